This design comes from an exercise in tuning for small area, a short achievable clock period and few clock cycles on the open sky130 flow, not from production work.
Where RTL was checked, it was by simulation tests only, not by an equivalence proof against the original.
Runs are listed by start time; runs that overlapped did not see each other's results, and the first one shown may already differ from the original design.
Not every run is shown, and edits may drop behaviour that the tests do not exercise.
No functional check of the RTL was part of runs 2 to 7, 10 to 12, 14, 15, 18, 21, 22, 26 to 30, 32, 33 and 36.

<file path="flow/config.mk">
export PLATFORM = sky130hd
export DESIGN_NAME = rsa_encrypt
export DESIGN_NICKNAME = rsa_encrypt
export VERILOG_FILES = /design/flow/design.v
export SDC_FILE = /design/flow/constraint.sdc
export NUM_CORES = 4
export LEC_CHECK = 0
export CAP_MARGIN = 20
export CORE_MARGIN = 2
export CORE_UTILIZATION = 40
export PLACE_DENSITY = 0.6
export SLEW_MARGIN = 20
</file>
<file path="flow/constraint.sdc">
create_clock -name core_clock -period 5.0 [get_ports {clk}]
set_input_delay 1.0000 -clock core_clock [delete_from_list [all_inputs] [get_ports {clk}]]
set_output_delay 1.0000 -clock core_clock [all_outputs]
set_load 0.01 [all_outputs]
</file>
<file path="flow/design.v">
module rsa_encrypt(input clk, reset_n, compute,
                   input [31:0] M, e, n,
                   output logic [31:0] C,
                   output logic encrypt_done);
  logic        busy, mul;
  logic [4:0]  i;       
  logic [3:0]  j;       
  logic [15:0] acc, X;
  function automatic [4:0] msb32(input [31:0] v);
    msb32 = 5'd0;
    for (int k = 1; k < 32; k++) if (v[k]) msb32 = k[4:0];
  endfunction
  function automatic [3:0] msb16(input [15:0] v);
    msb16 = 4'd0;
    for (int k = 1; k < 16; k++) if (v[k]) msb16 = k[3:0];
  endfunction
  wire [15:0] nn = n[15:0];
  wire [3:0]  jtop = msb16(nn);
  wire [4:0]  itop = msb32(e);
  wire [15:0] a = mul ? M[15:0] : X;
  wire        b = X[j];
  wire [17:0] t  = {1'b0, acc, 1'b0} + (b ? {2'b0, a} : 18'd0);
  wire [18:0] t1 = {1'b0, t} - {3'b0, nn};
  wire [18:0] t2 = {1'b0, t} - {2'b0, nn, 1'b0};
  wire [15:0] acc_n = !t2[18] ? t2[15:0] : (!t1[18] ? t1[15:0] : t[15:0]);
  always_ff @(posedge clk, negedge reset_n) begin
    if (!reset_n) begin
      busy <= 1'b0;
      encrypt_done <= 1'b0;
    end else if (busy) begin
      if (j == 4'd0 && !(!mul && e[i]) && i == 5'd0) begin
        busy <= 1'b0;
        encrypt_done <= 1'b1;
      end
    end else if (encrypt_done) begin
      if (!compute) encrypt_done <= 1'b0;
    end else if (compute) begin
      if (itop == 5'd0) encrypt_done <= 1'b1;
      else busy <= 1'b1;
    end
  end
  always_ff @(posedge clk) begin
    if (busy) begin
      if (j != 4'd0) begin
        acc <= acc_n;
        j <= j - 4'd1;
      end else begin
        X <= acc_n;
        acc <= 16'd0;
        j <= jtop;
        if (!mul && e[i]) mul <= 1'b1;
        else begin
          mul <= 1'b0;
          i <= i - 5'd1;
        end
      end
    end else if (!encrypt_done) begin
      X <= M[15:0];
      acc <= 16'd0;
      j <= jtop;
      mul <= 1'b0;
      i <= itop - 5'd1;
    end
  end
  assign C = {16'd0, X};
endmodule
</file>
<file path="flow/run.sh">
#!/bin/bash
# synth_recipe.tcl (not shown) runs the flow's synth.tcl, then flattens the netlist and writes it again
# the make line also repeats each setting of config.mk as NAME=value (left out here)
make -C /OpenROAD-flow-scripts/flow DESIGN_CONFIG=/design/flow/config.mk WORK_HOME=/design/flow/orfs CLKGATE_MAP_FILE= SYNTH_SCRIPT=/design/flow/synth_recipe.tcl finish
</file>
==> summary.md, run 1 <==
| Metric | Value |
|---|---|
| Nets | `about 1.0k` |
| Mapped Avg Cell Area | `between 8 and 9 um2` |
| Placed cell count | `about 1.0k` |
| Core area | `around 0.014 mm2` |
| Via count | `approximately 5.9k` |
| CP Class | `flop to flop` |
| Arr. time, crit path | `approximately 5.7 ns` |
| Async SR Flop Fraction | `0.0455` |
| Setup Slack @ Placement | `-0.699 ns` |
| Finished Layout Cells | `1,071` |
| CP Capture Type | `flop` |
| CTS max path bufs | `2` |
| Worst Max-Slew Pin Slew | `between 0.9 and 1 ns` |
| Vias in the first global route | `roughly 5.9k` |
| Total Routed Length | `approximately 19,000 um` |
| GRT Total Usage | `0.248` |
| Hpwl dp | `approximately 14,000 um` |
| Top cell type's share of synthesized area | `0.224` |
| Fin crit period | `around 5.6 ns` |
| Root buffer cell | `clkbuf_16` |
| Pin count of the biggest net entering global routing | `24` |
| TritonCTS Buffers | `5` |
| Finish-stage setup viols | `32` |
| Worst-Skew Late Latency | `approximately 0.29 ns` |
| Max Clk Rate | `178 MHz` |
| Detailed Route Iter0 Violations | `about 360` |
| IO Count | `approximately 130` |
| Worst-path clk slew | `0.07 ns` |
| Synth warnings | `1` |
| Row count | `43` |
| RSZ-0062 raised after global routing | `true` |
| Residual DRC | `0` |
| Sequential element share of the synthesized area | `0.232` |
| Fraction of layout cells with a size suffix above 1 | `0.334` |
| Area Overhead vs Synth | `54.3%` |
| Yosys reg bits | `44` |
| Area of the mapped netlist | `around 0.0056 mm2` |
| Max-cap violations | `0` |
| Largest fanout on the critical path | `5` |
| ANT cells | `0` |
| Per-cell routed wire length | `17.4 um` |
| Initial antenna violation count | `0` |
| Mapped Cells | `around 650` |
| Finished Core Util | `0.630` |
| Maximum level of the CTS H-tree | `2` |
| Largest cells by area after synthesis | `edfxtp_1 22%, ha_1 11%, mux2i_1 6.0%` |
| Final GP Congestion | `between 0.9 and 1` |
| # fillers | `1,159` |
| Setup TNS | `-16.20 ns` |
| Clk sinks | `44` |
| First-pass GRT wire length | `~30,000 um` |
| Die width | `about 120 um` |
| GR Overflow Total | `0` |
| Slew Limit Fails | `0` |
| Number of synthesized flops with an enable pin | `42` |
| CTS tree | `done` |
| Routed Antenna Nets | `0` |
| Initial Util | `0.408` |
| Period utilization | `1.12` |
| Port bufs | `83` |
| Top FF cell, synth | `edfxtp_1` |
| Synth area leader | `edfxtp_1` |
| Die Y | `123 um` |
| Worst setup margin | `-0.603 ns` |
| Status | `complete, but fails checks` |
| Final hold violations | `0` |
| Final Skew | `between 0.01 and 0.015 ns` |
| DR vias/cell | `~5.5` |
| Blocking Checks | `negative setup slack` |
| Min-Delay Path Class | `flop to flop` |
| Required @ worst endpoint | `about 5.1 ns` |
| Drt first pass iters | `7` |
| Post-synthesis cell type count | `a little under 70` |
| Relative slew slack | `0.355` |
| Hold Buf Count CTS | `0` |
| Die footprint | `approximately 0.015 mm2` |
| Kind of start point of the critical path | `flop` |
## critical path, cell delays in order, from the launching register on
cell and delay [ns]:
edfxtp_1 0.45, buf_4 0.17, buf_6 0.11, mux2i_1 0.25
a31oi_2 0.16, nor2_1 0.11, nor2_1 0.06, a221oi_2 0.17
buf_4 0.21, nor2_4 0.05, ha_4 0.17, fa_2 0.41
buf_6 0.13, a21o_1 0.20, a41oi_2 0.17, a31o_2 0.23
xnor2_2 0.14, buf_4 0.16, ha_4 0.19, or2_4 0.26
a31oi_4 0.22, a21oi_4 0.07, a2111oi_4 0.43, o21ai_4 0.18
buf_6 0.18, mux2i_4 0.18, mux2_4 0.27
## cell type report
| cell class | count | area, um2 | area share |
|---|---|---|---|
| multi-input cells | 546 | 4670 | 0.537 |
| clock buffers | 5 | 125 | 0.0144 |
| clock inverters | 3 | 23.8 | 0.00273 |
| flip-flops and latches | 44 | 1310 | 0.151 |
| well taps | 180 | 225 | 0.0259 |
| inverters | 39 | 146 | 0.0168 |
| repair buffers | 254 | 2200 | 0.253 |
## metrics by stage
step / hold slack (ns) / instance area, um2
final: 0.628 / 8710
after global routing: 0.659 / 8710
after CTS: 0.624 / 8530
after detailed placement: 0.607 / 7840
after global placement: 0.595 / 7840
after floorplan: 0.620 / 5830
## routing by layer
layer,track usage,share of wire,vias to the layer above,wire [um]
li1,-,-,2884,-
met1,0.330,0.43,2789,8040
met2,0.436,0.51,168,9490
met3,0.0237,0.043,23,811
met4,0.0474,0.017,0,318
met5,0,0,-,0
## synth_stat cells (all sizes together) (3+ instances only)
library cell / instances
nor3b: 4
inv: 39
ha: 49
o211ai: 5
a21o: 12
nor2b: 11
edfxtp: 42
fa: 3
or2: 4
o21a: 13
a31oi: 9
a21boi: 3
mux2i: 35
a21oi: 48
xnor2: 25
nor4b: 4
o31a: 3
nor3: 18
o41ai: 4
and3: 4
o21bai: 4
nand4: 4
a211oi: 15
nand2: 25
nor2: 86
nand3: 9
nand2b: 5
or3: 3
clkbuf: 7
nor4: 7
or4: 3
xor2: 12
mux2: 16
buf: 26
o21ai: 36
mux4: 12
and2: 13
## cells by family after synthesis
logic type,count (synthesis),synth area share
adder cells (fa/ha/maj),52,0.119
AO/OA/AOI/OAI,175,0.210
AND/OR/NAND/NOR,202,0.174
XOR/XNOR,37,0.0574
buffers and inverters,72,0.0623
multiplexers,63,0.144
flip-flops,44,0.232
other,1,0.000665
## final timing paths
path	cells past startpoint	start	end	slack, ns
setup / recovery	26	j[0]	X[14]	-0.60
hold / removal	1	encrypt_done	encrypt_done	0.63
setup reg to reg	26	j[0]	X[14]	-0.60
hold reg to reg	1	encrypt_done	encrypt_done	0.63
max in group asynchronous	1	reset_n	encrypt_done	4.02
min in group asynchronous	1	reset_n	busy	0.86
## repair_timing
item,in CTS,in global routing
setup endpoints to repair,32,32
gates cloned,3,0
pin swaps,47,26
buffers inserted,14,5
gates resized for setup,86,37
## registers in the layout, indices dropped and copies added, names as in the netlist
signal,count
mul,1
j,4
encrypt_done,1
i,5
X,16
busy,1
acc,16
## cells in the final DEF, fill, tap and decap left out, drive strengths merged, types with 3 or more instances in the layout
cell type,count
o21bai,4
xor2,12
xnor2,25
o31a,3
mux2i,35
a31oi,9
a21oi,48
inv,39
nor3,18
nand2b,5
nor4,7
edfxtp,42
or2,4
o41ai,4
o211ai,5
buf,171
or3,3
fa,3
nor2,86
clkdlybuf4s50,83
nand3,9
nor4b,4
or4,3
nand2,25
mux4,12
nand4,4
conb,16
mux2,16
o21ai,37
and3,4
clkbuf,5
a211oi,15
a21boi,3
nor2b,11
o21a,13
a21o,12
and2,13
ha,49
nor3b,4
Testbench counts, summed over its fixed seeds: cycles 6,521.
Power of run 1 is not shown: default switching activity piles up to over one toggle a cycle in this logic, so the estimate is an artifact.
==> run 2, diff against run 1 <==
--- a/flow/design.v
+++ b/flow/design.v
@@ -18,10 +18,18 @@
   wire [3:0]  jtop = msb16(nn);
   wire [4:0]  itop = msb32(e);
-  wire [15:0] a = mul ? M[15:0] : X;
-  wire        b = X[j];
-  wire [17:0] t  = {1'b0, acc, 1'b0} + (b ? {2'b0, a} : 18'd0);
-  wire [18:0] t1 = {1'b0, t} - {3'b0, nn};
-  wire [18:0] t2 = {1'b0, t} - {2'b0, nn, 1'b0};
-  wire [15:0] acc_n = !t2[18] ? t2[15:0] : (!t1[18] ? t1[15:0] : t[15:0]);
+  wire [15:0] a  = mul ? M[15:0] : X;
+  wire        b  = X[j];
+  wire [18:0] x  = {2'b0, acc, 1'b0};
+  wire [18:0] y  = b ? {3'b0, a} : 19'd0;
+  wire [18:0] z1 = ~{3'b0, nn};
+  wire [18:0] z2 = ~{2'b0, nn, 1'b0};
+  wire [18:0] s1 = x ^ y ^ z1;
+  wire [18:0] c1 = {(x[17:0] & y[17:0]) | (x[17:0] & z1[17:0]) | (y[17:0] & z1[17:0]), 1'b1};
+  wire [18:0] s2 = x ^ y ^ z2;
+  wire [18:0] c2 = {(x[17:0] & y[17:0]) | (x[17:0] & z2[17:0]) | (y[17:0] & z2[17:0]), 1'b1};
+  wire [18:0] t0 = x + y;
+  wire [18:0] t1 = s1 + c1;    
+  wire [18:0] t2 = s2 + c2;    
+  wire [15:0] acc_n = !t2[18] ? t2[15:0] : (!t1[18] ? t1[15:0] : t0[15:0]);
   always_ff @(posedge clk, negedge reset_n) begin
     if (!reset_n) begin
==> run 2 against run 1 <==
Net effect: now clean on timing, DRC and antenna; sequential share of layout area up 1.6 points; register-to-register slack better by 0.91 ns; synthesized cell count up 7.0%; global-route usage down 1.1 points; final area down 9.8%; hold slack worse by 0.044 ns; cell count down 5.0%; via count down 1.2%.
==> summary.md, run 2 <==
| Metric | Value |
|---|---|
| Status | `finished clean` |
| Die footprint | `0.0165 mm2 (+9.8%)` |
| Per-cell routed wire length | `18.6 um (+6.6%)` |
| Area Overhead vs Synth | `26.5%` |
| Setup slack, reg-to-reg | `0.31 ns (+0.91 ns)` |
| Final hold violations | `0 (unchanged)` |
| Largest cells by area after synthesis | `edfxtp_1 20%, fa_1 11%, ha_1 10%` |
| Synth top cells by count | `87 x nor2_1, 53 x a21oi_1, 50 x ha_1` |
| Worst Max-Slew Pin Slew | `0.906 ns (-0.0616 ns)` |
| Port bufs | `83 (unchanged)` |
| Fin crit period | `4.75 ns (-0.856 ns)` |
| Max Clk Rate | `211 MHz (+18%)` |
| Required @ worst endpoint | `5.12 ns (+0.07 ns)` |
| Relative slew slack | `0.396 (+0.0404)` |
| Initial Util | `0.409 (+0.000625)` |
| Most common cell after layout, fill and taps aside | `nor2_1` |
| Vias in the first global route | `5,821 (-0.67%)` |
| Routed Antenna Nets | `0 (unchanged)` |
| Root buffer cell | `clkbuf_16` |
| Nets | `1,011 (-2.9%)` |
| Row count | `45 (+4.7%)` |
| First-pass GRT wire length | `30,600 um (+4.6%)` |
| Finished Core Util | `0.517 (-0.113)` |
| Slew Limit Fails | `0 (unchanged)` |
| CTS max path bufs | `2 (unchanged)` |
| GR Overflow Total | `0 (unchanged)` |
| CP Class | `input pin to flop` |
| Top cell type's share of synthesized area | `0.203 (-0.0205)` |
| Mapped Cells | `691 (+7.0%)` |
| Arr. time, crit path | `4.86 ns (-0.79 ns)` |
| CP Capture Type | `flop` |
| Finish-stage setup viols | `0 (-100%)` |
| Core area | `0.0152 mm2 (+9.9%)` |
| Placed cell count | `1,007 (-3.6%)` |
| Maximum level of the CTS H-tree | `2 (unchanged)` |
| Initial antenna violation count | `0 (unchanged)` |
| CTS tree | `done` |
| Worst-Skew Late Latency | `0.30 ns (about the same)` |
| Yosys reg bits | `44 (unchanged)` |
| # fillers | `1,431 (+23%)` |
| Post-synthesis cell type count | `72 (+4.3%)` |
| Clk sinks | `44 (unchanged)` |
| Drt first pass iters | `5 (-2)` |
| Worst R2R Start | `X[1]` |
| Final GP Congestion | `0.925 (+0.31%)` |
| Min-Delay Path Class | `flop to flop` |
| Detailed Route Iter0 Violations | `285 (-20%)` |
| Max-cap violations | `0 (unchanged)` |
| IO Count | `132 (unchanged)` |
| Die Y | `129 um (+4.8%)` |
| Worst-path clk slew | `0.06 ns (about the same)` |
| Fraction of layout cells with a size suffix above 1 | `0.151 (-0.184)` |
| RSZ-0062 raised after global routing | `true` |
| Die width | `129 um (+4.8%)` |
| Period utilization | `0.949 (-0.171)` |
| Setup crit start | `M[0]` |
| Top-count cell post-synth | `nor2_1` |
| Crit path capture | `X[11]` |
| Hpwl dp | `15,900 um (+10%)` |
| Biggest regs | `X: 16 flops, acc: 16 flops, i: 5 flops` |
| Async SR Flop Fraction | `0.0455 (unchanged)` |
| Synth warnings | `1 (unchanged)` |
| Via count | `5,792 (-1.2%)` |
| Area of the mapped netlist | `0.00621 mm2 (+10%)` |
| Top FF cell, synth | `edfxtp_1` |
| DR vias/cell | `5.70 (+4.0%)` |
| Finished Layout Cells | `1,017 (-5.0%)` |
| Reg2Reg Capture Point | `X[11]` |
| TritonCTS Buffers | `5 (unchanged)` |
| Largest fanout on the critical path | `5 (unchanged)` |
| Final Skew | `0.00707 ns (-0.00487 ns)` |
| Kind of start point of the critical path | `input pin` |
| Most frequent cells in the layout | `85 x nor2_1, 83 x clkdlybuf4s50_1, 69 x buf_4` |
| ANT cells | `0 (unchanged)` |
| Sequential element share of the synthesized area | `0.211 (-0.0213)` |
| Residual DRC | `0 (unchanged)` |
| Synth area leader | `edfxtp_1` |
| Worst R2R Path Depth | `18 (-31%)` |
| GRT Total Usage | `0.236 (-0.0111)` |
| Pin count of the biggest net entering global routing | `35 (+46%)` |
| Total Routed Length | `18,900 um (+1.3%)` |
| Number of synthesized flops with an enable pin | `42 (unchanged)` |
| Mapped Avg Cell Area | `8.99 um2 (+2.9%)` |
run 2: cell count changes after synthesis, moves of 8 or more:
cell,delta
a21oi_1,+11
and2_1,-11
clkbuf_1,+8
fa_1,+30
mux2i_1,-9
nand2_1,+11
xnor2_1,-8
run 2: per-layer routing:
metal | routed length, um | part of all wire | GRT usage | vias to the layer above
met5 | 0 | 0 | 0 | -
met4 | 346 | 0.018 | 0.0575 | 0
met3 | 1240 | 0.066 | 0.0453 | 25
met2 | 8620 | 0.46 | 0.381 | 191
met1 | 8690 | 0.46 | 0.330 | 2774
li1 | - | - | - | 2802
run 2: repair_timing:
item,CTS,global route
endpoints found under the hold margin,0,0
setup endpoints to repair,1,30
pin swaps,0,2
cloned,0,0
gates resized for setup,1,14
buffers inserted,0,2
hold buffers,0,0
run 2: logic make-up (layout without fill, tap and decap cells):
family,count (synthesis),count (layout),synth area share
simple gates,212,212,0.159
compound gates,193,193,0.212
fa+ha+maj,83,83,0.207
buf+inv,77,200,0.0582
mux,45,45,0.102
flops,44,44,0.211
xor+xnor,36,36,0.0508
other cells,1,16,0.000604
run 2: final cells by class:
cell class | instances | area (um2) | area share
sequential | 44 | 1310 | 0.167
inverter | 40 | 150 | 0.0191
multi-input combinational | 585 | 4650 | 0.592
tap | 188 | 235 | 0.0299
timing repair buffer | 153 | 1370 | 0.174
clock buffer | 5 | 125 | 0.0159
clock inverter | 2 | 12.5 | 0.00159
run 2: how the worst min path moves through the flow:
stage / from / to / slack [ns] / cells after the start
after floorplan: encrypt_done / encrypt_done / 0.58 / 2
after global placement: encrypt_done / encrypt_done / 0.57 / 2
after detailed placement: encrypt_done / encrypt_done / 0.56 / 2
after CTS: encrypt_done / encrypt_done / 0.58 / 2
after global routing: encrypt_done / encrypt_done / 0.61 / 2
final: encrypt_done / encrypt_done / 0.58 / 2
run 2: worst max-delay path, cell delays in order:
cell and delay [ns]:
clkdlybuf4s50_1 0.44, mux2_2 0.29, and4b_1 0.22, a211oi_4 0.35, inv_2 0.07, ha_1 0.30, inv_1 0.06, fa_1 0.40
nor2b_2 0.16, o31a_1 0.18, o2111ai_2 0.19, a21oi_2 0.21, or2_0 0.16, buf_4 0.16, o22ai_1 0.08, a211o_1 0.33
a31oi_2 0.25
run 2: through the flow:
step / hold slack [ns] / setup slack (ns) / area [um2] / TNS [ns]
floorplan: 0.583 / 0.0293 / 6270 / 0
global placement: 0.571 / -0.168 / 7640 / -1.33
detailed placement: 0.565 / -0.242 / 7640 / -2.70
CTS: 0.583 / 0.0483 / 7780 / 0
global route: 0.609 / -0.00769 / 7860 / -0.0119
finish: 0.584 / 0.253 / 7860 / 0
Power of run 2 is left out for the same reason.
==> run 3, diff against run 2 <==
--- a/flow/design.v
+++ b/flow/design.v
@@ -3,8 +3,8 @@
                    output logic [31:0] C,
                    output logic encrypt_done);
-  logic        busy, mul;
+  logic        busy, first, mul, yb, eb;
   logic [4:0]  i;       
   logic [3:0]  j;       
-  logic [15:0] acc, X;
+  logic [15:0] acc, X, nr;
   function automatic [4:0] msb32(input [31:0] v);
     msb32 = 5'd0;
@@ -15,13 +15,12 @@
     for (int k = 1; k < 16; k++) if (v[k]) msb16 = k[3:0];
   endfunction
-  wire [15:0] nn = n[15:0];
-  wire [3:0]  jtop = msb16(nn);
+  always_ff @(posedge clk) nr <= n[15:0];
+  wire [3:0]  jtop = msb16(nr);
   wire [4:0]  itop = msb32(e);
-  wire [15:0] a  = mul ? M[15:0] : X;
-  wire        b  = X[j];
+  wire [15:0] Y    = mul ? M[15:0] : X;
   wire [18:0] x  = {2'b0, acc, 1'b0};
-  wire [18:0] y  = b ? {3'b0, a} : 19'd0;
-  wire [18:0] z1 = ~{3'b0, nn};
-  wire [18:0] z2 = ~{2'b0, nn, 1'b0};
+  wire [18:0] y  = yb ? {3'b0, X} : 19'd0;
+  wire [18:0] z1 = ~{3'b0, nr};
+  wire [18:0] z2 = ~{2'b0, nr, 1'b0};
   wire [18:0] s1 = x ^ y ^ z1;
   wire [18:0] c1 = {(x[17:0] & y[17:0]) | (x[17:0] & z1[17:0]) | (y[17:0] & z1[17:0]), 1'b1};
@@ -32,4 +31,5 @@
   wire [18:0] t2 = s2 + c2;    
   wire [15:0] acc_n = !t2[18] ? t2[15:0] : (!t1[18] ? t1[15:0] : t0[15:0]);
+  wire last = !first && j == 4'd0;
   always_ff @(posedge clk, negedge reset_n) begin
     if (!reset_n) begin
@@ -37,5 +37,5 @@
       encrypt_done <= 1'b0;
     end else if (busy) begin
-      if (j == 4'd0 && !(!mul && e[i]) && i == 5'd0) begin
+      if (last && !(!mul && eb) && i == 5'd0) begin
         busy <= 1'b0;
         encrypt_done <= 1'b1;
@@ -49,13 +49,19 @@
   end
   always_ff @(posedge clk) begin
+    eb <= e[i];
     if (busy) begin
-      if (j != 4'd0) begin
+      if (first) begin
+        acc <= Y[jtop] ? X : 16'd0;
+        yb <= Y[jtop - 4'd1];
+        j <= jtop - 4'd1;
+        first <= 1'b0;
+      end else if (!last) begin
         acc <= acc_n;
+        yb <= Y[j - 4'd1];
         j <= j - 4'd1;
       end else begin
         X <= acc_n;
-        acc <= 16'd0;
-        j <= jtop;
-        if (!mul && e[i]) mul <= 1'b1;
+        first <= 1'b1;
+        if (!mul && eb) mul <= 1'b1;
         else begin
           mul <= 1'b0;
@@ -65,6 +71,5 @@
     end else if (!encrypt_done) begin
       X <= M[15:0];
-      acc <= 16'd0;
-      j <= jtop;
+      first <= 1'b1;
       mul <= 1'b0;
       i <= itop - 5'd1;
==> run 3 against run 2 <==
Net effect: routed wire length up 0.71%; first-iteration DRC count increased by 15%; synthesized area increased by 17%; final area rose by 8.7%; via count up 4.6%; clock-buffer cell count rose by 4; cell count is 10% higher; maximum frequency up 1.8%; hold slack lost 0.022 ns; utilization fell by 3.8 points; synthesized cell count increased by 17%; die area is 16% higher.
==> summary.md, run 3 <==
| Metric | Value |
|---|---|
| Status | `finished clean` |
| Die width | `139 um (+7.8%)` |
| Via count | `6,059 (+4.6%)` |
| Biggest regs | `X: 16 flops, acc: 16 flops, nr: 16 flops` |
| Post-CTS Setup Repair Bufs | `0 (unchanged)` |
| Mapped Avg Cell Area | `8.97 um2 (-0.25%)` |
| Worst R2R Start | `yb` |
| Hold Path Stages | `1 (-1)` |
| ANT cells | `0 (unchanged)` |
| CTS tree | `done` |
| Slowest CP cell | `edfxtp_1` |
| Nets | `1,070 (+5.8%)` |
| Largest cells by area after synthesis | `edfxtp_1 18%, fa_1 9.1%, ha_1 8.6%` |
| Post-Synth Adder-Cell Area | `0.178 (-0.0295)` |
| Hold EP | `first` |
| Core area | `0.0178 mm2 (+17%)` |
| DR vias/cell | `5.40 (-5.2%)` |
| Drt first pass iters | `5 (unchanged)` |
| Max Clk Rate | `215 MHz (+1.8%)` |
| CP Capture Type | `flop` |
| Critical path's top delay family | `compound AO/OA/AOI/OAI gates` |
| Required @ worst endpoint | `5.07 ns (-0.05 ns)` |
| Sequential element share of the synthesized area | `0.236 (+0.0252)` |
| Die Y | `139 um (+7.8%)` |
| Placed cell count | `1,106 (+9.8%)` |
| Crit path largest cell delay | `0.75 ns (+0.31 ns)` |
| Per-cell routed wire length | `17.0 um (-8.7%)` |
| Top FF cell, synth | `edfxtp_1` |
| Finished Layout Cells | `1,122 (+10%)` |
| Synth area leader | `edfxtp_1` |
| Pin count of the biggest net entering global routing | `36 (+2.9%)` |
| GR Overflow Total | `0 (unchanged)` |
| Fin crit period | `4.66 ns (-0.0856 ns)` |
| GRT Total Usage | `0.203 (-0.0338)` |
| Vias in the first global route | `5,910 (+1.5%)` |
| Top-count cell post-synth | `inv_1` |
| Mux cell area share after synthesis | `0.117 (+0.0148)` |
| Final GP Congestion | `0.869 (-6.0%)` |
| Area Overhead vs Synth | `17.8%` |
| Root buffer cell | `clkbuf_16` |
| CTS max path bufs | `2 (unchanged)` |
| Largest fanout on the critical path | `17 (+12)` |
| Max-cap violations | `0 (unchanged)` |
| Initial Util | `0.406 (-0.00251)` |
| Top cell type's share of synthesized area | `0.182 (-0.0207)` |
| Die footprint | `0.0192 mm2 (+16%)` |
| Area of the mapped netlist | `0.00725 mm2 (+17%)` |
| Crit-path cells | `nand2_1 -> fa_1 -> inv_1 -> ha_1 -> nor3_1 -> nor3_1 -> a221oi_1 -> a21oi_1 -> a31oi_1 -> mux2i_1 -> o211ai_1 -> mux2i_1 -> buf_4 -> o22ai_2` |
| Yosys reg bits | `63 (+43%)` |
| Reg2Reg Capture Point | `acc[15]` |
| Quantity of gates resized following cts | `0 (-1)` |
| Worst-path clk slew | `0.06 ns (about the same)` |
| First-pass GRT wire length | `30,700 um (+0.57%)` |
| Mapped Cells | `808 (+17%)` |
| Most frequent cells in the layout | `115 x inv_1, 83 x clkdlybuf4s50_1, 62 x nand2_1` |
| Synth top cells by count | `115 x inv_1, 62 x nand2_1, 58 x nor2_1` |
| Clk sinks | `63 (+43%)` |
| Total Routed Length | `19,000 um (+0.71%)` |
| CP bufs+invs | `2 (-2)` |
| IO Count | `132 (unchanged)` |
| Period utilization | `0.932 (-0.0171)` |
| Worst R2R Path Depth | `14 (-4)` |
| Row count | `49 (+8.9%)` |
| Kind of start point of the critical path | `flop` |
| Number of synthesized flops with an enable pin | `44 (+4.8%)` |
| CP Class | `flop to flop` |
| Largest family of logic cells by synthesized area | `compound AO/OA/AOI/OAI gates` |
| Post-synthesis cell type count | `73 (+1.4%)` |
| Synth warnings | `1 (unchanged)` |
| Initial antenna violation count | `0 (unchanged)` |
| Routed Antenna Nets | `0 (unchanged)` |
| Fraction of layout cells with a size suffix above 1 | `0.0896 (-0.0612)` |
| Hpwl dp | `15,600 um (-2.1%)` |
| Setup TNS | `0 ns (unchanged)` |
| Hold wc startpoint | `busy` |
| Finish-stage setup viols | `0 (unchanged)` |
| Slew Limit Fails | `0 (unchanged)` |
| Relative slew slack | `0.361 (-0.0346)` |
| Async SR Flop Fraction | `0.0317 (-0.0137)` |
| XOR/XNOR Fraction of Synth Area | `0.0447 (-0.00603)` |
| Min-Delay Path Class | `flop to flop` |
| RSZ-0062 raised after global routing | `false` |
| Final hold violations | `0 (unchanged)` |
| Arr. time, crit path | `4.73 ns (-0.13 ns)` |
| Detailed Route Iter0 Violations | `329 (+15%)` |
| Setup slack, reg-to-reg | `0.34 ns (+0.03 ns)` |
| Final Skew | `0.0107 ns (+0.00368 ns)` |
| Most common cell after layout, fill and taps aside | `inv_1` |
| Hold Buf Count CTS | `0 (unchanged)` |
| Residual DRC | `0 (unchanged)` |
| TritonCTS Buffers | `9 (+4)` |
| Maximum level of the CTS H-tree | `3 (+1)` |
| Worst-Skew Late Latency | `0.35 ns (+0.05 ns)` |
| Port bufs | `83 (unchanged)` |
| Synth Area in Compound Gates | `0.198 (-0.0143)` |
| Worst Max-Slew Pin Slew | `0.958 ns (+0.0518 ns)` |
| Simple-gate portion of the synthesized area | `0.133 (-0.0254)` |
[run 3: layout make-up]
cell class                 count  area [um2]
clock buffer                   9         225
clock inverter                 7        55.1
fill                        1746        9300
inverter                     115         432
multi-input combinational    607        4920
sequential                    63        1710
tap                          229         287
timing repair buffer          92         911
[run 3: how the worst max path moves through the flow]
| stage | start | slack, ns | cells after the start | to |
|---|---|---|---|---|
| after floorplan | yb | 1.16 | 17 | acc[2] |
| after global placement | yb | 0.45 | 14 | acc[15] |
| after detailed placement | yb | 0.39 | 14 | acc[15] |
| after CTS | yb | 0.37 | 14 | acc[15] |
| after global routing | yb | 0.06 | 14 | acc[15] |
| final | yb | 0.34 | 14 | acc[15] |
[run 3: cell families after synthesis]
family                   after synthesis
multiplexers                          58
AND/OR/NAND/NOR                      206
AO/OA/AOI/OAI                        207
XOR/XNOR                              37
buffers and inverters                153
adder cells (fa/ha/maj)               83
flip-flops                            63
other                                  1
[run 3: layer usage]
metal | global-route usage | wire length (um) | up-vias
met3 | 0.0300 | 862 | 14
met1 | 0.286 | 9150 | 2899
met4 | 0.0456 | 197 | 0
met2 | 0.331 | 8820 | 127
li1 | - | - | 3019
met5 | 0 | 0 | -
[run 3: per-stage QoR]
step	utilization	area, um2	setup WS [ns]	hold slack, ns
final	0.479	8540	0.338	0.563
after global routing	0.479	8540	0.0618	0.594
after CTS	0.479	8540	0.368	0.561
after detailed placement	0.463	8260	0.386	0.555
after global placement	0.463	8260	0.448	0.535
after floorplan	-	7300	1.16	0.521
[run 3: worst register-to-register path, cell delays in order, from the launching register on]
cell and delay, ns:
edfxtp_1 0.75, nand2_1 0.28, fa_1 0.54, inv_1 0.04, ha_1 0.33, nor3_1 0.41, nor3_1 0.12, a221oi_1 0.51
a21oi_1 0.28, a31oi_1 0.26, mux2i_1 0.21, o211ai_1 0.12, mux2i_1 0.30, buf_4 0.18, o22ai_2 0.06
Power of run 3 is not shown: the default activity estimate is doubtful for this run.
==> run 4, diff against run 3 <==
--- a/flow/config.mk
+++ b/flow/config.mk
@@ -6,7 +6,9 @@
 export NUM_CORES = 4
 export LEC_CHECK = 0
+export ABC_CLOCK_PERIOD_IN_PS = 3000
 export CAP_MARGIN = 20
 export CORE_MARGIN = 2
 export CORE_UTILIZATION = 40
 export PLACE_DENSITY = 0.6
+export SETUP_SLACK_MARGIN = 1.5
 export SLEW_MARGIN = 20
==> run 4 against run 3 <==
Net effect: still clean; final area is 15% higher; first-iteration DRC count is 13% higher; sequential share of layout area is 2.6 points lower; via count is 6.2% higher; hold slack worse by 0.013 ns; global-route usage is 1.3 points higher; utilization is 7.3 points higher; largest cell class unchanged; setup slack better by 0.90 ns; synthesized cell count stayed put.
==> summary.md, run 4 <==
| Metric | Value |
|---|---|
| Mapped Cells | `808 (unchanged)` |
| Vias in the first global route | `6,367 (+7.7%)` |
| Max-cap violations | `0 (unchanged)` |
| CTS max path bufs | `2 (unchanged)` |
| Worst Max-Slew Pin Slew | `0.955 ns (-0.00277 ns)` |
| DR vias/cell | `5.50 (+1.8%)` |
| Area Overhead vs Synth | `35.7%` |
| Per-cell routed wire length | `18.0 um (+6.0%)` |
| Most frequent cells in the layout | `110 x inv_1, 83 x clkdlybuf4s50_1, 57 x nor2_1` |
| Kind of start point of the critical path | `flop` |
| Async SR Flop Fraction | `0.0317 (unchanged)` |
| Number of synthesized flops with an enable pin | `44 (unchanged)` |
| Die Y | `139 um (unchanged)` |
| Drt first pass iters | `4 (-1)` |
| Nets | `1,118 (+4.5%)` |
| Die footprint | `0.0192 mm2 (unchanged)` |
| Max Clk Rate | `266 MHz (+24%)` |
| Post-synthesis cell type count | `73 (unchanged)` |
| Via count | `6,432 (+6.2%)` |
| Sequential element share of the synthesized area | `0.236 (unchanged)` |
| Finish-stage setup viols | `0 (unchanged)` |
| Hold Buf Count CTS | `0 (unchanged)` |
| Synth warnings | `1 (unchanged)` |
| Detailed Route Iter0 Violations | `372 (+13%)` |
| Row count | `49 (unchanged)` |
| Yosys reg bits | `63 (unchanged)` |
| Initial antenna violation count | `0 (unchanged)` |
| CTS tree | `done` |
| Setup Slack @ Placement | `0.529 ns (+0.143 ns)` |
| Arr. time, crit path | `3.84 ns (-0.89 ns)` |
| Top FF cell, synth | `edfxtp_1` |
| Biggest regs | `X: 16 flops, acc: 16 flops, nr: 16 flops` |
| Initial Util | `0.406 (unchanged)` |
| Routed wl met3 | `966 um (+12%)` |
| RSZ-0062 raised after global routing | `true` |
| Die width | `139 um (unchanged)` |
| First-pass GRT wire length | `33,200 um (+7.9%)` |
| Uppermost layer routed | `met4` |
| IO Count | `132 (unchanged)` |
| Residual DRC | `0 (unchanged)` |
| Worst-path clk slew | `0.06 ns (about the same)` |
| GR Overflow Total | `0 (unchanged)` |
| Required @ worst endpoint | `5.08 ns (about the same)` |
| Top cell type's share of synthesized area | `0.182 (unchanged)` |
| Largest fanout on the critical path | `6 (-11)` |
| CP Capture Type | `flop` |
| Routed Antenna Nets | `0 (unchanged)` |
| Slew Limit Fails | `0 (unchanged)` |
| Pin count of the biggest net entering global routing | `36 (unchanged)` |
| Register area | `0.00171 mm2 (unchanged)` |
| Status | `finished clean` |
| Setup TNS | `0 ns (unchanged)` |
| Met2 WL | `10,300 um (+16%)` |
| Mapped Avg Cell Area | `8.97 um2 (unchanged)` |
| Synth area leader | `edfxtp_1` |
| Synth top cells by count | `115 x inv_1, 62 x nand2_1, 58 x nor2_1` |
| Wl on met1 | `9410 um (+2.8%)` |
| Fraction of layout cells with a size suffix above 1 | `0.244 (+0.155)` |
| Finished Layout Cells | `1,170 (+4.3%)` |
| Largest cells by area after synthesis | `edfxtp_1 18%, fa_1 9.1%, ha_1 8.6%` |
| Most common cell after layout, fill and taps aside | `inv_1` |
| Final Skew | `0.00896 ns (-0.00178 ns)` |
| GRT Total Usage | `0.216 (+0.0134)` |
| Clk sinks | `63 (unchanged)` |
| Placed cell count | `1,109 (+0.27%)` |
| CP Class | `flop to flop` |
| TritonCTS Buffers | `9 (unchanged)` |
| Fin crit period | `3.76 ns (-0.900 ns)` |
| Port bufs | `83 (unchanged)` |
| Final hold violations | `0 (unchanged)` |
| Min-Delay Path Class | `flop to flop` |
| # fillers | `1,557 (-11%)` |
| Hpwl dp | `15,700 um (+0.72%)` |
| Area of the mapped netlist | `0.00725 mm2 (unchanged)` |
| Finished Core Util | `0.551 (+0.0725)` |
| Core area | `0.0178 mm2 (unchanged)` |
| Worst-Skew Late Latency | `0.35 ns (about the same)` |
| Relative slew slack | `0.363 (+0.00185)` |
| Multi-input logic area | `0.00570 mm2 (+16%)` |
| Top-count cell post-synth | `inv_1` |
| Final GP Congestion | `0.916 (+5.3%)` |
| ANT cells | `0 (unchanged)` |
| Maximum level of the CTS H-tree | `3 (unchanged)` |
| Period utilization | `0.752 (-0.180)` |
| Total Routed Length | `21,000 um (+10%)` |
| Root buffer cell | `clkbuf_16` |
| Worst setup margin | `1.24 ns (+0.900 ns)` |
## run 4: cell counts after synthesis
No cell type changed its count.
## run 4: critical path, cell delays in order (launching register included)
cell and delay [ns]:
edfxtp_1 0.44, buf_6 0.16, nand2_8 0.06, fa_1 0.51
inv_2 0.05, ha_4 0.21, nor2b_4 0.12, o31a_1 0.37
o21ai_4 0.21, a31oi_4 0.13, o211ai_1 0.26, buf_4 0.21
nand2_8 0.08, buf_6 0.13, mux2i_1 0.13, mux2i_2 0.27
o22ai_2 0.12
## run 4: final timing paths
path | end | slack (ns) | start | depth (start not counted)
max reg2reg | acc[7] | 1.24 | yb | 16
max in group asynchronous | busy | 4.07 | reset_n | 1
min reg2reg | first | 0.55 | busy | 1
min in group asynchronous | encrypt_done | 0.81 | reset_n | 1
min | first | 0.55 | busy | 1
max | acc[7] | 1.24 | yb | 16
## run 4: area by class of cell
class                      instances  share of cell area
multi-input combinational        609               0.579
sequential                        63               0.174
timing repair buffer             138               0.137
inverter                         115              0.0443
tap                              229              0.0291
clock buffer                      11              0.0247
clock inverter                     5              0.0108
## run 4: metrics by stage
stage | hold WS (ns) | cell area, um2
after global routing | 0.585 | 9830
after global placement | 0.536 | 8290
after floorplan | 0.521 | 7360
after detailed placement | 0.537 | 8290
after CTS | 0.547 | 9370
final | 0.549 | 9830
## run 4: routing by layer
layer | track usage | vias up
li1 | - | 3128
met1 | 0.291 | 3088
met2 | 0.360 | 184
met3 | 0.0376 | 32
met4 | 0.0607 | 0
met5 | 0 | -
## run 4: cells by family (layout without fill, tap and decap cells)
kind of cell,Yosys count,count (layout),share of synthesized area
AOI/OAI and AO/OA,207,208,0.198
and+or+nand+nor,206,207,0.133
buffers and inverters,153,269,0.0936
adders and majority gates,83,83,0.178
DFF,63,63,0.236
muxes,58,58,0.117
xor gates and xnor gates,37,37,0.0447
other,1,16,0.000518
## run 4: what timing repair did
item / 4_1_cts / 5_1_grt
pin swaps: 34 / 28
endpoints found under the setup margin: 33 / 33
gates cloned: 2 / 1
resized for setup: 108 / 53
buffers inserted: 24 / 18
Power of run 4 is not shown: default switching activity piles up to over one toggle a cycle in this logic, so the estimate is an artifact.
==> run 5, diff against run 4 <==
--- a/flow/config.mk
+++ b/flow/config.mk
@@ -6,9 +6,9 @@
 export NUM_CORES = 4
 export LEC_CHECK = 0
-export ABC_CLOCK_PERIOD_IN_PS = 3000
+export ABC_CLOCK_PERIOD_IN_PS = 2000
 export CAP_MARGIN = 20
 export CORE_MARGIN = 2
 export CORE_UTILIZATION = 40
 export PLACE_DENSITY = 0.6
-export SETUP_SLACK_MARGIN = 1.5
+export SETUP_SLACK_MARGIN = 2.5
 export SLEW_MARGIN = 20
==> run 5 against run 4 <==
Net effect: routed wire length increased by 8.1%; first-iteration DRC count decreased by 9.9%; setup slack improved by 0.029 ns; clock skew about the same; die area unchanged; synthesized area unchanged; maximum frequency increased by 0.78%; highest routed layer unchanged.
==> summary.md, run 5 <==
| Metric | Value |
|---|---|
| First-pass GRT wire length | `35,100 um (+5.9%)` |
| Die width | `139 um (unchanged)` |
| Most common cell after layout, fill and taps aside | `inv_1` |
| CTS max path bufs | `2 (unchanged)` |
| Core area | `0.0178 mm2 (unchanged)` |
| Routed Antenna Nets | `0 (unchanged)` |
| # fillers | `1,531 (-1.7%)` |
| Setup crit start | `yb` |
| Initial antenna violation count | `0 (unchanged)` |
| Port bufs | `83 (unchanged)` |
| XOR/XNOR Fraction of Synth Area | `0.0447 (unchanged)` |
| Pin count of the biggest net entering global routing | `35 (-2.8%)` |
| Detailed Route Iter0 Violations | `335 (-9.9%)` |
| Finish-stage setup viols | `0 (unchanged)` |
| Die footprint | `0.0192 mm2 (unchanged)` |
| CTS tree | `done` |
| Largest cells by area after synthesis | `edfxtp_1 18%, fa_1 9.1%, ha_1 8.6%` |
| Most frequent cells in the layout | `106 x inv_1, 56 x buf_4, 49 x nor2_1` |
| Residual DRC | `0 (unchanged)` |
| Biggest regs | `X: 16 flops, acc: 16 flops, nr: 16 flops` |
| Slew Limit Fails | `0 (unchanged)` |
| Clk sinks | `63 (unchanged)` |
| Row count | `49 (unchanged)` |
| Area Overhead vs Synth | `43.9%` |
| GR Overflow Total | `0 (unchanged)` |
| Async SR Flop Fraction | `0.0317 (unchanged)` |
| Worst-Skew Late Latency | `0.35 ns (about the same)` |
| RSZ-0062 raised after global routing | `true` |
| Initial Util | `0.406 (unchanged)` |
| Final Skew | `0.00872 ns (-0.000244 ns)` |
| DR vias/cell | `5.66 (+2.9%)` |
| IO Count | `132 (unchanged)` |
| GRT Total Usage | `0.230 (+0.0143)` |
| Drt first pass iters | `5 (+1)` |
| Mapped Cells | `808 (unchanged)` |
| Vias in the first global route | `6,683 (+5.0%)` |
| Hold Buf Count CTS | `0 (unchanged)` |
| Synth warnings | `1 (unchanged)` |
| Worst Max-Slew Pin Slew | `0.692 ns (-0.263 ns)` |
| Post-synthesis cell type count | `73 (unchanged)` |
| Period utilization | `0.746 (-0.00584)` |
| Kind of start point of the critical path | `flop` |
| Root buffer cell | `clkbuf_16` |
| Die Y | `139 um (unchanged)` |
| ANT cells | `0 (unchanged)` |
| Synth top cells by count | `115 x inv_1, 62 x nand2_1, 58 x nor2_1` |
| Hold wc startpoint | `i[4]` |
| Final hold violations | `0 (unchanged)` |
| Max-cap violations | `0 (unchanged)` |
| Top cell type's share of synthesized area | `0.182 (unchanged)` |
| Post-Synth Adder-Cell Area | `0.178 (unchanged)` |
| Hpwl dp | `16,000 um (+1.7%)` |
| Per-cell routed wire length | `19.2 um (+6.6%)` |
| CP Capture Type | `flop` |
| Sequential element share of the synthesized area | `0.236 (unchanged)` |
| Total Routed Length | `22,700 um (+8.1%)` |
| Yosys reg bits | `63 (unchanged)` |
| Fraction of layout cells with a size suffix above 1 | `0.333 (+0.0886)` |
| Worst-path clk slew | `0.06 ns (about the same)` |
| Arr. time, crit path | `3.83 ns (about the same)` |
| Simple-gate portion of the synthesized area | `0.133 (unchanged)` |
| Largest family of logic cells by synthesized area | `compound AO/OA/AOI/OAI gates` |
| Synth Area in Compound Gates | `0.198 (unchanged)` |
| Top-count cell post-synth | `inv_1` |
| Relative slew slack | `0.539 (+0.176)` |
| Maximum level of the CTS H-tree | `3 (unchanged)` |
| Worst R2R Start | `yb` |
| CP Class | `flop to flop` |
| Via count | `6,714 (+4.4%)` |
| Mapped Avg Cell Area | `8.97 um2 (unchanged)` |
| Number of synthesized flops with an enable pin | `44 (unchanged)` |
| Largest fanout on the critical path | `8 (+2)` |
| Status | `finished clean` |
| Area of the mapped netlist | `0.00725 mm2 (unchanged)` |
| Fin crit period | `3.73 ns (-0.0292 ns)` |
| Required @ worst endpoint | `5.10 ns (+0.02 ns)` |
| Mux cell area share after synthesis | `0.117 (unchanged)` |
| Max Clk Rate | `268 MHz (+0.78%)` |
| Synth area leader | `edfxtp_1` |
| Nets | `1,135 (+1.5%)` |
| Top FF cell, synth | `edfxtp_1` |
| Setup TNS | `0 ns (unchanged)` |
| Min-Delay Path Class | `flop to flop` |
| TritonCTS Buffers | `9 (unchanged)` |
| Final GP Congestion | `0.840 (-8.3%)` |
[run 5: cell types whose count changed in the layout (fill, tap and decap cells not counted), moves of 10 or more]
cell,before,now
dlymetal6s2s_1,0,12
dlygate4sd2_1,0,10
buf_4,39,56
a21oi_1,43,29
clkdlybuf4s50_1,83,48
a21oi_2,9,20
[run 5: logic make-up (layout without fill, tap and decap cells)]
kind of cell / Yosys count / after routing
compound gates: 207 / 207
simple gates: 206 / 207
buf+inv: 153 / 287
fa+ha+maj: 83 / 83
flops: 63 / 63
mux: 58 / 58
xor+xnor: 37 / 37
other cells: 1 / 16
[run 5: layout make-up]
type	count	area (um2)	area share
clock buffer	9	225	0.0216
multi-input combinational	608	6090	0.584
inverter	115	438	0.0420
sequential	63	1720	0.165
clock inverter	7	128	0.0122
timing repair buffer	155	1530	0.147
timing repair inverter	1	5.00	0.000480
tap	229	287	0.0275
[run 5: per-stage QoR]
step                hold WS (ns)  cells  cell area [um2]   util  setup WS, ns
floorplan                  0.521    823             7560      -          1.65
global placement           0.570   1103             8420  0.472         0.815
detailed placement         0.561   1103             8420  0.472         0.738
CTS                        0.597   1165             9830  0.551          1.33
global route               0.638   1187            10400  0.584          1.13
finish                     0.595   1187            10400  0.584          1.27
[run 5: final timing paths]
check	endpoint	slack, ns	depth (start not counted)
min in group asynchronous	busy	0.80	1
max in group asynchronous	encrypt_done	4.08	1
worst min-delay path	eb	0.59	1
worst min register to register	eb	0.59	1
worst max register to register	X[11]	1.27	18
worst max-delay path	X[11]	1.27	18
[run 5: repair_timing]
action                                  4_1_cts  5_1_grt
endpoints found under the setup margin       48       47
setup buffers                                41       22
cloned                                        5        0
pin swaps                                    47       42
gates resized for setup                     168      114
[run 5: metal layers]
layer / up-vias / track usage / routed length [um]
li1: 3158 / - / -
met1: 3286 / 0.300 / 9820
met2: 240 / 0.402 / 11300
met3: 30 / 0.0335 / 1200
met4: 0 / 0.0618 / 387
met5: - / 0 / 0
[run 5: worst max-delay path, stage by stage (launching register included)]
cell      delay (ns)
edfxtp_1        0.37
buf_12          0.16
nand2_8         0.07
fa_1            0.50
inv_1           0.06
ha_4            0.26
o211ai_1        0.08
buf_4           0.16
a21oi_4         0.19
nor3_4          0.07
o31ai_4         0.26
o31ai_2         0.11
a22o_2          0.28
buf_12          0.14
buf_12          0.13
buf_16          0.13
nor2_1          0.13
a21oi_2         0.08
mux2_2          0.27
Power of run 5 is left out for the same reason.
==> run 6, diff against run 5 <==
==> flow/design.v (replaced) <==
module rsa_encrypt(input clk, reset_n, compute,
                   input [31:0] M, e, n,
                   output logic [31:0] C,
                   output logic encrypt_done);
  logic        busy, first, keep, mul, yb, ec;
  logic [4:0]  i;       
  logic [3:0]  j;       
  logic [15:0] acc, X, nr;
  function automatic [4:0] msb32(input [31:0] v);
    msb32 = 5'd0;
    for (int k = 1; k < 32; k++) if (v[k]) msb32 = k[4:0];
  endfunction
  function automatic [3:0] msb16(input [15:0] v);
    msb16 = 4'd0;
    for (int k = 1; k < 16; k++) if (v[k]) msb16 = k[3:0];
  endfunction
  function automatic below16(input [15:0] v);
    below16 = 1'b0;
    for (int k = 0; k < 15; k++) if (v[k+1]) below16 = v[k];
  endfunction
  always_ff @(posedge clk) nr <= n[15:0];
  wire [15:0] Y = mul ? M[15:0] : X;
  wire [18:0] x  = first ? 19'd0 : {2'b0, acc, 1'b0};
  wire [18:0] y  = (first | yb) ? {3'b0, X} : 19'd0;
  wire [18:0] z1 = ~{3'b0, nr};
  wire [18:0] z2 = ~{2'b0, nr, 1'b0};
  wire [18:0] s1 = x ^ y ^ z1;
  wire [18:0] c1 = {(x[17:0] & y[17:0]) | (x[17:0] & z1[17:0]) | (y[17:0] & z1[17:0]), 1'b1};
  wire [18:0] s2 = x ^ y ^ z2;
  wire [18:0] c2 = {(x[17:0] & y[17:0]) | (x[17:0] & z2[17:0]) | (y[17:0] & z2[17:0]), 1'b1};
  wire [18:0] t0 = x + y;
  wire [18:0] t1 = s1 + c1;    
  wire [18:0] t2 = s2 + c2;    
  wire [15:0] acc_n = !t2[18] ? t2[15:0] : (!t1[18] ? t1[15:0] : t0[15:0]);
  wire y01  = Y[15:1] == 15'd0;           
  wire fin  = !first && j == 4'd0;
  wire more = !mul && ec;                 
  wire adv  = fin && !more;               
  wire triv = (e[31:1] == 31'd0) || (M[15:1] == 15'd0);    
  always_ff @(posedge clk, negedge reset_n) begin
    if (!reset_n) begin
      busy <= 1'b0;
      encrypt_done <= 1'b0;
    end else if (busy) begin
      if (adv && i == 5'd0) begin
        busy <= 1'b0;
        encrypt_done <= 1'b1;
      end
    end else if (encrypt_done) begin
      if (!compute) encrypt_done <= 1'b0;
    end else if (compute) begin
      if (triv) encrypt_done <= 1'b1;
      else busy <= 1'b1;
    end
  end
  always_ff @(posedge clk) begin
    acc <= acc_n;
    ec <= e[i];
    if (busy) begin
      if (first) begin
        first <= 1'b0;
        keep <= y01;
        j <= y01 ? 4'd0 : msb16({1'b0, Y[15:1]});
        yb <= below16(Y);
      end else begin
        j <= j - 4'd1;
        yb <= Y[j - 4'd1];
      end
      if (fin) begin
        if (!keep) X <= acc_n;
        first <= 1'b1;
        mul <= more;
        if (adv) i <= i - 5'd1;
      end
    end else if (!encrypt_done) begin
      X <= M[15:0];
      first <= 1'b1;
      mul <= 1'b0;
      i <= msb32({1'b0, e[31:1]});
    end
  end
  assign C = {16'd0, X};
endmodule
--- a/flow/config.mk
+++ b/flow/config.mk
@@ -6,9 +6,9 @@
 export NUM_CORES = 4
 export LEC_CHECK = 0
-export ABC_CLOCK_PERIOD_IN_PS = 2000
+export ABC_CLOCK_PERIOD_IN_PS = 3000
 export CAP_MARGIN = 20
 export CORE_MARGIN = 2
 export CORE_UTILIZATION = 40
 export PLACE_DENSITY = 0.6
-export SETUP_SLACK_MARGIN = 2.5
+export SETUP_SLACK_MARGIN = 1.5
 export SLEW_MARGIN = 20
==> run 6 against run 5 <==
Net effect: sequential share of layout area rose by 0.42 points; utilization fell by 4.0 points; via count fell by 13%; final area fell by 11%; clock-buffer cell count rose by 1.
==> summary.md, run 6 <==
| Metric | Value |
|---|---|
| Status | `finished clean` |
| Mux cell area share after synthesis | `0.140 (+0.0233)` |
| Die width | `135 um (-2.3%)` |
| Area Overhead vs Synth | `35.0%` |
| Biggest regs | `X: 16 flops, acc: 16 flops, nr: 16 flops` |
| Crit path largest cell delay | `0.51 ns (about the same)` |
| Synth top cells by count | `114 x inv_1, 56 x nand2_1, 52 x ha_1` |
| GR Overflow Total | `0 (unchanged)` |
| CP bufs+invs | `3 (-3)` |
| Row count | `48 (-2.0%)` |
| # fillers | `1,531 (unchanged)` |
| Min-Delay Path Class | `flop to flop` |
| Relative slew slack | `0.319 (-0.220)` |
| Arr. time, crit path | `4.09 ns (+0.26 ns)` |
| Largest family of logic cells by synthesized area | `adder cells` |
| Slew Limit Fails | `0 (unchanged)` |
| Top cell type's share of synthesized area | `0.126 (-0.0563)` |
| Root buffer cell | `clkbuf_16` |
| Final GP Congestion | `0.847 (+0.81%)` |
| Clk sinks | `64 (+1.6%)` |
| Core area | `0.0171 mm2 (-4.1%)` |
| Period utilization | `0.801 (+0.0543)` |
| Post-Synth Adder-Cell Area | `0.190 (+0.0123)` |
| Vias in the first global route | `5,845 (-13%)` |
| Simple-gate portion of the synthesized area | `0.135 (+0.00142)` |
| Setup TNS | `0 ns (unchanged)` |
| Finish-stage setup viols | `0 (unchanged)` |
| Die Y | `135 um (-2.3%)` |
| Worst setup margin | `0.996 ns (-0.271 ns)` |
| First-pass GRT wire length | `30,200 um (-14%)` |
| Largest fanout on the critical path | `8 (unchanged)` |
| Final hold violations | `0 (unchanged)` |
| Sequential element share of the synthesized area | `0.229 (-0.00733)` |
| GRT Total Usage | `0.211 (-0.0197)` |
| Largest cells by area after synthesis | `edfxtp_1 13%, dfxtp_1 9.6%, fa_1 9.6%` |
| Via count | `5,856 (-13%)` |
| Most common cell after layout, fill and taps aside | `inv_1` |
| Max Clk Rate | `250 MHz (-6.8%)` |
| Hold Buf Count CTS | `0 (unchanged)` |
| Post-synthesis cell type count | `68 (-6.8%)` |
| ANT cells | `0 (unchanged)` |
| Total Routed Length | `18,500 um (-19%)` |
| Worst-Skew Late Latency | `0.34 ns (about the same)` |
| Yosys reg bits | `64 (+1.6%)` |
| Slowest CP cell | `fa_1` |
| Async SR Flop Fraction | `0.0313 (-0.000496)` |
| Max-cap violations | `0 (unchanged)` |
| Port bufs | `83 (unchanged)` |
| CTS max path bufs | `2 (unchanged)` |
| Worst Max-Slew Pin Slew | `1.02 ns (+0.329 ns)` |
| Pin count of the biggest net entering global routing | `26 (-26%)` |
| XOR/XNOR Fraction of Synth Area | `0.0570 (+0.0123)` |
| Number of synthesized flops with an enable pin | `29 (-34%)` |
| Area of the mapped netlist | `0.00691 mm2 (-4.6%)` |
| Die footprint | `0.0183 mm2 (-4.5%)` |
| Mapped Cells | `772 (-4.5%)` |
| Top-count cell post-synth | `inv_1` |
| Critical path's top delay family | `compound AO/OA/AOI/OAI gates` |
| TritonCTS Buffers | `9 (unchanged)` |
| Synth Area in Compound Gates | `0.156 (-0.0416)` |
| Per-cell routed wire length | `16.5 um (-14%)` |
| DR vias/cell | `5.21 (-7.8%)` |
| Routed Antenna Nets | `0 (unchanged)` |
| Mapped Avg Cell Area | `8.95 um2 (-0.20%)` |
| Maximum level of the CTS H-tree | `3 (unchanged)` |
| Worst-path clk slew | `0.05 ns (about the same)` |
| IO Count | `132 (unchanged)` |
| RSZ-0062 raised after global routing | `true` |
| Synth warnings | `1 (unchanged)` |
| Synth area leader | `edfxtp_1` |
| CTS tree | `done` |
| Kind of start point of the critical path | `flop` |
| Final Skew | `0.0102 ns (+0.00148 ns)` |
| Crit-path cells | `buf_6 -> nand2b_4 -> fa_1 -> inv_2 -> ha_2 -> o211ai_1 -> a21oi_2 -> or3_4 -> a31o_4 -> a31o_4 -> a21oi_4 -> buf_12 -> mux2_4 -> mux2_4` |
| Initial antenna violation count | `0 (unchanged)` |
| Initial Util | `0.404 (-0.00247)` |
| Top FF cell, synth | `dfxtp_1` |
| Most frequent cells in the layout | `108 x inv_1, 83 x clkdlybuf4s50_1, 49 x nor2_1` |
| Hpwl dp | `14,000 um (-12%)` |
| Fin crit period | `4.00 ns (+0.271 ns)` |
| CP Class | `flop to flop` |
| Detailed Route Iter0 Violations | `321 (-4.2%)` |
| Fraction of layout cells with a size suffix above 1 | `0.215 (-0.118)` |
| Required @ worst endpoint | `5.09 ns (about the same)` |
| CP Capture Type | `flop` |
| Setup slack, reg-to-reg | `1.0 ns (-0.27 ns)` |
| Setup Slack @ Placement | `0.573 ns (-0.165 ns)` |
| Drt first pass iters | `4 (-1)` |
| Residual DRC | `0 (unchanged)` |
| Nets | `1,077 (-5.1%)` |
[run 6: cell types whose count changed in the layout (fill, tap and decap cells not counted), sizes merged, moves of 11 or more]
cell	change
buf	-29
dfxtp	+16
edfxtp	-15
mux2i	+11
nand2b	+12
o22ai	-15
mux2	+11
dlymetal6s2s	-12
o21ai	-16
clkdlybuf4s50	+35
[run 6: final cells by class]
| type | count | area, um2 | share of cell area |
|---|---|---|---|
| Clock buffer | 10 | 229 | 0.0246 |
| Sequential cell | 64 | 1580 | 0.170 |
| Multi-Input combinational cell | 574 | 5430 | 0.583 |
| Clock inverter | 6 | 82.6 | 0.00886 |
| Inverter | 115 | 434 | 0.0466 |
| Tap cell | 225 | 282 | 0.0302 |
| Timing Repair Buffer | 129 | 1280 | 0.138 |
[run 6: cell families (layout without fill, tap and decap cells)]
group	after synthesis	after routing
AND/OR/NAND/NOR	195	196
other	1	16
AO/OA/AOI/OAI	158	158
buffers and inverters	150	260
XOR/XNOR	45	45
flip-flops	64	64
multiplexers	74	74
adder cells (fa/ha/maj)	85	85
[run 6: timing repair]
item	4_1_cts	5_1_grt
gates resized for setup	83	40
buffers inserted	32	7
endpoints found under the setup margin	32	32
pin swaps	21	5
cloned	1	0
[run 6: worst min-delay path, cell delays in order, from the launching register on]
cell and delay (ns):
dfrtp_1 0.40, nor2_1 0.06, nor2_1 0.09
[run 6: per-layer routing]
layer,vias to the layer above,share of wire,global-route usage
met2,107,0.49,0.353
met5,-,0,0
met4,0,0.013,0.0475
li1,2885,-,-
met1,2850,0.47,0.287
met3,14,0.033,0.0344
[run 6: final timing paths]
check / startpoint / to / cells past startpoint
max in group asynchronous: reset_n / busy / 1
max reg2reg: first / X[2] / 14
min reg2reg: encrypt_done / encrypt_done / 2
min in group asynchronous: reset_n / encrypt_done / 1
max: first / X[2] / 14
min: encrypt_done / encrypt_done / 2
[run 6: metrics by stage]
step            util  hold WS, ns  instances  area, um2
5_1_grt        0.545        0.622       1123       9320
2_1_floorplan      -        0.532        787       7150
6_report       0.545        0.585       1123       9320
4_1_cts        0.529        0.587       1116       9060
3_3_place_gp   0.470        0.600       1067       8050
3_5_place_dp   0.470        0.571       1067       8050
Power of run 6 is left out for the same reason.
==> run 7, diff against run 6 <==
--- a/flow/config.mk
+++ b/flow/config.mk
@@ -6,9 +6,9 @@
 export NUM_CORES = 4
 export LEC_CHECK = 0
-export ABC_CLOCK_PERIOD_IN_PS = 3000
+export ABC_CLOCK_PERIOD_IN_PS = 2500
 export CAP_MARGIN = 20
 export CORE_MARGIN = 2
 export CORE_UTILIZATION = 40
 export PLACE_DENSITY = 0.6
-export SETUP_SLACK_MARGIN = 1.5
+export SETUP_SLACK_MARGIN = 2.2
 export SLEW_MARGIN = 20
==> run 7 against run 6 <==
Net effect: via count decreased by 0.60%; clock-buffer cell count increased by 2; maximum frequency increased by 0.23%; sequential share of layout area about the same; first-iteration DRC count decreased by 10%; utilization about the same; setup slack improved by 0.0093 ns; die area unchanged; cell count about the same; register-to-register slack about the same; clock skew decreased by 0.0058 ns; routed wire length decreased by 0.65%.
==> summary.md, run 7 <==
| Metric | Value |
|---|---|
| Status | `finished clean` |
| CP Capture Type | `flop` |
| Maximum level of the CTS H-tree | `3 (unchanged)` |
| Row count | `48 (unchanged)` |
| Number of synthesized flops with an enable pin | `29 (unchanged)` |
| Detailed Route Iter0 Violations | `289 (-10%)` |
| Worst-Skew Late Latency | `0.35 ns (about the same)` |
| Finish-stage setup viols | `0 (unchanged)` |
| Slew Limit Fails | `0 (unchanged)` |
| Met2 usage | `0.345 (-0.00705)` |
| Setup Slack @ Placement | `0.546 ns (-0.0269 ns)` |
| TritonCTS Buffers | `9 (unchanged)` |
| CP Class | `flop to flop` |
| IO Count | `132 (unchanged)` |
| Synth top cells by count | `114 x inv_1, 56 x nand2_1, 52 x ha_1` |
| Root buffer cell | `clkbuf_16` |
| Slowest CP cell | `fa_1` |
| Global-route met3 utilization | `0.0325 (-0.00187)` |
| Min-Delay Path Class | `flop to flop` |
| Core area | `0.0171 mm2 (unchanged)` |
| Fin crit period | `3.99 ns (-0.00929 ns)` |
| Most frequent cells in the layout | `109 x inv_1, 76 x clkdlybuf4s50_1, 50 x nor2_1` |
| Area Overhead vs Synth | `35.0% (about the same)` |
| Worst setup margin | `1.01 ns (+0.00929 ns)` |
| Hold Buf Count CTS | `0 (unchanged)` |
| Synth warnings | `1 (unchanged)` |
| GR Overflow Total | `0 (unchanged)` |
| M1 GR Usage | `0.280 (-0.00712)` |
| Die Y | `135 um (unchanged)` |
| Final Skew | `0.00439 ns (-0.00581 ns)` |
| Top FF cell, synth | `dfxtp_1` |
| Crit path largest cell delay | `0.53 ns (+0.02 ns)` |
| Final hold violations | `0 (unchanged)` |
| Critical path's top delay family | `simple AND/OR/NAND/NOR gates` |
| Total Routed Length | `18,400 um (-0.65%)` |
| Vias in the first global route | `5,707 (-2.4%)` |
| Top cell type's share of synthesized area | `0.126 (unchanged)` |
| Initial Util | `0.404 (unchanged)` |
| CTS max path bufs | `2 (unchanged)` |
| Setup TNS | `0 ns (unchanged)` |
| Top-count cell post-synth | `inv_1` |
| Required @ worst endpoint | `5.10 ns (about the same)` |
| Worst-path clk slew | `0.06 ns (about the same)` |
| Fraction of layout cells with a size suffix above 1 | `0.219 (+0.00421)` |
| Critical Path Most Common Cell | `mux2_4` |
| First-pass GRT wire length | `29,300 um (-3.0%)` |
| Design area | `0.00933 mm2 (about the same)` |
| Clk sinks | `64 (unchanged)` |
| Residual DRC | `0 (unchanged)` |
| RSZ-0062 raised after global routing | `true` |
| Initial antenna violation count | `0 (unchanged)` |
| Finished Core Util | `0.545 (about the same)` |
| CTS tree | `done` |
| Kind of start point of the critical path | `flop` |
| Area of the mapped netlist | `0.00691 mm2 (unchanged)` |
| Most common cell after layout, fill and taps aside | `inv_1` |
| Per-cell routed wire length | `16.3 um (-0.74%)` |
| Via count | `5,821 (-0.60%)` |
| GRT Total Usage | `0.206 (-0.00458)` |
| Biggest regs | `X: 16 flops, acc: 16 flops, nr: 16 flops` |
| Crit-path cells | `or2_4 -> buf_6 -> nand2_4 -> fa_1 -> inv_1 -> ha_4 -> or3_1 -> or3_4 -> a31o_1 -> a31o_4 -> a21oi_4 -> buf_12 -> mux2_4 -> mux2_4` |
| Routed Antenna Nets | `0 (unchanged)` |
| Die footprint | `0.0183 mm2 (unchanged)` |
| Arr. time, crit path | `4.09 ns (about the same)` |
| Mapped Avg Cell Area | `8.95 um2 (unchanged)` |
| Placed Instance Area | `0.00805 mm2 (about the same)` |
| Final GP Congestion | `0.855 (+0.90%)` |
| GRT Max-Usage Layer | `met2` |
| ANT cells | `0 (unchanged)` |
| Period utilization | `0.799 (-0.00186)` |
| # fillers | `1,520 (-0.72%)` |
| Largest fanout on the critical path | `8 (unchanged)` |
| DR vias/cell | `5.18 (-0.69%)` |
| Largest cells by area after synthesis | `edfxtp_1 13%, dfxtp_1 9.6%, fa_1 9.6%` |
| Die width | `135 um (unchanged)` |
| Nets | `1,078 (+0.093%)` |
| Pin count of the biggest net entering global routing | `25 (-3.8%)` |
| Max-cap violations | `0 (unchanged)` |
| Async SR Flop Fraction | `0.0313 (unchanged)` |
| Worst Max-Slew Pin Slew | `0.740 ns (-0.281 ns)` |
| Hpwl dp | `14,000 um (-0.14%)` |
| Drt first pass iters | `4 (unchanged)` |
| CP bufs+invs | `3 (unchanged)` |
| Post-synthesis cell type count | `68 (unchanged)` |
| Yosys reg bits | `64 (unchanged)` |
| Max Clk Rate | `250 MHz (+0.23%)` |
| Port bufs | `83 (unchanged)` |
| Mapped Cells | `772 (unchanged)` |
| Sequential element share of the synthesized area | `0.229 (unchanged)` |
| Synth area leader | `edfxtp_1` |
| Relative slew slack | `0.502 (+0.183)` |
run 7: repair_timing:
| item | in CTS | in global routing |
|---|---|---|
| resized for setup | 79 | 51 |
| endpoints found under the setup margin | 34 | 37 |
| cloned | 1 | 0 |
| hold endpoints to repair | 0 | 0 |
| pin swaps | 9 | 14 |
| setup buffers | 26 | 13 |
run 7: worst paths after layout:
path	cells past startpoint	to	from	slack, ns
worst min-delay path	2	encrypt_done	encrypt_done	0.60
worst max register to register	14	X[2]	first	1.01
min in group asynchronous	1	encrypt_done	reset_n	0.81
max in group asynchronous	1	busy	reset_n	4.06
worst min register to register	2	encrypt_done	encrypt_done	0.60
worst max-delay path	14	X[2]	first	1.01
run 7: cells by family (layout without fill, tap and decap cells):
| kind of cell | Yosys count | after routing | synth area share |
|---|---|---|---|
| buffers and inverters | 150 | 262 | 0.0933 |
| AND/OR/NAND/NOR | 195 | 195 | 0.135 |
| AO/OA/AOI/OAI | 158 | 158 | 0.156 |
| adder cells (fa/ha/maj) | 85 | 85 | 0.190 |
| flip-flops | 64 | 64 | 0.229 |
| multiplexers | 74 | 74 | 0.140 |
| XOR/XNOR | 45 | 45 | 0.0570 |
| other | 1 | 16 | 0.000543 |
run 7: final cells by class:
cell class                      instances  area (um2)  share of cell area
Inverter                              115         432              0.0463
Tap cell                              225         282              0.0302
Clock inverter                          4        22.5             0.00241
Multi-Input combinational cell        573        5460               0.586
Sequential cell                        64        1580               0.170
Timing Repair Buffer                  131        1310               0.140
Clock buffer                           12         236              0.0254
run 7: worst min-delay path, delay by kind of cell (launching register included):
family | cells | cell delay [ns]
simple gates | 2 | 0.16
flops | 1 | 0.41
run 7: stage by stage:
step / hold WS [ns] / instances
after floorplan: 0.532 / 787
after global placement: 0.600 / 1068
after detailed placement: 0.581 / 1068
after CTS: 0.597 / 1111
after global routing: 0.653 / 1124
final: 0.598 / 1124
run 7: per-layer routing:
metal | vias to the layer above | wire length, um
met3 | 19 | 545
li1 | 2899 | -
met2 | 97 | 8880
met4 | 0 | 267
met1 | 2806 | 8660
met5 | - | 0
Power of run 7 is left out for the same reason.
==> run 8, diff against run 7 <==
==> flow/design.v (replaced) <==
module rsa_encrypt(input clk, reset_n, compute,
                   input [31:0] M, e, n,
                   output logic [31:0] C,
                   output logic encrypt_done);
  logic        busy, first, init, keep, trv, mul, yb, ec;
  logic        sa, sx, zx;    
  logic [4:0]  i;             
  logic [3:0]  j;             
  logic [15:0] acc, X, nr;
  function automatic [4:0] msb32(input [31:0] v);
    msb32 = 5'd0;
    for (int k = 1; k < 32; k++) if (v[k]) msb32 = k[4:0];
  endfunction
  function automatic [3:0] msb16(input [15:0] v);
    msb16 = 4'd0;
    for (int k = 1; k < 16; k++) if (v[k]) msb16 = k[3:0];
  endfunction
  function automatic below16(input [15:0] v);
    below16 = 1'b0;
    for (int k = 0; k < 15; k++) if (v[k+1]) below16 = v[k];
  endfunction
  wire idle = !busy && !encrypt_done;
  always_ff @(posedge clk) if (idle) nr <= n[15:0];
  wire [18:0] xa = zx ? 19'd0 : {2'b0, acc, 1'b0};
  wire [18:0] xb = {3'b0, ({16{sa}} & acc) | ({16{sx}} & X)};
  wire [18:0] z1 = ~{3'b0, nr};
  wire [18:0] z2 = ~{2'b0, nr, 1'b0};
  wire [18:0] s1 = xa ^ xb ^ z1;
  wire [18:0] c1 = {(xa[17:0] & xb[17:0]) | (xa[17:0] & z1[17:0]) | (xb[17:0] & z1[17:0]), 1'b1};
  wire [18:0] s2 = xa ^ xb ^ z2;
  wire [18:0] c2 = {(xa[17:0] & xb[17:0]) | (xa[17:0] & z2[17:0]) | (xb[17:0] & z2[17:0]), 1'b1};
  wire [18:0] t0 = xa + xb;
  wire [18:0] t1 = s1 + c1;    
  wire [18:0] t2 = s2 + c2;    
  wire [15:0] acc_n = !t2[18] ? t2[15:0] : (!t1[18] ? t1[15:0] : t0[15:0]);
  wire [15:0] Yf  = mul ? M[15:0] : (init ? X : acc);    
  wire [15:0] Y   = mul ? M[15:0] : X;                   
  wire y01  = Yf[15:1] == 15'd0;          
  wire fin  = !first && j == 4'd0;
  wire more = !mul && ec;                 
  wire adv  = fin && !more;               
  wire triv = (e[31:1] == 31'd0) || (M[15:1] == 15'd0);    
  logic busy_n, done_n, first_n, init_n, keep_n, mul_n, yb_n;
  logic [3:0] j_n;
  logic [4:0] i_n;
  always_comb begin
    busy_n = busy; done_n = encrypt_done;
    first_n = first; init_n = init; keep_n = keep; mul_n = mul;
    yb_n = yb; j_n = j; i_n = i;
    if (busy) begin
      if ((first && init && trv) || (adv && i == 5'd0)) begin
        busy_n = 1'b0;
        done_n = 1'b1;
      end
      if (first) begin
        first_n = 1'b0;
        init_n = 1'b0;
        keep_n = y01;
        j_n = y01 ? 4'd0 : msb16({1'b0, Yf[15:1]});
        yb_n = below16(Yf);
      end else begin
        j_n = j - 4'd1;
        yb_n = Y[j - 4'd1];
        keep_n = 1'b0;
      end
      if (fin) begin
        first_n = 1'b1;
        mul_n = more;
        if (adv) i_n = i - 5'd1;
      end
    end else begin
      if (encrypt_done) begin
        if (!compute) done_n = 1'b0;
      end else if (compute) busy_n = 1'b1;
      first_n = 1'b1;
      init_n = 1'b1;
      keep_n = 1'b0;
      mul_n = 1'b0;
      i_n = msb32({1'b0, e[31:1]});
    end
  end
  always_ff @(posedge clk, negedge reset_n) begin
    if (!reset_n) begin
      busy <= 1'b0;
      encrypt_done <= 1'b0;
    end else begin
      busy <= busy_n;
      encrypt_done <= done_n;
    end
  end
  always_ff @(posedge clk) begin
    acc <= acc_n;
    ec <= e[i];
    first <= first_n; init <= init_n; keep <= keep_n; mul <= mul_n;
    yb <= yb_n; j <= j_n; i <= i_n;
    sa <= (first_n && !init_n) || keep_n || !busy_n;
    sx <= busy_n && ((first_n && init_n) || (!first_n && !keep_n && yb_n));
    zx <= first_n || keep_n || !busy_n;
    if (busy && first && !init) X <= acc;
    if (!busy) begin
      X <= M[15:0];
      trv <= triv;
    end
  end
  assign C = {16'd0, acc};
endmodule
--- a/flow/config.mk
+++ b/flow/config.mk
@@ -6,9 +6,7 @@
 export NUM_CORES = 4
 export LEC_CHECK = 0
-export ABC_CLOCK_PERIOD_IN_PS = 2500
 export CAP_MARGIN = 20
 export CORE_MARGIN = 2
 export CORE_UTILIZATION = 40
 export PLACE_DENSITY = 0.6
-export SETUP_SLACK_MARGIN = 2.2
 export SLEW_MARGIN = 20
==> run 8 against run 7 <==
Net effect: still clean on timing, DRC and antenna; setup slack worse by 0.21 ns; via count grew 6.0%; register-to-register slack worse by 0.21 ns; global-route usage is 1.3 points lower; final area fell by 6.3%.
==> summary.md, run 8 <==
| Metric | Value |
|---|---|
| Routed Antenna Nets | `0 (unchanged)` |
| Post-CTS Setup Repair Bufs | `0 (-100%)` |
| Per-cell routed wire length | `16.8 um (+2.8%)` |
| Async SR Flop Fraction | `0.0299 (-0.00140)` |
| Finish-stage setup viols | `0 (unchanged)` |
| Arr. time, crit path | `4.43 ns (+0.34 ns)` |
| Uppermost layer routed | `met4` |
| Min-Delay Path Class | `flop to flop` |
| Top FF cell, synth | `edfxtp_1` |
| GR Overflow Total | `0 (unchanged)` |
| Die footprint | `0.0198 mm2 (+8.2%)` |
| Period utilization | `0.840 (+0.0411)` |
| Biggest regs | `X: 16 flops, acc: 16 flops, nr: 16 flops` |
| Area Overhead vs Synth | `16.6%` |
| Required @ worst endpoint | `5.23 ns (+0.13 ns)` |
| Die width | `141 um (+4.0%)` |
| Slew Limit Fails | `0 (unchanged)` |
| Port bufs | `83 (unchanged)` |
| Fin crit period | `4.20 ns (+0.206 ns)` |
| Quantity of gates resized following cts | `0 (-100%)` |
| Final GP Congestion | `0.866 (+1.3%)` |
| Synth top cells by count | `71 x inv_1, 56 x a21oi_1, 52 x ha_1` |
| Max Clk Rate | `238 MHz (-4.9%)` |
| Max-cap violations | `0 (unchanged)` |
| Residual DRC | `0 (unchanged)` |
| Detailed Route Iter0 Violations | `331 (+15%)` |
| Number of synthesized flops with an enable pin | `42 (+45%)` |
| CP Capture Type | `flop` |
| Hpwl dp | `15,000 um (+7.7%)` |
| Vias in the first global route | `5,939 (+4.1%)` |
| IO Count | `132 (unchanged)` |
| Largest cells by area after synthesis | `edfxtp_1 17%, fa_1 8.8%, ha_1 8.7%` |
| Nets | `1,055 (-2.1%)` |
| Relative slew slack | `0.303 (-0.199)` |
| Wl on met1 | `8830 um (+2.0%)` |
| Largest fanout on the critical path | `16 (+8)` |
| Final Skew | `0.00709 ns (+0.00270 ns)` |
| CP Class | `flop to flop` |
| Fraction of layout cells with a size suffix above 1 | `0.0947 (-0.124)` |
| CTS tree | `done` |
| ANT cells | `0 (unchanged)` |
| Synth warnings | `1 (unchanged)` |
| Maximum level of the CTS H-tree | `3 (unchanged)` |
| Clk sinks | `67 (+4.7%)` |
| CTS max path bufs | `2 (unchanged)` |
| Synth area leader | `edfxtp_1` |
| Kind of start point of the critical path | `flop` |
| Die Y | `141 um (+4.0%)` |
| Status | `finished clean` |
| Row count | `50 (+4.2%)` |
| Yosys reg bits | `67 (+4.7%)` |
| Drt first pass iters | `5 (+1)` |
| First-pass GRT wire length | `30,400 um (+3.7%)` |
| Initial Util | `0.405 (+0.00107)` |
| Initial antenna violation count | `0 (unchanged)` |
| Setup TNS | `0 ns (unchanged)` |
| Worst-path clk slew | `0.06 ns (about the same)` |
| Hold Buf Count CTS | `0 (unchanged)` |
| Most common cell after layout, fill and taps aside | `clkdlybuf4s50_1` |
| Via count | `6,172 (+6.0%)` |
| Sequential element share of the synthesized area | `0.236 (+0.00749)` |
| Final hold violations | `0 (unchanged)` |
| Core area | `0.0185 mm2 (+8.2%)` |
| DR vias/cell | `5.56 (+7.4%)` |
| Top-count cell post-synth | `inv_1` |
| Area of the mapped netlist | `0.00749 mm2 (+8.5%)` |
| Mapped Avg Cell Area | `9.39 um2 (+4.9%)` |
| Pin count of the biggest net entering global routing | `24 (-4.0%)` |
| Root buffer cell | `clkbuf_16` |
| GRT Total Usage | `0.193 (-0.0130)` |
| Routed wl met3 | `720 um (+32%)` |
| RSZ-0062 raised after global routing | `false` |
| Total Routed Length | `18,600 um (+1.5%)` |
| Met2 WL | `8790 um (-1.0%)` |
| Worst Max-Slew Pin Slew | `1.04 ns (+0.304 ns)` |
| Post-synthesis cell type count | `78 (+15%)` |
| TritonCTS Buffers | `9 (unchanged)` |
| Mapped Cells | `798 (+3.4%)` |
| Top cell type's share of synthesized area | `0.168 (+0.0422)` |
| Most frequent cells in the layout | `83 x clkdlybuf4s50_1, 71 x inv_1, 56 x a21oi_1` |
| Worst-Skew Late Latency | `0.35 ns (about the same)` |
-- run 8: cell count changes in the layout (fill, tap and decap cells not counted), sizes merged, moves of 10 or more --
cell / previous run / this run
dfxtp: 33 / 23
o21ai: 28 / 44
buf: 48 / 6
xor2: 25 / 13
inv: 115 / 72
a22o: 0 / 15
nand2b: 21 / 8
o21a: 4 / 19
nor2b: 9 / 23
edfxtp: 29 / 42
-- run 8: stage by stage --
stage | util | instance area [um2] | worst slack, ns | instances | hold slack (ns)
2_1_floorplan | - | 7550 | 1.47 | 813 | 0.510
3_3_place_gp | 0.456 | 8450 | 0.836 | 1094 | 0.551
3_5_place_dp | 0.456 | 8450 | 0.812 | 1094 | 0.561
4_1_cts | 0.472 | 8740 | 0.806 | 1110 | 0.574
5_1_grt | 0.472 | 8740 | 0.530 | 1110 | 0.630
6_report | 0.472 | 8740 | 0.800 | 1110 | 0.571
-- run 8: final timing paths --
path,start,endpoint,slack [ns],cells past startpoint
setup / recovery,sa,acc[15],0.80,13
hold / removal,encrypt_done,encrypt_done,0.57,2
setup reg to reg,sa,acc[15],0.80,13
hold reg to reg,encrypt_done,encrypt_done,0.57,2
max in group asynchronous,reset_n,busy,4.06,1
min in group asynchronous,reset_n,encrypt_done,0.82,1
-- run 8: layout make-up --
| class | instances | area, um2 |
|---|---|---|
| fill | 1791 | 9780 |
| multi-input combinational | 632 | 5240 |
| sequential | 67 | 1770 |
| timing repair buffer | 89 | 876 |
| tap | 234 | 293 |
| inverter | 72 | 270 |
| clock buffer | 11 | 233 |
| clock inverter | 5 | 55.1 |
-- run 8: worst max-delay path, cell delays in order, from the launching register on --
cell and delay [ns]:
dfxtp_1 0.71, a22o_1 0.27, inv_1 0.11, fa_1 0.50
inv_1 0.04, ha_1 0.31, nor2b_1 0.15, o21a_1 0.19
o21ai_2 0.19, a211o_1 0.19, a31o_2 0.21, o21a_1 0.69
o41ai_2 0.16, or3_1 0.38
-- run 8: cells by family (layout without fill, tap and decap cells) --
group,Yosys count,in the layout,synth area share
AO/OA/AOI/OAI,224,224,0.207
AND/OR/NAND/NOR,198,198,0.130
buffers and inverters,114,177,0.0723
adder cells (fa/ha/maj),85,85,0.175
multiplexers,74,74,0.139
flip-flops,67,67,0.236
XOR/XNOR,35,35,0.0409
other,1,16,0.000500
-- run 8: metal layers --
metal,vias up,GRT usage
met5,-,0
met3,22,0.0292
met4,0,0.0616
met2,125,0.316
li1,3068,-
met1,2957,0.264
Testbench counts for the RTL of run 8, summed over its fixed seeds: cycles 5,383.
Power of run 8 is not shown: the default activity estimate is doubtful for this run.
==> run 9, diff against run 8 <==
--- a/flow/config.mk
+++ b/flow/config.mk
@@ -6,7 +6,9 @@
 export NUM_CORES = 4
 export LEC_CHECK = 0
+export ABC_CLOCK_PERIOD_IN_PS = 3000
 export CAP_MARGIN = 20
 export CORE_MARGIN = 2
 export CORE_UTILIZATION = 40
 export PLACE_DENSITY = 0.6
+export SETUP_SLACK_MARGIN = 1.5
 export SLEW_MARGIN = 20
==> run 9 against run 8 <==
Net effect: sequential cell count unchanged; non-clock buffer count up 18; synthesized cell count unchanged; hold slack worse by 0.0097 ns; die area unchanged; final area up 3.9%; synthesized area unchanged; cell count up 1.7%; setup slack better by 0.78 ns; routed wire length up 3.8%; largest cell class unchanged; highest routed layer unchanged.
==> summary.md, run 9 <==
| Metric | Value |
|---|---|
| Relative slew slack | `0.289 (-0.0135)` |
| CTS max path bufs | `2 (unchanged)` |
| Nets | `1,074 (+1.8%)` |
| Top-count cell post-synth | `inv_1` |
| Most frequent cells in the layout | `83 x clkdlybuf4s50_1, 69 x inv_1, 53 x a21oi_1` |
| Required @ worst endpoint | `5.21 ns (-0.02 ns)` |
| Largest family of logic cells by synthesized area | `compound AO/OA/AOI/OAI gates` |
| Crit path largest cell delay | `0.49 ns (-0.22 ns)` |
| Routed Antenna Nets | `0 (unchanged)` |
| GRT Total Usage | `0.197 (+0.00383)` |
| Synth area leader | `edfxtp_1` |
| Met2 usage | `0.336 (+0.0203)` |
| GRT Max-Usage Layer | `met2` |
| Synth warnings | `1 (unchanged)` |
| Synth top cells by count | `71 x inv_1, 56 x a21oi_1, 52 x ha_1` |
| Crit-path cells | `a22o_4 -> buf_4 -> fa_1 -> ha_1 -> o21ai_2 -> a21o_1 -> a21oi_2 -> o31a_1 -> buf_4 -> buf_4 -> a31o_2 -> a21oi_2 -> xor2_1 -> o22ai_1` |
| Area of the mapped netlist | `0.00749 mm2 (unchanged)` |
| XOR/XNOR Fraction of Synth Area | `0.0409 (unchanged)` |
| Worst Max-Slew Pin Slew | `1.06 ns (+0.0202 ns)` |
| Core area | `0.0185 mm2 (unchanged)` |
| Sequential element share of the synthesized area | `0.236 (unchanged)` |
| # fillers | `1,785 (-0.34%)` |
| Slowest CP cell | `fa_1` |
| Clk sinks | `67 (unchanged)` |
| Per-cell routed wire length | `17.1 um (+2.1%)` |
| Top cell type's share of synthesized area | `0.168 (unchanged)` |
| Pin count of the biggest net entering global routing | `39 (+63%)` |
| Detailed Route Iter0 Violations | `445 (+34%)` |
| Max Clk Rate | `292 MHz (+23%)` |
| Residual DRC | `0 (unchanged)` |
| GR Overflow Total | `0 (unchanged)` |
| Via count | `6,321 (+2.4%)` |
| Final hold violations | `0 (unchanged)` |
| First-pass GRT wire length | `31,200 um (+2.7%)` |
| CP Capture Type | `flop` |
| Port bufs | `83 (unchanged)` |
| Status | `finished clean` |
| Number of synthesized flops with an enable pin | `42 (unchanged)` |
| Area Overhead vs Synth | `21.2%` |
| Arr. time, crit path | `3.63 ns (-0.80 ns)` |
| Maximum level of the CTS H-tree | `3 (unchanged)` |
| Simple-gate portion of the synthesized area | `0.130 (unchanged)` |
| Mapped Cells | `798 (unchanged)` |
| Global-route met3 utilization | `0.0285 (-0.000679)` |
| Largest cells by area after synthesis | `edfxtp_1 17%, fa_1 8.8%, ha_1 8.7%` |
| Mapped Avg Cell Area | `9.39 um2 (unchanged)` |
| ANT cells | `0 (unchanged)` |
| Setup TNS | `0 ns (unchanged)` |
| CTS tree | `done` |
| Worst-Skew Late Latency | `0.34 ns (about the same)` |
| Row count | `50 (unchanged)` |
| Period utilization | `0.685 (-0.155)` |
| Async SR Flop Fraction | `0.0299 (unchanged)` |
| Root buffer cell | `clkbuf_16` |
| Drt first pass iters | `5 (unchanged)` |
| Finish-stage setup viols | `0 (unchanged)` |
| Max-cap violations | `0 (unchanged)` |
| Biggest regs | `X: 16 flops, acc: 16 flops, nr: 16 flops` |
| Die width | `141 um (unchanged)` |
| CP Class | `flop to flop` |
| RSZ-0062 raised after global routing | `true` |
| Final Skew | `0.00729 ns (+0.000198 ns)` |
| Most common cell after layout, fill and taps aside | `clkdlybuf4s50_1` |
| Hpwl dp | `15,200 um (+1.3%)` |
| Fraction of layout cells with a size suffix above 1 | `0.161 (+0.0661)` |
| M1 GR Usage | `0.258 (-0.00574)` |
| Die footprint | `0.0198 mm2 (unchanged)` |
| Worst-path clk slew | `0.06 ns (about the same)` |
| Fin crit period | `3.42 ns (-0.777 ns)` |
| Critical Path Most Common Cell | `buf_4` |
| Die Y | `141 um (unchanged)` |
| TritonCTS Buffers | `9 (unchanged)` |
| Vias in the first global route | `6,195 (+4.3%)` |
| Post-synthesis cell type count | `78 (unchanged)` |
| IO Count | `132 (unchanged)` |
| Top FF cell, synth | `edfxtp_1` |
| Setup slack, reg-to-reg | `1.58 ns (+0.78 ns)` |
| Initial antenna violation count | `0 (unchanged)` |
| Mux cell area share after synthesis | `0.139 (unchanged)` |
| Largest fanout on the critical path | `3 (-13)` |
| Slew Limit Fails | `0 (unchanged)` |
| Initial Util | `0.405 (unchanged)` |
| Synth Area in Compound Gates | `0.207 (unchanged)` |
| DR vias/cell | `5.60 (+0.69%)` |
| Final GP Congestion | `0.905 (+4.5%)` |
| Kind of start point of the critical path | `flop` |
| Min-Delay Path Class | `flop to flop` |
| Total Routed Length | `19,400 um (+3.8%)` |
| Yosys reg bits | `67 (unchanged)` |
| Post-Synth Adder-Cell Area | `0.175 (unchanged)` |
## run 9: cells by family (layout without fill, tap and decap cells)
logic type | Yosys count | after routing
flops | 67 | 67
xor+xnor | 35 | 35
compound gates | 224 | 225
mux | 74 | 74
fa+ha+maj | 85 | 85
simple gates | 198 | 198
buf+inv | 114 | 195
other cells | 1 | 16
## run 9: worst paths after layout
kind	start	to	depth (start not counted)
setup / recovery	X[1]	acc[14]	14
hold / removal	encrypt_done	encrypt_done	2
setup reg to reg	X[1]	acc[14]	14
hold reg to reg	encrypt_done	encrypt_done	2
max in group asynchronous	reset_n	busy	1
min in group asynchronous	reset_n	encrypt_done	1
## run 9: layout make-up
| cell class | count | area (um2) | area share |
|---|---|---|---|
| timing repair buffer | 107 | 1010 | 0.111 |
| multi-input combinational | 633 | 5430 | 0.597 |
| clock inverter | 6 | 66.3 | 0.00730 |
| inverter | 72 | 270 | 0.0298 |
| sequential | 67 | 1790 | 0.197 |
| tap | 234 | 293 | 0.0322 |
| clock buffer | 10 | 229 | 0.0252 |
## run 9: critical path, delay by kind of cell, from the launching register on
| kind | cells | cell delay, ns |
|---|---|---|
| DFF | 1 | 0.41 |
| xor gates and xnor gates | 1 | 0.16 |
| buffers and inverters | 3 | 0.43 |
| AOI/OAI and AO/OA | 8 | 1.57 |
| adders and majority gates | 2 | 0.73 |
## run 9: timing repair
item	CTS	global route
pin swaps	2	9
hold buffers	0	0
cloned	1	0
endpoints found under the setup margin	15	16
gates resized for setup	16	36
setup buffers	5	12
## run 9: metal layers
| layer | up-vias | share of wire |
|---|---|---|
| met3 | 31 | 0.045 |
| li1 | 3108 | - |
| met5 | - | 0 |
| met2 | 153 | 0.48 |
| met4 | 0 | 0.023 |
| met1 | 3029 | 0.45 |
## run 9: through the flow
step / hold WS, ns / cells / instance area, um2 / util / worst slack [ns]
global route: 0.594 / 1129 / 9080 / 0.491 / 1.43
CTS: 0.567 / 1117 / 8860 / 0.479 / 1.50
finish: 0.562 / 1129 / 9080 / 0.491 / 1.58
floorplan: 0.510 / 813 / 7550 / - / 1.52
global placement: 0.546 / 1095 / 8460 / 0.457 / 1.06
detailed placement: 0.552 / 1095 / 8460 / 0.457 / 1.03
Power of run 9 is not shown: the default activity estimate is doubtful for this run.
==> run 10, diff against run 9 <==
==> flow/design.v (replaced) <==
module rsa_encrypt(input clk, reset_n, compute,
                   input [31:0] M, e, n,
                   output logic [31:0] C,
                   output logic encrypt_done);
  logic        busy, first, keep, trv, mul, yb, ec;
  logic [4:0]  i;             
  logic [3:0]  j;             
  logic [15:0] A, B, X, nr;
  function automatic [4:0] msb32(input [31:0] v);
    msb32 = 5'd0;
    for (int k = 1; k < 32; k++) if (v[k]) msb32 = k[4:0];
  endfunction
  function automatic [3:0] msb16(input [15:0] v);
    msb16 = 4'd0;
    for (int k = 1; k < 16; k++) if (v[k]) msb16 = k[3:0];
  endfunction
  function automatic below16(input [15:0] v);
    below16 = 1'b0;
    for (int k = 0; k < 15; k++) if (v[k+1]) below16 = v[k];
  endfunction
  function automatic [18:0] add19(input [18:0] a, input [18:0] b);
    logic [18:0] g, p, gg, pp, g2, p2;
    g = a & b;
    p = a ^ b;
    gg = g; pp = p;
    for (int d = 1; d < 19; d = d * 2) begin
      g2 = gg; p2 = pp;
      for (int k = d; k < 19; k++) begin
        g2[k] = gg[k] | (pp[k] & gg[k-d]);
        p2[k] = pp[k] & pp[k-d];
      end
      gg = g2; pp = p2;
    end
    add19 = p ^ {gg[17:0], 1'b0};
  endfunction
  wire idle = !busy && !encrypt_done;
  always_ff @(posedge clk) if (idle) nr <= n[15:0];
  wire [18:0] xa = {2'b0, A, 1'b0};
  wire [18:0] xb = {3'b0, B};
  wire [18:0] z1 = ~{3'b0, nr};
  wire [18:0] z2 = ~{2'b0, nr, 1'b0};
  wire [18:0] s1 = xa ^ xb ^ z1;
  wire [18:0] c1 = {(xa[17:0] & xb[17:0]) | (xa[17:0] & z1[17:0]) | (xb[17:0] & z1[17:0]), 1'b1};
  wire [18:0] s2 = xa ^ xb ^ z2;
  wire [18:0] c2 = {(xa[17:0] & xb[17:0]) | (xa[17:0] & z2[17:0]) | (xb[17:0] & z2[17:0]), 1'b1};
  wire [18:0] t0 = add19(xa, xb);
  wire [18:0] t1 = add19(s1, c1);    
  wire [18:0] t2 = add19(s2, c2);    
  wire [15:0] acc_n = !t2[18] ? t2[15:0] : (!t1[18] ? t1[15:0] : t0[15:0]);
  wire [15:0] Yf  = mul ? M[15:0] : B;       
  wire [15:0] Y   = mul ? M[15:0] : X;       
  wire y01  = Yf[15:1] == 15'd0;          
  wire fin  = !first && j == 4'd0;
  wire more = !mul && ec;                 
  wire adv  = fin && !more;               
  wire triv = (e[31:1] == 31'd0) || (M[15:1] == 15'd0);    
  logic busy_n, done_n, first_n, keep_n, mul_n, yb_n;
  logic [3:0] j_n;
  logic [4:0] i_n;
  logic [15:0] X_n;
  always_comb begin
    busy_n = busy; done_n = encrypt_done;
    first_n = first; keep_n = keep; mul_n = mul;
    yb_n = yb; j_n = j; i_n = i; X_n = X;
    if (busy) begin
      if ((first && trv) || (adv && i == 5'd0)) begin
        busy_n = 1'b0;
        done_n = 1'b1;
      end
      if (first) begin
        X_n = B;
        first_n = 1'b0;
        keep_n = y01;
        j_n = y01 ? 4'd0 : msb16({1'b0, Yf[15:1]});
        yb_n = below16(Yf) && !y01;
      end else begin
        j_n = j - 4'd1;
        yb_n = Y[j - 4'd1];
        keep_n = 1'b0;
      end
      if (fin) begin
        first_n = 1'b1;
        mul_n = more;
        if (adv) i_n = i - 5'd1;
      end
    end else begin
      if (encrypt_done) begin
        if (!compute) done_n = 1'b0;
      end else if (compute) busy_n = 1'b1;
      X_n = M[15:0];
      first_n = 1'b1;
      keep_n = 1'b0;
      mul_n = 1'b0;
      i_n = msb32({1'b0, e[31:1]});
    end
  end
  wire a_acc = busy_n && !first_n && !keep_n;           
  wire b_acc = (busy_n && first_n && busy) || keep_n || !busy_n;
  wire b_X   = (busy_n && !busy) || (a_acc && yb_n);    
  always_ff @(posedge clk, negedge reset_n) begin
    if (!reset_n) begin
      busy <= 1'b0;
      encrypt_done <= 1'b0;
    end else begin
      busy <= busy_n;
      encrypt_done <= done_n;
    end
  end
  always_ff @(posedge clk) begin
    ec <= e[i];
    first <= first_n; keep <= keep_n; mul <= mul_n;
    yb <= yb_n; j <= j_n; i <= i_n;
    X <= X_n;
    A <= a_acc ? acc_n : 16'd0;
    B <= ({16{b_acc}} & acc_n) | ({16{b_X}} & X_n);
    if (!busy) trv <= triv;
  end
  assign C = {16'd0, B};
endmodule
--- a/flow/config.mk
+++ b/flow/config.mk
@@ -6,9 +6,8 @@
 export NUM_CORES = 4
 export LEC_CHECK = 0
-export ABC_CLOCK_PERIOD_IN_PS = 3000
 export CAP_MARGIN = 20
 export CORE_MARGIN = 2
 export CORE_UTILIZATION = 40
 export PLACE_DENSITY = 0.6
-export SETUP_SLACK_MARGIN = 1.5
+export SETUP_SLACK_MARGIN = 2.0
 export SLEW_MARGIN = 20
==> run 10 against run 9 <==
Net effect: register-to-register slack improved by 0.26 ns; utilization increased by 4.0 points; cell count increased by 11%; via count increased by 5.5%; first-iteration DRC count decreased by 35%; critical path depth decreased by 2; synthesized cell count increased by 9.1%; clock-buffer cell count increased by 2; synthesized area increased by 3.3%; sequential share of layout area decreased by 0.69 points; clock skew increased by 0.0011 ns; hold slack got worse by 0.0023 ns; highest routed layer unchanged.
==> summary.md, run 10 <==
| Metric | Value |
|---|---|
| Drt first pass iters | `5 (unchanged)` |
| Die footprint | `0.0205 mm2 (+3.2%)` |
| Min-Delay Path Class | `flop to flop` |
| TritonCTS Buffers | `9 (unchanged)` |
| Yosys reg bits | `79 (+18%)` |
| Largest cells by area after synthesis | `dfxtp_1 13%, edfxtp_1 10%, fa_1 8.5%` |
| Setup TNS | `0 ns (unchanged)` |
| ANT cells | `0 (unchanged)` |
| Register area | `0.00190 mm2 (+6.1%)` |
| Core area | `0.0188 mm2 (+1.7%)` |
| Period utilization | `0.632 (-0.0526)` |
| Max-cap violations | `0 (unchanged)` |
| XOR/XNOR Fraction of Synth Area | `0.0498 (+0.00886)` |
| Area Overhead vs Synth | `28.9%` |
| Mapped Cells | `871 (+9.1%)` |
| Maximum level of the CTS H-tree | `3 (unchanged)` |
| Synth Area in Compound Gates | `0.187 (-0.0197)` |
| Hold Buf Count CTS | `0 (unchanged)` |
| CTS max path bufs | `2 (unchanged)` |
| Fin crit period | `3.16 ns (-0.263 ns)` |
| First-pass GRT wire length | `33,500 um (+7.5%)` |
| DR vias/cell | `5.33 (-4.9%)` |
| Sequential element share of the synthesized area | `0.239 (+0.00274)` |
| Required @ worst endpoint | `5.30 ns (+0.09 ns)` |
| Root buffer cell | `clkbuf_16` |
| Hpwl dp | `15,800 um (+3.9%)` |
| Number of synthesized flops with an enable pin | `26 (-38%)` |
| CTS tree | `done` |
| Most frequent cells in the layout | `101 x inv_1, 72 x nor2_1, 71 x clkdlybuf4s50_1` |
| Final hold violations | `0 (unchanged)` |
| Detailed Route Iter0 Violations | `288 (-35%)` |
| Worst-Skew Late Latency | `0.36 ns (+0.02 ns)` |
| Largest fanout on the critical path | `9 (+6)` |
| Per-cell routed wire length | `17.0 um (-0.89%)` |
| Row count | `50 (unchanged)` |
| Max Clk Rate | `316 MHz (+8.3%)` |
| Post-Synth Adder-Cell Area | `0.169 (-0.00563)` |
| GRT Total Usage | `0.211 (+0.0147)` |
| Multi-input logic area | `0.00575 mm2 (+5.9%)` |
| Simple-gate portion of the synthesized area | `0.147 (+0.0168)` |
| Die width | `143 um (+1.6%)` |
| Initial antenna violation count | `0 (unchanged)` |
| Most common cell after layout, fill and taps aside | `inv_1` |
| Fraction of layout cells with a size suffix above 1 | `0.208 (+0.0468)` |
| Arr. time, crit path | `3.46 ns (-0.17 ns)` |
| Total Routed Length | `21,300 um (+9.9%)` |
| Nets | `1,171 (+9.0%)` |
| Area of the mapped netlist | `0.00774 mm2 (+3.3%)` |
| Via count | `6,667 (+5.5%)` |
| # fillers | `1,747 (-2.1%)` |
| Port bufs | `83 (unchanged)` |
| Worst Max-Slew Pin Slew | `0.642 ns (-0.422 ns)` |
| Finished Core Util | `0.530 (+0.0397)` |
| Top cell type's share of synthesized area | `0.132 (-0.0364)` |
| Worst-path clk slew | `0.06 ns (about the same)` |
| Clk sinks | `79 (+18%)` |
| Synth top cells by count | `114 x inv_1, 75 x nor2_1, 70 x a21oi_1` |
| Initial Util | `0.411 (+0.00650)` |
| Top FF cell, synth | `dfxtp_1` |
| Mux cell area share after synthesis | `0.110 (-0.0287)` |
| Synth area leader | `dfxtp_1` |
| Synth warnings | `1 (unchanged)` |
| Async SR Flop Fraction | `0.0253 (-0.00453)` |
| Die Y | `143 um (+1.6%)` |
| Pin count of the biggest net entering global routing | `48 (+23%)` |
| Largest family of logic cells by synthesized area | `compound AO/OA/AOI/OAI gates` |
| Slew Limit Fails | `0 (unchanged)` |
| GR Overflow Total | `0 (unchanged)` |
| Setup slack, reg-to-reg | `1.84 ns (+0.26 ns)` |
| Residual DRC | `0 (unchanged)` |
| IO Count | `132 (unchanged)` |
| Kind of start point of the critical path | `flop` |
| CP Class | `flop to flop` |
| Mapped Avg Cell Area | `8.89 um2 (-5.3%)` |
| Post-synthesis cell type count | `83 (+6.4%)` |
| Final Skew | `0.00835 ns (+0.00106 ns)` |
| Relative slew slack | `0.569 (+0.279)` |
| Final GP Congestion | `0.869 (-4.0%)` |
| RSZ-0062 raised after global routing | `true` |
| Routed Antenna Nets | `0 (unchanged)` |
| Top-count cell post-synth | `inv_1` |
| CP Capture Type | `flop` |
| Finish-stage setup viols | `0 (unchanged)` |
| Vias in the first global route | `6,365 (+2.7%)` |
| Status | `finished clean` |
## run 10: area by class of cell
type	count	share of cell area
Clock buffer	12	0.0278
Clock inverter	4	0.00326
Inverter	115	0.0436
Multi-Input combinational cell	650	0.576
Sequential cell	79	0.190
Tap cell	260	0.0326
Timing Repair Buffer	132	0.127
## run 10: kinds of logic (layout without fill, tap and decap cells)
| kind of cell | after synthesis | count (layout) |
|---|---|---|
| compound gates | 220 | 220 |
| buf+inv | 158 | 263 |
| other cells | 1 | 16 |
| simple gates | 223 | 224 |
| mux | 61 | 61 |
| xor+xnor | 44 | 44 |
| flops | 79 | 79 |
| fa+ha+maj | 85 | 85 |
## run 10: worst max-delay path, stage by stage (launching register included)
cell	delay, ns
dfxtp_1	0.57
ha_1	0.37
fa_2	0.45
a211oi_4	0.26
o21a_2	0.24
nor3_4	0.07
nor3_4	0.22
nor2_4	0.06
buf_6	0.12
buf_6	0.12
o31a_1	0.33
nor3_2	0.16
a211o_1	0.11
## run 10: metal layers
| layer | GRT usage | wire length (um) | up-vias |
|---|---|---|---|
| met4 | 0.0641 | 395 | 0 |
| met2 | 0.360 | 10500 | 121 |
| met3 | 0.0362 | 760 | 24 |
| met1 | 0.275 | 9650 | 3215 |
| li1 | - | - | 3307 |
| met5 | 0 | 0 | - |
## run 10: worst paths after layout
check | start | to | cells past startpoint
hold reg to reg | encrypt_done | encrypt_done | 2
max in group asynchronous | reset_n | encrypt_done | 1
setup / recovery | B[0] | B[15] | 12
setup reg to reg | B[0] | B[15] | 12
min in group asynchronous | reset_n | busy | 1
hold / removal | encrypt_done | encrypt_done | 2
## run 10: through the flow
stage | hold WS (ns) | setup WS (ns) | cells | instance area, um2
floorplan | 0.529 | 1.98 | 886 | 7880
global placement | 0.551 | 0.953 | 1194 | 8770
detailed placement | 0.547 | 0.897 | 1194 | 8770
CTS | 0.561 | 1.82 | 1234 | 9680
global route | 0.591 | 1.75 | 1252 | 9980
finish | 0.559 | 1.84 | 1252 | 9980
## run 10: repair_timing
action | in CTS | in global routing
cloned | 1 | 0
gates resized for setup | 99 | 45
pin swaps | 30 | 29
endpoints found under the setup margin | 32 | 32
setup buffers | 23 | 18
Power of run 10 is not shown: default switching activity piles up to over one toggle a cycle in this logic, so the estimate is an artifact.
==> run 11, diff against run 10 <==
--- a/flow/config.mk
+++ b/flow/config.mk
@@ -10,4 +10,4 @@
 export CORE_UTILIZATION = 40
 export PLACE_DENSITY = 0.6
-export SETUP_SLACK_MARGIN = 2.0
+export SETUP_SLACK_MARGIN = 2.5
 export SLEW_MARGIN = 20
==> run 11 against run 10 <==
Net effect: still clean on timing, DRC and antenna; final area up 1.7%; setup slack better by 0.021 ns; cell count down 0.40%; die area unchanged; sequential cell count unchanged; clock skew up 0.0044 ns; sequential share of layout area down 0.20 points; maximum frequency up 0.66%; critical path type unchanged.
==> summary.md, run 11 <==
| Metric | Value |
|---|---|
| Worst-Skew Late Latency | `0.35 ns (about the same)` |
| ANT cells | `0 (unchanged)` |
| CTS max path bufs | `2 (unchanged)` |
| Per-cell routed wire length | `17.5 um (+2.8%)` |
| TritonCTS Buffers | `9 (unchanged)` |
| Finish-stage setup viols | `0 (unchanged)` |
| Hold wc startpoint | `X[8]` |
| IO Count | `132 (unchanged)` |
| Status | `finished clean` |
| Slew Limit Fails | `0 (unchanged)` |
| Nets | `1,166 (-0.43%)` |
| Critical Path Most Common Cell | `buf_4` |
| Residual DRC | `0 (unchanged)` |
| Setup TNS | `0 ns (unchanged)` |
| Fin crit period | `3.14 ns (-0.0208 ns)` |
| Die Y | `143 um (unchanged)` |
| Synth top cells by count | `114 x inv_1, 75 x nor2_1, 70 x a21oi_1` |
| Top-count cell post-synth | `inv_1` |
| Setup slack, reg-to-reg | `1.86 ns (+0.02 ns)` |
| Final hold violations | `0 (unchanged)` |
| Hpwl dp | `16,100 um (+2.1%)` |
| Initial Util | `0.411 (unchanged)` |
| Vias in the first global route | `6,459 (+1.5%)` |
| Detailed Route Iter0 Violations | `379 (+32%)` |
| Hold Buf Count CTS | `0 (unchanged)` |
| Worst R2R Path Depth | `14 (+2)` |
| Min-Delay Path Class | `flop to flop` |
| Max-cap violations | `0 (unchanged)` |
| Top FF cell, synth | `dfxtp_1` |
| Kind of start point of the critical path | `flop` |
| Largest fanout on the critical path | `6 (-3)` |
| Number of synthesized flops with an enable pin | `26 (unchanged)` |
| Fraction of layout cells with a size suffix above 1 | `0.243 (+0.0355)` |
| Worst R2R Start | `nr[1]` |
| Setup crit start | `nr[1]` |
| Routed Antenna Nets | `0 (unchanged)` |
| Register area | `0.00191 mm2 (+0.59%)` |
| Die width | `143 um (unchanged)` |
| Clk sinks | `79 (unchanged)` |
| Die footprint | `0.0205 mm2 (unchanged)` |
| Drt first pass iters | `6 (+1)` |
| RSZ-0062 raised after global routing | `true` |
| Final GP Congestion | `0.828 (-4.7%)` |
| Slowest CP cell | `fa_1` |
| Initial antenna violation count | `0 (unchanged)` |
| Synth area leader | `dfxtp_1` |
| Via count | `6,714 (+0.70%)` |
| Row count | `50 (unchanged)` |
| Sequential element share of the synthesized area | `0.239 (unchanged)` |
| Synth warnings | `1 (unchanged)` |
| Area Overhead vs Synth | `31.1%` |
| Hold Path Stages | `2 (unchanged)` |
| Setup Slack @ Placement | `0.929 ns (+0.0314 ns)` |
| Pin count of the biggest net entering global routing | `49 (+2.1%)` |
| Multi-input logic area | `0.00595 mm2 (+3.5%)` |
| Max Clk Rate | `319 MHz (+0.66%)` |
| First-pass GRT wire length | `34,000 um (+1.5%)` |
| GR Overflow Total | `0 (unchanged)` |
| Placed Instance Area | `0.00901 mm2 (+2.7%)` |
| Port bufs | `83 (unchanged)` |
| CP Class | `flop to flop` |
| Final Skew | `0.0127 ns (+0.00437 ns)` |
| Reg2Reg Capture Point | `B[15]` |
| CTS tree | `done` |
| Post-synthesis cell type count | `83 (unchanged)` |
| Worst setup margin | `1.86 ns (+0.0208 ns)` |
| Mapped Cells | `871 (unchanged)` |
| GRT Total Usage | `0.215 (+0.00371)` |
| Most common cell after layout, fill and taps aside | `inv_1` |
| Maximum level of the CTS H-tree | `3 (unchanged)` |
| Required @ worst endpoint | `5.24 ns (-0.06 ns)` |
| # fillers | `1,738 (-0.52%)` |
| Crit path largest cell delay | `0.49 ns (-0.08 ns)` |
| CP Capture Type | `flop` |
| Design area | `0.0102 mm2 (+1.7%)` |
| Worst-path clk slew | `0.07 ns (about the same)` |
| Async SR Flop Fraction | `0.0253 (unchanged)` |
| Mapped Avg Cell Area | `8.89 um2 (unchanged)` |
| Root buffer cell | `clkbuf_16` |
| Arr. time, crit path | `3.38 ns (-0.08 ns)` |
| DR vias/cell | `5.38 (+1.1%)` |
| Area of the mapped netlist | `0.00774 mm2 (unchanged)` |
| Top cell type's share of synthesized area | `0.132 (unchanged)` |
| Yosys reg bits | `79 (unchanged)` |
| Worst Max-Slew Pin Slew | `0.615 ns (-0.0276 ns)` |
| Total Routed Length | `21,800 um (+2.4%)` |
| Period utilization | `0.628 (-0.00417)` |
| Core area | `0.0188 mm2 (unchanged)` |
| Largest cells by area after synthesis | `dfxtp_1 13%, edfxtp_1 10%, fa_1 8.5%` |
| Relative slew slack | `0.587 (+0.0185)` |
| Most frequent cells in the layout | `97 x inv_1, 68 x nor2_1, 62 x a21oi_1` |
| Crit-path cells | `buf_4 -> fa_1 -> inv_2 -> ha_4 -> o211ai_1 -> buf_4 -> a21oi_4 -> o31ai_4 -> a2bb2oi_4 -> a221oi_4 -> buf_6 -> o31a_1 -> nor3_2 -> a211o_1` |
| Hold EP | `X[8]` |
==> run 11: layout make-up <==
class,instances,share of cell area
flip-flops and latches,79,0.188
repair buffers,127,0.120
clock inverters,5,0.00604
inverters,115,0.0433
well taps,260,0.0320
clock buffers,11,0.0250
multi-input cells,650,0.586
==> run 11: cell families after synthesis <==
group / count (synthesis) / share of synthesized area
AND/OR/NAND/NOR: 223 / 0.147
buffers and inverters: 158 / 0.0979
adder cells (fa/ha/maj): 85 / 0.169
XOR/XNOR: 44 / 0.0498
flip-flops: 79 / 0.239
AO/OA/AOI/OAI: 220 / 0.187
other: 1 / 0.000484
multiplexers: 61 / 0.110
==> run 11: repair_timing <==
item,4_1_cts,5_1_grt
resized for setup,118,47
setup buffers,18,15
pin swaps,35,23
endpoints found under the setup margin,43,39
gates cloned,3,1
endpoints found under the hold margin,0,0
==> run 11: critical path, delay by kind of cell (launching register included) <==
family          cells  cell delay [ns]
compound gates      7             1.30
fa+ha+maj           2             0.70
buf+inv             4             0.56
flops               1             0.42
simple gates        1             0.06
==> run 11: worst max path at each step <==
| stage | end | slack, ns |
|---|---|---|
| 3_3_place_gp | B[9] | 0.97 |
| 2_1_floorplan | B[8] | 2.16 |
| 4_1_cts | B[15] | 1.83 |
| 5_1_grt | B[15] | 1.74 |
| 3_5_place_dp | B[9] | 0.93 |
| 6_report | B[15] | 1.86 |
==> run 11: per-stage QoR <==
step | utilization | instances | hold slack [ns]
2_1_floorplan | - | 886 | 0.529
3_3_place_gp | 0.478 | 1194 | 0.555
3_5_place_dp | 0.478 | 1194 | 0.562
4_1_cts | 0.522 | 1231 | 0.572
5_1_grt | 0.539 | 1247 | 0.593
6_report | 0.539 | 1247 | 0.566
==> run 11: per-layer routing <==
layer | vias up | global-route usage | routed length, um
met3 | 20 | 0.0272 | 896
met4 | 0 | 0.0479 | 214
met5 | - | 0 | 0
met1 | 3239 | 0.285 | 9890
met2 | 149 | 0.375 | 10800
li1 | 3306 | - | -
Power of run 11 is left out for the same reason.
==> run 12, diff against run 11 <==
==> flow/design.v (replaced) <==
module rsa_encrypt(input clk, reset_n, compute,
                   input [31:0] M, e, n,
                   output logic [31:0] C,
                   output logic encrypt_done);
  logic        busy, first, init, keep, trv, mul, yb, ec;
  logic        sa, sx, zx;    
  logic [4:0]  i;             
  logic [3:0]  j;             
  logic [15:0] acc, X, nr;
  function automatic [4:0] msb32(input [31:0] v);
    msb32 = 5'd0;
    for (int k = 1; k < 32; k++) if (v[k]) msb32 = k[4:0];
  endfunction
  function automatic [3:0] msb16(input [15:0] v);
    msb16 = 4'd0;
    for (int k = 1; k < 16; k++) if (v[k]) msb16 = k[3:0];
  endfunction
  function automatic below16(input [15:0] v);
    below16 = 1'b0;
    for (int k = 0; k < 15; k++) if (v[k+1]) below16 = v[k];
  endfunction
  function automatic [18:0] add19(input [18:0] a, input [18:0] b, input ci);
    logic [18:0] g, p, gg, pp, g2, p2;
    g = a & b;
    p = a ^ b;
    gg = g; pp = p;
    gg[0] = g[0] | (p[0] & ci);
    for (int d = 1; d < 19; d = d * 2) begin
      g2 = gg; p2 = pp;
      for (int k = d; k < 19; k++) begin
        g2[k] = gg[k] | (pp[k] & gg[k-d]);
        p2[k] = pp[k] & pp[k-d];
      end
      gg = g2; pp = p2;
    end
    add19 = p ^ {gg[17:0], ci};
  endfunction
  wire idle = !busy && !encrypt_done;
  always_ff @(posedge clk) if (idle) nr <= n[15:0];
  wire [18:0] xa = zx ? 19'd0 : {2'b0, acc, 1'b0};
  wire [18:0] xb = {3'b0, ({16{sa}} & acc) | ({16{sx}} & X)};
  wire [18:0] z1 = ~{3'b0, nr};
  wire [18:0] z2 = ~{2'b0, nr, 1'b0};
  wire [18:0] s1 = xa ^ xb ^ z1;
  wire [18:0] c1 = {(xa[17:0] & xb[17:0]) | (xa[17:0] & z1[17:0]) | (xb[17:0] & z1[17:0]), 1'b1};
  wire [18:0] s2 = xa ^ xb ^ z2;
  wire [18:0] c2 = {(xa[17:0] & xb[17:0]) | (xa[17:0] & z2[17:0]) | (xb[17:0] & z2[17:0]), 1'b1};
  wire [18:0] t0 = add19(xa, xb, 1'b0);
  wire [18:0] t1 = add19(s1, c1, 1'b0);    
  wire [18:0] t2 = add19(s2, c2, 1'b0);    
  wire [15:0] acc_n = !t2[18] ? t2[15:0] : (!t1[18] ? t1[15:0] : t0[15:0]);
  wire [15:0] Yf  = mul ? M[15:0] : (init ? X : acc);    
  wire [15:0] Y   = mul ? M[15:0] : X;                   
  wire y01  = Yf[15:1] == 15'd0;          
  wire fin  = !first && j == 4'd0;
  wire more = !mul && ec;                 
  wire adv  = fin && !more;               
  wire triv = (e[31:1] == 31'd0) || (M[15:1] == 15'd0);    
  logic busy_n, done_n, first_n, init_n, keep_n, mul_n, yb_n;
  logic [3:0] j_n;
  logic [4:0] i_n;
  always_comb begin
    busy_n = busy; done_n = encrypt_done;
    first_n = first; init_n = init; keep_n = keep; mul_n = mul;
    yb_n = yb; j_n = j; i_n = i;
    if (busy) begin
      if ((first && init && trv) || (adv && i == 5'd0)) begin
        busy_n = 1'b0;
        done_n = 1'b1;
      end
      if (first) begin
        first_n = 1'b0;
        init_n = 1'b0;
        keep_n = y01;
        j_n = y01 ? 4'd0 : msb16({1'b0, Yf[15:1]});
        yb_n = below16(Yf);
      end else begin
        j_n = j - 4'd1;
        yb_n = Y[j - 4'd1];
        keep_n = 1'b0;
      end
      if (fin) begin
        first_n = 1'b1;
        mul_n = more;
        if (adv) i_n = i - 5'd1;
      end
    end else begin
      if (encrypt_done) begin
        if (!compute) done_n = 1'b0;
      end else if (compute) busy_n = 1'b1;
      first_n = 1'b1;
      init_n = 1'b1;
      keep_n = 1'b0;
      mul_n = 1'b0;
      i_n = msb32({1'b0, e[31:1]});
    end
  end
  always_ff @(posedge clk, negedge reset_n) begin
    if (!reset_n) begin
      busy <= 1'b0;
      encrypt_done <= 1'b0;
    end else begin
      busy <= busy_n;
      encrypt_done <= done_n;
    end
  end
  always_ff @(posedge clk) begin
    acc <= acc_n;
    ec <= e[i];
    first <= first_n; init <= init_n; keep <= keep_n; mul <= mul_n;
    yb <= yb_n; j <= j_n; i <= i_n;
    sa <= (first_n && !init_n) || keep_n || !busy_n;
    sx <= busy_n && ((first_n && init_n) || (!first_n && !keep_n && yb_n));
    zx <= first_n || keep_n || !busy_n;
    if (busy && first && !init) X <= acc;
    if (!busy) begin
      X <= M[15:0];
      trv <= triv;
    end
  end
  assign C = {16'd0, acc};
endmodule
--- a/flow/config.mk
+++ b/flow/config.mk
@@ -10,4 +10,4 @@
 export CORE_UTILIZATION = 40
 export PLACE_DENSITY = 0.6
-export SETUP_SLACK_MARGIN = 2.5
+export SETUP_SLACK_MARGIN = 2.0
 export SLEW_MARGIN = 20
==> run 12 against run 11 <==
Net effect: via count down 6.7%; non-clock buffer count is 3 lower; final area fell by 8.4%.
==> summary.md, run 12 <==
| Metric | Value |
|---|---|
| Setup TNS | `0 ns (unchanged)` |
| Top FF cell, synth | `edfxtp_1` |
| GR Overflow Total | `0 (unchanged)` |
| Worst-path clk slew | `0.06 ns (about the same)` |
| Nets | `1,048 (-10%)` |
| Yosys reg bits | `67 (-15%)` |
| CP Capture Type | `flop` |
| CTS max path bufs | `2 (unchanged)` |
| Post-synthesis cell type count | `76 (-8.4%)` |
| Number of synthesized flops with an enable pin | `42 (+62%)` |
| Setup slack, reg-to-reg | `1.44 ns (-0.42 ns)` |
| Mapped Cells | `755 (-13%)` |
| Top-count cell post-synth | `a21oi_1` |
| Max-cap violations | `0 (unchanged)` |
| Slew Limit Fails | `0 (unchanged)` |
| Area of the mapped netlist | `0.00724 mm2 (-6.4%)` |
| CP Class | `flop to flop` |
| Worst-Skew Late Latency | `0.35 ns (about the same)` |
| Largest cells by area after synthesis | `edfxtp_1 17%, fa_1 9.1%, ha_1 8.8%` |
| Hold EP | `ec` |
| Top cell type's share of synthesized area | `0.174 (+0.0422)` |
| DR vias/cell | `5.70 (+5.9%)` |
| Area Overhead vs Synth | `28.3%` |
| Finish-stage setup viols | `0 (unchanged)` |
| Per-cell routed wire length | `18.9 um (+7.9%)` |
| Final Skew | `0.0112 ns (-0.00154 ns)` |
| Arr. time, crit path | `3.79 ns (+0.41 ns)` |
| IO Count | `132 (unchanged)` |
| Multi-input logic area | `0.00545 mm2 (-8.5%)` |
| Placed cell count | `1,055 (-12%)` |
| Residual DRC | `0 (unchanged)` |
| Worst R2R Path Depth | `16 (+2)` |
| Root buffer cell | `clkbuf_16` |
| Maximum level of the CTS H-tree | `3 (unchanged)` |
| Register area | `0.00178 mm2 (-6.8%)` |
| Async SR Flop Fraction | `0.0299 (+0.00453)` |
| Mapped Avg Cell Area | `9.60 um2 (+7.9%)` |
| Synth area leader | `edfxtp_1` |
| Biggest regs | `X: 16 flops, acc: 16 flops, nr: 16 flops` |
| Die width | `139 um (-3.2%)` |
| Drt first pass iters | `5 (-1)` |
| Finished Layout Cells | `1,099 (-12%)` |
| RSZ-0062 raised after global routing | `true` |
| TritonCTS Buffers | `9 (unchanged)` |
| Reg2Reg Capture Point | `acc[13]` |
| Relative slew slack | `0.391 (-0.196)` |
| Die Y | `139 um (-3.2%)` |
| Period utilization | `0.712 (+0.0839)` |
| Most common cell after layout, fill and taps aside | `clkdlybuf4s50_1` |
| Hpwl dp | `15,200 um (-5.7%)` |
| # fillers | `1,559 (-10%)` |
| Max Clk Rate | `281 MHz (-12%)` |
| Required @ worst endpoint | `5.24 ns (about the same)` |
| Port bufs | `83 (unchanged)` |
| Sequential element share of the synthesized area | `0.245 (+0.00543)` |
| First-pass GRT wire length | `32,600 um (-4.2%)` |
| Pin count of the biggest net entering global routing | `41 (-16%)` |
| Hold wc startpoint | `i[4]` |
| ANT cells | `0 (unchanged)` |
| Initial antenna violation count | `0 (unchanged)` |
| Most frequent cells in the layout | `83 x clkdlybuf4s50_1, 54 x inv_1, 44 x a21oi_1` |
| Die footprint | `0.0192 mm2 (-6.3%)` |
| Hold Path Stages | `1 (-1)` |
| Vias in the first global route | `6,248 (-3.3%)` |
| Initial Util | `0.406 (-0.00517)` |
| Largest fanout on the critical path | `6 (unchanged)` |
| Worst Max-Slew Pin Slew | `0.913 ns (+0.298 ns)` |
| Synth top cells by count | `57 x a21oi_1, 55 x inv_1, 51 x ha_1` |
| Detailed Route Iter0 Violations | `457 (+21%)` |
| Via count | `6,267 (-6.7%)` |
| Min-Delay Path Class | `flop to flop` |
| Fraction of layout cells with a size suffix above 1 | `0.214 (-0.0294)` |
| CTS tree | `done` |
| Status | `finished clean` |
| Final GP Congestion | `0.906 (+9.4%)` |
| GRT Total Usage | `0.212 (-0.00289)` |
| Clk sinks | `67 (-15%)` |
| Total Routed Length | `20,700 um (-4.9%)` |
| Synth warnings | `1 (unchanged)` |
| Worst R2R Start | `sa` |
| Row count | `49 (-2.0%)` |
| Fin crit period | `3.56 ns (+0.420 ns)` |
| Kind of start point of the critical path | `flop` |
| Routed Antenna Nets | `0 (unchanged)` |
| Core area | `0.0178 mm2 (-5.3%)` |
| Final hold violations | `0 (unchanged)` |
## run 12: cell types whose count changed after synthesis, moves of 14 or more
cell,previous run,this run
nor2_1,75,50
inv_1,114,55
mux2_2,4,20
mux2i_1,39,21
edfxtp_1,26,42
dfxtp_1,51,23
a22o_1,1,15
## run 12: layout make-up
cell class	instances	share of cell area
clock buffer	9	0.0242
clock inverter	7	0.00740
inverter	55	0.0222
multi-input combinational	608	0.586
sequential	67	0.191
tap	229	0.0308
timing repair buffer	124	0.138
## run 12: cells by family (layout without fill, tap and decap cells)
logic type | count (synthesis) | after routing | share of synthesized area
AO/OA/AOI/OAI | 203 | 203 | 0.186
AND/OR/NAND/NOR | 199 | 199 | 0.142
buffers and inverters | 95 | 195 | 0.0655
adder cells (fa/ha/maj) | 84 | 84 | 0.179
multiplexers | 67 | 67 | 0.135
flip-flops | 67 | 67 | 0.245
XOR/XNOR | 39 | 39 | 0.0472
other | 1 | 16 | 0.000518
## run 12: what timing repair did
action,in CTS,in global routing
endpoints found under the setup margin,17,18
cloned,1,3
pin swaps,15,21
resized for setup,56,28
setup buffers,16,8
hold buffers,0,0
## run 12: worst max-delay path by stage
| stage | start | to | slack [ns] |
|---|---|---|---|
| after floorplan | sa | acc[15] | 1.74 |
| after global placement | zx | acc[4] | 0.98 |
| after detailed placement | zx | acc[4] | 0.93 |
| after CTS | sa | acc[0] | 1.49 |
| after global routing | sa | acc[11] | 1.33 |
| final | sa | acc[13] | 1.44 |
## run 12: per-stage QoR
| step | hold WS, ns | setup WS, ns | utilization | instance area (um2) |
|---|---|---|---|---|
| after floorplan | 0.536 | 1.74 | - | 7420 |
| after global placement | 0.566 | 0.981 | 0.468 | 8340 |
| after detailed placement | 0.570 | 0.926 | 0.468 | 8340 |
| after CTS | 0.589 | 1.49 | 0.507 | 9050 |
| after global routing | 0.636 | 1.33 | 0.521 | 9300 |
| final | 0.587 | 1.44 | 0.521 | 9300 |
## run 12: routing by layer
metal | vias to the layer above | wire [um] | global-route usage
li1 | 2978 | - | -
met5 | - | 0 | 0
met4 | 0 | 359 | 0.0585
met3 | 32 | 1060 | 0.0397
met1 | 3059 | 9440 | 0.289
met2 | 198 | 9860 | 0.348
## run 12: critical path, cell delays in order (launching register included)
cell	delay, ns
dfxtp_4	0.36
buf_8	0.14
a22o_1	0.26
inv_2	0.09
fa_1	0.47
fa_2	0.43
nor2b_4	0.15
o31ai_4	0.09
a211oi_4	0.36
o31ai_4	0.09
o21ai_2	0.22
a31o_4	0.29
buf_12	0.14
buf_16	0.13
nand2_1	0.06
o21ai_1	0.09
o21ai_1	0.07
Power of run 12 is left out for the same reason.
==> run 13, diff against run 12 <==
--- a/flow/design.v
+++ b/flow/design.v
@@ -20,20 +20,4 @@
     for (int k = 0; k < 15; k++) if (v[k+1]) below16 = v[k];
   endfunction
-  function automatic [18:0] add19(input [18:0] a, input [18:0] b, input ci);
-    logic [18:0] g, p, gg, pp, g2, p2;
-    g = a & b;
-    p = a ^ b;
-    gg = g; pp = p;
-    gg[0] = g[0] | (p[0] & ci);
-    for (int d = 1; d < 19; d = d * 2) begin
-      g2 = gg; p2 = pp;
-      for (int k = d; k < 19; k++) begin
-        g2[k] = gg[k] | (pp[k] & gg[k-d]);
-        p2[k] = pp[k] & pp[k-d];
-      end
-      gg = g2; pp = p2;
-    end
-    add19 = p ^ {gg[17:0], ci};
-  endfunction
   wire idle = !busy && !encrypt_done;
   always_ff @(posedge clk) if (idle) nr <= n[15:0];
@@ -46,7 +30,7 @@
   wire [18:0] s2 = xa ^ xb ^ z2;
   wire [18:0] c2 = {(xa[17:0] & xb[17:0]) | (xa[17:0] & z2[17:0]) | (xb[17:0] & z2[17:0]), 1'b1};
-  wire [18:0] t0 = add19(xa, xb, 1'b0);
-  wire [18:0] t1 = add19(s1, c1, 1'b0);    
-  wire [18:0] t2 = add19(s2, c2, 1'b0);    
+  wire [18:0] t0 = xa + xb;
+  wire [18:0] t1 = s1 + c1;    
+  wire [18:0] t2 = s2 + c2;    
   wire [15:0] acc_n = !t2[18] ? t2[15:0] : (!t1[18] ? t1[15:0] : t0[15:0]);
   wire [15:0] Yf  = mul ? M[15:0] : (init ? X : acc);    
==> flow/flow/run.sh (new file) <==
#!/bin/bash
# The standard layout, with the port buffers made from the smallest buffer
# cell instead of the delay cell buffer_ports picks by default.
set -euo pipefail
export BUFFER_PORTS_ARGS="-buffer_cell sky130_fd_sc_hd__buf_1"
bash standard.sh > standard_flow.log 2>&1
==> flow/standard.sh (new file) <==
#!/bin/bash
# synth_recipe.tcl (not shown) runs the flow's synth.tcl, then flattens the netlist and writes it again
# the make line also repeats each setting of config.mk as NAME=value (left out here)
make -C /OpenROAD-flow-scripts/flow DESIGN_CONFIG=/design/flow/config.mk WORK_HOME=/design/flow/orfs CLKGATE_MAP_FILE= SYNTH_SCRIPT=/design/flow/synth_recipe.tcl "${@:-finish}"
--- a/flow/config.mk
+++ b/flow/config.mk
@@ -6,8 +6,9 @@
 export NUM_CORES = 4
 export LEC_CHECK = 0
+export ABC_CLOCK_PERIOD_IN_PS = 3000
 export CAP_MARGIN = 20
 export CORE_MARGIN = 2
 export CORE_UTILIZATION = 40
 export PLACE_DENSITY = 0.6
-export SETUP_SLACK_MARGIN = 2.0
+export SETUP_SLACK_MARGIN = 1.5
 export SLEW_MARGIN = 20
removed: flow/run.sh
==> run 13 against run 12 <==
Net effect: still clean; via count grew 0.30%; hold slack lost 0.16 ns; synthesized area grew 3.5%.
==> summary.md, run 13 <==
| Metric | Value |
|---|---|
| Status | `finished clean` |
| Critical Path Most Common Cell | `o21a_1` |
| # fillers | `1,818 (+17%)` |
| RSZ-0062 raised after global routing | `true` |
| Per-cell routed wire length | `17.1 um (-9.2%)` |
| Kind of start point of the critical path | `flop` |
| Min-Delay Path Class | `input pin to async pin` |
| Routed Antenna Nets | `0 (unchanged)` |
| CP Capture Type | `flop` |
| Worst Max-Slew Pin Slew | `0.968 ns (+0.0551 ns)` |
| Largest family of logic cells by synthesized area | `compound AO/OA/AOI/OAI gates` |
| Detailed Route Iter0 Violations | `449 (-1.8%)` |
| Pin count of the biggest net entering global routing | `29 (-29%)` |
| Most frequent cells in the layout | `83 x buf_1, 69 x inv_1, 53 x a21oi_1` |
| Mapped Avg Cell Area | `9.39 um2 (-2.1%)` |
| CTS tree | `done` |
| Initial antenna violation count | `0 (unchanged)` |
| Worst-Skew Late Latency | `0.35 ns (about the same)` |
| Fin crit period | `3.45 ns (-0.113 ns)` |
| Final hold violations | `0 (unchanged)` |
| Fraction of layout cells with a size suffix above 1 | `0.158 (-0.0561)` |
| CTS max path bufs | `2 (unchanged)` |
| Setup Slack @ Placement | `0.865 ns (-0.0609 ns)` |
| Port bufs | `83 (unchanged)` |
| DR vias/cell | `5.57 (-2.3%)` |
| Synth area leader | `edfxtp_1` |
| IO Count | `132 (unchanged)` |
| First-pass GRT wire length | `30,900 um (-5.2%)` |
| Largest fanout on the critical path | `10 (+4)` |
| Max-cap violations | `0 (unchanged)` |
| XOR/XNOR Fraction of Synth Area | `0.0409 (-0.00625)` |
| Worst-path clk slew | `0.06 ns (about the same)` |
| Number of synthesized flops with an enable pin | `42 (unchanged)` |
| Nets | `1,073 (+2.4%)` |
| Via count | `6,286 (+0.30%)` |
| Register area | `0.00179 mm2 (+0.63%)` |
| Die Y | `141 um (+1.7%)` |
| Design area | `0.00858 mm2 (-7.7%)` |
| Synth Area in Compound Gates | `0.207 (+0.0205)` |
| Sequential element share of the synthesized area | `0.236 (-0.00817)` |
| Finished Core Util | `0.463 (-0.0578)` |
| Row count | `50 (+2.0%)` |
| Arr. time, crit path | `3.70 ns (-0.09 ns)` |
| Core area | `0.0185 mm2 (+3.8%)` |
| Clk sinks | `67 (unchanged)` |
| Maximum level of the CTS H-tree | `3 (unchanged)` |
| Biggest regs | `X: 16 flops, acc: 16 flops, nr: 16 flops` |
| Die width | `141 um (+1.7%)` |
| Top cell type's share of synthesized area | `0.168 (-0.00581)` |
| Required @ worst endpoint | `5.25 ns (about the same)` |
| Placed Instance Area | `0.00793 mm2 (-4.9%)` |
| GRT Total Usage | `0.196 (-0.0163)` |
| Root buffer cell | `clkbuf_16` |
| Hpwl dp | `15,300 um (+0.21%)` |
| Final GP Congestion | `0.917 (+1.3%)` |
| Mapped Cells | `798 (+5.7%)` |
| Area of the mapped netlist | `0.00749 mm2 (+3.5%)` |
| Final Skew | `0.00980 ns (-0.00138 ns)` |
| ANT cells | `0 (unchanged)` |
| Drt first pass iters | `4 (-1)` |
| Multi-input logic area | `0.00543 mm2 (-0.32%)` |
| Largest cells by area after synthesis | `edfxtp_1 17%, fa_1 8.8%, ha_1 8.7%` |
| Slowest CP cell | `fa_1` |
| Die footprint | `0.0198 mm2 (+3.4%)` |
| Crit-path cells | `buf_4 -> a22o_4 -> fa_1 -> ha_4 -> o21a_1 -> o21a_1 -> nor2_1 -> a211o_1 -> a31o_4 -> o21a_4 -> o31a_1 -> mux2i_1` |
| Synth top cells by count | `71 x inv_1, 56 x a21oi_1, 52 x ha_1` |
| CP bufs+invs | `1 (-3)` |
| Mux cell area share after synthesis | `0.139 (+0.00367)` |
| Critical path's top delay family | `compound AO/OA/AOI/OAI gates` |
| Top-count cell post-synth | `inv_1` |
| Simple-gate portion of the synthesized area | `0.130 (-0.0123)` |
| Area Overhead vs Synth | `14.4%` |
| Slew Limit Fails | `0 (unchanged)` |
| Top FF cell, synth | `edfxtp_1` |
| Crit path largest cell delay | `0.52 ns (+0.05 ns)` |
| Period utilization | `0.689 (-0.0227)` |
| Initial Util | `0.405 (-0.00133)` |
| Finish-stage setup viols | `0 (unchanged)` |
| Setup TNS | `0 ns (unchanged)` |
| Most common cell after layout, fill and taps aside | `buf_1` |
| Post-Synth Adder-Cell Area | `0.175 (-0.00432)` |
| TritonCTS Buffers | `9 (unchanged)` |
| Post-synthesis cell type count | `78 (+2.6%)` |
| GR Overflow Total | `0 (unchanged)` |
| Worst setup margin | `1.55 ns (+0.113 ns)` |
| Max Clk Rate | `290 MHz (+3.3%)` |
| Async SR Flop Fraction | `0.0299 (unchanged)` |
| Synth warnings | `1 (unchanged)` |
| Relative slew slack | `0.354 (-0.0368)` |
| Yosys reg bits | `67 (unchanged)` |
| CP Class | `flop to flop` |
| Residual DRC | `0 (unchanged)` |
| Vias in the first global route | `6,009 (-3.8%)` |
| Total Routed Length | `19,300 um (-6.8%)` |
run 13: cell types whose count changed after synthesis, sizes merged, moves of 8 or more:
cell,before,now
inv,55,72
nand2,40,49
o21a,10,19
mux2i,23,31
nand2b,16,8
xnor2,30,22
run 13: cell type report:
cell class	instances	area share
tap	234	0.0341
timing repair buffer	106	0.0565
inverter	72	0.0315
clock buffer	11	0.0296
sequential	67	0.209
clock inverter	5	0.00671
multi-input combinational	633	0.633
run 13: path summary, 6_finish.rpt:
| path | end | slack, ns | startpoint | cells past startpoint |
|---|---|---|---|---|
| hold reg to reg | encrypt_done | 0.55 | encrypt_done | 2 |
| min in group core_clock | encrypt_done | 0.55 | encrypt_done | 2 |
| setup / recovery | acc[12] | 1.55 | sa | 12 |
| setup reg to reg | acc[12] | 1.55 | sa | 12 |
| max in group asynchronous | busy | 4.43 | reset_n | 1 |
| hold / removal | encrypt_done | 0.43 | reset_n | 1 |
run 13: timing repair:
action,CTS,global route
hold buffers,0,0
setup buffers,6,11
cloned,1,0
setup endpoints to repair,16,17
pin swaps,6,11
gates resized for setup,25,25
run 13: through the flow:
| stage | std cells | hold slack, ns |
|---|---|---|
| floorplan | 813 | 0.510 |
| global placement | 1094 | 0.543 |
| detailed placement | 1094 | 0.549 |
| CTS | 1117 | 0.422 |
| global route | 1128 | 0.435 |
| finish | 1128 | 0.430 |
run 13: layer usage:
metal  vias to the layer above  track usage  part of all wire
met4                         0       0.0511             0.015
met5                         -            0                 0
met2                       151        0.329              0.48
met3                        22       0.0329             0.046
li1                       3102            -                 -
met1                      3011        0.264              0.45
run 13: kinds of logic (layout without fill, tap and decap cells):
logic type,count (synthesis),after routing
buffers and inverters,114,194
adders and majority gates,85,85
AOI/OAI and AO/OA,224,225
other,1,16
DFF,67,67
and+or+nand+nor,198,198
xor gates and xnor gates,35,35
muxes,74,74
run 13: worst reg2reg max path, cell delays in order (launching register included):
cell and delay (ns):
dfxtp_4 0.38, buf_4 0.18, a22o_4 0.29, fa_1 0.53
ha_4 0.31, o21a_1 0.14, o21a_1 0.11, nor2_1 0.05
a211o_1 0.32, a31o_4 0.28, o21a_4 0.27, o31a_1 0.30
mux2i_1 0.20
Testbench counts for the RTL of run 13, summed over its fixed seeds: cycles 5,383.
Power of run 13 is left out for the same reason.
==> run 14, diff against run 13 <==
--- a/flow/design.v
+++ b/flow/design.v
@@ -5,4 +5,5 @@
   logic        busy, first, init, keep, trv, mul, yb, ec;
   logic        sa, sx, zx;    
+  logic        nz;            
   logic [4:0]  i;             
   logic [3:0]  j;             
@@ -21,9 +22,10 @@
   endfunction
   wire idle = !busy && !encrypt_done;
-  always_ff @(posedge clk) if (idle) nr <= n[15:0];
+  always_ff @(posedge clk) nr <= n[15:0];
+  wire [15:0] nb = nz ? nr : 16'd0;
   wire [18:0] xa = zx ? 19'd0 : {2'b0, acc, 1'b0};
   wire [18:0] xb = {3'b0, ({16{sa}} & acc) | ({16{sx}} & X)};
-  wire [18:0] z1 = ~{3'b0, nr};
-  wire [18:0] z2 = ~{2'b0, nr, 1'b0};
+  wire [18:0] z1 = ~{3'b0, nb};
+  wire [18:0] z2 = ~{2'b0, nb, 1'b0};
   wire [18:0] s1 = xa ^ xb ^ z1;
   wire [18:0] c1 = {(xa[17:0] & xb[17:0]) | (xa[17:0] & z1[17:0]) | (xb[17:0] & z1[17:0]), 1'b1};
@@ -97,4 +99,5 @@
     sx <= busy_n && ((first_n && init_n) || (!first_n && !keep_n && yb_n));
     zx <= first_n || keep_n || !busy_n;
+    nz <= busy_n && !first_n && !keep_n;
     if (busy && first && !init) X <= acc;
     if (!busy) begin
--- a/flow/config.mk
+++ b/flow/config.mk
@@ -6,5 +6,4 @@
 export NUM_CORES = 4
 export LEC_CHECK = 0
-export ABC_CLOCK_PERIOD_IN_PS = 3000
 export CAP_MARGIN = 20
 export CORE_MARGIN = 2
==> run 14 against run 13 <==
Net effect: utilization increased by 1.8 points; maximum frequency decreased by 2.4%; routed wire length decreased by 1.9%; die area decreased by 6.2%; register-to-register slack got worse by 0.08 ns; setup slack got worse by 0.083 ns; global-route usage increased by 1.4 points; sequential cell count increased by 1.
==> summary.md, run 14 <==
| Metric | Value |
|---|---|
| Nets | `1,038 (-3.3%)` |
| Pin count of the biggest net entering global routing | `30 (+3.4%)` |
| Design area | `0.00829 mm2 (-3.3%)` |
| Largest cells by area after synthesis | `dfxtp_1 11%, edfxtp_1 11%, fa_1 9.4%` |
| Final hold violations | `0 (unchanged)` |
| Residual DRC | `0 (unchanged)` |
| Vias in the first global route | `5,782 (-3.8%)` |
| Worst-path clk slew | `0.06 ns (about the same)` |
| Most frequent cells in the layout | `83 x buf_1, 63 x nand2_1, 54 x nor2_1` |
| Yosys reg bits | `68 (+1.5%)` |
| Total Routed Length | `19,000 um (-1.9%)` |
| Crit path largest cell delay | `0.49 ns (-0.03 ns)` |
| Multi-input logic area | `0.00537 mm2 (-1.1%)` |
| Synth top cells by count | `64 x nand2_1, 54 x a21oi_1, 54 x nor2_1` |
| M1 GR Usage | `0.281 (+0.0168)` |
| GRT Total Usage | `0.210 (+0.0136)` |
| CTS max path bufs | `2 (unchanged)` |
| Biggest regs | `X: 16 flops, acc: 16 flops, nr: 16 flops` |
| TritonCTS Buffers | `9 (unchanged)` |
| Setup TNS | `0 ns (unchanged)` |
| Global-route met3 utilization | `0.0399 (+0.00695)` |
| Final Skew | `0.0109 ns (+0.00113 ns)` |
| CP bufs+invs | `2 (+1)` |
| CP Class | `flop to flop` |
| Port bufs | `83 (unchanged)` |
| Arr. time, crit path | `3.80 ns (+0.10 ns)` |
| Fraction of layout cells with a size suffix above 1 | `0.173 (+0.0157)` |
| Register area | `0.00165 mm2 (-8.0%)` |
| GRT Max-Usage Layer | `met2` |
| Largest fanout on the critical path | `12 (+2)` |
| Worst Max-Slew Pin Slew | `0.810 ns (-0.158 ns)` |
| Top cell type's share of synthesized area | `0.114 (-0.0542)` |
| Hpwl dp | `14,100 um (-7.8%)` |
| IO Count | `132 (unchanged)` |
| Required @ worst endpoint | `5.28 ns (+0.03 ns)` |
| Slowest CP cell | `fa_1` |
| Met2 usage | `0.346 (+0.0170)` |
| Core area | `0.0172 mm2 (-6.9%)` |
| Fin crit period | `3.53 ns (+0.0831 ns)` |
| CTS tree | `done` |
| Worst R2R Path Depth | `12 (unchanged)` |
| Number of synthesized flops with an enable pin | `26 (-38%)` |
| Sequential element share of the synthesized area | `0.232 (-0.00391)` |
| Synth area leader | `dfxtp_1` |
| Mapped Avg Cell Area | `9.32 um2 (-0.76%)` |
| Placed Instance Area | `0.00752 mm2 (-5.1%)` |
| Drt first pass iters | `5 (+1)` |
| Via count | `5,963 (-5.1%)` |
| CP Capture Type | `flop` |
| Placed cell count | `1,040 (-4.9%)` |
| Row count | `48 (-4.0%)` |
| # fillers | `1,658 (-8.8%)` |
| Die Y | `136 um (-3.1%)` |
| Detailed Route Iter0 Violations | `423 (-5.8%)` |
| Final GP Congestion | `0.859 (-6.4%)` |
| Die footprint | `0.0186 mm2 (-6.2%)` |
| DR vias/cell | `5.50 (-1.3%)` |
| Slew Limit Fails | `0 (unchanged)` |
| Top-count cell post-synth | `nand2_1` |
| Setup crit start | `sa` |
| Reg2Reg Capture Point | `acc[0]` |
| Relative slew slack | `0.459 (+0.105)` |
| Status | `finished clean` |
| Area Overhead vs Synth | `18.1%` |
| Worst R2R Start | `sa` |
| Synth warnings | `1 (unchanged)` |
| Worst-Skew Late Latency | `0.36 ns (about the same)` |
| Root buffer cell | `clkbuf_16` |
| Finish-stage setup viols | `0 (unchanged)` |
| Mapped Cells | `753 (-5.6%)` |
| Hold Buf Count CTS | `0 (unchanged)` |
| ANT cells | `0 (unchanged)` |
| Die width | `136 um (-3.1%)` |
| Area of the mapped netlist | `0.00702 mm2 (-6.4%)` |
| Period utilization | `0.706 (+0.0166)` |
| Initial antenna violation count | `0 (unchanged)` |
| Post-synthesis cell type count | `69 (-12%)` |
| Initial Util | `0.407 (+0.00243)` |
| First-pass GRT wire length | `30,100 um (-2.5%)` |
| Critical path's top delay family | `compound AO/OA/AOI/OAI gates` |
| Routed Antenna Nets | `0 (unchanged)` |
| Most common cell after layout, fill and taps aside | `buf_1` |
| Crit-path cells | `a22o_2 -> fa_1 -> ha_2 -> or4_4 -> o221a_4 -> o41ai_4 -> o2bb2ai_2 -> o21ba_4 -> buf_12 -> clkinvlp_4 -> nand2_2 -> mux2i_1` |
| Min-Delay Path Class | `input pin to async pin` |
| Per-cell routed wire length | `17.5 um (+2.1%)` |
| Clk sinks | `68 (+1.5%)` |
| GR Overflow Total | `0 (unchanged)` |
| Finished Layout Cells | `1,084 (-3.9%)` |
| Kind of start point of the critical path | `flop` |
| Async SR Flop Fraction | `0.0294 (-0.000439)` |
| Top FF cell, synth | `dfxtp_1` |
| Max Clk Rate | `283 MHz (-2.4%)` |
| RSZ-0062 raised after global routing | `true` |
| WHS | `0.416 ns (-0.0141 ns)` |
| Max-cap violations | `0 (unchanged)` |
| Maximum level of the CTS H-tree | `3 (unchanged)` |
| Setup slack, reg-to-reg | `1.47 ns (-0.08 ns)` |
## run 14: changes by cell type after synthesis, sizes merged, moves of 8 or more
cell | previous run | this run
inv | 72 | 30
mux2i | 31 | 23
o21a | 19 | 8
nand2 | 49 | 64
dfxtp | 23 | 40
o21ai | 44 | 52
edfxtp | 42 | 26
nand3 | 16 | 5
## run 14: worst register-to-register path, stage by stage (launching register included)
cell and delay (ns):
dfxtp_4 0.40, a22o_2 0.33, fa_1 0.49, ha_2 0.22
or4_4 0.49, o221a_4 0.26, o41ai_4 0.27, o2bb2ai_2 0.17
o21ba_4 0.19, buf_12 0.16, clkinvlp_4 0.17, nand2_2 0.11
mux2i_1 0.20
## run 14: cell families after synthesis
kind of cell,synth area share
AO/OA/AOI/OAI,0.205
XOR/XNOR,0.0462
adder cells (fa/ha/maj),0.187
buffers and inverters,0.0547
flip-flops,0.232
multiplexers,0.127
other,0.000534
AND/OR/NAND/NOR,0.147
## run 14: layout make-up
class	count	share of cell area
clock buffers	11	0.0281
repair buffers	116	0.0729
multi-input cells	629	0.648
inverters	30	0.0140
flip-flops and latches	68	0.199
well taps	225	0.0340
clock inverters	5	0.00468
## run 14: worst max-delay path by stage
| stage | to | slack, ns | depth (start not counted) |
|---|---|---|---|
| CTS | acc[0] | 1.47 | 13 |
| detailed placement | acc[0] | 0.76 | 12 |
| finish | acc[0] | 1.47 | 12 |
| global placement | acc[0] | 0.80 | 12 |
| global route | acc[0] | 1.35 | 12 |
| floorplan | acc[13] | 1.49 | 14 |
## run 14: stage by stage
stage	setup WS, ns	utilization
6_report	1.47	0.481
5_1_grt	1.35	0.481
4_1_cts	1.47	0.476
3_5_place_dp	0.759	0.437
3_3_place_gp	0.797	0.437
2_1_floorplan	1.49	-
## run 14: layer usage
layer  part of all wire  routed length (um)  vias up
li1                   -                   -     2988
met1               0.47                8810     2782
met2               0.46                8800      167
met3              0.050                 953       26
met4              0.020                 380        0
met5                  0                   0        -
## run 14: what timing repair did
item,in CTS,in global routing
gates resized for setup,50,13
cloned,4,0
pin swaps,18,6
setup endpoints to repair,16,16
buffers inserted,19,5
Power of run 14 is left out for the same reason.
==> run 15, diff against run 14 <==
--- a/flow/config.mk
+++ b/flow/config.mk
@@ -10,4 +10,4 @@
 export CORE_UTILIZATION = 40
 export PLACE_DENSITY = 0.6
-export SETUP_SLACK_MARGIN = 1.5
+export SETUP_SLACK_MARGIN = 1.9
 export SLEW_MARGIN = 20
==> run 15 against run 14 <==
Net effect: still clean; critical path type unchanged; global-route usage up 0.16 points; first-iteration DRC count down 28%; non-clock buffer count down 3; sequential share of layout area up 0.093 points; die area unchanged; setup slack worse by 0.0071 ns; maximum frequency down 0.20%; cell count down 0.28%; clock-buffer cell count up 1; hold slack better by 0.013 ns; routed wire length down 0.73%.
==> summary.md, run 15 <==
| Metric | Value |
|---|---|
| Post-synthesis cell type count | `69 (unchanged)` |
| Min-Delay Path Class | `input pin to async pin` |
| Nets | `1,035 (-0.29%)` |
| Period utilization | `0.707 (+0.00141)` |
| Initial antenna violation count | `0 (unchanged)` |
| Placed Instance Area | `0.00751 mm2 (-0.20%)` |
| Mapped Cells | `753 (unchanged)` |
| Crit path largest cell delay | `0.50 ns (about the same)` |
| Top cell type's share of synthesized area | `0.114 (unchanged)` |
| Fin crit period | `3.54 ns (+0.00705 ns)` |
| Max Clk Rate | `283 MHz (-0.20%)` |
| Synth top cells by count | `64 x nand2_1, 54 x a21oi_1, 54 x nor2_1` |
| # fillers | `1,653 (-0.30%)` |
| Residual DRC | `0 (unchanged)` |
| Die Y | `136 um (unchanged)` |
| Vias in the first global route | `5,837 (+0.95%)` |
| Largest fanout on the critical path | `8 (-4)` |
| Total Routed Length | `18,800 um (-0.73%)` |
| Port bufs | `83 (unchanged)` |
| Async SR Flop Fraction | `0.0294 (unchanged)` |
| Register area | `0.00165 mm2 (about the same)` |
| CP bufs+invs | `1 (-1)` |
| Crit-path cells | `nor2b_2 -> fa_1 -> ha_1 -> nand3_1 -> a21oi_2 -> or4b_4 -> a31oi_4 -> o21ai_4 -> a211oi_4 -> buf_4 -> o41a_4 -> o211ai_1 -> o21ai_1` |
| Synth Area in Compound Gates | `0.205 (unchanged)` |
| Core area | `0.0172 mm2 (unchanged)` |
| Synth area leader | `dfxtp_1` |
| Most common cell after layout, fill and taps aside | `buf_1` |
| Worst-Skew Late Latency | `0.34 ns (-0.02 ns)` |
| IO Count | `132 (unchanged)` |
| Status | `finished clean` |
| XOR/XNOR Fraction of Synth Area | `0.0462 (unchanged)` |
| Pin count of the biggest net entering global routing | `43 (+43%)` |
| CP Class | `flop to flop` |
| TritonCTS Buffers | `9 (unchanged)` |
| Sequential element share of the synthesized area | `0.232 (unchanged)` |
| GR Overflow Total | `0 (unchanged)` |
| Per-cell routed wire length | `17.4 um (-0.46%)` |
| Die footprint | `0.0186 mm2 (unchanged)` |
| Synth warnings | `1 (unchanged)` |
| CTS tree | `done` |
| Finish-stage setup viols | `0 (unchanged)` |
| GRT Total Usage | `0.211 (+0.00157)` |
| Area Overhead vs Synth | `17.7%` |
| Top FF cell, synth | `dfxtp_1` |
| ANT cells | `0 (unchanged)` |
| First-pass GRT wire length | `30,600 um (+1.4%)` |
| Final GP Congestion | `0.846 (-1.5%)` |
| RSZ-0062 raised after global routing | `true` |
| Maximum level of the CTS H-tree | `3 (unchanged)` |
| Design area | `0.00826 mm2 (-0.39%)` |
| Setup slack, reg-to-reg | `1.46 ns (about the same)` |
| Slew Limit Fails | `0 (unchanged)` |
| Arr. time, crit path | `3.80 ns (about the same)` |
| Relative slew slack | `0.646 (+0.187)` |
| Drt first pass iters | `5 (unchanged)` |
| Kind of start point of the critical path | `flop` |
| Top-count cell post-synth | `nand2_1` |
| Critical path's top delay family | `compound AO/OA/AOI/OAI gates` |
| Most frequent cells in the layout | `83 x buf_1, 63 x nand2_1, 54 x nor2_1` |
| Final hold violations | `0 (unchanged)` |
| Setup TNS | `0 ns (unchanged)` |
| Fraction of layout cells with a size suffix above 1 | `0.166 (-0.00757)` |
| Yosys reg bits | `68 (unchanged)` |
| Slowest CP cell | `or4b_4` |
| Max-cap violations | `0 (unchanged)` |
| Required @ worst endpoint | `5.26 ns (-0.02 ns)` |
| Post-Synth Adder-Cell Area | `0.187 (unchanged)` |
| Mux cell area share after synthesis | `0.127 (unchanged)` |
| Final Skew | `0.00761 ns (-0.00331 ns)` |
| Simple-gate portion of the synthesized area | `0.147 (unchanged)` |
| Row count | `48 (unchanged)` |
| Worst-path clk slew | `0.06 ns (about the same)` |
| Root buffer cell | `clkbuf_16` |
| Via count | `6,027 (+1.1%)` |
| Worst Max-Slew Pin Slew | `0.526 ns (-0.284 ns)` |
| DR vias/cell | `5.58 (+1.4%)` |
| CTS max path bufs | `2 (unchanged)` |
| Number of synthesized flops with an enable pin | `26 (unchanged)` |
| Initial Util | `0.407 (unchanged)` |
| Largest cells by area after synthesis | `dfxtp_1 11%, edfxtp_1 11%, fa_1 9.4%` |
| Multi-input logic area | `0.00535 mm2 (-0.42%)` |
| Largest family of logic cells by synthesized area | `compound AO/OA/AOI/OAI gates` |
| Clk sinks | `68 (unchanged)` |
| Detailed Route Iter0 Violations | `305 (-28%)` |
| Mapped Avg Cell Area | `9.32 um2 (unchanged)` |
| CP Capture Type | `flop` |
| Routed Antenna Nets | `0 (unchanged)` |
| Area of the mapped netlist | `0.00702 mm2 (unchanged)` |
| Biggest regs | `X: 16 flops, acc: 16 flops, nr: 16 flops` |
| Hpwl dp | `14,000 um (-0.33%)` |
| Die width | `136 um (unchanged)` |
## run 15: changes by cell type in the layout (fill, tap and decap cells not counted), sizes merged
| cell | delta |
|---|---|
| clkbuf | +1 |
| buf | -3 |
| clkinvlp | +1 |
| clkinv | -3 |
| bufinv | +1 |
## run 15: cells by family (layout without fill, tap and decap cells)
logic type | Yosys count | after routing
XOR/XNOR | 37 | 37
multiplexers | 62 | 62
buffers and inverters | 74 | 159
adder cells (fa/ha/maj) | 85 | 85
AND/OR/NAND/NOR | 212 | 212
flip-flops | 68 | 68
AO/OA/AOI/OAI | 214 | 217
other | 1 | 16
## run 15: final timing paths
check / start / endpoint / cells after the start
min in group core_clock: encrypt_done / encrypt_done / 2
max: acc[5] / acc[14] / 13
max reg2reg: acc[5] / acc[14] / 13
min: reset_n / encrypt_done / 1
max in group asynchronous: reset_n / busy / 1
min reg2reg: encrypt_done / encrypt_done / 2
## run 15: cell type report
cell class                 count  share of cell area
multi-input combinational    629               0.647
clock inverter                 4             0.00606
sequential                    68               0.200
timing repair buffer         113              0.0700
tap                          225              0.0341
clock buffer                  12              0.0286
inverter                      30              0.0141
## run 15: layer usage
metal	up-vias	track usage	routed length [um]
li1	2978	-	-
met2	170	0.337	8620
met5	-	0	0
met1	2842	0.291	8880
met4	0	0.0706	505
met3	37	0.0343	806
## run 15: per-stage QoR
step,hold WS (ns),cells,setup slack (ns),util
after floorplan,0.532,768,1.54,-
after global placement,0.517,1038,0.769,0.436
after detailed placement,0.522,1038,0.709,0.436
after CTS,0.422,1073,1.49,0.474
after global routing,0.428,1081,1.36,0.479
final,0.429,1081,1.46,0.479
## run 15: what timing repair did
item,in CTS,in global routing
endpoints found under the hold margin,0,0
setup buffers,15,8
hold buffers,0,0
cloned,4,0
resized for setup,50,8
pin swaps,8,6
endpoints found under the setup margin,16,18
Power of run 15 is left out for the same reason.
==> run 16, diff against run 15 <==
--- a/flow/design.v
+++ b/flow/design.v
@@ -21,5 +21,8 @@
     for (int k = 0; k < 15; k++) if (v[k+1]) below16 = v[k];
   endfunction
-  wire idle = !busy && !encrypt_done;
+  function automatic below2_16(input [15:0] v);
+    below2_16 = 1'b0;
+    for (int k = 0; k < 14; k++) if (v[k+2]) below2_16 = v[k];
+  endfunction
   always_ff @(posedge clk) nr <= n[15:0];
   wire [15:0] nb = nz ? nr : 16'd0;
@@ -36,8 +39,10 @@
   wire [18:0] t2 = s2 + c2;    
   wire [15:0] acc_n = !t2[18] ? t2[15:0] : (!t1[18] ? t1[15:0] : t0[15:0]);
-  wire [15:0] Yf  = mul ? M[15:0] : (init ? X : acc);    
-  wire [15:0] Y   = mul ? M[15:0] : X;                   
-  wire y01  = Yf[15:1] == 15'd0;          
-  wire fin  = !first && j == 4'd0;
+  wire [15:0] Xf  = init ? X : acc;       
+  wire [15:0] Y   = mul ? M[15:0] : X;    
+  wire y01  = Xf[15:1] == 15'd0;          
+  wire m2   = M[15:2] == 14'd0;           
+  wire bm   = below16(M[15:0]);           
+  wire fin  = first ? (mul && m2) : (j == 4'd0);
   wire more = !mul && ec;                 
   wire adv  = fin && !more;               
@@ -58,7 +63,13 @@
         first_n = 1'b0;
         init_n = 1'b0;
-        keep_n = y01;
-        j_n = y01 ? 4'd0 : msb16({1'b0, Yf[15:1]});
-        yb_n = below16(Yf);
+        if (mul) begin
+          keep_n = 1'b0;
+          j_n = msb16({2'b0, M[15:2]});
+          yb_n = below2_16(M[15:0]);
+        end else begin
+          keep_n = y01;
+          j_n = y01 ? 4'd0 : msb16({1'b0, Xf[15:1]});
+          yb_n = below16(Xf);
+        end
       end else begin
         j_n = j - 4'd1;
@@ -91,4 +102,7 @@
     end
   end
+  wire sq1 = busy_n && first_n && !mul_n;    
+  wire mu1 = busy_n && first_n && mul_n;     
+  wire stp = busy_n && !first_n && !keep_n;  
   always_ff @(posedge clk) begin
     acc <= acc_n;
@@ -96,8 +110,8 @@
     first <= first_n; init <= init_n; keep <= keep_n; mul <= mul_n;
     yb <= yb_n; j <= j_n; i <= i_n;
-    sa <= (first_n && !init_n) || keep_n || !busy_n;
-    sx <= busy_n && ((first_n && init_n) || (!first_n && !keep_n && yb_n));
-    zx <= first_n || keep_n || !busy_n;
-    nz <= busy_n && !first_n && !keep_n;
+    sa <= (sq1 && !init_n) || (mu1 && bm) || keep_n || !busy_n;
+    sx <= (sq1 && init_n) || (stp && yb_n);
+    zx <= sq1 || keep_n || !busy_n;
+    nz <= stp || mu1;
     if (busy && first && !init) X <= acc;
     if (!busy) begin
--- a/flow/config.mk
+++ b/flow/config.mk
@@ -10,4 +10,4 @@
 export CORE_UTILIZATION = 40
 export PLACE_DENSITY = 0.6
-export SETUP_SLACK_MARGIN = 1.9
+export SETUP_SLACK_MARGIN = 1.5
 export SLEW_MARGIN = 20
==> run 16 against run 15 <==
Net effect: still clean; global-route usage down 0.58 points; register-to-register slack improved by 0.14 ns; sequential cell count stayed put; clock skew rose by 0.00095 ns; synthesized cell count grew 11%; routed wire length is 5.9% higher; critical path type unchanged; highest routed layer unchanged.
==> summary.md, run 16 <==
| Metric | Value |
|---|---|
| Worst-Skew Late Latency | `0.35 ns (about the same)` |
| Slew Limit Fails | `0 (unchanged)` |
| Setup TNS | `0 ns (unchanged)` |
| Min-Delay Path Class | `input pin to async pin` |
| RSZ-0062 raised after global routing | `true` |
| Finish-stage setup viols | `0 (unchanged)` |
| CTS max path bufs | `2 (unchanged)` |
| Required @ worst endpoint | `5.22 ns (-0.04 ns)` |
| Kind of start point of the critical path | `flop` |
| WHS | `0.418 ns (-0.0112 ns)` |
| Port bufs | `83 (unchanged)` |
| Mapped Avg Cell Area | `8.92 um2 (-4.3%)` |
| Largest fanout on the critical path | `5 (-3)` |
| Placed Instance Area | `0.00789 mm2 (+5.0%)` |
| Fin crit period | `3.40 ns (-0.136 ns)` |
| Synth warnings | `1 (unchanged)` |
| Worst-path clk slew | `0.06 ns (about the same)` |
| Total Routed Length | `19,900 um (+5.9%)` |
| Design area | `0.00853 mm2 (+3.3%)` |
| CTS tree | `done` |
| Post-synthesis cell type count | `82 (+19%)` |
| Vias in the first global route | `6,319 (+8.3%)` |
| Final hold violations | `0 (unchanged)` |
| IO Count | `132 (unchanged)` |
| Drt first pass iters | `5 (unchanged)` |
| Top-count cell post-synth | `nor2_1` |
| Crit-path cells | `a22o_2 -> fa_1 -> ha_1 -> nor3_1 -> a21oi_2 -> a21oi_4 -> o211ai_4 -> a211oi_2 -> a211oi_4 -> buf_4 -> a2111oi_2 -> a31oi_1` |
| Fraction of layout cells with a size suffix above 1 | `0.139 (-0.0274)` |
| Final Skew | `0.00856 ns (+0.000950 ns)` |
| CP Capture Type | `flop` |
| Number of synthesized flops with an enable pin | `26 (unchanged)` |
| Die width | `141 um (+3.0%)` |
| ANT cells | `0 (unchanged)` |
| Maximum level of the CTS H-tree | `3 (unchanged)` |
| First-pass GRT wire length | `32,700 um (+6.9%)` |
| Setup slack, reg-to-reg | `1.60 ns (+0.14 ns)` |
| Initial Util | `0.411 (+0.00418)` |
| CP Class | `flop to flop` |
| Status | `finished clean` |
| Clk sinks | `68 (unchanged)` |
| Top cell type's share of synthesized area | `0.107 (-0.00683)` |
| Die footprint | `0.0198 mm2 (+6.2%)` |
| Async SR Flop Fraction | `0.0294 (unchanged)` |
| Largest cells by area after synthesis | `dfxtp_1 11%, edfxtp_1 10%, fa_1 8.9%` |
| Mapped Cells | `837 (+11%)` |
| Reg2Reg Capture Point | `acc[15]` |
| Crit path largest cell delay | `0.49 ns (about the same)` |
| Residual DRC | `0 (unchanged)` |
| Max Clk Rate | `294 MHz (+4.0%)` |
| Worst Max-Slew Pin Slew | `1.02 ns (+0.496 ns)` |
| Routed Antenna Nets | `0 (unchanged)` |
| TritonCTS Buffers | `9 (unchanged)` |
| Hold Buf Count CTS | `0 (unchanged)` |
| Die Y | `141 um (+3.0%)` |
| Hpwl dp | `15,300 um (+8.8%)` |
| Register area | `0.00165 mm2 (about the same)` |
| Via count | `6,467 (+7.3%)` |
| Area Overhead vs Synth | `14.3%` |
| Sequential element share of the synthesized area | `0.219 (-0.0139)` |
| Slowest CP cell | `edfxtp_1` |
| Initial antenna violation count | `0 (unchanged)` |
| Most frequent cells in the layout | `83 x buf_1, 68 x nor2_1, 65 x nand2_1` |
| Detailed Route Iter0 Violations | `353 (+16%)` |
| Nets | `1,102 (+6.5%)` |
| GRT Total Usage | `0.205 (-0.00575)` |
| Max-cap violations | `0 (unchanged)` |
| DR vias/cell | `5.61 (+0.60%)` |
| Yosys reg bits | `68 (unchanged)` |
| Most common cell after layout, fill and taps aside | `buf_1` |
| Area of the mapped netlist | `0.00746 mm2 (+6.4%)` |
| Worst R2R Path Depth | `12 (-1)` |
| Top FF cell, synth | `dfxtp_1` |
| Period utilization | `0.680 (-0.0271)` |
| Arr. time, crit path | `3.62 ns (-0.18 ns)` |
| Synth top cells by count | `70 x nor2_1, 65 x nand2_1, 57 x a21oi_1` |
| Biggest regs | `X: 16 flops, acc: 16 flops, nr: 16 flops` |
| GR Overflow Total | `0 (unchanged)` |
| Multi-input logic area | `0.00560 mm2 (+4.8%)` |
| Synth area leader | `dfxtp_1` |
| # fillers | `1,781 (+7.7%)` |
| Per-cell routed wire length | `17.3 um (-0.75%)` |
| Pin count of the biggest net entering global routing | `36 (-16%)` |
| Root buffer cell | `clkbuf_16` |
| Finished Core Util | `0.470 (-0.00902)` |
| Worst R2R Start | `X[4]` |
| Row count | `49 (+2.1%)` |
| Final GP Congestion | `0.843 (-0.32%)` |
| Core area | `0.0181 mm2 (+5.3%)` |
| Relative slew slack | `0.319 (-0.328)` |
-- run 16: cell count changes in the layout (fill, tap and decap cells not counted), sizes merged, moves of 6 or more --
cell    delta
nand3      +9
o21bai     +6
buf       -10
inv       +22
a211oi    +12
nor2      +16
mux2i      -7
a21oi      +6
-- run 16: logic make-up (layout without fill, tap and decap cells) --
family,Yosys count,count (layout),share of synthesized area
AOI/OAI and AO/OA,251,251,0.234
and+or+nand+nor,250,250,0.163
buffers and inverters,96,168,0.0624
adders and majority gates,84,84,0.174
DFF,68,68,0.219
muxes,50,50,0.103
xor gates and xnor gates,37,37,0.0434
other,1,16,0.000502
-- run 16: through the flow --
step / cells / setup WS (ns)
after floorplan: 852 / 1.53
after global placement: 1123 / 0.934
after detailed placement: 1123 / 0.909
after CTS: 1143 / 1.52
after global routing: 1153 / 1.45
final: 1153 / 1.60
-- run 16: worst max-delay path, delay by kind of cell (launching register included) --
family | cells | cell delay, ns
compound gates | 8 | 1.64
fa+ha+maj | 2 | 0.71
buf+inv | 1 | 0.19
flops | 1 | 0.49
simple gates | 1 | 0.24
-- run 16: layer usage --
layer / up-vias / track usage / wire [um]
li1: 3241 / - / -
met1: 3051 / 0.281 / 9330
met2: 157 / 0.340 / 9440
met3: 18 / 0.0326 / 822
met4: 0 / 0.0547 / 313
met5: - / 0 / 0
-- run 16: repair_timing --
action | 4_1_cts | 5_1_grt
setup buffers | 4 | 9
gates resized for setup | 17 | 38
endpoints found under the setup margin | 16 | 16
pin swaps | 3 | 7
cloned | 0 | 1
-- run 16: area by class of cell --
type / instances / area share
Multi-Input combinational cell: 688 / 0.657
Sequential cell: 68 / 0.193
Timing Repair Buffer: 102 / 0.0563
Tap cell: 229 / 0.0336
Clock buffer: 9 / 0.0264
Inverter: 50 / 0.0220
Clock inverter: 7 / 0.0116
-- run 16: worst max-delay path by stage --
stage / startpoint / cells past startpoint / slack, ns / to
after global routing: X[3] / 12 / 1.45 / acc[15]
final: X[4] / 12 / 1.60 / acc[15]
after CTS: acc[8] / 12 / 1.52 / acc[15]
after global placement: sa / 11 / 0.93 / acc[13]
after detailed placement: sa / 11 / 0.91 / acc[13]
after floorplan: sx / 13 / 1.53 / acc[13]
Testbench counts for the RTL of run 16, summed over its fixed seeds: cycles 5,140.
Power of run 16 is left out for the same reason.
==> run 17, diff against run 16 <==
--- a/flow/config.mk
+++ b/flow/config.mk
@@ -6,4 +6,5 @@
 export NUM_CORES = 4
 export LEC_CHECK = 0
+export ABC_AREA = 1
 export CAP_MARGIN = 20
 export CORE_MARGIN = 2
==> run 17 against run 16 <==
Net effect: still clean on timing, DRC and antenna; synthesized cell count rose by 23%; highest routed layer unchanged; sequential cell count rose by 1; hold slack improved by 0.0044 ns.
==> summary.md, run 17 <==
| Metric | Value |
|---|---|
| Final GP Congestion | `0.843 (unchanged)` |
| Top FF cell, synth | `dfxtp_1` |
| RSZ-0062 raised after global routing | `true` |
| Arr. time, crit path | `3.74 ns (+0.12 ns)` |
| Initial Util | `0.404 (-0.00703)` |
| Status | `finished clean` |
| Relative slew slack | `0.301 (-0.0177)` |
| Area Overhead vs Synth | `21.3%` |
| Max-cap violations | `0 (unchanged)` |
| Die Y | `138 um (-1.7%)` |
| Min-Delay Path Class | `input pin to async pin` |
| Worst Max-Slew Pin Slew | `1.05 ns (+0.0252 ns)` |
| Pin count of the biggest net entering global routing | `51 (+42%)` |
| Port bufs | `83 (unchanged)` |
| Maximum level of the CTS H-tree | `3 (unchanged)` |
| Most frequent cells in the layout | `200 x nand2_1, 139 x inv_1, 102 x o21ai_0` |
| Mapped Avg Cell Area | `7.00 um2 (-22%)` |
| Detailed Route Iter0 Violations | `475 (+35%)` |
| First-pass GRT wire length | `32,200 um (-1.4%)` |
| Yosys reg bits | `69 (+1.5%)` |
| Core area | `0.0178 mm2 (-1.7%)` |
| IO Count | `132 (unchanged)` |
| Die width | `138 um (-1.7%)` |
| Die footprint | `0.0191 mm2 (-3.3%)` |
| CP Capture Type | `flop` |
| CTS tree | `done` |
| Post-synthesis cell type count | `53 (-35%)` |
| Required @ worst endpoint | `5.23 ns (about the same)` |
| Async SR Flop Fraction | `0.0290 (-0.000426)` |
| Top-count cell post-synth | `nand2_1` |
| GRT Max-Usage Layer | `met2` |
| Met2 usage | `0.344 (+0.00426)` |
| Root buffer cell | `clkbuf_16` |
| Kind of start point of the critical path | `flop` |
| Routed Antenna Nets | `0 (unchanged)` |
| Synth area leader | `dfxtp_1` |
| Slew Limit Fails | `0 (unchanged)` |
| Hpwl dp | `15,200 um (-0.21%)` |
| CTS max path bufs | `2 (unchanged)` |
| GRT Total Usage | `0.206 (+0.00101)` |
| TritonCTS Buffers | `9 (unchanged)` |
| ANT cells | `0 (unchanged)` |
| Finish-stage setup viols | `0 (unchanged)` |
| DR vias/cell | `5.17 (-7.9%)` |
| M1 GR Usage | `0.270 (-0.0112)` |
| Number of synthesized flops with an enable pin | `26 (unchanged)` |
| Synth top cells by count | `205 x nand2_1, 141 x inv_1, 112 x o21ai_0` |
| Per-cell routed wire length | `14.7 um (-15%)` |
| Total Routed Length | `20,200 um (+1.4%)` |
| Residual DRC | `0 (unchanged)` |
| Setup TNS | `0 ns (unchanged)` |
| Top cell type's share of synthesized area | `0.114 (+0.00652)` |
| # fillers | `1,810 (+1.6%)` |
| Most common cell after layout, fill and taps aside | `nand2_1` |
| Global-route met3 utilization | `0.0381 (+0.00549)` |
| Sequential element share of the synthesized area | `0.229 (+0.0104)` |
| Drt first pass iters | `7 (+2)` |
| Largest fanout on the critical path | `8 (+3)` |
| Area of the mapped netlist | `0.00721 mm2 (-3.4%)` |
| Worst-Skew Late Latency | `0.35 ns (about the same)` |
| Largest cells by area after synthesis | `dfxtp_1 11%, edfxtp_1 11%, nand2_1 11%` |
| Synth warnings | `1 (unchanged)` |
| Clk sinks | `69 (+1.5%)` |
| Max Clk Rate | `285 MHz (-3.0%)` |
| Via count | `7,089 (+9.6%)` |
| Fin crit period | `3.51 ns (+0.106 ns)` |
| Worst-path clk slew | `0.06 ns (about the same)` |
| Mapped Cells | `1,031 (+23%)` |
| Initial antenna violation count | `0 (unchanged)` |
| Period utilization | `0.701 (+0.0213)` |
| GR Overflow Total | `0 (unchanged)` |
| CP Class | `flop to flop` |
| Nets | `1,321 (+20%)` |
| Fraction of layout cells with a size suffix above 1 | `0.125 (-0.0134)` |
| Final Skew | `0.00531 ns (-0.00325 ns)` |
| Vias in the first global route | `6,650 (+5.2%)` |
| Row count | `49 (unchanged)` |
| WHS | `0.422 ns (+0.00440 ns)` |
| Biggest regs | `X: 16 flops, acc: 16 flops, nr: 16 flops` |
| Final hold violations | `0 (unchanged)` |
==> run 17: cell families (layout without fill, tap and decap cells) <==
group	count (synthesis)	after routing	share of synthesized area
xor+xnor	41	41	0.0498
compound gates	278	278	0.218
buf+inv	195	290	0.114
simple gates	363	365	0.209
other cells	1	16	0.000520
fa+ha+maj	84	84	0.180
flops	69	69	0.229
==> run 17: through the flow <==
| step | util | cells | setup slack [ns] | cell area (um2) |
|---|---|---|---|---|
| CTS | 0.467 | 1355 | 1.49 | 8340 |
| finish | 0.490 | 1372 | 1.49 | 8750 |
| global route | 0.490 | 1372 | 1.27 | 8750 |
| global placement | 0.427 | 1313 | 0.926 | 7620 |
| detailed placement | 0.427 | 1313 | 0.901 | 7620 |
| floorplan | - | 1046 | 1.53 | 7270 |
==> run 17: final timing paths <==
path	from	endpoint	slack, ns	cells past startpoint
max	sa	acc[0]	1.49	22
max in group asynchronous	reset_n	busy	4.45	1
max reg2reg	sa	acc[0]	1.49	22
min reg2reg	encrypt_done	encrypt_done	0.56	2
min in group core_clock	encrypt_done	encrypt_done	0.56	2
min	reset_n	encrypt_done	0.42	1
==> run 17: timing repair <==
action,in CTS,in global routing
pin swaps,14,31
setup endpoints to repair,16,16
buffers inserted,23,16
hold buffers,0,0
gates cloned,3,1
resized for setup,49,55
==> run 17: layout make-up <==
type,count,area (um2),share of cell area
Tap cell,229,287,0.0327
Inverter,147,572,0.0654
Timing Repair inverter,2,11.3,0.00129
Clock buffer,9,225,0.0257
Clock inverter,7,81.3,0.00930
Sequential cell,69,1660,0.190
Multi-Input combinational cell,784,5240,0.599
Timing Repair Buffer,125,671,0.0766
==> run 17: critical path, cell delays in order, from the launching register on <==
cell	delay, ns
dfxtp_2	0.34
clkinvlp_4	0.10
buf_12	0.15
o21ai_4	0.18
fa_1	0.48
ha_4	0.25
a21oi_2	0.14
o21ai_2	0.09
a21oi_2	0.15
o21bai_2	0.08
a21boi_2	0.18
o21ai_2	0.09
nand2_2	0.07
nor2_2	0.04
nor2_2	0.13
nor2_1	0.06
nor2_1	0.10
nor2_1	0.06
o21ai_2	0.14
buf_4	0.17
nand2_4	0.10
o21ai_2	0.20
o31ai_2	0.08
==> run 17: metal layers <==
metal | vias up | routed length (um) | part of all wire
met5 | - | 0 | 0
met4 | 0 | 518 | 0.026
met3 | 38 | 912 | 0.045
met2 | 189 | 9440 | 0.47
met1 | 3224 | 9330 | 0.46
li1 | 3638 | - | -
Power of run 17 is left out for the same reason.
==> run 18, diff against run 17 <==
--- a/flow/design.v
+++ b/flow/design.v
@@ -8,5 +8,5 @@
   logic [4:0]  i;             
   logic [3:0]  j;             
-  logic [15:0] acc, X, nr;
+  logic [15:0] acc, X;
   function automatic [4:0] msb32(input [31:0] v);
     msb32 = 5'd0;
@@ -25,6 +25,5 @@
     for (int k = 0; k < 14; k++) if (v[k+2]) below2_16 = v[k];
   endfunction
-  always_ff @(posedge clk) nr <= n[15:0];
-  wire [15:0] nb = nz ? nr : 16'd0;
+  wire [15:0] nb = nz ? n[15:0] : 16'd0;
   wire [18:0] xa = zx ? 19'd0 : {2'b0, acc, 1'b0};
   wire [18:0] xb = {3'b0, ({16{sa}} & acc) | ({16{sx}} & X)};
--- a/flow/config.mk
+++ b/flow/config.mk
@@ -6,5 +6,4 @@
 export NUM_CORES = 4
 export LEC_CHECK = 0
-export ABC_AREA = 1
 export CAP_MARGIN = 20
 export CORE_MARGIN = 2
==> run 18 against run 17 <==
Net effect: final area is 5.0% lower; clock-buffer cell count is 2 lower; sequential cell count is 17 lower; critical path depth is 8 lower; sequential share of layout area is 3.0 points lower; first-iteration DRC count is 3.8% lower; utilization is 1.2 points lower; register-to-register slack better by 0.13 ns; die area is 0.92% lower; via count is 7.8% lower; synthesized area is 0.95% lower; non-clock buffer count is 16 lower; critical endpoint is now acc[15].
==> summary.md, run 18 <==
| Metric | Value |
|---|---|
| GR Overflow Total | `0 (unchanged)` |
| Synth area leader | `edfxtp_1` |
| Setup slack, reg-to-reg | `1.62 ns (+0.13 ns)` |
| Status | `finished clean` |
| Top-count cell post-synth | `nor2_1` |
| Die width | `138 um (-0.46%)` |
| Synth top cells by count | `70 x nor2_1, 65 x nand2_1, 57 x a21oi_1` |
| Pin count of the biggest net entering global routing | `45 (-12%)` |
| DR vias/cell | `5.77 (+12%)` |
| Reg2Reg Capture Point | `acc[15]` |
| Finish-stage setup viols | `0 (unchanged)` |
| Biggest regs | `X: 16 flops, acc: 16 flops, i: 5 flops` |
| Hpwl dp | `15,300 um (+0.83%)` |
| Detailed Route Iter0 Violations | `457 (-3.8%)` |
| Required @ worst endpoint | `5.19 ns (-0.04 ns)` |
| Via count | `6,535 (-7.8%)` |
| Largest family of logic cells by synthesized area | `compound AO/OA/AOI/OAI gates` |
| Worst Max-Slew Pin Slew | `0.899 ns (-0.148 ns)` |
| Sequential element share of the synthesized area | `0.184 (-0.0454)` |
| Kind of start point of the critical path | `input pin` |
| Root buffer cell | `clkbuf_16` |
| Synth Area in Compound Gates | `0.245 (+0.0270)` |
| Relative slew slack | `0.400 (+0.0987)` |
| Worst R2R Path Depth | `13 (-41%)` |
| # fillers | `1,702 (-6.0%)` |
| Worst-path clk slew | `0.08 ns (+0.02 ns)` |
| Routed Antenna Nets | `0 (unchanged)` |
| Residual DRC | `0 (unchanged)` |
| RSZ-0062 raised after global routing | `false` |
| Worst-Skew Late Latency | `0.30 ns (-0.05 ns)` |
| Row count | `48 (-2.0%)` |
| XOR/XNOR Fraction of Synth Area | `0.0454 (-0.00442)` |
| Vias in the first global route | `6,114 (-8.1%)` |
| Final hold violations | `0 (unchanged)` |
| Slew Limit Fails | `0 (unchanged)` |
| CP Capture Type | `flop` |
| Min-Delay Path Class | `input pin to async pin` |
| Top cell type's share of synthesized area | `0.109 (-0.00451)` |
| Most common cell after layout, fill and taps aside | `buf_1` |
| Largest cells by area after synthesis | `edfxtp_1 11%, fa_1 9.2%, ha_1 8.9%` |
| Port bufs | `83 (unchanged)` |
| Top FF cell, synth | `edfxtp_1` |
| Max Clk Rate | `292 MHz (+2.4%)` |
| Final Skew | `0.0113 ns (+0.00601 ns)` |
| Worst R2R Start | `X[2]` |
| Setup TNS | `0 ns (unchanged)` |
| Initial Util | `0.412 (+0.00731)` |
| Max-cap violations | `0 (unchanged)` |
| Initial antenna violation count | `0 (unchanged)` |
| Total Routed Length | `19,900 um (-1.4%)` |
| Largest fanout on the critical path | `6 (-2)` |
| Most frequent cells in the layout | `82 x buf_1, 67 x nor2_1, 56 x nand2_1` |
| Final GP Congestion | `0.886 (+5.1%)` |
| Mapped Cells | `821 (-20%)` |
| Drt first pass iters | `5 (-2)` |
| Maximum level of the CTS H-tree | `2 (-1)` |
| TritonCTS Buffers | `5 (-4)` |
| Register area | `0.00132 mm2 (-20%)` |
| Clk sinks | `52 (-25%)` |
| Die footprint | `0.0189 mm2 (-0.92%)` |
| Nets | `1,089 (-18%)` |
| Arr. time, crit path | `3.61 ns (-0.13 ns)` |
| Area of the mapped netlist | `0.00714 mm2 (-0.95%)` |
| IO Count | `132 (unchanged)` |
| Per-cell routed wire length | `17.6 um (+20%)` |
| Fraction of layout cells with a size suffix above 1 | `0.165 (+0.0403)` |
| Async SR Flop Fraction | `0.0385 (+0.00948)` |
| CTS max path bufs | `2 (unchanged)` |
| Yosys reg bits | `52 (-25%)` |
| CTS tree | `done` |
| Core area | `0.0174 mm2 (-2.7%)` |
| Simple-gate portion of the synthesized area | `0.171 (-0.0377)` |
| GRT Total Usage | `0.210 (+0.00367)` |
| Synth warnings | `1 (unchanged)` |
| Fin crit period | `3.43 ns (-0.0818 ns)` |
| Area Overhead vs Synth | `16.3%` |
| CP Class | `input pin to flop` |
| Mux cell area share after synthesis | `0.108 (+0.108)` |
| Period utilization | `0.685 (-0.0164)` |
| First-pass GRT wire length | `31,500 um (-2.2%)` |
| Number of synthesized flops with an enable pin | `26 (unchanged)` |
| Post-Synth Adder-Cell Area | `0.182 (+0.00173)` |
| ANT cells | `0 (unchanged)` |
| Die Y | `138 um (-0.46%)` |
| Post-synthesis cell type count | `82 (+55%)` |
| Multi-input logic area | `0.00582 mm2 (+11%)` |
| Mapped Avg Cell Area | `8.70 um2 (+24%)` |
run 18: worst max-delay path by stage:
stage                     startpoint      end
after floorplan                 n[1]  acc[13]
after global placement          n[2]   acc[1]
after detailed placement        n[2]   acc[6]
after CTS                         sx  acc[15]
after global routing            n[3]  acc[15]
final                          n[11]  acc[15]
run 18: cell type report:
class | count | share of cell area
clock buffer | 7 | 0.0172
clock inverter | 1 | 0.000452
inverter | 50 | 0.0226
multi-input combinational | 688 | 0.700
sequential | 52 | 0.159
tap | 225 | 0.0339
timing repair buffer | 109 | 0.0668
run 18: kinds of logic (layout without fill, tap and decap cells):
logic type / after synthesis / count (layout)
xor+xnor: 37 / 37
other cells: 1 / 16
mux: 50 / 50
simple gates: 250 / 250
buf+inv: 96 / 167
fa+ha+maj: 84 / 84
flops: 52 / 52
compound gates: 251 / 251
run 18: critical path, stage by stage:
cell and delay, ns:
buf_1 0.09, nand2_2 0.09, fa_1 0.61, ha_4 0.24, a21o_4 0.23, a221oi_4 0.29
buf_4 0.16, a31oi_4 0.03, a21oi_4 0.16, buf_12 0.14, buf_4 0.10, nor2_1 0.05
a2111oi_4 0.33, a31oi_1 0.07
run 18: routing by layer:
metal / wire length, um / track usage / share of wire / up-vias
met5: 0 / 0 / 0 / -
met1: 9460 / 0.306 / 0.47 / 3125
met3: 980 / 0.0291 / 0.049 / 25
met2: 9170 / 0.333 / 0.46 / 193
li1: - / - / - / 3192
met4: 315 / 0.0401 / 0.016 / 0
run 18: through the flow:
stage | hold WS, ns | worst slack [ns] | area, um2 | utilization | instances
after floorplan | 0.532 | 1.53 | 7200 | - | 836
after global placement | 0.518 | 0.774 | 7570 | 0.436 | 1105
after detailed placement | 0.525 | 0.732 | 7570 | 0.436 | 1105
after CTS | 0.484 | 1.51 | 7930 | 0.457 | 1124
after global routing | 0.487 | 1.48 | 8310 | 0.479 | 1132
final | 0.482 | 1.57 | 8310 | 0.479 | 1132
run 18: repair_timing:
item / 4_1_cts / 5_1_grt
cloned: 1 / 0
hold buffers: 0 / 0
endpoints found under the setup margin: 16 / 16
buffers inserted: 10 / 8
gates resized for setup: 26 / 71
pin swaps: 11 / 27
Power of run 18 is left out for the same reason.
==> run 19, diff against run 18 <==
--- a/flow/design.v
+++ b/flow/design.v
@@ -9,11 +9,24 @@
   logic [3:0]  j;             
   logic [15:0] acc, X;
+  function automatic [1:0] lod4(input [3:0] v);
+    lod4 = v[3] ? 2'd3 : v[2] ? 2'd2 : v[1] ? 2'd1 : 2'd0;
+  endfunction
   function automatic [4:0] msb32(input [31:0] v);
-    msb32 = 5'd0;
-    for (int k = 1; k < 32; k++) if (v[k]) msb32 = k[4:0];
+    logic [7:0] nz;
+    logic [1:0] hi;
+    logic [1:0] lo;
+    logic [3:0] q;
+    for (int k = 0; k < 8; k++) nz[k] = |v[4*k +: 4];
+    hi = lod4({|nz[7:6], |nz[5:4], |nz[3:2], |nz[1:0]});
+    lo = nz[2*hi+1] ? 2'd1 : 2'd0;
+    q = v[4*(2*hi+lo) +: 4];
+    msb32 = {hi, lo[0], lod4(q)};
   endfunction
   function automatic [3:0] msb16(input [15:0] v);
-    msb16 = 4'd0;
-    for (int k = 1; k < 16; k++) if (v[k]) msb16 = k[3:0];
+    logic [3:0] nz;
+    logic [1:0] hi;
+    for (int k = 0; k < 4; k++) nz[k] = |v[4*k +: 4];
+    hi = lod4(nz);
+    msb16 = {hi, lod4(v[4*hi +: 4])};
   endfunction
   function automatic below16(input [15:0] v);
==> run 19 against run 18 <==
Net effect: still clean; via count decreased by 4.1%; highest routed layer unchanged; global-route usage up 0.093 points; first-iteration DRC count down 16%; setup slack lost 0.14 ns.
==> summary.md, run 19 <==
| Metric | Value |
|---|---|
| Status | `finished clean` |
| Synth top cells by count | `67 x nor2_1, 55 x a21oi_1, 52 x nand2_1` |
| CP Class | `input pin to flop` |
| Routed wl met3 | `973 um (-0.71%)` |
| Yosys reg bits | `52 (unchanged)` |
| Uppermost layer routed | `met4` |
| Via count | `6,270 (-4.1%)` |
| Finished Layout Cells | `1,103 (-2.6%)` |
| Port bufs | `83 (unchanged)` |
| # fillers | `1,774 (+4.2%)` |
| Kind of start point of the critical path | `input pin` |
| Initial Util | `0.406 (-0.00581)` |
| RSZ-0062 raised after global routing | `true` |
| Arr. time, crit path | `3.78 ns (+0.17 ns)` |
| Multi-input logic area | `0.00551 mm2 (-5.3%)` |
| Finish-stage setup viols | `0 (unchanged)` |
| Max-cap violations | `0 (unchanged)` |
| Fin crit period | `3.56 ns (+0.136 ns)` |
| Largest fanout on the critical path | `6 (unchanged)` |
| Vias in the first global route | `5,990 (-2.0%)` |
| Fraction of layout cells with a size suffix above 1 | `0.118 (-0.0469)` |
| Finished Core Util | `0.465 (-0.0139)` |
| Mapped Cells | `790 (-3.8%)` |
| Die footprint | `0.0185 mm2 (-2.4%)` |
| Synth area leader | `edfxtp_1` |
| Most common cell after layout, fill and taps aside | `buf_1` |
| Max Clk Rate | `281 MHz (-3.8%)` |
| CP Capture Type | `flop` |
| Maximum level of the CTS H-tree | `2 (unchanged)` |
| Top-count cell post-synth | `nor2_1` |
| DR vias/cell | `5.68 (-1.5%)` |
| Nets | `1,060 (-2.7%)` |
| TritonCTS Buffers | `5 (unchanged)` |
| IO Count | `132 (unchanged)` |
| Slew Limit Fails | `0 (unchanged)` |
| Worst-Skew Late Latency | `0.30 ns (about the same)` |
| Largest cells by area after synthesis | `edfxtp_1 11%, fa_1 9.5%, ha_1 9.2%` |
| Most frequent cells in the layout | `83 x buf_1, 67 x nor2_1, 54 x a21oi_1` |
| Hpwl dp | `15,100 um (-1.6%)` |
| Setup slack, reg-to-reg | `1.48 ns (-0.14 ns)` |
| WHS | `0.470 ns (-0.0123 ns)` |
| Final Skew | `0.00881 ns (-0.00252 ns)` |
| ANT cells | `0 (unchanged)` |
| Mapped Avg Cell Area | `8.82 um2 (+1.4%)` |
| Hold Buf Count CTS | `0 (unchanged)` |
| Total Routed Length | `19,200 um (-3.5%)` |
| Area Overhead vs Synth | `14.6%` |
| Register area | `0.00132 mm2 (-0.57%)` |
| Met2 WL | `8960 um (-2.3%)` |
| Wl on met1 | `9140 um (-3.3%)` |
| Worst Max-Slew Pin Slew | `1.03 ns (+0.131 ns)` |
| Area of the mapped netlist | `0.00697 mm2 (-2.4%)` |
| Required @ worst endpoint | `5.22 ns (+0.03 ns)` |
| Drt first pass iters | `5 (unchanged)` |
| Placed cell count | `1,079 (-2.4%)` |
| Top cell type's share of synthesized area | `0.112 (+0.00273)` |
| Number of synthesized flops with an enable pin | `26 (unchanged)` |
| Per-cell routed wire length | `17.4 um (-0.98%)` |
| Detailed Route Iter0 Violations | `385 (-16%)` |
| Pin count of the biggest net entering global routing | `32 (-29%)` |
| Routed Antenna Nets | `0 (unchanged)` |
| Relative slew slack | `0.313 (-0.0866)` |
| Synth warnings | `1 (unchanged)` |
| GR Overflow Total | `0 (unchanged)` |
| Sequential element share of the synthesized area | `0.188 (+0.00458)` |
| Final hold violations | `0 (unchanged)` |
| First-pass GRT wire length | `30,900 um (-2.1%)` |
| Core area | `0.0172 mm2 (-1.0%)` |
| Die width | `136 um (-1.2%)` |
| Min-Delay Path Class | `input pin to async pin` |
| Biggest regs | `X: 16 flops, acc: 16 flops, i: 5 flops` |
| CTS max path bufs | `2 (unchanged)` |
| Row count | `48 (unchanged)` |
| Worst-path clk slew | `0.07 ns (about the same)` |
| CTS tree | `done` |
| Async SR Flop Fraction | `0.0385 (unchanged)` |
| Post-synthesis cell type count | `71 (-13%)` |
| Clk sinks | `52 (unchanged)` |
| Final GP Congestion | `0.903 (+1.9%)` |
| Die Y | `136 um (-1.2%)` |
| Setup TNS | `0 ns (unchanged)` |
| Period utilization | `0.712 (+0.0272)` |
| Initial antenna violation count | `0 (unchanged)` |
| GRT Total Usage | `0.211 (+0.000934)` |
| Root buffer cell | `clkbuf_16` |
| Top FF cell, synth | `edfxtp_1` |
| Residual DRC | `0 (unchanged)` |
==> run 19: worst max-delay path, cell delays in order <==
cell and delay [ns]:
buf_1 0.08, nand2_2 0.07, fa_1 0.54, inv_2 0.05, fa_2 0.38, nor2b_4 0.12
o31a_1 0.18, nor2b_2 0.06, o31a_1 0.37, a21oi_4 0.21, a31oi_4 0.19, buf_6 0.19
or2_1 0.20, a31oi_1 0.13
==> run 19: cells by family after synthesis <==
family / Yosys count / synth area share
simple gates: 258 / 0.186
compound gates: 202 / 0.194
fa+ha+maj: 84 / 0.186
buf+inv: 84 / 0.0565
mux: 71 / 0.141
flops: 52 / 0.188
xor+xnor: 38 / 0.0477
other cells: 1 / 0.000538
==> run 19: per-layer routing <==
layer,vias up,global-route usage
li1,3082,-
met1,2995,0.301
met2,181,0.347
met3,12,0.0287
met4,0,0.0330
met5,-,0
==> run 19: metrics by stage <==
step                      setup slack (ns)  area [um2]
after floorplan                       1.50        7070
after global placement               0.830        7480
after detailed placement             0.832        7480
after CTS                             1.45        7890
after global routing                  1.31        7990
final                                 1.44        7990
==> run 19: path summary, 6_finish.rpt <==
kind                              startpoint      endpoint  depth (start not counted)
min in group core_clock         encrypt_done  encrypt_done                          2
worst min-delay path                 reset_n  encrypt_done                          1
worst max-delay path                    n[1]        acc[1]                         14
worst max register to register          X[1]       acc[15]                         12
worst min register to register  encrypt_done  encrypt_done                          2
max in group asynchronous            reset_n          busy                          1
==> run 19: timing repair <==
item	CTS	global route
pin swaps	12	9
resized for setup	27	20
gates cloned	2	0
endpoints found under the setup margin	16	16
buffers inserted	13	1
==> run 19: layout make-up <==
class                   instances  share of cell area
flip-flops and latches         52               0.165
multi-input cells             669               0.690
inverters                      41              0.0193
well taps                     225              0.0353
clock inverters                 2             0.00172
repair buffers                108              0.0732
clock buffers                   6              0.0161
Testbench counts for the RTL of run 19, summed over its fixed seeds: cycles 5,140.
Power of run 19 is left out for the same reason.
==> run 20, diff against run 19 <==
--- a/flow/design.v
+++ b/flow/design.v
@@ -8,25 +8,12 @@
   logic [4:0]  i;             
   logic [3:0]  j;             
-  logic [15:0] acc, X;
-  function automatic [1:0] lod4(input [3:0] v);
-    lod4 = v[3] ? 2'd3 : v[2] ? 2'd2 : v[1] ? 2'd1 : 2'd0;
-  endfunction
+  logic [15:0] acc, X, nr;
   function automatic [4:0] msb32(input [31:0] v);
-    logic [7:0] nz;
-    logic [1:0] hi;
-    logic [1:0] lo;
-    logic [3:0] q;
-    for (int k = 0; k < 8; k++) nz[k] = |v[4*k +: 4];
-    hi = lod4({|nz[7:6], |nz[5:4], |nz[3:2], |nz[1:0]});
-    lo = nz[2*hi+1] ? 2'd1 : 2'd0;
-    q = v[4*(2*hi+lo) +: 4];
-    msb32 = {hi, lo[0], lod4(q)};
+    msb32 = 5'd0;
+    for (int k = 1; k < 32; k++) if (v[k]) msb32 = k[4:0];
   endfunction
   function automatic [3:0] msb16(input [15:0] v);
-    logic [3:0] nz;
-    logic [1:0] hi;
-    for (int k = 0; k < 4; k++) nz[k] = |v[4*k +: 4];
-    hi = lod4(nz);
-    msb16 = {hi, lod4(v[4*hi +: 4])};
+    msb16 = 4'd0;
+    for (int k = 1; k < 16; k++) if (v[k]) msb16 = k[3:0];
   endfunction
   function automatic below16(input [15:0] v);
@@ -38,5 +25,6 @@
     for (int k = 0; k < 14; k++) if (v[k+2]) below2_16 = v[k];
   endfunction
-  wire [15:0] nb = nz ? n[15:0] : 16'd0;
+  always_ff @(posedge clk) nr <= n[15:0];
+  wire [15:0] nb = nz ? nr : 16'd0;
   wire [18:0] xa = zx ? 19'd0 : {2'b0, acc, 1'b0};
   wire [18:0] xb = {3'b0, ({16{sa}} & acc) | ({16{sx}} & X)};
--- a/flow/config.mk
+++ b/flow/config.mk
@@ -9,4 +9,5 @@
 export CORE_MARGIN = 2
 export CORE_UTILIZATION = 40
+export CTS_BUF_LIST = sky130_fd_sc_hd__clkbuf_8
 export PLACE_DENSITY = 0.6
 export SETUP_SLACK_MARGIN = 1.5
==> run 20 against run 19 <==
Net effect: synthesized area is 7.1% higher; still clean on timing, DRC and antenna; die area grew 6.9%; highest routed layer unchanged; non-clock buffer count decreased by 1; critical path depth down 2; synthesized cell count grew 5.9%; utilization grew 0.37 points.
==> summary.md, run 20 <==
| Metric | Value |
|---|---|
| Routed Antenna Nets | `0 (unchanged)` |
| CP Class | `flop to flop` |
| Worst-path clk slew | `0.09 ns (+0.02 ns)` |
| Die Y | `141 um (+3.4%)` |
| Residual DRC | `0 (unchanged)` |
| Final GP Congestion | `0.843 (-6.6%)` |
| Slew Limit Fails | `0 (unchanged)` |
| Fin crit period | `3.38 ns (-0.180 ns)` |
| Mapped Avg Cell Area | `8.92 um2 (+1.1%)` |
| RSZ-0062 raised after global routing | `true` |
| Hold Buf Count CTS | `0 (unchanged)` |
| Initial antenna violation count | `0 (unchanged)` |
| Maximum level of the CTS H-tree | `3 (+1)` |
| Crit-path cells | `buf_6 -> a22o_1 -> inv_1 -> fa_1 -> inv_1 -> ha_1 -> or4b_2 -> a211oi_2 -> a211oi_2 -> buf_4 -> buf_4 -> o41ai_2` |
| Fraction of layout cells with a size suffix above 1 | `0.152 (+0.0333)` |
| Initial Util | `0.411 (+0.00552)` |
| Synth warnings | `1 (unchanged)` |
| Kind of start point of the critical path | `flop` |
| Final hold violations | `0 (unchanged)` |
| Worst-Skew Late Latency | `0.37 ns (+0.07 ns)` |
| Required @ worst endpoint | `5.25 ns (+0.03 ns)` |
| Setup TNS | `0 ns (unchanged)` |
| Hpwl dp | `15,300 um (+0.98%)` |
| Mapped Cells | `837 (+5.9%)` |
| Pin count of the biggest net entering global routing | `36 (+13%)` |
| ANT cells | `0 (unchanged)` |
| Vias in the first global route | `6,274 (+4.7%)` |
| Finished Core Util | `0.469 (+0.00367)` |
| GRT Max-Usage Layer | `met2` |
| DR vias/cell | `5.64 (-0.81%)` |
| Core area | `0.0181 mm2 (+5.7%)` |
| Met2 usage | `0.338 (-0.00861)` |
| Biggest regs | `X: 16 flops, acc: 16 flops, nr: 16 flops` |
| Period utilization | `0.676 (-0.0360)` |
| Row count | `49 (+2.1%)` |
| Area of the mapped netlist | `0.00746 mm2 (+7.1%)` |
| Design area | `0.00850 mm2 (+6.5%)` |
| Synth area leader | `dfxtp_1` |
| Max Clk Rate | `296 MHz (+5.3%)` |
| Port bufs | `83 (unchanged)` |
| Number of synthesized flops with an enable pin | `26 (unchanged)` |
| Status | `finished clean` |
| CP bufs+invs | `5 (+2)` |
| Crit path largest cell delay | `0.66 ns (+0.12 ns)` |
| M1 GR Usage | `0.281 (-0.0203)` |
| Largest cells by area after synthesis | `dfxtp_1 11%, edfxtp_1 10%, fa_1 8.9%` |
| Placed Instance Area | `0.00789 mm2 (+5.5%)` |
| CTS tree | `done` |
| Finish-stage setup viols | `0 (unchanged)` |
| Arr. time, crit path | `3.63 ns (-0.15 ns)` |
| Top FF cell, synth | `dfxtp_1` |
| Clk sinks | `68 (+31%)` |
| Synth top cells by count | `70 x nor2_1, 65 x nand2_1, 57 x a21oi_1` |
| Relative slew slack | `0.319 (+0.00592)` |
| Async SR Flop Fraction | `0.0294 (-0.00905)` |
| Per-cell routed wire length | `17.2 um (-1.2%)` |
| Nets | `1,107 (+4.4%)` |
| Worst Max-Slew Pin Slew | `1.02 ns (-0.00901 ns)` |
| IO Count | `132 (unchanged)` |
| Total Routed Length | `19,900 um (+3.8%)` |
| Most common cell after layout, fill and taps aside | `buf_1` |
| Drt first pass iters | `5 (unchanged)` |
| GR Overflow Total | `0 (unchanged)` |
| Top-count cell post-synth | `nor2_1` |
| Final Skew | `0.0114 ns (+0.00260 ns)` |
| Area Overhead vs Synth | `13.9%` |
| Via count | `6,529 (+4.1%)` |
| Largest fanout on the critical path | `9 (+3)` |
| Die width | `141 um (+3.4%)` |
| Root buffer cell | `clkbuf_8` |
| Critical path's top delay family | `compound AO/OA/AOI/OAI gates` |
| Most frequent cells in the layout | `83 x buf_1, 68 x nor2_1, 65 x nand2_1` |
| Yosys reg bits | `68 (+31%)` |
| Die footprint | `0.0198 mm2 (+6.9%)` |
| TritonCTS Buffers | `9 (+4)` |
| GRT Total Usage | `0.203 (-0.00786)` |
| CTS max path bufs | `2 (unchanged)` |
| CP Capture Type | `flop` |
| Sequential element share of the synthesized area | `0.219 (+0.0305)` |
| Global-route met3 utilization | `0.0265 (-0.00222)` |
| First-pass GRT wire length | `32,500 um (+5.1%)` |
| Post-synthesis cell type count | `82 (+15%)` |
| Min-Delay Path Class | `input pin to async pin` |
| Slowest CP cell | `or4b_2` |
| Detailed Route Iter0 Violations | `405 (+5.2%)` |
| Top cell type's share of synthesized area | `0.107 (-0.00473)` |
| Max-cap violations | `0 (unchanged)` |
==> run 20: cell type report <==
| cell class | instances | area (um2) |
|---|---|---|
| Clock buffer | 9 | 124 |
| Clock inverter | 7 | 98.8 |
| Fill cell | 1794 | 9640 |
| Inverter | 50 | 188 |
| Multi-Input combinational cell | 688 | 5620 |
| Sequential cell | 68 | 1650 |
| Tap cell | 229 | 287 |
| Timing Repair Buffer | 107 | 534 |
==> run 20: kinds of logic (layout without fill, tap and decap cells) <==
kind of cell,count (synthesis),count (layout),share of synthesized area
AOI/OAI and AO/OA,251,251,0.234
xor gates and xnor gates,37,37,0.0434
adders and majority gates,84,84,0.174
buffers and inverters,96,173,0.0624
DFF,68,68,0.219
muxes,50,50,0.103
other,1,16,0.000502
and+or+nand+nor,250,250,0.163
==> run 20: path summary, 6_finish.rpt <==
path,startpoint,endpoint,slack (ns),cells past startpoint
max,sa,acc[14],1.62,12
min,reset_n,encrypt_done,0.39,1
max reg2reg,sa,acc[14],1.62,12
min reg2reg,encrypt_done,encrypt_done,0.55,2
max in group asynchronous,reset_n,busy,4.49,1
min in group core_clock,encrypt_done,encrypt_done,0.55,2
==> run 20: routing by layer <==
layer / share of wire / routed length (um)
met5: 0 / 0
met4: 0.015 / 297
met3: 0.039 / 784
met2: 0.47 / 9450
met1: 0.47 / 9400
==> run 20: stage by stage <==
| step | instances | worst slack [ns] | hold WS [ns] |
|---|---|---|---|
| global route | 1158 | 1.46 | 0.382 |
| global placement | 1123 | 0.934 | 0.517 |
| floorplan | 852 | 1.53 | 0.532 |
| CTS | 1142 | 1.51 | 0.381 |
| detailed placement | 1123 | 0.909 | 0.530 |
| finish | 1158 | 1.62 | 0.391 |
==> run 20: what timing repair did <==
action | in CTS | in global routing
gates cloned | 0 | 1
resized for setup | 17 | 48
pin swaps | 2 | 9
buffers inserted | 3 | 15
setup endpoints to repair | 16 | 16
endpoints found under the hold margin | 0 | 0
Testbench counts for the RTL of run 20, summed over its fixed seeds: cycles 5,140.
Power of run 20 is left out for the same reason.
==> run 21, diff against run 20 <==
==> flow/design.v (replaced) <==
module rsa_encrypt(input clk, reset_n, compute,
                   input [31:0] M, e, n,
                   output logic [31:0] C,
                   output logic encrypt_done);
  logic        busy, first, init, keep, trv, mul, yb, ec;
  logic        a2, a1, ax;    
  logic        wy, wn;        
  logic [4:0]  i;             
  logic [3:0]  j;             
  logic [15:0] acc, X;
  logic [16:0] Xm1;           
  logic [17:0] Xm2;           
  function automatic [1:0] lod4(input [3:0] v);
    lod4 = v[3] ? 2'd3 : v[2] ? 2'd2 : v[1] ? 2'd1 : 2'd0;
  endfunction
  function automatic [3:0] msb16(input [15:0] v);
    logic [3:0] nz;
    logic [1:0] hi;
    for (int k = 0; k < 4; k++) nz[k] = |v[4*k +: 4];
    hi = lod4(nz);
    msb16 = {hi, lod4(v[4*hi +: 4])};
  endfunction
  function automatic [4:0] msb32(input [31:0] v);
    logic [7:0] nz;
    logic [1:0] hi;
    logic [1:0] lo;
    logic [3:0] q;
    for (int k = 0; k < 8; k++) nz[k] = |v[4*k +: 4];
    hi = lod4({|nz[7:6], |nz[5:4], |nz[3:2], |nz[1:0]});
    lo = nz[2*hi+1] ? 2'd1 : 2'd0;
    q = v[4*(2*hi+lo) +: 4];
    msb32 = {hi, lo[0], lod4(q)};
  endfunction
  function automatic below16(input [15:0] v);
    below16 = 1'b0;
    for (int k = 0; k < 15; k++) if (v[k+1]) below16 = v[k];
  endfunction
  wire [18:0] xa = ({19{a2}} & {2'b0, acc, 1'b0}) | ({19{a1}} & {3'b0, acc})
                 | ({19{ax}} & {3'b0, X});
  wire [18:0] w0 = {19{wy}} & {3'b0, X};
  wire [18:0] w1 = ({19{wy}} & {{2{Xm1[16]}}, Xm1}) | ({19{wn}} & ~{3'b0, n[15:0]});
  wire [18:0] w2 = ({19{wy}} & {Xm2[17], Xm2}) | ({19{wn}} & ~{2'b0, n[15:0], 1'b0});
  wire [18:0] t0 = xa + w0;
  wire [19:0] u1 = {xa, 1'b1} + {w1, wn};    
  wire [19:0] u2 = {xa, 1'b1} + {w2, wn};
  wire [18:0] t1 = u1[19:1];    
  wire [18:0] t2 = u2[19:1];    
  wire [15:0] acc_n = !t2[18] ? t2[15:0] : (!t1[18] ? t1[15:0] : t0[15:0]);
  wire [15:0] Yf  = mul ? M[15:0] : (init ? X : acc);    
  wire [15:0] Y   = mul ? M[15:0] : X;                   
  wire y01  = Yf[15:1] == 15'd0;          
  wire fin  = !first && j == 4'd0;
  wire more = !mul && ec;                 
  wire adv  = fin && !more;               
  wire triv = (e[31:1] == 31'd0) || (M[15:1] == 15'd0);    
  logic busy_n, done_n, first_n, init_n, keep_n, mul_n, yb_n;
  logic [3:0] j_n;
  logic [4:0] i_n;
  always_comb begin
    busy_n = busy; done_n = encrypt_done;
    first_n = first; init_n = init; keep_n = keep; mul_n = mul;
    yb_n = yb; j_n = j; i_n = i;
    if (busy) begin
      if ((first && init && trv) || (adv && i == 5'd0)) begin
        busy_n = 1'b0;
        done_n = 1'b1;
      end
      if (first) begin
        first_n = 1'b0;
        init_n = 1'b0;
        keep_n = y01;
        j_n = y01 ? 4'd0 : msb16({1'b0, Yf[15:1]});
        yb_n = below16(Yf);
      end else begin
        j_n = j - 4'd1;
        yb_n = Y[j - 4'd1];
        keep_n = 1'b0;
      end
      if (fin) begin
        first_n = 1'b1;
        mul_n = more;
        if (adv) i_n = i - 5'd1;
      end
    end else begin
      if (encrypt_done) begin
        if (!compute) done_n = 1'b0;
      end else if (compute) busy_n = 1'b1;
      first_n = 1'b1;
      init_n = 1'b1;
      keep_n = 1'b0;
      mul_n = 1'b0;
      i_n = msb32({1'b0, e[31:1]});
    end
  end
  always_ff @(posedge clk, negedge reset_n) begin
    if (!reset_n) begin
      busy <= 1'b0;
      encrypt_done <= 1'b0;
    end else begin
      busy <= busy_n;
      encrypt_done <= done_n;
    end
  end
  wire stp = busy_n && !first_n && !keep_n;    
  always_ff @(posedge clk) begin
    acc <= acc_n;
    ec <= e[i];
    first <= first_n; init <= init_n; keep <= keep_n; mul <= mul_n;
    yb <= yb_n; j <= j_n; i <= i_n;
    a2 <= stp;
    a1 <= !stp && !(busy_n && first_n && init_n);
    ax <= busy_n && first_n && init_n;
    wy <= stp && yb_n;
    wn <= busy_n && !(stp && yb_n);
    if (busy && first) begin
      if (!init) X <= acc;
      Xm1 <= t1[16:0];
      Xm2 <= t2[17:0];
    end
    if (!busy) begin
      X <= M[15:0];
      trv <= triv;
    end
  end
  assign C = {16'd0, acc};
endmodule
--- a/flow/config.mk
+++ b/flow/config.mk
@@ -9,5 +9,4 @@
 export CORE_MARGIN = 2
 export CORE_UTILIZATION = 40
-export CTS_BUF_LIST = sky130_fd_sc_hd__clkbuf_8
 export PLACE_DENSITY = 0.6
 export SETUP_SLACK_MARGIN = 1.5
==> run 21 against run 20 <==
Net effect: sequential cell count grew 20; critical path depth fell by 1; hold slack better by 0.031 ns.
==> summary.md, run 21 <==
| Metric | Value |
|---|---|
| Mapped Cells | `874 (+4.4%)` |
| Pin count of the biggest net entering global routing | `37 (+2.8%)` |
| GRT Total Usage | `0.197 (-0.00599)` |
| ANT cells | `0 (unchanged)` |
| Mapped Avg Cell Area | `9.13 um2 (+2.4%)` |
| Top-count cell post-synth | `nand2_1` |
| Per-cell routed wire length | `17.3 um (+0.22%)` |
| Area of the mapped netlist | `0.00798 mm2 (+6.9%)` |
| Status | `finished clean` |
| Reg with most FFs | `Xm2` |
| Detailed Route Iter0 Violations | `567 (+40%)` |
| Final Skew | `0.0107 ns (-0.000665 ns)` |
| Top FF cell, synth | `edfxtp_1` |
| Slew Limit Fails | `0 (unchanged)` |
| Core area | `0.0195 mm2 (+7.6%)` |
| Placed Instance Area | `0.00847 mm2 (+7.4%)` |
| CP Class | `flop to flop` |
| Initial Util | `0.409 (-0.00252)` |
| Fraction of layout cells with a size suffix above 1 | `0.108 (-0.0436)` |
| # fillers | `1,962 (+9.4%)` |
| Finished Core Util | `0.455 (-0.0131)` |
| Synth area leader | `edfxtp_1` |
| Worst setup margin | `1.63 ns (+0.0111 ns)` |
| Worst-Skew Late Latency | `0.36 ns (about the same)` |
| CTS tree | `done` |
| Root buffer cell | `clkbuf_16` |
| Via count | `6,721 (+2.9%)` |
| Synth top cells by count | `96 x nand2_1, 95 x nor2_1, 61 x edfxtp_1` |
| Residual DRC | `0 (unchanged)` |
| GR Overflow Total | `0 (unchanged)` |
| Biggest regs | `Xm2: 18 flops, Xm1: 17 flops` |
| IO Count | `132 (unchanged)` |
| Finish-stage setup viols | `0 (unchanged)` |
| Kind of start point of the critical path | `flop` |
| Drt first pass iters | `8 (+3)` |
| Design area | `0.00889 mm2 (+4.6%)` |
| Top cell type's share of synthesized area | `0.229 (+0.122)` |
| CTS max path bufs | `2 (unchanged)` |
| Clk sinks | `88 (+29%)` |
| TritonCTS Buffers | `9 (unchanged)` |
| Most common cell after layout, fill and taps aside | `nand2_1` |
| Routed Antenna Nets | `0 (unchanged)` |
| Sequential element share of the synthesized area | `0.298 (+0.0799)` |
| First-pass GRT wire length | `33,600 um (+3.5%)` |
| Number of synthesized flops with an enable pin | `61 (+130%)` |
| Die footprint | `0.0211 mm2 (+6.7%)` |
| Post-synthesis cell type count | `83 (+1.2%)` |
| Die Y | `145 um (+3.3%)` |
| Initial antenna violation count | `0 (unchanged)` |
| Final hold violations | `0 (unchanged)` |
| Yosys reg bits | `88 (+29%)` |
| Maximum level of the CTS H-tree | `3 (unchanged)` |
| Final GP Congestion | `0.909 (+7.7%)` |
| Max reg flops | `18` |
| DR vias/cell | `5.52 (-2.0%)` |
| Fin crit period | `3.37 ns (-0.0111 ns)` |
| Setup Slack @ Placement | `1.13 ns (+0.225 ns)` |
| Required @ worst endpoint | `5.24 ns (about the same)` |
| Period utilization | `0.674 (-0.00221)` |
| Hold Buf Count CTS | `0 (unchanged)` |
| Largest fanout on the critical path | `16 (+7)` |
| Relative slew slack | `0.448 (+0.129)` |
| Vias in the first global route | `6,465 (+3.0%)` |
| Die width | `145 um (+3.3%)` |
| Row count | `51 (+4.1%)` |
| Max-cap violations | `0 (unchanged)` |
| Worst Max-Slew Pin Slew | `0.827 ns (-0.194 ns)` |
| Port bufs | `83 (unchanged)` |
| Hpwl dp | `16,000 um (+5.1%)` |
| RSZ-0062 raised after global routing | `true` |
| Max Clk Rate | `297 MHz (+0.33%)` |
| Largest cells by area after synthesis | `edfxtp_1 23%, ha_1 8.5%, dfxtp_1 6.3%` |
| Nets | `1,102 (-0.45%)` |
| Most frequent cells in the layout | `96 x nand2_1, 95 x nor2_1, 83 x buf_1` |
| Synth warnings | `1 (unchanged)` |
| Area Overhead vs Synth | `11.4%` |
| CP Capture Type | `flop` |
| Min-Delay Path Class | `input pin to async pin` |
| Setup TNS | `0 ns (unchanged)` |
| Async SR Flop Fraction | `0.0227 (-0.00668)` |
| Arr. time, crit path | `3.61 ns (-0.02 ns)` |
| Worst-path clk slew | `0.06 ns (-0.03 ns)` |
| Total Routed Length | `21,000 um (+5.3%)` |
[run 21: cell count changes after synthesis, moves of 14 or more]
| cell | previous run | this run |
|---|---|---|
| a22o_1 | 15 | 0 |
| o21ai_0 | 52 | 26 |
| fa_1 | 33 | 2 |
| nor2_1 | 70 | 95 |
| mux2i_1 | 15 | 29 |
| a222oi_1 | 0 | 15 |
| dfxtp_1 | 40 | 25 |
| nor2b_1 | 27 | 8 |
| edfxtp_1 | 26 | 61 |
| nand2_1 | 65 | 96 |
| and2_1 | 2 | 22 |
[run 21: final cells by class]
cell class	instances	area, um2	area share
Inverter	37	139	0.0156
Clock buffer	10	229	0.0257
Multi-Input combinational cell	716	5290	0.595
Clock inverter	6	108	0.0121
Sequential cell	88	2390	0.269
Tap cell	265	332	0.0373
Timing Repair Buffer	95	409	0.0460
[run 21: cell families after synthesis]
| kind of cell | Yosys count | share of synthesized area |
|---|---|---|
| AND/OR/NAND/NOR | 323 | 0.197 |
| AO/OA/AOI/OAI | 193 | 0.165 |
| flip-flops | 88 | 0.298 |
| buffers and inverters | 85 | 0.0534 |
| multiplexers | 80 | 0.141 |
| adder cells (fa/ha/maj) | 56 | 0.0897 |
| XOR/XNOR | 48 | 0.0550 |
| other | 1 | 0.000470 |
[run 21: path summary, 6_finish.rpt]
| check | depth (start not counted) | from | slack [ns] | endpoint |
|---|---|---|---|---|
| min reg2reg | 2 | mul | 0.51 | mul |
| min | 1 | reset_n | 0.42 | encrypt_done |
| min in group core_clock | 2 | mul | 0.51 | mul |
| max reg2reg | 11 | a1 | 1.63 | acc[12] |
| max | 11 | a1 | 1.63 | acc[12] |
| max in group asynchronous | 1 | reset_n | 4.45 | busy |
[run 21: what timing repair did]
action | in CTS | in global routing
gates cloned | 0 | 1
pin swaps | 1 | 2
setup buffers | 1 | 1
endpoints found under the setup margin | 18 | 19
resized for setup | 3 | 14
[run 21: per-stage QoR]
stage	hold WS (ns)	std cells
3_5_place_dp	0.491	1198
2_1_floorplan	0.510	889
4_1_cts	0.416	1215
5_1_grt	0.415	1217
6_report	0.423	1217
3_3_place_gp	0.481	1198
[run 21: metal layers]
layer  vias up  GRT usage  wire (um)
li1       3349          -          -
met1      3156      0.278      10100
met2       193      0.315       9520
met3        23     0.0330       1020
met4         0     0.0510        312
met5         -          0          0
[run 21: worst max-delay path, cell delays in order (launching register included)]
cell	delay, ns
dfxtp_2	0.41
a222oi_1	0.34
inv_1	0.17
ha_1	0.39
a21o_1	0.20
a21o_1	0.18
a31o_2	0.24
a21oi_1	0.24
o31ai_4	0.14
xnor2_4	0.31
mux2_1	0.35
mux2_2	0.28
Power of run 21 is left out for the same reason.
==> run 22, diff against run 21 <==
--- a/flow/config.mk
+++ b/flow/config.mk
@@ -9,5 +9,6 @@
 export CORE_MARGIN = 2
 export CORE_UTILIZATION = 40
+export CTS_BUF_LIST = sky130_fd_sc_hd__clkbuf_8
 export PLACE_DENSITY = 0.6
-export SETUP_SLACK_MARGIN = 1.5
+export SETUP_SLACK_MARGIN = 2.5
 export SLEW_MARGIN = 20
==> run 22 against run 21 <==
Net effect: hold slack got worse by 0.029 ns; sequential cell count unchanged; utilization increased by 11 points; via count grew 8.7%; maximum frequency increased by 7.1%; die area is the same; routed wire length rose by 17%; synthesized cell count is the same; final area rose by 24%; critical path depth is 3 higher; largest cell class unchanged.
==> summary.md, run 22 <==
| Metric | Value |
|---|---|
| Status | `finished clean` |
| Area of the mapped netlist | `0.00798 mm2 (unchanged)` |
| Pin count of the biggest net entering global routing | `52 (+41%)` |
| Synth top cells by count | `96 x nand2_1, 95 x nor2_1, 61 x edfxtp_1` |
| Top-count cell post-synth | `nand2_1` |
| Worst R2R Path Depth | `14 (+3)` |
| Mapped Avg Cell Area | `9.13 um2 (unchanged)` |
| Largest cells by area after synthesis | `edfxtp_1 23%, ha_1 8.5%, dfxtp_1 6.3%` |
| Finish-stage setup viols | `0 (unchanged)` |
| Area Overhead vs Synth | `37.7%` |
| Setup Slack @ Placement | `1.19 ns (+0.0556 ns)` |
| Per-cell routed wire length | `18.6 um (+7.6%)` |
| Required @ worst endpoint | `5.26 ns (+0.02 ns)` |
| Reg with most FFs | `Xm2` |
| CTS max path bufs | `2 (unchanged)` |
| Relative slew slack | `0.446 (-0.00220)` |
| Crit path largest cell delay | `0.38 ns (-0.03 ns)` |
| First-pass GRT wire length | `37,000 um (+10%)` |
| IO Count | `132 (unchanged)` |
| Fraction of layout cells with a size suffix above 1 | `0.335 (+0.227)` |
| Max Clk Rate | `318 MHz (+7.1%)` |
| Max-cap violations | `0 (unchanged)` |
| Sequential element share of the synthesized area | `0.298 (unchanged)` |
| Vias in the first global route | `6,999 (+8.3%)` |
| Die width | `145 um (unchanged)` |
| Yosys reg bits | `88 (unchanged)` |
| Critical path's top delay family | `compound AO/OA/AOI/OAI gates` |
| Largest fanout on the critical path | `8 (-8)` |
| Core area | `0.0195 mm2 (unchanged)` |
| GR Overflow Total | `0 (unchanged)` |
| Kind of start point of the critical path | `flop` |
| Most frequent cells in the layout | `92 x nand2_1, 92 x nor2_1, 78 x buf_1` |
| Worst Max-Slew Pin Slew | `0.831 ns (+0.00444 ns)` |
| Maximum level of the CTS H-tree | `3 (unchanged)` |
| Die Y | `145 um (unchanged)` |
| Nets | `1,207 (+9.5%)` |
| CTS tree | `done` |
| DR vias/cell | `5.53 (about the same)` |
| Worst-path clk slew | `0.09 ns (+0.03 ns)` |
| Arr. time, crit path | `3.41 ns (-0.20 ns)` |
| Biggest regs | `Xm2: 18 flops, Xm1: 17 flops` |
| Post-synthesis cell type count | `83 (unchanged)` |
| Hpwl dp | `16,100 um (+0.77%)` |
| Setup TNS | `0 ns (unchanged)` |
| Worst setup margin | `1.85 ns (+0.224 ns)` |
| CP Capture Type | `flop` |
| Drt first pass iters | `7 (-1)` |
| Row count | `51 (unchanged)` |
| Max reg flops | `18 (unchanged)` |
| Top cell type's share of synthesized area | `0.229 (unchanged)` |
| Die footprint | `0.0211 mm2 (unchanged)` |
| CP Class | `flop to flop` |
| Min-Delay Path Class | `input pin to async pin` |
| Worst-Skew Late Latency | `0.38 ns (+0.02 ns)` |
| Setup slack, reg-to-reg | `1.85 ns (+0.22 ns)` |
| ANT cells | `0 (unchanged)` |
| Period utilization | `0.629 (-0.0447)` |
| Root buffer cell | `clkbuf_8` |
| Number of synthesized flops with an enable pin | `61 (unchanged)` |
| Top FF cell, synth | `edfxtp_1` |
| Final GP Congestion | `0.866 (-4.7%)` |
| Clk sinks | `88 (unchanged)` |
| Reg2Reg Capture Point | `acc[2]` |
| CP bufs+invs | `4 (+3)` |
| Port bufs | `83 (unchanged)` |
| Initial Util | `0.409 (unchanged)` |
| Residual DRC | `0 (unchanged)` |
| Mapped Cells | `874 (unchanged)` |
| TritonCTS Buffers | `9 (unchanged)` |
| Crit-path cells | `buf_6 -> a222oi_1 -> inv_2 -> buf_4 -> ha_4 -> nand3_2 -> o22ai_2 -> a211o_2 -> nand2_4 -> o31ai_4 -> xnor2_4 -> buf_12 -> mux2_4 -> mux2_4` |
| Final Skew | `0.0156 ns (+0.00483 ns)` |
| Finished Layout Cells | `1,322 (+8.6%)` |
| Total Routed Length | `24,500 um (+17%)` |
| Synth area leader | `edfxtp_1` |
| Fin crit period | `3.15 ns (-0.224 ns)` |
| Initial antenna violation count | `0 (unchanged)` |
| Routed Antenna Nets | `0 (unchanged)` |
| Detailed Route Iter0 Violations | `572 (+0.88%)` |
| Slew Limit Fails | `0 (unchanged)` |
| Slowest CP cell | `dfxtp_4` |
| Synth warnings | `1 (unchanged)` |
| Async SR Flop Fraction | `0.0227 (unchanged)` |
| Placed cell count | `1,194 (-0.33%)` |
| Final hold violations | `0 (unchanged)` |
| Via count | `7,306 (+8.7%)` |
| GRT Total Usage | `0.219 (+0.0218)` |
| Worst R2R Start | `a1` |
| Critical Path Most Common Cell | `mux2_4` |
| RSZ-0062 raised after global routing | `true` |
==> run 22: how the worst max path moves through the flow <==
stage                from      end  slack, ns  depth (start not counted)
finish                 a1   acc[2]       1.85                         14
global route           a1   acc[2]       1.74                         14
CTS                    a1   acc[2]       1.88                         13
detailed placement   n[2]  acc[12]       1.19                         12
global placement    n[10]  acc[12]       1.17                         12
floorplan            n[5]  acc[12]       1.75                         12
==> run 22: timing repair <==
item / 4_1_cts / 5_1_grt
gates cloned: 2 / 1
setup endpoints to repair: 52 / 49
buffers inserted: 67 / 42
pin swaps: 65 / 55
hold buffers: 0 / 0
gates resized for setup: 125 / 99
==> run 22: layout make-up <==
class	count	area [um2]
tap	265	332
fill	1704	8530
inverter	37	139
timing repair buffer	200	1440
multi-input combinational	716	6480
clock inverter	7	81.3
clock buffer	9	124
sequential	88	2400
==> run 22: per-stage QoR <==
step           utilization  hold WS, ns  area, um2
2_1_floorplan            -        0.510       8390
3_3_place_gp         0.449        0.484       8770
3_5_place_dp         0.449        0.492       8770
4_1_cts              0.521        0.377      10200
5_1_grt              0.563        0.385      11000
6_report             0.563        0.393      11000
==> run 22: logic make-up (layout without fill, tap and decap cells) <==
group	count (synthesis)	after routing	synth area share
and+or+nand+nor	323	323	0.197
DFF	88	88	0.298
muxes	80	80	0.141
xor gates and xnor gates	48	48	0.0550
other	1	16	0.000470
buffers and inverters	85	253	0.0534
adders and majority gates	56	56	0.0897
AOI/OAI and AO/OA	193	193	0.165
==> run 22: layer usage <==
metal,up-vias,share of wire,track usage
met4,0,0.013,0.0480
met5,-,0,0
met2,205,0.48,0.371
met3,18,0.050,0.0308
met1,3522,0.46,0.298
li1,3561,-,-
Power of run 22 is left out for the same reason.
==> run 23, diff against run 22 <==
==> flow/design.v: back to that of run 19 <==
--- a/flow/config.mk
+++ b/flow/config.mk
@@ -11,4 +11,4 @@
 export CTS_BUF_LIST = sky130_fd_sc_hd__clkbuf_8
 export PLACE_DENSITY = 0.6
-export SETUP_SLACK_MARGIN = 2.5
+export SETUP_SLACK_MARGIN = 1.0
 export SLEW_MARGIN = 20
==> run 23 against run 22 <==
Net effect: still clean on timing, DRC and antenna; cell count fell by 17%; die area decreased by 12%; synthesized cell count decreased by 9.6%; hold slack gained 0.038 ns; critical path depth unchanged; clock skew shrank 0.0041 ns; register-to-register slack worse by 0.61 ns; sequential cell count is 36 lower; setup slack worse by 0.64 ns; first-iteration DRC count is 38% lower; non-clock buffer count decreased by 102; via count fell by 17%; largest cell class unchanged; highest routed layer is now met5.
==> summary.md, run 23 <==
| Metric | Value |
|---|---|
| Initial Util | `0.406 (-0.00300)` |
| Row count | `48 (-5.9%)` |
| Worst-path clk slew | `0.11 ns (+0.02 ns)` |
| Top FF cell, synth | `edfxtp_1` |
| Worst-Skew Late Latency | `0.33 ns (-0.05 ns)` |
| Number of synthesized flops with an enable pin | `26 (-57%)` |
| Vias in the first global route | `5,804 (-17%)` |
| Final Skew | `0.0114 ns (-0.00414 ns)` |
| Most common cell after layout, fill and taps aside | `buf_1` |
| Kind of start point of the critical path | `input pin` |
| Synth area leader | `edfxtp_1` |
| Finish-stage setup viols | `0 (unchanged)` |
| Max-cap violations | `0 (unchanged)` |
| Pin count of the biggest net entering global routing | `43 (-17%)` |
| Mapped Avg Cell Area | `8.82 um2 (-3.4%)` |
| Max Clk Rate | `264 MHz (-17%)` |
| Slowest CP cell | `fa_1` |
| Per-cell routed wire length | `17.1 um (-8.1%)` |
| Nets | `1,050 (-13%)` |
| Fraction of layout cells with a size suffix above 1 | `0.0749 (-0.260)` |
| Die footprint | `0.0185 mm2 (-12%)` |
| ANT cells | `0 (unchanged)` |
| RSZ-0062 raised after global routing | `false` |
| First-pass GRT wire length | `30,200 um (-18%)` |
| Top cell type's share of synthesized area | `0.112 (-0.117)` |
| GRT Total Usage | `0.205 (-0.0141)` |
| Async SR Flop Fraction | `0.0385 (+0.0157)` |
| Die width | `136 um (-6.4%)` |
| Die Y | `136 um (-6.4%)` |
| Synth warnings | `1 (unchanged)` |
| Post-synthesis cell type count | `71 (-14%)` |
| Area of the mapped netlist | `0.00697 mm2 (-13%)` |
| Worst Max-Slew Pin Slew | `0.911 ns (+0.0800 ns)` |
| Largest cells by area after synthesis | `edfxtp_1 11%, fa_1 9.5%, ha_1 9.2%` |
| Required @ worst endpoint | `5.27 ns (about the same)` |
| Initial antenna violation count | `1 (+1)` |
| Top-count cell post-synth | `nor2_1` |
| Crit-path cells | `buf_1 -> nand2_1 -> fa_1 -> inv_1 -> fa_1 -> nor2b_1 -> o31a_1 -> nor2b_1 -> o31a_1 -> a21oi_4 -> a31oi_4 -> buf_4 -> or2_1 -> a31oi_1` |
| Detailed Route Iter0 Violations | `355 (-38%)` |
| Area Overhead vs Synth | `9.68%` |
| Root buffer cell | `clkbuf_8` |
| Routed Antenna Nets | `0 (unchanged)` |
| Biggest regs | `X: 16 flops, acc: 16 flops, i: 5 flops` |
| Sequential element share of the synthesized area | `0.188 (-0.110)` |
| Hold Buf Count CTS | `0 (unchanged)` |
| Final hold violations | `0 (unchanged)` |
| IO Count | `132 (unchanged)` |
| CTS tree | `done` |
| Relative slew slack | `0.392 (-0.0542)` |
| Status | `finished clean` |
| Slew Limit Fails | `0 (unchanged)` |
| Via count | `6,097 (-17%)` |
| Clk sinks | `52 (-41%)` |
| Most frequent cells in the layout | `83 x buf_1, 67 x nor2_1, 54 x a21oi_1` |
| Mapped Cells | `790 (-9.6%)` |
| CP Capture Type | `flop` |
| Crit path largest cell delay | `0.53 ns (+0.15 ns)` |
| Maximum level of the CTS H-tree | `2 (-1)` |
| TritonCTS Buffers | `5 (-4)` |
| Port bufs | `83 (unchanged)` |
| Hpwl dp | `15,000 um (-6.9%)` |
| Drt first pass iters | `7 (unchanged)` |
| Yosys reg bits | `52 (-41%)` |
| Arr. time, crit path | `4.06 ns (+0.65 ns)` |
| CP Class | `input pin to flop` |
| Setup TNS | `0 ns (unchanged)` |
| Residual DRC | `0 (unchanged)` |
| Core area | `0.0172 mm2 (-12%)` |
| GR Overflow Total | `0 (unchanged)` |
| Fin crit period | `3.79 ns (+0.643 ns)` |
| Synth top cells by count | `67 x nor2_1, 55 x a21oi_1, 52 x nand2_1` |
| Min-Delay Path Class | `input pin to async pin` |
| Final GP Congestion | `0.885 (+2.2%)` |
| Period utilization | `0.758 (+0.129)` |
| Largest fanout on the critical path | `12 (+4)` |
| DR vias/cell | `5.58 (+0.94%)` |
| Total Routed Length | `18,700 um (-24%)` |
| CTS max path bufs | `2 (unchanged)` |
[run 23: cell types whose count changed after synthesis, sizes merged, moves of 18 or more]
cell	previous run	this run
nor2	95	67
nand2	97	52
and2	24	2
nor2b	8	26
fa	2	33
edfxtp	61	26
[run 23: cell type report]
| cell class | instances | area, um2 |
|---|---|---|
| clock inverters | 3 | 42.5 |
| fillers | 1785 | 9530 |
| inverters | 41 | 154 |
| flip-flops and latches | 52 | 1320 |
| multi-input cells | 669 | 5350 |
| clock buffers | 5 | 68.8 |
| repair buffers | 98 | 428 |
| well taps | 225 | 282 |
[run 23: timing repair]
item / in CTS / in global routing
buffers inserted: 0 / 7
cloned: 0 / 0
setup endpoints to repair: 15 / 15
endpoints found under the hold margin: 0 / 0
pin swaps: 0 / 1
gates resized for setup: 4 / 8
[run 23: cell families (layout without fill, tap and decap cells)]
| family | count (synthesis) | in the layout | share of synthesized area |
|---|---|---|---|
| mux | 71 | 71 | 0.141 |
| fa+ha+maj | 84 | 84 | 0.186 |
| other cells | 1 | 16 | 0.000538 |
| simple gates | 258 | 258 | 0.186 |
| buf+inv | 84 | 147 | 0.0565 |
| xor+xnor | 38 | 38 | 0.0477 |
| flops | 52 | 52 | 0.188 |
| compound gates | 202 | 202 | 0.194 |
[run 23: worst paths after layout]
| check | slack (ns) | cells past startpoint | start | end |
|---|---|---|---|---|
| setup / recovery | 1.21 | 14 | n[1] | acc[1] |
| hold / removal | 0.43 | 1 | reset_n | encrypt_done |
| setup reg to reg | 1.24 | 13 | X[1] | acc[1] |
| hold reg to reg | 0.52 | 2 | busy | encrypt_done |
| max in group asynchronous | 4.45 | 1 | reset_n | busy |
| min in group core_clock | 0.52 | 2 | busy | encrypt_done |
[run 23: metrics by stage]
stage / hold slack (ns) / util / setup WS [ns] / cells / instance area, um2
5_1_grt: 0.435 / 0.445 / 1.02 / 1093 / 7640
3_3_place_gp: 0.515 / 0.433 / 0.517 / 1078 / 7440
6_report: 0.431 / 0.445 / 1.21 / 1093 / 7640
4_1_cts: 0.429 / 0.440 / 1.08 / 1086 / 7570
3_5_place_dp: 0.499 / 0.433 / 0.501 / 1078 / 7440
2_1_floorplan: 0.542 / - / 1.28 / 805 / 7030
[run 23: critical path: cells and delay by family]
| family | cells | cell delay (ns) |
|---|---|---|
| AO/OA/AOI/OAI | 5 | 1.20 |
| adder cells (fa/ha/maj) | 2 | 0.96 |
| AND/OR/NAND/NOR | 4 | 0.55 |
| buffers and inverters | 3 | 0.35 |
[run 23: layer usage]
metal / GRT usage / wire length (um) / vias up
met2: 0.340 / 8640 / 168
met4: 0.0208 / 118 / 2
met1: 0.292 / 8940 / 2846
met3: 0.0302 / 935 / 13
met5: 0 / 13 / -
li1: - / - / 3068
Testbench counts for the RTL of run 23, summed over its fixed seeds: cycles 5,140.
Power of run 23 is left out for the same reason.
==> run 24, diff against run 23 <==
--- a/flow/config.mk
+++ b/flow/config.mk
@@ -11,4 +11,4 @@
 export CTS_BUF_LIST = sky130_fd_sc_hd__clkbuf_8
 export PLACE_DENSITY = 0.6
-export SETUP_SLACK_MARGIN = 1.0
+export SETUP_SLACK_MARGIN = 1.5
 export SLEW_MARGIN = 20
==> run 24 against run 23 <==
Net effect: setup slack gained 0.26 ns; sequential share of layout area is 0.59 points lower; still clean on timing, DRC and antenna; maximum frequency rose by 7.2%; via count increased by 2.5%; non-clock buffer count grew 10; critical path depth stayed put; highest routed layer is now met4; first-iteration DRC count increased by 30%.
==> summary.md, run 24 <==
| Metric | Value |
|---|---|
| Status | `finished clean` |
| GR Overflow Total | `0 (unchanged)` |
| Root buffer cell | `clkbuf_8` |
| Row count | `48 (unchanged)` |
| Pin count of the biggest net entering global routing | `32 (-26%)` |
| Slew Limit Fails | `0 (unchanged)` |
| Per-cell routed wire length | `17.5 um (+2.3%)` |
| Mapped Cells | `790 (unchanged)` |
| Sequential element share of the synthesized area | `0.188 (unchanged)` |
| Area of the mapped netlist | `0.00697 mm2 (unchanged)` |
| Initial Util | `0.406 (unchanged)` |
| IO Count | `132 (unchanged)` |
| Required @ worst endpoint | `5.24 ns (-0.03 ns)` |
| Area Overhead vs Synth | `13.8%` |
| Synth top cells by count | `67 x nor2_1, 55 x a21oi_1, 52 x nand2_1` |
| First-pass GRT wire length | `30,800 um (+1.8%)` |
| Port bufs | `83 (unchanged)` |
| Detailed Route Iter0 Violations | `460 (+30%)` |
| Routed Antenna Nets | `0 (unchanged)` |
| DR vias/cell | `5.67 (+1.6%)` |
| Max Clk Rate | `283 MHz (+7.2%)` |
| Worst Max-Slew Pin Slew | `1.02 ns (+0.113 ns)` |
| Hold Buf Count CTS | `0 (unchanged)` |
| Initial antenna violation count | `0 (-1)` |
| GRT Total Usage | `0.210 (+0.00486)` |
| Via count | `6,249 (+2.5%)` |
| Biggest regs | `X: 16 flops, acc: 16 flops, i: 5 flops` |
| Most common cell after layout, fill and taps aside | `buf_1` |
| CTS max path bufs | `2 (unchanged)` |
| Worst-path clk slew | `0.10 ns (about the same)` |
| Die width | `136 um (unchanged)` |
| Mapped Avg Cell Area | `8.82 um2 (unchanged)` |
| Finish-stage setup viols | `0 (unchanged)` |
| Maximum level of the CTS H-tree | `2 (unchanged)` |
| CP Class | `input pin to flop` |
| Critical path's top delay family | `compound AO/OA/AOI/OAI gates` |
| Synth area leader | `edfxtp_1` |
| Die Y | `136 um (unchanged)` |
| Synth warnings | `1 (unchanged)` |
| Max-cap violations | `0 (unchanged)` |
| Die footprint | `0.0185 mm2 (unchanged)` |
| CP bufs+invs | `3 (unchanged)` |
| RSZ-0062 raised after global routing | `true` |
| Arr. time, crit path | `3.78 ns (-0.28 ns)` |
| Final GP Congestion | `0.903 (+2.1%)` |
| Most frequent cells in the layout | `83 x buf_1, 66 x nor2_1, 54 x a21oi_1` |
| Kind of start point of the critical path | `input pin` |
| Fraction of layout cells with a size suffix above 1 | `0.120 (+0.0447)` |
| Core area | `0.0172 mm2 (unchanged)` |
| Top cell type's share of synthesized area | `0.112 (unchanged)` |
| TritonCTS Buffers | `5 (unchanged)` |
| Relative slew slack | `0.317 (-0.0748)` |
| Slowest CP cell | `fa_1` |
| Clk sinks | `52 (unchanged)` |
| Async SR Flop Fraction | `0.0385 (unchanged)` |
| Top-count cell post-synth | `nor2_1` |
| Number of synthesized flops with an enable pin | `26 (unchanged)` |
| Critical Path Most Common Cell | `o31a_1` |
| Total Routed Length | `19,300 um (+3.2%)` |
| Crit-path cells | `buf_1 -> nand2_2 -> fa_1 -> inv_2 -> fa_2 -> nor2b_4 -> o31a_1 -> nor2b_2 -> o31a_1 -> a21oi_4 -> a31oi_4 -> buf_6 -> or2_1 -> a31oi_1` |
| Top FF cell, synth | `edfxtp_1` |
| Period utilization | `0.707 (-0.0512)` |
| Residual DRC | `0 (unchanged)` |
| Hpwl dp | `15,100 um (+0.48%)` |
| Yosys reg bits | `52 (unchanged)` |
| Largest cells by area after synthesis | `edfxtp_1 11%, fa_1 9.5%, ha_1 9.2%` |
| Min-Delay Path Class | `input pin to async pin` |
| Final Skew | `0.0147 ns (+0.00331 ns)` |
| Fin crit period | `3.53 ns (-0.256 ns)` |
| Setup TNS | `0 ns (unchanged)` |
| Nets | `1,060 (+0.95%)` |
| CTS tree | `done` |
| Drt first pass iters | `6 (-1)` |
| CP Capture Type | `flop` |
| ANT cells | `0 (unchanged)` |
| Vias in the first global route | `5,971 (+2.9%)` |
| Crit path largest cell delay | `0.54 ns (about the same)` |
| Final hold violations | `0 (unchanged)` |
| Largest fanout on the critical path | `5 (-7)` |
| Post-synthesis cell type count | `71 (unchanged)` |
| Worst-Skew Late Latency | `0.32 ns (about the same)` |
-- run 24: cell counts after synthesis --
Identical to the previous run, type by type.
-- run 24: final cells by class --
class,count,area (um2)
clock inverter,3,17.5
timing repair buffer,108,584
tap,225,282
sequential,52,1320
clock buffer,5,68.8
fill,1779,9250
inverter,41,154
multi-input combinational,669,5500
-- run 24: cells by family (layout without fill, tap and decap cells) --
| kind of cell | count (synthesis) | after routing | synth area share |
|---|---|---|---|
| adder cells (fa/ha/maj) | 84 | 84 | 0.186 |
| buffers and inverters | 84 | 157 | 0.0565 |
| XOR/XNOR | 38 | 38 | 0.0477 |
| AND/OR/NAND/NOR | 258 | 258 | 0.186 |
| multiplexers | 71 | 71 | 0.141 |
| flip-flops | 52 | 52 | 0.188 |
| other | 1 | 16 | 0.000538 |
| AO/OA/AOI/OAI | 202 | 202 | 0.194 |
-- run 24: worst reg2reg max path, cell delays in order, from the launching register on --
cell and delay (ns):
edfxtp_1 0.44, a22o_1 0.31, fa_1 0.58, inv_2 0.05, fa_2 0.38, nor2b_4 0.13
o31a_1 0.19, nor2b_2 0.06, o31a_1 0.37, a21oi_4 0.21, a31oi_4 0.18, buf_6 0.18
or2_1 0.20, a31oi_1 0.13
-- run 24: path summary, 6_finish.rpt --
kind,startpoint,end,slack (ns),depth (start not counted)
hold reg to reg,encrypt_done,encrypt_done,0.55,2
setup reg to reg,X[1],acc[1],1.52,13
hold / removal,reset_n,encrypt_done,0.45,1
max in group asynchronous,reset_n,busy,4.43,1
min in group core_clock,encrypt_done,encrypt_done,0.55,2
setup / recovery,n[1],acc[1],1.47,14
-- run 24: timing repair --
action                     CTS  global route
cloned                       2             0
setup buffers               11             3
setup endpoints to repair   16            16
gates resized for setup     23            27
pin swaps                   10             9
-- run 24: layer usage --
metal,vias up,GRT usage,wire (um)
met1,2979,0.301,9150
met2,186,0.346,9070
met5,-,0,0
met3,9,0.0268,954
met4,0,0.0278,83
li1,3075,-,-
-- run 24: per-stage QoR --
step / cells / utilization / setup slack [ns] / hold WS, ns / area [um2]
6_report: 1103 / 0.462 / 1.47 / 0.446 / 7930
5_1_grt: 1103 / 0.462 / 1.34 / 0.444 / 7930
4_1_cts: 1100 / 0.454 / 1.48 / 0.441 / 7800
3_5_place_dp: 1079 / 0.435 / 0.832 / 0.525 / 7480
3_3_place_gp: 1079 / 0.435 / 0.830 / 0.511 / 7480
2_1_floorplan: 805 / - / 1.50 / 0.542 / 7070
Power of run 24 is left out for the same reason.
==> run 25, diff against run 24 <==
--- a/flow/config.mk
+++ b/flow/config.mk
@@ -8,7 +8,7 @@
 export CAP_MARGIN = 20
 export CORE_MARGIN = 2
-export CORE_UTILIZATION = 40
+export CORE_UTILIZATION = 50
 export CTS_BUF_LIST = sky130_fd_sc_hd__clkbuf_8
-export PLACE_DENSITY = 0.6
+export PLACE_DENSITY = 0.8
 export SETUP_SLACK_MARGIN = 1.5
 export SLEW_MARGIN = 20
==> run 25 against run 24 <==
Net effect: register-to-register slack worse by 0.02 ns; utilization is 11 points higher; final area is 0.63% lower; global-route usage is 3.7 points higher; routed wire length is 3.1% lower; cell count is 4.0% lower; clock-buffer cell count stayed put; critical path depth stayed put; synthesized cell count stayed put; setup slack worse by 0.015 ns.
==> summary.md, run 25 <==
| Metric | Value |
|---|---|
| Status | `finished clean` |
| Kind of start point of the critical path | `input pin` |
| Initial Util | `0.506 (+0.100)` |
| CP bufs+invs | `3 (unchanged)` |
| Vias in the first global route | `6,025 (+0.90%)` |
| Number of synthesized flops with an enable pin | `26 (unchanged)` |
| Detailed Route Iter0 Violations | `559 (+22%)` |
| Worst R2R Start | `sa` |
| Crit-path cells | `buf_1 -> nand2_2 -> fa_2 -> inv_1 -> fa_2 -> nor2b_4 -> o31a_1 -> nor2b_2 -> o31a_1 -> a21oi_4 -> a31oi_4 -> buf_6 -> or2_1 -> a31oi_1` |
| Hpwl dp | `14,300 um (-5.7%)` |
| Sequential element share of the synthesized area | `0.188 (unchanged)` |
| CTS max path bufs | `2 (unchanged)` |
| GRT Total Usage | `0.246 (+0.0367)` |
| Post-synthesis cell type count | `71 (unchanged)` |
| RSZ-0062 raised after global routing | `true` |
| Root buffer cell | `clkbuf_8` |
| Nets | `1,061 (+0.094%)` |
| Die footprint | `0.0149 mm2 (-19%)` |
| IO Count | `132 (unchanged)` |
| Clk sinks | `52 (unchanged)` |
| Top FF cell, synth | `edfxtp_1` |
| Die Y | `122 um (-10%)` |
| Final GP Congestion | `0.918 (+1.6%)` |
| Area of the mapped netlist | `0.00697 mm2 (unchanged)` |
| ANT cells | `0 (unchanged)` |
| Max-cap violations | `0 (unchanged)` |
| Max Clk Rate | `282 MHz (-0.43%)` |
| Worst Max-Slew Pin Slew | `0.904 ns (-0.120 ns)` |
| Pin count of the biggest net entering global routing | `32 (unchanged)` |
| Routed Antenna Nets | `0 (unchanged)` |
| Top cell type's share of synthesized area | `0.112 (unchanged)` |
| Final Skew | `0.00509 ns (-0.00965 ns)` |
| Most common cell after layout, fill and taps aside | `buf_1` |
| Top-count cell post-synth | `nor2_1` |
| CP Class | `input pin to flop` |
| Biggest regs | `X: 16 flops, acc: 16 flops, i: 5 flops` |
| Mapped Avg Cell Area | `8.82 um2 (unchanged)` |
| Hold Buf Count CTS | `0 (unchanged)` |
| Most frequent cells in the layout | `83 x buf_1, 66 x nor2_1, 53 x a21oi_1` |
| Async SR Flop Fraction | `0.0385 (unchanged)` |
| Initial antenna violation count | `1 (+1)` |
| Reg2Reg Capture Point | `acc[10]` |
| # fillers | `1,273 (-28%)` |
| GR Overflow Total | `0 (unchanged)` |
| Fin crit period | `3.55 ns (+0.0153 ns)` |
| DR vias/cell | `6.03 (+6.4%)` |
| Per-cell routed wire length | `17.6 um (+0.90%)` |
| Maximum level of the CTS H-tree | `2 (unchanged)` |
| Arr. time, crit path | `3.80 ns (+0.02 ns)` |
| Mapped Cells | `790 (unchanged)` |
| Critical path's top delay family | `compound AO/OA/AOI/OAI gates` |
| Largest fanout on the critical path | `7 (+2)` |
| Residual DRC | `0 (unchanged)` |
| Core area | `0.0138 mm2 (-20%)` |
| Worst-Skew Late Latency | `0.32 ns (about the same)` |
| Total Routed Length | `18,700 um (-3.1%)` |
| Required @ worst endpoint | `5.25 ns (about the same)` |
| Area Overhead vs Synth | `13.0%` |
| CP Capture Type | `flop` |
| Slew Limit Fails | `0 (unchanged)` |
| Finish-stage setup viols | `0 (unchanged)` |
| TritonCTS Buffers | `5 (unchanged)` |
| Die width | `122 um (-10%)` |
| Period utilization | `0.710 (+0.00307)` |
| Synth top cells by count | `67 x nor2_1, 55 x a21oi_1, 52 x nand2_1` |
| Setup TNS | `0 ns (unchanged)` |
| Largest cells by area after synthesis | `edfxtp_1 11%, fa_1 9.5%, ha_1 9.2%` |
| Relative slew slack | `0.396 (+0.0794)` |
| Setup slack, reg-to-reg | `1.50 ns (-0.02 ns)` |
| Crit path largest cell delay | `0.55 ns (about the same)` |
| Synth area leader | `edfxtp_1` |
| First-pass GRT wire length | `29,500 um (-4.2%)` |
| Drt first pass iters | `5 (-1)` |
| Via count | `6,385 (+2.2%)` |
| Worst-path clk slew | `0.10 ns (about the same)` |
| Synth warnings | `1 (unchanged)` |
| Min-Delay Path Class | `input pin to async pin` |
| Row count | `43 (-10%)` |
| Fraction of layout cells with a size suffix above 1 | `0.126 (+0.00669)` |
| Slowest CP cell | `fa_2` |
| CTS tree | `done` |
| Port bufs | `83 (unchanged)` |
| Final hold violations | `0 (unchanged)` |
| Worst R2R Path Depth | `14 (+1)` |
| Yosys reg bits | `52 (unchanged)` |
==> run 25: cell types whose count changed in the layout (fill, tap and decap cells not counted), sizes merged <==
cell and delta:
buf +2, bufbuf -1
==> run 25: worst max-delay path by stage <==
stage / startpoint / end / slack (ns) / cells after the start
6_report: n[1] / acc[1] / 1.45 / 14
4_1_cts: n[2] / acc[5] / 1.47 / 12
5_1_grt: n[1] / acc[1] / 1.36 / 14
2_1_floorplan: n[1] / acc[15] / 1.50 / 13
3_5_place_dp: n[2] / acc[5] / 0.79 / 12
3_3_place_gp: n[2] / acc[5] / 0.82 / 12
==> run 25: through the flow <==
stage / instances / util / worst slack, ns / hold WS [ns] / cell area (um2)
final: 1059 / 0.572 / 1.45 / 0.445 / 7880
after global placement: 1028 / 0.536 / 0.825 / 0.503 / 7380
after detailed placement: 1028 / 0.536 / 0.789 / 0.511 / 7380
after global routing: 1059 / 0.572 / 1.36 / 0.434 / 7880
after CTS: 1051 / 0.556 / 1.47 / 0.441 / 7660
after floorplan: 805 / - / 1.50 / 0.542 / 7070
==> run 25: repair_timing <==
item,in CTS,in global routing
pin swaps,6,12
gates resized for setup,21,34
setup buffers,15,8
gates cloned,0,0
setup endpoints to repair,16,16
==> run 25: cell families after synthesis <==
logic type,after synthesis,synth area share
buffers and inverters,84,0.0565
XOR/XNOR,38,0.0477
other,1,0.000538
AND/OR/NAND/NOR,258,0.186
multiplexers,71,0.141
AO/OA/AOI/OAI,202,0.194
adder cells (fa/ha/maj),84,0.186
flip-flops,52,0.188
==> run 25: per-layer routing <==
metal	track usage	up-vias	wire length, um	share of wire
li1	-	3079	-	-
met1	0.329	3043	8150	0.44
met2	0.417	226	9120	0.49
met3	0.0346	35	1010	0.054
met4	0.0718	2	361	0.019
met5	0	-	13	0.00070
==> run 25: area by class of cell <==
class                      instances  area, um2  share of cell area
clock inverter                     3       17.5             0.00222
tap                              180        225              0.0286
clock buffer                       5       68.8             0.00873
inverter                          41        154              0.0195
multi-input combinational        669       5540               0.703
sequential                        52       1330               0.168
timing repair buffer             109        549              0.0697
Power of run 25 is left out for the same reason.
==> run 26, diff against run 25 <==
==> flow/design.v (replaced) <==
module rsa_encrypt(input clk, reset_n, compute,
                   input [31:0] M, e, n,
                   output logic [31:0] C,
                   output logic encrypt_done);
  logic        busy, first, keep, trv, mul, yb, ec, bm, nz;
  logic [4:0]  i;             
  logic [3:0]  j;             
  logic [15:0] A, B, X;
  function automatic [1:0] lod4(input [3:0] v);
    lod4 = v[3] ? 2'd3 : v[2] ? 2'd2 : v[1] ? 2'd1 : 2'd0;
  endfunction
  function automatic [3:0] msb16(input [15:0] v);
    logic [3:0] nz;
    logic [1:0] hi;
    for (int k = 0; k < 4; k++) nz[k] = |v[4*k +: 4];
    hi = lod4(nz);
    msb16 = {hi, lod4(v[4*hi +: 4])};
  endfunction
  function automatic [4:0] msb32(input [31:0] v);
    logic [7:0] nz;
    logic [1:0] hi;
    logic [1:0] lo;
    logic [3:0] q;
    for (int k = 0; k < 8; k++) nz[k] = |v[4*k +: 4];
    hi = lod4({|nz[7:6], |nz[5:4], |nz[3:2], |nz[1:0]});
    lo = nz[2*hi+1] ? 2'd1 : 2'd0;
    q = v[4*(2*hi+lo) +: 4];
    msb32 = {hi, lo[0], lod4(q)};
  endfunction
  function automatic below16(input [15:0] v);
    below16 = 1'b0;
    for (int k = 0; k < 15; k++) if (v[k+1]) below16 = v[k];
  endfunction
  function automatic below2_16(input [15:0] v);
    below2_16 = 1'b0;
    for (int k = 0; k < 14; k++) if (v[k+2]) below2_16 = v[k];
  endfunction
  wire [15:0] nb = nz ? n[15:0] : 16'd0;
  wire [18:0] xa = {2'b0, A, 1'b0};
  wire [18:0] xb = {3'b0, B};
  wire [18:0] z1 = ~{3'b0, nb};
  wire [18:0] z2 = ~{2'b0, nb, 1'b0};
  wire [18:0] s1 = xa ^ xb ^ z1;
  wire [18:0] c1 = {(xa[17:0] & xb[17:0]) | (xa[17:0] & z1[17:0]) | (xb[17:0] & z1[17:0]), 1'b1};
  wire [18:0] s2 = xa ^ xb ^ z2;
  wire [18:0] c2 = {(xa[17:0] & xb[17:0]) | (xa[17:0] & z2[17:0]) | (xb[17:0] & z2[17:0]), 1'b1};
  wire [18:0] t0 = xa + xb;
  wire [18:0] t1 = s1 + c1;    
  wire [18:0] t2 = s2 + c2;    
  wire [15:0] acc_n = !t2[18] ? t2[15:0] : (!t1[18] ? t1[15:0] : t0[15:0]);
  wire [15:0] Y   = mul ? M[15:0] : X;    
  wire y01  = B[15:1] == 15'd0;           
  wire m2   = M[15:2] == 14'd0;           
  wire fin  = first ? (mul && m2) : (j == 4'd0);
  wire more = !mul && ec;                 
  wire adv  = fin && !more;               
  wire triv = (e[31:1] == 31'd0) || (M[15:1] == 15'd0);    
  logic busy_n, done_n, first_n, keep_n, mul_n, yb_n;
  logic [3:0] j_n;
  logic [4:0] i_n;
  logic [15:0] X_n;
  always_comb begin
    busy_n = busy; done_n = encrypt_done;
    first_n = first; keep_n = keep; mul_n = mul;
    yb_n = yb; j_n = j; i_n = i; X_n = X;
    if (busy) begin
      if ((first && !mul && trv) || (adv && i == 5'd0)) begin
        busy_n = 1'b0;
        done_n = 1'b1;
      end
      if (first) begin
        first_n = 1'b0;
        if (mul) begin
          X_n = A;
          keep_n = 1'b0;
          j_n = msb16({2'b0, M[15:2]});
          yb_n = below2_16(M[15:0]);
        end else begin
          X_n = B;
          keep_n = y01;
          j_n = y01 ? 4'd0 : msb16({1'b0, B[15:1]});
          yb_n = below16(B);
        end
      end else begin
        j_n = j - 4'd1;
        yb_n = Y[j - 4'd1];
        keep_n = 1'b0;
      end
      if (fin) begin
        first_n = 1'b1;
        mul_n = more;
        if (adv) i_n = i - 5'd1;
      end
    end else begin
      if (encrypt_done) begin
        if (!compute) done_n = 1'b0;
      end else if (compute) busy_n = 1'b1;
      X_n = M[15:0];
      first_n = 1'b1;
      keep_n = 1'b0;
      mul_n = 1'b0;
      i_n = msb32({1'b0, e[31:1]});
    end
  end
  wire stp   = busy_n && !first_n && !keep_n;           
  wire mu1   = busy_n && first_n && mul_n;              
  wire sq1   = busy_n && first_n && !mul_n;             
  wire a_acc = stp || mu1;
  wire b_acc = (sq1 && busy) || keep_n || !busy_n || (mu1 && bm);
  wire b_X   = (sq1 && !busy) || (stp && yb_n);         
  always_ff @(posedge clk, negedge reset_n) begin
    if (!reset_n) begin
      busy <= 1'b0;
      encrypt_done <= 1'b0;
    end else begin
      busy <= busy_n;
      encrypt_done <= done_n;
    end
  end
  always_ff @(posedge clk) begin
    ec <= e[i];
    first <= first_n; keep <= keep_n; mul <= mul_n;
    yb <= yb_n; j <= j_n; i <= i_n;
    X <= X_n;
    nz <= a_acc;
    A <= a_acc ? acc_n : 16'd0;
    B <= ({16{b_acc}} & acc_n) | ({16{b_X}} & X_n);
    if (!busy) begin
      trv <= triv;
      bm <= below16(M[15:0]);    
    end
  end
  assign C = {16'd0, B};
endmodule
--- a/flow/config.mk
+++ b/flow/config.mk
@@ -8,7 +8,7 @@
 export CAP_MARGIN = 20
 export CORE_MARGIN = 2
-export CORE_UTILIZATION = 50
+export CORE_UTILIZATION = 40
 export CTS_BUF_LIST = sky130_fd_sc_hd__clkbuf_8
-export PLACE_DENSITY = 0.8
+export PLACE_DENSITY = 0.6
 export SETUP_SLACK_MARGIN = 1.5
 export SLEW_MARGIN = 20
==> run 26 against run 25 <==
Net effect: setup slack lost 0.033 ns; utilization shrank 9.2 points; critical path type unchanged; non-clock buffer count grew 11; synthesized cell count grew 22%; largest cell class unchanged.
==> summary.md, run 26 <==
| Metric | Value |
|---|---|
| Worst R2R Start | `B[2]` |
| Number of synthesized flops with an enable pin | `11 (-58%)` |
| GR Overflow Total | `0 (unchanged)` |
| Synth area leader | `dfxtp_1` |
| Synth top cells by count | `117 x inv_1, 70 x a21oi_1, 64 x o21ai_0` |
| Required @ worst endpoint | `5.22 ns (-0.03 ns)` |
| Maximum level of the CTS H-tree | `3 (+1)` |
| Die width | `144 um (+18%)` |
| First-pass GRT wire length | `38,300 um (+30%)` |
| IO Count | `132 (unchanged)` |
| Fin crit period | `3.58 ns (+0.0330 ns)` |
| Area of the mapped netlist | `0.00781 mm2 (+12%)` |
| Residual DRC | `0 (unchanged)` |
| Vias in the first global route | `7,168 (+19%)` |
| Mapped Avg Cell Area | `8.12 um2 (-7.9%)` |
| ANT cells | `0 (unchanged)` |
| Synth warnings | `1 (unchanged)` |
| Setup slack, reg-to-reg | `1.51 ns (about the same)` |
| Crit path largest cell delay | `0.49 ns (-0.06 ns)` |
| DR vias/cell | `5.67 (-6.0%)` |
| Slew Limit Fails | `0 (unchanged)` |
| Critical Path Most Common Cell | `o211ai_1` |
| Clk sinks | `65 (+25%)` |
| Initial antenna violation count | `0 (-1)` |
| Crit-path cells | `buf_1 -> and2_4 -> fa_1 -> inv_2 -> ha_4 -> nor2b_4 -> o2111ai_4 -> nand3_4 -> a211oi_4 -> o211ai_1 -> buf_6 -> a2111o_1 -> o21ai_1 -> o211ai_1` |
| Most frequent cells in the layout | `117 x inv_1, 83 x buf_1, 62 x a21oi_1` |
| Largest cells by area after synthesis | `dfxtp_1 13%, fa_1 8.5%, ha_1 8.2%` |
| TritonCTS Buffers | `9 (+4)` |
| Top cell type's share of synthesized area | `0.133 (+0.0212)` |
| Row count | `51 (+19%)` |
| Nets | `1,239 (+17%)` |
| Relative slew slack | `0.416 (+0.0198)` |
| Worst R2R Path Depth | `13 (-1)` |
| Slowest CP cell | `fa_1` |
| Async SR Flop Fraction | `0.0308 (-0.00769)` |
| CTS max path bufs | `2 (unchanged)` |
| Status | `finished clean` |
| Period utilization | `0.716 (+0.00661)` |
| GRT Total Usage | `0.237 (-0.00972)` |
| CP Class | `input pin to flop` |
| RSZ-0062 raised after global routing | `true` |
| Die footprint | `0.0207 mm2 (+39%)` |
| Core area | `0.0193 mm2 (+40%)` |
| Kind of start point of the critical path | `input pin` |
| Top-count cell post-synth | `inv_1` |
| Top FF cell, synth | `dfxtp_1` |
| Pin count of the biggest net entering global routing | `33 (+3.1%)` |
| Final GP Congestion | `0.885 (-3.5%)` |
| Fraction of layout cells with a size suffix above 1 | `0.169 (+0.0424)` |
| Via count | `7,515 (+18%)` |
| Port bufs | `83 (unchanged)` |
| Worst-path clk slew | `0.07 ns (-0.03 ns)` |
| Hpwl dp | `18,700 um (+31%)` |
| Initial Util | `0.404 (-0.102)` |
| CP bufs+invs | `3 (unchanged)` |
| Yosys reg bits | `65 (+25%)` |
| Die Y | `144 um (+18%)` |
| Worst Max-Slew Pin Slew | `0.868 ns (-0.0364 ns)` |
| Hold Buf Count CTS | `0 (unchanged)` |
| Reg2Reg Capture Point | `B[14]` |
| Total Routed Length | `24,000 um (+29%)` |
| Largest fanout on the critical path | `9 (+2)` |
| Biggest regs | `A: 16 flops, B: 16 flops, X: 16 flops` |
| Routed Antenna Nets | `0 (unchanged)` |
| Arr. time, crit path | `3.80 ns (about the same)` |
| Root buffer cell | `clkbuf_8` |
| Final Skew | `0.0129 ns (+0.00783 ns)` |
| Critical path's top delay family | `compound AO/OA/AOI/OAI gates` |
| Detailed Route Iter0 Violations | `498 (-11%)` |
| CTS tree | `done` |
| CP Capture Type | `flop` |
| Post-synthesis cell type count | `88 (+24%)` |
| Finish-stage setup viols | `0 (unchanged)` |
| Most common cell after layout, fill and taps aside | `inv_1` |
| Min-Delay Path Class | `input pin to async pin` |
| Setup TNS | `0 ns (unchanged)` |
| Worst-Skew Late Latency | `0.35 ns (+0.03 ns)` |
| Max Clk Rate | `279 MHz (-0.92%)` |
| Area Overhead vs Synth | `18.7%` |
| Sequential element share of the synthesized area | `0.182 (-0.00621)` |
| Per-cell routed wire length | `18.1 um (+2.8%)` |
| Max-cap violations | `0 (unchanged)` |
| Drt first pass iters | `5 (unchanged)` |
| Mapped Cells | `962 (+22%)` |
| Final hold violations | `0 (unchanged)` |
## run 26: cell type report
type | instances | area (um2)
Fill cell | 1986 | 10100
Multi-Input combinational cell | 739 | 6270
Sequential cell | 65 | 1420
Timing Repair Buffer | 120 | 618
Inverter | 121 | 454
Tap cell | 265 | 332
Clock buffer | 9 | 124
Clock inverter | 7 | 55.1
## run 26: stage by stage
| stage | util | hold WS, ns | setup WS, ns | instances | instance area [um2] |
|---|---|---|---|---|---|
| 2_1_floorplan | - | 0.489 | 1.36 | 977 | 8050 |
| 3_3_place_gp | 0.438 | 0.542 | 0.693 | 1284 | 8470 |
| 3_5_place_dp | 0.438 | 0.534 | 0.677 | 1284 | 8470 |
| 4_1_cts | 0.465 | 0.410 | 1.39 | 1318 | 9000 |
| 5_1_grt | 0.480 | 0.422 | 1.30 | 1326 | 9280 |
| 6_report | 0.480 | 0.417 | 1.42 | 1326 | 9280 |
## run 26: cell families after synthesis
family          after synthesis  synth area share
mux                          41            0.0852
flops                        65             0.182
compound gates              304             0.257
buf+inv                     176            0.0961
simple gates                255             0.173
xor+xnor                     36            0.0404
other cells                   1          0.000480
fa+ha+maj                    84             0.166
## run 26: how the worst max path moves through the flow
stage               startpoint    end  slack, ns  cells after the start
floorplan                 n[9]  A[11]       1.36                     13
global placement          n[3]   B[1]       0.69                     13
detailed placement        n[3]   B[1]       0.68                     13
CTS                       n[0]  B[10]       1.39                     16
global route              n[0]   A[2]       1.30                     16
finish                    n[2]  B[14]       1.42                     14
## run 26: per-layer routing
metal	GRT usage	wire (um)	share of wire
met1	0.334	11300	0.47
met2	0.394	11300	0.47
met3	0.0223	1020	0.042
met4	0.0485	421	0.018
met5	0	0	0
## run 26: repair_timing
action	CTS	global route
gates resized for setup	44	42
setup endpoints to repair	32	32
setup buffers	16	6
pin swaps	17	11
gates cloned	2	2
Power of run 26 is left out for the same reason.
==> run 27, diff against run 26 <==
==> flow/design.v (replaced) <==
module rsa_encrypt(input clk, reset_n, compute,
                   input [31:0] M, e, n,
                   output logic [31:0] C,
                   output logic encrypt_done);
  logic        busy, first, init, keep, trv, mul, yb, ec;
  logic        sa, sx, zx;    
  logic        nz;            
  logic [4:0]  i;             
  logic [3:0]  j;             
  logic [15:0] acc, X;
  function automatic [1:0] lod4(input [3:0] v);
    lod4 = v[3] ? 2'd3 : v[2] ? 2'd2 : v[1] ? 2'd1 : 2'd0;
  endfunction
  function automatic [4:0] msb32(input [31:0] v);
    logic [7:0] nz;
    logic [1:0] hi;
    logic [1:0] lo;
    logic [3:0] q;
    for (int k = 0; k < 8; k++) nz[k] = |v[4*k +: 4];
    hi = lod4({|nz[7:6], |nz[5:4], |nz[3:2], |nz[1:0]});
    lo = nz[2*hi+1] ? 2'd1 : 2'd0;
    q = v[4*(2*hi+lo) +: 4];
    msb32 = {hi, lo[0], lod4(q)};
  endfunction
  function automatic [3:0] msb16(input [15:0] v);
    logic [3:0] nz;
    logic [1:0] hi;
    for (int k = 0; k < 4; k++) nz[k] = |v[4*k +: 4];
    hi = lod4(nz);
    msb16 = {hi, lod4(v[4*hi +: 4])};
  endfunction
  function automatic below16(input [15:0] v);
    below16 = 1'b0;
    for (int k = 0; k < 15; k++) if (v[k+1]) below16 = v[k];
  endfunction
  function automatic below2_16(input [15:0] v);
    below2_16 = 1'b0;
    for (int k = 0; k < 14; k++) if (v[k+2]) below2_16 = v[k];
  endfunction
  wire [15:0] nb = nz ? n[15:0] : 16'd0;
  wire [17:0] xa = zx ? 18'd0 : {1'b0, acc, 1'b0};
  wire [17:0] xb = {2'b0, ({16{sa}} & acc) | ({16{sx}} & X)};
  wire [17:0] z1 = ~{2'b0, nb};
  wire [17:0] z2 = ~{1'b0, nb, 1'b0};
  wire [17:0] s1 = xa ^ xb ^ z1;
  wire [17:0] c1 = {(xa[16:0] & xb[16:0]) | (xa[16:0] & z1[16:0]) | (xb[16:0] & z1[16:0]), 1'b1};
  wire [17:0] s2 = xa ^ xb ^ z2;
  wire [17:0] c2 = {(xa[16:0] & xb[16:0]) | (xa[16:0] & z2[16:0]) | (xb[16:0] & z2[16:0]), 1'b1};
  wire [15:0] t0 = xa[15:0] + xb[15:0];
  wire [17:0] t1 = s1 + c1;    
  wire [17:0] t2 = s2 + c2;    
  wire [15:0] acc_n = !t2[17] ? t2[15:0] : (!t1[17] ? t1[15:0] : t0);
  wire [15:0] Xf  = init ? X : acc;       
  wire [15:0] Y   = mul ? M[15:0] : X;    
  wire y01  = Xf[15:1] == 15'd0;          
  wire m2   = M[15:2] == 14'd0;           
  wire bm   = below16(M[15:0]);           
  wire fin  = first ? (mul && m2) : (j == 4'd0);
  wire more = !mul && ec;                 
  wire adv  = fin && !more;               
  wire triv = (e[31:1] == 31'd0) || (M[15:1] == 15'd0);    
  logic busy_n, done_n, first_n, init_n, keep_n, mul_n, yb_n;
  logic [3:0] j_n;
  logic [4:0] i_n;
  always_comb begin
    busy_n = busy; done_n = encrypt_done;
    first_n = first; init_n = init; keep_n = keep; mul_n = mul;
    yb_n = yb; j_n = j; i_n = i;
    if (busy) begin
      if ((first && init && trv) || (adv && i == 5'd0)) begin
        busy_n = 1'b0;
        done_n = 1'b1;
      end
      if (first) begin
        first_n = 1'b0;
        init_n = 1'b0;
        if (mul) begin
          keep_n = 1'b0;
          j_n = msb16({2'b0, M[15:2]});
          yb_n = below2_16(M[15:0]);
        end else begin
          keep_n = y01;
          j_n = y01 ? 4'd0 : msb16({1'b0, Xf[15:1]});
          yb_n = below16(Xf);
        end
      end else begin
        j_n = j - 4'd1;
        yb_n = Y[j - 4'd1];
        keep_n = 1'b0;
      end
      if (fin) begin
        first_n = 1'b1;
        mul_n = more;
        if (adv) i_n = i - 5'd1;
      end
    end else begin
      if (encrypt_done) begin
        if (!compute) done_n = 1'b0;
      end else if (compute) busy_n = 1'b1;
      first_n = 1'b1;
      init_n = 1'b1;
      keep_n = 1'b0;
      mul_n = 1'b0;
      i_n = msb32({1'b0, e[31:1]});
    end
  end
  always_ff @(posedge clk, negedge reset_n) begin
    if (!reset_n) begin
      busy <= 1'b0;
      encrypt_done <= 1'b0;
    end else begin
      busy <= busy_n;
      encrypt_done <= done_n;
    end
  end
  wire sq1 = busy_n && first_n && !mul_n;    
  wire mu1 = busy_n && first_n && mul_n;     
  wire stp = busy_n && !first_n && !keep_n;  
  always_ff @(posedge clk) begin
    acc <= acc_n;
    ec <= e[i];
    first <= first_n; init <= init_n; keep <= keep_n; mul <= mul_n;
    yb <= yb_n; j <= j_n; i <= i_n;
    sa <= (sq1 && !init_n) || (mu1 && bm) || keep_n || !busy_n;
    sx <= (sq1 && init_n) || (stp && yb_n);
    zx <= sq1 || keep_n || !busy_n;
    nz <= stp || mu1;
    if (busy && first && !init) X <= acc;
    if (!busy) begin
      X <= M[15:0];
      trv <= triv;
    end
  end
  assign C = {16'd0, acc};
endmodule
==> run 27 against run 26 <==
Net effect: cell count decreased by 16%; synthesized cell count fell by 16%; still clean; global-route usage shrank 3.5 points.
==> summary.md, run 27 <==
| Metric | Value |
|---|---|
| First-pass GRT wire length | `32,100 um (-16%)` |
| Total Routed Length | `19,700 um (-18%)` |
| Top cell type's share of synthesized area | `0.107 (-0.0262)` |
| Vias in the first global route | `6,137 (-14%)` |
| Reg2Reg Capture Point | `acc[7]` |
| Residual DRC | `0 (unchanged)` |
| Worst R2R Path Depth | `12 (-1)` |
| # fillers | `1,776 (-11%)` |
| Row count | `49 (-3.9%)` |
| Via count | `6,331 (-16%)` |
| Crit path largest cell delay | `0.51 ns (+0.02 ns)` |
| Port bufs | `83 (unchanged)` |
| Slowest CP cell | `fa_1` |
| Sequential element share of the synthesized area | `0.180 (-0.00215)` |
| Async SR Flop Fraction | `0.0385 (+0.00769)` |
| Area Overhead vs Synth | `14.7%` |
| GRT Total Usage | `0.202 (-0.0347)` |
| Largest fanout on the critical path | `5 (-4)` |
| Most frequent cells in the layout | `83 x buf_1, 50 x inv_1, 48 x a21oi_1` |
| Largest cells by area after synthesis | `edfxtp_1 11%, ha_1 9.1%, fa_1 8.8%` |
| Max-cap violations | `0 (unchanged)` |
| Mapped Avg Cell Area | `9.06 um2 (+12%)` |
| Most common cell after layout, fill and taps aside | `buf_1` |
| Setup crit start | `n[1]` |
| Nets | `1,070 (-14%)` |
| Worst-Skew Late Latency | `0.33 ns (-0.02 ns)` |
| Root buffer cell | `clkbuf_8` |
| CTS max path bufs | `2 (unchanged)` |
| Setup TNS | `0 ns (unchanged)` |
| Pin count of the biggest net entering global routing | `24 (-27%)` |
| Per-cell routed wire length | `17.7 um (-2.3%)` |
| Worst R2R Start | `sa` |
| TritonCTS Buffers | `5 (-4)` |
| Synth warnings | `1 (unchanged)` |
| Min-Delay Path Class | `input pin to async pin` |
| RSZ-0062 raised after global routing | `true` |
| Number of synthesized flops with an enable pin | `26 (+15)` |
| CP Class | `input pin to flop` |
| Worst-path clk slew | `0.11 ns (+0.04 ns)` |
| Max Clk Rate | `273 MHz (-2.1%)` |
| CP bufs+invs | `2 (-1)` |
| Finish-stage setup viols | `0 (unchanged)` |
| Synth area leader | `edfxtp_1` |
| Hold Buf Count CTS | `0 (unchanged)` |
| Mapped Cells | `805 (-16%)` |
| Die width | `139 um (-3.3%)` |
| Arr. time, crit path | `3.87 ns (+0.07 ns)` |
| Status | `finished clean` |
| Top FF cell, synth | `edfxtp_1` |
| Kind of start point of the critical path | `input pin` |
| Slew Limit Fails | `0 (unchanged)` |
| Core area | `0.0179 mm2 (-7.4%)` |
| Detailed Route Iter0 Violations | `376 (-24%)` |
| Fin crit period | `3.66 ns (+0.0779 ns)` |
| Crit-path cells | `buf_1 -> and2_4 -> fa_1 -> inv_2 -> ha_4 -> a211oi_4 -> o21ai_2 -> and4bb_2 -> nor4_4 -> or4_4 -> and2_4 -> mux2i_2 -> mux2i_1` |
| ANT cells | `0 (unchanged)` |
| Initial antenna violation count | `0 (unchanged)` |
| IO Count | `132 (unchanged)` |
| Post-synthesis cell type count | `87 (-1.1%)` |
| CP Capture Type | `flop` |
| Worst Max-Slew Pin Slew | `0.903 ns (+0.0345 ns)` |
| Setup slack, reg-to-reg | `1.36 ns (-0.15 ns)` |
| Synth top cells by count | `53 x ha_1, 53 x inv_1, 49 x a21oi_1, 49 x nand2_1` |
| Area of the mapped netlist | `0.00729 mm2 (-6.6%)` |
| Drt first pass iters | `5 (unchanged)` |
| CTS tree | `done` |
| Routed Antenna Nets | `0 (unchanged)` |
| Critical Path Most Common Cell | `and2_4` |
| DR vias/cell | `5.67 (about the same)` |
| Final GP Congestion | `0.858 (-3.1%)` |
| Biggest regs | `X: 16 flops, acc: 16 flops, i: 5 flops` |
| Yosys reg bits | `52 (-20%)` |
| Required @ worst endpoint | `5.21 ns (about the same)` |
| Die Y | `139 um (-3.3%)` |
| Die footprint | `0.0193 mm2 (-6.5%)` |
| Final hold violations | `0 (unchanged)` |
| Maximum level of the CTS H-tree | `2 (-1)` |
| Initial Util | `0.407 (+0.00334)` |
| Fraction of layout cells with a size suffix above 1 | `0.186 (+0.0173)` |
| Clk sinks | `52 (-20%)` |
| Relative slew slack | `0.398 (-0.0178)` |
| GR Overflow Total | `0 (unchanged)` |
| Final Skew | `0.0166 ns (+0.00372 ns)` |
| Hpwl dp | `16,000 um (-14%)` |
| Critical path's top delay family | `simple AND/OR/NAND/NOR gates` |
| Period utilization | `0.732 (+0.0156)` |
==> run 27: cell count changes in the layout (fill, tap and decap cells not counted), sizes merged, moves of 16 or more <==
cell   previous run  this run
mux2              4        21
inv             124        55
o21ai            74        50
o31ai            19         3
nor2             62        41
mux2i            17        43
buf             120       104
dfxtp            52        24
a21oi            71        51
==> run 27: area by class of cell <==
cell class / instances / area (um2) / share of cell area
inverter: 53 / 199 / 0.0238
clock inverter: 3 / 25.0 / 0.00299
sequential: 52 / 1330 / 0.158
timing repair buffer: 104 / 489 / 0.0585
clock buffer: 5 / 68.8 / 0.00823
tap: 229 / 287 / 0.0343
multi-input combinational: 670 / 5970 / 0.714
==> run 27: per-layer routing <==
layer | track usage | up-vias | part of all wire
met5 | 0 | - | 0
met4 | 0.0340 | 0 | 0.011
met3 | 0.0142 | 14 | 0.036
met2 | 0.328 | 139 | 0.47
met1 | 0.300 | 3042 | 0.48
li1 | - | 3136 | -
==> run 27: worst max-delay path by stage <==
| stage | endpoint | depth (start not counted) | slack [ns] |
|---|---|---|---|
| after floorplan | acc[2] | 12 | 1.29 |
| after global placement | acc[6] | 12 | 0.62 |
| after detailed placement | acc[0] | 13 | 0.62 |
| after CTS | acc[13] | 13 | 1.23 |
| after global routing | acc[6] | 13 | 1.21 |
| final | acc[7] | 13 | 1.34 |
==> run 27: per-stage QoR <==
| step | utilization | worst slack [ns] | instance area (um2) | cells | hold slack [ns] |
|---|---|---|---|---|---|
| floorplan | - | 1.29 | 7460 | 820 | 0.534 |
| detailed placement | 0.436 | 0.622 | 7810 | 1092 | 0.567 |
| finish | 0.467 | 1.34 | 8370 | 1116 | 0.433 |
| global placement | 0.436 | 0.624 | 7810 | 1092 | 0.561 |
| global route | 0.467 | 1.21 | 8370 | 1116 | 0.424 |
| CTS | 0.459 | 1.23 | 8220 | 1113 | 0.430 |
==> run 27: kinds of logic after synthesis <==
logic type	synth area share
other	0.000514
AND/OR/NAND/NOR	0.166
adder cells (fa/ha/maj)	0.179
XOR/XNOR	0.0492
flip-flops	0.180
buffers and inverters	0.0672
multiplexers	0.154
AO/OA/AOI/OAI	0.205
==> run 27: what timing repair did <==
item / 4_1_cts / 5_1_grt
pin swaps: 20 / 13
setup buffers: 12 / 3
endpoints found under the setup margin: 16 / 16
resized for setup: 42 / 28
gates cloned: 1 / 0
Power of run 27 is left out for the same reason.
==> run 28, diff against run 27 <==
--- a/flow/design.v
+++ b/flow/design.v
@@ -3,6 +3,7 @@
                    output logic [31:0] C,
                    output logic encrypt_done);
-  logic        busy, first, init, keep, trv, mul, yb, ec;
-  logic        sa, sx, zx;    
+  logic        busy, first, keep, trv, mul, yb, ec;
+  logic        sa, sx;        
+  logic        ua, xX;        
   logic        nz;            
   logic [4:0]  i;             
@@ -39,19 +40,18 @@
   endfunction
   wire [15:0] nb = nz ? n[15:0] : 16'd0;
-  wire [17:0] xa = zx ? 18'd0 : {1'b0, acc, 1'b0};
-  wire [17:0] xb = {2'b0, ({16{sa}} & acc) | ({16{sx}} & X)};
-  wire [17:0] z1 = ~{2'b0, nb};
-  wire [17:0] z2 = ~{1'b0, nb, 1'b0};
-  wire [17:0] s1 = xa ^ xb ^ z1;
-  wire [17:0] c1 = {(xa[16:0] & xb[16:0]) | (xa[16:0] & z1[16:0]) | (xb[16:0] & z1[16:0]), 1'b1};
-  wire [17:0] s2 = xa ^ xb ^ z2;
-  wire [17:0] c2 = {(xa[16:0] & xb[16:0]) | (xa[16:0] & z2[16:0]) | (xb[16:0] & z2[16:0]), 1'b1};
-  wire [15:0] t0 = xa[15:0] + xb[15:0];
-  wire [17:0] t1 = s1 + c1;    
-  wire [17:0] t2 = s2 + c2;    
-  wire [15:0] acc_n = !t2[17] ? t2[15:0] : (!t1[17] ? t1[15:0] : t0);
-  wire [15:0] Xf  = init ? X : acc;       
+  wire [18:0] xa = {2'b0, ({16{ua}} & acc) | ({16{xX}} & X), 1'b0};
+  wire [18:0] xb = {3'b0, ({16{sa}} & acc) | ({16{sx}} & X)};
+  wire [18:0] z1 = ~{3'b0, nb};
+  wire [18:0] z2 = ~{2'b0, nb, 1'b0};
+  wire [18:0] s1 = xa ^ xb ^ z1;
+  wire [18:0] c1 = {(xa[17:0] & xb[17:0]) | (xa[17:0] & z1[17:0]) | (xb[17:0] & z1[17:0]), 1'b1};
+  wire [18:0] s2 = xa ^ xb ^ z2;
+  wire [18:0] c2 = {(xa[17:0] & xb[17:0]) | (xa[17:0] & z2[17:0]) | (xb[17:0] & z2[17:0]), 1'b1};
+  wire [18:0] t0 = xa + xb;
+  wire [18:0] t1 = s1 + c1;    
+  wire [18:0] t2 = s2 + c2;    
+  wire [15:0] acc_n = !t2[18] ? t2[15:0] : (!t1[18] ? t1[15:0] : t0[15:0]);
   wire [15:0] Y   = mul ? M[15:0] : X;    
-  wire y01  = Xf[15:1] == 15'd0;          
+  wire y01  = acc[15:1] == 15'd0;         
   wire m2   = M[15:2] == 14'd0;           
   wire bm   = below16(M[15:0]);           
@@ -60,13 +60,13 @@
   wire adv  = fin && !more;               
   wire triv = (e[31:1] == 31'd0) || (M[15:1] == 15'd0);    
-  logic busy_n, done_n, first_n, init_n, keep_n, mul_n, yb_n;
+  logic busy_n, done_n, first_n, keep_n, mul_n, yb_n;
   logic [3:0] j_n;
   logic [4:0] i_n;
   always_comb begin
     busy_n = busy; done_n = encrypt_done;
-    first_n = first; init_n = init; keep_n = keep; mul_n = mul;
+    first_n = first; keep_n = keep; mul_n = mul;
     yb_n = yb; j_n = j; i_n = i;
     if (busy) begin
-      if ((first && init && trv) || (adv && i == 5'd0)) begin
+      if (trv || (adv && i == 5'd0)) begin
         busy_n = 1'b0;
         done_n = 1'b1;
@@ -74,5 +74,4 @@
       if (first) begin
         first_n = 1'b0;
-        init_n = 1'b0;
         if (mul) begin
           keep_n = 1'b0;
@@ -81,6 +80,6 @@
         end else begin
           keep_n = y01;
-          j_n = y01 ? 4'd0 : msb16({1'b0, Xf[15:1]});
-          yb_n = below16(Xf);
+          j_n = y01 ? 4'd0 : msb16({1'b0, acc[15:1]});
+          yb_n = below16(acc);
         end
       end else begin
@@ -98,8 +97,9 @@
         if (!compute) done_n = 1'b0;
       end else if (compute) busy_n = 1'b1;
-      first_n = 1'b1;
-      init_n = 1'b1;
+      first_n = 1'b0;
       keep_n = 1'b0;
       mul_n = 1'b0;
+      j_n = msb16({1'b0, M[15:1]});
+      yb_n = below16(M[15:0]);
       i_n = msb32({1'b0, e[31:1]});
     end
@@ -117,18 +117,18 @@
   wire mu1 = busy_n && first_n && mul_n;     
   wire stp = busy_n && !first_n && !keep_n;  
+  wire st1 = !busy && busy_n;                
   always_ff @(posedge clk) begin
     acc <= acc_n;
-    ec <= e[i];
-    first <= first_n; init <= init_n; keep <= keep_n; mul <= mul_n;
+    ec <= e[busy ? i : i_n];
+    first <= first_n; keep <= keep_n; mul <= mul_n;
     yb <= yb_n; j <= j_n; i <= i_n;
-    sa <= (sq1 && !init_n) || (mu1 && bm) || keep_n || !busy_n;
-    sx <= (sq1 && init_n) || (stp && yb_n);
-    zx <= sq1 || keep_n || !busy_n;
-    nz <= stp || mu1;
-    if (busy && first && !init) X <= acc;
-    if (!busy) begin
-      X <= M[15:0];
-      trv <= triv;
-    end
+    sa <= sq1 || (mu1 && bm) || keep_n || done_n;
+    sx <= (stp && yb_n && !(st1 && triv)) || (st1 && triv);
+    ua <= (stp && !st1) || mu1;
+    xX <= st1 && !triv;
+    trv <= st1 && triv;          
+    nz <= (stp && !(st1 && triv)) || mu1;
+    if (busy && first) X <= acc;
+    if (!busy) X <= M[15:0];
   end
   assign C = {16'd0, acc};
==> run 28 against run 27 <==
Net effect: maximum frequency shrank 1.2%; critical path type unchanged; hold slack worse by 0.0026 ns; still clean; setup slack worse by 0.044 ns; critical path depth increased by 4; clock skew is 0.0047 ns lower; first-iteration DRC count increased by 32%.
==> summary.md, run 28 <==
| Metric | Value |
|---|---|
| Status | `finished clean` |
| Largest fanout on the critical path | `6 (+1)` |
| # fillers | `1,690 (-4.8%)` |
| Root buffer cell | `clkbuf_8` |
| Most frequent cells in the layout | `80 x buf_1, 71 x nand2_1, 54 x nor2_1` |
| Yosys reg bits | `52 (unchanged)` |
| Uppermost layer routed | `met4` |
| Fin crit period | `3.70 ns (+0.0438 ns)` |
| Area Overhead vs Synth | `20.9%` |
| Fraction of layout cells with a size suffix above 1 | `0.202 (+0.0161)` |
| Arr. time, crit path | `3.96 ns (+0.09 ns)` |
| Wl on met1 | `10,100 um (+6.8%)` |
| Final Skew | `0.0119 ns (-0.00473 ns)` |
| Async SR Flop Fraction | `0.0385 (unchanged)` |
| Kind of start point of the critical path | `input pin` |
| Synth top cells by count | `75 x nand2_1, 58 x nor2_1, 54 x a21oi_1` |
| Pin count of the biggest net entering global routing | `52 (+120%)` |
| DR vias/cell | `5.90 (+4.0%)` |
| Crit path largest cell delay | `0.59 ns (+0.08 ns)` |
| TritonCTS Buffers | `5 (unchanged)` |
| Finish-stage setup viols | `0 (unchanged)` |
| Period utilization | `0.741 (+0.00877)` |
| Slew Limit Fails | `0 (unchanged)` |
| Synth area leader | `fa_1` |
| Maximum level of the CTS H-tree | `2 (unchanged)` |
| Most common cell after layout, fill and taps aside | `buf_1` |
| Detailed Route Iter0 Violations | `497 (+32%)` |
| Synth warnings | `1 (unchanged)` |
| Drt first pass iters | `7 (+2)` |
| Setup TNS | `0 ns (unchanged)` |
| CTS max path bufs | `2 (unchanged)` |
| Residual DRC | `0 (unchanged)` |
| Worst-Skew Late Latency | `0.33 ns (about the same)` |
| Port bufs | `83 (unchanged)` |
| Hold Buf Count CTS | `0 (unchanged)` |
| CP Capture Type | `flop` |
| Post-synthesis cell type count | `90 (+3.4%)` |
| Worst-path clk slew | `0.11 ns (about the same)` |
| Initial Util | `0.410 (+0.00250)` |
| Biggest regs | `X: 16 flops, acc: 16 flops, j: 4 flops` |
| IO Count | `132 (unchanged)` |
| Placed cell count | `1,121 (+2.7%)` |
| Initial antenna violation count | `0 (unchanged)` |
| Max Clk Rate | `270 MHz (-1.2%)` |
| Die Y | `137 um (-1.2%)` |
| Largest cells by area after synthesis | `fa_1 9.3%, ha_1 9.1%, dfxtp_1 8.7%` |
| Die footprint | `0.0189 mm2 (-2.4%)` |
| CP Class | `input pin to flop` |
| Min-Delay Path Class | `input pin to async pin` |
| Top-count cell post-synth | `nand2_1` |
| Relative slew slack | `0.433 (+0.0347)` |
| Mapped Cells | `836 (+3.9%)` |
| Clk sinks | `52 (unchanged)` |
| Crit-path cells | `buf_8 -> nand2_8 -> inv_4 -> fa_2 -> fa_2 -> nor2b_4 -> o2111ai_2 -> nand3_2 -> o311ai_4 -> o21ai_2 -> o311ai_4 -> buf_12 -> a21oi_4 -> buf_12 -> buf_6 -> mux2i_1 -> o21ai_1` |
| Vias in the first global route | `6,412 (+4.5%)` |
| Hpwl dp | `16,200 um (+0.91%)` |
| Per-cell routed wire length | `18.4 um (+4.0%)` |
| Max-cap violations | `0 (unchanged)` |
| Final GP Congestion | `0.906 (+5.6%)` |
| Core area | `0.0174 mm2 (-3.0%)` |
| CTS tree | `done` |
| Required @ worst endpoint | `5.25 ns (+0.04 ns)` |
| Critical path's top delay family | `compound AO/OA/AOI/OAI gates` |
| RSZ-0062 raised after global routing | `true` |
| Routed Antenna Nets | `0 (unchanged)` |
| Met2 WL | `10,000 um (+7.2%)` |
| Slowest CP cell | `fa_2` |
| Finished Layout Cells | `1,160 (+3.9%)` |
| Sequential element share of the synthesized area | `0.174 (-0.00533)` |
| First-pass GRT wire length | `33,500 um (+4.5%)` |
| Via count | `6,844 (+8.1%)` |
| ANT cells | `0 (unchanged)` |
| GR Overflow Total | `0 (unchanged)` |
| Mapped Avg Cell Area | `8.51 um2 (-6.1%)` |
| Top FF cell, synth | `dfxtp_1` |
| Nets | `1,118 (+4.5%)` |
| Final hold violations | `0 (unchanged)` |
| CP bufs+invs | `5 (+3)` |
| Worst Max-Slew Pin Slew | `0.849 ns (-0.0531 ns)` |
| GRT Total Usage | `0.224 (+0.0223)` |
| Die width | `137 um (-1.2%)` |
| Routed wl met3 | `873 um (+25%)` |
| Area of the mapped netlist | `0.00712 mm2 (-2.5%)` |
| Top cell type's share of synthesized area | `0.0928 (-0.0142)` |
| Number of synthesized flops with an enable pin | `19 (-27%)` |
| Total Routed Length | `21,300 um (+8.1%)` |
| Row count | `48 (-2.0%)` |
-- run 28: timing repair --
action                     in CTS  in global routing
setup endpoints to repair      17                 21
gates cloned                    2                  0
gates resized for setup        65                 63
buffers inserted               23                  6
pin swaps                      31                 36
-- run 28: worst paths after layout --
kind / startpoint / cells past startpoint / slack [ns] / to
worst min-delay path: reset_n / 1 / 0.43 / encrypt_done
min in group core_clock: trv / 3 / 0.59 / busy
worst max register to register: X[2] / 15 / 1.37 / acc[5]
worst max-delay path: n[1] / 17 / 1.30 / acc[5]
worst min register to register: trv / 3 / 0.59 / busy
max in group asynchronous: reset_n / 1 / 4.43 / busy
-- run 28: cell families (layout without fill, tap and decap cells) --
group,count (synthesis),after routing,synth area share
simple gates,249,249,0.177
fa+ha+maj,85,85,0.184
compound gates,269,270,0.268
other cells,1,16,0.000527
buf+inv,97,180,0.0629
flops,52,52,0.174
mux,46,46,0.0877
xor+xnor,37,37,0.0455
-- run 28: per-layer routing --
layer,vias to the layer above,global-route usage
met5,-,0
met4,0,0.0441
met3,20,0.0173
met2,188,0.369
met1,3318,0.324
li1,3318,-
-- run 28: layout make-up --
type / count / area, um2 / area share
clock buffers: 5 / 68.8 / 0.00800
multi-input cells: 703 / 6040 / 0.702
repair buffers: 126 / 751 / 0.0872
flip-flops and latches: 52 / 1270 / 0.147
well taps: 225 / 282 / 0.0327
clock inverters: 3 / 23.8 / 0.00276
inverters: 46 / 175 / 0.0204
-- run 28: through the flow --
stage / hold WS [ns] / util / setup slack (ns) / cell area [um2]
2_1_floorplan: 0.519 / - / 1.38 / 7330
3_3_place_gp: 0.571 / 0.446 / 0.334 / 7730
3_5_place_dp: 0.569 / 0.446 / 0.341 / 7730
4_1_cts: 0.425 / 0.479 / 1.35 / 8320
5_1_grt: 0.420 / 0.496 / 1.19 / 8600
6_report: 0.430 / 0.496 / 1.30 / 8600
Power of run 28 is not shown: the default activity estimate is doubtful for this run.
==> run 29, diff against run 28 <==
--- a/flow/config.mk
+++ b/flow/config.mk
@@ -11,4 +11,4 @@
 export CTS_BUF_LIST = sky130_fd_sc_hd__clkbuf_8
 export PLACE_DENSITY = 0.6
-export SETUP_SLACK_MARGIN = 1.5
+export SETUP_SLACK_MARGIN = 1.8
 export SLEW_MARGIN = 20
==> run 29 against run 28 <==
Net effect: routed wire length fell by 2.6%; sequential cell count is the same; synthesized area unchanged; non-clock buffer count is 11 higher; die area unchanged; still clean.
==> summary.md, run 29 <==
| Metric | Value |
|---|---|
| Crit path largest cell delay | `0.53 ns (-0.06 ns)` |
| Design area | `0.00865 mm2 (+0.49%)` |
| Final hold violations | `0 (unchanged)` |
| Fraction of layout cells with a size suffix above 1 | `0.207 (+0.00527)` |
| Min-Delay Path Class | `input pin to async pin` |
| Nets | `1,128 (+0.89%)` |
| Port bufs | `83 (unchanged)` |
| Hold Buf Count CTS | `0 (unchanged)` |
| Worst Max-Slew Pin Slew | `0.857 ns (+0.00764 ns)` |
| Mapped Cells | `836 (unchanged)` |
| Per-cell routed wire length | `17.8 um (-3.4%)` |
| Synth top cells by count | `75 x nand2_1, 58 x nor2_1, 54 x a21oi_1` |
| CP Capture Type | `flop` |
| CP Class | `input pin to flop` |
| Setup slack, reg-to-reg | `1.27 ns (-0.10 ns)` |
| Via count | `6,823 (-0.31%)` |
| Worst-Skew Late Latency | `0.32 ns (about the same)` |
| Crit-path cells | `buf_6 -> nand2_4 -> fa_1 -> ha_2 -> o211ai_1 -> a21boi_2 -> o2111ai_2 -> a21oi_2 -> o41a_1 -> o31ai_4 -> a211oi_4 -> buf_12 -> buf_12 -> buf_6 -> mux2i_1` |
| Maximum level of the CTS H-tree | `2 (unchanged)` |
| Row count | `48 (unchanged)` |
| Clk sinks | `52 (unchanged)` |
| Die footprint | `0.0189 mm2 (unchanged)` |
| Top-count cell post-synth | `nand2_1` |
| Top cell type's share of synthesized area | `0.0928 (unchanged)` |
| Status | `finished clean` |
| Period utilization | `0.750 (+0.00900)` |
| Required @ worst endpoint | `5.22 ns (-0.03 ns)` |
| Most common cell after layout, fill and taps aside | `buf_1` |
| Biggest regs | `X: 16 flops, acc: 16 flops, j: 4 flops` |
| RSZ-0062 raised after global routing | `true` |
| Largest cells by area after synthesis | `fa_1 9.3%, ha_1 9.1%, dfxtp_1 8.7%` |
| Routed Antenna Nets | `0 (unchanged)` |
| Residual DRC | `0 (unchanged)` |
| Worst setup margin | `1.25 ns (-0.0450 ns)` |
| Slowest CP cell | `fa_1` |
| Kind of start point of the critical path | `input pin` |
| Core area | `0.0174 mm2 (unchanged)` |
| Slew Limit Fails | `0 (unchanged)` |
| Largest fanout on the critical path | `8 (+2)` |
| WHS | `0.445 ns (+0.0152 ns)` |
| Worst-path clk slew | `0.10 ns (about the same)` |
| Relative slew slack | `0.429 (-0.00432)` |
| Die Y | `137 um (unchanged)` |
| Max-cap violations | `0 (unchanged)` |
| Top FF cell, synth | `dfxtp_1` |
| Post-synthesis cell type count | `90 (unchanged)` |
| ANT cells | `0 (unchanged)` |
| GR Overflow Total | `0 (unchanged)` |
| Detailed Route Iter0 Violations | `553 (+11%)` |
| Drt first pass iters | `8 (+1)` |
| IO Count | `132 (unchanged)` |
| Area of the mapped netlist | `0.00712 mm2 (unchanged)` |
| Area Overhead vs Synth | `21.5%` |
| Hpwl dp | `16,000 um (-1.2%)` |
| Yosys reg bits | `52 (unchanged)` |
| CTS tree | `done` |
| CP bufs+invs | `4 (-1)` |
| Initial antenna violation count | `0 (unchanged)` |
| Vias in the first global route | `6,454 (+0.66%)` |
| Async SR Flop Fraction | `0.0385 (unchanged)` |
| Total Routed Length | `20,800 um (-2.6%)` |
| Root buffer cell | `clkbuf_8` |
| # fillers | `1,745 (+3.3%)` |
| Fin crit period | `3.75 ns (+0.0450 ns)` |
| Pin count of the biggest net entering global routing | `52 (unchanged)` |
| Synth area leader | `fa_1` |
| Initial Util | `0.410 (unchanged)` |
| GRT Total Usage | `0.222 (-0.00241)` |
| Sequential element share of the synthesized area | `0.174 (unchanged)` |
| Synth warnings | `1 (unchanged)` |
| Number of synthesized flops with an enable pin | `19 (unchanged)` |
| Arr. time, crit path | `3.97 ns (about the same)` |
| DR vias/cell | `5.83 (-1.2%)` |
| Final Skew | `0.0130 ns (+0.00112 ns)` |
| Die width | `137 um (unchanged)` |
| Setup Slack @ Placement | `0.337 ns (-0.00446 ns)` |
| Final GP Congestion | `0.923 (+1.9%)` |
| Setup TNS | `0 ns (unchanged)` |
| Finish-stage setup viols | `0 (unchanged)` |
| First-pass GRT wire length | `33,200 um (-0.92%)` |
| CTS max path bufs | `2 (unchanged)` |
| Most frequent cells in the layout | `76 x buf_1, 69 x nand2_1, 55 x nor2_1` |
| TritonCTS Buffers | `5 (unchanged)` |
| Placed Instance Area | `0.00774 mm2 (+0.11%)` |
| Mapped Avg Cell Area | `8.51 um2 (unchanged)` |
| Max Clk Rate | `267 MHz (-1.2%)` |
| Critical path's top delay family | `compound AO/OA/AOI/OAI gates` |
==> run 29: cell families after synthesis <==
family                     after synthesis  synth area share
xor gates and xnor gates                37            0.0455
and+or+nand+nor                        249             0.177
muxes                                   46            0.0877
adders and majority gates               85             0.184
DFF                                     52             0.174
buffers and inverters                   97            0.0629
other                                    1          0.000527
AOI/OAI and AO/OA                      269             0.268
==> run 29: final timing paths <==
check	from	endpoint	depth (start not counted)
max	n[0]	acc[12]	15
min	reset_n	encrypt_done	1
max reg2reg	X[0]	acc[12]	15
min reg2reg	trv	busy	3
max in group asynchronous	reset_n	busy	1
min in group core_clock	trv	busy	3
==> run 29: layer usage <==
layer / track usage / up-vias / part of all wire
met2: 0.366 / 175 / 0.47
met5: 0 / - / 0
met1: 0.325 / 3293 / 0.48
met4: 0.0321 / 0 / 0.010
met3: 0.0166 / 17 / 0.042
li1: - / 3338 / -
==> run 29: area by class of cell <==
class	count	area, um2	area share
Inverter	46	173	0.0200
Clock buffer	5	68.8	0.00796
Multi-Input combinational cell	702	5970	0.691
Timing Repair Buffer	137	851	0.0984
Sequential cell	52	1260	0.145
Tap cell	225	282	0.0326
Clock inverter	3	42.5	0.00492
==> run 29: through the flow <==
| step | instances | utilization |
|---|---|---|
| 6_report | 1170 | 0.498 |
| 3_5_place_dp | 1119 | 0.446 |
| 4_1_cts | 1158 | 0.485 |
| 3_3_place_gp | 1119 | 0.446 |
| 5_1_grt | 1170 | 0.498 |
| 2_1_floorplan | 851 | - |
==> run 29: repair_timing <==
action                     in CTS  in global routing
pin swaps                      30                 27
setup endpoints to repair      19                 22
buffers inserted               30                 12
gates cloned                    1                  0
gates resized for setup        67                 44
Power of run 29 is not shown: the default activity estimate is doubtful for this run.
==> run 30, diff against run 29 <==
--- a/flow/design.v
+++ b/flow/design.v
@@ -3,7 +3,6 @@
                    output logic [31:0] C,
                    output logic encrypt_done);
-  logic        busy, first, keep, trv, mul, yb, ec;
-  logic        sa, sx;        
-  logic        ua, xX;        
+  logic        busy, first, init, keep, trv, mul, yb, ec;
+  logic        sa, sx, zx;    
   logic        nz;            
   logic [4:0]  i;             
@@ -40,5 +39,5 @@
   endfunction
   wire [15:0] nb = nz ? n[15:0] : 16'd0;
-  wire [18:0] xa = {2'b0, ({16{ua}} & acc) | ({16{xX}} & X), 1'b0};
+  wire [18:0] xa = zx ? 19'd0 : {2'b0, acc, 1'b0};
   wire [18:0] xb = {3'b0, ({16{sa}} & acc) | ({16{sx}} & X)};
   wire [18:0] z1 = ~{3'b0, nb};
@@ -60,13 +59,13 @@
   wire adv  = fin && !more;               
   wire triv = (e[31:1] == 31'd0) || (M[15:1] == 15'd0);    
-  logic busy_n, done_n, first_n, keep_n, mul_n, yb_n;
+  logic busy_n, done_n, first_n, init_n, keep_n, mul_n, yb_n;
   logic [3:0] j_n;
   logic [4:0] i_n;
   always_comb begin
     busy_n = busy; done_n = encrypt_done;
-    first_n = first; keep_n = keep; mul_n = mul;
+    first_n = first; init_n = init; keep_n = keep; mul_n = mul;
     yb_n = yb; j_n = j; i_n = i;
     if (busy) begin
-      if (trv || (adv && i == 5'd0)) begin
+      if ((first && init && trv) || (adv && i == 5'd0)) begin
         busy_n = 1'b0;
         done_n = 1'b1;
@@ -74,13 +73,14 @@
       if (first) begin
         first_n = 1'b0;
+        init_n = 1'b0;
         if (mul) begin
           keep_n = 1'b0;
           j_n = msb16({2'b0, M[15:2]});
           yb_n = below2_16(M[15:0]);
-        end else begin
+        end else if (!init) begin
           keep_n = y01;
           j_n = y01 ? 4'd0 : msb16({1'b0, acc[15:1]});
           yb_n = below16(acc);
-        end
+        end    
       end else begin
         j_n = j - 4'd1;
@@ -97,10 +97,11 @@
         if (!compute) done_n = 1'b0;
       end else if (compute) busy_n = 1'b1;
-      first_n = 1'b0;
+      first_n = 1'b1;
+      init_n = 1'b1;
       keep_n = 1'b0;
       mul_n = 1'b0;
+      i_n = msb32({1'b0, e[31:1]});
       j_n = msb16({1'b0, M[15:1]});
-      yb_n = below16(M[15:0]);
-      i_n = msb32({1'b0, e[31:1]});
+      yb_n = bm;
     end
   end
@@ -117,18 +118,20 @@
   wire mu1 = busy_n && first_n && mul_n;     
   wire stp = busy_n && !first_n && !keep_n;  
-  wire st1 = !busy && busy_n;                
+  wire xl_acc = busy && first && !init;
+  wire xl_hold = busy && !xl_acc;
+  always_ff @(posedge clk)
+    X <= ({16{xl_hold}} & X) | ({16{xl_acc}} & acc) | ({16{!busy}} & M[15:0]);
   always_ff @(posedge clk) begin
     acc <= acc_n;
-    ec <= e[busy ? i : i_n];
-    first <= first_n; keep <= keep_n; mul <= mul_n;
+    ec <= e[i];
+    first <= first_n; init <= init_n; keep <= keep_n; mul <= mul_n;
     yb <= yb_n; j <= j_n; i <= i_n;
-    sa <= sq1 || (mu1 && bm) || keep_n || done_n;
-    sx <= (stp && yb_n && !(st1 && triv)) || (st1 && triv);
-    ua <= (stp && !st1) || mu1;
-    xX <= st1 && !triv;
-    trv <= st1 && triv;          
-    nz <= (stp && !(st1 && triv)) || mu1;
-    if (busy && first) X <= acc;
-    if (!busy) X <= M[15:0];
+    sa <= (sq1 && !init_n) || (mu1 && bm) || keep_n || !busy_n;
+    sx <= (sq1 && init_n) || (stp && yb_n);
+    zx <= sq1 || keep_n || !busy_n;
+    nz <= stp || mu1;
+    if (!busy) begin
+      trv <= triv;
+    end
   end
   assign C = {16'd0, acc};
--- a/flow/config.mk
+++ b/flow/config.mk
@@ -11,4 +11,4 @@
 export CTS_BUF_LIST = sky130_fd_sc_hd__clkbuf_8
 export PLACE_DENSITY = 0.6
-export SETUP_SLACK_MARGIN = 1.8
+export SETUP_SLACK_MARGIN = 1.5
 export SLEW_MARGIN = 20
==> run 30 against run 29 <==
Net effect: via count shrank 5.7%; register-to-register slack gained 0.12 ns; routed wire length decreased by 6.6%; die area down 0.81%; sequential cell count rose by 2; highest routed layer unchanged.
==> summary.md, run 30 <==
| Metric | Value |
|---|---|
| Detailed Route Iter0 Violations | `355 (-36%)` |
| Via count | `6,432 (-5.7%)` |
| Largest cells by area after synthesis | `dfxtp_1 12%, fa_1 9.4%, ha_1 9.0%` |
| Fin crit period | `3.66 ns (-0.0908 ns)` |
| Top-count cell post-synth | `a21oi_1` |
| Clk sinks | `54 (+3.8%)` |
| Required @ worst endpoint | `5.26 ns (+0.04 ns)` |
| Initial Util | `0.408 (-0.00198)` |
| Vias in the first global route | `5,914 (-8.4%)` |
| Crit path largest cell delay | `0.53 ns (about the same)` |
| DR vias/cell | `5.69 (-2.4%)` |
| Sequential element share of the synthesized area | `0.169 (-0.00564)` |
| Min-Delay Path Class | `input pin to async pin` |
| Register area | `0.00120 mm2 (-4.2%)` |
| Period utilization | `0.732 (-0.0182)` |
| Initial antenna violation count | `0 (unchanged)` |
| Worst-path clk slew | `0.11 ns (about the same)` |
| CP Class | `input pin to flop` |
| Die width | `137 um (-0.40%)` |
| Nets | `1,087 (-3.6%)` |
| RSZ-0062 raised after global routing | `true` |
| Top FF cell, synth | `dfxtp_1` |
| Hold Buf Count CTS | `0 (unchanged)` |
| Maximum level of the CTS H-tree | `2 (unchanged)` |
| Yosys reg bits | `54 (+3.8%)` |
| Max Clk Rate | `273 MHz (+2.5%)` |
| First-pass GRT wire length | `30,900 um (-7.2%)` |
| CTS tree | `done` |
| Final hold violations | `0 (unchanged)` |
| IO Count | `132 (unchanged)` |
| Synth warnings | `1 (unchanged)` |
| Area of the mapped netlist | `0.00706 mm2 (-0.83%)` |
| ANT cells | `0 (unchanged)` |
| Final Skew | `0.00537 ns (-0.00767 ns)` |
| Top cell type's share of synthesized area | `0.119 (+0.0263)` |
| Die Y | `137 um (-0.40%)` |
| Mapped Avg Cell Area | `8.58 um2 (+0.86%)` |
| TritonCTS Buffers | `5 (unchanged)` |
| Per-cell routed wire length | `17.2 um (-3.3%)` |
| Worst Max-Slew Pin Slew | `0.928 ns (+0.0713 ns)` |
| Synth top cells by count | `81 x a21oi_1, 80 x nor2_1, 53 x nand2_1` |
| Area Overhead vs Synth | `13.5%` |
| Max-cap violations | `0 (unchanged)` |
| Residual DRC | `0 (unchanged)` |
| Status | `finished clean` |
| Routed Antenna Nets | `0 (unchanged)` |
| Drt first pass iters | `5 (-3)` |
| # fillers | `1,731 (-0.80%)` |
| Arr. time, crit path | `3.92 ns (-0.05 ns)` |
| Setup TNS | `0 ns (unchanged)` |
| Worst-Skew Late Latency | `0.32 ns (about the same)` |
| Total Routed Length | `19,400 um (-6.6%)` |
| Multi-input logic area | `0.00564 mm2 (-5.6%)` |
| Biggest regs | `X: 16 flops, acc: 16 flops, i: 5 flops` |
| Relative slew slack | `0.380 (-0.0491)` |
| Most common cell after layout, fill and taps aside | `buf_1` |
| Mapped Cells | `822 (-1.7%)` |
| CTS max path bufs | `2 (unchanged)` |
| Most frequent cells in the layout | `83 x buf_1, 78 x a21oi_1, 75 x nor2_1` |
| Fraction of layout cells with a size suffix above 1 | `0.129 (-0.0781)` |
| Slew Limit Fails | `0 (unchanged)` |
| GR Overflow Total | `0 (unchanged)` |
| GRT Total Usage | `0.208 (-0.0136)` |
| Post-synthesis cell type count | `80 (-11%)` |
| Placed Instance Area | `0.00749 mm2 (-3.2%)` |
| Root buffer cell | `clkbuf_8` |
| Core area | `0.0173 mm2 (-0.35%)` |
| Synth area leader | `dfxtp_1` |
| Crit-path cells | `buf_1 -> nand2_2 -> fa_1 -> ha_4 -> nor2b_4 -> o31a_1 -> o211ai_1 -> a31oi_1 -> a211oi_2 -> o21a_4 -> buf_12 -> mux2_2 -> a21oi_1` |
| Final GP Congestion | `0.815 (-12%)` |
| Slowest CP cell | `fa_1` |
| CP Capture Type | `flop` |
| Async SR Flop Fraction | `0.0370 (-0.00142)` |
| Row count | `48 (unchanged)` |
| Kind of start point of the critical path | `input pin` |
| Finish-stage setup viols | `0 (unchanged)` |
| Number of synthesized flops with an enable pin | `10 (-9)` |
| Port bufs | `83 (unchanged)` |
| Hpwl dp | `15,000 um (-6.5%)` |
| Pin count of the biggest net entering global routing | `44 (-15%)` |
| Die footprint | `0.0187 mm2 (-0.81%)` |
| Largest fanout on the critical path | `5 (-3)` |
| Design area | `0.00801 mm2 (-7.4%)` |
run 30: logic make-up (layout without fill, tap and decap cells):
| family | after synthesis | count (layout) | synth area share |
|---|---|---|---|
| DFF | 54 | 54 | 0.169 |
| buffers and inverters | 94 | 162 | 0.0656 |
| xor gates and xnor gates | 40 | 40 | 0.0496 |
| and+or+nand+nor | 252 | 252 | 0.177 |
| muxes | 61 | 61 | 0.124 |
| other | 1 | 16 | 0.000531 |
| AOI/OAI and AO/OA | 236 | 236 | 0.230 |
| adders and majority gates | 84 | 84 | 0.184 |
run 30: metrics by stage:
step                utilization  std cells  hold WS [ns]  setup WS [ns]
floorplan                     -        837         0.519           1.51
global placement          0.433       1101         0.550          0.820
detailed placement        0.433       1101         0.547          0.832
CTS                       0.455       1125         0.437           1.28
global route              0.463       1130         0.430           1.26
finish                    0.463       1130         0.440           1.34
run 30: worst paths after layout:
| kind | to | cells after the start | slack [ns] | startpoint |
|---|---|---|---|---|
| worst max register to register | acc[2] | 12 | 1.39 | sa |
| worst min register to register | X[4] | 2 | 0.56 | X[4] |
| max in group asynchronous | encrypt_done | 1 | 4.44 | reset_n |
| worst max-delay path | acc[2] | 13 | 1.34 | n[2] |
| min in group core_clock | X[4] | 2 | 0.56 | X[4] |
| worst min-delay path | busy | 1 | 0.44 | reset_n |
run 30: cell type report:
type / count / share of cell area
well taps: 225 / 0.0352
inverters: 43 / 0.0202
repair buffers: 111 / 0.0758
clock inverters: 3 / 0.00531
multi-input cells: 689 / 0.704
flip-flops and latches: 54 / 0.150
clock buffers: 5 / 0.00860
run 30: per-layer routing:
layer,GRT usage,up-vias,wire length (um)
met2,0.346,182,9090
met1,0.303,3075,9300
met3,0.0181,9,911
met5,0,-,0
li1,-,3166,-
met4,0.0269,0,110
run 30: repair_timing:
item | in CTS | in global routing
setup endpoints to repair | 16 | 16
cloned | 2 | 0
setup buffers | 14 | 5
pin swaps | 11 | 17
gates resized for setup | 32 | 25
run 30: worst max-delay path: cells and delay by family:
kind            cells  cell delay, ns
simple gates        2            0.20
buf+inv             2            0.23
fa+ha+maj           2            0.74
mux                 1            0.32
compound gates      6            1.41
Power of run 30 is left out: the tool's default activity adds up to more than one toggle a clock period on the data nets, which glitch-free logic cannot reach.
==> run 31, diff against run 30 <==
--- a/flow/design.v
+++ b/flow/design.v
@@ -118,8 +118,4 @@
   wire mu1 = busy_n && first_n && mul_n;     
   wire stp = busy_n && !first_n && !keep_n;  
-  wire xl_acc = busy && first && !init;
-  wire xl_hold = busy && !xl_acc;
-  always_ff @(posedge clk)
-    X <= ({16{xl_hold}} & X) | ({16{xl_acc}} & acc) | ({16{!busy}} & M[15:0]);
   always_ff @(posedge clk) begin
     acc <= acc_n;
@@ -131,5 +127,7 @@
     zx <= sq1 || keep_n || !busy_n;
     nz <= stp || mu1;
+    if (busy && first && !init) X <= acc;
     if (!busy) begin
+      X <= M[15:0];
       trv <= triv;
     end
==> run 31 against run 30 <==
Net effect: still clean; sequential cell count did not move; via count fell by 4.3%; sequential share of layout area rose by 2.5 points; clock skew rose by 0.017 ns; global-route usage rose by 0.21 points; non-clock buffer count fell by 10; cell count fell by 3.2%; maximum frequency rose by 6.5%; hold slack got worse by 0.013 ns; final area fell by 2.1%.
==> summary.md, run 31 <==
| Metric | Value |
|---|---|
| Final GP Congestion | `0.855 (+4.9%)` |
| Fraction of layout cells with a size suffix above 1 | `0.137 (+0.00766)` |
| RSZ-0062 raised after global routing | `true` |
| Period utilization | `0.687 (-0.0450)` |
| GR Overflow Total | `0 (unchanged)` |
| Mapped Cells | `801 (-2.6%)` |
| Top FF cell, synth | `edfxtp_1` |
| Worst-path clk slew | `0.11 ns (about the same)` |
| GRT Total Usage | `0.211 (+0.00215)` |
| Core area | `0.0172 mm2 (-0.69%)` |
| Number of synthesized flops with an enable pin | `26 (+16)` |
| Setup slack, reg-to-reg | `1.61 ns (+0.22 ns)` |
| Kind of start point of the critical path | `input pin` |
| CP Class | `input pin to flop` |
| Area of the mapped netlist | `0.00699 mm2 (-0.89%)` |
| CP bufs+invs | `2 (unchanged)` |
| Finish-stage setup viols | `0 (unchanged)` |
| Vias in the first global route | `5,928 (+0.24%)` |
| Area Overhead vs Synth | `12.1%` |
| Placed Instance Area | `0.00739 mm2 (-1.4%)` |
| Pin count of the biggest net entering global routing | `43 (-2.3%)` |
| Via count | `6,156 (-4.3%)` |
| Top-count cell post-synth | `a21oi_1` |
| TritonCTS Buffers | `5 (unchanged)` |
| Worst-Skew Late Latency | `0.33 ns (about the same)` |
| Min-Delay Path Class | `input pin to async pin` |
| Max Clk Rate | `291 MHz (+6.5%)` |
| Top cell type's share of synthesized area | `0.112 (-0.00752)` |
| Routed Antenna Nets | `0 (unchanged)` |
| WP depth | `12 (-1)` |
| Hpwl dp | `15,000 um (+0.32%)` |
| Residual DRC | `0 (unchanged)` |
| Relative slew slack | `0.413 (+0.0331)` |
| Yosys reg bits | `54 (unchanged)` |
| Slowest CP cell | `fa_2` |
| Synth warnings | `1 (unchanged)` |
| Worst R2R Start | `sa` |
| Largest fanout on the critical path | `6 (+1)` |
| Synth area leader | `edfxtp_1` |
| Drt first pass iters | `5 (unchanged)` |
| Per-cell routed wire length | `17.6 um (+2.7%)` |
| Max-cap violations | `0 (unchanged)` |
| Worst R2R Path Depth | `11 (-1)` |
| Detailed Route Iter0 Violations | `457 (+29%)` |
| Setup TNS | `0 ns (unchanged)` |
| Initial antenna violation count | `0 (unchanged)` |
| Die footprint | `0.0186 mm2 (-0.86%)` |
| Die width | `136 um (-0.43%)` |
| Biggest regs | `X: 16 flops, acc: 16 flops, i: 5 flops` |
| Synth top cells by count | `70 x a21oi_1, 65 x nand2_1, 59 x nor2_1` |
| Most common cell after layout, fill and taps aside | `buf_1` |
| CP Capture Type | `flop` |
| Most frequent cells in the layout | `82 x buf_1, 69 x a21oi_1, 63 x nand2_1` |
| Worst Max-Slew Pin Slew | `0.873 ns (-0.0554 ns)` |
| Total Routed Length | `19,300 um (-0.55%)` |
| Largest cells by area after synthesis | `edfxtp_1 11%, fa_1 9.4%, ha_1 9.1%` |
| Status | `finished clean` |
| Required @ worst endpoint | `5.23 ns (-0.03 ns)` |
| # fillers | `1,756 (+1.4%)` |
| ANT cells | `0 (unchanged)` |
| Fin crit period | `3.43 ns (-0.225 ns)` |
| CTS max path bufs | `2 (unchanged)` |
| Async SR Flop Fraction | `0.0370 (unchanged)` |
| Design area | `0.00784 mm2 (-2.1%)` |
| IO Count | `132 (unchanged)` |
| Die Y | `136 um (-0.43%)` |
| Mapped Avg Cell Area | `8.73 um2 (+1.7%)` |
| Critical path's top delay family | `compound AO/OA/AOI/OAI gates` |
| Final Skew | `0.0221 ns (+0.0167 ns)` |
| Slew Limit Fails | `0 (unchanged)` |
| Final hold violations | `0 (unchanged)` |
| Crit-path cells | `buf_1 -> nand2_2 -> fa_2 -> ha_4 -> a21o_1 -> o21a_1 -> a211oi_4 -> nand2b_1 -> a31o_4 -> a21oi_4 -> buf_6 -> mux2i_1` |
| Sequential element share of the synthesized area | `0.193 (+0.0244)` |
| Arr. time, crit path | `3.66 ns (-0.26 ns)` |
| Root buffer cell | `clkbuf_8` |
| Crit path largest cell delay | `0.58 ns (+0.05 ns)` |
| Port bufs | `83 (unchanged)` |
| Clk sinks | `54 (unchanged)` |
| First-pass GRT wire length | `31,000 um (+0.42%)` |
| Row count | `48 (unchanged)` |
| DR vias/cell | `5.63 (-1.1%)` |
| CTS tree | `done` |
| Initial Util | `0.407 (-0.000789)` |
| Maximum level of the CTS H-tree | `2 (unchanged)` |
| Nets | `1,051 (-3.3%)` |
| Reg2Reg Capture Point | `acc[13]` |
| Post-synthesis cell type count | `74 (-7.5%)` |
-- run 31: timing repair --
| item | CTS | global route |
|---|---|---|
| endpoints found under the setup margin | 16 | 16 |
| hold buffers | 0 | 0 |
| buffers inserted | 7 | 7 |
| pin swaps | 4 | 10 |
| gates resized for setup | 29 | 31 |
-- run 31: logic make-up after synthesis --
logic type	after synthesis	share of synthesized area
and+or+nand+nor	242	0.174
buffers and inverters	96	0.0626
DFF	54	0.193
xor gates and xnor gates	39	0.0488
other	1	0.000536
adders and majority gates	84	0.186
AOI/OAI and AO/OA	227	0.212
muxes	58	0.123
-- run 31: worst max-delay path by stage --
stage                     slack [ns]  startpoint  endpoint
after CTS                       1.48        n[1]   acc[10]
after detailed placement        0.92        n[6]    acc[4]
final                           1.57        n[6]   acc[13]
after global placement          0.89        n[7]    acc[4]
after floorplan                 1.52        n[5]   acc[10]
after global routing            1.48        n[6]   acc[10]
-- run 31: cell type report --
type | instances | area, um2 | area share
timing repair buffer | 101 | 482 | 0.0614
sequential | 54 | 1380 | 0.176
clock inverter | 3 | 42.5 | 0.00543
multi-input combinational | 666 | 5440 | 0.694
tap | 225 | 282 | 0.0359
clock buffer | 5 | 68.8 | 0.00878
inverter | 40 | 150 | 0.0192
-- run 31: per-layer routing --
layer / GRT usage / vias up / wire length, um
met1: 0.299 / 2956 / 9210
li1: - / 3058 / -
met2: 0.351 / 129 / 9290
met5: 0 / - / 0
met3: 0.0205 / 13 / 649
met4: 0.0382 / 0 / 154
-- run 31: stage by stage --
step                setup WS [ns]  utilization  cells  hold WS [ns]
floorplan                    1.52            -    816         0.529
global placement            0.886        0.430   1072         0.547
detailed placement          0.924        0.430   1072         0.549
CTS                          1.48        0.446   1087         0.433
global route                 1.48        0.456   1094         0.432
finish                       1.57        0.456   1094         0.427
Testbench counts for the RTL of run 31, summed over its fixed seeds: cycles 5,140.
Power of run 31 is left out for the same reason.
==> run 32, diff against run 31 <==
--- a/flow/design.v
+++ b/flow/design.v
@@ -34,8 +34,4 @@
     for (int k = 0; k < 15; k++) if (v[k+1]) below16 = v[k];
   endfunction
-  function automatic below2_16(input [15:0] v);
-    below2_16 = 1'b0;
-    for (int k = 0; k < 14; k++) if (v[k+2]) below2_16 = v[k];
-  endfunction
   wire [15:0] nb = nz ? n[15:0] : 16'd0;
   wire [18:0] xa = zx ? 19'd0 : {2'b0, acc, 1'b0};
@@ -53,7 +49,7 @@
   wire [15:0] Y   = mul ? M[15:0] : X;    
   wire y01  = acc[15:1] == 15'd0;         
-  wire m2   = M[15:2] == 14'd0;           
   wire bm   = below16(M[15:0]);           
-  wire fin  = first ? (mul && m2) : (j == 4'd0);
+  wire [3:0] jm = msb16({1'b0, M[15:1]});  
+  wire fin  = (!first || mul) && j == 4'd0;
   wire more = !mul && ec;                 
   wire adv  = fin && !more;               
@@ -74,14 +70,11 @@
         first_n = 1'b0;
         init_n = 1'b0;
-        if (mul) begin
-          keep_n = 1'b0;
-          j_n = msb16({2'b0, M[15:2]});
-          yb_n = below2_16(M[15:0]);
-        end else if (!init) begin
+        if (!mul && !init) begin
           keep_n = y01;
           j_n = y01 ? 4'd0 : msb16({1'b0, acc[15:1]});
           yb_n = below16(acc);
         end    
-      end else begin
+      end
+      if (!first || mul) begin    
         j_n = j - 4'd1;
         yb_n = Y[j - 4'd1];
@@ -91,4 +84,5 @@
         first_n = 1'b1;
         mul_n = more;
+        j_n = jm;                 
         if (adv) i_n = i - 5'd1;
       end
@@ -102,5 +96,5 @@
       mul_n = 1'b0;
       i_n = msb32({1'b0, e[31:1]});
-      j_n = msb16({1'b0, M[15:1]});
+      j_n = jm;
       yb_n = bm;
     end
==> run 32 against run 31 <==
Net effect: utilization is 1.2 points higher; largest cell class unchanged; clock skew is 0.0097 ns lower; still clean; die area is 4.1% lower; sequential cell count stayed put; first-iteration DRC count is 37% lower.
==> summary.md, run 32 <==
| Metric | Value |
|---|---|
| Status | `finished clean` |
| Finish-stage setup viols | `0 (unchanged)` |
| Most common cell after layout, fill and taps aside | `buf_1` |
| Mux cell area share after synthesis | `0.130 (+0.00725)` |
| Simple-gate portion of the synthesized area | `0.158 (-0.0161)` |
| Register area | `0.00137 mm2 (-0.45%)` |
| Top cell type's share of synthesized area | `0.117 (+0.00490)` |
| Setup TNS | `0 ns (unchanged)` |
| Residual DRC | `0 (unchanged)` |
| Relative slew slack | `0.530 (+0.117)` |
| Slowest CP cell | `fa_1` |
| Multi-input logic area | `0.00527 mm2 (-3.1%)` |
| Max Clk Rate | `280 MHz (-3.9%)` |
| Die Y | `133 um (-2.1%)` |
| Largest family of logic cells by synthesized area | `compound AO/OA/AOI/OAI gates` |
| Row count | `47 (-2.1%)` |
| Synth top cells by count | `67 x a21oi_1, 67 x nor2_1, 56 x nand2_1` |
| Slew Limit Fails | `0 (unchanged)` |
| TritonCTS Buffers | `5 (unchanged)` |
| Pin count of the biggest net entering global routing | `25 (-42%)` |
| Top FF cell, synth | `edfxtp_1` |
| Die width | `133 um (-2.1%)` |
| Nets | `1,015 (-3.4%)` |
| Required @ worst endpoint | `5.24 ns (about the same)` |
| Synth area leader | `edfxtp_1` |
| Crit-path cells | `buf_8 -> nand2_8 -> fa_1 -> inv_1 -> fa_2 -> and2b_2 -> o31ai_4 -> a2111oi_4 -> o21ai_1 -> nand2_2 -> a31oi_4 -> buf_12 -> or3_1 -> a31oi_1` |
| Die footprint | `0.0178 mm2 (-4.1%)` |
| Root buffer cell | `clkbuf_8` |
| Routed Antenna Nets | `0 (unchanged)` |
| Kind of start point of the critical path | `input pin` |
| Async SR Flop Fraction | `0.0370 (unchanged)` |
| Area of the mapped netlist | `0.00670 mm2 (-4.2%)` |
| Final GP Congestion | `0.921 (+7.8%)` |
| Hold Buf Count CTS | `0 (unchanged)` |
| IO Count | `132 (unchanged)` |
| Sequential element share of the synthesized area | `0.202 (+0.00848)` |
| Largest fanout on the critical path | `6 (unchanged)` |
| # fillers | `1,647 (-6.2%)` |
| Drt first pass iters | `7 (+2)` |
| Arr. time, crit path | `3.81 ns (+0.15 ns)` |
| CTS tree | `done` |
| Crit path largest cell delay | `0.52 ns (-0.06 ns)` |
| Final Skew | `0.0124 ns (-0.00971 ns)` |
| Post-synthesis cell type count | `70 (-5.4%)` |
| Largest cells by area after synthesis | `edfxtp_1 12%, fa_1 9.9%, ha_1 9.7%` |
| Max-cap violations | `0 (unchanged)` |
| Total Routed Length | `18,200 um (-5.6%)` |
| Mapped Cells | `738 (-7.9%)` |
| XOR/XNOR Fraction of Synth Area | `0.0549 (+0.00606)` |
| Worst-Skew Late Latency | `0.32 ns (about the same)` |
| Core area | `0.0165 mm2 (-4.1%)` |
| ANT cells | `0 (unchanged)` |
| GRT Total Usage | `0.207 (-0.00377)` |
| Mapped Avg Cell Area | `9.08 um2 (+4.0%)` |
| Post-Synth Adder-Cell Area | `0.196 (+0.0100)` |
| Hpwl dp | `14,600 um (-2.6%)` |
| Initial Util | `0.407 (about the same)` |
| Per-cell routed wire length | `17.3 um (-1.8%)` |
| Clk sinks | `54 (unchanged)` |
| CP Capture Type | `flop` |
| Period utilization | `0.714 (+0.0275)` |
| First-pass GRT wire length | `29,800 um (-3.8%)` |
| Yosys reg bits | `54 (unchanged)` |
| Vias in the first global route | `5,732 (-3.3%)` |
| CTS max path bufs | `2 (unchanged)` |
| GR Overflow Total | `0 (unchanged)` |
| Synth Area in Compound Gates | `0.207 (-0.00544)` |
| Setup slack, reg-to-reg | `1.49 ns (-0.12 ns)` |
| Fin crit period | `3.57 ns (+0.138 ns)` |
| Via count | `5,907 (-4.0%)` |
| Number of synthesized flops with an enable pin | `26 (unchanged)` |
| Worst-path clk slew | `0.10 ns (about the same)` |
| DR vias/cell | `5.62 (-0.21%)` |
| Area Overhead vs Synth | `15.0%` |
| Maximum level of the CTS H-tree | `2 (unchanged)` |
| CP Class | `input pin to flop` |
| Worst Max-Slew Pin Slew | `0.705 ns (-0.168 ns)` |
| Fraction of layout cells with a size suffix above 1 | `0.148 (+0.0109)` |
| Detailed Route Iter0 Violations | `289 (-37%)` |
| Most frequent cells in the layout | `81 x buf_1, 65 x nor2_1, 62 x a21oi_1` |
| Final hold violations | `0 (unchanged)` |
| Synth warnings | `1 (unchanged)` |
| Min-Delay Path Class | `input pin to async pin` |
| Initial antenna violation count | `0 (unchanged)` |
| RSZ-0062 raised after global routing | `true` |
| Port bufs | `83 (unchanged)` |
| Biggest regs | `X: 16 flops, acc: 16 flops, i: 5 flops` |
==> run 32: routing by layer <==
layer	part of all wire	track usage	vias to the layer above
met5	0	0	-
met1	0.49	0.305	2862
met4	0.011	0.0349	0
li1	-	-	2884
met2	0.46	0.333	149
met3	0.039	0.0213	12
==> run 32: stage by stage <==
step,hold WS (ns),instance area [um2],worst slack [ns],util,instances
3_3_place_gp,0.543,7200,0.750,0.437,1024
2_1_floorplan,0.525,6780,1.42,-,753
4_1_cts,0.449,7500,1.45,0.455,1041
3_5_place_dp,0.553,7200,0.744,0.437,1024
6_report,0.454,7710,1.43,0.468,1052
5_1_grt,0.453,7710,1.35,0.468,1052
==> run 32: kinds of logic after synthesis <==
kind of cell / count (synthesis)
AO/OA/AOI/OAI: 207
XOR/XNOR: 42
buffers and inverters: 75
adder cells (fa/ha/maj): 85
multiplexers: 60
AND/OR/NAND/NOR: 214
other: 1
flip-flops: 54
==> run 32: critical path, delay by kind of cell <==
family,cells,cell delay [ns]
simple gates,4,0.76
buf+inv,3,0.31
fa+ha+maj,2,0.86
compound gates,5,0.89
==> run 32: final cells by class <==
cell class / instances / area share
clock buffers: 5 / 0.00893
multi-input cells: 624 / 0.684
clock inverters: 3 / 0.00552
repair buffers: 107 / 0.0692
well taps: 220 / 0.0357
inverters: 39 / 0.0190
flip-flops and latches: 54 / 0.178
==> run 32: worst paths after layout <==
check,start,to,cells past startpoint
worst max-delay path,n[1],acc[3],14
worst min-delay path,reset_n,encrypt_done,1
worst max register to register,sa,acc[3],13
worst min register to register,encrypt_done,encrypt_done,2
max in group asynchronous,reset_n,busy,1
min in group core_clock,encrypt_done,encrypt_done,2
==> run 32: what timing repair did <==
| item | in CTS | in global routing |
|---|---|---|
| pin swaps | 10 | 3 |
| setup buffers | 9 | 11 |
| cloned | 0 | 0 |
| setup endpoints to repair | 16 | 16 |
| hold endpoints to repair | 0 | 0 |
| resized for setup | 38 | 17 |
Power of run 32 is left out for the same reason.
==> run 33, diff against run 32 <==
--- a/flow/config.mk
+++ b/flow/config.mk
@@ -11,4 +11,4 @@
 export CTS_BUF_LIST = sky130_fd_sc_hd__clkbuf_8
 export PLACE_DENSITY = 0.6
-export SETUP_SLACK_MARGIN = 1.5
+export SETUP_SLACK_MARGIN = 2.0
 export SLEW_MARGIN = 20
==> run 33 against run 32 <==
Net effect: still clean on timing, DRC and antenna; final area barely moved; cell count up 0.38%; sequential cell count unchanged; critical path type unchanged; critical endpoint unchanged.
==> summary.md, run 33 <==
| Metric | Value |
|---|---|
| Status | `finished clean` |
| Die Y | `133 um (unchanged)` |
| Async SR Flop Fraction | `0.0370 (unchanged)` |
| Die width | `133 um (unchanged)` |
| Clk sinks | `54 (unchanged)` |
| Max-cap violations | `0 (unchanged)` |
| Hpwl dp | `14,800 um (+1.3%)` |
| Worst R2R Start | `acc[3]` |
| Initial antenna violation count | `0 (unchanged)` |
| Largest fanout on the critical path | `7 (+1)` |
| Yosys reg bits | `54 (unchanged)` |
| Maximum level of the CTS H-tree | `2 (unchanged)` |
| Wl on met1 | `8950 um (-0.13%)` |
| Relative slew slack | `0.532 (+0.00263)` |
| First-pass GRT wire length | `29,800 um (about the same)` |
| Arr. time, crit path | `3.87 ns (+0.06 ns)` |
| IO Count | `132 (unchanged)` |
| Total Routed Length | `18,500 um (+1.6%)` |
| Routed wl met3 | `779 um (+8.8%)` |
| CTS tree | `done` |
| Required @ worst endpoint | `5.25 ns (about the same)` |
| CTS max path bufs | `2 (unchanged)` |
| Area of the mapped netlist | `0.00670 mm2 (unchanged)` |
| Post-synthesis cell type count | `70 (unchanged)` |
| Period utilization | `0.723 (+0.00872)` |
| Hold Buf Count CTS | `0 (unchanged)` |
| Final hold violations | `0 (unchanged)` |
| Core area | `0.0165 mm2 (unchanged)` |
| Detailed Route Iter0 Violations | `375 (+30%)` |
| Mapped Avg Cell Area | `9.08 um2 (unchanged)` |
| ANT cells | `0 (unchanged)` |
| Die footprint | `0.0178 mm2 (unchanged)` |
| Worst Max-Slew Pin Slew | `0.701 ns (-0.00395 ns)` |
| Most common cell after layout, fill and taps aside | `buf_1` |
| Final GP Congestion | `0.910 (-1.2%)` |
| Worst-path clk slew | `0.11 ns (about the same)` |
| Biggest regs | `X: 16 flops, acc: 16 flops, i: 5 flops` |
| Sequential element share of the synthesized area | `0.202 (unchanged)` |
| Initial Util | `0.407 (unchanged)` |
| CP Class | `input pin to flop` |
| Routed Antenna Nets | `0 (unchanged)` |
| Met2 WL | `8700 um (+4.1%)` |
| Pin count of the biggest net entering global routing | `25 (unchanged)` |
| Synth area leader | `edfxtp_1` |
| Nets | `1,019 (+0.39%)` |
| Max Clk Rate | `277 MHz (-1.2%)` |
| Row count | `47 (unchanged)` |
| Via count | `5,955 (+0.81%)` |
| GR Overflow Total | `0 (unchanged)` |
| Port bufs | `83 (unchanged)` |
| Per-cell routed wire length | `17.5 um (+1.2%)` |
| DR vias/cell | `5.64 (+0.43%)` |
| Mapped Cells | `738 (unchanged)` |
| Residual DRC | `0 (unchanged)` |
| Area Overhead vs Synth | `15.1% (about the same)` |
| Uppermost layer routed | `met4` |
| Drt first pass iters | `5 (-2)` |
| RSZ-0062 raised after global routing | `true` |
| Setup TNS | `0 ns (unchanged)` |
| Slew Limit Fails | `0 (unchanged)` |
| Fin crit period | `3.61 ns (+0.0436 ns)` |
| Finish-stage setup viols | `0 (unchanged)` |
| Largest cells by area after synthesis | `edfxtp_1 12%, fa_1 9.9%, ha_1 9.7%` |
| Number of synthesized flops with an enable pin | `26 (unchanged)` |
| Min-Delay Path Class | `input pin to async pin` |
| GRT Total Usage | `0.208 (+0.00110)` |
| Setup crit start | `n[1]` |
| Synth warnings | `1 (unchanged)` |
| Final Skew | `0.0104 ns (-0.00197 ns)` |
| Kind of start point of the critical path | `input pin` |
| Top FF cell, synth | `edfxtp_1` |
| Vias in the first global route | `5,738 (+0.10%)` |
| Root buffer cell | `clkbuf_8` |
| Fraction of layout cells with a size suffix above 1 | `0.142 (-0.00549)` |
| Synth top cells by count | `67 x a21oi_1, 67 x nor2_1, 56 x nand2_1` |
| CP Capture Type | `flop` |
| TritonCTS Buffers | `5 (unchanged)` |
| Most frequent cells in the layout | `82 x buf_1, 65 x nor2_1, 64 x a21oi_1` |
| Top cell type's share of synthesized area | `0.117 (unchanged)` |
| Worst-Skew Late Latency | `0.32 ns (about the same)` |
==> run 33: layout make-up <==
class | instances | area (um2)
clock buffer | 5 | 68.8
tap | 220 | 275
inverter | 39 | 146
sequential | 54 | 1370
clock inverter | 3 | 42.5
timing repair buffer | 111 | 569
fill | 1656 | 8750
multi-input combinational | 624 | 5240
==> run 33: cells by family after synthesis <==
kind of cell             count (synthesis)  synth area share
AND/OR/NAND/NOR                        214             0.158
AO/OA/AOI/OAI                          207             0.207
adder cells (fa/ha/maj)                 85             0.196
buffers and inverters                   75            0.0523
multiplexers                            60             0.130
flip-flops                              54             0.202
XOR/XNOR                                42            0.0549
other                                    1          0.000560
==> run 33: path summary, 6_finish.rpt <==
| kind | slack (ns) | depth (start not counted) | to |
|---|---|---|---|
| worst max-delay path | 1.39 | 15 | acc[3] |
| min in group core_clock | 0.57 | 2 | encrypt_done |
| worst min register to register | 0.57 | 2 | encrypt_done |
| worst min-delay path | 0.45 | 1 | encrypt_done |
| max in group asynchronous | 4.41 | 1 | busy |
| worst max register to register | 1.49 | 13 | acc[3] |
==> run 33: per-stage QoR <==
| step | hold slack (ns) | setup WS [ns] | cell area, um2 | util | instances |
|---|---|---|---|---|---|
| 2_1_floorplan | 0.525 | 1.42 | 6780 | - | 753 |
| 3_3_place_gp | 0.544 | 0.611 | 7190 | 0.437 | 1023 |
| 3_5_place_dp | 0.554 | 0.560 | 7190 | 0.437 | 1023 |
| 4_1_cts | 0.454 | 1.36 | 7540 | 0.458 | 1046 |
| 5_1_grt | 0.446 | 1.26 | 7710 | 0.468 | 1056 |
| 6_report | 0.455 | 1.39 | 7710 | 0.468 | 1056 |
==> run 33: repair_timing <==
item,CTS,global route
setup buffers,15,10
gates resized for setup,36,18
pin swaps,9,12
setup endpoints to repair,18,18
==> run 33: per-layer routing <==
layer,up-vias,global-route usage
met4,0,0.0242
met3,10,0.0198
met1,2892,0.307
met5,-,0
met2,154,0.342
li1,2899,-
==> run 33: critical path, stage by stage <==
cell and delay, ns:
buf_8 0.08, nand2_8 0.05, fa_1 0.54, inv_1 0.06, fa_2 0.33, and2b_2 0.25
o31ai_4 0.08, a2111oi_4 0.41, o21ai_2 0.09, nand2_2 0.11, a31oi_4 0.12, buf_12 0.16
buf_6 0.11, or3_1 0.31, a31oi_1 0.16
Power of run 33 is left out for the same reason.
==> run 34, diff against run 33 <==
--- a/flow/design.v
+++ b/flow/design.v
@@ -34,4 +34,8 @@
     for (int k = 0; k < 15; k++) if (v[k+1]) below16 = v[k];
   endfunction
+  function automatic below2_16(input [15:0] v);
+    below2_16 = 1'b0;
+    for (int k = 0; k < 14; k++) if (v[k+2]) below2_16 = v[k];
+  endfunction
   wire [15:0] nb = nz ? n[15:0] : 16'd0;
   wire [18:0] xa = zx ? 19'd0 : {2'b0, acc, 1'b0};
@@ -49,7 +53,7 @@
   wire [15:0] Y   = mul ? M[15:0] : X;    
   wire y01  = acc[15:1] == 15'd0;         
+  wire m2   = M[15:2] == 14'd0;           
   wire bm   = below16(M[15:0]);           
-  wire [3:0] jm = msb16({1'b0, M[15:1]});  
-  wire fin  = (!first || mul) && j == 4'd0;
+  wire fin  = first ? (mul && m2) : (j == 4'd0);
   wire more = !mul && ec;                 
   wire adv  = fin && !more;               
@@ -70,11 +74,14 @@
         first_n = 1'b0;
         init_n = 1'b0;
-        if (!mul && !init) begin
+        if (mul) begin
+          keep_n = 1'b0;
+          j_n = msb16({2'b0, M[15:2]});
+          yb_n = below2_16(M[15:0]);
+        end else if (!init) begin
           keep_n = y01;
           j_n = y01 ? 4'd0 : msb16({1'b0, acc[15:1]});
           yb_n = below16(acc);
         end    
-      end
-      if (!first || mul) begin    
+      end else begin
         j_n = j - 4'd1;
         yb_n = Y[j - 4'd1];
@@ -84,5 +91,4 @@
         first_n = 1'b1;
         mul_n = more;
-        j_n = jm;                 
         if (adv) i_n = i - 5'd1;
       end
@@ -96,5 +102,5 @@
       mul_n = 1'b0;
       i_n = msb32({1'b0, e[31:1]});
-      j_n = jm;
+      j_n = msb16({1'b0, M[15:1]});
       yb_n = bm;
     end
--- a/flow/config.mk
+++ b/flow/config.mk
@@ -7,8 +7,10 @@
 export LEC_CHECK = 0
 export CAP_MARGIN = 20
+export CELL_PAD_IN_SITES_DETAIL_PLACEMENT = 0
+export CELL_PAD_IN_SITES_GLOBAL_PLACEMENT = 0
 export CORE_MARGIN = 2
 export CORE_UTILIZATION = 40
 export CTS_BUF_LIST = sky130_fd_sc_hd__clkbuf_8
 export PLACE_DENSITY = 0.6
-export SETUP_SLACK_MARGIN = 2.0
+export SETUP_SLACK_MARGIN = 1.5
 export SLEW_MARGIN = 20
==> run 34 against run 33 <==
Net effect: still clean; clock-buffer cell count stayed put; setup slack gained 0.18 ns; die area rose by 4.2%.
==> summary.md, run 34 <==
| Metric | Value |
|---|---|
| Status | `finished clean` |
| Setup Slack @ Placement | `0.924 ns (+0.364 ns)` |
| Port bufs | `83 (unchanged)` |
| Placed cell count | `1,072 (+4.8%)` |
| Nets | `1,051 (+3.1%)` |
| Relative slew slack | `0.413 (-0.120)` |
| Die footprint | `0.0186 mm2 (+4.2%)` |
| CTS tree | `done` |
| Setup TNS | `0 ns (unchanged)` |
| Mapped Avg Cell Area | `8.73 um2 (-3.8%)` |
| Min-Delay Path Class | `input pin to async pin` |
| Number of synthesized flops with an enable pin | `26 (unchanged)` |
| CP Class | `input pin to flop` |
| Hpwl dp | `15,000 um (+1.4%)` |
| CP Capture Type | `flop` |
| Clk sinks | `54 (unchanged)` |
| Top FF cell, synth | `edfxtp_1` |
| # fillers | `1,756 (+6.0%)` |
| Detailed Route Iter0 Violations | `457 (+22%)` |
| Area Overhead vs Synth | `12.1%` |
| Crit-path cells | `buf_1 -> nand2_2 -> fa_2 -> ha_4 -> a21o_1 -> o21a_1 -> a211oi_4 -> nand2b_1 -> a31o_4 -> a21oi_4 -> buf_6 -> mux2i_1` |
| Initial Util | `0.407 (about the same)` |
| Largest fanout on the critical path | `6 (-1)` |
| Die Y | `136 um (+2.1%)` |
| Via count | `6,156 (+3.4%)` |
| TritonCTS Buffers | `5 (unchanged)` |
| Finish-stage setup viols | `0 (unchanged)` |
| Kind of start point of the critical path | `input pin` |
| ANT cells | `0 (unchanged)` |
| Initial antenna violation count | `0 (unchanged)` |
| Core area | `0.0172 mm2 (+4.3%)` |
| Synth warnings | `1 (unchanged)` |
| Largest cells by area after synthesis | `edfxtp_1 11%, fa_1 9.4%, ha_1 9.1%` |
| Fin crit period | `3.43 ns (-0.181 ns)` |
| RSZ-0062 raised after global routing | `true` |
| Arr. time, crit path | `3.66 ns (-0.21 ns)` |
| Final GP Congestion | `0.855 (-6.1%)` |
| Vias in the first global route | `5,928 (+3.3%)` |
| Required @ worst endpoint | `5.23 ns (-0.02 ns)` |
| Synth top cells by count | `70 x a21oi_1, 65 x nand2_1, 59 x nor2_1` |
| Die width | `136 um (+2.1%)` |
| Top cell type's share of synthesized area | `0.112 (-0.00490)` |
| IO Count | `132 (unchanged)` |
| Residual DRC | `0 (unchanged)` |
| Register area | `0.00138 mm2 (+0.55%)` |
| Final hold violations | `0 (unchanged)` |
| Worst-path clk slew | `0.11 ns (about the same)` |
| Most common cell after layout, fill and taps aside | `buf_1` |
| Reg2Reg Capture Point | `acc[13]` |
| Most frequent cells in the layout | `82 x buf_1, 69 x a21oi_1, 63 x nand2_1` |
| Maximum level of the CTS H-tree | `2 (unchanged)` |
| Worst Max-Slew Pin Slew | `0.873 ns (+0.172 ns)` |
| Finished Layout Cells | `1,094 (+3.6%)` |
| WHS | `0.427 ns (-0.0280 ns)` |
| Total Routed Length | `19,300 um (+4.2%)` |
| Sequential element share of the synthesized area | `0.193 (-0.00848)` |
| Routed Antenna Nets | `0 (unchanged)` |
| Final Skew | `0.0221 ns (+0.0117 ns)` |
| Drt first pass iters | `5 (unchanged)` |
| Fraction of layout cells with a size suffix above 1 | `0.137 (-0.00541)` |
| Worst-Skew Late Latency | `0.33 ns (about the same)` |
| Root buffer cell | `clkbuf_8` |
| Max-cap violations | `0 (unchanged)` |
| Slew Limit Fails | `0 (unchanged)` |
| Biggest regs | `X: 16 flops, acc: 16 flops, i: 5 flops` |
| DR vias/cell | `5.63 (-0.22%)` |
| Max Clk Rate | `291 MHz (+5.3%)` |
| GRT Total Usage | `0.211 (+0.00267)` |
| Worst setup margin | `1.57 ns (+0.181 ns)` |
| First-pass GRT wire length | `31,000 um (+4.0%)` |
| Worst R2R Start | `sa` |
| Worst R2R Path Depth | `11 (-2)` |
| Area of the mapped netlist | `0.00699 mm2 (+4.4%)` |
| Hold Buf Count CTS | `0 (unchanged)` |
| Slowest CP cell | `fa_2` |
| Post-synthesis cell type count | `74 (+5.7%)` |
| Top-count cell post-synth | `a21oi_1` |
| Period utilization | `0.687 (-0.0362)` |
| Crit path largest cell delay | `0.58 ns (+0.04 ns)` |
| Async SR Flop Fraction | `0.0370 (unchanged)` |
| Per-cell routed wire length | `17.6 um (+0.57%)` |
| Mapped Cells | `801 (+8.5%)` |
| Yosys reg bits | `54 (unchanged)` |
| Pin count of the biggest net entering global routing | `43 (+72%)` |
| Setup slack, reg-to-reg | `1.61 ns (+0.12 ns)` |
| Multi-input logic area | `0.00544 mm2 (+3.8%)` |
| Synth area leader | `edfxtp_1` |
| Row count | `48 (+2.1%)` |
| GR Overflow Total | `0 (unchanged)` |
| CTS max path bufs | `2 (unchanged)` |
[run 34: cell count changes in the layout (fill, tap and decap cells not counted), moves of 6 or more]
| cell | delta |
|---|---|
| nand2_1 | +9 |
| nor2_1 | -8 |
| a31oi_1 | -7 |
| nor4_1 | +6 |
| o21ai_1 | +9 |
| nand2b_1 | +6 |
| buf_4 | -9 |
| xor2_1 | -6 |
[run 34: worst max-delay path by stage]
stage | startpoint | end | slack [ns]
after floorplan | n[5] | acc[10] | 1.52
after global placement | n[7] | acc[4] | 0.89
final | n[6] | acc[13] | 1.57
after detailed placement | n[6] | acc[4] | 0.92
after global routing | n[6] | acc[10] | 1.48
after CTS | n[1] | acc[10] | 1.48
[run 34: cell families (layout without fill, tap and decap cells)]
group | count (synthesis) | count (layout) | synth area share
xor gates and xnor gates | 39 | 39 | 0.0488
buffers and inverters | 96 | 149 | 0.0626
muxes | 58 | 58 | 0.123
AOI/OAI and AO/OA | 227 | 227 | 0.212
and+or+nand+nor | 242 | 242 | 0.174
other | 1 | 16 | 0.000536
DFF | 54 | 54 | 0.193
adders and majority gates | 84 | 84 | 0.186
[run 34: critical path: cells and delay by family]
kind | cells | cell delay [ns]
adders and majority gates | 2 | 0.80
and+or+nand+nor | 2 | 0.21
muxes | 1 | 0.24
AOI/OAI and AO/OA | 5 | 1.16
buffers and inverters | 2 | 0.26
[run 34: through the flow]
step | instance area, um2 | utilization
floorplan | 7050 | -
global placement | 7390 | 0.430
detailed placement | 7390 | 0.430
CTS | 7650 | 0.446
global route | 7840 | 0.456
finish | 7840 | 0.456
[run 34: metal layers]
layer  GRT usage  vias up  routed length (um)
met3      0.0205       13                 649
met5           0        -                   0
met2       0.351      129                9290
li1            -     3058                   -
met1       0.299     2956                9210
met4      0.0382        0                 154
[run 34: cell type report]
| type | instances | area share |
|---|---|---|
| Multi-Input combinational cell | 666 | 0.694 |
| Inverter | 40 | 0.0192 |
| Clock inverter | 3 | 0.00543 |
| Timing Repair Buffer | 101 | 0.0614 |
| Sequential cell | 54 | 0.176 |
| Clock buffer | 5 | 0.00878 |
| Tap cell | 225 | 0.0359 |
[run 34: what timing repair did]
action	in CTS	in global routing
pin swaps	4	10
resized for setup	29	31
endpoints found under the setup margin	16	16
buffers inserted	7	7
hold endpoints to repair	0	0
cloned	0	0
Testbench counts for the RTL of run 34, summed over its fixed seeds: cycles 5,140.
Power of run 34 is left out for the same reason.
==> run 35, diff against run 34 <==
--- a/flow/config.mk
+++ b/flow/config.mk
@@ -7,9 +7,8 @@
 export LEC_CHECK = 0
 export CAP_MARGIN = 20
-export CELL_PAD_IN_SITES_DETAIL_PLACEMENT = 0
-export CELL_PAD_IN_SITES_GLOBAL_PLACEMENT = 0
 export CORE_MARGIN = 2
 export CORE_UTILIZATION = 40
 export CTS_BUF_LIST = sky130_fd_sc_hd__clkbuf_8
+export GPL_ROUTABILITY_DRIVEN = 0
 export PLACE_DENSITY = 0.6
 export SETUP_SLACK_MARGIN = 1.5
==> run 35 against run 34 <==
Net effect: non-clock buffer count stayed put; critical path type unchanged; highest routed layer unchanged; maximum frequency stayed put; routed wire length stayed put; largest cell class unchanged; global-route usage stayed put.
==> summary.md, run 35 <==
| Metric | Value |
|---|---|
| Largest fanout on the critical path | `6 (unchanged)` |
| Sequential element share of the synthesized area | `0.193 (unchanged)` |
| Status | `finished clean` |
| Post-synthesis cell type count | `74 (unchanged)` |
| CTS tree | `done` |
| Max-cap violations | `0 (unchanged)` |
| Port bufs | `83 (unchanged)` |
| Detailed Route Iter0 Violations | `457 (unchanged)` |
| Worst-path clk slew | `0.11 ns (about the same)` |
| Initial Util | `0.407 (unchanged)` |
| Finished Layout Cells | `1,094 (unchanged)` |
| Area Overhead vs Synth | `12.1% (unchanged)` |
| Required @ worst endpoint | `5.23 ns (about the same)` |
| Synth area leader | `edfxtp_1` |
| Core area | `0.0172 mm2 (unchanged)` |
| Hpwl dp | `15,000 um (unchanged)` |
| IO Count | `132 (unchanged)` |
| Fraction of layout cells with a size suffix above 1 | `0.137 (unchanged)` |
| Min-Delay Path Class | `input pin to async pin` |
| GRT Total Usage | `0.211 (unchanged)` |
| CTS max path bufs | `2 (unchanged)` |
| Synth warnings | `1 (unchanged)` |
| Area of the mapped netlist | `0.00699 mm2 (unchanged)` |
| Initial antenna violation count | `0 (unchanged)` |
| Die Y | `136 um (unchanged)` |
| DR vias/cell | `5.63 (unchanged)` |
| Kind of start point of the critical path | `input pin` |
| Most common cell after layout, fill and taps aside | `buf_1` |
| Drt first pass iters | `5 (unchanged)` |
| Worst Max-Slew Pin Slew | `0.873 ns (unchanged)` |
| Hold Buf Count CTS | `0 (unchanged)` |
| Most frequent cells in the layout | `82 x buf_1, 69 x a21oi_1, 63 x nand2_1` |
| Vias in the first global route | `5,928 (unchanged)` |
| Routed Antenna Nets | `0 (unchanged)` |
| Relative slew slack | `0.413 (unchanged)` |
| Pin count of the biggest net entering global routing | `43 (unchanged)` |
| Setup TNS | `0 ns (unchanged)` |
| RSZ-0062 raised after global routing | `true` |
| CP Class | `input pin to flop` |
| CP Capture Type | `flop` |
| Async SR Flop Fraction | `0.0370 (unchanged)` |
| Root buffer cell | `clkbuf_8` |
| ANT cells | `0 (unchanged)` |
| Worst-Skew Late Latency | `0.33 ns (about the same)` |
| Clk sinks | `54 (unchanged)` |
| Nets | `1,051 (unchanged)` |
| Finished Core Util | `0.456 (unchanged)` |
| Residual DRC | `0 (unchanged)` |
| Largest cells by area after synthesis | `edfxtp_1 11%, fa_1 9.4%, ha_1 9.1%` |
| Placed cell count | `1,072 (unchanged)` |
| Top FF cell, synth | `edfxtp_1` |
| Top-count cell post-synth | `a21oi_1` |
| Final Skew | `0.0221 ns (unchanged)` |
| Synth top cells by count | `70 x a21oi_1, 65 x nand2_1, 59 x nor2_1` |
| Period utilization | `0.687 (unchanged)` |
| Mapped Cells | `801 (unchanged)` |
| Placed Instance Area | `0.00739 mm2 (unchanged)` |
| Biggest regs | `X: 16 flops, acc: 16 flops, i: 5 flops` |
| Row count | `48 (unchanged)` |
| Number of synthesized flops with an enable pin | `26 (unchanged)` |
| Fin crit period | `3.43 ns (unchanged)` |
| Slew Limit Fails | `0 (unchanged)` |
| GR Overflow Total | `0 (unchanged)` |
| Maximum level of the CTS H-tree | `2 (unchanged)` |
| Mapped Avg Cell Area | `8.73 um2 (unchanged)` |
| Yosys reg bits | `54 (unchanged)` |
| Finish-stage setup viols | `0 (unchanged)` |
| Total Routed Length | `19,300 um (unchanged)` |
| Max Clk Rate | `291 MHz (unchanged)` |
| # fillers | `1,756 (unchanged)` |
| Die width | `136 um (unchanged)` |
| Via count | `6,156 (unchanged)` |
| Final hold violations | `0 (unchanged)` |
| First-pass GRT wire length | `31,000 um (unchanged)` |
| Per-cell routed wire length | `17.6 um (unchanged)` |
| Design area | `0.00784 mm2 (unchanged)` |
| Arr. time, crit path | `3.66 ns (about the same)` |
| Die footprint | `0.0186 mm2 (unchanged)` |
| TritonCTS Buffers | `5 (unchanged)` |
| Top cell type's share of synthesized area | `0.112 (unchanged)` |
[run 35: timing repair]
action                     CTS  global route
pin swaps                    4            10
resized for setup           29            31
setup buffers                7             7
setup endpoints to repair   16            16
[run 35: cells by family after synthesis]
group                    after synthesis  share of synthesized area
flip-flops                            54                      0.193
buffers and inverters                 96                     0.0626
other                                  1                   0.000536
AND/OR/NAND/NOR                      242                      0.174
AO/OA/AOI/OAI                        227                      0.212
adder cells (fa/ha/maj)               84                      0.186
multiplexers                          58                      0.123
XOR/XNOR                              39                     0.0488
[run 35: area by class of cell]
type                    count  area (um2)  share of cell area
inverters                  40         150              0.0192
clock buffers               5        68.8             0.00878
repair buffers            101         482              0.0614
clock inverters             3        42.5             0.00543
well taps                 225         282              0.0359
flip-flops and latches     54        1380               0.176
multi-input cells         666        5440               0.694
[run 35: worst paths after layout]
kind / startpoint / end / slack (ns) / cells past startpoint
setup / recovery: n[6] / acc[13] / 1.57 / 12
hold / removal: reset_n / encrypt_done / 0.43 / 1
setup reg to reg: sa / acc[13] / 1.61 / 11
hold reg to reg: encrypt_done / encrypt_done / 0.57 / 2
max in group asynchronous: reset_n / busy / 4.45 / 1
min in group core_clock: encrypt_done / encrypt_done / 0.57 / 2
[run 35: per-stage QoR]
step / setup slack, ns / hold WS (ns)
after floorplan: 1.52 / 0.529
after global placement: 0.886 / 0.547
after detailed placement: 0.924 / 0.549
after CTS: 1.48 / 0.433
after global routing: 1.48 / 0.432
final: 1.57 / 0.427
[run 35: worst max-delay path: stages]
cell      delay (ns)
buf_1           0.08
nand2_2         0.07
fa_2            0.58
ha_4            0.22
a21o_1          0.17
o21a_1          0.22
a211oi_4        0.23
nand2b_1        0.14
a31o_4          0.29
a21oi_4         0.25
buf_6           0.18
mux2i_1         0.24
[run 35: per-layer routing]
metal / vias to the layer above / share of wire / global-route usage
li1: 3058 / - / -
met1: 2956 / 0.48 / 0.299
met2: 129 / 0.48 / 0.351
met3: 13 / 0.034 / 0.0205
met4: 0 / 0.0080 / 0.0382
met5: - / 0 / 0
Power of run 35 is left out for the same reason.
==> run 36, diff against run 35 <==
--- a/flow/design.v
+++ b/flow/design.v
@@ -50,5 +50,8 @@
   wire [18:0] t1 = s1 + c1;    
   wire [18:0] t2 = s2 + c2;    
-  wire [15:0] acc_n = !t2[18] ? t2[15:0] : (!t1[18] ? t1[15:0] : t0[15:0]);
+  wire p2 = !t2[18];
+  wire p1 = t2[18] && !t1[18];
+  wire p0 = t1[18];
+  wire [15:0] acc_n = ({16{p2}} & t2[15:0]) | ({16{p1}} & t1[15:0]) | ({16{p0}} & t0[15:0]);
   wire [15:0] Y   = mul ? M[15:0] : X;    
   wire y01  = acc[15:1] == 15'd0;         
--- a/flow/config.mk
+++ b/flow/config.mk
@@ -10,5 +10,4 @@
 export CORE_UTILIZATION = 40
 export CTS_BUF_LIST = sky130_fd_sc_hd__clkbuf_8
-export GPL_ROUTABILITY_DRIVEN = 0
 export PLACE_DENSITY = 0.6
 export SETUP_SLACK_MARGIN = 1.5
==> run 36 against run 35 <==
Net effect: setup slack worse by 0.087 ns; sequential share of layout area decreased by 0.97 points; first-iteration DRC count down 6.1%; routed wire length is 3.7% higher; critical endpoint unchanged; via count grew 4.0%; utilization rose by 2.2 points; clock-buffer cell count rose by 1; critical path depth up 2; global-route usage is 0.63 points higher; critical path type unchanged.
==> summary.md, run 36 <==
| Metric | Value |
|---|---|
| RSZ-0062 raised after global routing | `true` |
| Pin count of the biggest net entering global routing | `25 (-42%)` |
| Maximum level of the CTS H-tree | `2 (unchanged)` |
| Min-Delay Path Class | `input pin to async pin` |
| Max Clk Rate | `284 MHz (-2.5%)` |
| Worst setup margin | `1.48 ns (-0.0868 ns)` |
| Worst R2R Path Depth | `13 (+2)` |
| Total Routed Length | `20,000 um (+3.7%)` |
| Kind of start point of the critical path | `input pin` |
| CP Class | `input pin to flop` |
| Detailed Route Iter0 Violations | `429 (-6.1%)` |
| Most common cell after layout, fill and taps aside | `buf_1` |
| Vias in the first global route | `6,317 (+6.6%)` |
| Arr. time, crit path | `3.71 ns (+0.05 ns)` |
| Nets | `1,085 (+3.2%)` |
| Final GP Congestion | `slightly below 0.9` |
| Row count | `48 (unchanged)` |
| Finished Layout Cells | `1,128 (+3.1%)` |
| Status | `finished clean` |
| DR vias/cell | `5.67 (+0.83%)` |
| Initial Util | `0.410 (+0.00318)` |
| Number of synthesized flops with an enable pin | `26 (unchanged)` |
| Mapped Cells | `819 (+2.2%)` |
| Post-synthesis cell type count | `80 (+8.1%)` |
| Die footprint | `0.0188 mm2 (+1.4%)` |
| Drt first pass iters | `5 (unchanged)` |
| Worst-path clk slew | `0.10 ns (about the same)` |
| Root buffer cell | `clkbuf_8` |
| CP Capture Type | `flop` |
| Largest fanout on the critical path | `5 (-1)` |
| Required @ worst endpoint | `5.19 ns (-0.04 ns)` |
| Core area | `0.0173 mm2 (+0.70%)` |
| Final hold violations | `0 (unchanged)` |
| Mapped Avg Cell Area | `8.67 um2 (-0.75%)` |
| Die Y | `137 um (+0.72%)` |
| IO Count | `132 (unchanged)` |
| Synth warnings | `1 (unchanged)` |
| TritonCTS Buffers | `5 (unchanged)` |
| Area of the mapped netlist | `0.00710 mm2 (+1.5%)` |
| Reg2Reg Capture Point | `acc[13]` |
| Clk sinks | `54 (unchanged)` |
| Final Skew | `0.00868 ns (-0.0134 ns)` |
| Design area | `0.00827 mm2 (+5.5%)` |
| Fin crit period | `3.52 ns (+0.0868 ns)` |
| Via count | `6,400 (+4.0%)` |
| Period utilization | `0.704 (+0.0174)` |
| Top FF cell, synth | `edfxtp_1` |
| Placed cell count | `1,098 (+2.4%)` |
| Finish-stage setup viols | `0 (unchanged)` |
| Port bufs | `83 (unchanged)` |
| Per-cell routed wire length | `17.7 um (+0.56%)` |
| Die width | `137 um (+0.72%)` |
| Setup TNS | `0 ns (unchanged)` |
| Top-count cell post-synth | `inv_1` |
| Initial antenna violation count | `0 (unchanged)` |
| Async SR Flop Fraction | `0.0370 (unchanged)` |
| Setup slack, reg-to-reg | `1.61 ns (about the same)` |
| Sequential element share of the synthesized area | `0.190 (-0.00283)` |
| Worst R2R Start | `sa` |
| Worst-Skew Late Latency | `0.33 ns (about the same)` |
| Max-cap violations | `0 (unchanged)` |
| Residual DRC | `0 (unchanged)` |
| GR Overflow Total | `0 (unchanged)` |
| Worst Max-Slew Pin Slew | `0.805 ns (-0.0682 ns)` |
| Top cell type's share of synthesized area | `0.110 (-0.00163)` |
| # fillers | `1,712 (-2.5%)` |
| CTS tree | `done` |
| Relative slew slack | `0.463 (+0.0501)` |
| First-pass GRT wire length | `32,100 um (+3.6%)` |
| Hpwl dp | `15,500 um (+3.4%)` |
| Synth top cells by count | `76 x inv_1, 64 x a21oi_1, 54 x nor2_1` |
| Yosys reg bits | `54 (unchanged)` |
| Largest cells by area after synthesis | `edfxtp_1 11%, fa_1 9.3%, ha_1 9.0%` |
| Routed Antenna Nets | `0 (unchanged)` |
| Slew Limit Fails | `0 (unchanged)` |
| GRT Total Usage | `0.217 (+0.00630)` |
| Hold Buf Count CTS | `0 (unchanged)` |
| ANT cells | `0 (unchanged)` |
| Area Overhead vs Synth | `16.5%` |
| Biggest regs | `X: 16 flops, acc: 16 flops, i: 5 flops` |
| Placed Instance Area | `0.00763 mm2 (+3.3%)` |
| Fraction of layout cells with a size suffix above 1 | `0.174 (+0.0369)` |
| Synth area leader | `edfxtp_1` |
| CTS max path bufs | `2 (unchanged)` |
| Most frequent cells in the layout | `83 x buf_1, 74 x inv_1, 58 x a21oi_1` |
| Setup Slack @ Placement | `0.846 ns (-0.0782 ns)` |
-- run 36: cell count changes after synthesis, moves of 6 or more --
cell / delta
mux2i_1: -13
and2_1: +7
clkbuf_1: -7
o21ai_0: +8
inv_1: +36
nand2_1: -17
a211oi_1: +10
a21oi_1: -6
a22oi_1: +6
o21ai_1: -11
-- run 36: worst max path at each step --
stage / from / endpoint / slack [ns] / cells past startpoint
3_3_place_gp: n[2] / acc[13] / 0.84 / 13
2_1_floorplan: n[5] / acc[15] / 1.49 / 12
5_1_grt: n[1] / acc[13] / 1.40 / 14
6_report: n[1] / acc[13] / 1.48 / 14
3_5_place_dp: n[2] / acc[13] / 0.85 / 13
4_1_cts: n[5] / acc[15] / 1.50 / 13
-- run 36: cells by family (layout without fill, tap and decap cells) --
family / Yosys count / count (layout) / share of synthesized area
AOI/OAI and AO/OA: 244 / 244 / 0.228
xor gates and xnor gates: 38 / 38 / 0.0469
adders and majority gates: 84 / 84 / 0.183
buffers and inverters: 124 / 193 / 0.0776
DFF: 54 / 54 / 0.190
muxes: 46 / 46 / 0.104
other: 1 / 16 / 0.000528
and+or+nand+nor: 228 / 228 / 0.170
-- run 36: critical path, cell delays in order --
cell and delay, ns:
buf_1 0.08, nand2_2 0.09, fa_1 0.61, ha_4 0.24, a21oi_4 0.18, o22ai_4 0.09
or3_4 0.37, a21oi_4 0.19, buf_6 0.12, buf_6 0.08, o21bai_1 0.06, a21oi_1 0.17
xor2_1 0.27, o211ai_1 0.16
-- run 36: layer usage --
metal	part of all wire	up-vias	GRT usage
met5	0	-	0
met4	0.013	0	0.0372
met3	0.046	18	0.0188
met2	0.47	155	0.356
met1	0.47	3095	0.315
li1	-	3132	-
-- run 36: area by class of cell --
type	instances	area [um2]	share of cell area
clock buffers	6	82.6	0.00998
clock inverters	2	38.8	0.00469
inverters	77	289	0.0349
multi-input cells	656	5670	0.686
flip-flops and latches	54	1370	0.166
well taps	225	282	0.0340
repair buffers	108	536	0.0648
-- run 36: stage by stage --
| stage | hold slack, ns | util |
|---|---|---|
| floorplan | 0.541 | - |
| global placement | 0.545 | 0.441 |
| detailed placement | 0.553 | 0.441 |
| CTS | 0.429 | 0.456 |
| global route | 0.436 | 0.478 |
| finish | 0.438 | 0.478 |
-- run 36: repair_timing --
action / CTS / global route
resized for setup: 21 / 59
pin swaps: 8 / 27
hold endpoints to repair: 0 / 0
setup buffers: 7 / 15
endpoints found under the setup margin: 16 / 16
Power of run 36 is left out for the same reason.

static timing again, ports no longer ideal:
In the flow no input, the clock included, has a driving cell. The finished layouts below were timed again as built, in two steps. Step 1, drivers: a clkbuf_16 drives clk and a buf_2 each remaining input, both assumed. Step 2 moves the port delays by t, midway between the first and last clock arrival at a register: inputs arrive t later, outputs are due t later. That takes back most of the time a late clock gives input paths. a / b / c = ideal ports / drivers / drivers and shift; a / b = the first two.
run	t (ns)	slack for setup (ns)	hold slack, ns	clock arrival spread, ns	cell pins on the clock port's net
run 1	0.327	-0.603 / -0.603 / -0.667	0.628 / 0.628 / 0.628	0.012 / 0.012	1
run 2	0.328	0.253 / 0.263 / -0.065	0.584 / 0.584 / 0.584	0.007 / 0.007	1
run 3	0.394	0.338 / 0.338 / 0.338	0.563 / 0.563 / 0.563	0.011 / 0.011	1
run 4	0.387	1.238 / 1.238 / 1.238	0.549 / 0.549 / 0.549	0.009 / 0.009	1
run 5	0.392	1.268 / 1.268 / 1.268	0.595 / 0.595 / 0.595	0.008 / 0.009	1
run 6	0.382	0.996 / 0.996 / 0.996	0.585 / 0.585 / 0.585	0.011 / 0.011	1
run 7	0.387	1.005 / 1.005 / 1.005	0.598 / 0.598 / 0.598	0.004 / 0.005	1
run 8	0.386	0.800 / 0.800 / 0.800	0.571 / 0.571 / 0.571	0.007 / 0.007	1
run 9	0.386	1.577 / 1.577 / 1.577	0.562 / 0.562 / 0.562	0.007 / 0.007	1
run 10	0.400	1.840 / 1.840 / 1.601	0.559 / 0.559 / 0.559	0.009 / 0.009	1
run 11	0.389	1.861 / 1.861 / 1.581	0.566 / 0.566 / 0.566	0.013 / 0.012	1
run 12	0.388	1.441 / 1.441 / 1.441	0.587 / 0.587 / 0.587	0.011 / 0.011	1
run 13	0.383	1.554 / 1.554 / 1.554	0.430 / 0.415 / 0.554	0.010 / 0.010	1
run 14	0.392	1.471 / 1.471 / 1.471	0.416 / 0.404 / 0.538	0.011 / 0.011	1
run 15	0.380	1.464 / 1.464 / 1.464	0.429 / 0.415 / 0.531	0.009 / 0.009	1
run 16	0.391	1.600 / 1.600 / 1.600	0.418 / 0.401 / 0.540	0.009 / 0.009	1
run 17	0.383	1.493 / 1.493 / 1.493	0.422 / 0.417 / 0.559	0.008 / 0.007	1
run 18	0.338	1.575 / 1.593 / 1.255	0.482 / 0.468 / 0.529	0.012 / 0.012	1
run 19	0.335	1.439 / 1.453 / 1.118	0.470 / 0.458 / 0.547	0.009 / 0.009	1
run 20	0.401	1.619 / 1.619 / 1.619	0.391 / 0.382 / 0.548	0.011 / 0.012	1
run 21	0.398	1.630 / 1.630 / 1.305	0.423 / 0.402 / 0.511	0.011 / 0.011	1
run 22	0.413	1.853 / 1.853 / 1.540	0.393 / 0.382 / 0.526	0.015 / 0.016	1
run 23	0.361	1.211 / 1.218 / 0.857	0.431 / 0.423 / 0.524	0.012 / 0.012	1
run 24	0.347	1.466 / 1.475 / 1.128	0.446 / 0.440 / 0.551	0.014 / 0.015	1
run 25	0.345	1.451 / 1.454 / 1.109	0.445 / 0.437 / 0.536	0.006 / 0.006	1
run 26	0.384	1.418 / 1.433 / 1.050	0.417 / 0.405 / 0.548	0.013 / 0.013	1
run 27	0.350	1.340 / 1.351 / 1.001	0.433 / 0.423 / 0.573	0.016 / 0.016	1
run 28	0.357	1.296 / 1.292 / 0.935	0.430 / 0.423 / 0.593	0.012 / 0.012	1
run 29	0.352	1.251 / 1.243 / 0.890	0.445 / 0.440 / 0.587	0.013 / 0.013	1
run 30	0.354	1.342 / 1.357 / 1.003	0.440 / 0.425 / 0.560	0.005 / 0.005	1
run 31	0.355	1.567 / 1.575 / 1.220	0.427 / 0.417 / 0.570	0.022 / 0.022	1
run 32	0.347	1.429 / 1.409 / 1.063	0.454 / 0.444 / 0.573	0.012 / 0.013	1
run 33	0.345	1.386 / 1.364 / 1.019	0.455 / 0.444 / 0.571	0.011 / 0.011	1
run 34	0.355	1.567 / 1.575 / 1.220	0.427 / 0.417 / 0.570	0.022 / 0.022	1
run 35	0.355	1.567 / 1.575 / 1.220	0.427 / 0.417 / 0.570	0.022 / 0.022	1
run 36	0.354	1.480 / 1.483 / 1.128	0.438 / 0.429 / 0.576	0.008 / 0.009	1
With both steps, setup timing fails in run 2, where it was met with ideal ports. For run 26, which loses most, drivers alone change the setup slack by +0.015 ns; drivers and shift together by -0.368 ns.
